Background: an optimization exercise with open tools, aiming at small area and a short achievable clock period. Do not read the settings as production practice.
At most, simulation tests tie the RTL to the original design; equivalence was not proved.
Runs are listed by start time; runs that overlapped did not see each other's results, and the first one shown may already differ from the original design.
The series may have gaps, and a smaller design here may also do less where the tests do not look.
Only the layout flow was run in runs 2, 3 and 5 to 9; the RTL was not checked for function there.

File: run.sh
#!/bin/bash
# synth_recipe.tcl (not shown) runs the flow's synth.tcl, then flattens the netlist and writes it again
# the make line also repeats each setting of config.mk as NAME=value (left out here)
make -C /OpenROAD-flow-scripts/flow DESIGN_CONFIG=/design/flow/config.mk WORK_HOME=/design/flow/orfs CLKGATE_MAP_FILE= SYNTH_SCRIPT=/design/flow/synth_recipe.tcl finish
File: config.mk
export PLATFORM = sky130hd
export DESIGN_NAME = sin_cos
export DESIGN_NICKNAME = sin_cos
export VERILOG_FILES = /design/flow/design.v
export SDC_FILE = /design/flow/constraint.sdc
export NUM_CORES = 4
export LEC_CHECK = 0
export CAP_MARGIN = 20
export CORE_MARGIN = 2
export CORE_UTILIZATION = 40
export SLEW_MARGIN = 20
File: constraint.sdc
create_clock -name core_clock -period 6.5 [get_ports {clock}]
set_input_delay 1.3000 -clock core_clock [delete_from_list [all_inputs] [get_ports {clock}]]
set_output_delay 1.3000 -clock core_clock [all_outputs]
set_load 0.01 [all_outputs]
File: design.v
`timescale 1ns/1ps
module rotation #(
	parameter DSIZE		= 16
)(
	input				clock,
	input				rst_n,
	input [DSIZE-1:0]	idata,
	input [DSIZE-1:0]	comp,
	output[DSIZE-1:0]	odata,
	output				cmp_rel			 
);
reg [DSIZE-1:0]	data_reg;
always@(posedge clock,negedge rst_n)
	if(~rst_n)	data_reg	<= {DSIZE{1'b0}};
	else begin
		if(comp > idata)
				data_reg	<= idata;
		else	data_reg	<= idata - comp;
	end   
reg 			cmp_reg;
always@(posedge clock)
	cmp_reg		<= !(comp > idata);
assign	odata	= data_reg;
assign	cmp_rel	= cmp_reg;
endmodule
`timescale 1ns/1ps
module shift_add #(
	parameter	DSIZE	= 16,
	parameter	SNUM	= 0
)(
	input				clock	,
	input				en		,
	input [DSIZE-1:0]	X       ,
	input [DSIZE-1:0]	Y       ,
	output[DSIZE-1:0]	Z       
);
reg [DSIZE:0]		data;
always@(posedge clock)
	if(en)	data	<= X + (Y>>SNUM);
	else	data	<= X;
assign	Z = data[DSIZE]? {DSIZE{1'b1}} : data[DSIZE-1:0];
endmodule
`timescale 1ns/1ps
module shift_sub #(
	parameter	DSIZE	= 16,
	parameter	SNUM
)(
	input				clock	,
	input				en		,
	input [DSIZE-1:0]	X		,
	input [DSIZE-1:0]	Y		,
	output[DSIZE-1:0]	Z
);
reg [DSIZE:0]	data;
always@(posedge clock)
	if(en)	data	<= X - (Y>>SNUM);
	else	data	<= X;
assign	Z	= data[DSIZE]? {DSIZE{1'b0}} : data[DSIZE-1:0];
endmodule
`timescale 1ns/1ps
module collect_cos #(
	parameter		DSIZE	= 16,
	parameter		SEL		= 16
)(
	input				clock	,
	input				en		,
	input [DSIZE-1:0]	X		,
	output[DSIZE-1:0]	Y
);
localparam		CSIZE	= DSIZE;
localparam		COS_45_000		=  0.7071 * 2**CSIZE,      
                COS_26_565      =  0.8944 * 2**CSIZE,
                COS_14_036      =  0.9701 * 2**CSIZE,
                COS_7_1250      =  0.9923 * 2**CSIZE,
                COS_3_5763      =  0.9981 * 2**CSIZE,
                COS_1_7899      =  0.9995 * 2**CSIZE,
                COS_0_8952      =  0.9999 * 2**CSIZE,
                COS_0_4476      =  1.0000 * 2**CSIZE,
                COS_0_2238      =  1.0000 * 2**CSIZE,
                COS_0_1119      =  1.0000 * 2**CSIZE,
                COS_0_0560      =  1.0000 * 2**CSIZE,
                COS_0_0280      =  1.0000 * 2**CSIZE,
                COS_0_0140      =  1.0000 * 2**CSIZE,
                COS_0_0070      =  1.0000 * 2**CSIZE,
                COS_0_0035      =  1.0000 * 2**CSIZE,
                COS_0_0017      =  1.0000 * 2**CSIZE,
	            COS_0_0009	    =  1.0000 * 2**CSIZE;
wire [CSIZE:0]	cos_cf [16:0]	;
assign	cos_cf[ 0]	= COS_45_000		;
assign	cos_cf[ 1]	= COS_26_565		;
assign	cos_cf[ 2]	= COS_14_036		;
assign	cos_cf[ 3]	= COS_7_1250		;
assign	cos_cf[ 4]	= COS_3_5763		;
assign	cos_cf[ 5]	= COS_1_7899		;
assign	cos_cf[ 6]	= COS_0_8952		;
assign	cos_cf[ 7]	= COS_0_4476		;
assign	cos_cf[ 8]	= COS_0_2238		;
assign	cos_cf[ 9]	= COS_0_1119		;
assign	cos_cf[10]	= COS_0_0560		;
assign	cos_cf[11]	= COS_0_0280		;
assign	cos_cf[12]	= COS_0_0140		;
assign	cos_cf[13]	= COS_0_0070		;
assign	cos_cf[14]	= COS_0_0035		;
assign	cos_cf[15]	= COS_0_0017		;
assign	cos_cf[16]	= COS_0_0009		;
localparam [4:0]	SM = (SEL > 16)? 16 : SEL; 
reg [DSIZE+CSIZE-1:0]		mul_data;
always@(posedge clock)
	case(SM)
	5'd0	: mul_data	<= en? X * cos_cf[ 0]	: X << CSIZE ;
	5'd1    : mul_data	<= en? X * cos_cf[ 1]   : X << CSIZE ;
    5'd2    : mul_data	<= en? X * cos_cf[ 2]   : X << CSIZE ;
    5'd3    : mul_data	<= en? X * cos_cf[ 3]   : X << CSIZE ;
    5'd4    : mul_data	<= en? X * cos_cf[ 4]   : X << CSIZE ;
    5'd5    : mul_data	<= en? X * cos_cf[ 5]   : X << CSIZE ;
    5'd6    : mul_data	<= en? X * cos_cf[ 6]   : X << CSIZE ;
    5'd7    : mul_data	<= en? X * cos_cf[ 7]   : X << CSIZE ;
    5'd8    : mul_data	<= en? X * cos_cf[ 8]   : X << CSIZE ;
    5'd9    : mul_data	<= en? X * cos_cf[ 9]   : X << CSIZE ;
    5'd10   : mul_data	<= en? X * cos_cf[10]   : X << CSIZE ;
    5'd11   : mul_data	<= en? X * cos_cf[11]   : X << CSIZE ;
    5'd12   : mul_data	<= en? X * cos_cf[12]   : X << CSIZE ;
    5'd13   : mul_data	<= en? X * cos_cf[13]   : X << CSIZE ;
    5'd14   : mul_data	<= en? X * cos_cf[14]   : X << CSIZE ;
	5'd15   : mul_data	<= en? X * cos_cf[15]   : X << CSIZE ;
	5'd16   : mul_data	<= en? X * cos_cf[16]   : X << CSIZE ;  
	default : mul_data	<= X << DSIZE;
	endcase
assign	Y = mul_data[CSIZE+DSIZE-1-:DSIZE];
endmodule
`timescale 1ns/1ps
module sin_cos #(
	parameter	ASIZE	=	16,
	parameter	DSIZE	= 	16,
	parameter	RNUM	= 	16
)(
	input				clock 	,
	input [ASIZE-1:0]	angle   ,
	output[DSIZE-1:0]	cos		,
	output[DSIZE-1:0]	sin		
);
localparam	RSIZE	= (RNUM > 16)? 16 : RNUM;
localparam		Angle_45		= 45*2**     (1*ASIZE)	/90,			 
				Angle_26		= 26.5651*2**(1*ASIZE)	/90,       
				Angle_14		= 14.0362*2**(1*ASIZE)	/90,       
				Angle_7			= 7.1250*2** (1*ASIZE)	/90,        
				Angle_3			= 3.5763*2** (1*ASIZE)	/90,        
				Angle_1_7899	= 1.7899*2** (1*ASIZE)	/90,        
				Angle_0_8952	= 0.8952*2** (1*ASIZE)	/90,        
				Angle_0_4476	= 0.4476*2** (1*ASIZE)	/90,        
				Angle_0_2238	= 0.2238*2** (1*ASIZE)	/90,        
				Angle_0_1119	= 0.1119*2** (1*ASIZE)	/90,
				Angle_0_0560	= 0.0560*2** (1*ASIZE)	/90,
				Angle_0_0280	= 0.0280*2** (1*ASIZE)	/90,    	
                Angle_0_0140    = 0.0140*2** (1*ASIZE)	/90,
                Angle_0_0070    = 0.0070*2** (1*ASIZE)	/90,
                Angle_0_0035    = 0.0035*2** (1*ASIZE)	/90,
                Angle_0_0017    = 0.0017*2** (1*ASIZE)	/90,
                Angle_0_0009    = 0.0009*2** (1*ASIZE)	/90;
wire [ASIZE-1:0]	ANGLE [16:0];
assign	ANGLE [ 0]	= Angle_45				;    
assign	ANGLE [ 1]	= Angle_26	            ;
assign	ANGLE [ 2]	= Angle_14	            ;
assign	ANGLE [ 3]	= Angle_7		        ;
assign	ANGLE [ 4]	= Angle_3		        ;
assign	ANGLE [ 5]	= Angle_1_7899          ;
assign	ANGLE [ 6]	= Angle_0_8952          ;
assign	ANGLE [ 7]	= Angle_0_4476          ;
assign	ANGLE [ 8]	= Angle_0_2238          ;
assign	ANGLE [ 9]	= Angle_0_1119          ;
assign	ANGLE [10]	= Angle_0_0560          ;
assign	ANGLE [11]	= Angle_0_0280          ;
assign	ANGLE [12]	= Angle_0_0140          ;
assign	ANGLE [13]	= Angle_0_0070          ;
assign	ANGLE [14]	= Angle_0_0035          ;
assign	ANGLE [15]	= Angle_0_0017          ;
assign	ANGLE [16]	= Angle_0_0009          ;
wire[ASIZE-1:0]		angle_value	[RSIZE-1:0];
wire[ASIZE-1:0]		angle_rotate_result [RSIZE-1:0];	 
reg [RSIZE-1:0]		rotation_occure;
wire[RSIZE-1:0]		shift_en;			
assign	angle_value[0] = angle;
genvar II;
generate
for(II=0;II<RSIZE;II=II+1)begin:LOOP_BLOCK
rotation #(
	.DSIZE			(ASIZE)
)rotation_inst(
	.clock			(clock						),
	.rst_n          (1'b1						),
	.idata          (angle_value[II]			),
	.comp           (ANGLE[II]					),
	.odata          (angle_rotate_result[II]	),
	.cmp_rel		(shift_en[II]				)
);
if(II != (RSIZE-1))begin
assign	angle_value[II+1]	= angle_rotate_result[II];
end
end
endgenerate
wire[DSIZE:0]	xcoords_value 	[RSIZE-1:0];
wire[DSIZE:0]	ycoords_value	[RSIZE-1:0];
wire[DSIZE:0]	x_shift_result [RSIZE-1:0];
wire[DSIZE:0]	y_shift_result [RSIZE-1:0];
assign	xcoords_value[0]	= 1'b1<<DSIZE;
assign	ycoords_value[0]	= {DSIZE{1'b0}};
generate
for (II = 0;II<RSIZE;II=II+1)begin:SHIFT_BLOCK
shift_sub #(
	.DSIZE		(DSIZE+1		),
	.SNUM 		(II				)
)shift_sub_inst(
	.clock		(clock					),
	.en			(shift_en[II]           ),
	.X			(xcoords_value[II]          ),
	.Y			(ycoords_value[II]          ),
	.Z      	(x_shift_result[II]   )
);
shift_add #(
	.DSIZE		(DSIZE+1		),
	.SNUM 		(II				)
)shift_add_inst(
	.clock		(clock					),
	.en			(shift_en[II]           ),
	.X			(ycoords_value[II]          ),
	.Y			(xcoords_value[II]          ),
	.Z      	(y_shift_result[II]   )
);
if(II != (RSIZE-1))begin
assign	ycoords_value[II+1] = y_shift_result[II];
assign	xcoords_value[II+1]	= x_shift_result[II];
end
end
endgenerate
wire[DSIZE-1:0]		cos_coeff [RSIZE-1:0];
wire[DSIZE-1:0]		cos_coeff_result [RSIZE-1:0];
assign	cos_coeff[0]	= {DSIZE{1'b1}};
generate
for(II=0;II<RSIZE;II=II+1)begin:COS_COEFF_BLOCK
collect_cos #(
	.DSIZE			(DSIZE		),
	.SEL			(II			)
)collect_cos_inst(
	.clock			(clock					),
	.en				(shift_en[II]           ),
	.X				(cos_coeff[II]          ),
	.Y      		(cos_coeff_result[II]   )
);
if(II != (RSIZE-1))begin
assign	 cos_coeff[II+1] = cos_coeff_result[II];
end
end
endgenerate
reg [DSIZE+DSIZE:0]		X_reg,Y_reg;
always@(posedge clock)begin
	X_reg	<=  cos_coeff_result[RSIZE-1][DSIZE-1:0] *  x_shift_result[RSIZE-1][DSIZE-:(DSIZE+1)]; 
	Y_reg	<=  cos_coeff_result[RSIZE-1][DSIZE-1:0] *  y_shift_result[RSIZE-1][DSIZE-:(DSIZE+1)]; 
end
assign	cos	= X_reg[DSIZE+DSIZE-1-:DSIZE];
assign	sin	= Y_reg[DSIZE+DSIZE-1-:DSIZE];
endmodule
==> results_dict.tcl, run 1 <==
set metrics [dict create \
    status "timing/DRC/antenna clean" \
    seqCellArea_um2 19400 \
    grt_pass1_wl_um 288000 \
    slowest_delay_ps 550 \
    worst-path-buf-inv 5 \
    grt_overflow 0 \
    synthesis.area_um2 79100 \
    cts.sinks 970 \
    finalSetupViolCount 0 \
    final-hold-violation-count 0 \
    ctsHtreeMaxLevel 3 \
    cts_buffer_depth 3 \
    hold_class "reg -> reg" \
    synth-seq-cells 970 \
    final_cell_mix "inv_1 (1391), dfxtp_1 (965), fa_1 (918), ha_1 (916), nand2_1 (606)" \
    required_ps 7090 \
    fin_crit_sh 0.957 \
    cp_max_fo 14 \
    core_um2 197000 \
    largest_reg_flops 239 \
    drc 0 \
    ant_nets 0 \
    path_delay_family "adder cells" \
    fin_worst_skew_ps 51.7 \
    crit_arrival_ps 6810 \
    multi_input_area_um2 53800 \
    synth_area_per_cell_um2 9.46 \
    cpMostUsedCell "fa_1" \
    drive_gt1_frac 0.0731 \
    synth-edff-count 0 \
    first_global_vias 57679 \
    gp_congestion 0.899 \
    die-area_um2 201000 \
    final_common_cell "inv_1" \
    drt_first_iter_violations 2636 \
    first_pass_iters 6 \
    tightest_slew_ps 910 \
    ys.flop_type "dfxtp_1" \
    routedWlPerCell_um 15.4 \
    vias_per_cell 4.87 \
    ctsHoldBuffers 0 \
    rsz0062_at_grt "yes" \
    grt_max_degree 59 \
    cts_tree "done" \
    synthArstFlopShare 0 \
    fin_util 0.443 \
    dpl.hpwl_um 142000 \
    netlist-cell-type-count 99 \
    clk_pin_slew_ps 60 \
    cts-root-buf "clkbuf_16" \
    n_fill_cell 18978 \
    finalMaxSlewViolations 0 \
    initial_core_util 0.402 \
    rows 163 \
    ios 49 \
    drv_cap 0 \
    routed_wl_um 172000 \
    clock_latency_ps 750 \
    vias 54535 \
    hold_ws_ps 297 \
    yosys_warnings 354 \
    antenna_found_initial 6 \
    r2r_slack_ps 280 \
    critical_path_class "reg -> reg" \
    critPathCaptureType "register" \
    die_y_um 449 \
    nNetsFinal 10328 \
    track_usage 0.173 \
    fmax_mhz 161 \
    numCtsBuffers 106 \
    portBuffers 48 \
    path_cells "buf_4, or2_2, and2_1, fa_1, fa_1, fa_1, fa_1, fa_1, inv_1, fa_1, inv_1, ha_1, buf_4, a21oi_1, o21a_1, a2bb2oi_1, nand4_1, nand2_2, buf_4, o21ai_0, a211oi_1, nor2_1" \
    fin_crit_ps 6220 \
    worst_path_max_delay_cell "fa_1" \
    area_growth_pct 10.4 \
    synth.yosys.seq_area_share 0.245 \
    syn_inst 8368 \
    die-width_um 449 \
    slew_headroom 0.392 \
    start_kind "register" \
]
## path summary, 6_finish.rpt
| kind | to | depth (start not counted) | start |
|---|---|---|---|
| worst min-delay path | COS_COEFF_BLOCK[14].collect_cos_inst.mul_data[29]$_DFF_P_ | 0 | COS_COEFF_BLOCK[13].collect_cos_inst.mul_data[29]$_DFF_P_ |
| worst max register to register | Y_reg[26]$_DFF_P_ | 22 | SHIFT_BLOCK[15].shift_add_inst.data[17]$_SDFF_PN0_ |
| worst max-delay path | Y_reg[26]$_DFF_P_ | 22 | SHIFT_BLOCK[15].shift_add_inst.data[17]$_SDFF_PN0_ |
| worst min register to register | COS_COEFF_BLOCK[14].collect_cos_inst.mul_data[29]$_DFF_P_ | 0 | COS_COEFF_BLOCK[13].collect_cos_inst.mul_data[29]$_DFF_P_ |
## routing by layer
metal | GRT usage | up-vias | share of wire
li1 | - | 27099 | -
met1 | 0.214 | 26343 | 0.44
met2 | 0.313 | 814 | 0.50
met3 | 0.0207 | 279 | 0.031
met4 | 0.0535 | 0 | 0.031
met5 | 0 | - | 0
## cells in the mapped netlist, types with 30 or more instances
cell type,count,area [µm²]
a21oi_1,317,1590
mux2_2,93,1050
xor2_1,191,1670
a21o_1,128,961
o21a_1,47,353
nand4_1,33,206
nand2_1,607,2280
o21bai_1,38,285
or3_1,31,194
o21ai_0,236,1180
a31oi_1,33,206
fa_1,919,18400
clkbuf_1,196,736
and3_1,40,250
nand3_1,95,475
xnor2_1,305,2670
nor3_1,169,846
dfxtp_1,970,19400
nor2b_1,218,1360
and2_1,249,1560
nor2_1,506,1900
a211oi_1,37,278
or2_2,119,744
ha_1,916,11500
mux2i_1,30,300
nand2b_1,54,338
nor4_1,45,282
inv_1,1393,5230
## per-stage QoR
stage	area [µm²]	cells	TNS [ps]	setup WS, ps
global placement	83400	11006	-104	-58.4
floorplan	79200	8376	-71.7	-71.7
CTS	87200	11204	0	27.2
finish	87300	11209	0	277
global route	87300	11208	-62.6	-48.0
detailed placement	83400	11006	-275	-124
## cell type report
type,count,area share
Sequential cell,970,0.222
Tap cell,2640,0.0378
Multi-Input combinational cell,5793,0.616
Clock buffer,147,0.0352
Timing Repair Buffer,205,0.0206
Antenna cell,3,0.0000859
Clock inverter,51,0.00755
Inverter,1400,0.0602
## cell families (layout without fill, tap and decap cells)
| group | after synthesis | count (layout) | share of synthesized area |
|---|---|---|---|
| and+or+nand+nor | 2244 | 2244 | 0.140 |
| xor gates and xnor gates | 496 | 496 | 0.0549 |
| adders and majority gates | 1835 | 1835 | 0.377 |
| other | 2 | 13 | 0.0000949 |
| DFF | 970 | 970 | 0.245 |
| AOI/OAI and AO/OA | 1085 | 1085 | 0.0884 |
| buffers and inverters | 1613 | 1803 | 0.0768 |
| muxes | 123 | 123 | 0.0170 |
## timing repair
item | in CTS | in global routing
endpoints found under the setup margin | 8 | 17
buffers inserted | 0 | 2
gates resized for setup | 10 | 33
pin swaps | 1 | 4
endpoints found under the hold margin | 0 | 0
Power of run 1 is left out: the tool's default activity adds up to more than one toggle a clock period on the data nets, which glitch-free logic cannot reach.
--- run 2: outline of the changes from run 1 ---
design.v: 261 -> 1217 lines; modules unchanged: 0
  sin_cos: edited, 130 -> 1216 lines, shown in part
  removed: rotation, shift_add, shift_sub, collect_cos
  code outside the modules changed too, not shown
==> module sin_cos as of run 2, first 37 of 1216 lines <==
module sin_cos #(parameter ASIZE = 16, parameter DSIZE = 16, parameter RNUM = 16) (
  input clock, input [15:0] angle, output [15:0] cos, output [15:0] sin);
reg [15:0] a0;
always @(posedge clock) a0 <= angle;
wire [14:0] r1 = a0[14:0];
wire c1 = r1 >= 15'd19344;
wire c2 = c1 ? (r1 >= 15'd29565) : (r1 >= 15'd10221);
wire [14:0] r3n = r1 - (c1 ? (c2 ? 15'd29565 : 15'd19344) : (c2 ? 15'd10221 : 15'd0));
reg [13:0] r3; reg [2:0] e_1;
always @(posedge clock) begin r3 <= r3n[13:0]; e_1 <= {c2, c1, a0[15]}; end
wire c3 = r3 >= 14'd5188;
wire [13:0] r4n = c3 ? r3 - 14'd5188 : r3;
reg [12:0] r4; reg [3:0] e_2;
always @(posedge clock) begin r4 <= r4n[12:0]; e_2 <= {c3, e_1}; end
reg [16:0] x4n, y4n;
always @* case (e_2)
  4'd0: begin x4n = 17'd65536; y4n = 17'd0; end
  4'd1: begin x4n = 17'd65536; y4n = 17'd65536; end
  4'd2: begin x4n = 17'd65536; y4n = 17'd32768; end
  4'd3: begin x4n = 17'd32768; y4n = 17'd98304; end
  4'd4: begin x4n = 17'd65536; y4n = 17'd16384; end
  4'd5: begin x4n = 17'd49152; y4n = 17'd81920; end
  4'd6: begin x4n = 17'd57344; y4n = 17'd49152; end
  4'd7: begin x4n = 17'd8192; y4n = 17'd106496; end
  4'd8: begin x4n = 17'd65536; y4n = 17'd8192; end
  4'd9: begin x4n = 17'd57344; y4n = 17'd73728; end
  4'd10: begin x4n = 17'd61440; y4n = 17'd40960; end
  4'd11: begin x4n = 17'd20480; y4n = 17'd102400; end
  4'd12: begin x4n = 17'd63488; y4n = 17'd24576; end
  4'd13: begin x4n = 17'd38912; y4n = 17'd88064; end
  4'd14: begin x4n = 17'd51200; y4n = 17'd56320; end
  4'd15: begin x4n = 17'd0; y4n = 17'd107520; end
  default: begin x4n = 17'd0; y4n = 17'd0; end
endcase
wire c4 = r4 >= 13'd2604;
wire [12:0] r5n = c4 ? r4 - 13'd2604 : r4;
reg [16:0] x4, y4; reg [11:0] r5; reg e4; reg [3:0] g_3;
==> results_dict.tcl, run 2 <==
set metrics [dict create \
    nNetsFinal 6194 \
    syn_inst 5801 \
    required_ps 7030 \
    synth-seq-cells 791 \
    holdPathStages 0 \
    post-place-ws_ps 1370 \
    clock_latency_ps 700 \
    critPathCaptureType "register" \
    reg2reg_from "g[5]$_DFF_P_" \
    ctsHoldBuffers 0 \
    area_growth_pct 10.1 \
    drt_first_iter_violations 3286 \
    fmax_mhz 189 \
    grt_overflow 0 \
    cp_max_fo 35 \
    portBuffers 48 \
    synth.top_cells.by_count "dfxtp_1 (791), nand2_1 (524), a21oi_1 (491)" \
    fin_util 0.443 \
    die-width_um 353 \
    ant_nets 0 \
    clk_pin_slew_ps 70 \
    initial_core_util 0.402 \
    cts.sinks 791 \
    synth_top_area_share 0.324 \
    start_kind "register" \
    finalWorstSetupSlack_ps 1220 \
    yosysMostFrequentCell "dfxtp_1" \
    vias 39664 \
    r2r_end "ps_b[20]$_DFF_P_" \
    grt_util_met1 0.272 \
    final-hold-violation-count 0 \
    routedWlPerCell_um 18.0 \
    netlist-cell-type-count 77 \
    ios 49 \
    hold_path_end "g_7[2]$_DFF_P_" \
    track_usage 0.209 \
    yosys_warnings 1 \
    grt_pass1_wl_um 210000 \
    reg2regPathDepth 15 \
    finalSetupViolCount 0 \
    finalMaxSlewViolations 0 \
    critical_path_class "reg -> reg" \
    cts-root-buf "clkbuf_16" \
    r2r_slack_ps 1220 \
    core_um2 121000 \
    status "timing/DRC/antenna clean" \
    die_y_um 353 \
    grt_max_degree 92 \
    reg_top3 "pc_a (32), ps_a (32), ps_b (31)" \
    drc 0 \
    cts_tree "done" \
    use_met2 0.345 \
    tightest_slew_ps 1170 \
    yosys.area.top_type "dfxtp_1" \
    slew_headroom 0.221 \
    fin_crit_ps 5280 \
    dpl.hpwl_um 95400 \
    drv_cap 0 \
    grtUsageMet3 0.0304 \
    crit_arrival_ps 5810 \
    vias_per_cell 5.41 \
    die-area_um2 125000 \
    final_area_um2 53800 \
    numCtsBuffers 87 \
    first_global_vias 38089 \
    rsz0062_at_grt "no" \
    fin_worst_skew_ps 55.7 \
    antenna_found_initial 3 \
    ys.flop_type "dfxtp_1" \
    synthesis.area_um2 48800 \
    final_cell_mix "dfxtp_1 (774), nand2_1 (523), a21oi_1 (491), inv_1 (470), nor2_1 (450)" \
    cts_setup_buffers 0 \
    gp_congestion 0.918 \
    synth_area_per_cell_um2 8.42 \
    finalSetupTns_ps 0 \
    rows 128 \
    synthArstFlopShare 0 \
    synth-edff-count 0 \
    drive_gt1_frac 0.0498 \
    synth.area.top_cells "dfxtp_1 (32%), fa_1 (9.5%), ha_1 (7.9%)" \
    cts_resized 0 \
    hold_class "reg -> reg" \
    routed_wl_um 132000 \
    grt-busiest-layer "met2" \
    first_pass_iters 7 \
    placed_cell_area_um2 50600 \
    final_common_cell "dfxtp_1" \
    fin_crit_sh 0.813 \
    synth.yosys.seq_area_share 0.324 \
    min_from "g_6[2]$_DFF_P_" \
    ctsHtreeMaxLevel 3 \
    cts_buffer_depth 3 \
]
## run 2: cell count changes after synthesis, sizes merged, moves of 170 or more
cell	previous run	this run
inv	1396	475
fa	919	231
ha	916	308
dfxtp	970	791
a21oi	318	493
nor2b	218	48
## run 2: through the flow
stage	hold WS, ps	instances
after floorplan	310	5801
after global placement	311	7174
after detailed placement	312	7174
after CTS	286	7333
after global routing	293	7336
final	298	7336
## run 2: critical path: stages (launching register included)
cell      delay (ps)
dfxtp_2          770
buf_4            400
nor2b_1          730
buf_4            330
nand2_1           70
o211ai_1          90
o21ai_0          130
o21ai_0          170
inv_1             80
ha_1             320
fa_1             520
inv_1             60
fa_1             440
fa_1             510
inv_1             50
fa_1             440
## run 2: final cells by class
| cell class | count | area (µm²) |
|---|---|---|
| Clock inverter | 42 | 704 |
| Timing Repair Buffer | 123 | 1060 |
| Tap cell | 1625 | 2030 |
| Clock buffer | 117 | 2490 |
| Multi-Input combinational cell | 4142 | 29700 |
| Inverter | 493 | 1850 |
| Fill cell | 11944 | 67600 |
| Antenna cell | 3 | 7.51 |
| Sequential cell | 791 | 15900 |
## run 2: logic make-up after synthesis
| group | after synthesis | synth area share |
|---|---|---|
| muxes | 33 | 0.00825 |
| adders and majority gates | 604 | 0.187 |
| DFF | 791 | 0.324 |
| AOI/OAI and AO/OA | 1501 | 0.187 |
| xor gates and xnor gates | 449 | 0.0805 |
| and+or+nand+nor | 1555 | 0.146 |
| buffers and inverters | 868 | 0.0668 |
## run 2: how the worst max path moves through the flow
| stage | start | endpoint | depth (start not counted) |
|---|---|---|---|
| finish | g[5]$_DFF_P_ | ps_b[20]$_DFF_P_ | 15 |
| floorplan | g[3]$_DFF_P_ | pc_b[19]$_DFF_P_ | 13 |
| global placement | g[5]$_DFF_P_ | ps_b[20]$_DFF_P_ | 15 |
| CTS | g[5]$_DFF_P_ | ps_b[20]$_DFF_P_ | 15 |
| detailed placement | g[5]$_DFF_P_ | ps_b[20]$_DFF_P_ | 15 |
| global route | g[5]$_DFF_P_ | ps_b[20]$_DFF_P_ | 15 |
## run 2: metal layers
metal  vias to the layer above  part of all wire
met4                         4             0.040
met5                         -           0.00020
li1                      19426                 -
met2                      1417              0.46
met1                     18512              0.43
met3                       305             0.069
Power of run 2 is left out for the same reason.
## Run 3: large edit since run 2, in outline
design.v: 1217 -> 3725 lines; modules unchanged: 0
  sin_cos: edited, 1216 -> 3724 lines, shown in part
==> module sin_cos, changes in run 3, first 37 of 4679 lines <==
@@ -1,112 +1,2599 @@
-module sin_cos #(parameter ASIZE = 16, parameter DSIZE = 16, parameter RNUM = 16) (
+module sin_cos (
   input clock, input [15:0] angle, output [15:0] cos, output [15:0] sin);
-reg [15:0] a0;
-always @(posedge clock) a0 <= angle;
-wire [14:0] r1 = a0[14:0];
-wire c1 = r1 >= 15'd19344;
-wire c2 = c1 ? (r1 >= 15'd29565) : (r1 >= 15'd10221);
-wire [14:0] r3n = r1 - (c1 ? (c2 ? 15'd29565 : 15'd19344) : (c2 ? 15'd10221 : 15'd0));
-reg [13:0] r3; reg [2:0] e_1;
-always @(posedge clock) begin r3 <= r3n[13:0]; e_1 <= {c2, c1, a0[15]}; end
-wire c3 = r3 >= 14'd5188;
-wire [13:0] r4n = c3 ? r3 - 14'd5188 : r3;
-reg [12:0] r4; reg [3:0] e_2;
-always @(posedge clock) begin r4 <= r4n[12:0]; e_2 <= {c3, e_1}; end
-reg [16:0] x4n, y4n;
-always @* case (e_2)
-  4'd0: begin x4n = 17'd65536; y4n = 17'd0; end
-  4'd1: begin x4n = 17'd65536; y4n = 17'd65536; end
-  4'd2: begin x4n = 17'd65536; y4n = 17'd32768; end
-  4'd3: begin x4n = 17'd32768; y4n = 17'd98304; end
-  4'd4: begin x4n = 17'd65536; y4n = 17'd16384; end
-  4'd5: begin x4n = 17'd49152; y4n = 17'd81920; end
-  4'd6: begin x4n = 17'd57344; y4n = 17'd49152; end
-  4'd7: begin x4n = 17'd8192; y4n = 17'd106496; end
-  4'd8: begin x4n = 17'd65536; y4n = 17'd8192; end
-  4'd9: begin x4n = 17'd57344; y4n = 17'd73728; end
-  4'd10: begin x4n = 17'd61440; y4n = 17'd40960; end
-  4'd11: begin x4n = 17'd20480; y4n = 17'd102400; end
-  4'd12: begin x4n = 17'd63488; y4n = 17'd24576; end
-  4'd13: begin x4n = 17'd38912; y4n = 17'd88064; end
-  4'd14: begin x4n = 17'd51200; y4n = 17'd56320; end
-  4'd15: begin x4n = 17'd0; y4n = 17'd107520; end
-  default: begin x4n = 17'd0; y4n = 17'd0; end
+reg e0_0; always @(posedge clock) e0_0 <= angle[15];
+reg e0_1; always @(posedge clock) e0_1 <= e0_0;
--- a/config.mk
+++ b/config.mk
@@ -5,7 +5,9 @@
 export SDC_FILE = /design/flow/constraint.sdc
 export NUM_CORES = 4
 export LEC_CHECK = 0
+export ABC_CLOCK_PERIOD_IN_PS = 2700
 export CAP_MARGIN = 20
 export CORE_MARGIN = 2
 export CORE_UTILIZATION = 40
+export SETUP_SLACK_MARGIN = 3.6
 export SLEW_MARGIN = 20
==> results_dict.tcl, run 3 <==
set metrics [dict create \
    synth_adder_area_share 0.229 \
    grt_overflow 0 \
    start_kind "register" \
    yosys.area.top_type "dfxtp_1" \
    synthArstFlopShare 0 \
    cts.sinks 793 \
    final_cell_mix "dfxtp_1 (730), inv_1 (471), xnor2_1 (352), ha_1 (338), nand2_1 (287)" \
    vias 29689 \
    numCtsBuffers 87 \
    holdPathStages 0 \
    routed_wl_um 94800 \
    reg2regPathDepth 13 \
    vias_per_cell 5.01 \
    cts_buffer_depth 3 \
    synth_top_area_share 0.365 \
    crit_arrival_ps 3820 \
    synth_compound_area_frac 0.126 \
    clock_latency_ps 670 \
    synth.area.top_cells "dfxtp_1 (36%), fa_1 (13%), ha_1 (10%)" \
    grt_max_degree 74 \
    ios 49 \
    status "timing/DRC/antenna clean" \
    fin_util 0.469 \
    cts-root-buf "clkbuf_16" \
    synth_xor_area_frac 0.116 \
    cp_max_fo 3 \
    post-place-ws_ps 2490 \
    finalMaxSlewViolations 0 \
    finalSetupViolCount 0 \
    ant_nets 0 \
    reg2reg_from "pc_h2[1]$_DFF_P_" \
    dpl.hpwl_um 65700 \
    critPathCaptureType "register" \
    grt_pass1_wl_um 155000 \
    synth-edff-count 0 \
    ys.flop_type "dfxtp_1" \
    rsz0062_at_grt "yes" \
    synth-seq-cells 793 \
    rows 120 \
    netlist-cell-type-count 79 \
    required_ps 7050 \
    tightest_slew_ps 1070 \
    first_global_vias 30335 \
    synth.top_cells.by_count "dfxtp_1 (793), inv_1 (481), xnor2_1 (354)" \
    finalWorstSetupSlack_ps 3230 \
    core_um2 108000 \
    synth_area_per_cell_um2 9.86 \
    synth_top_family_by_area "adder cells" \
    fin_worst_skew_ps 36.3 \
    yosys_warnings 1 \
    drv_cap 0 \
    cp-startpoint "pc_h2[1]$_DFF_P_" \
    final-hold-violation-count 0 \
    portBuffers 48 \
    synth.yosys.seq_area_share 0.365 \
    fin_crit_ps 3270 \
    finalSetupTns_ps 0 \
    critical_path_class "reg -> reg" \
    die-area_um2 111000 \
    cpMostUsedCell "fa_1" \
    min_from "e2_8$_DFF_P_" \
    die-width_um 334 \
    n_antenna_cell 0 \
    ctsHtreeMaxLevel 3 \
    gp_congestion 0.867 \
    synth-simple-area-share 0.0950 \
    initial_core_util 0.405 \
    final_common_cell "dfxtp_1" \
    antenna_found_initial 0 \
    syn_inst 4414 \
    synthMuxAreaShare 0.00685 \
    slowest_delay_ps 520 \
    hold_class "reg -> reg" \
    fin_crit_sh 0.503 \
    first_pass_iters 8 \
    routedWlPerCell_um 16.0 \
    fmax_mhz 306 \
    drt_first_iter_violations 1690 \
    clk_pin_slew_ps 60 \
    slew_headroom 0.286 \
    area_growth_pct 15.8 \
    die_y_um 334 \
    track_usage 0.170 \
    drc 0 \
    yosysMostFrequentCell "dfxtp_1" \
    nNetsFinal 5095 \
    worst_path_max_delay_cell "fa_1" \
    path_cells "fa_1, inv_1, fa_1, inv_2, ha_4, a31o_4, a211oi_4, nor3b_2, nor3_2, buf_4, a21oi_4, a311oi_2, xnor2_1" \
    synthesis.area_um2 43500 \
    cts_tree "done" \
    drive_gt1_frac 0.121 \
]
## run 3: cell types whose count changed after synthesis, sizes merged, moves of 75 or more
cell,change
nor2,-276
nand2,-235
o22ai,-93
o21ai,-229
a21oi,-329
a22oi,+196
nand3,-92
xnor2,+75
clkbuf,-82
## run 3: final cells by class
class,count,area (µm²)
tap,1403,1760
clock inverter,43,608
fill,10067,57100
sequential,793,16000
multi-input combinational,2904,25900
clock buffer,120,2530
timing repair buffer,179,1680
inverter,486,1840
## run 3: per-stage QoR
step / instance area, µm² / hold WS [ps] / std cells
after floorplan: 43800 / 310 / 4414
after global placement: 45300 / 310 / 5666
after detailed placement: 45300 / 312 / 5666
after CTS: 49300 / 300 / 5877
after global routing: 50400 / 317 / 5928
final: 50400 / 296 / 5928
## run 3: logic make-up after synthesis
group,Yosys count
buf+inv,717
flops,793
fa+ha+maj,631
compound gates,820
simple gates,849
mux,26
xor+xnor,578
## run 3: worst max-delay path: cells and delay by family, from the launching register on
kind / cells / cell delay, ps
AO/OA/AOI/OAI: 4 / 870
XOR/XNOR: 1 / 170
adder cells (fa/ha/maj): 3 / 1250
buffers and inverters: 3 / 260
flip-flops: 1 / 320
AND/OR/NAND/NOR: 2 / 290
## run 3: layer usage
metal	vias to the layer above	GRT usage	wire (µm)
li1	14720	-	-
met1	14128	0.206	39900
met2	662	0.303	47400
met3	179	0.0265	4360
met4	0	0.0609	3140
met5	-	0	0
## run 3: worst paths after layout
check                                         end  slack, ps
worst min register to register       e2_9$_DFF_P_        300
worst max register to register  cos_r[10]$_DFF_P_       3230
worst max-delay path            cos_r[10]$_DFF_P_       3230
worst min-delay path                 e2_9$_DFF_P_        300
## run 3: what timing repair did
| action | in CTS | in global routing |
|---|---|---|
| gates resized for setup | 187 | 154 |
| hold buffers | 0 | 0 |
| setup endpoints to repair | 197 | 154 |
| setup buffers | 45 | 50 |
| pin swaps | 60 | 93 |
| gates cloned | 3 | 1 |
Power of run 3 is left out for the same reason.
==> run 4: changes to the inputs <==
==> design.v (replaced) <==
`timescale 1ns/1ps
module sin_cos (
  input clock, input [15:0] angle, output [15:0] cos, output [15:0] sin);
reg [15:0] a0;
always @(posedge clock) a0 <= angle;
reg e0_1; always @(posedge clock) e0_1 <= a0[15];
reg e0_2; always @(posedge clock) e0_2 <= e0_1;
reg e0_3; always @(posedge clock) e0_3 <= e0_2;
reg e0_4; always @(posedge clock) e0_4 <= e0_3;
reg e0_5; always @(posedge clock) e0_5 <= e0_4;
reg e0_6; always @(posedge clock) e0_6 <= e0_5;
reg e0_7; always @(posedge clock) e0_7 <= e0_6;
reg e0_8; always @(posedge clock) e0_8 <= e0_7;
reg e0_9; always @(posedge clock) e0_9 <= e0_8;
reg e0_10; always @(posedge clock) e0_10 <= e0_9;
reg e0_11; always @(posedge clock) e0_11 <= e0_10;
reg e0_12; always @(posedge clock) e0_12 <= e0_11;
reg e0_13; always @(posedge clock) e0_13 <= e0_12;
reg e1_2; always @(posedge clock) e1_2 <= e1_1;
reg e1_3; always @(posedge clock) e1_3 <= e1_2;
reg e1_4; always @(posedge clock) e1_4 <= e1_3;
reg e1_5; always @(posedge clock) e1_5 <= e1_4;
reg e1_6; always @(posedge clock) e1_6 <= e1_5;
reg e1_7; always @(posedge clock) e1_7 <= e1_6;
reg e1_8; always @(posedge clock) e1_8 <= e1_7;
reg e1_9; always @(posedge clock) e1_9 <= e1_8;
reg e1_10; always @(posedge clock) e1_10 <= e1_9;
reg e1_11; always @(posedge clock) e1_11 <= e1_10;
reg e1_12; always @(posedge clock) e1_12 <= e1_11;
reg e1_13; always @(posedge clock) e1_13 <= e1_12;
reg e2_2; always @(posedge clock) e2_2 <= e2_1;
reg e2_3; always @(posedge clock) e2_3 <= e2_2;
reg e2_4; always @(posedge clock) e2_4 <= e2_3;
reg e2_5; always @(posedge clock) e2_5 <= e2_4;
reg e2_6; always @(posedge clock) e2_6 <= e2_5;
reg e2_7; always @(posedge clock) e2_7 <= e2_6;
reg e2_8; always @(posedge clock) e2_8 <= e2_7;
reg e2_9; always @(posedge clock) e2_9 <= e2_8;
reg e2_10; always @(posedge clock) e2_10 <= e2_9;
reg e2_11; always @(posedge clock) e2_11 <= e2_10;
reg e2_12; always @(posedge clock) e2_12 <= e2_11;
reg e2_13; always @(posedge clock) e2_13 <= e2_12;
reg e3_3; always @(posedge clock) e3_3 <= e3_2;
reg e3_4; always @(posedge clock) e3_4 <= e3_3;
reg e3_5; always @(posedge clock) e3_5 <= e3_4;
reg e3_6; always @(posedge clock) e3_6 <= e3_5;
reg e3_7; always @(posedge clock) e3_7 <= e3_6;
reg e3_8; always @(posedge clock) e3_8 <= e3_7;
reg e3_9; always @(posedge clock) e3_9 <= e3_8;
reg e3_10; always @(posedge clock) e3_10 <= e3_9;
reg e3_11; always @(posedge clock) e3_11 <= e3_10;
reg e3_12; always @(posedge clock) e3_12 <= e3_11;
reg e3_13; always @(posedge clock) e3_13 <= e3_12;
reg e4_4; always @(posedge clock) e4_4 <= e4_3;
reg e4_5; always @(posedge clock) e4_5 <= e4_4;
reg e4_6; always @(posedge clock) e4_6 <= e4_5;
reg e4_7; always @(posedge clock) e4_7 <= e4_6;
reg e4_8; always @(posedge clock) e4_8 <= e4_7;
reg e4_9; always @(posedge clock) e4_9 <= e4_8;
reg e4_10; always @(posedge clock) e4_10 <= e4_9;
reg e4_11; always @(posedge clock) e4_11 <= e4_10;
reg e4_12; always @(posedge clock) e4_12 <= e4_11;
reg e4_13; always @(posedge clock) e4_13 <= e4_12;
reg e5_5; always @(posedge clock) e5_5 <= e5_4;
reg e5_6; always @(posedge clock) e5_6 <= e5_5;
reg e5_7; always @(posedge clock) e5_7 <= e5_6;
reg e5_8; always @(posedge clock) e5_8 <= e5_7;
reg e5_9; always @(posedge clock) e5_9 <= e5_8;
reg e5_10; always @(posedge clock) e5_10 <= e5_9;
reg e5_11; always @(posedge clock) e5_11 <= e5_10;
reg e5_12; always @(posedge clock) e5_12 <= e5_11;
reg e5_13; always @(posedge clock) e5_13 <= e5_12;
reg e6_6; always @(posedge clock) e6_6 <= e6_5;
reg e6_7; always @(posedge clock) e6_7 <= e6_6;
reg e6_8; always @(posedge clock) e6_8 <= e6_7;
reg e6_9; always @(posedge clock) e6_9 <= e6_8;
reg e6_10; always @(posedge clock) e6_10 <= e6_9;
reg e6_11; always @(posedge clock) e6_11 <= e6_10;
reg e6_12; always @(posedge clock) e6_12 <= e6_11;
reg e6_13; always @(posedge clock) e6_13 <= e6_12;
wire c1 = (a0[14:0] >= 15'd19344);
wire c2 = (c1 ? (a0[14:0] >= 15'd29565) : (a0[14:0] >= 15'd10221));
wire [14:0] r3n = a0[14:0] - ((c1 ? 15'd19344 : 15'd0) + (c2 ? 15'd10221 : 15'd0));
reg [13:0] r3; always @(posedge clock) r3 <= r3n[13:0];
reg e1_1; always @(posedge clock) e1_1 <= c1;
reg e2_1; always @(posedge clock) e2_1 <= c2;
wire c3 = (r3 >= 14'd5188);
wire [13:0] r4n = r3 - ((c3 ? 14'd5188 : 14'd0));
reg [12:0] r4; always @(posedge clock) r4 <= r4n[12:0];
reg e3_2; always @(posedge clock) e3_2 <= c3;
wire c4 = (r4 >= 13'd2604);
wire [12:0] r5n = r4 - ((c4 ? 13'd2604 : 13'd0));
reg [11:0] r5; always @(posedge clock) r5 <= r5n[11:0];
reg e4_3; always @(posedge clock) e4_3 <= c4;
wire c5 = (r5 >= 12'd1303);
wire [11:0] r6n = r5 - ((c5 ? 12'd1303 : 12'd0));
reg [10:0] r6; always @(posedge clock) r6 <= r6n[10:0];
reg e5_4; always @(posedge clock) e5_4 <= c5;
wire c6 = (r6 >= 11'd652);
wire [10:0] r7n = r6 - ((c6 ? 11'd652 : 11'd0));
reg [9:0] r7; always @(posedge clock) r7 <= r7n[9:0];
reg e6_5; always @(posedge clock) e6_5 <= c6;
wire c7 = (r7 >= 10'd326);
wire [9:0] r8n = r7 - ((c7 ? 10'd326 : 10'd0));
reg [8:0] r8; always @(posedge clock) r8 <= r8n[8:0];
reg e7_6; always @(posedge clock) e7_6 <= c7;
wire c8 = (r8 >= 9'd163);
wire [8:0] r9n = r8 - ((c8 ? 9'd163 : 9'd0));
reg [7:0] r9; always @(posedge clock) r9 <= r9n[7:0];
reg e8_7; always @(posedge clock) e8_7 <= c8;
wire c9 = (r9 >= 8'd81);
wire [7:0] r10n = r9 - ((c9 ? 8'd81 : 8'd0));
reg [6:0] r10; always @(posedge clock) r10 <= r10n[6:0];
reg e9_8; always @(posedge clock) e9_8 <= c9;
wire c10 = (r10 >= 7'd41);
wire [6:0] r11n = r10 - ((c10 ? 7'd41 : 7'd0));
reg [5:0] r11; always @(posedge clock) r11 <= r11n[5:0];
reg e10_9; always @(posedge clock) e10_9 <= c10;
wire c11 = (r11 >= 6'd20);
wire [5:0] r12n = r11 - ((c11 ? 6'd20 : 6'd0));
reg [4:0] r12; always @(posedge clock) r12 <= r12n[4:0];
reg e11_10; always @(posedge clock) e11_10 <= c11;
wire c12 = (r12 >= 5'd10);
wire [4:0] r13n = r12 - ((c12 ? 5'd10 : 5'd0));
reg [3:0] r13; always @(posedge clock) r13 <= r13n[3:0];
reg e12_11; always @(posedge clock) e12_11 <= c12;
wire c13 = (r13 >= 4'd5);
wire [3:0] r14n = r13 - ((c13 ? 4'd5 : 4'd0));
reg [2:0] r14; always @(posedge clock) r14 <= r14n[2:0];
reg e13_12; always @(posedge clock) e13_12 <= c13;
wire c14 = (r14 >= 3'd3);
wire [2:0] r15n = r14 - ((c14 ? 3'd3 : 3'd0));
reg [1:0] r15; always @(posedge clock) r15 <= r15n[1:0];
reg e14_13; always @(posedge clock) e14_13 <= c14;
wire c15 = (r15 >= 2'd1);
reg e15_14; always @(posedge clock) e15_14 <= c15;
reg [16:0] x6n, y6n;
always @* case ({e5_4, e4_4, e3_4, e2_4, e1_4, e0_4})
  6'd0: begin x6n = 17'd65536; y6n = 17'd0; end
  6'd1: begin x6n = 17'd65536; y6n = 17'd65536; end
  6'd2: begin x6n = 17'd65536; y6n = 17'd32768; end
  6'd3: begin x6n = 17'd32768; y6n = 17'd98304; end
  6'd4: begin x6n = 17'd65536; y6n = 17'd16384; end
  6'd5: begin x6n = 17'd49152; y6n = 17'd81920; end
  6'd6: begin x6n = 17'd57344; y6n = 17'd49152; end
  6'd7: begin x6n = 17'd8192; y6n = 17'd106496; end
  6'd8: begin x6n = 17'd65536; y6n = 17'd8192; end
  6'd9: begin x6n = 17'd57344; y6n = 17'd73728; end
  6'd10: begin x6n = 17'd61440; y6n = 17'd40960; end
  6'd11: begin x6n = 17'd20480; y6n = 17'd102400; end
  6'd12: begin x6n = 17'd63488; y6n = 17'd24576; end
  6'd13: begin x6n = 17'd38912; y6n = 17'd88064; end
  6'd14: begin x6n = 17'd51200; y6n = 17'd56320; end
  6'd15: begin x6n = 17'd0; y6n = 17'd107520; end
  6'd16: begin x6n = 17'd65536; y6n = 17'd4096; end
  6'd17: begin x6n = 17'd61440; y6n = 17'd69632; end
  6'd18: begin x6n = 17'd63488; y6n = 17'd36864; end
  6'd19: begin x6n = 17'd26624; y6n = 17'd100352; end
  6'd20: begin x6n = 17'd64512; y6n = 17'd20480; end
  6'd21: begin x6n = 17'd44032; y6n = 17'd84992; end
  6'd22: begin x6n = 17'd54272; y6n = 17'd52736; end
  6'd23: begin x6n = 17'd1536; y6n = 17'd107008; end
  6'd24: begin x6n = 17'd65024; y6n = 17'd12288; end
  6'd25: begin x6n = 17'd52736; y6n = 17'd77312; end
  6'd26: begin x6n = 17'd58880; y6n = 17'd44800; end
  6'd27: begin x6n = 17'd14080; y6n = 17'd103680; end
  6'd28: begin x6n = 17'd61952; y6n = 17'd28544; end
  6'd29: begin x6n = 17'd33408; y6n = 17'd90496; end
  6'd30: begin x6n = 17'd47680; y6n = 17'd59520; end
  6'd31: begin x6n = 17'd0; y6n = 17'd107520; end
  6'd32: begin x6n = 17'd65536; y6n = 17'd2048; end
  6'd33: begin x6n = 17'd63488; y6n = 17'd67584; end
  6'd34: begin x6n = 17'd64512; y6n = 17'd34816; end
  6'd35: begin x6n = 17'd29696; y6n = 17'd99328; end
  6'd36: begin x6n = 17'd65024; y6n = 17'd18432; end
  6'd37: begin x6n = 17'd46592; y6n = 17'd83456; end
  6'd38: begin x6n = 17'd55808; y6n = 17'd50944; end
  6'd39: begin x6n = 17'd4864; y6n = 17'd106752; end
  6'd40: begin x6n = 17'd65280; y6n = 17'd10240; end
  6'd41: begin x6n = 17'd55040; y6n = 17'd75520; end
  6'd42: begin x6n = 17'd60160; y6n = 17'd42880; end
  6'd43: begin x6n = 17'd17280; y6n = 17'd103040; end
  6'd44: begin x6n = 17'd62720; y6n = 17'd26560; end
  6'd45: begin x6n = 17'd36160; y6n = 17'd89280; end
  6'd46: begin x6n = 17'd49440; y6n = 17'd57920; end
  6'd47: begin x6n = 17'd0; y6n = 17'd107520; end
  6'd48: begin x6n = 17'd65408; y6n = 17'd6144; end
  6'd49: begin x6n = 17'd59264; y6n = 17'd71552; end
  6'd50: begin x6n = 17'd62336; y6n = 17'd38848; end
  6'd51: begin x6n = 17'd23488; y6n = 17'd101184; end
  6'd52: begin x6n = 17'd63872; y6n = 17'd22496; end
  6'd53: begin x6n = 17'd41376; y6n = 17'd86368; end
  6'd54: begin x6n = 17'd52624; y6n = 17'd54432; end
  6'd55: begin x6n = 17'd0; y6n = 17'd107056; end
  6'd56: begin x6n = 17'd64640; y6n = 17'd14320; end
  6'd57: begin x6n = 17'd50320; y6n = 17'd78960; end
  6'd58: begin x6n = 17'd57480; y6n = 17'd46640; end
  6'd59: begin x6n = 17'd10840; y6n = 17'd104120; end
  6'd60: begin x6n = 17'd61060; y6n = 17'd30480; end
  6'd61: begin x6n = 17'd30580; y6n = 17'd91540; end
  6'd62: begin x6n = 17'd45820; y6n = 17'd61010; end
  6'd63: begin x6n = 17'd0; y6n = 17'd107520; end
  default: begin x6n = 17'd0; y6n = 17'd0; end
endcase
reg [16:0] x6, y6;
always @(posedge clock) begin x6 <= x6n; y6 <= y6n; end
wire [16:0] x7n = x6 - ({17{e6_5}} & (y6 >> 6));
wire [16:0] y7n = y6 + ({17{e6_5}} & (x6 >> 6));
reg [16:0] x7, y7;
always @(posedge clock) begin x7 <= x7n; y7 <= y7n; end
wire [16:0] x8n = x7 - ({17{e7_6}} & (y7 >> 7));
wire [16:0] y8n = y7 + ({17{e7_6}} & (x7 >> 7));
reg [16:0] x8, y8;
always @(posedge clock) begin x8 <= x8n; y8 <= y8n; end
wire [16:0] x9n = x8 - ({17{e8_7}} & (y8 >> 8));
wire [16:0] y9n = y8 + ({17{e8_7}} & (x8 >> 8));
reg [16:0] x9, y9;
always @(posedge clock) begin x9 <= x9n; y9 <= y9n; end
wire [16:0] x10n = x9 - ({17{e9_8}} & (y9 >> 9));
wire [16:0] y10n = y9 + ({17{e9_8}} & (x9 >> 9));
reg [16:0] x10, y10;
always @(posedge clock) begin x10 <= x10n; y10 <= y10n; end
wire [16:0] x11n = x10 - ({17{e10_9}} & (y10 >> 10));
wire [16:0] y11n = y10 + ({17{e10_9}} & (x10 >> 10));
reg [16:0] x11, y11;
always @(posedge clock) begin x11 <= x11n; y11 <= y11n; end
wire [16:0] x12n = x11 - ({17{e11_10}} & (y11 >> 11));
wire [16:0] y12n = y11 + ({17{e11_10}} & (x11 >> 11));
reg [16:0] x12, y12;
always @(posedge clock) begin x12 <= x12n; y12 <= y12n; end
wire [16:0] x13n = x12 - ({17{e12_11}} & (y12 >> 12));
wire [16:0] y13n = y12 + ({17{e12_11}} & (x12 >> 12));
reg [16:0] x13, y13;
always @(posedge clock) begin x13 <= x13n; y13 <= y13n; end
wire [16:0] x14n = x13 - ({17{e13_12}} & (y13 >> 13));
wire [16:0] y14n = y13 + ({17{e13_12}} & (x13 >> 13));
reg [16:0] x14, y14;
always @(posedge clock) begin x14 <= x14n; y14 <= y14n; end
wire [16:0] x15n = x14 - ({17{e14_13}} & (y14 >> 14));
wire [16:0] y15n = y14 + ({17{e14_13}} & (x14 >> 14));
reg [16:0] x15, y15;
always @(posedge clock) begin x15 <= x15n; y15 <= y15n; end
wire [16:0] x16n = x15 - ({17{e15_14}} & (y15 >> 15));
wire [16:0] y16n = y15 + ({17{e15_14}} & (x15 >> 15));
reg [16:0] x16, y16;
always @(posedge clock) begin x16 <= x16n; y16 <= y16n; end
reg [15:0] gn;
always @* case ({e6_13, e5_13, e4_13, e3_13, e2_13, e1_13, e0_13})
  7'd0: gn = 16'd65535;
  7'd1: gn = 16'd46340;
  7'd2: gn = 16'd58614;
  7'd3: gn = 16'd41446;
  7'd4: gn = 16'd63575;
  7'd5: gn = 16'd44954;
  7'd6: gn = 16'd56861;
  7'd7: gn = 16'd40206;
  7'd8: gn = 16'd65030;
  7'd9: gn = 16'd45982;
  7'd10: gn = 16'd58162;
  7'd11: gn = 16'd41126;
  7'd12: gn = 16'd63085;
  7'd13: gn = 16'd44607;
  7'd14: gn = 16'd56422;
  7'd15: gn = 16'd39896;
  7'd16: gn = 16'd65410;
  7'd17: gn = 16'd46251;
  7'd18: gn = 16'd58502;
  7'd19: gn = 16'd41366;
  7'd20: gn = 16'd63453;
  7'd21: gn = 16'd44868;
  7'd22: gn = 16'd56752;
  7'd23: gn = 16'd40129;
  7'd24: gn = 16'd64905;
  7'd25: gn = 16'd45894;
  7'd26: gn = 16'd58051;
  7'd27: gn = 16'd41047;
  7'd28: gn = 16'd62964;
  7'd29: gn = 16'd44521;
  7'd30: gn = 16'd56314;
  7'd31: gn = 16'd39819;
  7'd32: gn = 16'd65502;
  7'd33: gn = 16'd46316;
  7'd34: gn = 16'd58584;
  7'd35: gn = 16'd41425;
  7'd36: gn = 16'd63542;
  7'd37: gn = 16'd44931;
  7'd38: gn = 16'd56832;
  7'd39: gn = 16'd40185;
  7'd40: gn = 16'd64997;
  7'd41: gn = 16'd45958;
  7'd42: gn = 16'd58132;
  7'd43: gn = 16'd41105;
  7'd44: gn = 16'd63053;
  7'd45: gn = 16'd44584;
  7'd46: gn = 16'd56393;
  7'd47: gn = 16'd39875;
  7'd48: gn = 16'd65377;
  7'd49: gn = 16'd46227;
  7'd50: gn = 16'd58472;
  7'd51: gn = 16'd41345;
  7'd52: gn = 16'd63421;
  7'd53: gn = 16'd44845;
  7'd54: gn = 16'd56723;
  7'd55: gn = 16'd40108;
  7'd56: gn = 16'd64872;
  7'd57: gn = 16'd45870;
  7'd58: gn = 16'd58021;
  7'd59: gn = 16'd41026;
  7'd60: gn = 16'd62932;
  7'd61: gn = 16'd44498;
  7'd62: gn = 16'd56285;
  7'd63: gn = 16'd39798;
  7'd64: gn = 16'd65528;
  7'd65: gn = 16'd46335;
  7'd66: gn = 16'd58607;
  7'd67: gn = 16'd41441;
  7'd68: gn = 16'd63568;
  7'd69: gn = 16'd44949;
  7'd70: gn = 16'd56854;
  7'd71: gn = 16'd40201;
  7'd72: gn = 16'd65023;
  7'd73: gn = 16'd45977;
  7'd74: gn = 16'd58155;
  7'd75: gn = 16'd41121;
  7'd76: gn = 16'd63078;
  7'd77: gn = 16'd44602;
  7'd78: gn = 16'd56415;
  7'd79: gn = 16'd39891;
  7'd80: gn = 16'd65403;
  7'd81: gn = 16'd46246;
  7'd82: gn = 16'd58495;
  7'd83: gn = 16'd41361;
  7'd84: gn = 16'd63446;
  7'd85: gn = 16'd44863;
  7'd86: gn = 16'd56745;
  7'd87: gn = 16'd40124;
  7'd88: gn = 16'd64898;
  7'd89: gn = 16'd45889;
  7'd90: gn = 16'd58044;
  7'd91: gn = 16'd41042;
  7'd92: gn = 16'd62957;
  7'd93: gn = 16'd44516;
  7'd94: gn = 16'd56307;
  7'd95: gn = 16'd39814;
  7'd96: gn = 16'd65495;
  7'd97: gn = 16'd46311;
  7'd98: gn = 16'd58577;
  7'd99: gn = 16'd41420;
  7'd100: gn = 16'd63535;
  7'd101: gn = 16'd44926;
  7'd102: gn = 16'd56825;
  7'd103: gn = 16'd40180;
  7'd104: gn = 16'd64990;
  7'd105: gn = 16'd45953;
  7'd106: gn = 16'd58125;
  7'd107: gn = 16'd41100;
  7'd108: gn = 16'd63046;
  7'd109: gn = 16'd44579;
  7'd110: gn = 16'd56386;
  7'd111: gn = 16'd39870;
  7'd112: gn = 16'd65370;
  7'd113: gn = 16'd46222;
  7'd114: gn = 16'd58465;
  7'd115: gn = 16'd41340;
  7'd116: gn = 16'd63414;
  7'd117: gn = 16'd44840;
  7'd118: gn = 16'd56716;
  7'd119: gn = 16'd40103;
  7'd120: gn = 16'd64865;
  7'd121: gn = 16'd45865;
  7'd122: gn = 16'd58014;
  7'd123: gn = 16'd41021;
  7'd124: gn = 16'd62925;
  7'd125: gn = 16'd44493;
  7'd126: gn = 16'd56278;
  7'd127: gn = 16'd39793;
  default: gn = 16'd0;
endcase
reg [15:0] g14; always @(posedge clock) g14 <= gn;
wire [17:0] g3n = {2'b00, g14} + {1'b0, g14, 1'b0};
reg [15:0] gm; reg [17:0] g3m; always @(posedge clock) begin gm <= g14; g3m <= g3n; end
wire [19:0] pc_xe = {2'b00, x16n, 1'b0};
reg [5:0] pc_d1, pc_d2, pc_d3, pc_d4, pc_dn;
always @(posedge clock) begin : pc_enc
  integer j; reg [3:0] q; reg [2:0] v;
  for (j = 0; j < 6; j = j + 1) begin
    q = pc_xe[3*j +: 4];
    v = {1'b0, q[2]} * 2 + q[1] + q[0];
    if (q[3]) v = 3'd4 - v;
    pc_d1[j] <= (v == 3'd1); pc_d2[j] <= (v == 3'd2); pc_d3[j] <= (v == 3'd3); pc_d4[j] <= (v == 3'd4);
    pc_dn[j] <= q[3];
  end
end
wire [19:0] ps_xe = {2'b00, y16n, 1'b0};
reg [5:0] ps_d1, ps_d2, ps_d3, ps_d4, ps_dn;
always @(posedge clock) begin : ps_enc
  integer j; reg [3:0] q; reg [2:0] v;
  for (j = 0; j < 6; j = j + 1) begin
    q = ps_xe[3*j +: 4];
    v = {1'b0, q[2]} * 2 + q[1] + q[0];
    if (q[3]) v = 3'd4 - v;
    ps_d1[j] <= (v == 3'd1); ps_d2[j] <= (v == 3'd2); ps_d3[j] <= (v == 3'd3); ps_d4[j] <= (v == 3'd4);
    ps_dn[j] <= q[3];
  end
end
wire pc_t1 = ((pc_d1[0] & gm[0]) | (pc_d3[0] & g3m[0])) ^ pc_dn[0];
wire pc_t2 = ((pc_d1[0] & gm[1]) | (pc_d2[0] & gm[0]) | (pc_d3[0] & g3m[1])) ^ pc_dn[0];
wire pc_t3 = ((pc_d1[0] & gm[2]) | (pc_d2[0] & gm[1]) | (pc_d3[0] & g3m[2]) | (pc_d4[0] & gm[0])) ^ pc_dn[0];
wire pc_t4 = ((pc_d1[0] & gm[3]) | (pc_d2[0] & gm[2]) | (pc_d3[0] & g3m[3]) | (pc_d4[0] & gm[1])) ^ pc_dn[0];
wire pc_t5 = ((pc_d1[0] & gm[4]) | (pc_d2[0] & gm[3]) | (pc_d3[0] & g3m[4]) | (pc_d4[0] & gm[2])) ^ pc_dn[0];
wire pc_t6 = ((pc_d1[0] & gm[5]) | (pc_d2[0] & gm[4]) | (pc_d3[0] & g3m[5]) | (pc_d4[0] & gm[3])) ^ pc_dn[0];
wire pc_t7 = ((pc_d1[0] & gm[6]) | (pc_d2[0] & gm[5]) | (pc_d3[0] & g3m[6]) | (pc_d4[0] & gm[4])) ^ pc_dn[0];
wire pc_t8 = ((pc_d1[0] & gm[7]) | (pc_d2[0] & gm[6]) | (pc_d3[0] & g3m[7]) | (pc_d4[0] & gm[5])) ^ pc_dn[0];
wire pc_t9 = ((pc_d1[0] & gm[8]) | (pc_d2[0] & gm[7]) | (pc_d3[0] & g3m[8]) | (pc_d4[0] & gm[6])) ^ pc_dn[0];
wire pc_t10 = ((pc_d1[0] & gm[9]) | (pc_d2[0] & gm[8]) | (pc_d3[0] & g3m[9]) | (pc_d4[0] & gm[7])) ^ pc_dn[0];
wire pc_t11 = ((pc_d1[0] & gm[10]) | (pc_d2[0] & gm[9]) | (pc_d3[0] & g3m[10]) | (pc_d4[0] & gm[8])) ^ pc_dn[0];
wire pc_t12 = ((pc_d1[0] & gm[11]) | (pc_d2[0] & gm[10]) | (pc_d3[0] & g3m[11]) | (pc_d4[0] & gm[9])) ^ pc_dn[0];
wire pc_t13 = ((pc_d1[0] & gm[12]) | (pc_d2[0] & gm[11]) | (pc_d3[0] & g3m[12]) | (pc_d4[0] & gm[10])) ^ pc_dn[0];
wire pc_t14 = ((pc_d1[0] & gm[13]) | (pc_d2[0] & gm[12]) | (pc_d3[0] & g3m[13]) | (pc_d4[0] & gm[11])) ^ pc_dn[0];
wire pc_t15 = ((pc_d1[0] & gm[14]) | (pc_d2[0] & gm[13]) | (pc_d3[0] & g3m[14]) | (pc_d4[0] & gm[12])) ^ pc_dn[0];
wire pc_t16 = ((pc_d1[0] & gm[15]) | (pc_d2[0] & gm[14]) | (pc_d3[0] & g3m[15]) | (pc_d4[0] & gm[13])) ^ pc_dn[0];
wire pc_t17 = ((pc_d2[0] & gm[15]) | (pc_d3[0] & g3m[16]) | (pc_d4[0] & gm[14])) ^ pc_dn[0];
wire pc_t18 = ((pc_d3[0] & g3m[17]) | (pc_d4[0] & gm[15])) ^ pc_dn[0];
wire pc_t19 = ~pc_dn[0];
wire pc_t20 = ((pc_d1[1] & gm[0]) | (pc_d3[1] & g3m[0])) ^ pc_dn[1];
wire pc_t21 = ((pc_d1[1] & gm[1]) | (pc_d2[1] & gm[0]) | (pc_d3[1] & g3m[1])) ^ pc_dn[1];
wire pc_t22 = ((pc_d1[1] & gm[2]) | (pc_d2[1] & gm[1]) | (pc_d3[1] & g3m[2]) | (pc_d4[1] & gm[0])) ^ pc_dn[1];
wire pc_t23 = ((pc_d1[1] & gm[3]) | (pc_d2[1] & gm[2]) | (pc_d3[1] & g3m[3]) | (pc_d4[1] & gm[1])) ^ pc_dn[1];
wire pc_t24 = ((pc_d1[1] & gm[4]) | (pc_d2[1] & gm[3]) | (pc_d3[1] & g3m[4]) | (pc_d4[1] & gm[2])) ^ pc_dn[1];
wire pc_t25 = ((pc_d1[1] & gm[5]) | (pc_d2[1] & gm[4]) | (pc_d3[1] & g3m[5]) | (pc_d4[1] & gm[3])) ^ pc_dn[1];
wire pc_t26 = ((pc_d1[1] & gm[6]) | (pc_d2[1] & gm[5]) | (pc_d3[1] & g3m[6]) | (pc_d4[1] & gm[4])) ^ pc_dn[1];
wire pc_t27 = ((pc_d1[1] & gm[7]) | (pc_d2[1] & gm[6]) | (pc_d3[1] & g3m[7]) | (pc_d4[1] & gm[5])) ^ pc_dn[1];
wire pc_t28 = ((pc_d1[1] & gm[8]) | (pc_d2[1] & gm[7]) | (pc_d3[1] & g3m[8]) | (pc_d4[1] & gm[6])) ^ pc_dn[1];
wire pc_t29 = ((pc_d1[1] & gm[9]) | (pc_d2[1] & gm[8]) | (pc_d3[1] & g3m[9]) | (pc_d4[1] & gm[7])) ^ pc_dn[1];
wire pc_t30 = ((pc_d1[1] & gm[10]) | (pc_d2[1] & gm[9]) | (pc_d3[1] & g3m[10]) | (pc_d4[1] & gm[8])) ^ pc_dn[1];
wire pc_t31 = ((pc_d1[1] & gm[11]) | (pc_d2[1] & gm[10]) | (pc_d3[1] & g3m[11]) | (pc_d4[1] & gm[9])) ^ pc_dn[1];
wire pc_t32 = ((pc_d1[1] & gm[12]) | (pc_d2[1] & gm[11]) | (pc_d3[1] & g3m[12]) | (pc_d4[1] & gm[10])) ^ pc_dn[1];
wire pc_t33 = ((pc_d1[1] & gm[13]) | (pc_d2[1] & gm[12]) | (pc_d3[1] & g3m[13]) | (pc_d4[1] & gm[11])) ^ pc_dn[1];
wire pc_t34 = ((pc_d1[1] & gm[14]) | (pc_d2[1] & gm[13]) | (pc_d3[1] & g3m[14]) | (pc_d4[1] & gm[12])) ^ pc_dn[1];
wire pc_t35 = ((pc_d1[1] & gm[15]) | (pc_d2[1] & gm[14]) | (pc_d3[1] & g3m[15]) | (pc_d4[1] & gm[13])) ^ pc_dn[1];
wire pc_t36 = ((pc_d2[1] & gm[15]) | (pc_d3[1] & g3m[16]) | (pc_d4[1] & gm[14])) ^ pc_dn[1];
wire pc_t37 = ((pc_d3[1] & g3m[17]) | (pc_d4[1] & gm[15])) ^ pc_dn[1];
wire pc_t38 = ~pc_dn[1];
wire pc_t39 = ((pc_d1[2] & gm[0]) | (pc_d3[2] & g3m[0])) ^ pc_dn[2];
wire pc_t40 = ((pc_d1[2] & gm[1]) | (pc_d2[2] & gm[0]) | (pc_d3[2] & g3m[1])) ^ pc_dn[2];
wire pc_t41 = ((pc_d1[2] & gm[2]) | (pc_d2[2] & gm[1]) | (pc_d3[2] & g3m[2]) | (pc_d4[2] & gm[0])) ^ pc_dn[2];
wire pc_t42 = ((pc_d1[2] & gm[3]) | (pc_d2[2] & gm[2]) | (pc_d3[2] & g3m[3]) | (pc_d4[2] & gm[1])) ^ pc_dn[2];
wire pc_t43 = ((pc_d1[2] & gm[4]) | (pc_d2[2] & gm[3]) | (pc_d3[2] & g3m[4]) | (pc_d4[2] & gm[2])) ^ pc_dn[2];
wire pc_t44 = ((pc_d1[2] & gm[5]) | (pc_d2[2] & gm[4]) | (pc_d3[2] & g3m[5]) | (pc_d4[2] & gm[3])) ^ pc_dn[2];
wire pc_t45 = ((pc_d1[2] & gm[6]) | (pc_d2[2] & gm[5]) | (pc_d3[2] & g3m[6]) | (pc_d4[2] & gm[4])) ^ pc_dn[2];
wire pc_t46 = ((pc_d1[2] & gm[7]) | (pc_d2[2] & gm[6]) | (pc_d3[2] & g3m[7]) | (pc_d4[2] & gm[5])) ^ pc_dn[2];
wire pc_t47 = ((pc_d1[2] & gm[8]) | (pc_d2[2] & gm[7]) | (pc_d3[2] & g3m[8]) | (pc_d4[2] & gm[6])) ^ pc_dn[2];
wire pc_t48 = ((pc_d1[2] & gm[9]) | (pc_d2[2] & gm[8]) | (pc_d3[2] & g3m[9]) | (pc_d4[2] & gm[7])) ^ pc_dn[2];
wire pc_t49 = ((pc_d1[2] & gm[10]) | (pc_d2[2] & gm[9]) | (pc_d3[2] & g3m[10]) | (pc_d4[2] & gm[8])) ^ pc_dn[2];
wire pc_t50 = ((pc_d1[2] & gm[11]) | (pc_d2[2] & gm[10]) | (pc_d3[2] & g3m[11]) | (pc_d4[2] & gm[9])) ^ pc_dn[2];
wire pc_t51 = ((pc_d1[2] & gm[12]) | (pc_d2[2] & gm[11]) | (pc_d3[2] & g3m[12]) | (pc_d4[2] & gm[10])) ^ pc_dn[2];
wire pc_t52 = ((pc_d1[2] & gm[13]) | (pc_d2[2] & gm[12]) | (pc_d3[2] & g3m[13]) | (pc_d4[2] & gm[11])) ^ pc_dn[2];
wire pc_t53 = ((pc_d1[2] & gm[14]) | (pc_d2[2] & gm[13]) | (pc_d3[2] & g3m[14]) | (pc_d4[2] & gm[12])) ^ pc_dn[2];
wire pc_t54 = ((pc_d1[2] & gm[15]) | (pc_d2[2] & gm[14]) | (pc_d3[2] & g3m[15]) | (pc_d4[2] & gm[13])) ^ pc_dn[2];
wire pc_t55 = ((pc_d2[2] & gm[15]) | (pc_d3[2] & g3m[16]) | (pc_d4[2] & gm[14])) ^ pc_dn[2];
wire pc_t56 = ((pc_d3[2] & g3m[17]) | (pc_d4[2] & gm[15])) ^ pc_dn[2];
wire pc_t57 = ~pc_dn[2];
wire pc_t58 = ((pc_d1[3] & gm[0]) | (pc_d3[3] & g3m[0])) ^ pc_dn[3];
wire pc_t59 = ((pc_d1[3] & gm[1]) | (pc_d2[3] & gm[0]) | (pc_d3[3] & g3m[1])) ^ pc_dn[3];
wire pc_t60 = ((pc_d1[3] & gm[2]) | (pc_d2[3] & gm[1]) | (pc_d3[3] & g3m[2]) | (pc_d4[3] & gm[0])) ^ pc_dn[3];
wire pc_t61 = ((pc_d1[3] & gm[3]) | (pc_d2[3] & gm[2]) | (pc_d3[3] & g3m[3]) | (pc_d4[3] & gm[1])) ^ pc_dn[3];
wire pc_t62 = ((pc_d1[3] & gm[4]) | (pc_d2[3] & gm[3]) | (pc_d3[3] & g3m[4]) | (pc_d4[3] & gm[2])) ^ pc_dn[3];
wire pc_t63 = ((pc_d1[3] & gm[5]) | (pc_d2[3] & gm[4]) | (pc_d3[3] & g3m[5]) | (pc_d4[3] & gm[3])) ^ pc_dn[3];
wire pc_t64 = ((pc_d1[3] & gm[6]) | (pc_d2[3] & gm[5]) | (pc_d3[3] & g3m[6]) | (pc_d4[3] & gm[4])) ^ pc_dn[3];
wire pc_t65 = ((pc_d1[3] & gm[7]) | (pc_d2[3] & gm[6]) | (pc_d3[3] & g3m[7]) | (pc_d4[3] & gm[5])) ^ pc_dn[3];
wire pc_t66 = ((pc_d1[3] & gm[8]) | (pc_d2[3] & gm[7]) | (pc_d3[3] & g3m[8]) | (pc_d4[3] & gm[6])) ^ pc_dn[3];
wire pc_t67 = ((pc_d1[3] & gm[9]) | (pc_d2[3] & gm[8]) | (pc_d3[3] & g3m[9]) | (pc_d4[3] & gm[7])) ^ pc_dn[3];
wire pc_t68 = ((pc_d1[3] & gm[10]) | (pc_d2[3] & gm[9]) | (pc_d3[3] & g3m[10]) | (pc_d4[3] & gm[8])) ^ pc_dn[3];
wire pc_t69 = ((pc_d1[3] & gm[11]) | (pc_d2[3] & gm[10]) | (pc_d3[3] & g3m[11]) | (pc_d4[3] & gm[9])) ^ pc_dn[3];
wire pc_t70 = ((pc_d1[3] & gm[12]) | (pc_d2[3] & gm[11]) | (pc_d3[3] & g3m[12]) | (pc_d4[3] & gm[10])) ^ pc_dn[3];
wire pc_t71 = ((pc_d1[3] & gm[13]) | (pc_d2[3] & gm[12]) | (pc_d3[3] & g3m[13]) | (pc_d4[3] & gm[11])) ^ pc_dn[3];
wire pc_t72 = ((pc_d1[3] & gm[14]) | (pc_d2[3] & gm[13]) | (pc_d3[3] & g3m[14]) | (pc_d4[3] & gm[12])) ^ pc_dn[3];
wire pc_t73 = ((pc_d1[3] & gm[15]) | (pc_d2[3] & gm[14]) | (pc_d3[3] & g3m[15]) | (pc_d4[3] & gm[13])) ^ pc_dn[3];
wire pc_t74 = ((pc_d2[3] & gm[15]) | (pc_d3[3] & g3m[16]) | (pc_d4[3] & gm[14])) ^ pc_dn[3];
wire pc_t75 = ((pc_d3[3] & g3m[17]) | (pc_d4[3] & gm[15])) ^ pc_dn[3];
wire pc_t76 = ~pc_dn[3];
wire pc_t77 = ((pc_d1[4] & gm[0]) | (pc_d3[4] & g3m[0])) ^ pc_dn[4];
wire pc_t78 = ((pc_d1[4] & gm[1]) | (pc_d2[4] & gm[0]) | (pc_d3[4] & g3m[1])) ^ pc_dn[4];
wire pc_t79 = ((pc_d1[4] & gm[2]) | (pc_d2[4] & gm[1]) | (pc_d3[4] & g3m[2]) | (pc_d4[4] & gm[0])) ^ pc_dn[4];
wire pc_t80 = ((pc_d1[4] & gm[3]) | (pc_d2[4] & gm[2]) | (pc_d3[4] & g3m[3]) | (pc_d4[4] & gm[1])) ^ pc_dn[4];
wire pc_t81 = ((pc_d1[4] & gm[4]) | (pc_d2[4] & gm[3]) | (pc_d3[4] & g3m[4]) | (pc_d4[4] & gm[2])) ^ pc_dn[4];
wire pc_t82 = ((pc_d1[4] & gm[5]) | (pc_d2[4] & gm[4]) | (pc_d3[4] & g3m[5]) | (pc_d4[4] & gm[3])) ^ pc_dn[4];
wire pc_t83 = ((pc_d1[4] & gm[6]) | (pc_d2[4] & gm[5]) | (pc_d3[4] & g3m[6]) | (pc_d4[4] & gm[4])) ^ pc_dn[4];
wire pc_t84 = ((pc_d1[4] & gm[7]) | (pc_d2[4] & gm[6]) | (pc_d3[4] & g3m[7]) | (pc_d4[4] & gm[5])) ^ pc_dn[4];
wire pc_t85 = ((pc_d1[4] & gm[8]) | (pc_d2[4] & gm[7]) | (pc_d3[4] & g3m[8]) | (pc_d4[4] & gm[6])) ^ pc_dn[4];
wire pc_t86 = ((pc_d1[4] & gm[9]) | (pc_d2[4] & gm[8]) | (pc_d3[4] & g3m[9]) | (pc_d4[4] & gm[7])) ^ pc_dn[4];
wire pc_t87 = ((pc_d1[4] & gm[10]) | (pc_d2[4] & gm[9]) | (pc_d3[4] & g3m[10]) | (pc_d4[4] & gm[8])) ^ pc_dn[4];
wire pc_t88 = ((pc_d1[4] & gm[11]) | (pc_d2[4] & gm[10]) | (pc_d3[4] & g3m[11]) | (pc_d4[4] & gm[9])) ^ pc_dn[4];
wire pc_t89 = ((pc_d1[4] & gm[12]) | (pc_d2[4] & gm[11]) | (pc_d3[4] & g3m[12]) | (pc_d4[4] & gm[10])) ^ pc_dn[4];
wire pc_t90 = ((pc_d1[4] & gm[13]) | (pc_d2[4] & gm[12]) | (pc_d3[4] & g3m[13]) | (pc_d4[4] & gm[11])) ^ pc_dn[4];
wire pc_t91 = ((pc_d1[4] & gm[14]) | (pc_d2[4] & gm[13]) | (pc_d3[4] & g3m[14]) | (pc_d4[4] & gm[12])) ^ pc_dn[4];
wire pc_t92 = ((pc_d1[4] & gm[15]) | (pc_d2[4] & gm[14]) | (pc_d3[4] & g3m[15]) | (pc_d4[4] & gm[13])) ^ pc_dn[4];
wire pc_t93 = ((pc_d2[4] & gm[15]) | (pc_d3[4] & g3m[16]) | (pc_d4[4] & gm[14])) ^ pc_dn[4];
wire pc_t94 = ((pc_d3[4] & g3m[17]) | (pc_d4[4] & gm[15])) ^ pc_dn[4];
wire pc_t95 = ~pc_dn[4];
wire pc_t96 = (pc_d1[5] & gm[0]) | (pc_d3[5] & g3m[0]);
wire pc_t97 = (pc_d1[5] & gm[1]) | (pc_d2[5] & gm[0]) | (pc_d3[5] & g3m[1]);
wire pc_t98 = (pc_d1[5] & gm[2]) | (pc_d2[5] & gm[1]) | (pc_d3[5] & g3m[2]) | (pc_d4[5] & gm[0]);
wire pc_t99 = (pc_d1[5] & gm[3]) | (pc_d2[5] & gm[2]) | (pc_d3[5] & g3m[3]) | (pc_d4[5] & gm[1]);
wire pc_t100 = (pc_d1[5] & gm[4]) | (pc_d2[5] & gm[3]) | (pc_d3[5] & g3m[4]) | (pc_d4[5] & gm[2]);
wire pc_t101 = (pc_d1[5] & gm[5]) | (pc_d2[5] & gm[4]) | (pc_d3[5] & g3m[5]) | (pc_d4[5] & gm[3]);
wire pc_t102 = (pc_d1[5] & gm[6]) | (pc_d2[5] & gm[5]) | (pc_d3[5] & g3m[6]) | (pc_d4[5] & gm[4]);
wire pc_t103 = (pc_d1[5] & gm[7]) | (pc_d2[5] & gm[6]) | (pc_d3[5] & g3m[7]) | (pc_d4[5] & gm[5]);
wire pc_t104 = (pc_d1[5] & gm[8]) | (pc_d2[5] & gm[7]) | (pc_d3[5] & g3m[8]) | (pc_d4[5] & gm[6]);
wire pc_t105 = (pc_d1[5] & gm[9]) | (pc_d2[5] & gm[8]) | (pc_d3[5] & g3m[9]) | (pc_d4[5] & gm[7]);
wire pc_t106 = (pc_d1[5] & gm[10]) | (pc_d2[5] & gm[9]) | (pc_d3[5] & g3m[10]) | (pc_d4[5] & gm[8]);
wire pc_t107 = (pc_d1[5] & gm[11]) | (pc_d2[5] & gm[10]) | (pc_d3[5] & g3m[11]) | (pc_d4[5] & gm[9]);
wire pc_t108 = (pc_d1[5] & gm[12]) | (pc_d2[5] & gm[11]) | (pc_d3[5] & g3m[12]) | (pc_d4[5] & gm[10]);
wire pc_t109 = (pc_d1[5] & gm[13]) | (pc_d2[5] & gm[12]) | (pc_d3[5] & g3m[13]) | (pc_d4[5] & gm[11]);
wire pc_t110 = (pc_d1[5] & gm[14]) | (pc_d2[5] & gm[13]) | (pc_d3[5] & g3m[14]) | (pc_d4[5] & gm[12]);
wire pc_t111 = (pc_d1[5] & gm[15]) | (pc_d2[5] & gm[14]) | (pc_d3[5] & g3m[15]) | (pc_d4[5] & gm[13]);
wire pc_t112 = (pc_d2[5] & gm[15]) | (pc_d3[5] & g3m[16]) | (pc_d4[5] & gm[14]);
wire pc_t113 = (pc_d3[5] & g3m[17]) | (pc_d4[5] & gm[15]);
wire pc_t114 = pc_t10 ^ pc_t26;
wire pc_t115 = pc_t10 & pc_t26;
wire pc_t116 = pc_t11 ^ pc_t27;
wire pc_t117 = pc_t11 & pc_t27;
wire pc_t118 = pc_t12 ^ pc_t28;
wire pc_t119 = pc_t12 & pc_t28;
wire pc_t120 = pc_t13 ^ pc_t29 ^ pc_t45;
wire pc_t121 = (pc_t13 & pc_t29) | (pc_t13 & pc_t45) | (pc_t29 & pc_t45);
wire pc_t122 = pc_t61 ^ pc_t77;
wire pc_t123 = pc_t61 & pc_t77;
wire pc_t124 = pc_t14 ^ pc_t30 ^ pc_t46;
wire pc_t125 = (pc_t14 & pc_t30) | (pc_t14 & pc_t46) | (pc_t30 & pc_t46);
wire pc_t126 = pc_t62 ^ pc_t78;
wire pc_t127 = pc_t62 & pc_t78;
wire pc_t128 = pc_t15 ^ pc_t31 ^ pc_t47;
wire pc_t129 = (pc_t15 & pc_t31) | (pc_t15 & pc_t47) | (pc_t31 & pc_t47);
wire pc_t130 = pc_t63 ^ pc_t79;
wire pc_t131 = pc_t63 & pc_t79;
wire pc_t132 = pc_t16 ^ pc_t32 ^ pc_t48;
wire pc_t133 = (pc_t16 & pc_t32) | (pc_t16 & pc_t48) | (pc_t32 & pc_t48);
wire pc_t134 = pc_t64 ^ pc_t80 ^ pc_t96;
wire pc_t135 = (pc_t64 & pc_t80) | (pc_t64 & pc_t96) | (pc_t80 & pc_t96);
wire pc_t136 = pc_t17 ^ pc_t33 ^ pc_t49;
wire pc_t137 = (pc_t17 & pc_t33) | (pc_t17 & pc_t49) | (pc_t33 & pc_t49);
wire pc_t138 = pc_t65 ^ pc_t81 ^ pc_t97;
wire pc_t139 = (pc_t65 & pc_t81) | (pc_t65 & pc_t97) | (pc_t81 & pc_t97);
wire pc_t140 = pc_t18 ^ pc_t34 ^ pc_t50;
wire pc_t141 = (pc_t18 & pc_t34) | (pc_t18 & pc_t50) | (pc_t34 & pc_t50);
wire pc_t142 = pc_t66 ^ pc_t82 ^ pc_t98;
wire pc_t143 = (pc_t66 & pc_t82) | (pc_t66 & pc_t98) | (pc_t82 & pc_t98);
wire pc_t144 = pc_t35 ^ pc_t51 ^ pc_t67;
wire pc_t145 = (pc_t35 & pc_t51) | (pc_t35 & pc_t67) | (pc_t51 & pc_t67);
wire pc_t146 = pc_t83 ^ pc_t99 ^ pc_dn[0];
wire pc_t147 = (pc_t83 & pc_t99) | (pc_t83 & pc_dn[0]) | (pc_t99 & pc_dn[0]);
wire pc_t148 = pc_t36 ^ pc_t52 ^ pc_t68;
wire pc_t149 = (pc_t36 & pc_t52) | (pc_t36 & pc_t68) | (pc_t52 & pc_t68);
wire pc_t150 = pc_t84 ^ pc_t100 ^ pc_dn[0];
wire pc_t151 = (pc_t84 & pc_t100) | (pc_t84 & pc_dn[0]) | (pc_t100 & pc_dn[0]);
wire pc_t152 = pc_t37 ^ pc_t53 ^ pc_t69;
wire pc_t153 = (pc_t37 & pc_t53) | (pc_t37 & pc_t69) | (pc_t53 & pc_t69);
wire pc_t154 = pc_t85 ^ pc_t101 ^ pc_dn[0];
wire pc_t155 = (pc_t85 & pc_t101) | (pc_t85 & pc_dn[0]) | (pc_t101 & pc_dn[0]);
wire pc_t156 = pc_t38 ^ pc_t54 ^ pc_t70;
wire pc_t157 = (pc_t38 & pc_t54) | (pc_t38 & pc_t70) | (pc_t54 & pc_t70);
wire pc_t158 = pc_t86 ^ pc_t102 ^ pc_t19;
wire pc_t159 = (pc_t86 & pc_t102) | (pc_t86 & pc_t19) | (pc_t102 & pc_t19);
wire pc_t160 = pc_t55 ^ pc_t71 ^ pc_t87;
wire pc_t161 = (pc_t55 & pc_t71) | (pc_t55 & pc_t87) | (pc_t71 & pc_t87);
wire pc_t162 = pc_t103 ^ 1'b1;
wire pc_t163 = pc_t103 & 1'b1;
wire pc_t164 = pc_t56 ^ pc_t72 ^ pc_t88;
wire pc_t165 = (pc_t56 & pc_t72) | (pc_t56 & pc_t88) | (pc_t72 & pc_t88);
wire pc_t166 = pc_t104 ^ 1'b1;
wire pc_t167 = pc_t104 & 1'b1;
wire pc_t168 = pc_t57 ^ pc_t73 ^ pc_t89;
wire pc_t169 = (pc_t57 & pc_t73) | (pc_t57 & pc_t89) | (pc_t73 & pc_t89);
wire pc_t170 = pc_t74 ^ pc_t90;
wire pc_t171 = pc_t74 & pc_t90;
wire pc_t172 = pc_t75 ^ pc_t91;
wire pc_t173 = pc_t75 & pc_t91;
wire pc_t174 = pc_t7 ^ pc_t23;
wire pc_t175 = pc_t7 & pc_t23;
wire pc_t176 = pc_t8 ^ pc_t24;
wire pc_t177 = pc_t8 & pc_t24;
wire pc_t178 = pc_t9 ^ pc_t25;
wire pc_t179 = pc_t9 & pc_t25;
wire pc_t180 = pc_t114 ^ pc_t42 ^ pc_t58;
wire pc_t181 = (pc_t114 & pc_t42) | (pc_t114 & pc_t58) | (pc_t42 & pc_t58);
wire pc_t182 = pc_t115 ^ pc_t116 ^ pc_t43;
wire pc_t183 = (pc_t115 & pc_t116) | (pc_t115 & pc_t43) | (pc_t116 & pc_t43);
wire pc_t184 = pc_t117 ^ pc_t118 ^ pc_t44;
wire pc_t185 = (pc_t117 & pc_t118) | (pc_t117 & pc_t44) | (pc_t118 & pc_t44);
wire pc_t186 = pc_t119 ^ pc_t120 ^ pc_t122;
wire pc_t187 = (pc_t119 & pc_t120) | (pc_t119 & pc_t122) | (pc_t120 & pc_t122);
wire pc_t188 = pc_t121 ^ pc_t123 ^ pc_t124;
wire pc_t189 = (pc_t121 & pc_t123) | (pc_t121 & pc_t124) | (pc_t123 & pc_t124);
wire pc_t190 = pc_t125 ^ pc_t127 ^ pc_t128;
wire pc_t191 = (pc_t125 & pc_t127) | (pc_t125 & pc_t128) | (pc_t127 & pc_t128);
wire pc_t192 = pc_t129 ^ pc_t131 ^ pc_t132;
wire pc_t193 = (pc_t129 & pc_t131) | (pc_t129 & pc_t132) | (pc_t131 & pc_t132);
wire pc_t194 = pc_t133 ^ pc_t135 ^ pc_t136;
wire pc_t195 = (pc_t133 & pc_t135) | (pc_t133 & pc_t136) | (pc_t135 & pc_t136);
wire pc_t196 = pc_t137 ^ pc_t139 ^ pc_t140;
wire pc_t197 = (pc_t137 & pc_t139) | (pc_t137 & pc_t140) | (pc_t139 & pc_t140);
wire pc_t198 = pc_t141 ^ pc_t143 ^ pc_t144;
wire pc_t199 = (pc_t141 & pc_t143) | (pc_t141 & pc_t144) | (pc_t143 & pc_t144);
wire pc_t200 = pc_t145 ^ pc_t147 ^ pc_t148;
wire pc_t201 = (pc_t145 & pc_t147) | (pc_t145 & pc_t148) | (pc_t147 & pc_t148);
wire pc_t202 = pc_t149 ^ pc_t151 ^ pc_t152;
wire pc_t203 = (pc_t149 & pc_t151) | (pc_t149 & pc_t152) | (pc_t151 & pc_t152);
wire pc_t204 = pc_t153 ^ pc_t155 ^ pc_t156;
wire pc_t205 = (pc_t153 & pc_t155) | (pc_t153 & pc_t156) | (pc_t155 & pc_t156);
wire pc_t206 = pc_t157 ^ pc_t159 ^ pc_t160;
wire pc_t207 = (pc_t157 & pc_t159) | (pc_t157 & pc_t160) | (pc_t159 & pc_t160);
wire pc_t208 = pc_t161 ^ pc_t163 ^ pc_t164;
wire pc_t209 = (pc_t161 & pc_t163) | (pc_t161 & pc_t164) | (pc_t163 & pc_t164);
wire pc_t210 = pc_t165 ^ pc_t167 ^ pc_t168;
wire pc_t211 = (pc_t165 & pc_t167) | (pc_t165 & pc_t168) | (pc_t167 & pc_t168);
wire pc_t212 = pc_t169 ^ pc_t170 ^ pc_t106;
wire pc_t213 = (pc_t169 & pc_t170) | (pc_t169 & pc_t106) | (pc_t170 & pc_t106);
wire pc_t214 = pc_t171 ^ pc_t172 ^ pc_t107;
wire pc_t215 = (pc_t171 & pc_t172) | (pc_t171 & pc_t107) | (pc_t172 & pc_t107);
wire pc_t216 = pc_t173 ^ pc_t76 ^ pc_t92;
wire pc_t217 = (pc_t173 & pc_t76) | (pc_t173 & pc_t92) | (pc_t76 & pc_t92);
wire pc_t218 = pc_t93 ^ pc_t109;
wire pc_t219 = pc_t93 & pc_t109;
wire pc_t220 = pc_t94 ^ pc_t110;
wire pc_t221 = pc_t94 & pc_t110;
wire pc_t222 = pc_t4 ^ pc_t20;
wire pc_t223 = pc_t4 & pc_t20;
wire pc_t224 = pc_t5 ^ pc_t21;
wire pc_t225 = pc_t5 & pc_t21;
wire pc_t226 = pc_t6 ^ pc_t22;
wire pc_t227 = pc_t6 & pc_t22;
wire pc_t228 = pc_t174 ^ pc_t39 ^ pc_dn[2];
wire pc_t229 = (pc_t174 & pc_t39) | (pc_t174 & pc_dn[2]) | (pc_t39 & pc_dn[2]);
wire pc_t230 = pc_t175 ^ pc_t176 ^ pc_t40;
wire pc_t231 = (pc_t175 & pc_t176) | (pc_t175 & pc_t40) | (pc_t176 & pc_t40);
wire pc_t232 = pc_t177 ^ pc_t178 ^ pc_t41;
wire pc_t233 = (pc_t177 & pc_t178) | (pc_t177 & pc_t41) | (pc_t178 & pc_t41);
wire pc_t234 = pc_t179 ^ pc_t180 ^ pc_dn[3];
wire pc_t235 = (pc_t179 & pc_t180) | (pc_t179 & pc_dn[3]) | (pc_t180 & pc_dn[3]);
wire pc_t236 = pc_t181 ^ pc_t182 ^ pc_t59;
wire pc_t237 = (pc_t181 & pc_t182) | (pc_t181 & pc_t59) | (pc_t182 & pc_t59);
wire pc_t238 = pc_t183 ^ pc_t184 ^ pc_t60;
wire pc_t239 = (pc_t183 & pc_t184) | (pc_t183 & pc_t60) | (pc_t184 & pc_t60);
wire pc_t240 = pc_t185 ^ pc_t186 ^ pc_dn[4];
wire pc_t241 = (pc_t185 & pc_t186) | (pc_t185 & pc_dn[4]) | (pc_t186 & pc_dn[4]);
wire pc_t242 = pc_t187 ^ pc_t188 ^ pc_t126;
wire pc_t243 = (pc_t187 & pc_t188) | (pc_t187 & pc_t126) | (pc_t188 & pc_t126);
wire pc_t244 = pc_t189 ^ pc_t190 ^ pc_t130;
wire pc_t245 = (pc_t189 & pc_t190) | (pc_t189 & pc_t130) | (pc_t190 & pc_t130);
wire pc_t246 = pc_t191 ^ pc_t192 ^ pc_t134;
wire pc_t247 = (pc_t191 & pc_t192) | (pc_t191 & pc_t134) | (pc_t192 & pc_t134);
wire pc_t248 = pc_t193 ^ pc_t194 ^ pc_t138;
wire pc_t249 = (pc_t193 & pc_t194) | (pc_t193 & pc_t138) | (pc_t194 & pc_t138);
wire pc_t250 = pc_t195 ^ pc_t196 ^ pc_t142;
wire pc_t251 = (pc_t195 & pc_t196) | (pc_t195 & pc_t142) | (pc_t196 & pc_t142);
wire pc_t252 = pc_t197 ^ pc_t198 ^ pc_t146;
wire pc_t253 = (pc_t197 & pc_t198) | (pc_t197 & pc_t146) | (pc_t198 & pc_t146);
wire pc_t254 = pc_t199 ^ pc_t200 ^ pc_t150;
wire pc_t255 = (pc_t199 & pc_t200) | (pc_t199 & pc_t150) | (pc_t200 & pc_t150);
wire pc_t256 = pc_t201 ^ pc_t202 ^ pc_t154;
wire pc_t257 = (pc_t201 & pc_t202) | (pc_t201 & pc_t154) | (pc_t202 & pc_t154);
wire pc_t258 = pc_t203 ^ pc_t204 ^ pc_t158;
wire pc_t259 = (pc_t203 & pc_t204) | (pc_t203 & pc_t158) | (pc_t204 & pc_t158);
wire pc_t260 = pc_t205 ^ pc_t206 ^ pc_t162;
wire pc_t261 = (pc_t205 & pc_t206) | (pc_t205 & pc_t162) | (pc_t206 & pc_t162);
wire pc_t262 = pc_t207 ^ pc_t208 ^ pc_t166;
wire pc_t263 = (pc_t207 & pc_t208) | (pc_t207 & pc_t166) | (pc_t208 & pc_t166);
wire pc_t264 = pc_t209 ^ pc_t210 ^ pc_t105;
wire pc_t265 = (pc_t209 & pc_t210) | (pc_t209 & pc_t105) | (pc_t210 & pc_t105);
wire pc_t266 = pc_t211 ^ pc_t212 ^ 1'b1;
wire pc_t267 = (pc_t211 & pc_t212) | (pc_t211 & 1'b1) | (pc_t212 & 1'b1);
wire pc_t268 = pc_t213 ^ pc_t214 ^ 1'b1;
wire pc_t269 = (pc_t213 & pc_t214) | (pc_t213 & 1'b1) | (pc_t214 & 1'b1);
wire pc_t270 = pc_t215 ^ pc_t216 ^ pc_t108;
wire pc_t271 = (pc_t215 & pc_t216) | (pc_t215 & pc_t108) | (pc_t216 & pc_t108);
wire pc_t272 = pc_t217 ^ pc_t218 ^ 1'b1;
wire pc_t273 = (pc_t217 & pc_t218) | (pc_t217 & 1'b1) | (pc_t218 & 1'b1);
wire pc_t274 = pc_t219 ^ pc_t220 ^ 1'b1;
wire pc_t275 = (pc_t219 & pc_t220) | (pc_t219 & 1'b1) | (pc_t220 & 1'b1);
wire pc_t276 = pc_t221 ^ pc_t95 ^ pc_t111;
wire pc_t277 = (pc_t221 & pc_t95) | (pc_t221 & pc_t111) | (pc_t95 & pc_t111);
wire pc_t278 = pc_t112 ^ 1'b1;
wire pc_t279 = pc_t112 & 1'b1;
reg [31:0] pc_a, pc_b;
always @(posedge clock) begin pc_a <= {pc_t277, pc_t275, pc_t273, pc_t271, pc_t269, pc_t267, pc_t265, pc_t263, pc_t261, pc_t259, pc_t257, pc_t255, pc_t253, pc_t251, pc_t249, pc_t247, pc_t245, pc_t243, pc_t241, pc_t239, pc_t237, pc_t235, pc_t233, pc_t231, pc_t229, pc_t227, pc_t225, pc_t223, pc_t222, pc_t3, pc_t2, pc_t1}; pc_b <= {pc_t278, pc_t276, pc_t274, pc_t272, pc_t270, pc_t268, pc_t266, pc_t264, pc_t262, pc_t260, pc_t258, pc_t256, pc_t254, pc_t252, pc_t250, pc_t248, pc_t246, pc_t244, pc_t242, pc_t240, pc_t238, pc_t236, pc_t234, pc_t232, pc_t230, pc_t228, pc_t226, pc_t224, pc_dn[1], 1'b0, 1'b0, pc_dn[0]}; end
wire ps_t1 = ((ps_d1[0] & gm[0]) | (ps_d3[0] & g3m[0])) ^ ps_dn[0];
wire ps_t2 = ((ps_d1[0] & gm[1]) | (ps_d2[0] & gm[0]) | (ps_d3[0] & g3m[1])) ^ ps_dn[0];
wire ps_t3 = ((ps_d1[0] & gm[2]) | (ps_d2[0] & gm[1]) | (ps_d3[0] & g3m[2]) | (ps_d4[0] & gm[0])) ^ ps_dn[0];
wire ps_t4 = ((ps_d1[0] & gm[3]) | (ps_d2[0] & gm[2]) | (ps_d3[0] & g3m[3]) | (ps_d4[0] & gm[1])) ^ ps_dn[0];
wire ps_t5 = ((ps_d1[0] & gm[4]) | (ps_d2[0] & gm[3]) | (ps_d3[0] & g3m[4]) | (ps_d4[0] & gm[2])) ^ ps_dn[0];
wire ps_t6 = ((ps_d1[0] & gm[5]) | (ps_d2[0] & gm[4]) | (ps_d3[0] & g3m[5]) | (ps_d4[0] & gm[3])) ^ ps_dn[0];
wire ps_t7 = ((ps_d1[0] & gm[6]) | (ps_d2[0] & gm[5]) | (ps_d3[0] & g3m[6]) | (ps_d4[0] & gm[4])) ^ ps_dn[0];
wire ps_t8 = ((ps_d1[0] & gm[7]) | (ps_d2[0] & gm[6]) | (ps_d3[0] & g3m[7]) | (ps_d4[0] & gm[5])) ^ ps_dn[0];
wire ps_t9 = ((ps_d1[0] & gm[8]) | (ps_d2[0] & gm[7]) | (ps_d3[0] & g3m[8]) | (ps_d4[0] & gm[6])) ^ ps_dn[0];
wire ps_t10 = ((ps_d1[0] & gm[9]) | (ps_d2[0] & gm[8]) | (ps_d3[0] & g3m[9]) | (ps_d4[0] & gm[7])) ^ ps_dn[0];
wire ps_t11 = ((ps_d1[0] & gm[10]) | (ps_d2[0] & gm[9]) | (ps_d3[0] & g3m[10]) | (ps_d4[0] & gm[8])) ^ ps_dn[0];
wire ps_t12 = ((ps_d1[0] & gm[11]) | (ps_d2[0] & gm[10]) | (ps_d3[0] & g3m[11]) | (ps_d4[0] & gm[9])) ^ ps_dn[0];
wire ps_t13 = ((ps_d1[0] & gm[12]) | (ps_d2[0] & gm[11]) | (ps_d3[0] & g3m[12]) | (ps_d4[0] & gm[10])) ^ ps_dn[0];
wire ps_t14 = ((ps_d1[0] & gm[13]) | (ps_d2[0] & gm[12]) | (ps_d3[0] & g3m[13]) | (ps_d4[0] & gm[11])) ^ ps_dn[0];
wire ps_t15 = ((ps_d1[0] & gm[14]) | (ps_d2[0] & gm[13]) | (ps_d3[0] & g3m[14]) | (ps_d4[0] & gm[12])) ^ ps_dn[0];
wire ps_t16 = ((ps_d1[0] & gm[15]) | (ps_d2[0] & gm[14]) | (ps_d3[0] & g3m[15]) | (ps_d4[0] & gm[13])) ^ ps_dn[0];
wire ps_t17 = ((ps_d2[0] & gm[15]) | (ps_d3[0] & g3m[16]) | (ps_d4[0] & gm[14])) ^ ps_dn[0];
wire ps_t18 = ((ps_d3[0] & g3m[17]) | (ps_d4[0] & gm[15])) ^ ps_dn[0];
wire ps_t19 = ~ps_dn[0];
wire ps_t20 = ((ps_d1[1] & gm[0]) | (ps_d3[1] & g3m[0])) ^ ps_dn[1];
wire ps_t21 = ((ps_d1[1] & gm[1]) | (ps_d2[1] & gm[0]) | (ps_d3[1] & g3m[1])) ^ ps_dn[1];
wire ps_t22 = ((ps_d1[1] & gm[2]) | (ps_d2[1] & gm[1]) | (ps_d3[1] & g3m[2]) | (ps_d4[1] & gm[0])) ^ ps_dn[1];
wire ps_t23 = ((ps_d1[1] & gm[3]) | (ps_d2[1] & gm[2]) | (ps_d3[1] & g3m[3]) | (ps_d4[1] & gm[1])) ^ ps_dn[1];
wire ps_t24 = ((ps_d1[1] & gm[4]) | (ps_d2[1] & gm[3]) | (ps_d3[1] & g3m[4]) | (ps_d4[1] & gm[2])) ^ ps_dn[1];
wire ps_t25 = ((ps_d1[1] & gm[5]) | (ps_d2[1] & gm[4]) | (ps_d3[1] & g3m[5]) | (ps_d4[1] & gm[3])) ^ ps_dn[1];
wire ps_t26 = ((ps_d1[1] & gm[6]) | (ps_d2[1] & gm[5]) | (ps_d3[1] & g3m[6]) | (ps_d4[1] & gm[4])) ^ ps_dn[1];
wire ps_t27 = ((ps_d1[1] & gm[7]) | (ps_d2[1] & gm[6]) | (ps_d3[1] & g3m[7]) | (ps_d4[1] & gm[5])) ^ ps_dn[1];
wire ps_t28 = ((ps_d1[1] & gm[8]) | (ps_d2[1] & gm[7]) | (ps_d3[1] & g3m[8]) | (ps_d4[1] & gm[6])) ^ ps_dn[1];
wire ps_t29 = ((ps_d1[1] & gm[9]) | (ps_d2[1] & gm[8]) | (ps_d3[1] & g3m[9]) | (ps_d4[1] & gm[7])) ^ ps_dn[1];
wire ps_t30 = ((ps_d1[1] & gm[10]) | (ps_d2[1] & gm[9]) | (ps_d3[1] & g3m[10]) | (ps_d4[1] & gm[8])) ^ ps_dn[1];
wire ps_t31 = ((ps_d1[1] & gm[11]) | (ps_d2[1] & gm[10]) | (ps_d3[1] & g3m[11]) | (ps_d4[1] & gm[9])) ^ ps_dn[1];
wire ps_t32 = ((ps_d1[1] & gm[12]) | (ps_d2[1] & gm[11]) | (ps_d3[1] & g3m[12]) | (ps_d4[1] & gm[10])) ^ ps_dn[1];
wire ps_t33 = ((ps_d1[1] & gm[13]) | (ps_d2[1] & gm[12]) | (ps_d3[1] & g3m[13]) | (ps_d4[1] & gm[11])) ^ ps_dn[1];
wire ps_t34 = ((ps_d1[1] & gm[14]) | (ps_d2[1] & gm[13]) | (ps_d3[1] & g3m[14]) | (ps_d4[1] & gm[12])) ^ ps_dn[1];
wire ps_t35 = ((ps_d1[1] & gm[15]) | (ps_d2[1] & gm[14]) | (ps_d3[1] & g3m[15]) | (ps_d4[1] & gm[13])) ^ ps_dn[1];
wire ps_t36 = ((ps_d2[1] & gm[15]) | (ps_d3[1] & g3m[16]) | (ps_d4[1] & gm[14])) ^ ps_dn[1];
wire ps_t37 = ((ps_d3[1] & g3m[17]) | (ps_d4[1] & gm[15])) ^ ps_dn[1];
wire ps_t38 = ~ps_dn[1];
wire ps_t39 = ((ps_d1[2] & gm[0]) | (ps_d3[2] & g3m[0])) ^ ps_dn[2];
wire ps_t40 = ((ps_d1[2] & gm[1]) | (ps_d2[2] & gm[0]) | (ps_d3[2] & g3m[1])) ^ ps_dn[2];
wire ps_t41 = ((ps_d1[2] & gm[2]) | (ps_d2[2] & gm[1]) | (ps_d3[2] & g3m[2]) | (ps_d4[2] & gm[0])) ^ ps_dn[2];
wire ps_t42 = ((ps_d1[2] & gm[3]) | (ps_d2[2] & gm[2]) | (ps_d3[2] & g3m[3]) | (ps_d4[2] & gm[1])) ^ ps_dn[2];
wire ps_t43 = ((ps_d1[2] & gm[4]) | (ps_d2[2] & gm[3]) | (ps_d3[2] & g3m[4]) | (ps_d4[2] & gm[2])) ^ ps_dn[2];
wire ps_t44 = ((ps_d1[2] & gm[5]) | (ps_d2[2] & gm[4]) | (ps_d3[2] & g3m[5]) | (ps_d4[2] & gm[3])) ^ ps_dn[2];
wire ps_t45 = ((ps_d1[2] & gm[6]) | (ps_d2[2] & gm[5]) | (ps_d3[2] & g3m[6]) | (ps_d4[2] & gm[4])) ^ ps_dn[2];
wire ps_t46 = ((ps_d1[2] & gm[7]) | (ps_d2[2] & gm[6]) | (ps_d3[2] & g3m[7]) | (ps_d4[2] & gm[5])) ^ ps_dn[2];
wire ps_t47 = ((ps_d1[2] & gm[8]) | (ps_d2[2] & gm[7]) | (ps_d3[2] & g3m[8]) | (ps_d4[2] & gm[6])) ^ ps_dn[2];
wire ps_t48 = ((ps_d1[2] & gm[9]) | (ps_d2[2] & gm[8]) | (ps_d3[2] & g3m[9]) | (ps_d4[2] & gm[7])) ^ ps_dn[2];
wire ps_t49 = ((ps_d1[2] & gm[10]) | (ps_d2[2] & gm[9]) | (ps_d3[2] & g3m[10]) | (ps_d4[2] & gm[8])) ^ ps_dn[2];
wire ps_t50 = ((ps_d1[2] & gm[11]) | (ps_d2[2] & gm[10]) | (ps_d3[2] & g3m[11]) | (ps_d4[2] & gm[9])) ^ ps_dn[2];
wire ps_t51 = ((ps_d1[2] & gm[12]) | (ps_d2[2] & gm[11]) | (ps_d3[2] & g3m[12]) | (ps_d4[2] & gm[10])) ^ ps_dn[2];
wire ps_t52 = ((ps_d1[2] & gm[13]) | (ps_d2[2] & gm[12]) | (ps_d3[2] & g3m[13]) | (ps_d4[2] & gm[11])) ^ ps_dn[2];
wire ps_t53 = ((ps_d1[2] & gm[14]) | (ps_d2[2] & gm[13]) | (ps_d3[2] & g3m[14]) | (ps_d4[2] & gm[12])) ^ ps_dn[2];
wire ps_t54 = ((ps_d1[2] & gm[15]) | (ps_d2[2] & gm[14]) | (ps_d3[2] & g3m[15]) | (ps_d4[2] & gm[13])) ^ ps_dn[2];
wire ps_t55 = ((ps_d2[2] & gm[15]) | (ps_d3[2] & g3m[16]) | (ps_d4[2] & gm[14])) ^ ps_dn[2];
wire ps_t56 = ((ps_d3[2] & g3m[17]) | (ps_d4[2] & gm[15])) ^ ps_dn[2];
wire ps_t57 = ~ps_dn[2];
wire ps_t58 = ((ps_d1[3] & gm[0]) | (ps_d3[3] & g3m[0])) ^ ps_dn[3];
wire ps_t59 = ((ps_d1[3] & gm[1]) | (ps_d2[3] & gm[0]) | (ps_d3[3] & g3m[1])) ^ ps_dn[3];
wire ps_t60 = ((ps_d1[3] & gm[2]) | (ps_d2[3] & gm[1]) | (ps_d3[3] & g3m[2]) | (ps_d4[3] & gm[0])) ^ ps_dn[3];
wire ps_t61 = ((ps_d1[3] & gm[3]) | (ps_d2[3] & gm[2]) | (ps_d3[3] & g3m[3]) | (ps_d4[3] & gm[1])) ^ ps_dn[3];
wire ps_t62 = ((ps_d1[3] & gm[4]) | (ps_d2[3] & gm[3]) | (ps_d3[3] & g3m[4]) | (ps_d4[3] & gm[2])) ^ ps_dn[3];
wire ps_t63 = ((ps_d1[3] & gm[5]) | (ps_d2[3] & gm[4]) | (ps_d3[3] & g3m[5]) | (ps_d4[3] & gm[3])) ^ ps_dn[3];
wire ps_t64 = ((ps_d1[3] & gm[6]) | (ps_d2[3] & gm[5]) | (ps_d3[3] & g3m[6]) | (ps_d4[3] & gm[4])) ^ ps_dn[3];
wire ps_t65 = ((ps_d1[3] & gm[7]) | (ps_d2[3] & gm[6]) | (ps_d3[3] & g3m[7]) | (ps_d4[3] & gm[5])) ^ ps_dn[3];
wire ps_t66 = ((ps_d1[3] & gm[8]) | (ps_d2[3] & gm[7]) | (ps_d3[3] & g3m[8]) | (ps_d4[3] & gm[6])) ^ ps_dn[3];
wire ps_t67 = ((ps_d1[3] & gm[9]) | (ps_d2[3] & gm[8]) | (ps_d3[3] & g3m[9]) | (ps_d4[3] & gm[7])) ^ ps_dn[3];
wire ps_t68 = ((ps_d1[3] & gm[10]) | (ps_d2[3] & gm[9]) | (ps_d3[3] & g3m[10]) | (ps_d4[3] & gm[8])) ^ ps_dn[3];
wire ps_t69 = ((ps_d1[3] & gm[11]) | (ps_d2[3] & gm[10]) | (ps_d3[3] & g3m[11]) | (ps_d4[3] & gm[9])) ^ ps_dn[3];
wire ps_t70 = ((ps_d1[3] & gm[12]) | (ps_d2[3] & gm[11]) | (ps_d3[3] & g3m[12]) | (ps_d4[3] & gm[10])) ^ ps_dn[3];
wire ps_t71 = ((ps_d1[3] & gm[13]) | (ps_d2[3] & gm[12]) | (ps_d3[3] & g3m[13]) | (ps_d4[3] & gm[11])) ^ ps_dn[3];
wire ps_t72 = ((ps_d1[3] & gm[14]) | (ps_d2[3] & gm[13]) | (ps_d3[3] & g3m[14]) | (ps_d4[3] & gm[12])) ^ ps_dn[3];
wire ps_t73 = ((ps_d1[3] & gm[15]) | (ps_d2[3] & gm[14]) | (ps_d3[3] & g3m[15]) | (ps_d4[3] & gm[13])) ^ ps_dn[3];
wire ps_t74 = ((ps_d2[3] & gm[15]) | (ps_d3[3] & g3m[16]) | (ps_d4[3] & gm[14])) ^ ps_dn[3];
wire ps_t75 = ((ps_d3[3] & g3m[17]) | (ps_d4[3] & gm[15])) ^ ps_dn[3];
wire ps_t76 = ~ps_dn[3];
wire ps_t77 = ((ps_d1[4] & gm[0]) | (ps_d3[4] & g3m[0])) ^ ps_dn[4];
wire ps_t78 = ((ps_d1[4] & gm[1]) | (ps_d2[4] & gm[0]) | (ps_d3[4] & g3m[1])) ^ ps_dn[4];
wire ps_t79 = ((ps_d1[4] & gm[2]) | (ps_d2[4] & gm[1]) | (ps_d3[4] & g3m[2]) | (ps_d4[4] & gm[0])) ^ ps_dn[4];
wire ps_t80 = ((ps_d1[4] & gm[3]) | (ps_d2[4] & gm[2]) | (ps_d3[4] & g3m[3]) | (ps_d4[4] & gm[1])) ^ ps_dn[4];
wire ps_t81 = ((ps_d1[4] & gm[4]) | (ps_d2[4] & gm[3]) | (ps_d3[4] & g3m[4]) | (ps_d4[4] & gm[2])) ^ ps_dn[4];
wire ps_t82 = ((ps_d1[4] & gm[5]) | (ps_d2[4] & gm[4]) | (ps_d3[4] & g3m[5]) | (ps_d4[4] & gm[3])) ^ ps_dn[4];
wire ps_t83 = ((ps_d1[4] & gm[6]) | (ps_d2[4] & gm[5]) | (ps_d3[4] & g3m[6]) | (ps_d4[4] & gm[4])) ^ ps_dn[4];
wire ps_t84 = ((ps_d1[4] & gm[7]) | (ps_d2[4] & gm[6]) | (ps_d3[4] & g3m[7]) | (ps_d4[4] & gm[5])) ^ ps_dn[4];
wire ps_t85 = ((ps_d1[4] & gm[8]) | (ps_d2[4] & gm[7]) | (ps_d3[4] & g3m[8]) | (ps_d4[4] & gm[6])) ^ ps_dn[4];
wire ps_t86 = ((ps_d1[4] & gm[9]) | (ps_d2[4] & gm[8]) | (ps_d3[4] & g3m[9]) | (ps_d4[4] & gm[7])) ^ ps_dn[4];
wire ps_t87 = ((ps_d1[4] & gm[10]) | (ps_d2[4] & gm[9]) | (ps_d3[4] & g3m[10]) | (ps_d4[4] & gm[8])) ^ ps_dn[4];
wire ps_t88 = ((ps_d1[4] & gm[11]) | (ps_d2[4] & gm[10]) | (ps_d3[4] & g3m[11]) | (ps_d4[4] & gm[9])) ^ ps_dn[4];
wire ps_t89 = ((ps_d1[4] & gm[12]) | (ps_d2[4] & gm[11]) | (ps_d3[4] & g3m[12]) | (ps_d4[4] & gm[10])) ^ ps_dn[4];
wire ps_t90 = ((ps_d1[4] & gm[13]) | (ps_d2[4] & gm[12]) | (ps_d3[4] & g3m[13]) | (ps_d4[4] & gm[11])) ^ ps_dn[4];
wire ps_t91 = ((ps_d1[4] & gm[14]) | (ps_d2[4] & gm[13]) | (ps_d3[4] & g3m[14]) | (ps_d4[4] & gm[12])) ^ ps_dn[4];
wire ps_t92 = ((ps_d1[4] & gm[15]) | (ps_d2[4] & gm[14]) | (ps_d3[4] & g3m[15]) | (ps_d4[4] & gm[13])) ^ ps_dn[4];
wire ps_t93 = ((ps_d2[4] & gm[15]) | (ps_d3[4] & g3m[16]) | (ps_d4[4] & gm[14])) ^ ps_dn[4];
wire ps_t94 = ((ps_d3[4] & g3m[17]) | (ps_d4[4] & gm[15])) ^ ps_dn[4];
wire ps_t95 = ~ps_dn[4];
wire ps_t96 = (ps_d1[5] & gm[0]) | (ps_d3[5] & g3m[0]);
wire ps_t97 = (ps_d1[5] & gm[1]) | (ps_d2[5] & gm[0]) | (ps_d3[5] & g3m[1]);
wire ps_t98 = (ps_d1[5] & gm[2]) | (ps_d2[5] & gm[1]) | (ps_d3[5] & g3m[2]) | (ps_d4[5] & gm[0]);
wire ps_t99 = (ps_d1[5] & gm[3]) | (ps_d2[5] & gm[2]) | (ps_d3[5] & g3m[3]) | (ps_d4[5] & gm[1]);
wire ps_t100 = (ps_d1[5] & gm[4]) | (ps_d2[5] & gm[3]) | (ps_d3[5] & g3m[4]) | (ps_d4[5] & gm[2]);
wire ps_t101 = (ps_d1[5] & gm[5]) | (ps_d2[5] & gm[4]) | (ps_d3[5] & g3m[5]) | (ps_d4[5] & gm[3]);
wire ps_t102 = (ps_d1[5] & gm[6]) | (ps_d2[5] & gm[5]) | (ps_d3[5] & g3m[6]) | (ps_d4[5] & gm[4]);
wire ps_t103 = (ps_d1[5] & gm[7]) | (ps_d2[5] & gm[6]) | (ps_d3[5] & g3m[7]) | (ps_d4[5] & gm[5]);
wire ps_t104 = (ps_d1[5] & gm[8]) | (ps_d2[5] & gm[7]) | (ps_d3[5] & g3m[8]) | (ps_d4[5] & gm[6]);
wire ps_t105 = (ps_d1[5] & gm[9]) | (ps_d2[5] & gm[8]) | (ps_d3[5] & g3m[9]) | (ps_d4[5] & gm[7]);
wire ps_t106 = (ps_d1[5] & gm[10]) | (ps_d2[5] & gm[9]) | (ps_d3[5] & g3m[10]) | (ps_d4[5] & gm[8]);
wire ps_t107 = (ps_d1[5] & gm[11]) | (ps_d2[5] & gm[10]) | (ps_d3[5] & g3m[11]) | (ps_d4[5] & gm[9]);
wire ps_t108 = (ps_d1[5] & gm[12]) | (ps_d2[5] & gm[11]) | (ps_d3[5] & g3m[12]) | (ps_d4[5] & gm[10]);
wire ps_t109 = (ps_d1[5] & gm[13]) | (ps_d2[5] & gm[12]) | (ps_d3[5] & g3m[13]) | (ps_d4[5] & gm[11]);
wire ps_t110 = (ps_d1[5] & gm[14]) | (ps_d2[5] & gm[13]) | (ps_d3[5] & g3m[14]) | (ps_d4[5] & gm[12]);
wire ps_t111 = (ps_d1[5] & gm[15]) | (ps_d2[5] & gm[14]) | (ps_d3[5] & g3m[15]) | (ps_d4[5] & gm[13]);
wire ps_t112 = (ps_d2[5] & gm[15]) | (ps_d3[5] & g3m[16]) | (ps_d4[5] & gm[14]);
wire ps_t113 = (ps_d3[5] & g3m[17]) | (ps_d4[5] & gm[15]);
wire ps_t114 = ps_t10 ^ ps_t26;
wire ps_t115 = ps_t10 & ps_t26;
wire ps_t116 = ps_t11 ^ ps_t27;
wire ps_t117 = ps_t11 & ps_t27;
wire ps_t118 = ps_t12 ^ ps_t28;
wire ps_t119 = ps_t12 & ps_t28;
wire ps_t120 = ps_t13 ^ ps_t29 ^ ps_t45;
wire ps_t121 = (ps_t13 & ps_t29) | (ps_t13 & ps_t45) | (ps_t29 & ps_t45);
wire ps_t122 = ps_t61 ^ ps_t77;
wire ps_t123 = ps_t61 & ps_t77;
wire ps_t124 = ps_t14 ^ ps_t30 ^ ps_t46;
wire ps_t125 = (ps_t14 & ps_t30) | (ps_t14 & ps_t46) | (ps_t30 & ps_t46);
wire ps_t126 = ps_t62 ^ ps_t78;
wire ps_t127 = ps_t62 & ps_t78;
wire ps_t128 = ps_t15 ^ ps_t31 ^ ps_t47;
wire ps_t129 = (ps_t15 & ps_t31) | (ps_t15 & ps_t47) | (ps_t31 & ps_t47);
wire ps_t130 = ps_t63 ^ ps_t79;
wire ps_t131 = ps_t63 & ps_t79;
wire ps_t132 = ps_t16 ^ ps_t32 ^ ps_t48;
wire ps_t133 = (ps_t16 & ps_t32) | (ps_t16 & ps_t48) | (ps_t32 & ps_t48);
wire ps_t134 = ps_t64 ^ ps_t80 ^ ps_t96;
wire ps_t135 = (ps_t64 & ps_t80) | (ps_t64 & ps_t96) | (ps_t80 & ps_t96);
wire ps_t136 = ps_t17 ^ ps_t33 ^ ps_t49;
wire ps_t137 = (ps_t17 & ps_t33) | (ps_t17 & ps_t49) | (ps_t33 & ps_t49);
wire ps_t138 = ps_t65 ^ ps_t81 ^ ps_t97;
wire ps_t139 = (ps_t65 & ps_t81) | (ps_t65 & ps_t97) | (ps_t81 & ps_t97);
wire ps_t140 = ps_t18 ^ ps_t34 ^ ps_t50;
wire ps_t141 = (ps_t18 & ps_t34) | (ps_t18 & ps_t50) | (ps_t34 & ps_t50);
wire ps_t142 = ps_t66 ^ ps_t82 ^ ps_t98;
wire ps_t143 = (ps_t66 & ps_t82) | (ps_t66 & ps_t98) | (ps_t82 & ps_t98);
wire ps_t144 = ps_t35 ^ ps_t51 ^ ps_t67;
wire ps_t145 = (ps_t35 & ps_t51) | (ps_t35 & ps_t67) | (ps_t51 & ps_t67);
wire ps_t146 = ps_t83 ^ ps_t99 ^ ps_dn[0];
wire ps_t147 = (ps_t83 & ps_t99) | (ps_t83 & ps_dn[0]) | (ps_t99 & ps_dn[0]);
wire ps_t148 = ps_t36 ^ ps_t52 ^ ps_t68;
wire ps_t149 = (ps_t36 & ps_t52) | (ps_t36 & ps_t68) | (ps_t52 & ps_t68);
wire ps_t150 = ps_t84 ^ ps_t100 ^ ps_dn[0];
wire ps_t151 = (ps_t84 & ps_t100) | (ps_t84 & ps_dn[0]) | (ps_t100 & ps_dn[0]);
wire ps_t152 = ps_t37 ^ ps_t53 ^ ps_t69;
wire ps_t153 = (ps_t37 & ps_t53) | (ps_t37 & ps_t69) | (ps_t53 & ps_t69);
wire ps_t154 = ps_t85 ^ ps_t101 ^ ps_dn[0];
wire ps_t155 = (ps_t85 & ps_t101) | (ps_t85 & ps_dn[0]) | (ps_t101 & ps_dn[0]);
wire ps_t156 = ps_t38 ^ ps_t54 ^ ps_t70;
wire ps_t157 = (ps_t38 & ps_t54) | (ps_t38 & ps_t70) | (ps_t54 & ps_t70);
wire ps_t158 = ps_t86 ^ ps_t102 ^ ps_t19;
wire ps_t159 = (ps_t86 & ps_t102) | (ps_t86 & ps_t19) | (ps_t102 & ps_t19);
wire ps_t160 = ps_t55 ^ ps_t71 ^ ps_t87;
wire ps_t161 = (ps_t55 & ps_t71) | (ps_t55 & ps_t87) | (ps_t71 & ps_t87);
wire ps_t162 = ps_t103 ^ 1'b1;
wire ps_t163 = ps_t103 & 1'b1;
wire ps_t164 = ps_t56 ^ ps_t72 ^ ps_t88;
wire ps_t165 = (ps_t56 & ps_t72) | (ps_t56 & ps_t88) | (ps_t72 & ps_t88);
wire ps_t166 = ps_t104 ^ 1'b1;
wire ps_t167 = ps_t104 & 1'b1;
wire ps_t168 = ps_t57 ^ ps_t73 ^ ps_t89;
wire ps_t169 = (ps_t57 & ps_t73) | (ps_t57 & ps_t89) | (ps_t73 & ps_t89);
wire ps_t170 = ps_t74 ^ ps_t90;
wire ps_t171 = ps_t74 & ps_t90;
wire ps_t172 = ps_t75 ^ ps_t91;
wire ps_t173 = ps_t75 & ps_t91;
wire ps_t174 = ps_t7 ^ ps_t23;
wire ps_t175 = ps_t7 & ps_t23;
wire ps_t176 = ps_t8 ^ ps_t24;
wire ps_t177 = ps_t8 & ps_t24;
wire ps_t178 = ps_t9 ^ ps_t25;
wire ps_t179 = ps_t9 & ps_t25;
wire ps_t180 = ps_t114 ^ ps_t42 ^ ps_t58;
wire ps_t181 = (ps_t114 & ps_t42) | (ps_t114 & ps_t58) | (ps_t42 & ps_t58);
wire ps_t182 = ps_t115 ^ ps_t116 ^ ps_t43;
wire ps_t183 = (ps_t115 & ps_t116) | (ps_t115 & ps_t43) | (ps_t116 & ps_t43);
wire ps_t184 = ps_t117 ^ ps_t118 ^ ps_t44;
wire ps_t185 = (ps_t117 & ps_t118) | (ps_t117 & ps_t44) | (ps_t118 & ps_t44);
wire ps_t186 = ps_t119 ^ ps_t120 ^ ps_t122;
wire ps_t187 = (ps_t119 & ps_t120) | (ps_t119 & ps_t122) | (ps_t120 & ps_t122);
wire ps_t188 = ps_t121 ^ ps_t123 ^ ps_t124;
wire ps_t189 = (ps_t121 & ps_t123) | (ps_t121 & ps_t124) | (ps_t123 & ps_t124);
wire ps_t190 = ps_t125 ^ ps_t127 ^ ps_t128;
wire ps_t191 = (ps_t125 & ps_t127) | (ps_t125 & ps_t128) | (ps_t127 & ps_t128);
wire ps_t192 = ps_t129 ^ ps_t131 ^ ps_t132;
wire ps_t193 = (ps_t129 & ps_t131) | (ps_t129 & ps_t132) | (ps_t131 & ps_t132);
wire ps_t194 = ps_t133 ^ ps_t135 ^ ps_t136;
wire ps_t195 = (ps_t133 & ps_t135) | (ps_t133 & ps_t136) | (ps_t135 & ps_t136);
wire ps_t196 = ps_t137 ^ ps_t139 ^ ps_t140;
wire ps_t197 = (ps_t137 & ps_t139) | (ps_t137 & ps_t140) | (ps_t139 & ps_t140);
wire ps_t198 = ps_t141 ^ ps_t143 ^ ps_t144;
wire ps_t199 = (ps_t141 & ps_t143) | (ps_t141 & ps_t144) | (ps_t143 & ps_t144);
wire ps_t200 = ps_t145 ^ ps_t147 ^ ps_t148;
wire ps_t201 = (ps_t145 & ps_t147) | (ps_t145 & ps_t148) | (ps_t147 & ps_t148);
wire ps_t202 = ps_t149 ^ ps_t151 ^ ps_t152;
wire ps_t203 = (ps_t149 & ps_t151) | (ps_t149 & ps_t152) | (ps_t151 & ps_t152);
wire ps_t204 = ps_t153 ^ ps_t155 ^ ps_t156;
wire ps_t205 = (ps_t153 & ps_t155) | (ps_t153 & ps_t156) | (ps_t155 & ps_t156);
wire ps_t206 = ps_t157 ^ ps_t159 ^ ps_t160;
wire ps_t207 = (ps_t157 & ps_t159) | (ps_t157 & ps_t160) | (ps_t159 & ps_t160);
wire ps_t208 = ps_t161 ^ ps_t163 ^ ps_t164;
wire ps_t209 = (ps_t161 & ps_t163) | (ps_t161 & ps_t164) | (ps_t163 & ps_t164);
wire ps_t210 = ps_t165 ^ ps_t167 ^ ps_t168;
wire ps_t211 = (ps_t165 & ps_t167) | (ps_t165 & ps_t168) | (ps_t167 & ps_t168);
wire ps_t212 = ps_t169 ^ ps_t170 ^ ps_t106;
wire ps_t213 = (ps_t169 & ps_t170) | (ps_t169 & ps_t106) | (ps_t170 & ps_t106);
wire ps_t214 = ps_t171 ^ ps_t172 ^ ps_t107;
wire ps_t215 = (ps_t171 & ps_t172) | (ps_t171 & ps_t107) | (ps_t172 & ps_t107);
wire ps_t216 = ps_t173 ^ ps_t76 ^ ps_t92;
wire ps_t217 = (ps_t173 & ps_t76) | (ps_t173 & ps_t92) | (ps_t76 & ps_t92);
wire ps_t218 = ps_t93 ^ ps_t109;
wire ps_t219 = ps_t93 & ps_t109;
wire ps_t220 = ps_t94 ^ ps_t110;
wire ps_t221 = ps_t94 & ps_t110;
wire ps_t222 = ps_t4 ^ ps_t20;
wire ps_t223 = ps_t4 & ps_t20;
wire ps_t224 = ps_t5 ^ ps_t21;
wire ps_t225 = ps_t5 & ps_t21;
wire ps_t226 = ps_t6 ^ ps_t22;
wire ps_t227 = ps_t6 & ps_t22;
wire ps_t228 = ps_t174 ^ ps_t39 ^ ps_dn[2];
wire ps_t229 = (ps_t174 & ps_t39) | (ps_t174 & ps_dn[2]) | (ps_t39 & ps_dn[2]);
wire ps_t230 = ps_t175 ^ ps_t176 ^ ps_t40;
wire ps_t231 = (ps_t175 & ps_t176) | (ps_t175 & ps_t40) | (ps_t176 & ps_t40);
wire ps_t232 = ps_t177 ^ ps_t178 ^ ps_t41;
wire ps_t233 = (ps_t177 & ps_t178) | (ps_t177 & ps_t41) | (ps_t178 & ps_t41);
wire ps_t234 = ps_t179 ^ ps_t180 ^ ps_dn[3];
wire ps_t235 = (ps_t179 & ps_t180) | (ps_t179 & ps_dn[3]) | (ps_t180 & ps_dn[3]);
wire ps_t236 = ps_t181 ^ ps_t182 ^ ps_t59;
wire ps_t237 = (ps_t181 & ps_t182) | (ps_t181 & ps_t59) | (ps_t182 & ps_t59);
wire ps_t238 = ps_t183 ^ ps_t184 ^ ps_t60;
wire ps_t239 = (ps_t183 & ps_t184) | (ps_t183 & ps_t60) | (ps_t184 & ps_t60);
wire ps_t240 = ps_t185 ^ ps_t186 ^ ps_dn[4];
wire ps_t241 = (ps_t185 & ps_t186) | (ps_t185 & ps_dn[4]) | (ps_t186 & ps_dn[4]);
wire ps_t242 = ps_t187 ^ ps_t188 ^ ps_t126;
wire ps_t243 = (ps_t187 & ps_t188) | (ps_t187 & ps_t126) | (ps_t188 & ps_t126);
wire ps_t244 = ps_t189 ^ ps_t190 ^ ps_t130;
wire ps_t245 = (ps_t189 & ps_t190) | (ps_t189 & ps_t130) | (ps_t190 & ps_t130);
wire ps_t246 = ps_t191 ^ ps_t192 ^ ps_t134;
wire ps_t247 = (ps_t191 & ps_t192) | (ps_t191 & ps_t134) | (ps_t192 & ps_t134);
wire ps_t248 = ps_t193 ^ ps_t194 ^ ps_t138;
wire ps_t249 = (ps_t193 & ps_t194) | (ps_t193 & ps_t138) | (ps_t194 & ps_t138);
wire ps_t250 = ps_t195 ^ ps_t196 ^ ps_t142;
wire ps_t251 = (ps_t195 & ps_t196) | (ps_t195 & ps_t142) | (ps_t196 & ps_t142);
wire ps_t252 = ps_t197 ^ ps_t198 ^ ps_t146;
wire ps_t253 = (ps_t197 & ps_t198) | (ps_t197 & ps_t146) | (ps_t198 & ps_t146);
wire ps_t254 = ps_t199 ^ ps_t200 ^ ps_t150;
wire ps_t255 = (ps_t199 & ps_t200) | (ps_t199 & ps_t150) | (ps_t200 & ps_t150);
wire ps_t256 = ps_t201 ^ ps_t202 ^ ps_t154;
wire ps_t257 = (ps_t201 & ps_t202) | (ps_t201 & ps_t154) | (ps_t202 & ps_t154);
wire ps_t258 = ps_t203 ^ ps_t204 ^ ps_t158;
wire ps_t259 = (ps_t203 & ps_t204) | (ps_t203 & ps_t158) | (ps_t204 & ps_t158);
wire ps_t260 = ps_t205 ^ ps_t206 ^ ps_t162;
wire ps_t261 = (ps_t205 & ps_t206) | (ps_t205 & ps_t162) | (ps_t206 & ps_t162);
wire ps_t262 = ps_t207 ^ ps_t208 ^ ps_t166;
wire ps_t263 = (ps_t207 & ps_t208) | (ps_t207 & ps_t166) | (ps_t208 & ps_t166);
wire ps_t264 = ps_t209 ^ ps_t210 ^ ps_t105;
wire ps_t265 = (ps_t209 & ps_t210) | (ps_t209 & ps_t105) | (ps_t210 & ps_t105);
wire ps_t266 = ps_t211 ^ ps_t212 ^ 1'b1;
wire ps_t267 = (ps_t211 & ps_t212) | (ps_t211 & 1'b1) | (ps_t212 & 1'b1);
wire ps_t268 = ps_t213 ^ ps_t214 ^ 1'b1;
wire ps_t269 = (ps_t213 & ps_t214) | (ps_t213 & 1'b1) | (ps_t214 & 1'b1);
wire ps_t270 = ps_t215 ^ ps_t216 ^ ps_t108;
wire ps_t271 = (ps_t215 & ps_t216) | (ps_t215 & ps_t108) | (ps_t216 & ps_t108);
wire ps_t272 = ps_t217 ^ ps_t218 ^ 1'b1;
wire ps_t273 = (ps_t217 & ps_t218) | (ps_t217 & 1'b1) | (ps_t218 & 1'b1);
wire ps_t274 = ps_t219 ^ ps_t220 ^ 1'b1;
wire ps_t275 = (ps_t219 & ps_t220) | (ps_t219 & 1'b1) | (ps_t220 & 1'b1);
wire ps_t276 = ps_t221 ^ ps_t95 ^ ps_t111;
wire ps_t277 = (ps_t221 & ps_t95) | (ps_t221 & ps_t111) | (ps_t95 & ps_t111);
wire ps_t278 = ps_t112 ^ 1'b1;
wire ps_t279 = ps_t112 & 1'b1;
reg [31:0] ps_a, ps_b;
always @(posedge clock) begin ps_a <= {ps_t277, ps_t275, ps_t273, ps_t271, ps_t269, ps_t267, ps_t265, ps_t263, ps_t261, ps_t259, ps_t257, ps_t255, ps_t253, ps_t251, ps_t249, ps_t247, ps_t245, ps_t243, ps_t241, ps_t239, ps_t237, ps_t235, ps_t233, ps_t231, ps_t229, ps_t227, ps_t225, ps_t223, ps_t222, ps_t3, ps_t2, ps_t1}; ps_b <= {ps_t278, ps_t276, ps_t274, ps_t272, ps_t270, ps_t268, ps_t266, ps_t264, ps_t262, ps_t260, ps_t258, ps_t256, ps_t254, ps_t252, ps_t250, ps_t248, ps_t246, ps_t244, ps_t242, ps_t240, ps_t238, ps_t236, ps_t234, ps_t232, ps_t230, ps_t228, ps_t226, ps_t224, ps_dn[1], 1'b0, 1'b0, ps_dn[0]}; end
wire [31:0] pcs = pc_a + pc_b;
wire [31:0] pss = ps_a + ps_b;
reg [15:0] cos_r, sin_r;
always @(posedge clock) begin cos_r <= pcs[31:16]; sin_r <= pss[31:16]; end
assign cos = cos_r;
assign sin = sin_r;
endmodule
--- a/config.mk
+++ b/config.mk
@@ -5,9 +5,9 @@
 export SDC_FILE = /design/flow/constraint.sdc
 export NUM_CORES = 4
 export LEC_CHECK = 0
-export ABC_CLOCK_PERIOD_IN_PS = 2700
+export ABC_CLOCK_PERIOD_IN_PS = 2500
 export CAP_MARGIN = 20
 export CORE_MARGIN = 2
 export CORE_UTILIZATION = 40
-export SETUP_SLACK_MARGIN = 3.6
+export SETUP_SLACK_MARGIN = 3.8
 export SLEW_MARGIN = 20
==> results_dict.tcl, run 4 <==
set metrics [dict create \
    tightest_slew_ps 971 \
    cp_max_fo 3 \
    synthArstFlopShare 0 \
    first_global_vias 32784 \
    r2r_slack_ps 3270 \
    cts_buffer_depth 3 \
    synth.top_cells.by_count "dfxtp_1 (806), inv_1 (425), xnor2_1 (402)" \
    die-width_um 335 \
    finalSetupViolCount 0 \
    synth_xor_area_frac 0.112 \
    drive_gt1_frac 0.189 \
    reg2regPathDepth 16 \
    area_growth_pct 21.3 \
    holdPathStages 0 \
    drc 0 \
    clock_latency_ps 670 \
    portBuffers 48 \
    ctsHoldBuffers 0 \
    ant_nets 0 \
    ctsHtreeMaxLevel 3 \
    ys.flop_type "dfxtp_1" \
    crit_arrival_ps 3820 \
    reg2reg_from "a0[7]$_DFF_P_" \
    finalSetupTns_ps 0 \
    grt_max_degree 73 \
    slew_headroom 0.352 \
    vias 33476 \
    synth-edff-count 0 \
    n_fill_cell 9925 \
    synth_area_per_cell_um2 9.30 \
    netlist-cell-type-count 79 \
    track_usage 0.188 \
    routed_wl_um 110000 \
    initial_core_util 0.403 \
    critical_path_class "reg -> reg" \
    yosys_warnings 1 \
    ios 49 \
    final_cell_mix "dfxtp_1 (715), xnor2_1 (369), inv_1 (368), nand2_1 (328), ha_1 (308)" \
    yosysMostFrequentCell "dfxtp_1" \
    core_um2 109000 \
    first_pass_iters 8 \
    synth_compound_area_frac 0.169 \
    synthesis.area_um2 43800 \
    rows 121 \
    final_common_cell "dfxtp_1" \
    fin_crit_ps 3230 \
    critPathCaptureType "register" \
    reg_top3 "pc_a (32), ps_a (32)" \
    synth-seq-cells 806 \
    synth-simple-area-share 0.117 \
    synth.area.top_cells "dfxtp_1 (37%), ha_1 (10%), xnor2_1 (8.0%)" \
    grt_pass1_wl_um 172000 \
    required_ps 7090 \
    cts.sinks 806 \
    synth.yosys.seq_area_share 0.368 \
    finalMaxSlewViolations 0 \
    cts_tree "done" \
    numCtsBuffers 87 \
    gp_congestion 0.859 \
    start_kind "register" \
    hold_path_end "e3_8$_DFF_P_" \
    drt_first_iter_violations 2216 \
    die_y_um 335 \
    r2r_end "r3[11]$_DFF_P_" \
    rsz0062_at_grt "yes" \
    fin_worst_skew_ps 25.2 \
    n_antenna_cell 0 \
    antenna_found_initial 0 \
    routedWlPerCell_um 17.6 \
    synth_top_area_share 0.368 \
    fmax_mhz 310 \
    nNetsFinal 5310 \
    final-hold-violation-count 0 \
    die-area_um2 112000 \
    cts-root-buf "clkbuf_16" \
    min_from "e3_7$_DFF_P_" \
    syn_inst 4709 \
    grt_overflow 0 \
    fin_crit_sh 0.497 \
    synthMuxAreaShare 0.00849 \
    synth_top_family_by_area "compound AO/OA/AOI/OAI gates" \
    clk_pin_slew_ps 60 \
    synth_adder_area_share 0.165 \
    dpl.hpwl_um 74200 \
    status "timing/DRC/antenna clean" \
    yosys.area.top_type "dfxtp_1" \
    vias_per_cell 5.33 \
    hold_class "reg -> reg" \
    drv_cap 0 \
]
-- run 4: repair_timing --
action                     in CTS  in global routing
pin swaps                     145                186
buffers inserted               72                 97
setup endpoints to repair     282                220
gates resized for setup       338                340
gates cloned                    6                  3
-- run 4: metal layers --
metal,global-route usage,vias up,share of wire
li1,-,16385,-
met1,0.220,15726,0.40
met2,0.335,1029,0.50
met3,0.0270,336,0.055
met4,0.0900,0,0.051
met5,0,-,0
-- run 4: worst max-delay path by stage --
stage	from	to	slack [ps]
2_1_floorplan	a0[5]$_DFF_P_	r3[11]$_DFF_P_	3460
3_5_place_dp	ps_dn[2]$_DFF_P_	ps_b[23]$_DFF_P_	3100
5_1_grt	a0[8]$_DFF_P_	r3[11]$_DFF_P_	3110
6_report	a0[7]$_DFF_P_	r3[11]$_DFF_P_	3270
3_3_place_gp	a0[5]$_DFF_P_	r3[11]$_DFF_P_	3120
4_1_cts	e15_14$_DFF_P_	pc_d2[4]$_DFF_P_	3390
-- run 4: through the flow --
step | cell area (µm²) | instances | worst slack [ps] | hold WS, ps | utilization
floorplan | 44800 | 4709 | 3460 | 310 | -
global placement | 46000 | 5948 | 3120 | 310 | 0.423
detailed placement | 46000 | 5948 | 3100 | 312 | 0.423
CTS | 50900 | 6185 | 3390 | 321 | 0.468
global route | 53100 | 6285 | 3110 | 324 | 0.489
finish | 53100 | 6285 | 3270 | 317 | 0.489
-- run 4: layout make-up --
class / instances / area, µm² / share of cell area
Multi-Input combinational cell: 3214 / 27800 / 0.523
Inverter: 432 / 1660 / 0.0312
Clock inverter: 39 / 548 / 0.0103
Timing Repair Buffer: 260 / 2550 / 0.0481
Sequential cell: 806 / 16300 / 0.307
Clock buffer: 120 / 2500 / 0.0471
Tap cell: 1414 / 1770 / 0.0333
-- run 4: logic make-up (layout without fill, tap and decap cells) --
family          count (synthesis)  count (layout)
mux                            30              30
buf+inv                       689             851
xor+xnor                      561             561
compound gates               1052            1052
fa+ha+maj                     496             496
simple gates                 1075            1075
flops                         806             806
-- run 4: worst max-delay path, cell delays in order, from the launching register on --
cell and delay [ps]:
dfxtp_1 390, a31oi_2 120, nor3_1 280, o31ai_2 120, nor2_2 150, nor2_4 80, buf_6 120, ha_1 330
nand2_1 100, o31a_1 270, o21a_1 200, o21a_1 210, o211ai_1 200, nand2_1 120, a41oi_2 180, nor2b_2 180
xnor2_1 110
Power of run 4 is left out for the same reason.
==> run 5: too many edits to list; what changed since run 4 <==
design.v: 974 -> 3657 lines; modules unchanged: 0
  sin_cos: edited, 973 -> 3656 lines, shown in part
==> module sin_cos, changes in run 5, first 39 of 4012 lines <==
@@ -1,8 +1,7 @@
 module sin_cos (
   input clock, input [15:0] angle, output [15:0] cos, output [15:0] sin);
-reg [15:0] a0;
-always @(posedge clock) a0 <= angle;
-reg e0_1; always @(posedge clock) e0_1 <= a0[15];
+reg e0_0; always @(posedge clock) e0_0 <= angle[15];
+reg e0_1; always @(posedge clock) e0_1 <= e0_0;
 reg e0_2; always @(posedge clock) e0_2 <= e0_1;
 reg e0_3; always @(posedge clock) e0_3 <= e0_2;
 reg e0_4; always @(posedge clock) e0_4 <= e0_3;
@@ -15,6 +14,8 @@
 reg e0_11; always @(posedge clock) e0_11 <= e0_10;
 reg e0_12; always @(posedge clock) e0_12 <= e0_11;
 reg e0_13; always @(posedge clock) e0_13 <= e0_12;
+reg e0_14; always @(posedge clock) e0_14 <= e0_13;
+reg e1_1; always @(posedge clock) e1_1 <= e1_0;
 reg e1_2; always @(posedge clock) e1_2 <= e1_1;
 reg e1_3; always @(posedge clock) e1_3 <= e1_2;
 reg e1_4; always @(posedge clock) e1_4 <= e1_3;
@@ -27,6 +28,7 @@
 reg e1_11; always @(posedge clock) e1_11 <= e1_10;
 reg e1_12; always @(posedge clock) e1_12 <= e1_11;
 reg e1_13; always @(posedge clock) e1_13 <= e1_12;
+reg e1_14; always @(posedge clock) e1_14 <= e1_13;
 reg e2_2; always @(posedge clock) e2_2 <= e2_1;
 reg e2_3; always @(posedge clock) e2_3 <= e2_2;
 reg e2_4; always @(posedge clock) e2_4 <= e2_3;
@@ -39,6 +41,7 @@
 reg e2_11; always @(posedge clock) e2_11 <= e2_10;
 reg e2_12; always @(posedge clock) e2_12 <= e2_11;
 reg e2_13; always @(posedge clock) e2_13 <= e2_12;
+reg e2_14; always @(posedge clock) e2_14 <= e2_13;
 reg e3_3; always @(posedge clock) e3_3 <= e3_2;
 reg e3_4; always @(posedge clock) e3_4 <= e3_3;
 reg e3_5; always @(posedge clock) e3_5 <= e3_4;
@@ -50,6 +53,7 @@
 reg e3_11; always @(posedge clock) e3_11 <= e3_10;
 reg e3_12; always @(posedge clock) e3_12 <= e3_11;
--- a/config.mk
+++ b/config.mk
@@ -5,9 +5,12 @@
 export SDC_FILE = /design/flow/constraint.sdc
 export NUM_CORES = 4
 export LEC_CHECK = 0
-export ABC_CLOCK_PERIOD_IN_PS = 2500
+export ABC_CLOCK_PERIOD_IN_PS = 2700
 export CAP_MARGIN = 20
 export CORE_MARGIN = 2
 export CORE_UTILIZATION = 40
-export SETUP_SLACK_MARGIN = 3.8
+export CTS_BUF_LIST = sky130_fd_sc_hd__clkbuf_4 sky130_fd_sc_hd__clkbuf_8
+export CTS_CLUSTER_DIAMETER = 60
+export CTS_CLUSTER_SIZE = 30
+export SETUP_SLACK_MARGIN = 3.75
 export SLEW_MARGIN = 20
==> results_dict.tcl, run 5 <==
set metrics [dict create \
    r2r_end "sin_r[7]$_DFF_P_" \
    cpMostUsedCell "inv_2" \
    reg2reg_from "ps_h1[6]$_DFF_P_" \
    finalMaxSlewViolations 0 \
    hold_class "reg -> reg" \
    fin_worst_skew_ps 77.1 \
    vias_per_cell 5.08 \
    ios 49 \
    routed_wl_um 102000 \
    cts_buffer_depth 3 \
    first_global_vias 30582 \
    yosys_warnings 1 \
    worst_path_max_delay_cell "fa_1" \
    vias 30101 \
    cp_max_fo 5 \
    ant_nets 0 \
    synth-edff-count 0 \
    min_from "e3_12$_DFF_P_" \
    drive_gt1_frac 0.145 \
    cp-startpoint "ps_h1[6]$_DFF_P_" \
    cts.sinks 825 \
    hold_path_end "e3_13$_DFF_P_" \
    cts_tree "done" \
    cts-root-buf "clkbuf_8" \
    synth.top_cells.by_count "dfxtp_1 (825), inv_1 (459), xnor2_1 (371)" \
    gp_congestion 0.873 \
    drt_first_iter_violations 1726 \
    synthesis.area_um2 43800 \
    drc 0 \
    portBuffers 48 \
    antenna_found_initial 2 \
    routedWlPerCell_um 17.2 \
    reg2regPathDepth 13 \
    first_pass_iters 5 \
    grt_pass1_wl_um 162000 \
    synth.yosys.seq_area_share 0.377 \
    synth.area.top_cells "dfxtp_1 (38%), fa_1 (13%), ha_1 (8.7%)" \
    final_cell_mix "dfxtp_1 (723), inv_1 (444), xnor2_1 (367), nand2_1 (309), ha_1 (284)" \
    synthArstFlopShare 0 \
    fin_crit_ps 2960 \
    synth-seq-cells 825 \
    final-hold-violation-count 0 \
    ys.flop_type "dfxtp_1" \
    syn_inst 4411 \
    fin_crit_sh 0.455 \
    reg_top3 "pc_h0 (32), ps_h0 (32), ps_h1 (31)" \
    dpl.hpwl_um 68500 \
    n_fill_cell 10108 \
    tightest_slew_ps 1040 \
    grt_max_degree 71 \
    start_kind "register" \
    ctsHtreeMaxLevel 3 \
    yosysMostFrequentCell "dfxtp_1" \
    clk_pin_slew_ps 120 \
    path_cells "inv_2, fa_1, inv_2, ha_4, a21oi_2, o21ai_2, o211ai_1, a31oi_4, a311oi_4, buf_4, buf_6, o21bai_4, xor2_1" \
    yosys.area.top_type "dfxtp_1" \
    synth_area_per_cell_um2 9.94 \
    fmax_mhz 338 \
    critPathCaptureType "register" \
    holdPathStages 0 \
    slowest_delay_ps 540 \
    crit_arrival_ps 3590 \
    required_ps 7130 \
    slew_headroom 0.306 \
    status "timing/DRC/antenna clean" \
    die-area_um2 112000 \
    nNetsFinal 5047 \
    critical_path_class "reg -> reg" \
    finalSetupTns_ps 0 \
    numCtsBuffers 75 \
    netlist-cell-type-count 83 \
    die-width_um 335 \
    r2r_slack_ps 3540 \
    synth_top_area_share 0.377 \
    drv_cap 0 \
    rsz0062_at_grt "yes" \
    die_y_um 335 \
    clock_latency_ps 770 \
    area_growth_pct 14.5 \
    final_common_cell "dfxtp_1" \
    core_um2 109000 \
    initial_core_util 0.403 \
    rows 121 \
    grt_overflow 0 \
    finalSetupViolCount 0 \
    track_usage 0.179 \
]
## run 5: cell families (layout without fill, tap and decap cells)
kind of cell,after synthesis,in the layout,share of synthesized area
AND/OR/NAND/NOR,876,876,0.0978
flip-flops,825,825,0.377
AO/OA/AOI/OAI,815,815,0.125
buffers and inverters,699,793,0.0601
adder cells (fa/ha/maj),591,591,0.217
XOR/XNOR,574,574,0.115
multiplexers,31,31,0.00876
other,0,2,0
## run 5: worst max-delay path by stage
stage | endpoint | cells after the start
2_1_floorplan | r2[13]$_DFF_P_ | 14
3_3_place_gp | r2[13]$_DFF_P_ | 15
3_5_place_dp | r2[13]$_DFF_P_ | 15
4_1_cts | sin_r[12]$_DFF_P_ | 13
5_1_grt | cos_r[13]$_DFF_P_ | 12
6_report | sin_r[7]$_DFF_P_ | 13
## run 5: stage by stage
stage               utilization  std cells  setup slack (ps)  hold WS (ps)  area (µm²)
floorplan                     -       4411              3400           310       44100
global placement          0.419       5664              2640           311       45600
detailed placement        0.419       5664              2670           312       45600
CTS                       0.450       5867              3540           316       48900
global route              0.462       5921              3370           320       50200
finish                    0.462       5921              3540           311       50200
## run 5: layout make-up
cell class | count | area, µm² | share of cell area
Multi-Input combinational cell | 2887 | 26100 | 0.520
Clock buffer | 81 | 1090 | 0.0217
Timing Repair Buffer | 191 | 1970 | 0.0393
Inverter | 462 | 1760 | 0.0351
Clock inverter | 58 | 726 | 0.0145
Timing Repair inverter | 1 | 7.51 | 0.000150
Tap cell | 1414 | 1770 | 0.0353
Antenna cell | 2 | 5.00 | 0.0000997
Sequential cell | 825 | 16800 | 0.334
## run 5: what timing repair did
action / in CTS / in global routing
hold buffers: 0 / 0
buffers inserted: 62 / 51
pin swaps: 68 / 93
cloned: 2 / 1
gates resized for setup: 314 / 223
endpoints found under the setup margin: 296 / 188
## run 5: critical path: cells and delay by family, from the launching register on
kind,cells,cell delay (ps)
xor+xnor,1,160
flops,1,340
fa+ha+maj,2,800
buf+inv,4,390
compound gates,6,1170
## run 5: layer usage
layer | GRT usage | wire length [µm] | vias up
met5 | 0 | 0 | -
met4 | 0.0612 | 3450 | 0
met3 | 0.0295 | 5350 | 224
met2 | 0.320 | 50700 | 815
met1 | 0.218 | 42200 | 14385
li1 | - | - | 14677
Power of run 5 is left out for the same reason.
==> run 6: changes to the inputs <==
--- a/design.v
+++ b/design.v
@@ -85,370 +85,341 @@
 reg e6_12; always @(posedge clock) e6_12 <= e6_11;
 reg e6_13; always @(posedge clock) e6_13 <= e6_12;
 reg e6_14; always @(posedge clock) e6_14 <= e6_13;
-wire c1 = (angle[14:0] >= 15'd19344);
-wire [14:0] r2n = angle[14:0] - ((c1 ? 15'd19344 : 15'd0));
+wire [15:0] d1 = {1'b0, angle[14:0]} - 16'd19344;
+wire c1 = ~d1[15];
+wire [14:0] r2n = c1 ? d1[14:0] : angle[14:0];
 reg [14:0] r2; always @(posedge clock) r2 <= r2n[14:0];
 reg e1_0; always @(posedge clock) e1_0 <= c1;
-wire c2 = (r2 >= 15'd10221);
-wire [14:0] r3n = r2 - ((c2 ? 15'd10221 : 15'd0));
+wire [15:0] d2 = {1'b0, r2} - 16'd10221;
+wire c2 = ~d2[15];
+wire [14:0] r3n = c2 ? d2[14:0] : r2;
 reg [13:0] r3; always @(posedge clock) r3 <= r3n[13:0];
 reg e2_1; always @(posedge clock) e2_1 <= c2;
-wire c3 = (r3 >= 14'd5188);
-wire [13:0] r4n = r3 - ((c3 ? 14'd5188 : 14'd0));
+wire [14:0] d3 = {1'b0, r3} - 15'd5188;
+wire c3 = ~d3[14];
+wire [13:0] r4n = c3 ? d3[13:0] : r3;
 reg [12:0] r4; always @(posedge clock) r4 <= r4n[12:0];
 reg e3_2; always @(posedge clock) e3_2 <= c3;
-wire c4 = (r4 >= 13'd2604);
-wire [12:0] r5n = r4 - ((c4 ? 13'd2604 : 13'd0));
+wire [13:0] d4 = {1'b0, r4} - 14'd2604;
+wire c4 = ~d4[13];
+wire [12:0] r5n = c4 ? d4[12:0] : r4;
 reg [11:0] r5; always @(posedge clock) r5 <= r5n[11:0];
 reg e4_3; always @(posedge clock) e4_3 <= c4;
-wire c5 = (r5 >= 12'd1303);
-wire [11:0] r6n = r5 - ((c5 ? 12'd1303 : 12'd0));
+wire [12:0] d5 = {1'b0, r5} - 13'd1303;
+wire c5 = ~d5[12];
+wire [11:0] r6n = c5 ? d5[11:0] : r5;
 reg [10:0] r6; always @(posedge clock) r6 <= r6n[10:0];
 reg e5_4; always @(posedge clock) e5_4 <= c5;
-wire c6 = (r6 >= 11'd652);
-wire [10:0] r7n = r6 - ((c6 ? 11'd652 : 11'd0));
+wire [11:0] d6 = {1'b0, r6} - 12'd652;
+wire c6 = ~d6[11];
+wire [10:0] r7n = c6 ? d6[10:0] : r6;
 reg [9:0] r7; always @(posedge clock) r7 <= r7n[9:0];
 reg e6_5; always @(posedge clock) e6_5 <= c6;
-wire c7 = (r7 >= 10'd326);
-wire [9:0] r8n = r7 - ((c7 ? 10'd326 : 10'd0));
+wire [10:0] d7 = {1'b0, r7} - 11'd326;
+wire c7 = ~d7[10];
+wire [9:0] r8n = c7 ? d7[9:0] : r7;
 reg [8:0] r8; always @(posedge clock) r8 <= r8n[8:0];
 reg e7_6; always @(posedge clock) e7_6 <= c7;
-wire c8 = (r8 >= 9'd163);
-wire [8:0] r9n = r8 - ((c8 ? 9'd163 : 9'd0));
+wire [9:0] d8 = {1'b0, r8} - 10'd163;
+wire c8 = ~d8[9];
+wire [8:0] r9n = c8 ? d8[8:0] : r8;
 reg [7:0] r9; always @(posedge clock) r9 <= r9n[7:0];
 reg e8_7; always @(posedge clock) e8_7 <= c8;
-wire c9 = (r9 >= 8'd81);
-wire [7:0] r10n = r9 - ((c9 ? 8'd81 : 8'd0));
+wire [8:0] d9 = {1'b0, r9} - 9'd81;
+wire c9 = ~d9[8];
+wire [7:0] r10n = c9 ? d9[7:0] : r9;
 reg [6:0] r10; always @(posedge clock) r10 <= r10n[6:0];
 reg e9_8; always @(posedge clock) e9_8 <= c9;
-wire c10 = (r10 >= 7'd41);
-wire [6:0] r11n = r10 - ((c10 ? 7'd41 : 7'd0));
+wire [7:0] d10 = {1'b0, r10} - 8'd41;
+wire c10 = ~d10[7];
+wire [6:0] r11n = c10 ? d10[6:0] : r10;
 reg [5:0] r11; always @(posedge clock) r11 <= r11n[5:0];
 reg e10_9; always @(posedge clock) e10_9 <= c10;
-wire c11 = (r11 >= 6'd20);
-wire [5:0] r12n = r11 - ((c11 ? 6'd20 : 6'd0));
+wire [6:0] d11 = {1'b0, r11} - 7'd20;
+wire c11 = ~d11[6];
+wire [5:0] r12n = c11 ? d11[5:0] : r11;
 reg [4:0] r12; always @(posedge clock) r12 <= r12n[4:0];
 reg e11_10; always @(posedge clock) e11_10 <= c11;
-wire c12 = (r12 >= 5'd10);
-wire [4:0] r13n = r12 - ((c12 ? 5'd10 : 5'd0));
+wire [5:0] d12 = {1'b0, r12} - 6'd10;
+wire c12 = ~d12[5];
+wire [4:0] r13n = c12 ? d12[4:0] : r12;
 reg [3:0] r13; always @(posedge clock) r13 <= r13n[3:0];
 reg e12_11; always @(posedge clock) e12_11 <= c12;
-wire c13 = (r13 >= 4'd5);
-wire [3:0] r14n = r13 - ((c13 ? 4'd5 : 4'd0));
+wire [4:0] d13 = {1'b0, r13} - 5'd5;
+wire c13 = ~d13[4];
+wire [3:0] r14n = c13 ? d13[3:0] : r13;
 reg [2:0] r14; always @(posedge clock) r14 <= r14n[2:0];
 reg e13_12; always @(posedge clock) e13_12 <= c13;
-wire c14 = (r14 >= 3'd3);
-wire [2:0] r15n = r14 - ((c14 ? 3'd3 : 3'd0));
+wire [3:0] d14 = {1'b0, r14} - 4'd3;
+wire c14 = ~d14[3];
+wire [2:0] r15n = c14 ? d14[2:0] : r14;
 reg [1:0] r15; always @(posedge clock) r15 <= r15n[1:0];
 reg e14_13; always @(posedge clock) e14_13 <= c14;
 wire c15 = (r15 >= 2'd1);
 reg e15_14; always @(posedge clock) e15_14 <= c15;
-reg [16:0] x6n, y6n;
-always @* case ({e5_4, e4_4, e3_4, e2_4, e1_4, e0_4})
-  6'd0: begin x6n = 17'd65536; y6n = 17'd0; end
-  6'd1: begin x6n = 17'd65536; y6n = 17'd65536; end
-  6'd2: begin x6n = 17'd65536; y6n = 17'd32768; end
-  6'd3: begin x6n = 17'd32768; y6n = 17'd98304; end
-  6'd4: begin x6n = 17'd65536; y6n = 17'd16384; end
-  6'd5: begin x6n = 17'd49152; y6n = 17'd81920; end
-  6'd6: begin x6n = 17'd57344; y6n = 17'd49152; end
-  6'd7: begin x6n = 17'd8192; y6n = 17'd106496; end
-  6'd8: begin x6n = 17'd65536; y6n = 17'd8192; end
-  6'd9: begin x6n = 17'd57344; y6n = 17'd73728; end
-  6'd10: begin x6n = 17'd61440; y6n = 17'd40960; end
-  6'd11: begin x6n = 17'd20480; y6n = 17'd102400; end
-  6'd12: begin x6n = 17'd63488; y6n = 17'd24576; end
-  6'd13: begin x6n = 17'd38912; y6n = 17'd88064; end
-  6'd14: begin x6n = 17'd51200; y6n = 17'd56320; end
-  6'd15: begin x6n = 17'd0; y6n = 17'd107520; end
-  6'd16: begin x6n = 17'd65536; y6n = 17'd4096; end
-  6'd17: begin x6n = 17'd61440; y6n = 17'd69632; end
-  6'd18: begin x6n = 17'd63488; y6n = 17'd36864; end
-  6'd19: begin x6n = 17'd26624; y6n = 17'd100352; end
-  6'd20: begin x6n = 17'd64512; y6n = 17'd20480; end
-  6'd21: begin x6n = 17'd44032; y6n = 17'd84992; end
-  6'd22: begin x6n = 17'd54272; y6n = 17'd52736; end
-  6'd23: begin x6n = 17'd1536; y6n = 17'd107008; end
-  6'd24: begin x6n = 17'd65024; y6n = 17'd12288; end
-  6'd25: begin x6n = 17'd52736; y6n = 17'd77312; end
-  6'd26: begin x6n = 17'd58880; y6n = 17'd44800; end
-  6'd27: begin x6n = 17'd14080; y6n = 17'd103680; end
-  6'd28: begin x6n = 17'd61952; y6n = 17'd28544; end
-  6'd29: begin x6n = 17'd33408; y6n = 17'd90496; end
-  6'd30: begin x6n = 17'd47680; y6n = 17'd59520; end
-  6'd31: begin x6n = 17'd0; y6n = 17'd107520; end
-  6'd32: begin x6n = 17'd65536; y6n = 17'd2048; end
-  6'd33: begin x6n = 17'd63488; y6n = 17'd67584; end
-  6'd34: begin x6n = 17'd64512; y6n = 17'd34816; end
-  6'd35: begin x6n = 17'd29696; y6n = 17'd99328; end
-  6'd36: begin x6n = 17'd65024; y6n = 17'd18432; end
-  6'd37: begin x6n = 17'd46592; y6n = 17'd83456; end
-  6'd38: begin x6n = 17'd55808; y6n = 17'd50944; end
-  6'd39: begin x6n = 17'd4864; y6n = 17'd106752; end
-  6'd40: begin x6n = 17'd65280; y6n = 17'd10240; end
-  6'd41: begin x6n = 17'd55040; y6n = 17'd75520; end
-  6'd42: begin x6n = 17'd60160; y6n = 17'd42880; end
-  6'd43: begin x6n = 17'd17280; y6n = 17'd103040; end
-  6'd44: begin x6n = 17'd62720; y6n = 17'd26560; end
-  6'd45: begin x6n = 17'd36160; y6n = 17'd89280; end
-  6'd46: begin x6n = 17'd49440; y6n = 17'd57920; end
-  6'd47: begin x6n = 17'd0; y6n = 17'd107520; end
-  6'd48: begin x6n = 17'd65408; y6n = 17'd6144; end
-  6'd49: begin x6n = 17'd59264; y6n = 17'd71552; end
-  6'd50: begin x6n = 17'd62336; y6n = 17'd38848; end
-  6'd51: begin x6n = 17'd23488; y6n = 17'd101184; end
-  6'd52: begin x6n = 17'd63872; y6n = 17'd22496; end
-  6'd53: begin x6n = 17'd41376; y6n = 17'd86368; end
-  6'd54: begin x6n = 17'd52624; y6n = 17'd54432; end
-  6'd55: begin x6n = 17'd0; y6n = 17'd107056; end
-  6'd56: begin x6n = 17'd64640; y6n = 17'd14320; end
-  6'd57: begin x6n = 17'd50320; y6n = 17'd78960; end
-  6'd58: begin x6n = 17'd57480; y6n = 17'd46640; end
-  6'd59: begin x6n = 17'd10840; y6n = 17'd104120; end
-  6'd60: begin x6n = 17'd61060; y6n = 17'd30480; end
-  6'd61: begin x6n = 17'd30580; y6n = 17'd91540; end
-  6'd62: begin x6n = 17'd45820; y6n = 17'd61010; end
-  6'd63: begin x6n = 17'd0; y6n = 17'd107520; end
-  default: begin x6n = 17'd0; y6n = 17'd0; end
+reg [16:0] x7n, y7n;
+always @* case ({e6_5, e5_5, e4_5, e3_5, e2_5, e1_5, e0_5})
+  7'd0: x7n = 17'd65536;
+  7'd1: x7n = 17'd65536;
+  7'd2: x7n = 17'd65536;
+  7'd3: x7n = 17'd32768;
+  7'd4: x7n = 17'd65536;
+  7'd5: x7n = 17'd49152;
+  7'd6: x7n = 17'd57344;
+  7'd7: x7n = 17'd8192;
+  7'd8: x7n = 17'd65536;
+  7'd9: x7n = 17'd57344;
+  7'd10: x7n = 17'd61440;
+  7'd11: x7n = 17'd20480;
+  7'd12: x7n = 17'd63488;
+  7'd13: x7n = 17'd38912;
+  7'd14: x7n = 17'd51200;
+  7'd15: x7n = 17'd0;
+  7'd16: x7n = 17'd65536;
+  7'd17: x7n = 17'd61440;
+  7'd18: x7n = 17'd63488;
+  7'd19: x7n = 17'd26624;
+  7'd20: x7n = 17'd64512;
+  7'd21: x7n = 17'd44032;
+  7'd22: x7n = 17'd54272;
+  7'd23: x7n = 17'd1536;
+  7'd24: x7n = 17'd65024;
+  7'd25: x7n = 17'd52736;
+  7'd26: x7n = 17'd58880;
+  7'd27: x7n = 17'd14080;
+  7'd28: x7n = 17'd61952;
+  7'd29: x7n = 17'd33408;
+  7'd30: x7n = 17'd47680;
+  7'd31: x7n = 17'd0;
+  7'd32: x7n = 17'd65536;
+  7'd33: x7n = 17'd63488;
+  7'd34: x7n = 17'd64512;
+  7'd35: x7n = 17'd29696;
+  7'd36: x7n = 17'd65024;
+  7'd37: x7n = 17'd46592;
+  7'd38: x7n = 17'd55808;
+  7'd39: x7n = 17'd4864;
+  7'd40: x7n = 17'd65280;
+  7'd41: x7n = 17'd55040;
+  7'd42: x7n = 17'd60160;
+  7'd43: x7n = 17'd17280;
+  7'd44: x7n = 17'd62720;
+  7'd45: x7n = 17'd36160;
+  7'd46: x7n = 17'd49440;
+  7'd47: x7n = 17'd0;
+  7'd48: x7n = 17'd65408;
+  7'd49: x7n = 17'd59264;
+  7'd50: x7n = 17'd62336;
+  7'd51: x7n = 17'd23488;
+  7'd52: x7n = 17'd63872;
+  7'd53: x7n = 17'd41376;
+  7'd54: x7n = 17'd52624;
+  7'd55: x7n = 17'd0;
+  7'd56: x7n = 17'd64640;
+  7'd57: x7n = 17'd50320;
+  7'd58: x7n = 17'd57480;
+  7'd59: x7n = 17'd10840;
+  7'd60: x7n = 17'd61060;
+  7'd61: x7n = 17'd30580;
+  7'd62: x7n = 17'd45820;
+  7'd63: x7n = 17'd0;
+  7'd64: x7n = 17'd65536;
+  7'd65: x7n = 17'd64512;
+  7'd66: x7n = 17'd65024;
+  7'd67: x7n = 17'd31232;
+  7'd68: x7n = 17'd65280;
+  7'd69: x7n = 17'd47872;
+  7'd70: x7n = 17'd56576;
+  7'd71: x7n = 17'd6528;
+  7'd72: x7n = 17'd65408;
+  7'd73: x7n = 17'd56192;
+  7'd74: x7n = 17'd60800;
+  7'd75: x7n = 17'd18880;
+  7'd76: x7n = 17'd63104;
+  7'd77: x7n = 17'd37536;
+  7'd78: x7n = 17'd50320;
+  7'd79: x7n = 17'd0;
+  7'd80: x7n = 17'd65472;
+  7'd81: x7n = 17'd60352;
+  7'd82: x7n = 17'd62912;
+  7'd83: x7n = 17'd25056;
+  7'd84: x7n = 17'd64192;
+  7'd85: x7n = 17'd42704;
+  7'd86: x7n = 17'd53448;
+  7'd87: x7n = 17'd0;
+  7'd88: x7n = 17'd64832;
+  7'd89: x7n = 17'd51528;
+  7'd90: x7n = 17'd58180;
+  7'd91: x7n = 17'd12460;
+  7'd92: x7n = 17'd61506;
+  7'd93: x7n = 17'd31994;
+  7'd94: x7n = 17'd46750;
+  7'd95: x7n = 17'd0;
+  7'd96: x7n = 17'd65504;
+  7'd97: x7n = 17'd62432;
+  7'd98: x7n = 17'd63968;
+  7'd99: x7n = 17'd28144;
+  7'd100: x7n = 17'd64736;
+  7'd101: x7n = 17'd45288;
+  7'd102: x7n = 17'd55012;
+  7'd103: x7n = 17'd3196;
+  7'd104: x7n = 17'd65120;
+  7'd105: x7n = 17'd53860;
+  7'd106: x7n = 17'd59490;
+  7'd107: x7n = 17'd15670;
+  7'd108: x7n = 17'd62305;
+  7'd109: x7n = 17'd34765;
+  7'd110: x7n = 17'd48535;
+  7'd111: x7n = 17'd0;
+  7'd112: x7n = 17'd65312;
+  7'd113: x7n = 17'd58146;
+  7'd114: x7n = 17'd61729;
+  7'd115: x7n = 17'd21907;
+  7'd116: x7n = 17'd63521;
+  7'd117: x7n = 17'd40027;
+  7'd118: x7n = 17'd51774;
+  7'd119: x7n = 17'd0;
+  7'd120: x7n = 17'd64417;
+  7'd121: x7n = 17'd49087;
+  7'd122: x7n = 17'd56752;
+  7'd123: x7n = 17'd9214;
+  7'd124: x7n = 17'd60584;
+  7'd125: x7n = 17'd29150;
+  7'd126: x7n = 17'd44867;
+  7'd127: x7n = 17'd0;
+  default: x7n = 17'd0;
+endcase
+always @* case ({e6_5, e5_5, e4_5, e3_5, e2_5, e1_5, e0_5})
+  7'd0: y7n = 17'd0;
+  7'd1: y7n = 17'd65536;
+  7'd2: y7n = 17'd32768;
+  7'd3: y7n = 17'd98304;
+  7'd4: y7n = 17'd16384;
+  7'd5: y7n = 17'd81920;
+  7'd6: y7n = 17'd49152;
+  7'd7: y7n = 17'd106496;
+  7'd8: y7n = 17'd8192;
+  7'd9: y7n = 17'd73728;
+  7'd10: y7n = 17'd40960;
+  7'd11: y7n = 17'd102400;
+  7'd12: y7n = 17'd24576;
+  7'd13: y7n = 17'd88064;
+  7'd14: y7n = 17'd56320;
+  7'd15: y7n = 17'd107520;
+  7'd16: y7n = 17'd4096;
+  7'd17: y7n = 17'd69632;
+  7'd18: y7n = 17'd36864;
+  7'd19: y7n = 17'd100352;
+  7'd20: y7n = 17'd20480;
+  7'd21: y7n = 17'd84992;
+  7'd22: y7n = 17'd52736;
+  7'd23: y7n = 17'd107008;
+  7'd24: y7n = 17'd12288;
+  7'd25: y7n = 17'd77312;
+  7'd26: y7n = 17'd44800;
+  7'd27: y7n = 17'd103680;
+  7'd28: y7n = 17'd28544;
+  7'd29: y7n = 17'd90496;
+  7'd30: y7n = 17'd59520;
+  7'd31: y7n = 17'd107520;
+  7'd32: y7n = 17'd2048;
+  7'd33: y7n = 17'd67584;
+  7'd34: y7n = 17'd34816;
+  7'd35: y7n = 17'd99328;
+  7'd36: y7n = 17'd18432;
+  7'd37: y7n = 17'd83456;
+  7'd38: y7n = 17'd50944;
+  7'd39: y7n = 17'd106752;
+  7'd40: y7n = 17'd10240;
+  7'd41: y7n = 17'd75520;
+  7'd42: y7n = 17'd42880;
+  7'd43: y7n = 17'd103040;
+  7'd44: y7n = 17'd26560;
+  7'd45: y7n = 17'd89280;
+  7'd46: y7n = 17'd57920;
+  7'd47: y7n = 17'd107520;
+  7'd48: y7n = 17'd6144;
+  7'd49: y7n = 17'd71552;
+  7'd50: y7n = 17'd38848;
+  7'd51: y7n = 17'd101184;
+  7'd52: y7n = 17'd22496;
+  7'd53: y7n = 17'd86368;
+  7'd54: y7n = 17'd54432;
+  7'd55: y7n = 17'd107056;
+  7'd56: y7n = 17'd14320;
+  7'd57: y7n = 17'd78960;
+  7'd58: y7n = 17'd46640;
+  7'd59: y7n = 17'd104120;
+  7'd60: y7n = 17'd30480;
+  7'd61: y7n = 17'd91540;
+  7'd62: y7n = 17'd61010;
+  7'd63: y7n = 17'd107520;
+  7'd64: y7n = 17'd1024;
+  7'd65: y7n = 17'd66560;
+  7'd66: y7n = 17'd33792;
+  7'd67: y7n = 17'd98816;
+  7'd68: y7n = 17'd17408;
+  7'd69: y7n = 17'd82688;
+  7'd70: y7n = 17'd50048;
+  7'd71: y7n = 17'd106624;
+  7'd72: y7n = 17'd9216;
+  7'd73: y7n = 17'd74624;
+  7'd74: y7n = 17'd41920;
+  7'd75: y7n = 17'd102720;
+  7'd76: y7n = 17'd25568;
+  7'd77: y7n = 17'd88672;
+  7'd78: y7n = 17'd57120;
+  7'd79: y7n = 17'd107520;
+  7'd80: y7n = 17'd5120;
+  7'd81: y7n = 17'd70592;
+  7'd82: y7n = 17'd37856;
+  7'd83: y7n = 17'd100768;
+  7'd84: y7n = 17'd21488;
+  7'd85: y7n = 17'd85680;
+  7'd86: y7n = 17'd53584;
+  7'd87: y7n = 17'd107032;
+  7'd88: y7n = 17'd13304;
+  7'd89: y7n = 17'd78136;
+  7'd90: y7n = 17'd45720;
+  7'd91: y7n = 17'd103900;
+  7'd92: y7n = 17'd29512;
+  7'd93: y7n = 17'd91018;
+  7'd94: y7n = 17'd60265;
+  7'd95: y7n = 17'd107520;
+  7'd96: y7n = 17'd3072;
+  7'd97: y7n = 17'd68576;
+  7'd98: y7n = 17'd35824;
+  7'd99: y7n = 17'd99792;
+  7'd100: y7n = 17'd19448;
+  7'd101: y7n = 17'd84184;
+  7'd102: y7n = 17'd51816;
+  7'd103: y7n = 17'd106828;
+  7'd104: y7n = 17'd11260;
+  7'd105: y7n = 17'd76380;
+  7'd106: y7n = 17'd43820;
+  7'd107: y7n = 17'd103310;
+  7'd108: y7n = 17'd27540;
+  7'd109: y7n = 17'd89845;
+  7'd110: y7n = 17'd58692;
+  7'd111: y7n = 17'd107520;
+  7'd112: y7n = 17'd7166;
+  7'd113: y7n = 17'd72478;
+  7'd114: y7n = 17'd39822;
+  7'd115: y7n = 17'd101551;
+  7'd116: y7n = 17'd23494;
+  7'd117: y7n = 17'd87014;
+  7'd118: y7n = 17'd55254;
+  7'd119: y7n = 17'd107056;
+  7'd120: y7n = 17'd15330;
+  7'd121: y7n = 17'd79746;
+  7'd122: y7n = 17'd47538;
+  7'd123: y7n = 17'd104289;
+  7'd124: y7n = 17'd31434;
+  7'd125: y7n = 17'd92017;
+  7'd126: y7n = 17'd61725;
+  7'd127: y7n = 17'd107520;
+  default: y7n = 17'd0;
 endcase
-reg [16:0] x6, y6;
-always @(posedge clock) begin x6 <= x6n; y6 <= y6n; end
-wire ax6_1 = x6[0] & ~(e6_5 & y6[6]);
-wire ax6_2 = x6[1] & ~(e6_5 & y6[7]);
-wire ax6_3 = x6[2] & ~(e6_5 & y6[8]);
-wire ax6_4 = x6[3] & ~(e6_5 & y6[9]);
-wire ax6_5 = x6[4] & ~(e6_5 & y6[10]);
-wire ax6_6 = x6[5] & ~(e6_5 & y6[11]);
-wire ax6_7 = x6[6] & ~(e6_5 & y6[12]);
-wire ax6_8 = x6[7] & ~(e6_5 & y6[13]);
-wire ax6_9 = x6[8] & ~(e6_5 & y6[14]);
-wire ax6_10 = x6[9] & ~(e6_5 & y6[15]);
-wire ax6_11 = x6[10] & ~(e6_5 & y6[16]);
-wire ax6_12 = x6[11] & 1'b1;
-wire ax6_13 = x6[12] & 1'b1;
-wire ax6_14 = x6[13] & 1'b1;
-wire ax6_15 = x6[14] & 1'b1;
-wire ax6_16 = x6[15] & 1'b1;
-wire ax6_17 = x6[16] & 1'b1;
-wire ax6_18 = x6[0] ^ ~(e6_5 & y6[6]);
-wire ax6_19 = x6[1] ^ ~(e6_5 & y6[7]);
-wire ax6_20 = x6[2] ^ ~(e6_5 & y6[8]);
-wire ax6_21 = x6[3] ^ ~(e6_5 & y6[9]);
-wire ax6_22 = x6[4] ^ ~(e6_5 & y6[10]);
-wire ax6_23 = x6[5] ^ ~(e6_5 & y6[11]);
-wire ax6_24 = x6[6] ^ ~(e6_5 & y6[12]);
-wire ax6_25 = x6[7] ^ ~(e6_5 & y6[13]);
-wire ax6_26 = x6[8] ^ ~(e6_5 & y6[14]);
-wire ax6_27 = x6[9] ^ ~(e6_5 & y6[15]);
-wire ax6_28 = x6[10] ^ ~(e6_5 & y6[16]);
-wire ax6_29 = x6[11] ^ 1'b1;
-wire ax6_30 = x6[12] ^ 1'b1;
-wire ax6_31 = x6[13] ^ 1'b1;
-wire ax6_32 = x6[14] ^ 1'b1;
-wire ax6_33 = x6[15] ^ 1'b1;
-wire ax6_34 = x6[16] ^ 1'b1;
-wire ax6_35 = ax6_1 | (ax6_18 & 1'b1);
-wire ax6_36 = ax6_2 | (ax6_19 & ax6_35);
-wire ax6_37 = ax6_19 & ax6_18;
-wire ax6_38 = ax6_4 | (ax6_21 & ax6_3);
-wire ax6_39 = ax6_21 & ax6_20;
-wire ax6_40 = ax6_6 | (ax6_23 & ax6_5);
-wire ax6_41 = ax6_23 & ax6_22;
-wire ax6_42 = ax6_8 | (ax6_25 & ax6_7);
-wire ax6_43 = ax6_25 & ax6_24;
-wire ax6_44 = ax6_10 | (ax6_27 & ax6_9);
-wire ax6_45 = ax6_27 & ax6_26;
-wire ax6_46 = ax6_12 | (ax6_29 & ax6_11);
-wire ax6_47 = ax6_29 & ax6_28;
-wire ax6_48 = ax6_14 | (ax6_31 & ax6_13);
-wire ax6_49 = ax6_31 & ax6_30;
-wire ax6_50 = ax6_16 | (ax6_33 & ax6_15);
-wire ax6_51 = ax6_33 & ax6_32;
-wire ax6_52 = ax6_3 | (ax6_20 & ax6_36);
-wire ax6_53 = ax6_20 & ax6_37;
-wire ax6_54 = ax6_38 | (ax6_39 & ax6_36);
-wire ax6_55 = ax6_39 & ax6_37;
-wire ax6_56 = ax6_7 | (ax6_24 & ax6_40);
-wire ax6_57 = ax6_24 & ax6_41;
-wire ax6_58 = ax6_42 | (ax6_43 & ax6_40);
-wire ax6_59 = ax6_43 & ax6_41;
-wire ax6_60 = ax6_11 | (ax6_28 & ax6_44);
-wire ax6_61 = ax6_28 & ax6_45;
-wire ax6_62 = ax6_46 | (ax6_47 & ax6_44);
-wire ax6_63 = ax6_47 & ax6_45;
-wire ax6_64 = ax6_15 | (ax6_32 & ax6_48);
-wire ax6_65 = ax6_32 & ax6_49;
-wire ax6_66 = ax6_50 | (ax6_51 & ax6_48);
-wire ax6_67 = ax6_51 & ax6_49;
-wire ax6_68 = ax6_5 | (ax6_22 & ax6_54);
-wire ax6_69 = ax6_22 & ax6_55;
-wire ax6_70 = ax6_40 | (ax6_41 & ax6_54);
-wire ax6_71 = ax6_41 & ax6_55;
-wire ax6_72 = ax6_56 | (ax6_57 & ax6_54);
-wire ax6_73 = ax6_57 & ax6_55;
-wire ax6_74 = ax6_58 | (ax6_59 & ax6_54);
-wire ax6_75 = ax6_59 & ax6_55;
-wire ax6_76 = ax6_13 | (ax6_30 & ax6_62);
-wire ax6_77 = ax6_30 & ax6_63;
-wire ax6_78 = ax6_48 | (ax6_49 & ax6_62);
-wire ax6_79 = ax6_49 & ax6_63;
-wire ax6_80 = ax6_64 | (ax6_65 & ax6_62);
-wire ax6_81 = ax6_65 & ax6_63;
-wire ax6_82 = ax6_66 | (ax6_67 & ax6_62);
-wire ax6_83 = ax6_67 & ax6_63;
-wire ax6_84 = ax6_9 | (ax6_26 & ax6_74);
-wire ax6_85 = ax6_26 & ax6_75;
-wire ax6_86 = ax6_44 | (ax6_45 & ax6_74);
-wire ax6_87 = ax6_45 & ax6_75;
-wire ax6_88 = ax6_60 | (ax6_61 & ax6_74);
-wire ax6_89 = ax6_61 & ax6_75;
-wire ax6_90 = ax6_62 | (ax6_63 & ax6_74);
-wire ax6_91 = ax6_63 & ax6_75;
-wire ax6_92 = ax6_76 | (ax6_77 & ax6_74);
-wire ax6_93 = ax6_77 & ax6_75;
-wire ax6_94 = ax6_78 | (ax6_79 & ax6_74);
-wire ax6_95 = ax6_79 & ax6_75;
-wire ax6_96 = ax6_80 | (ax6_81 & ax6_74);
-wire ax6_97 = ax6_81 & ax6_75;
-wire ax6_98 = ax6_82 | (ax6_83 & ax6_74);
-wire ax6_99 = ax6_83 & ax6_75;
-wire ax6_100 = ax6_17 | (ax6_34 & ax6_98);
-wire ax6_101 = ax6_34 & ax6_99;
-wire ax6_102 = ax6_18 ^ 1'b1;
-wire ax6_103 = ax6_19 ^ ax6_35;
-wire ax6_104 = ax6_20 ^ ax6_36;
-wire ax6_105 = ax6_21 ^ ax6_52;
-wire ax6_106 = ax6_22 ^ ax6_54;
-wire ax6_107 = ax6_23 ^ ax6_68;
-wire ax6_108 = ax6_24 ^ ax6_70;
-wire ax6_109 = ax6_25 ^ ax6_72;
-wire ax6_110 = ax6_26 ^ ax6_74;
-wire ax6_111 = ax6_27 ^ ax6_84;
-wire ax6_112 = ax6_28 ^ ax6_86;
-wire ax6_113 = ax6_29 ^ ax6_88;
-wire ax6_114 = ax6_30 ^ ax6_90;
-wire ax6_115 = ax6_31 ^ ax6_92;
-wire ax6_116 = ax6_32 ^ ax6_94;
-wire ax6_117 = ax6_33 ^ ax6_96;
-wire ax6_118 = ax6_34 ^ ax6_98;
-wire ay6_1 = y6[0] & (e6_5 & x6[6]);
-wire ay6_2 = y6[1] & (e6_5 & x6[7]);
-wire ay6_3 = y6[2] & (e6_5 & x6[8]);
-wire ay6_4 = y6[3] & (e6_5 & x6[9]);
-wire ay6_5 = y6[4] & (e6_5 & x6[10]);
-wire ay6_6 = y6[5] & (e6_5 & x6[11]);
-wire ay6_7 = y6[6] & (e6_5 & x6[12]);
-wire ay6_8 = y6[7] & (e6_5 & x6[13]);
-wire ay6_9 = y6[8] & (e6_5 & x6[14]);
-wire ay6_10 = y6[9] & (e6_5 & x6[15]);
-wire ay6_11 = y6[10] & (e6_5 & x6[16]);
-wire ay6_12 = y6[11] & 1'b0;
-wire ay6_13 = y6[12] & 1'b0;
-wire ay6_14 = y6[13] & 1'b0;
-wire ay6_15 = y6[14] & 1'b0;
-wire ay6_16 = y6[15] & 1'b0;
-wire ay6_17 = y6[16] & 1'b0;
-wire ay6_18 = y6[0] ^ (e6_5 & x6[6]);
-wire ay6_19 = y6[1] ^ (e6_5 & x6[7]);
-wire ay6_20 = y6[2] ^ (e6_5 & x6[8]);
-wire ay6_21 = y6[3] ^ (e6_5 & x6[9]);
-wire ay6_22 = y6[4] ^ (e6_5 & x6[10]);
-wire ay6_23 = y6[5] ^ (e6_5 & x6[11]);
-wire ay6_24 = y6[6] ^ (e6_5 & x6[12]);
-wire ay6_25 = y6[7] ^ (e6_5 & x6[13]);
-wire ay6_26 = y6[8] ^ (e6_5 & x6[14]);
-wire ay6_27 = y6[9] ^ (e6_5 & x6[15]);
-wire ay6_28 = y6[10] ^ (e6_5 & x6[16]);
-wire ay6_29 = y6[11] ^ 1'b0;
-wire ay6_30 = y6[12] ^ 1'b0;
-wire ay6_31 = y6[13] ^ 1'b0;
-wire ay6_32 = y6[14] ^ 1'b0;
-wire ay6_33 = y6[15] ^ 1'b0;
-wire ay6_34 = y6[16] ^ 1'b0;
-wire ay6_35 = ay6_2 | (ay6_19 & ay6_1);
-wire ay6_36 = ay6_19 & ay6_18;
-wire ay6_37 = ay6_4 | (ay6_21 & ay6_3);
-wire ay6_38 = ay6_21 & ay6_20;
-wire ay6_39 = ay6_6 | (ay6_23 & ay6_5);
-wire ay6_40 = ay6_23 & ay6_22;
-wire ay6_41 = ay6_8 | (ay6_25 & ay6_7);
-wire ay6_42 = ay6_25 & ay6_24;
-wire ay6_43 = ay6_10 | (ay6_27 & ay6_9);
-wire ay6_44 = ay6_27 & ay6_26;
-wire ay6_45 = ay6_12 | (ay6_29 & ay6_11);
-wire ay6_46 = ay6_29 & ay6_28;
-wire ay6_47 = ay6_14 | (ay6_31 & ay6_13);
-wire ay6_48 = ay6_31 & ay6_30;
-wire ay6_49 = ay6_16 | (ay6_33 & ay6_15);
-wire ay6_50 = ay6_33 & ay6_32;
-wire ay6_51 = ay6_3 | (ay6_20 & ay6_35);
-wire ay6_52 = ay6_20 & ay6_36;
-wire ay6_53 = ay6_37 | (ay6_38 & ay6_35);
-wire ay6_54 = ay6_38 & ay6_36;
-wire ay6_55 = ay6_7 | (ay6_24 & ay6_39);
-wire ay6_56 = ay6_24 & ay6_40;
-wire ay6_57 = ay6_41 | (ay6_42 & ay6_39);
-wire ay6_58 = ay6_42 & ay6_40;
-wire ay6_59 = ay6_11 | (ay6_28 & ay6_43);
-wire ay6_60 = ay6_28 & ay6_44;
-wire ay6_61 = ay6_45 | (ay6_46 & ay6_43);
-wire ay6_62 = ay6_46 & ay6_44;
-wire ay6_63 = ay6_15 | (ay6_32 & ay6_47);
-wire ay6_64 = ay6_32 & ay6_48;
-wire ay6_65 = ay6_49 | (ay6_50 & ay6_47);
-wire ay6_66 = ay6_50 & ay6_48;
-wire ay6_67 = ay6_5 | (ay6_22 & ay6_53);
-wire ay6_68 = ay6_22 & ay6_54;
-wire ay6_69 = ay6_39 | (ay6_40 & ay6_53);
-wire ay6_70 = ay6_40 & ay6_54;
-wire ay6_71 = ay6_55 | (ay6_56 & ay6_53);
-wire ay6_72 = ay6_56 & ay6_54;
-wire ay6_73 = ay6_57 | (ay6_58 & ay6_53);
-wire ay6_74 = ay6_58 & ay6_54;
-wire ay6_75 = ay6_13 | (ay6_30 & ay6_61);
-wire ay6_76 = ay6_30 & ay6_62;
-wire ay6_77 = ay6_47 | (ay6_48 & ay6_61);
-wire ay6_78 = ay6_48 & ay6_62;
-wire ay6_79 = ay6_63 | (ay6_64 & ay6_61);
-wire ay6_80 = ay6_64 & ay6_62;
-wire ay6_81 = ay6_65 | (ay6_66 & ay6_61);
-wire ay6_82 = ay6_66 & ay6_62;
-wire ay6_83 = ay6_9 | (ay6_26 & ay6_73);
-wire ay6_84 = ay6_26 & ay6_74;
-wire ay6_85 = ay6_43 | (ay6_44 & ay6_73);
-wire ay6_86 = ay6_44 & ay6_74;
-wire ay6_87 = ay6_59 | (ay6_60 & ay6_73);
-wire ay6_88 = ay6_60 & ay6_74;
-wire ay6_89 = ay6_61 | (ay6_62 & ay6_73);
-wire ay6_90 = ay6_62 & ay6_74;
-wire ay6_91 = ay6_75 | (ay6_76 & ay6_73);
-wire ay6_92 = ay6_76 & ay6_74;
-wire ay6_93 = ay6_77 | (ay6_78 & ay6_73);
-wire ay6_94 = ay6_78 & ay6_74;
-wire ay6_95 = ay6_79 | (ay6_80 & ay6_73);
-wire ay6_96 = ay6_80 & ay6_74;
-wire ay6_97 = ay6_81 | (ay6_82 & ay6_73);
-wire ay6_98 = ay6_82 & ay6_74;
-wire ay6_99 = ay6_17 | (ay6_34 & ay6_97);
-wire ay6_100 = ay6_34 & ay6_98;
-wire ay6_101 = ay6_19 ^ ay6_1;
-wire ay6_102 = ay6_20 ^ ay6_35;
-wire ay6_103 = ay6_21 ^ ay6_51;
-wire ay6_104 = ay6_22 ^ ay6_53;
-wire ay6_105 = ay6_23 ^ ay6_67;
-wire ay6_106 = ay6_24 ^ ay6_69;
-wire ay6_107 = ay6_25 ^ ay6_71;
-wire ay6_108 = ay6_26 ^ ay6_73;
-wire ay6_109 = ay6_27 ^ ay6_83;
-wire ay6_110 = ay6_28 ^ ay6_85;
-wire ay6_111 = ay6_29 ^ ay6_87;
-wire ay6_112 = ay6_30 ^ ay6_89;
-wire ay6_113 = ay6_31 ^ ay6_91;
-wire ay6_114 = ay6_32 ^ ay6_93;
-wire ay6_115 = ay6_33 ^ ay6_95;
-wire ay6_116 = ay6_34 ^ ay6_97;
-wire [16:0] x7n = {ax6_118, ax6_117, ax6_116, ax6_115, ax6_114, ax6_113, ax6_112, ax6_111, ax6_110, ax6_109, ax6_108, ax6_107, ax6_106, ax6_105, ax6_104, ax6_103, ax6_102};
-wire [16:0] y7n = {ay6_116, ay6_115, ay6_114, ay6_113, ay6_112, ay6_111, ay6_110, ay6_109, ay6_108, ay6_107, ay6_106, ay6_105, ay6_104, ay6_103, ay6_102, ay6_101, ay6_18};
 reg [16:0] x7, y7;
 always @(posedge clock) begin x7 <= x7n; y7 <= y7n; end
 wire ax7_1 = x7[0] & ~(e7_6 & y7[7]);
--- a/config.mk
+++ b/config.mk
@@ -9,8 +9,5 @@
 export CAP_MARGIN = 20
 export CORE_MARGIN = 2
 export CORE_UTILIZATION = 40
-export CTS_BUF_LIST = sky130_fd_sc_hd__clkbuf_4 sky130_fd_sc_hd__clkbuf_8
-export CTS_CLUSTER_DIAMETER = 60
-export CTS_CLUSTER_SIZE = 30
 export SETUP_SLACK_MARGIN = 3.75
 export SLEW_MARGIN = 20
==> results_dict.tcl, run 6 <==
set metrics [dict create \
    first_global_vias 31331 \
    fin_crit_sh 0.487 \
    finalSetupTns_ps 0 \
    core_um2 107000 \
    routedWlPerCell_um 17.9 \
    rsz0062_at_grt "yes" \
    slowest_delay_ps 600 \
    synth.yosys.seq_area_share 0.371 \
    tightest_slew_ps 992 \
    antenna_found_initial 1 \
    synth-edff-count 0 \
    fin_crit_ps 3160 \
    die-width_um 331 \
    grt_max_degree 85 \
    ys.flop_type "dfxtp_1" \
    netlist-cell-type-count 92 \
    cts.sinks 794 \
    finalMaxSlewViolations 0 \
    reg2regPathDepth 12 \
    dpl.hpwl_um 69100 \
    grt_overflow 0 \
    synth_top_area_share 0.371 \
    clk_pin_slew_ps 60 \
    crit_arrival_ps 3740 \
    syn_inst 4401 \
    gp_congestion 0.907 \
    drive_gt1_frac 0.167 \
    status "timing/DRC/antenna clean" \
    cts_tree "done" \
    synth_xor_area_frac 0.117 \
    finalWorstSetupSlack_ps 3340 \
    drc 0 \
    first_pass_iters 6 \
    hold_class "reg -> reg" \
    area_growth_pct 19.3 \
    synth_area_per_cell_um2 9.73 \
    track_usage 0.187 \
    n_antenna_cell 0 \
    start_kind "register" \
    path_depth 12 \
    final_cell_mix "dfxtp_1 (708), inv_1 (399), xnor2_1 (385), nand2_1 (330), fa_1 (254)" \
    nNetsFinal 5049 \
    ios 49 \
    multi_input_area_um2 25600 \
    fmax_mhz 316 \
    numCtsBuffers 86 \
    worst_path_max_delay_cell "fa_1" \
    routed_wl_um 107000 \
    ant_nets 0 \
    cpMostUsedCell "o31ai_4" \
    drv_cap 0 \
    reg_top3 "pc_h0 (32), ps_h0 (32), ps_h1 (31)" \
    holdPathStages 0 \
    rows 120 \
    slew_headroom 0.338 \
    portBuffers 48 \
    die_y_um 331 \
    critPathCaptureType "register" \
    cts-root-buf "clkbuf_16" \
    n_fill_cell 9859 \
    ctsHtreeMaxLevel 3 \
    synthMuxAreaShare 0.0114 \
    synth_top_family_by_area "adder cells" \
    critical_path_class "reg -> reg" \
    synthesis.area_um2 42800 \
    path_cells "fa_1, ha_4, a211oi_2, o211ai_1, a211o_1, o31a_1, o31ai_4, o21ai_2, buf_4, buf_6, o31ai_4, xnor2_1" \
    vias_per_cell 5.21 \
    hold_ws_ps 322 \
    fin_worst_skew_ps 39.4 \
    synth-simple-area-share 0.0946 \
    post-place-ws_ps 3080 \
    seqCellArea_um2 16100 \
    synth_compound_area_frac 0.142 \
    worst-path-buf-inv 2 \
    vias 31143 \
    synth-seq-cells 794 \
    synth_adder_area_share 0.202 \
    clock_latency_ps 670 \
    cp_max_fo 3 \
    yosys.area.top_type "dfxtp_1" \
    grt_pass1_wl_um 166000 \
    synthArstFlopShare 0 \
    path_delay_family "compound AO/OA/AOI/OAI gates" \
    finalSetupViolCount 0 \
    yosys_warnings 1 \
    cts_buffer_depth 3 \
    die-area_um2 110000 \
    drt_first_iter_violations 2436 \
    synth.top_cells.by_count "dfxtp_1 (794), inv_1 (424), xnor2_1 (395)" \
    required_ps 7080 \
    initial_core_util 0.402 \
    final_common_cell "dfxtp_1" \
    yosysMostFrequentCell "dfxtp_1" \
    synth.area.top_cells "dfxtp_1 (37%), fa_1 (13%), xnor2_1 (8.1%)" \
    final-hold-violation-count 0 \
]
-- run 6: cell types whose count changed in the layout (fill, tap and decap cells not counted), moves of 25 or more --
cell and delta:
xor2_1 -26, and2_1 -37, inv_1 -45, clkbuf_16 +94, ha_1 -67, clkbuf_8 -61
o21ai_0 +25, buf_6 +28, a21oi_1 +39, buf_4 +65
-- run 6: routing by layer --
layer,part of all wire,global-route usage,wire length [µm]
met1,0.39,0.221,41600
met4,0.045,0.0792,4770
met3,0.064,0.0298,6850
met5,0,0,0
met2,0.50,0.336,53800
-- run 6: stage by stage --
| stage | util | cell area, µm² | cells |
|---|---|---|---|
| 2_1_floorplan | - | 43200 | 4401 |
| 3_3_place_gp | 0.418 | 44600 | 5618 |
| 3_5_place_dp | 0.418 | 44600 | 5618 |
| 4_1_cts | 0.463 | 49400 | 5888 |
| 5_1_grt | 0.479 | 51100 | 5979 |
| 6_report | 0.479 | 51100 | 5979 |
-- run 6: repair_timing --
| action | CTS | global route |
|---|---|---|
| pin swaps | 82 | 116 |
| gates cloned | 0 | 8 |
| buffers inserted | 113 | 83 |
| hold buffers | 0 | 0 |
| endpoints found under the setup margin | 256 | 187 |
| resized for setup | 288 | 221 |
-- run 6: cell type report --
class | instances | area share
Multi-Input combinational cell | 2896 | 0.502
Sequential cell | 794 | 0.315
Clock inverter | 44 | 0.0123
Timing Repair Buffer | 288 | 0.0557
Inverter | 441 | 0.0331
Clock buffer | 113 | 0.0477
Tap cell | 1403 | 0.0344
-- run 6: cells by family after synthesis --
kind of cell,Yosys count
simple gates,858
flops,794
xor+xnor,570
fa+ha+maj,530
compound gates,897
buf+inv,711
mux,41
-- run 6: worst paths after layout --
check / start / to / slack (ps)
hold / removal: e3_11$_DFF_P_ / e3_12$_DFF_P_ / 320
setup / recovery: pc_h1[13]$_DFF_P_ / cos_r[13]$_DFF_P_ / 3340
setup reg to reg: pc_h1[13]$_DFF_P_ / cos_r[13]$_DFF_P_ / 3340
hold reg to reg: e3_11$_DFF_P_ / e3_12$_DFF_P_ / 320
-- run 6: worst register-to-register path, delay by kind of cell, from the launching register on --
kind	cells	cell delay [ps]
fa+ha+maj	2	820
compound gates	7	1570
xor+xnor	1	160
flops	1	310
buf+inv	2	260
Power of run 6 is left out for the same reason.
==> run 7: changes to the inputs <==
--- a/config.mk
+++ b/config.mk
@@ -9,5 +9,8 @@
 export CAP_MARGIN = 20
 export CORE_MARGIN = 2
 export CORE_UTILIZATION = 40
+export CTS_BUF_LIST = sky130_fd_sc_hd__clkbuf_8
+export CTS_CLUSTER_DIAMETER = 45
+export CTS_CLUSTER_SIZE = 20
 export SETUP_SLACK_MARGIN = 3.75
 export SLEW_MARGIN = 20
==> results_dict.tcl, run 7 <==
set metrics [dict create \
    die-area_um2 110000 \
    ant_nets 0 \
    crit_arrival_ps 3810 \
    fin_crit_ps 3130 \
    dr.max_layer_used "met4" \
    synth-simple-area-share 0.0946 \
    synth_area_per_cell_um2 9.73 \
    drv_cap 0 \
    synth_top_family_by_area "adder cells" \
    portBuffers 48 \
    clk_pin_slew_ps 90 \
    n_fill_cell 10004 \
    die-width_um 331 \
    ctsHtreeMaxLevel 3 \
    fin_worst_skew_ps 53.3 \
    cp_max_fo 3 \
    first_global_vias 31335 \
    vias 31265 \
    synth.top_cells.by_count "dfxtp_1 (794), inv_1 (424), xnor2_1 (395)" \
    critical_path_class "reg -> reg" \
    yosys.area.top_type "dfxtp_1" \
    cts-root-buf "clkbuf_8" \
    numCtsBuffers 101 \
    path_cells "fa_1, ha_4, a211oi_2, o211ai_1, a211o_1, o31a_1, buf_6, o31ai_4, o21ai_2, o41ai_2, o21ba_1, xnor2_1" \
    routedWlPerCell_um 17.6 \
    ios 49 \
    clock_latency_ps 790 \
    dpl.hpwl_um 69100 \
    drt-met1-wl_um 41300 \
    grt_max_degree 85 \
    fin_crit_sh 0.482 \
    die_y_um 331 \
    final_cell_mix "dfxtp_1 (709), inv_1 (407), xnor2_1 (382), nand2_1 (328), fa_1 (254)" \
    critPathCaptureType "register" \
    yosys_warnings 1 \
    ys.flop_type "dfxtp_1" \
    synth-edff-count 0 \
    first_pass_iters 6 \
    gp_congestion 0.907 \
    reg_top3 "pc_h0 (32), ps_h0 (32), ps_h1 (31)" \
    hold_class "reg -> reg" \
    tightest_slew_ps 936 \
    cts_tree "done" \
    core_um2 107000 \
    antenna_found_initial 3 \
    track_usage 0.186 \
    status "timing/DRC/antenna clean" \
    drt_first_iter_violations 2371 \
    cts_buffer_depth 3 \
    start_kind "register" \
    finalSetupViolCount 0 \
    worst_path_max_delay_cell "fa_1" \
    nNetsFinal 5064 \
    final_common_cell "dfxtp_1" \
    finalSetupTns_ps 0 \
    synthArstFlopShare 0 \
    fmax_mhz 319 \
    vias_per_cell 5.20 \
    synth-seq-cells 794 \
    area_growth_pct 17.7 \
    synth.yosys.seq_area_share 0.371 \
    yosysMostFrequentCell "dfxtp_1" \
    synth_xor_area_frac 0.117 \
    synthMuxAreaShare 0.0114 \
    route.met3.wl_um 6710 \
    wl_met2_um 53400 \
    slowest_delay_ps 590 \
    grt_pass1_wl_um 165000 \
    syn_inst 4401 \
    drive_gt1_frac 0.177 \
    required_ps 7180 \
    synthesis.area_um2 42800 \
    drc 0 \
    cts.sinks 794 \
    routed_wl_um 106000 \
    initial_core_util 0.402 \
    rsz0062_at_grt "yes" \
    finalMaxSlewViolations 0 \
    final-hold-violation-count 0 \
    synth_top_area_share 0.371 \
    synth_adder_area_share 0.202 \
    slew_headroom 0.375 \
    synth_compound_area_frac 0.142 \
    netlist-cell-type-count 92 \
    rows 120 \
    synth.area.top_cells "dfxtp_1 (37%), fa_1 (13%), xnor2_1 (8.1%)" \
    grt_overflow 0 \
]
## run 7: cell counts after synthesis
No cell type changed its count.
## run 7: layout make-up
cell class | count | area [µm²] | share of cell area
Clock buffer | 112 | 1540 | 0.0306
Multi-Input combinational cell | 2896 | 25700 | 0.509
Clock inverter | 77 | 871 | 0.0173
Antenna cell | 2 | 5.00 | 0.0000993
Sequential cell | 794 | 16100 | 0.320
Tap cell | 1403 | 1760 | 0.0348
Timing Repair Buffer | 288 | 2770 | 0.0550
Inverter | 441 | 1700 | 0.0337
## run 7: final timing paths
check                    start           endpoint  slack (ps)  depth (start not counted)
max reg2reg  pc_h0[13]$_DFF_P_  cos_r[15]$_DFF_P_        3370                         12
max          pc_h0[13]$_DFF_P_  cos_r[15]$_DFF_P_        3370                         12
min reg2reg      r4[0]$_DFF_P_      r5[0]$_DFF_P_         320                          0
min              r4[0]$_DFF_P_      r5[0]$_DFF_P_         320                          0
## run 7: routing by layer
layer  up-vias  GRT usage
met5         -          0
met4         0     0.0809
met3       288     0.0316
met2      1105      0.331
met1     14960      0.219
li1      14912          -
## run 7: critical path, delay by kind of cell, from the launching register on
kind                     cells  cell delay (ps)
AO/OA/AOI/OAI                8             1650
adder cells (fa/ha/maj)      2              810
flip-flops                   1              330
buffers and inverters        1              140
XOR/XNOR                     1              130
## run 7: cells by family (layout without fill, tap and decap cells)
group           count (synthesis)  in the layout
compound gates                897            897
simple gates                  858            858
flops                         794            794
buf+inv                       711            918
xor+xnor                      570            570
fa+ha+maj                     530            530
mux                            41             41
other cells                     0              2
## run 7: what timing repair did
action | in CTS | in global routing
gates resized for setup | 322 | 231
gates cloned | 0 | 5
hold buffers | 0 | 0
buffers inserted | 123 | 76
setup endpoints to repair | 254 | 183
pin swaps | 91 | 121
## run 7: stage by stage
step	instances	util	setup WS (ps)	cell area (µm²)	hold slack, ps
after floorplan	4401	-	3450	43200	310
after global placement	5618	0.418	3150	44600	310
after global routing	6013	0.473	3220	50400	319
final	6013	0.473	3370	50400	318
after detailed placement	5618	0.418	3080	44600	312
after CTS	5930	0.457	3250	48800	313
Power of run 7 is left out for the same reason.
==> run 8: changes to the inputs <==
==> config.mk (replaced) <==
export PLATFORM = sky130hd
export DESIGN_NAME = sin_cos
export DESIGN_NICKNAME = sin_cos
export VERILOG_FILES = /design/flow/design.v
export SDC_FILE = /design/flow/constraint.sdc
export NUM_CORES = 4
export LEC_CHECK = 0
export ABC_AREA = 1
export CAP_MARGIN = 20
export CORE_MARGIN = 2
export CORE_UTILIZATION = 40
export SETUP_SLACK_MARGIN = 3.8
export SLEW_MARGIN = 20
==> results_dict.tcl, run 8 <==
set metrics [dict create \
    status "timing/DRC/antenna clean" \
    crit_arrival_ps 3290 \
    numCtsBuffers 88 \
    cts-root-buf "clkbuf_16" \
    synth.top_cells.by_count "nand2_1 (1555), inv_1 (994), dfxtp_1 (794)" \
    critical_path_class "reg -> reg" \
    yosys.area.top_type "dfxtp_1" \
    cts_tree "done" \
    n_antenna_cell 0 \
    finalSetupViolCount 0 \
    portBuffers 48 \
    slew_headroom 0.441 \
    drive_gt1_frac 0.0844 \
    yosysMostFrequentCell "nand2_1" \
    critPathCaptureType "register" \
    fmax_mhz 365 \
    synth-edff-count 0 \
    rsz0062_at_grt "yes" \
    vias_per_cell 4.99 \
    fin_util 0.460 \
    netlist-cell-type-count 56 \
    vias 38219 \
    finalSetupTns_ps 0 \
    final_cell_mix "nand2_1 (1554), inv_1 (960), dfxtp_1 (752), xor2_1 (346), nor2_1 (331)" \
    grt_pass1_wl_um 198000 \
    synthArstFlopShare 0 \
    finalMaxSlewViolations 0 \
    cp_max_fo 4 \
    antenna_found_initial 0 \
    drv_cap 0 \
    cts_buffer_depth 3 \
    die_y_um 345 \
    area_growth_pct 14.5 \
    dp.cells 7385 \
    fin_worst_skew_ps 61.3 \
    synth.yosys.seq_area_share 0.342 \
    synth_area_per_cell_um2 7.80 \
    ios 49 \
    drt_first_iter_violations 2892 \
    hold_ws_ps 323 \
    holdPathStages 0 \
    ys.flop_type "dfxtp_1" \
    first_pass_iters 6 \
    drc 0 \
    initial_core_util 0.402 \
    final_common_cell "nand2_1" \
    r2r_end "pc_h1[19]$_DFF_P_" \
    start_kind "register" \
    ctsHtreeMaxLevel 3 \
    ant_nets 0 \
    yosys_warnings 1 \
    fin_cells 7665 \
    nNetsFinal 6614 \
    synth.area.top_cells "dfxtp_1 (34%), nand2_1 (13%), fa_1 (12%)" \
    die-width_um 345 \
    routed_wl_um 125000 \
    grt_overflow 0 \
    min_from "r3[0]$_DFF_P_" \
    cts.sinks 794 \
    final-hold-violation-count 0 \
    required_ps 7050 \
    tightest_slew_ps 836 \
    routedWlPerCell_um 16.3 \
    syn_inst 5969 \
    clk_pin_slew_ps 80 \
    fin_crit_ps 2740 \
    reg2regPathDepth 8 \
    fin_crit_sh 0.421 \
    synth-seq-cells 794 \
    hold_path_end "r4[0]$_DFF_P_" \
    reg2reg_from "b_one[1]$_DFF_P_" \
    synth_top_area_share 0.342 \
    rows 125 \
    clock_latency_ps 710 \
    synthesis.area_um2 46500 \
    die-area_um2 119000 \
    r2r_slack_ps 3760 \
    track_usage 0.207 \
    core_um2 116000 \
    ctsHoldBuffers 0 \
    first_global_vias 37533 \
    n_fill_cell 11377 \
    gp_congestion 0.935 \
    dpl.hpwl_um 90000 \
    reg_top3 "pc_h0 (32), ps_h0 (32), ps_h1 (31)" \
    grt_max_degree 58 \
    hold_class "reg -> reg" \
]
## run 8: changes by cell type after synthesis, sizes merged, moves of 38 or more
cell and delta:
xnor2 -338, and2 -48, inv +573, clkbuf -136
xor2 +178, nand3 +223, a211oi -38, nor2 +150
buf +49, a22oi -248, nand2b -39, nand2 +1232
o22ai +253
## run 8: worst max path at each step
stage                           startpoint                 to  slack [ps]  depth (start not counted)
after floorplan           b_one[2]$_DFF_P_  pc_h1[13]$_DFF_P_        3800                          9
after global placement    b_neg[2]$_DFF_P_  pc_h1[12]$_DFF_P_        2410                          6
after detailed placement  b_neg[2]$_DFF_P_  pc_h1[12]$_DFF_P_        2840                          6
after CTS                   x16[8]$_DFF_P_  pc_h1[13]$_DFF_P_        3780                          8
after global routing      b_one[1]$_DFF_P_  pc_h1[14]$_DFF_P_        3700                          9
final                     b_one[1]$_DFF_P_  pc_h1[19]$_DFF_P_        3760                          8
## run 8: cell families (layout without fill, tap and decap cells)
family | count (synthesis) | in the layout | share of synthesized area
AND/OR/NAND/NOR | 2333 | 2333 | 0.205
flip-flops | 794 | 794 | 0.342
buffers and inverters | 1209 | 1381 | 0.102
adder cells (fa/ha/maj) | 527 | 527 | 0.185
AO/OA/AOI/OAI | 691 | 691 | 0.0873
XOR/XNOR | 410 | 410 | 0.0775
multiplexers | 5 | 5 | 0.00121
## run 8: final cells by class
class                           count  area, µm²  share of cell area
Clock buffer                      115       2470              0.0464
Tap cell                         1524       1910              0.0358
Inverter                         1026       4050              0.0760
Timing Repair inverter              8       60.1             0.00113
Multi-Input combinational cell   3966      26200               0.492
Sequential cell                   794      16000               0.300
Clock inverter                     44        726              0.0136
Timing Repair Buffer              188       1860              0.0348
## run 8: routing by layer
| metal | routed length, µm | global-route usage | share of wire |
|---|---|---|---|
| met5 | 0 | 0 | 0 |
| met1 | 49700 | 0.245 | 0.40 |
| met4 | 5310 | 0.0880 | 0.042 |
| met2 | 61300 | 0.368 | 0.49 |
| met3 | 8600 | 0.0343 | 0.069 |
## run 8: metrics by stage
stage	area [µm²]	setup slack, ps
finish	53300	3760
detailed placement	48200	2840
global placement	48200	2410
global route	53300	3700
CTS	52400	3780
floorplan	46600	3800
## run 8: repair_timing
item | CTS | global route
pin swaps | 3 | 28
resized for setup | 145 | 119
hold endpoints to repair | 0 | 0
cloned | 8 | 2
endpoints found under the setup margin | 187 | 111
buffers inserted | 67 | 44
## run 8: worst max-delay path, cell delays in order (launching register included)
cell and delay (ps):
dfxtp_4 390, clkinvlp_4 160, buf_6 170, buf_4 160
o22ai_1 200, xor2_1 200, fa_1 470, fa_1 410
fa_1 450
Power of run 8 is left out for the same reason.
==> run 9: too many edits to list; what changed since run 8 <==
design.v: 3628 -> 1522 lines; modules unchanged: 0
  sin_cos: edited, 3627 -> 1521 lines, shown in part
==> module sin_cos as of run 9, first 36 of 1521 lines <==
module sin_cos (
  input clock, input [15:0] angle, output [15:0] cos, output [15:0] sin);
reg e0_0; always @(posedge clock) e0_0 <= angle[15];
reg e0_1; always @(posedge clock) e0_1 <= e0_0;
reg e0_2; always @(posedge clock) e0_2 <= e0_1;
reg e0_3; always @(posedge clock) e0_3 <= e0_2;
reg e0_4; always @(posedge clock) e0_4 <= e0_3;
reg e0_5; always @(posedge clock) e0_5 <= e0_4;
reg e0_6; always @(posedge clock) e0_6 <= e0_5;
reg e0_7; always @(posedge clock) e0_7 <= e0_6;
reg e0_8; always @(posedge clock) e0_8 <= e0_7;
reg e0_9; always @(posedge clock) e0_9 <= e0_8;
reg e0_10; always @(posedge clock) e0_10 <= e0_9;
reg e0_11; always @(posedge clock) e0_11 <= e0_10;
reg e0_12; always @(posedge clock) e0_12 <= e0_11;
reg e0_13; always @(posedge clock) e0_13 <= e0_12;
reg e0_14; always @(posedge clock) e0_14 <= e0_13;
reg e1_1; always @(posedge clock) e1_1 <= e1_0;
reg e1_2; always @(posedge clock) e1_2 <= e1_1;
reg e1_3; always @(posedge clock) e1_3 <= e1_2;
reg e1_4; always @(posedge clock) e1_4 <= e1_3;
reg e1_5; always @(posedge clock) e1_5 <= e1_4;
reg e1_6; always @(posedge clock) e1_6 <= e1_5;
reg e1_7; always @(posedge clock) e1_7 <= e1_6;
reg e1_8; always @(posedge clock) e1_8 <= e1_7;
reg e1_9; always @(posedge clock) e1_9 <= e1_8;
reg e1_10; always @(posedge clock) e1_10 <= e1_9;
reg e1_11; always @(posedge clock) e1_11 <= e1_10;
reg e1_12; always @(posedge clock) e1_12 <= e1_11;
reg e1_13; always @(posedge clock) e1_13 <= e1_12;
reg e1_14; always @(posedge clock) e1_14 <= e1_13;
reg e2_2; always @(posedge clock) e2_2 <= e2_1;
reg e2_3; always @(posedge clock) e2_3 <= e2_2;
reg e2_4; always @(posedge clock) e2_4 <= e2_3;
reg e2_5; always @(posedge clock) e2_5 <= e2_4;
reg e2_6; always @(posedge clock) e2_6 <= e2_5;
--- a/config.mk
+++ b/config.mk
@@ -5,7 +5,6 @@
 export SDC_FILE = /design/flow/constraint.sdc
 export NUM_CORES = 4
 export LEC_CHECK = 0
-export ABC_AREA = 1
 export CAP_MARGIN = 20
 export CORE_MARGIN = 2
 export CORE_UTILIZATION = 40
==> results_dict.tcl, run 9 <==
set metrics [dict create \
    status "timing/DRC/antenna clean" \
    reg2reg_from "ps_h2[12]$_DFF_P_" \
    antenna_found_initial 3 \
    area_growth_pct 13.9 \
    fin_crit_ps 3030 \
    synth_area_per_cell_um2 9.48 \
    yosys.area.top_type "dfxtp_1" \
    slew_headroom 0.332 \
    dpl.hpwl_um 72300 \
    synth_top_area_share 0.364 \
    routed_wl_um 106000 \
    first_pass_iters 6 \
    clock_latency_ps 670 \
    yosysMostFrequentCell "dfxtp_1" \
    synthArstFlopShare 0 \
    track_usage 0.188 \
    synth_adder_area_share 0.182 \
    die-width_um 334 \
    crit_arrival_ps 3570 \
    cts.sinks 794 \
    rsz0062_at_grt "yes" \
    final-hold-violation-count 0 \
    finalSetupTns_ps 0 \
    grt_pass1_wl_um 171000 \
    fin_worst_skew_ps 37.6 \
    critPathCaptureType "register" \
    multi_input_area_um2 25900 \
    ios 49 \
    ctsHtreeMaxLevel 3 \
    finalSetupViolCount 0 \
    fmax_mhz 330 \
    n_antenna_cell 0 \
    cpMostUsedCell "a221oi_2" \
    synth_xor_area_frac 0.125 \
    synth_compound_area_frac 0.152 \
    syn_inst 4606 \
    start_kind "register" \
    synth.area.top_cells "dfxtp_1 (36%), fa_1 (11%), xnor2_1 (8.9%)" \
    synthesis.area_um2 43700 \
    finalMaxSlewViolations 0 \
    path_depth 10 \
    tightest_slew_ps 1000 \
    reg_top3 "pc_h0 (32), ps_h0 (32), pc_h1 (31)" \
    synth-edff-count 0 \
    final_common_cell "dfxtp_1" \
    netlist-cell-type-count 83 \
    fin_crit_sh 0.467 \
    drv_cap 0 \
    ys.flop_type "dfxtp_1" \
    first_global_vias 32012 \
    required_ps 7040 \
    ant_nets 0 \
    slowest_delay_ps 570 \
    seqCellArea_um2 16000 \
    die_y_um 334 \
    nNetsFinal 5069 \
    crit_end "sin_r[12]$_DFF_P_" \
    routedWlPerCell_um 17.6 \
    synth-simple-area-share 0.111 \
    drive_gt1_frac 0.0997 \
    vias_per_cell 5.30 \
    yosys_warnings 1 \
    n_fill_cell 10225 \
    critical_path_class "reg -> reg" \
    hold_class "reg -> reg" \
    gp_congestion 0.928 \
    path_delay_family "compound AO/OA/AOI/OAI gates" \
    final_cell_mix "dfxtp_1 (723), xnor2_1 (445), nand2_1 (348), inv_1 (338), a22oi_1 (255)" \
    numCtsBuffers 87 \
    synth.top_cells.by_count "dfxtp_1 (794), xnor2_1 (445), inv_1 (353)" \
    die-area_um2 112000 \
    cts_buffer_depth 3 \
    rows 121 \
    drc 0 \
    core_um2 109000 \
    r2r_end "sin_r[12]$_DFF_P_" \
    path_cells "fa_1, ha_4, a211oi_2, o211ai_1, a221oi_2, o221ai_4, a31oi_4, o21ai_4, a221oi_2, xnor2_1" \
    cts-root-buf "clkbuf_16" \
    r2r_slack_ps 3470 \
    worst-path-buf-inv 0 \
    initial_core_util 0.402 \
    clk_pin_slew_ps 70 \
    cts_tree "done" \
    cp_max_fo 5 \
    synthMuxAreaShare 0.0119 \
    drt_first_iter_violations 2391 \
    ctsHoldBuffers 0 \
    cp-startpoint "ps_h2[12]$_DFF_P_" \
    worst_path_max_delay_cell "fa_1" \
    portBuffers 48 \
    vias 32057 \
    synth_top_family_by_area "adder cells" \
    grt_overflow 0 \
    synth.yosys.seq_area_share 0.364 \
    reg2regPathDepth 10 \
    synth-seq-cells 794 \
    grt_max_degree 95 \
]
## run 9: final cells by class
class | instances | share of cell area
Multi-Input combinational cell | 3184 | 0.522
Sequential cell | 794 | 0.323
Clock buffer | 112 | 0.0489
Tap cell | 1414 | 0.0356
Inverter | 364 | 0.0285
Timing Repair Buffer | 132 | 0.0285
Clock inverter | 46 | 0.0142
Timing Repair inverter | 1 | 0.000101
## run 9: how the worst min path moves through the flow
stage | start | endpoint | slack [ps] | cells past startpoint
2_1_floorplan | e0_0$_DFF_P_ | e0_1$_DFF_P_ | 310 | 0
3_3_place_gp | e5_6$_DFF_P_ | e5_7$_DFF_P_ | 310 | 0
3_5_place_dp | e3_12$_DFF_P_ | e3_13$_DFF_P_ | 310 | 0
4_1_cts | e4_6$_DFF_P_ | e4_7$_DFF_P_ | 320 | 0
5_1_grt | e0_7$_DFF_P_ | e0_8$_DFF_P_ | 330 | 0
6_report | e4_6$_DFF_P_ | e4_7$_DFF_P_ | 320 | 0
## run 9: kinds of logic (layout without fill, tap and decap cells)
group	Yosys count	count (layout)
xor gates and xnor gates	622	622
buffers and inverters	628	655
and+or+nand+nor	1025	1025
muxes	42	42
AOI/OAI and AO/OA	1003	1003
adders and majority gates	492	492
DFF	794	794
## run 9: layer usage
metal,GRT usage,part of all wire,up-vias
met2,0.315,0.47,1042
met1,0.242,0.43,15242
met3,0.0297,0.065,228
met4,0.0780,0.034,0
li1,-,-,15545
met5,0,0,-
## run 9: worst register-to-register path: stages, from the launching register on
cell,delay [ps]
dfxtp_2,320
fa_1,570
ha_4,210
a211oi_2,220
o211ai_1,140
a221oi_2,400
o221ai_4,230
a31oi_4,330
o21ai_4,100
a221oi_2,270
xnor2_1,110
## run 9: per-stage QoR
stage,util,cells,hold WS (ps),setup slack [ps],instance area [µm²]
floorplan,-,4606,310,3780,43800
global placement,0.417,5839,310,3190,45300
detailed placement,0.417,5839,312,3140,45300
CTS,0.451,6014,317,3450,48900
global route,0.458,6047,329,3280,49700
finish,0.458,6047,318,3470,49700
## run 9: repair_timing
action | CTS | global route
buffers inserted | 17 | 30
endpoints found under the hold margin | 0 | 0
endpoints found under the setup margin | 238 | 160
resized for setup | 182 | 150
pin swaps | 34 | 56
gates cloned | 0 | 3
Power of run 9 is left out for the same reason.
==> run 10: too many edits to list; what changed since run 9 <==
design.v: 1522 -> 1224 lines; modules unchanged: 0
  sin_cos: edited, 1521 -> 1223 lines, shown in part
==> module sin_cos as of run 10, first 37 of 1223 lines <==
module sin_cos (
  input clock, input [15:0] angle, output [15:0] cos, output [15:0] sin);
reg e0_0; always @(posedge clock) e0_0 <= angle[15];
reg e0_1; always @(posedge clock) e0_1 <= e0_0;
reg e0_2; always @(posedge clock) e0_2 <= e0_1;
reg e0_3; always @(posedge clock) e0_3 <= e0_2;
reg e0_4; always @(posedge clock) e0_4 <= e0_3;
reg e0_5; always @(posedge clock) e0_5 <= e0_4;
reg e0_6; always @(posedge clock) e0_6 <= e0_5;
reg e0_7; always @(posedge clock) e0_7 <= e0_6;
reg e0_8; always @(posedge clock) e0_8 <= e0_7;
reg e0_9; always @(posedge clock) e0_9 <= e0_8;
reg e0_10; always @(posedge clock) e0_10 <= e0_9;
reg e0_11; always @(posedge clock) e0_11 <= e0_10;
reg e0_12; always @(posedge clock) e0_12 <= e0_11;
reg e0_13; always @(posedge clock) e0_13 <= e0_12;
reg e1_1; always @(posedge clock) e1_1 <= e1_0;
reg e1_2; always @(posedge clock) e1_2 <= e1_1;
reg e1_3; always @(posedge clock) e1_3 <= e1_2;
reg e1_4; always @(posedge clock) e1_4 <= e1_3;
reg e1_5; always @(posedge clock) e1_5 <= e1_4;
reg e1_6; always @(posedge clock) e1_6 <= e1_5;
reg e1_7; always @(posedge clock) e1_7 <= e1_6;
reg e1_8; always @(posedge clock) e1_8 <= e1_7;
reg e1_9; always @(posedge clock) e1_9 <= e1_8;
reg e1_10; always @(posedge clock) e1_10 <= e1_9;
reg e1_11; always @(posedge clock) e1_11 <= e1_10;
reg e1_12; always @(posedge clock) e1_12 <= e1_11;
reg e1_13; always @(posedge clock) e1_13 <= e1_12;
reg e2_2; always @(posedge clock) e2_2 <= e2_1;
reg e2_3; always @(posedge clock) e2_3 <= e2_2;
reg e2_4; always @(posedge clock) e2_4 <= e2_3;
reg e2_5; always @(posedge clock) e2_5 <= e2_4;
reg e2_6; always @(posedge clock) e2_6 <= e2_5;
reg e2_7; always @(posedge clock) e2_7 <= e2_6;
reg e2_8; always @(posedge clock) e2_8 <= e2_7;
reg e2_9; always @(posedge clock) e2_9 <= e2_8;
--- a/config.mk
+++ b/config.mk
@@ -5,8 +5,12 @@
 export SDC_FILE = /design/flow/constraint.sdc
 export NUM_CORES = 4
 export LEC_CHECK = 0
+export ABC_AREA = 1
 export CAP_MARGIN = 20
 export CORE_MARGIN = 2
 export CORE_UTILIZATION = 40
-export SETUP_SLACK_MARGIN = 3.8
+export CTS_BUF_LIST = sky130_fd_sc_hd__clkbuf_16
+export CTS_CLUSTER_DIAMETER = 100
+export CTS_CLUSTER_SIZE = 30
+export SETUP_SLACK_MARGIN = 3.9
 export SLEW_MARGIN = 20
==> results_dict.tcl, run 10 <==
set metrics [dict create \
    synth.top_cells.by_count "nand2_1 (1022), dfxtp_1 (818), inv_1 (718)" \
    worst_path_max_delay_cell "a21oi_1" \
    fin_crit_sh 0.412 \
    cts-root-buf "clkbuf_16" \
    cts_tree "done" \
    fin_worst_skew_ps 45.0 \
    rsz0062_at_grt "yes" \
    final_cell_mix "nand2_1 (1014), dfxtp_1 (769), inv_1 (684), xor2_1 (414), nor2_1 (372)" \
    yosys.area.top_type "dfxtp_1" \
    ios 49 \
    synth-edff-count 0 \
    ctsHtreeMaxLevel 2 \
    ant_nets 0 \
    status "timing/DRC/antenna clean" \
    vias 39053 \
    finalMaxSlewViolations 0 \
    synth_top_area_share 0.353 \
    drc 0 \
    grt_max_degree 62 \
    gp_congestion 0.978 \
    synth.yosys.seq_area_share 0.353 \
    routed_wl_um 132000 \
    slowest_delay_ps 570 \
    crit_arrival_ps 3200 \
    path_cells "buf_4, clkinvlp_4, a21oi_1, fa_1, fa_1" \
    initial_core_util 0.404 \
    drv_cap 0 \
    critical_path_class "reg -> reg" \
    finalSetupViolCount 0 \
    numCtsBuffers 39 \
    grt_overflow 0 \
    cts_buffer_depth 3 \
    first_global_vias 37873 \
    synthArstFlopShare 0 \
    cp_max_fo 23 \
    fin_crit_ps 2680 \
    final-hold-violation-count 0 \
    ys.flop_type "dfxtp_1" \
    fmax_mhz 373 \
    synthesis.area_um2 46400 \
    grtUsageMet3 0.0425 \
    grt_pass1_wl_um 207000 \
    die-area_um2 119000 \
    core_um2 115000 \
    portBuffers 48 \
    die_y_um 344 \
    start_kind "register" \
    n_antenna_cell 0 \
    required_ps 7020 \
    track_usage 0.218 \
    synth.area.top_cells "dfxtp_1 (35%), ha_1 (8.6%), nand2_1 (8.3%)" \
    tightest_slew_ps 910 \
    grt-busiest-layer "met2" \
    final_common_cell "nand2_1" \
    ctsHoldBuffers 0 \
    drt_first_iter_violations 3993 \
    vias_per_cell 5.38 \
    critPathCaptureType "register" \
    hold_class "reg -> reg" \
    antenna_found_initial 2 \
    clock_latency_ps 660 \
    synth_area_per_cell_um2 8.04 \
    netlist-cell-type-count 72 \
    nNetsFinal 6205 \
    slew_headroom 0.390 \
    reg_top3 "pc_h0 (32), ps_h0 (32)" \
    use_met2 0.374 \
    first_pass_iters 7 \
    clk_pin_slew_ps 110 \
    yosysMostFrequentCell "nand2_1" \
    syn_inst 5770 \
    finalSetupTns_ps 0 \
    yosys_warnings 1 \
    drive_gt1_frac 0.0647 \
    routedWlPerCell_um 18.2 \
    dpl.hpwl_um 98200 \
    cts.sinks 818 \
    die-width_um 344 \
    r2r_slack_ps 3820 \
    grt_util_met1 0.270 \
    cpMostUsedCell "fa_1" \
    synth-seq-cells 818 \
    rows 124 \
    area_growth_pct 8.88 \
]
run 10: changes by cell type after synthesis, sizes merged, moves of 172 or more:
cell   change
xor2     +238
xnor2    -335
nand3    +172
a22oi    -249
nand2    +677
inv      +397
run 10: cell type report:
type / count / area (µm²)
timing repair inverter: 10 / 67.6
tap: 1512 / 1890
fill: 11592 / 64200
inverter: 765 / 3030
multi-input combinational: 3962 / 26500
sequential: 818 / 16500
clock buffer: 39 / 976
timing repair buffer: 132 / 1110
clock inverter: 23 / 388
run 10: metrics by stage:
stage	hold slack (ps)	area (µm²)	cells	utilization	setup slack [ps]
2_1_floorplan	310	46400	5770	-	4110
3_3_place_gp	310	47900	7120	0.418	3090
3_5_place_dp	312	47900	7120	0.418	3090
4_1_cts	318	49700	7219	0.434	3900
5_1_grt	323	50500	7261	0.440	3830
6_report	310	50500	7261	0.440	3820
run 10: cells by family (layout without fill, tap and decap cells):
kind of cell / after synthesis / in the layout / share of synthesized area
simple gates: 1839 / 1839 / 0.165
compound gates: 1130 / 1130 / 0.152
buf+inv: 990 / 969 / 0.0816
flops: 818 / 818 / 0.353
xor+xnor: 525 / 525 / 0.0993
fa+ha+maj: 462 / 462 / 0.147
mux: 6 / 6 / 0.00140
run 10: what timing repair did:
action                                 in CTS  in global routing
cloned                                      8                  2
pin swaps                                   2                 14
endpoints found under the hold margin       0                  0
setup endpoints to repair                 197                132
buffers inserted                           29                 40
resized for setup                         114                117
run 10: routing by layer:
layer	wire length (µm)	part of all wire	up-vias
met5	7	0.000053	-
met4	5850	0.044	2
met3	10900	0.082	429
met2	61600	0.47	1639
met1	54000	0.41	17962
li1	-	-	19021
run 10: final timing paths:
check | from | depth (start not counted) | end
worst min-delay path | e1_11$_DFF_P_ | 0 | e1_12$_DFF_P_
worst min register to register | e1_11$_DFF_P_ | 0 | e1_12$_DFF_P_
worst max-delay path | g3m[0]$_DFF_P_ | 5 | ps_h1[16]$_DFF_P_
worst max register to register | g3m[0]$_DFF_P_ | 5 | ps_h1[16]$_DFF_P_
run 10: critical path: cells and delay by family, from the launching register on:
kind | cells | cell delay (ps)
buf+inv | 2 | 870
fa+ha+maj | 2 | 770
compound gates | 1 | 570
flops | 1 | 330
Power of run 10 is left out for the same reason.
==> run 11: changes to the inputs <==
--- a/config.mk
+++ b/config.mk
@@ -9,8 +9,5 @@
 export CAP_MARGIN = 20
 export CORE_MARGIN = 2
 export CORE_UTILIZATION = 40
-export CTS_BUF_LIST = sky130_fd_sc_hd__clkbuf_16
-export CTS_CLUSTER_DIAMETER = 100
-export CTS_CLUSTER_SIZE = 30
 export SETUP_SLACK_MARGIN = 3.9
 export SLEW_MARGIN = 20
==> results_dict.tcl, run 11 <==
set metrics [dict create \
    status "timing/DRC/antenna clean" \
    core_um2 115000 \
    cpMostUsedCell "fa_1" \
    crit_arrival_ps 3200 \
    yosysMostFrequentCell "nand2_1" \
    fin_cells 7364 \
    hold_class "reg -> reg" \
    slew_headroom 0.341 \
    antenna_found_initial 2 \
    fin_worst_skew_ps 28.8 \
    area_growth_pct 12.8 \
    cp-startpoint "ps_d3[1]$_DFF_P_" \
    netlist-cell-type-count 72 \
    track_usage 0.221 \
    fin_crit_sh 0.410 \
    grt_pass1_wl_um 209000 \
    die-area_um2 119000 \
    n_antenna_cell 0 \
    rows 124 \
    drv_cap 0 \
    vias_per_cell 5.35 \
    drt_first_iter_violations 3890 \
    finalSetupTns_ps 0 \
    synth.area.top_cells "dfxtp_1 (35%), ha_1 (8.6%), nand2_1 (8.3%)" \
    synthesis.area_um2 46400 \
    cts_buffer_depth 3 \
    cp_max_fo 18 \
    placed_cell_area_um2 47900 \
    worst-path-buf-inv 0 \
    required_ps 7030 \
    yosys.area.top_type "dfxtp_1" \
    clk_pin_slew_ps 60 \
    yosys_warnings 1 \
    cts-root-buf "clkbuf_16" \
    synth.top_cells.by_count "nand2_1 (1022), dfxtp_1 (818), inv_1 (718)" \
    drc 0 \
    hold_ws_ps 323 \
    initial_core_util 0.404 \
    final_area_um2 52300 \
    vias 39417 \
    path_cells "a221oi_1, xor2_1, fa_1, fa_1" \
    first_pass_iters 9 \
    synthArstFlopShare 0 \
    syn_inst 5770 \
    worst_path_max_delay_cell "dfxtp_1" \
    drive_gt1_frac 0.0796 \
    gp_congestion 0.978 \
    nNetsFinal 6256 \
    ctsHoldBuffers 0 \
    grt_overflow 0 \
    ys.flop_type "dfxtp_1" \
    first_global_vias 38415 \
    tightest_slew_ps 983 \
    final_common_cell "nand2_1" \
    synth-seq-cells 818 \
    synth-edff-count 0 \
    die-width_um 344 \
    ctsHtreeMaxLevel 3 \
    finalMaxSlewViolations 0 \
    cts_tree "done" \
    clock_latency_ps 680 \
    die_y_um 344 \
    seqCellArea_um2 16500 \
    final-hold-violation-count 0 \
    critPathCaptureType "register" \
    fmax_mhz 375 \
    dpl.hpwl_um 98200 \
    synth_area_per_cell_um2 8.04 \
    cts.sinks 818 \
    n_fill_cell 11456 \
    grt_max_degree 62 \
    reg2reg_from "ps_d3[1]$_DFF_P_" \
    routedWlPerCell_um 18.1 \
    path_delay_family "adder cells" \
    ios 49 \
    critical_path_class "reg -> reg" \
    fin_crit_ps 2670 \
    finalSetupViolCount 0 \
    dp.cells 7120 \
    min_from "e1_8$_DFF_P_" \
    ant_nets 0 \
    start_kind "register" \
    final_cell_mix "nand2_1 (1012), dfxtp_1 (769), inv_1 (683), xor2_1 (414), nor2_1 (373)" \
    reg_top3 "pc_h0 (32), ps_h0 (32)" \
    synth_top_area_share 0.353 \
    portBuffers 48 \
    multi_input_area_um2 26500 \
    numCtsBuffers 91 \
    slowest_delay_ps 890 \
    rsz0062_at_grt "yes" \
    routed_wl_um 133000 \
    synth.yosys.seq_area_share 0.353 \
]
run 11: layer usage:
layer	GRT usage	share of wire	vias to the layer above
met5	0	0	-
met4	0.0962	0.048	0
met3	0.0484	0.080	452
met2	0.374	0.46	1665
met1	0.271	0.41	18104
li1	-	-	19196
run 11: kinds of logic after synthesis:
family                   share of synthesized area
multiplexers                               0.00140
XOR/XNOR                                    0.0993
AND/OR/NAND/NOR                              0.165
flip-flops                                   0.353
buffers and inverters                       0.0816
AO/OA/AOI/OAI                                0.152
adder cells (fa/ha/maj)                      0.147
run 11: final timing paths:
path                            end  slack (ps)  cells past startpoint
hold reg to reg        e1_9$_DFF_P_         320                      0
setup reg to reg  ps_h1[19]$_DFF_P_        3830                      4
setup / recovery  ps_h1[19]$_DFF_P_        3830                      4
hold / removal         e1_9$_DFF_P_         320                      0
run 11: layout make-up:
class                           instances  area share
Clock buffer                          116      0.0488
Tap cell                             1512      0.0362
Clock inverter                         50      0.0133
Timing Repair inverter                 10     0.00129
Multi-Input combinational cell       3962       0.506
Timing Repair Buffer                  131      0.0212
Sequential cell                       818       0.315
Inverter                              765      0.0581
run 11: repair_timing:
| action | CTS | global route |
|---|---|---|
| endpoints found under the setup margin | 197 | 134 |
| pin swaps | 2 | 11 |
| resized for setup | 112 | 125 |
| buffers inserted | 26 | 42 |
| cloned | 8 | 2 |
run 11: worst reg2reg max path, cell delays in order (launching register included):
cell      delay [ps]
dfxtp_1          890
a221oi_1         240
xor2_1           440
fa_1             510
fa_1             450
run 11: stage by stage:
| stage | setup slack [ps] | utilization |
|---|---|---|
| 2_1_floorplan | 4110 | - |
| 3_3_place_gp | 3090 | 0.418 |
| 3_5_place_dp | 3090 | 0.418 |
| 4_1_cts | 3900 | 0.450 |
| 5_1_grt | 3840 | 0.456 |
| 6_report | 3830 | 0.456 |
Power of run 11 is left out for the same reason.
==> run 12: changes to the inputs <==
--- a/config.mk
+++ b/config.mk
@@ -9,5 +9,8 @@
 export CAP_MARGIN = 20
 export CORE_MARGIN = 2
 export CORE_UTILIZATION = 40
+export CTS_BUF_LIST = sky130_fd_sc_hd__clkbuf_16
+export CTS_CLUSTER_DIAMETER = 80
+export CTS_CLUSTER_SIZE = 24
 export SETUP_SLACK_MARGIN = 3.9
 export SLEW_MARGIN = 20
==> results_dict.tcl, run 12 <==
set metrics [dict create \
    holdPathStages 0 \
    rsz0062_at_grt "yes" \
    drt_first_iter_violations 4143 \
    slowest_delay_ps 920 \
    synthesis.area_um2 46400 \
    clock_latency_ps 680 \
    cpMostUsedCell "fa_1" \
    synth_area_per_cell_um2 8.04 \
    ctsHtreeMaxLevel 2 \
    reg2reg_from "ps_d4[2]$_DFF_P_" \
    fin_crit_ps 2620 \
    portBuffers 48 \
    ios 49 \
    drc 0 \
    finalMaxSlewViolations 0 \
    hold_class "reg -> reg" \
    grt_max_degree 62 \
    required_ps 7050 \
    synth-seq-cells 818 \
    nNetsFinal 6213 \
    status "timing/DRC/antenna clean" \
    initial_core_util 0.404 \
    path_delay_family "flip-flops" \
    ys.flop_type "dfxtp_1" \
    vias_per_cell 5.37 \
    post-place-ws_ps 3090 \
    vias 39039 \
    cts_buffer_depth 3 \
    cp_max_fo 16 \
    first_global_vias 37930 \
    final-hold-violation-count 0 \
    synth_top_area_share 0.353 \
    die-width_um 344 \
    die-area_um2 119000 \
    synth.yosys.seq_area_share 0.353 \
    grt_pass1_wl_um 207000 \
    start_kind "register" \
    fin_worst_skew_ps 21.7 \
    core_um2 115000 \
    final_common_cell "nand2_1" \
    finalSetupTns_ps 0 \
    critical_path_class "reg -> reg" \
    syn_inst 5770 \
    final_cell_mix "nand2_1 (1017), dfxtp_1 (772), inv_1 (685), xor2_1 (414), nor2_1 (374)" \
    rows 124 \
    cts.sinks 818 \
    track_usage 0.219 \
    synth.area.top_cells "dfxtp_1 (35%), ha_1 (8.6%), nand2_1 (8.3%)" \
    netlist-cell-type-count 72 \
    worst_path_max_delay_cell "dfxtp_1" \
    fin_util 0.441 \
    reg2regPathDepth 5 \
    synth.top_cells.by_count "nand2_1 (1022), dfxtp_1 (818), inv_1 (718)" \
    multi_input_area_um2 26500 \
    slew_headroom 0.367 \
    reg_top3 "pc_h0 (32), ps_h0 (32)" \
    cts-root-buf "clkbuf_16" \
    gp_congestion 0.978 \
    cts_tree "done" \
    yosys_warnings 1 \
    r2r_end "ps_h1[22]$_DFF_P_" \
    dpl.hpwl_um 98200 \
    n_fill_cell 11601 \
    first_pass_iters 7 \
    routedWlPerCell_um 18.2 \
    crit_arrival_ps 3170 \
    hold_path_end "e1_13$_DFF_P_" \
    min_from "e1_12$_DFF_P_" \
    fmax_mhz 382 \
    path_cells "a221oi_1, xor2_1, fa_1, inv_1, fa_1" \
    tightest_slew_ps 944 \
    area_growth_pct 9.14 \
    synthArstFlopShare 0 \
    critPathCaptureType "register" \
    synth-edff-count 0 \
    die_y_um 344 \
    ant_nets 0 \
    yosys.area.top_type "dfxtp_1" \
    finalSetupViolCount 0 \
    drv_cap 0 \
    n_antenna_cell 0 \
    seqCellArea_um2 16500 \
    antenna_found_initial 2 \
    grt_overflow 0 \
    drive_gt1_frac 0.0639 \
    yosysMostFrequentCell "nand2_1" \
    worst-path-buf-inv 1 \
    hold_ws_ps 328 \
    fin_crit_sh 0.403 \
    r2r_slack_ps 3880 \
    finalWorstSetupSlack_ps 3880 \
    routed_wl_um 132000 \
    clk_pin_slew_ps 90 \
    numCtsBuffers 49 \
]
[run 12: cell counts after synthesis]
Identical to the previous run, type by type.
[run 12: stage by stage]
stage | instance area [µm²] | std cells
finish | 50600 | 7274
global route | 50600 | 7274
CTS | 49900 | 7231
detailed placement | 47900 | 7120
global placement | 47900 | 7120
floorplan | 46400 | 5770
[run 12: cell type report]
cell class	count	area share
clock inverter	28	0.00697
clock buffer	49	0.0242
multi-input combinational	3962	0.523
timing repair buffer	130	0.0216
sequential	818	0.326
timing repair inverter	10	0.00129
tap	1512	0.0374
inverter	765	0.0599
[run 12: worst max path at each step]
stage | end | slack (ps) | depth (start not counted) | start
final | ps_h1[22]$_DFF_P_ | 3880 | 5 | ps_d4[2]$_DFF_P_
after detailed placement | pc_h1[14]$_DFF_P_ | 3090 | 7 | gm[7]$_DFF_P_
after floorplan | ps_d1[4]$_DFF_P_ | 4110 | 14 | y15[2]$_DFF_P_
after CTS | ps_h1[18]$_DFF_P_ | 3900 | 6 | ps_d1[2]$_DFF_P_
after global routing | x9[11]$_DFF_P_ | 3840 | 10 | e8_7$_DFF_P_
after global placement | pc_h1[14]$_DFF_P_ | 3090 | 7 | gm[7]$_DFF_P_
[run 12: timing repair]
item | CTS | global route
gates resized for setup | 109 | 114
gates cloned | 8 | 2
pin swaps | 2 | 7
hold buffers | 0 | 0
endpoints found under the setup margin | 196 | 142
setup buffers | 26 | 41
[run 12: cell families after synthesis]
logic type                 share of synthesized area
AOI/OAI and AO/OA                              0.152
xor gates and xnor gates                      0.0993
adders and majority gates                      0.147
buffers and inverters                         0.0816
DFF                                            0.353
muxes                                        0.00140
and+or+nand+nor                                0.165
[run 12: metal layers]
metal	global-route usage	routed length [µm]	share of wire
met5	0	0	0
met4	0.0853	5790	0.044
met3	0.0458	11100	0.083
met2	0.373	61700	0.47
met1	0.269	53900	0.41
[run 12: worst reg2reg max path, delay by kind of cell, from the launching register on]
family,cells,cell delay (ps)
AOI/OAI and AO/OA,1,230
buffers and inverters,1,80
adders and majority gates,2,860
DFF,1,920
xor gates and xnor gates,1,420
Power of run 12 is left out for the same reason.
==> run 13: changes to the inputs <==
--- a/config.mk
+++ b/config.mk
@@ -8,7 +8,7 @@
 export ABC_AREA = 1
 export CAP_MARGIN = 20
 export CORE_MARGIN = 2
-export CORE_UTILIZATION = 40
+export CORE_UTILIZATION = 55
 export CTS_BUF_LIST = sky130_fd_sc_hd__clkbuf_16
 export CTS_CLUSTER_DIAMETER = 80
 export CTS_CLUSTER_SIZE = 24
==> results_dict.tcl, run 13 <==
set metrics [dict create \
    ys.flop_type "dfxtp_1" \
    track_usage 0.302 \
    rsz0062_at_grt "yes" \
    crit_arrival_ps 3130 \
    synth-seq-cells 818 \
    first_pass_iters 8 \
    final-hold-violation-count 0 \
    fin_worst_skew_ps 31.5 \
    synth.area.top_cells "dfxtp_1 (35%), ha_1 (8.6%), nand2_1 (8.3%)" \
    reg2reg_from "gm[1]$_DFF_P_" \
    dpl.hpwl_um 97500 \
    final_common_cell "nand2_1" \
    r2r_end "ps_h1[15]$_DFF_P_" \
    cts-root-buf "clkbuf_16" \
    grt_overflow 0 \
    synth_area_per_cell_um2 8.04 \
    grt_pass1_wl_um 207000 \
    vias_per_cell 5.75 \
    hold_ws_ps 327 \
    gp_congestion 0.965 \
    antenna_found_initial 1 \
    required_ps 7030 \
    clock_latency_ps 640 \
    start_kind "register" \
    core_um2 83600 \
    grt_max_degree 61 \
    routed_wl_um 133000 \
    cts_tree "done" \
    tightest_slew_ps 1090 \
    synth_top_area_share 0.353 \
    synthesis.area_um2 46400 \
    portBuffers 48 \
    syn_inst 5770 \
    hold_path_end "e6_13$_DFF_P_" \
    yosys.area.top_type "dfxtp_1" \
    initial_core_util 0.555 \
    nNetsFinal 6208 \
    cts_buffer_depth 3 \
    vias 39297 \
    status "timing/DRC/antenna clean" \
    slew_headroom 0.271 \
    yosysMostFrequentCell "nand2_1" \
    die-width_um 294 \
    cp_max_fo 15 \
    synth-edff-count 0 \
    critical_path_class "reg -> reg" \
    synth.yosys.seq_area_share 0.353 \
    drive_gt1_frac 0.0632 \
    min_from "e6_12$_DFF_P_" \
    synthArstFlopShare 0 \
    cts.sinks 818 \
    die-area_um2 86600 \
    fin_crit_sh 0.400 \
    r2r_slack_ps 3900 \
    die_y_um 294 \
    clk_pin_slew_ps 100 \
    ios 49 \
    routedWlPerCell_um 19.4 \
    yosys_warnings 1 \
    reg_top3 "pc_h0 (32), ps_h0 (32)" \
    first_global_vias 38251 \
    area_growth_pct 7.72 \
    drc 0 \
    ctsHtreeMaxLevel 2 \
    fin_crit_ps 2600 \
    ant_nets 0 \
    final_cell_mix "nand2_1 (1019), dfxtp_1 (773), inv_1 (687), xor2_1 (414), nor2_1 (374)" \
    n_fill_cell 7713 \
    holdPathStages 0 \
    critPathCaptureType "register" \
    rows 106 \
    finalSetupViolCount 0 \
    reg2regPathDepth 8 \
    numCtsBuffers 47 \
    drt_first_iter_violations 3764 \
    synth.top_cells.by_count "nand2_1 (1022), dfxtp_1 (818), inv_1 (718)" \
    finalSetupTns_ps 0 \
    netlist-cell-type-count 72 \
    fmax_mhz 384 \
    finalMaxSlewViolations 0 \
    drv_cap 0 \
    hold_class "reg -> reg" \
]
==> run 13: cell counts after synthesis <==
Identical to the previous run, type by type.
==> run 13: what timing repair did <==
item	CTS	global route
setup buffers	27	36
gates resized for setup	105	103
endpoints found under the setup margin	185	124
gates cloned	8	1
pin swaps	1	9
hold buffers	0	0
==> run 13: cells by family (layout without fill, tap and decap cells) <==
logic type | Yosys count | after routing | share of synthesized area
buffers and inverters | 990 | 975 | 0.0816
adders and majority gates | 462 | 462 | 0.147
xor gates and xnor gates | 525 | 525 | 0.0993
other | 0 | 1 | 0
DFF | 818 | 818 | 0.353
muxes | 6 | 6 | 0.00140
AOI/OAI and AO/OA | 1130 | 1130 | 0.152
and+or+nand+nor | 1839 | 1839 | 0.165
==> run 13: worst max-delay path, cell delays in order, from the launching register on <==
cell	delay, ps
dfxtp_1	320
buf_4	290
clkinvlp_4	400
buf_4	310
o22ai_1	170
a221oi_1	90
xor2_1	200
ha_1	240
fa_1	470
==> run 13: through the flow <==
step / cells / worst slack (ps) / util / cell area, µm²
6_report: 6836 / 3900 / 0.598 / 49900
3_3_place_gp: 6689 / 3120 / 0.567 / 47400
4_1_cts: 6797 / 3860 / 0.590 / 49300
3_5_place_dp: 6689 / 3130 / 0.567 / 47400
2_1_floorplan: 5770 / 4110 / - / 46400
5_1_grt: 6835 / 3900 / 0.598 / 49900
==> run 13: how the worst max path moves through the flow <==
stage                startpoint                 to  cells past startpoint  slack (ps)
6_report          gm[1]$_DFF_P_  ps_h1[15]$_DFF_P_                      8        3900
5_1_grt          y15[5]$_DFF_P_   ps_d4[4]$_DFF_P_                     16        3900
4_1_cts        ps_d1[3]$_DFF_P_  ps_h1[24]$_DFF_P_                      8        3860
3_5_place_dp     gm[10]$_DFF_P_  ps_h1[23]$_DFF_P_                      7        3130
3_3_place_gp     gm[10]$_DFF_P_  ps_h1[23]$_DFF_P_                      7        3120
2_1_floorplan    y15[2]$_DFF_P_   ps_d1[4]$_DFF_P_                     14        4110
==> run 13: metal layers <==
layer  routed length, µm  part of all wire  global-route usage  vias up
li1                    -                 -                   -    19007
met1               52900              0.40               0.365    18028
met5                   0                 0                   0        -
met4                8040             0.061               0.162        0
met2               61300              0.46               0.508     1772
met3               10500             0.079              0.0556      490
==> run 13: final cells by class <==
cell class / count / area (µm²) / area share
repair buffers: 128 / 1080 / 0.0216
clock buffers: 47 / 1180 / 0.0235
multi-input cells: 3962 / 26500 / 0.530
flip-flops and latches: 818 / 16500 / 0.330
diodes: 1 / 2.50 / 0.0000501
repair inverters: 9 / 60.1 / 0.00120
well taps: 1080 / 1350 / 0.0271
clock inverters: 26 / 299 / 0.00599
inverters: 765 / 3040 / 0.0608
Power of run 13 is left out for the same reason.
## Run 14: large edit since run 13, in outline
design.v: 1224 -> 2904 lines; modules unchanged: 0
  sin_cos: edited, 1223 -> 2903 lines, shown in part
==> module sin_cos, changes in run 14, first 49 of 1733 lines <==
@@ -414,36 +414,1716 @@
 endcase
 reg [16:0] x7, y7;
 always @(posedge clock) begin x7 <= x7n; y7 <= y7n; end
-wire [16:0] x8n = x7 - ({17{e7_6}} & (y7 >> 7));
-wire [16:0] y8n = y7 + ({17{e7_6}} & (x7 >> 7));
+wire ax7_1 = x7[0] & ~(e7_6 & y7[7]);
+wire ax7_2 = x7[1] & ~(e7_6 & y7[8]);
+wire ax7_3 = x7[2] & ~(e7_6 & y7[9]);
+wire ax7_4 = x7[3] & ~(e7_6 & y7[10]);
+wire ax7_5 = x7[4] & ~(e7_6 & y7[11]);
+wire ax7_6 = x7[5] & ~(e7_6 & y7[12]);
+wire ax7_7 = x7[6] & ~(e7_6 & y7[13]);
+wire ax7_8 = x7[7] & ~(e7_6 & y7[14]);
+wire ax7_9 = x7[8] & ~(e7_6 & y7[15]);
+wire ax7_10 = x7[9] & ~(e7_6 & y7[16]);
+wire ax7_11 = x7[10] & 1'b1;
+wire ax7_12 = x7[11] & 1'b1;
+wire ax7_13 = x7[12] & 1'b1;
+wire ax7_14 = x7[13] & 1'b1;
+wire ax7_15 = x7[14] & 1'b1;
+wire ax7_16 = x7[15] & 1'b1;
+wire ax7_17 = x7[16] & 1'b1;
+wire ax7_18 = x7[0] ^ ~(e7_6 & y7[7]);
+wire ax7_19 = x7[1] ^ ~(e7_6 & y7[8]);
+wire ax7_20 = x7[2] ^ ~(e7_6 & y7[9]);
+wire ax7_21 = x7[3] ^ ~(e7_6 & y7[10]);
+wire ax7_22 = x7[4] ^ ~(e7_6 & y7[11]);
+wire ax7_23 = x7[5] ^ ~(e7_6 & y7[12]);
+wire ax7_24 = x7[6] ^ ~(e7_6 & y7[13]);
+wire ax7_25 = x7[7] ^ ~(e7_6 & y7[14]);
+wire ax7_26 = x7[8] ^ ~(e7_6 & y7[15]);
+wire ax7_27 = x7[9] ^ ~(e7_6 & y7[16]);
+wire ax7_28 = x7[10] ^ 1'b1;
+wire ax7_29 = x7[11] ^ 1'b1;
+wire ax7_30 = x7[12] ^ 1'b1;
+wire ax7_31 = x7[13] ^ 1'b1;
+wire ax7_32 = x7[14] ^ 1'b1;
+wire ax7_33 = x7[15] ^ 1'b1;
+wire ax7_34 = x7[16] ^ 1'b1;
+wire ax7_35 = ax7_1 | (ax7_18 & 1'b1);
+wire ax7_36 = ax7_2 | (ax7_19 & ax7_35);
+wire ax7_37 = ax7_19 & ax7_18;
+wire ax7_38 = ax7_4 | (ax7_21 & ax7_3);
+wire ax7_39 = ax7_21 & ax7_20;
+wire ax7_40 = ax7_6 | (ax7_23 & ax7_5);
+wire ax7_41 = ax7_23 & ax7_22;
+wire ax7_42 = ax7_8 | (ax7_25 & ax7_7);
+wire ax7_43 = ax7_25 & ax7_24;
==> results_dict.tcl, run 14 <==
set metrics [dict create \
    final_cell_mix "nand2_1 (849), dfxtp_1 (779), inv_1 (737), xor2_1 (363), ha_1 (363)" \
    nNetsFinal 5953 \
    routed_wl_um 127000 \
    synth.yosys.seq_area_share 0.359 \
    antenna_found_initial 1 \
    n_fill_cell 7461 \
    synthArstFlopShare 0 \
    yosys_warnings 1 \
    fin_crit_ps 2680 \
    tightest_slew_ps 1010 \
    ant_nets 0 \
    multi_input_area_um2 25500 \
    cts.sinks 818 \
    gp_congestion 0.961 \
    grt_overflow 0 \
    synthesis.area_um2 45600 \
    final_common_cell "nand2_1" \
    reg_top3 "pc_h0 (32), ps_h0 (32)" \
    fin_worst_skew_ps 30.0 \
    synth_top_area_share 0.359 \
    core_um2 82100 \
    critical_path_class "reg -> reg" \
    numCtsBuffers 48 \
    required_ps 7020 \
    ios 49 \
    die-width_um 292 \
    crit_arrival_ps 3190 \
    die_y_um 292 \
    portBuffers 48 \
    initial_core_util 0.555 \
    track_usage 0.293 \
    synth-edff-count 0 \
    clk_pin_slew_ps 100 \
    drt_first_iter_violations 3468 \
    final-hold-violation-count 0 \
    vias_per_cell 5.75 \
    netlist-cell-type-count 74 \
    slew_headroom 0.329 \
    dp.cells 6312 \
    clock_latency_ps 650 \
    fin_util 0.600 \
    synth.area.top_cells "dfxtp_1 (36%), ha_1 (10%), fa_1 (7.9%)" \
    status "timing/DRC/antenna clean" \
    drc 0 \
    first_pass_iters 6 \
    fmax_mhz 374 \
    die-area_um2 85200 \
    ctsHtreeMaxLevel 2 \
    fin_crit_sh 0.412 \
    cp_max_fo 18 \
    rsz0062_at_grt "yes" \
    area_growth_pct 8.14 \
    synth_area_per_cell_um2 8.43 \
    drive_gt1_frac 0.0766 \
    finalSetupViolCount 0 \
    vias 37217 \
    start_kind "register" \
    finalMaxSlewViolations 0 \
    hold_class "reg -> reg" \
    seqCellArea_um2 16500 \
    fin_cells 6473 \
    finalSetupTns_ps 0 \
    rows 105 \
    cts-root-buf "clkbuf_16" \
    first_global_vias 36031 \
    grt_pass1_wl_um 197000 \
    critPathCaptureType "register" \
    syn_inst 5404 \
    routedWlPerCell_um 19.6 \
    grt_max_degree 53 \
    dpl.hpwl_um 91700 \
    yosysMostFrequentCell "nand2_1" \
    yosys.area.top_type "dfxtp_1" \
    synth.top_cells.by_count "nand2_1 (859), dfxtp_1 (818), inv_1 (770)" \
    cts_buffer_depth 3 \
    drv_cap 0 \
    ctsHoldBuffers 0 \
    cts_tree "done" \
    synth-seq-cells 818 \
    ys.flop_type "dfxtp_1" \
]
==> run 14: cell count changes after synthesis, moves of 43 or more <==
| cell | change |
|---|---|
| ha_1 | +56 |
| xnor2_1 | -43 |
| xor2_1 | -51 |
| inv_1 | +52 |
| nand2_1 | -163 |
| nor2_1 | -100 |
| buf_2 | +43 |
==> run 14: cell type report <==
class / instances / share of cell area
multi-input combinational: 3555 / 0.518
inverter: 804 / 0.0644
sequential: 818 / 0.334
clock buffer: 48 / 0.0244
timing repair buffer: 143 / 0.0245
tap: 1070 / 0.0272
timing repair inverter: 10 / 0.00132
clock inverter: 24 / 0.00622
antenna: 1 / 0.0000508
==> run 14: per-stage QoR <==
stage	setup slack (ps)	area, µm²	hold WS (ps)
5_1_grt	3770	49300	333
6_report	3820	49300	330
2_1_floorplan	4090	45600	310
3_5_place_dp	3040	46500	312
3_3_place_gp	3080	46500	310
4_1_cts	3890	48400	331
==> run 14: final timing paths <==
check / start / endpoint / slack [ps] / cells after the start
setup / recovery: pc_d3[1]$_DFF_P_ / pc_h1[19]$_DFF_P_ / 3820 / 4
hold / removal: e0_12$_DFF_P_ / e0_13$_DFF_P_ / 330 / 0
setup reg to reg: pc_d3[1]$_DFF_P_ / pc_h1[19]$_DFF_P_ / 3820 / 4
hold reg to reg: e0_12$_DFF_P_ / e0_13$_DFF_P_ / 330 / 0
==> run 14: cells by family (layout without fill, tap and decap cells) <==
family                   after synthesis  after routing  synth area share
buffers and inverters               1031           1029            0.0879
AO/OA/AOI/OAI                       1023           1023             0.142
other                                  0              1                 0
multiplexers                           5              5           0.00118
AND/OR/NAND/NOR                     1536           1536             0.143
adder cells (fa/ha/maj)              558            558             0.183
flip-flops                           818            818             0.359
XOR/XNOR                             433            433            0.0840
==> run 14: layer usage <==
| layer | vias to the layer above | GRT usage | wire length [µm] |
|---|---|---|---|
| met3 | 442 | 0.0446 | 9160 |
| met5 | - | 0 | 0 |
| li1 | 17770 | - | - |
| met4 | 0 | 0.146 | 7060 |
| met2 | 1699 | 0.508 | 60900 |
| met1 | 17306 | 0.352 | 49500 |
==> run 14: timing repair <==
item | CTS | global route
endpoints found under the setup margin | 238 | 155
pin swaps | 0 | 15
setup buffers | 23 | 55
gates resized for setup | 110 | 117
gates cloned | 9 | 1
==> run 14: critical path, stage by stage, from the launching register on <==
cell	delay (ps)
dfxtp_1	990
a221oi_1	270
xor2_1	350
fa_1	470
fa_1	450
Power of run 14 is left out for the same reason.
==> run 15: changes to the inputs <==
--- a/config.mk
+++ b/config.mk
@@ -8,7 +8,7 @@
 export ABC_AREA = 1
 export CAP_MARGIN = 20
 export CORE_MARGIN = 2
-export CORE_UTILIZATION = 55
+export CORE_UTILIZATION = 40
 export CTS_BUF_LIST = sky130_fd_sc_hd__clkbuf_16
 export CTS_CLUSTER_DIAMETER = 80
 export CTS_CLUSTER_SIZE = 24
==> results_dict.tcl, run 15 <==
set metrics [dict create \
    crit_arrival_ps 3190 \
    netlist-cell-type-count 74 \
    synth-edff-count 0 \
    path_cells "inv_2, xor2_1, fa_1, inv_1, fa_1, inv_1" \
    reg2regPathDepth 6 \
    synth_xor_area_frac 0.0840 \
    synth_top_area_share 0.359 \
    nNetsFinal 5979 \
    rows 123 \
    yosysMostFrequentCell "nand2_1" \
    final-hold-violation-count 0 \
    synth_adder_area_share 0.183 \
    area_growth_pct 9.76 \
    required_ps 7060 \
    finalSetupViolCount 0 \
    synthMuxAreaShare 0.00118 \
    start_kind "register" \
    vias_per_cell 5.36 \
    die_y_um 341 \
    status "timing/DRC/antenna clean" \
    ctsHoldBuffers 0 \
    final_common_cell "nand2_1" \
    holdPathStages 0 \
    ys.flop_type "dfxtp_1" \
    critPathCaptureType "register" \
    fin_crit_ps 2630 \
    clock_latency_ps 660 \
    synth-simple-area-share 0.143 \
    synthArstFlopShare 0 \
    core_um2 113000 \
    drv_cap 0 \
    synth_area_per_cell_um2 8.43 \
    numCtsBuffers 49 \
    first_global_vias 36446 \
    grt_pass1_wl_um 198000 \
    fin_worst_skew_ps 28.6 \
    drive_gt1_frac 0.0772 \
    cts_tree "done" \
    critical_path_class "reg -> reg" \
    hold_class "reg -> reg" \
    synth_top_family_by_area "adder cells" \
    reg2reg_from "pc_dn[3]$_DFF_P_" \
    grt_max_degree 53 \
    fin_util 0.443 \
    dpl.hpwl_um 91900 \
    drt_first_iter_violations 3703 \
    routed_wl_um 126000 \
    yosys.area.top_type "dfxtp_1" \
    min_from "e2_8$_DFF_P_" \
    vias 37147 \
    rsz0062_at_grt "yes" \
    die-width_um 341 \
    reg_top3 "pc_h0 (32), ps_h0 (32)" \
    first_pass_iters 9 \
    n_antenna_cell 0 \
    fin_crit_sh 0.405 \
    ant_nets 0 \
    synth-seq-cells 818 \
    antenna_found_initial 0 \
    ios 49 \
    drc 0 \
    finalSetupTns_ps 0 \
    cp-startpoint "pc_dn[3]$_DFF_P_" \
    portBuffers 48 \
    r2r_slack_ps 3870 \
    fmax_mhz 380 \
    synth.area.top_cells "dfxtp_1 (36%), ha_1 (10%), fa_1 (7.9%)" \
    cts.sinks 818 \
    tightest_slew_ps 993 \
    synthesis.area_um2 45600 \
    cp_max_fo 16 \
    r2r_end "pc_h1[24]$_DFF_P_" \
    cts-root-buf "clkbuf_16" \
    synth_compound_area_frac 0.142 \
    routedWlPerCell_um 18.2 \
    synth.top_cells.by_count "nand2_1 (859), dfxtp_1 (818), inv_1 (770)" \
    track_usage 0.212 \
    clk_pin_slew_ps 90 \
    cts_buffer_depth 3 \
    initial_core_util 0.404 \
    ctsHtreeMaxLevel 2 \
    finalMaxSlewViolations 0 \
    grt_overflow 0 \
    die-area_um2 117000 \
    synth.yosys.seq_area_share 0.359 \
    final_cell_mix "nand2_1 (856), dfxtp_1 (777), inv_1 (736), ha_1 (369), xor2_1 (364)" \
    slowest_delay_ps 740 \
    slew_headroom 0.337 \
    hold_path_end "e2_9$_DFF_P_" \
    yosys_warnings 1 \
    syn_inst 5404 \
    gp_congestion 0.969 \
    worst_path_max_delay_cell "dfxtp_1" \
]
[run 15: how the worst max path moves through the flow]
stage                                   end  slack [ps]  cells past startpoint
after floorplan            ps_d1[4]$_DFF_P_        4090                     16
after global placement    ps_h1[13]$_DFF_P_        3060                      7
after detailed placement  ps_h1[12]$_DFF_P_        3010                      7
after CTS                           sin[14]        3900                      1
after global routing          y7[6]$_DFF_P_        3890                     10
final                     pc_h1[24]$_DFF_P_        3870                      6
[run 15: kinds of logic after synthesis]
group / after synthesis
buffers and inverters: 1031
DFF: 818
and+or+nand+nor: 1536
adders and majority gates: 558
xor gates and xnor gates: 433
muxes: 5
AOI/OAI and AO/OA: 1023
[run 15: through the flow]
stage / hold slack, ps / instances / area, µm² / worst slack, ps
2_1_floorplan: 310 / 5404 / 45600 / 4090
3_3_place_gp: 310 / 6742 / 47100 / 3060
3_5_place_dp: 312 / 6742 / 47100 / 3010
4_1_cts: 308 / 6859 / 49100 / 3900
5_1_grt: 303 / 6930 / 50000 / 3890
6_report: 309 / 6930 / 50000 / 3870
[run 15: cell type report]
| class | count | area [µm²] |
|---|---|---|
| multi-input combinational | 3555 | 25300 |
| inverter | 804 | 3170 |
| clock inverter | 25 | 360 |
| clock buffer | 50 | 1250 |
| timing repair buffer | 168 | 1450 |
| timing repair inverter | 10 | 67.6 |
| fill | 11181 | 62800 |
| sequential | 818 | 16500 |
| tap | 1500 | 1880 |
[run 15: layer usage]
metal	vias up	part of all wire	track usage	routed length, µm
li1	17812	-	-	-
met1	17273	0.40	0.256	50400
met2	1632	0.47	0.366	59300
met3	430	0.077	0.0379	9750
met4	0	0.054	0.0970	6880
met5	-	0	0	0
[run 15: critical path, delay by kind of cell (launching register included)]
| family | cells | cell delay, ps |
|---|---|---|
| xor+xnor | 1 | 290 |
| fa+ha+maj | 2 | 1000 |
| buf+inv | 3 | 500 |
| flops | 1 | 740 |
[run 15: repair_timing]
action,4_1_cts,5_1_grt
pin swaps,3,8
gates cloned,9,1
setup buffers,33,70
endpoints found under the setup margin,231,148
resized for setup,116,90
Power of run 15 is left out for the same reason.
==> run 16: changes to the inputs <==
--- a/design.v
+++ b/design.v
@@ -166,8 +166,8 @@
   7'd11: x7n = 17'd20480;
   7'd12: x7n = 17'd63488;
   7'd13: x7n = 17'd38912;
-  7'd14: x7n = 17'd51200;
-  7'd15: x7n = 17'd0;
+  7'd14: x7n = 17'd63488;
+  7'd15: x7n = 17'd63488;
   7'd16: x7n = 17'd65536;
   7'd17: x7n = 17'd61440;
   7'd18: x7n = 17'd63488;
@@ -182,8 +182,8 @@
   7'd27: x7n = 17'd14080;
   7'd28: x7n = 17'd61952;
   7'd29: x7n = 17'd33408;
-  7'd30: x7n = 17'd47680;
-  7'd31: x7n = 17'd0;
+  7'd30: x7n = 17'd61952;
+  7'd31: x7n = 17'd61952;
   7'd32: x7n = 17'd65536;
   7'd33: x7n = 17'd63488;
   7'd34: x7n = 17'd64512;
@@ -198,24 +198,24 @@
   7'd43: x7n = 17'd17280;
   7'd44: x7n = 17'd62720;
   7'd45: x7n = 17'd36160;
-  7'd46: x7n = 17'd49440;
-  7'd47: x7n = 17'd0;
+  7'd46: x7n = 17'd62720;
+  7'd47: x7n = 17'd62720;
   7'd48: x7n = 17'd65408;
   7'd49: x7n = 17'd59264;
   7'd50: x7n = 17'd62336;
   7'd51: x7n = 17'd23488;
   7'd52: x7n = 17'd63872;
   7'd53: x7n = 17'd41376;
-  7'd54: x7n = 17'd52624;
-  7'd55: x7n = 17'd0;
+  7'd54: x7n = 17'd63872;
+  7'd55: x7n = 17'd63872;
   7'd56: x7n = 17'd64640;
   7'd57: x7n = 17'd50320;
   7'd58: x7n = 17'd57480;
   7'd59: x7n = 17'd10840;
   7'd60: x7n = 17'd61060;
   7'd61: x7n = 17'd30580;
-  7'd62: x7n = 17'd45820;
-  7'd63: x7n = 17'd0;
+  7'd62: x7n = 17'd61060;
+  7'd63: x7n = 17'd61060;
   7'd64: x7n = 17'd65536;
   7'd65: x7n = 17'd64512;
   7'd66: x7n = 17'd65024;
@@ -230,24 +230,24 @@
   7'd75: x7n = 17'd18880;
   7'd76: x7n = 17'd63104;
   7'd77: x7n = 17'd37536;
-  7'd78: x7n = 17'd50320;
-  7'd79: x7n = 17'd0;
+  7'd78: x7n = 17'd63104;
+  7'd79: x7n = 17'd63104;
   7'd80: x7n = 17'd65472;
   7'd81: x7n = 17'd60352;
   7'd82: x7n = 17'd62912;
   7'd83: x7n = 17'd25056;
   7'd84: x7n = 17'd64192;
   7'd85: x7n = 17'd42704;
-  7'd86: x7n = 17'd53448;
-  7'd87: x7n = 17'd0;
+  7'd86: x7n = 17'd64192;
+  7'd87: x7n = 17'd64192;
   7'd88: x7n = 17'd64832;
   7'd89: x7n = 17'd51528;
   7'd90: x7n = 17'd58180;
   7'd91: x7n = 17'd12460;
   7'd92: x7n = 17'd61506;
   7'd93: x7n = 17'd31994;
-  7'd94: x7n = 17'd46750;
-  7'd95: x7n = 17'd0;
+  7'd94: x7n = 17'd61506;
+  7'd95: x7n = 17'd61506;
   7'd96: x7n = 17'd65504;
   7'd97: x7n = 17'd62432;
   7'd98: x7n = 17'd63968;
@@ -262,24 +262,24 @@
   7'd107: x7n = 17'd15670;
   7'd108: x7n = 17'd62305;
   7'd109: x7n = 17'd34765;
-  7'd110: x7n = 17'd48535;
-  7'd111: x7n = 17'd0;
+  7'd110: x7n = 17'd62305;
+  7'd111: x7n = 17'd62305;
   7'd112: x7n = 17'd65312;
   7'd113: x7n = 17'd58146;
   7'd114: x7n = 17'd61729;
   7'd115: x7n = 17'd21907;
   7'd116: x7n = 17'd63521;
   7'd117: x7n = 17'd40027;
-  7'd118: x7n = 17'd51774;
-  7'd119: x7n = 17'd0;
+  7'd118: x7n = 17'd63521;
+  7'd119: x7n = 17'd63521;
   7'd120: x7n = 17'd64417;
   7'd121: x7n = 17'd49087;
   7'd122: x7n = 17'd56752;
   7'd123: x7n = 17'd9214;
-  7'd124: x7n = 17'd60584;
-  7'd125: x7n = 17'd29150;
-  7'd126: x7n = 17'd44867;
-  7'd127: x7n = 17'd0;
+  7'd124: x7n = 17'd64417;
+  7'd125: x7n = 17'd64417;
+  7'd126: x7n = 17'd64417;
+  7'd127: x7n = 17'd64417;
   default: x7n = 17'd0;
 endcase
 always @* case ({e6_5, e5_5, e4_5, e3_5, e2_5, e1_5, e0_5})
@@ -297,8 +297,8 @@
   7'd11: y7n = 17'd102400;
   7'd12: y7n = 17'd24576;
   7'd13: y7n = 17'd88064;
-  7'd14: y7n = 17'd56320;
-  7'd15: y7n = 17'd107520;
+  7'd14: y7n = 17'd24576;
+  7'd15: y7n = 17'd24576;
   7'd16: y7n = 17'd4096;
   7'd17: y7n = 17'd69632;
   7'd18: y7n = 17'd36864;
@@ -313,8 +313,8 @@
   7'd27: y7n = 17'd103680;
   7'd28: y7n = 17'd28544;
   7'd29: y7n = 17'd90496;
-  7'd30: y7n = 17'd59520;
-  7'd31: y7n = 17'd107520;
+  7'd30: y7n = 17'd28544;
+  7'd31: y7n = 17'd28544;
   7'd32: y7n = 17'd2048;
   7'd33: y7n = 17'd67584;
   7'd34: y7n = 17'd34816;
@@ -329,24 +329,24 @@
   7'd43: y7n = 17'd103040;
   7'd44: y7n = 17'd26560;
   7'd45: y7n = 17'd89280;
-  7'd46: y7n = 17'd57920;
-  7'd47: y7n = 17'd107520;
+  7'd46: y7n = 17'd26560;
+  7'd47: y7n = 17'd26560;
   7'd48: y7n = 17'd6144;
   7'd49: y7n = 17'd71552;
   7'd50: y7n = 17'd38848;
   7'd51: y7n = 17'd101184;
   7'd52: y7n = 17'd22496;
   7'd53: y7n = 17'd86368;
-  7'd54: y7n = 17'd54432;
-  7'd55: y7n = 17'd107056;
+  7'd54: y7n = 17'd22496;
+  7'd55: y7n = 17'd22496;
   7'd56: y7n = 17'd14320;
   7'd57: y7n = 17'd78960;
   7'd58: y7n = 17'd46640;
   7'd59: y7n = 17'd104120;
   7'd60: y7n = 17'd30480;
   7'd61: y7n = 17'd91540;
-  7'd62: y7n = 17'd61010;
-  7'd63: y7n = 17'd107520;
+  7'd62: y7n = 17'd30480;
+  7'd63: y7n = 17'd30480;
   7'd64: y7n = 17'd1024;
   7'd65: y7n = 17'd66560;
   7'd66: y7n = 17'd33792;
@@ -361,24 +361,24 @@
   7'd75: y7n = 17'd102720;
   7'd76: y7n = 17'd25568;
   7'd77: y7n = 17'd88672;
-  7'd78: y7n = 17'd57120;
-  7'd79: y7n = 17'd107520;
+  7'd78: y7n = 17'd25568;
+  7'd79: y7n = 17'd25568;
   7'd80: y7n = 17'd5120;
   7'd81: y7n = 17'd70592;
   7'd82: y7n = 17'd37856;
   7'd83: y7n = 17'd100768;
   7'd84: y7n = 17'd21488;
   7'd85: y7n = 17'd85680;
-  7'd86: y7n = 17'd53584;
-  7'd87: y7n = 17'd107032;
+  7'd86: y7n = 17'd21488;
+  7'd87: y7n = 17'd21488;
   7'd88: y7n = 17'd13304;
   7'd89: y7n = 17'd78136;
   7'd90: y7n = 17'd45720;
   7'd91: y7n = 17'd103900;
   7'd92: y7n = 17'd29512;
   7'd93: y7n = 17'd91018;
-  7'd94: y7n = 17'd60265;
-  7'd95: y7n = 17'd107520;
+  7'd94: y7n = 17'd29512;
+  7'd95: y7n = 17'd29512;
   7'd96: y7n = 17'd3072;
   7'd97: y7n = 17'd68576;
   7'd98: y7n = 17'd35824;
@@ -393,24 +393,24 @@
   7'd107: y7n = 17'd103310;
   7'd108: y7n = 17'd27540;
   7'd109: y7n = 17'd89845;
-  7'd110: y7n = 17'd58692;
-  7'd111: y7n = 17'd107520;
+  7'd110: y7n = 17'd27540;
+  7'd111: y7n = 17'd27540;
   7'd112: y7n = 17'd7166;
   7'd113: y7n = 17'd72478;
   7'd114: y7n = 17'd39822;
   7'd115: y7n = 17'd101551;
   7'd116: y7n = 17'd23494;
   7'd117: y7n = 17'd87014;
-  7'd118: y7n = 17'd55254;
-  7'd119: y7n = 17'd107056;
+  7'd118: y7n = 17'd23494;
+  7'd119: y7n = 17'd23494;
   7'd120: y7n = 17'd15330;
   7'd121: y7n = 17'd79746;
   7'd122: y7n = 17'd47538;
   7'd123: y7n = 17'd104289;
-  7'd124: y7n = 17'd31434;
-  7'd125: y7n = 17'd92017;
-  7'd126: y7n = 17'd61725;
-  7'd127: y7n = 17'd107520;
+  7'd124: y7n = 17'd15330;
+  7'd125: y7n = 17'd15330;
+  7'd126: y7n = 17'd15330;
+  7'd127: y7n = 17'd15330;
   default: y7n = 17'd0;
 endcase
 reg [16:0] x7, y7;
@@ -2178,8 +2178,8 @@
   7'd11: gn = 16'd41126;
   7'd12: gn = 16'd63085;
   7'd13: gn = 16'd44607;
-  7'd14: gn = 16'd56422;
-  7'd15: gn = 16'd39896;
+  7'd14: gn = 16'd63085;
+  7'd15: gn = 16'd63085;
   7'd16: gn = 16'd65410;
   7'd17: gn = 16'd46251;
   7'd18: gn = 16'd58502;
@@ -2194,8 +2194,8 @@
   7'd27: gn = 16'd41047;
   7'd28: gn = 16'd62964;
   7'd29: gn = 16'd44521;
-  7'd30: gn = 16'd56314;
-  7'd31: gn = 16'd39819;
+  7'd30: gn = 16'd62964;
+  7'd31: gn = 16'd62964;
   7'd32: gn = 16'd65502;
   7'd33: gn = 16'd46316;
   7'd34: gn = 16'd58584;
@@ -2210,24 +2210,24 @@
   7'd43: gn = 16'd41105;
   7'd44: gn = 16'd63053;
   7'd45: gn = 16'd44584;
-  7'd46: gn = 16'd56393;
-  7'd47: gn = 16'd39875;
+  7'd46: gn = 16'd63053;
+  7'd47: gn = 16'd63053;
   7'd48: gn = 16'd65377;
   7'd49: gn = 16'd46227;
   7'd50: gn = 16'd58472;
   7'd51: gn = 16'd41345;
   7'd52: gn = 16'd63421;
   7'd53: gn = 16'd44845;
-  7'd54: gn = 16'd56723;
-  7'd55: gn = 16'd40108;
+  7'd54: gn = 16'd63421;
+  7'd55: gn = 16'd63421;
   7'd56: gn = 16'd64872;
   7'd57: gn = 16'd45870;
   7'd58: gn = 16'd58021;
   7'd59: gn = 16'd41026;
   7'd60: gn = 16'd62932;
   7'd61: gn = 16'd44498;
-  7'd62: gn = 16'd56285;
-  7'd63: gn = 16'd39798;
+  7'd62: gn = 16'd62932;
+  7'd63: gn = 16'd62932;
   7'd64: gn = 16'd65528;
   7'd65: gn = 16'd46335;
   7'd66: gn = 16'd58607;
@@ -2242,24 +2242,24 @@
   7'd75: gn = 16'd41121;
   7'd76: gn = 16'd63078;
   7'd77: gn = 16'd44602;
-  7'd78: gn = 16'd56415;
-  7'd79: gn = 16'd39891;
+  7'd78: gn = 16'd63078;
+  7'd79: gn = 16'd63078;
   7'd80: gn = 16'd65403;
   7'd81: gn = 16'd46246;
   7'd82: gn = 16'd58495;
   7'd83: gn = 16'd41361;
   7'd84: gn = 16'd63446;
   7'd85: gn = 16'd44863;
-  7'd86: gn = 16'd56745;
-  7'd87: gn = 16'd40124;
+  7'd86: gn = 16'd63446;
+  7'd87: gn = 16'd63446;
   7'd88: gn = 16'd64898;
   7'd89: gn = 16'd45889;
   7'd90: gn = 16'd58044;
   7'd91: gn = 16'd41042;
   7'd92: gn = 16'd62957;
   7'd93: gn = 16'd44516;
-  7'd94: gn = 16'd56307;
-  7'd95: gn = 16'd39814;
+  7'd94: gn = 16'd62957;
+  7'd95: gn = 16'd62957;
   7'd96: gn = 16'd65495;
   7'd97: gn = 16'd46311;
   7'd98: gn = 16'd58577;
@@ -2274,24 +2274,24 @@
   7'd107: gn = 16'd41100;
   7'd108: gn = 16'd63046;
   7'd109: gn = 16'd44579;
-  7'd110: gn = 16'd56386;
-  7'd111: gn = 16'd39870;
+  7'd110: gn = 16'd63046;
+  7'd111: gn = 16'd63046;
   7'd112: gn = 16'd65370;
   7'd113: gn = 16'd46222;
   7'd114: gn = 16'd58465;
   7'd115: gn = 16'd41340;
   7'd116: gn = 16'd63414;
   7'd117: gn = 16'd44840;
-  7'd118: gn = 16'd56716;
-  7'd119: gn = 16'd40103;
+  7'd118: gn = 16'd63414;
+  7'd119: gn = 16'd63414;
   7'd120: gn = 16'd64865;
   7'd121: gn = 16'd45865;
   7'd122: gn = 16'd58014;
   7'd123: gn = 16'd41021;
-  7'd124: gn = 16'd62925;
-  7'd125: gn = 16'd44493;
-  7'd126: gn = 16'd56278;
-  7'd127: gn = 16'd39793;
+  7'd124: gn = 16'd64865;
+  7'd125: gn = 16'd64865;
+  7'd126: gn = 16'd64865;
+  7'd127: gn = 16'd64865;
   default: gn = 16'd0;
 endcase
 reg [15:0] g14; always @(posedge clock) g14 <= gn;
==> results_dict.tcl, run 16 <==
set metrics [dict create \
    fin_worst_skew_ps 20.2 \
    crit_arrival_ps 3160 \
    synth_adder_area_share 0.184 \
    path_depth 8 \
    initial_core_util 0.403 \
    cts-root-buf "clkbuf_16" \
    yosysMostFrequentCell "dfxtp_1" \
    ctsHtreeMaxLevel 2 \
    cp_max_fo 6 \
    final_cell_mix "nand2_1 (794), dfxtp_1 (780), inv_1 (742), ha_1 (371), xor2_1 (365)" \
    hold_class "reg -> reg" \
    ctsHoldBuffers 0 \
    fin_cells 6818 \
    hold_ws_ps 323 \
    synthesis.area_um2 45200 \
    cpMostUsedCell "buf_4" \
    routedWlPerCell_um 17.7 \
    placed_cell_area_um2 46700 \
    fin_crit_sh 0.404 \
    synth.yosys.seq_area_share 0.363 \
    first_global_vias 34683 \
    fin_crit_ps 2620 \
    required_ps 7040 \
    reg2regPathDepth 8 \
    ant_nets 0 \
    ys.flop_type "dfxtp_1" \
    die_y_um 340 \
    synthMuxAreaShare 0.00119 \
    n_fill_cell 11128 \
    antenna_found_initial 0 \
    worst-path-buf-inv 3 \
    first_pass_iters 6 \
    status "timing/DRC/antenna clean" \
    synth.area.top_cells "dfxtp_1 (36%), ha_1 (10%), fa_1 (7.9%)" \
    drc 0 \
    netlist-cell-type-count 65 \
    track_usage 0.202 \
    grt_overflow 0 \
    core_um2 112000 \
    final-hold-violation-count 0 \
    fmax_mhz 381 \
    final_common_cell "nand2_1" \
    grt_max_degree 47 \
    synth_top_family_by_area "adder cells" \
    yosys_warnings 1 \
    dp.cells 6656 \
    grt_pass1_wl_um 189000 \
    synth-seq-cells 820 \
    drt_first_iter_violations 3158 \
    die-width_um 340 \
    path_delay_family "buffers and inverters" \
    holdPathStages 0 \
    clock_latency_ps 660 \
    vias_per_cell 5.31 \
    slowest_delay_ps 470 \
    synthArstFlopShare 0 \
    drv_cap 0 \
    yosys.area.top_type "dfxtp_1" \
    syn_inst 5311 \
    cts_buffer_depth 3 \
    dpl.hpwl_um 88400 \
    synth.top_cells.by_count "dfxtp_1 (820), nand2_1 (798), inv_1 (778)" \
    cts.sinks 820 \
    synth_area_per_cell_um2 8.51 \
    slew_headroom 0.343 \
    die-area_um2 116000 \
    synth-edff-count 0 \
    start_kind "register" \
    path_cells "clkinvlp_2, buf_4, buf_4, o22ai_1, a221oi_1, xor2_1, ha_1, fa_1" \
    synth-simple-area-share 0.140 \
    drive_gt1_frac 0.0707 \
    rsz0062_at_grt "no" \
    gp_congestion 0.951 \
    critical_path_class "reg -> reg" \
    finalMaxSlewViolations 0 \
    worst_path_max_delay_cell "dfxtp_2" \
    clk_pin_slew_ps 90 \
    finalSetupTns_ps 0 \
    vias 36173 \
    rows 123 \
    nNetsFinal 5869 \
    reg_top3 "pc_h0 (32), ps_h0 (32)" \
    synth_xor_area_frac 0.0872 \
    synth_compound_area_frac 0.137 \
    ios 49 \
    cts_tree "done" \
    critPathCaptureType "register" \
    routed_wl_um 121000 \
    area_growth_pct 9.21 \
    numCtsBuffers 47 \
    synth_top_area_share 0.363 \
    finalSetupViolCount 0 \
    final_area_um2 49300 \
    portBuffers 48 \
    tightest_slew_ps 985 \
]
## run 16: cell types whose count changed after synthesis, moves of 9 or more
cell      delta
o21ai_1     -32
o211ai_1    +13
a21oi_1     -12
xnor2_1     +11
nand2_1     -61
inv_2        -9
## run 16: layout make-up
cell class	instances	area [µm²]	area share
clock buffers	47	1180	0.0238
clock inverters	23	343	0.00695
flip-flops and latches	820	16500	0.335
diodes	1	2.50	0.0000507
inverters	803	3190	0.0647
repair inverters	9	57.6	0.00117
repair buffers	145	1190	0.0240
well taps	1500	1880	0.0380
multi-input cells	3470	25000	0.506
## run 16: cell families (layout without fill, tap and decap cells)
| logic type | after synthesis | count (layout) |
|---|---|---|
| other | 0 | 1 |
| and+or+nand+nor | 1483 | 1483 |
| adders and majority gates | 558 | 558 |
| DFF | 820 | 820 |
| muxes | 5 | 5 |
| buffers and inverters | 1021 | 1027 |
| AOI/OAI and AO/OA | 978 | 978 |
| xor gates and xnor gates | 446 | 446 |
## run 16: through the flow
stage           util  setup WS, ps
2_1_floorplan      -          3980
3_3_place_gp   0.416          2890
3_5_place_dp   0.416          2930
4_1_cts        0.433          3900
5_1_grt        0.440          3880
6_report       0.440          3880
## run 16: worst paths after layout
path	start	slack [ps]	end
max	ps_d1[3]$_DFF_P_	3880	ps_h1[14]$_DFF_P_
min	e0_6$_DFF_P_	320	e0_7$_DFF_P_
max reg2reg	ps_d1[3]$_DFF_P_	3880	ps_h1[14]$_DFF_P_
min reg2reg	e0_6$_DFF_P_	320	e0_7$_DFF_P_
## run 16: what timing repair did
action | in CTS | in global routing
buffers inserted | 26 | 56
setup endpoints to repair | 255 | 185
cloned | 6 | 3
pin swaps | 0 | 6
resized for setup | 111 | 97
## run 16: routing by layer
metal,part of all wire,global-route usage,vias to the layer above
met5,0,0,-
met4,0.051,0.0858,0
met3,0.073,0.0314,404
met2,0.47,0.349,1513
met1,0.40,0.250,16840
li1,-,-,17416
Power of run 16 is left out for the same reason.
==> run 17: changes to the inputs <==
==> design.v: back to that of run 14 <==
--- a/config.mk
+++ b/config.mk
@@ -12,5 +12,5 @@
 export CTS_BUF_LIST = sky130_fd_sc_hd__clkbuf_16
 export CTS_CLUSTER_DIAMETER = 80
 export CTS_CLUSTER_SIZE = 24
-export SETUP_SLACK_MARGIN = 3.9
+export SETUP_SLACK_MARGIN = 4.0
 export SLEW_MARGIN = 20
==> results_dict.tcl, run 17 <==
set metrics [dict create \
    synth-edff-count 0 \
    hold_class "reg -> reg" \
    fin_worst_skew_ps 31.7 \
    tightest_slew_ps 869 \
    die_y_um 341 \
    ys.flop_type "dfxtp_1" \
    track_usage 0.213 \
    routed_wl_um 127000 \
    synthArstFlopShare 0 \
    fin_crit_sh 0.390 \
    rsz0062_at_grt "yes" \
    finalSetupViolCount 0 \
    clock_latency_ps 660 \
    grt_max_degree 53 \
    ios 49 \
    area_growth_pct 11.6 \
    finalMaxSlewViolations 0 \
    ant_nets 0 \
    numCtsBuffers 49 \
    die-width_um 341 \
    synth.area.top_cells "dfxtp_1 (36%), ha_1 (10%), fa_1 (7.9%)" \
    synth.yosys.seq_area_share 0.359 \
    dpl.hpwl_um 91900 \
    drive_gt1_frac 0.113 \
    nNetsFinal 6035 \
    drt_first_iter_violations 3506 \
    fmax_mhz 394 \
    cts-root-buf "clkbuf_16" \
    critical_path_class "reg -> reg" \
    ctsHtreeMaxLevel 2 \
    final_common_cell "nand2_1" \
    gp_congestion 0.969 \
    drc 0 \
    synthesis.area_um2 45600 \
    grt_overflow 0 \
    yosys_warnings 1 \
    antenna_found_initial 0 \
    first_global_vias 36616 \
    routedWlPerCell_um 18.2 \
    yosysMostFrequentCell "nand2_1" \
    rows 123 \
    clk_pin_slew_ps 90 \
    cp_max_fo 16 \
    finalSetupTns_ps 0 \
    syn_inst 5404 \
    cts_buffer_depth 3 \
    drv_cap 0 \
    synth.top_cells.by_count "nand2_1 (859), dfxtp_1 (818), inv_1 (770)" \
    slew_headroom 0.420 \
    n_fill_cell 11083 \
    synth_area_per_cell_um2 8.43 \
    critPathCaptureType "register" \
    portBuffers 48 \
    initial_core_util 0.404 \
    cts.sinks 818 \
    vias 37398 \
    required_ps 7030 \
    cts_tree "done" \
    netlist-cell-type-count 74 \
    start_kind "register" \
    final_cell_mix "nand2_1 (842), dfxtp_1 (746), inv_1 (732), xor2_1 (363), ha_1 (355)" \
    synth-seq-cells 818 \
    die-area_um2 117000 \
    core_um2 113000 \
    yosys.area.top_type "dfxtp_1" \
    fin_crit_ps 2540 \
    hold_ws_ps 309 \
    status "timing/DRC/antenna clean" \
    reg_top3 "pc_h0 (32), ps_h0 (32)" \
    first_pass_iters 9 \
    synth_top_area_share 0.359 \
    final-hold-violation-count 0 \
    grt_pass1_wl_um 199000 \
    crit_arrival_ps 3070 \
    vias_per_cell 5.35 \
]
## run 17: changes by cell type after synthesis, moves of 7 or more
cell | previous run | this run
nor4_1 | 8 | 15
xnor2_1 | 77 | 66
a21oi_1 | 257 | 269
o211ai_1 | 46 | 33
inv_2 | 19 | 28
nand4_1 | 38 | 30
buf_2 | 76 | 83
nand3_1 | 213 | 206
o21ai_1 | 5 | 37
or2_2 | 16 | 9
o21ai_0 | 219 | 212
inv_1 | 778 | 770
nand2_1 | 798 | 859
## run 17: routing by layer
metal,up-vias,part of all wire,GRT usage
li1,17912,-,-
met1,17405,0.40,0.254
met2,1641,0.47,0.368
met3,440,0.079,0.0409
met4,0,0.052,0.0977
met5,-,0,0
## run 17: metrics by stage
step	instances	setup slack [ps]	utilization	cell area [µm²]
2_1_floorplan	5404	4090	-	45600
3_3_place_gp	6742	3060	0.417	47100
3_5_place_dp	6742	3010	0.417	47100
4_1_cts	6884	3940	0.438	49400
5_1_grt	6986	3920	0.451	50800
6_report	6987	3960	0.451	50800
## run 17: timing repair
item	4_1_cts	5_1_grt
setup buffers	57	100
hold buffers	0	0
pin swaps	8	32
cloned	10	2
setup endpoints to repair	293	183
resized for setup	257	182
## run 17: final cells by class
| cell class | instances | area, µm² | area share |
|---|---|---|---|
| Inverter | 804 | 3190 | 0.0628 |
| Clock buffer | 50 | 1250 | 0.0246 |
| Timing Repair Buffer | 222 | 1790 | 0.0352 |
| Multi-Input combinational cell | 3555 | 25700 | 0.506 |
| Timing Repair inverter | 12 | 80.1 | 0.00157 |
| Clock inverter | 25 | 360 | 0.00709 |
| Antenna cell | 1 | 2.50 | 0.0000492 |
| Tap cell | 1500 | 1880 | 0.0369 |
| Sequential cell | 818 | 16500 | 0.325 |
## run 17: path summary, 6_finish.rpt
| check | cells after the start | slack [ps] | startpoint | end |
|---|---|---|---|---|
| max | 4 | 3960 | pc_d4[1]$_DFF_P_ | pc_h1[19]$_DFF_P_ |
| min | 0 | 310 | e2_8$_DFF_P_ | e2_9$_DFF_P_ |
| max reg2reg | 4 | 3960 | pc_d4[1]$_DFF_P_ | pc_h1[19]$_DFF_P_ |
| min reg2reg | 0 | 310 | e2_8$_DFF_P_ | e2_9$_DFF_P_ |
## run 17: critical path, cell delays in order (launching register included)
cell and delay (ps):
dfxtp_1 840, a221oi_1 230, xor2_1 410, fa_1 510, fa_1 430
## run 17: kinds of logic after synthesis
kind of cell	synth area share
and+or+nand+nor	0.143
adders and majority gates	0.183
xor gates and xnor gates	0.0840
AOI/OAI and AO/OA	0.142
muxes	0.00118
buffers and inverters	0.0879
DFF	0.359
Power of run 17 is left out for the same reason.
==> run 18: changes to the inputs <==
==> design.v: back to that of run 16 <==
==> results_dict.tcl, run 18 <==
set metrics [dict create \
    synthMuxAreaShare 0.00119 \
    worst_path_max_delay_cell "dfxtp_1" \
    fin_worst_skew_ps 42.1 \
    crit_arrival_ps 3050 \
    synthesis.area_um2 45200 \
    route.met3.wl_um 9620 \
    critPathCaptureType "register" \
    min_from "e0_9$_DFF_P_" \
    vias 36459 \
    holdPathStages 0 \
    post-place-ws_ps 2960 \
    ctsHtreeMaxLevel 2 \
    drive_gt1_frac 0.106 \
    fin_crit_sh 0.384 \
    dr.max_layer_used "met4" \
    final-hold-violation-count 0 \
    clk_pin_slew_ps 90 \
    synth.area.top_cells "dfxtp_1 (36%), ha_1 (10%), fa_1 (7.9%)" \
    cpMostUsedCell "fa_1" \
    reg_top3 "pc_h0 (32), ps_h0 (32)" \
    rsz0062_at_grt "yes" \
    netlist-cell-type-count 65 \
    cp_max_fo 16 \
    antenna_found_initial 0 \
    finalSetupViolCount 0 \
    tightest_slew_ps 940 \
    wl_met2_um 59600 \
    reg2reg_from "pc_d4[2]$_DFF_P_" \
    synth_area_per_cell_um2 8.51 \
    gp_congestion 0.953 \
    drc 0 \
    syn_inst 5311 \
    yosys_warnings 1 \
    drt-met1-wl_um 49100 \
    synth_top_family_by_area "adder cells" \
    synth.top_cells.by_count "dfxtp_1 (820), nand2_1 (798), inv_1 (778)" \
    path_depth 5 \
    status "timing/DRC/antenna clean" \
    clock_latency_ps 690 \
    ys.flop_type "dfxtp_1" \
    synth_compound_area_frac 0.137 \
    slowest_delay_ps 850 \
    grt_max_degree 47 \
    routed_wl_um 124000 \
    final_cell_mix "nand2_1 (785), dfxtp_1 (752), inv_1 (740), xor2_1 (361), ha_1 (358)" \
    die-width_um 340 \
    first_pass_iters 10 \
    critical_path_class "reg -> reg" \
    synth-simple-area-share 0.140 \
    initial_core_util 0.403 \
    r2r_end "pc_h1[22]$_DFF_P_" \
    first_global_vias 35237 \
    finalWorstSetupSlack_ps 4000 \
    slew_headroom 0.367 \
    die-area_um2 116000 \
    path_cells "a221oi_1, xor2_1, fa_1, inv_1, fa_1" \
    hold_class "reg -> reg" \
    fmax_mhz 400 \
    n_antenna_cell 0 \
    drv_cap 0 \
    fin_crit_ps 2500 \
    synth.yosys.seq_area_share 0.363 \
    synth-edff-count 0 \
    start_kind "register" \
    ios 49 \
    ant_nets 0 \
    core_um2 112000 \
    drt_first_iter_violations 3603 \
    numCtsBuffers 50 \
    routedWlPerCell_um 18.1 \
    cts.sinks 820 \
    reg2regPathDepth 5 \
    finalSetupTns_ps 0 \
    grt_pass1_wl_um 193000 \
    yosysMostFrequentCell "dfxtp_1" \
    track_usage 0.208 \
    synth_xor_area_frac 0.0872 \
    path_delay_family "adder cells" \
    required_ps 7050 \
    vias_per_cell 5.30 \
    rows 123 \
    grt_overflow 0 \
    synth_adder_area_share 0.184 \
    cts-root-buf "clkbuf_16" \
    synth-seq-cells 820 \
    finalMaxSlewViolations 0 \
    r2r_slack_ps 4000 \
    cts_buffer_depth 3 \
    yosys.area.top_type "dfxtp_1" \
    cts_tree "done" \
    final_common_cell "nand2_1" \
    die_y_um 340 \
    portBuffers 48 \
    nNetsFinal 5931 \
    hold_path_end "e0_10$_DFF_P_" \
    dpl.hpwl_um 89700 \
    area_growth_pct 11.4 \
    synth_top_area_share 0.363 \
    synthArstFlopShare 0 \
    worst-path-buf-inv 1 \
]
-- run 18: cell types whose count changed after synthesis, sizes merged, moves of 8 or more --
cell,change
a21oi,-14
o211ai,+13
xnor2,+11
nand2,-67
nand3,+8
o21ai,-28
-- run 18: cells by family after synthesis --
family          count (synthesis)
simple gates                 1483
buf+inv                      1021
compound gates                978
flops                         820
fa+ha+maj                     558
xor+xnor                      446
mux                             5
-- run 18: metal layers --
metal | up-vias | global-route usage
met5 | - | 0
met4 | 0 | 0.0926
met3 | 373 | 0.0365
met2 | 1581 | 0.358
met1 | 16943 | 0.254
li1 | 17562 | -
-- run 18: how the worst max path moves through the flow --
stage,start,endpoint,slack [ps]
6_report,pc_d4[2]$_DFF_P_,pc_h1[22]$_DFF_P_,4000
5_1_grt,e11_10$_DFF_P_,y12[15]$_DFF_P_,3940
4_1_cts,pc_d2[3]$_DFF_P_,pc_h1[24]$_DFF_P_,4000
3_5_place_dp,gm[10]$_DFF_P_,pc_h1[13]$_DFF_P_,2960
3_3_place_gp,gm[10]$_DFF_P_,ps_h1[13]$_DFF_P_,2960
2_1_floorplan,y15[2]$_DFF_P_,ps_d1[4]$_DFF_P_,4000
-- run 18: final cells by class --
type                            instances  area [µm²]
Multi-Input combinational cell       3470       25400
Tap cell                             1500        1880
Clock inverter                         29         443
Timing Repair inverter                 12        82.6
Inverter                              803        3200
Clock buffer                           50        1250
Timing Repair Buffer                  201        1540
Sequential cell                       820       16600
Fill cell                           10938       61900
-- run 18: through the flow --
| stage | instance area (µm²) | std cells | hold slack [ps] | util |
|---|---|---|---|---|
| finish | 50300 | 6885 | 318 | 0.449 |
| global route | 50300 | 6885 | 333 | 0.449 |
| floorplan | 45200 | 5311 | 310 | - |
| global placement | 46700 | 6657 | 310 | 0.416 |
| CTS | 49000 | 6795 | 320 | 0.437 |
| detailed placement | 46700 | 6657 | 312 | 0.416 |
-- run 18: timing repair --
item / 4_1_cts / 5_1_grt
setup buffers: 51 / 86
endpoints found under the setup margin: 301 / 172
pin swaps: 5 / 30
hold buffers: 0 / 0
resized for setup: 264 / 171
cloned: 8 / 4
Power of run 18 is left out for the same reason.
==> run 19: changes to the inputs <==
--- a/config.mk
+++ b/config.mk
@@ -8,7 +8,7 @@
 export ABC_AREA = 1
 export CAP_MARGIN = 20
 export CORE_MARGIN = 2
-export CORE_UTILIZATION = 40
+export CORE_UTILIZATION = 50
 export CTS_BUF_LIST = sky130_fd_sc_hd__clkbuf_16
 export CTS_CLUSTER_DIAMETER = 80
 export CTS_CLUSTER_SIZE = 24
==> results_dict.tcl, run 19 <==
set metrics [dict create \
    status "timing/DRC/antenna clean" \
    start_kind "register" \
    synthesis.area_um2 45200 \
    drt_first_iter_violations 3460 \
    drc 0 \
    vias_per_cell 5.61 \
    fin_crit_ps 2490 \
    hold_class "reg -> reg" \
    synth_xor_area_frac 0.0872 \
    dp.cells 6339 \
    grt_pass1_wl_um 195000 \
    portBuffers 48 \
    critical_path_class "reg -> reg" \
    die_y_um 305 \
    synth.top_cells.by_count "dfxtp_1 (820), nand2_1 (798), inv_1 (778)" \
    critPathCaptureType "register" \
    reg2regPathDepth 5 \
    routed_wl_um 126000 \
    rows 110 \
    die-area_um2 92800 \
    hold_ws_ps 315 \
    finalSetupViolCount 0 \
    fin_util 0.557 \
    synth-edff-count 0 \
    reg_top3 "pc_h0 (32), ps_h0 (32)" \
    synthMuxAreaShare 0.00119 \
    drv_cap 0 \
    finalMaxSlewViolations 0 \
    synth.area.top_cells "dfxtp_1 (36%), ha_1 (10%), fa_1 (7.9%)" \
    n_antenna_cell 0 \
    path_cells "a221oi_1, xor2_1, fa_1, inv_1, fa_1" \
    crit_arrival_ps 3030 \
    holdPathStages 0 \
    cts-root-buf "clkbuf_16" \
    gp_congestion 0.959 \
    synth.yosys.seq_area_share 0.363 \
    cts.sinks 820 \
    synth_compound_area_frac 0.137 \
    die-width_um 305 \
    netlist-cell-type-count 65 \
    antenna_found_initial 1 \
    final_cell_mix "nand2_1 (782), dfxtp_1 (752), inv_1 (739), xor2_1 (360), ha_1 (351)" \
    cpMostUsedCell "fa_1" \
    yosys.area.top_type "dfxtp_1" \
    synth_top_family_by_area "adder cells" \
    synth_adder_area_share 0.184 \
    final_common_cell "nand2_1" \
    core_um2 89700 \
    ios 49 \
    dpl.hpwl_um 89100 \
    fin_worst_skew_ps 42.2 \
    final-hold-violation-count 0 \
    ys.flop_type "dfxtp_1" \
    numCtsBuffers 49 \
    ant_nets 0 \
    cts_tree "done" \
    tightest_slew_ps 1060 \
    initial_core_util 0.503 \
    track_usage 0.264 \
    syn_inst 5311 \
    synthArstFlopShare 0 \
    cp_max_fo 12 \
    fmax_mhz 402 \
    grt_max_degree 47 \
    synth_area_per_cell_um2 8.51 \
    n_fill_cell 8292 \
    fin_cells 6549 \
    clk_pin_slew_ps 90 \
    vias 36714 \
    slew_headroom 0.292 \
    ctsHtreeMaxLevel 2 \
    nNetsFinal 5925 \
    fin_crit_sh 0.383 \
    grt_overflow 0 \
    slowest_delay_ps 870 \
    drive_gt1_frac 0.109 \
    yosysMostFrequentCell "dfxtp_1" \
    yosys_warnings 1 \
    finalSetupTns_ps 0 \
    first_global_vias 35594 \
    clock_latency_ps 680 \
    rsz0062_at_grt "yes" \
    area_growth_pct 10.7 \
    worst_path_max_delay_cell "dfxtp_1" \
    cts_buffer_depth 3 \
    ctsHoldBuffers 0 \
    synth_top_area_share 0.363 \
    first_pass_iters 7 \
    synth-seq-cells 820 \
    required_ps 7040 \
    routedWlPerCell_um 19.2 \
    synth-simple-area-share 0.140 \
]
==> run 19: cell counts after synthesis <==
No cell type changed its count.
==> run 19: area by class of cell <==
type	count	area, µm²	area share
clock inverter	23	345	0.00691
timing repair inverter	10	65.1	0.00130
timing repair buffer	198	1580	0.0315
sequential	820	16600	0.331
tap	1176	1470	0.0294
multi-input combinational	3470	25600	0.511
inverter	803	3210	0.0642
clock buffer	49	1230	0.0245
==> run 19: critical path: cells and delay by family, from the launching register on <==
family          cells  cell delay [ps]
compound gates      1              260
xor+xnor            1              220
fa+ha+maj           2              960
buf+inv             1               50
flops               1              870
==> run 19: worst paths after layout <==
path,startpoint,endpoint,slack (ps)
min,e3_10$_DFF_P_,e3_11$_DFF_P_,310
max,g3m[6]$_DFF_P_,pc_h1[12]$_DFF_P_,4010
min reg2reg,e3_10$_DFF_P_,e3_11$_DFF_P_,310
max reg2reg,g3m[6]$_DFF_P_,pc_h1[12]$_DFF_P_,4010
==> run 19: cells by family after synthesis <==
kind of cell               count (synthesis)
and+or+nand+nor                         1483
buffers and inverters                   1021
AOI/OAI and AO/OA                        978
DFF                                      820
adders and majority gates                558
xor gates and xnor gates                 446
muxes                                      5
==> run 19: routing by layer <==
layer / GRT usage / routed length, µm / vias to the layer above
met2: 0.452 / 59100 / 1573
met5: 0 / 0 / -
li1: - / - / 17552
met4: 0.124 / 7070 / 0
met3: 0.0561 / 10300 / 468
met1: 0.317 / 49400 / 17121
==> run 19: per-stage QoR <==
step / setup slack (ps) / area [µm²]
final: 4010 / 50000
after global routing: 3850 / 50000
after CTS: 3980 / 48600
after detailed placement: 2930 / 46400
after global placement: 3020 / 46400
after floorplan: 4000 / 45200
==> run 19: repair_timing <==
item / 4_1_cts / 5_1_grt
pin swaps: 3 / 35
setup endpoints to repair: 294 / 199
resized for setup: 263 / 202
gates cloned: 7 / 3
buffers inserted: 57 / 71
Power of run 19 is left out for the same reason.
==> run 20: changes to the inputs <==
--- a/config.mk
+++ b/config.mk
@@ -8,7 +8,7 @@
 export ABC_AREA = 1
 export CAP_MARGIN = 20
 export CORE_MARGIN = 2
-export CORE_UTILIZATION = 50
+export CORE_UTILIZATION = 60
 export CTS_BUF_LIST = sky130_fd_sc_hd__clkbuf_16
 export CTS_CLUSTER_DIAMETER = 80
 export CTS_CLUSTER_SIZE = 24
==> results_dict.tcl, run 20 <==
set metrics [dict create \
    holdPathStages 0 \
    final_cell_mix "nand2_1 (779), dfxtp_1 (759), inv_1 (738), xor2_1 (362), ha_1 (349)" \
    routed_wl_um 123000 \
    nNetsFinal 5925 \
    synth.yosys.seq_area_share 0.363 \
    ios 49 \
    ctsHoldBuffers 0 \
    first_pass_iters 7 \
    synthesis.area_um2 45200 \
    drv_cap 0 \
    grt_max_degree 47 \
    vias_per_cell 5.85 \
    finalSetupViolCount 0 \
    hold_class "reg -> reg" \
    start_kind "register" \
    tightest_slew_ps 994 \
    synth_top_area_share 0.363 \
    grt_overflow 0 \
    placed_cell_area_um2 46100 \
    synth-edff-count 0 \
    yosys.area.top_type "dfxtp_1" \
    hold_ws_ps 303 \
    rsz0062_at_grt "yes" \
    n_antenna_cell 0 \
    cts_tree "done" \
    routedWlPerCell_um 19.3 \
    slew_headroom 0.337 \
    grt_pass1_wl_um 192000 \
    ant_nets 0 \
    clk_pin_slew_ps 90 \
    antenna_found_initial 0 \
    synth.top_cells.by_count "dfxtp_1 (820), nand2_1 (798), inv_1 (778)" \
    ctsHtreeMaxLevel 2 \
    vias 37107 \
    final-hold-violation-count 0 \
    cts.sinks 820 \
    synthArstFlopShare 0 \
    crit_arrival_ps 3050 \
    reg_top3 "pc_h0 (32), ps_h0 (32)" \
    fmax_mhz 397 \
    final_area_um2 49800 \
    dpl.hpwl_um 86600 \
    reg2regPathDepth 4 \
    rows 100 \
    die_y_um 278 \
    netlist-cell-type-count 65 \
    first_global_vias 35991 \
    cts_buffer_depth 3 \
    synth_area_per_cell_um2 8.51 \
    ys.flop_type "dfxtp_1" \
    area_growth_pct 10.2 \
    fin_crit_ps 2520 \
    finalMaxSlewViolations 0 \
    core_um2 74400 \
    drc 0 \
    die-width_um 278 \
    die-area_um2 77500 \
    track_usage 0.310 \
    syn_inst 5311 \
    n_fill_cell 6230 \
    cp_max_fo 15 \
    required_ps 7030 \
    fin_crit_sh 0.388 \
    yosys_warnings 1 \
    critical_path_class "reg -> reg" \
    yosysMostFrequentCell "dfxtp_1" \
    status "timing/DRC/antenna clean" \
    gp_congestion 0.992 \
    final_common_cell "nand2_1" \
    drt_first_iter_violations 3729 \
    portBuffers 48 \
    finalSetupTns_ps 0 \
    synth-seq-cells 820 \
    synth.area.top_cells "dfxtp_1 (36%), ha_1 (10%), fa_1 (7.9%)" \
    drive_gt1_frac 0.108 \
    critPathCaptureType "register" \
    numCtsBuffers 47 \
    clock_latency_ps 640 \
    cts-root-buf "clkbuf_16" \
    initial_core_util 0.607 \
    fin_worst_skew_ps 40.5 \
    fin_util 0.669 \
]
==> run 20: through the flow <==
stage | cells | worst slack, ps
after floorplan | 5311 | 4000
after global placement | 6130 | 3020
after detailed placement | 6130 | 2920
after CTS | 6260 | 4000
after global routing | 6343 | 3960
final | 6343 | 3980
==> run 20: kinds of logic after synthesis <==
| family | Yosys count | synth area share |
|---|---|---|
| buf+inv | 1021 | 0.0876 |
| flops | 820 | 0.363 |
| fa+ha+maj | 558 | 0.184 |
| simple gates | 1483 | 0.140 |
| xor+xnor | 446 | 0.0872 |
| compound gates | 978 | 0.137 |
| mux | 5 | 0.00119 |
==> run 20: worst max-delay path, stage by stage, from the launching register on <==
cell and delay, ps:
dfxtp_1 690, inv_2 410, xor2_2 300, fa_1 600, fa_1 410
==> run 20: layout make-up <==
type | count | area (µm²) | share of cell area
Timing Repair Buffer | 201 | 1700 | 0.0342
Sequential cell | 820 | 16500 | 0.332
Timing Repair inverter | 9 | 57.6 | 0.00116
Clock inverter | 24 | 290 | 0.00583
Inverter | 803 | 3220 | 0.0647
Multi-Input combinational cell | 3470 | 25600 | 0.514
Clock buffer | 47 | 1180 | 0.0236
Tap cell | 969 | 1210 | 0.0244
==> run 20: metal layers <==
metal / routed length [µm] / share of wire / up-vias / track usage
met5: 0 / 0 / - / 0
met4: 7230 / 0.059 / 0 / 0.153
met3: 10100 / 0.082 / 514 / 0.0606
met2: 58100 / 0.47 / 1815 / 0.536
met1: 47100 / 0.38 / 17211 / 0.369
li1: - / - / 17567 / -
==> run 20: final timing paths <==
path              slack [ps]                end        startpoint
hold / removal           300      e6_12$_DFF_P_     e6_11$_DFF_P_
setup reg to reg        3980  pc_h1[19]$_DFF_P_  pc_dn[1]$_DFF_P_
setup / recovery        3980  pc_h1[19]$_DFF_P_  pc_dn[1]$_DFF_P_
hold reg to reg          300      e6_12$_DFF_P_     e6_11$_DFF_P_
==> run 20: timing repair <==
| action | CTS | global route |
|---|---|---|
| endpoints found under the setup margin | 307 | 222 |
| gates resized for setup | 207 | 233 |
| pin swaps | 4 | 34 |
| buffers inserted | 52 | 81 |
| gates cloned | 7 | 2 |
Power of run 20 is left out for the same reason.
==> run 21: changes to the inputs <==
--- a/config.mk
+++ b/config.mk
@@ -8,7 +8,7 @@
 export ABC_AREA = 1
 export CAP_MARGIN = 20
 export CORE_MARGIN = 2
-export CORE_UTILIZATION = 60
+export CORE_UTILIZATION = 70
 export CTS_BUF_LIST = sky130_fd_sc_hd__clkbuf_16
 export CTS_CLUSTER_DIAMETER = 80
 export CTS_CLUSTER_SIZE = 24
==> results_dict.tcl, run 21 <==
set metrics [dict create \
    status "timing/DRC/antenna clean" \
    ctsHoldBuffers 0 \
    routed_wl_um 127000 \
    cts.sinks 820 \
    drive_gt1_frac 0.105 \
    use_met2 0.617 \
    synth.top_cells.by_count "dfxtp_1 (820), nand2_1 (798), inv_1 (778)" \
    die_y_um 258 \
    cts_tree "done" \
    critPathCaptureType "register" \
    routedWlPerCell_um 20.4 \
    dpl.hpwl_um 86900 \
    finalMaxSlewViolations 0 \
    start_kind "register" \
    cp_max_fo 16 \
    track_usage 0.362 \
    crit_arrival_ps 3080 \
    grt-busiest-layer "met2" \
    synth.area.top_cells "dfxtp_1 (36%), ha_1 (10%), fa_1 (7.9%)" \
    synthArstFlopShare 0 \
    slew_headroom 0.278 \
    grt_pass1_wl_um 192000 \
    rows 93 \
    initial_core_util 0.705 \
    hold_ws_ps 323 \
    antenna_found_initial 2 \
    ctsHtreeMaxLevel 2 \
    rsz0062_at_grt "yes" \
    grt_overflow 0 \
    first_global_vias 37075 \
    drv_cap 0 \
    netlist-cell-type-count 65 \
    area_growth_pct 9.31 \
    fin_crit_sh 0.391 \
    final-hold-violation-count 0 \
    syn_inst 5311 \
    vias 38262 \
    synth_area_per_cell_um2 8.51 \
    ios 49 \
    clk_pin_slew_ps 90 \
    gp_congestion 1.01 \
    portBuffers 48 \
    synthesis.area_um2 45200 \
    critical_path_class "reg -> reg" \
    grt_util_met1 0.414 \
    synth-seq-cells 820 \
    yosysMostFrequentCell "dfxtp_1" \
    required_ps 7030 \
    fin_worst_skew_ps 37.4 \
    first_pass_iters 11 \
    vias_per_cell 6.15 \
    die-area_um2 66600 \
    nNetsFinal 5919 \
    fmax_mhz 393 \
    tightest_slew_ps 1070 \
    yosys.area.top_type "dfxtp_1" \
    core_um2 64100 \
    ys.flop_type "dfxtp_1" \
    reg_top3 "pc_h0 (32), ps_h0 (32)" \
    yosys_warnings 1 \
    finalSetupTns_ps 0 \
    synth_top_area_share 0.363 \
    cts_buffer_depth 3 \
    synth.yosys.seq_area_share 0.363 \
    clock_latency_ps 660 \
    final_cell_mix "nand2_1 (780), dfxtp_1 (751), inv_1 (738), xor2_1 (363), ha_1 (355)" \
    hold_class "reg -> reg" \
    fin_crit_ps 2540 \
    final_common_cell "nand2_1" \
    die-width_um 258 \
    drt_first_iter_violations 5033 \
    ant_nets 0 \
    numCtsBuffers 45 \
    grt_max_degree 47 \
    grtUsageMet3 0.0795 \
    fin_util 0.770 \
    cts-root-buf "clkbuf_16" \
    finalSetupViolCount 0 \
    synth-edff-count 0 \
    drc 0 \
]
## run 21: area by class of cell
type / count / area (µm²)
multi-input combinational: 3470 / 25500
antenna: 1 / 2.50
sequential: 820 / 16600
clock inverter: 17 / 231
tap: 855 / 1070
clock buffer: 45 / 1130
fill: 4426 / 14700
timing repair buffer: 195 / 1650
inverter: 803 / 3200
timing repair inverter: 11 / 70.1
## run 21: what timing repair did
item                       4_1_cts  5_1_grt
setup endpoints to repair      294      244
resized for setup              210      220
gates cloned                     7        4
setup buffers                   45       85
pin swaps                        2       27
## run 21: cells by family after synthesis
| family | count (synthesis) | synth area share |
|---|---|---|
| buffers and inverters | 1021 | 0.0876 |
| AND/OR/NAND/NOR | 1483 | 0.140 |
| XOR/XNOR | 446 | 0.0872 |
| flip-flops | 820 | 0.363 |
| AO/OA/AOI/OAI | 978 | 0.137 |
| multiplexers | 5 | 0.00119 |
| adder cells (fa/ha/maj) | 558 | 0.184 |
## run 21: layer usage
metal	share of wire	vias up
met1	0.36	17655
li1	-	17546
met2	0.47	2278
met3	0.099	777
met5	0.00036	-
met4	0.076	6
## run 21: worst paths after layout
check                                 startpoint           endpoint  slack, ps  cells past startpoint
worst max register to register  pc_d4[0]$_DFF_P_  pc_h1[12]$_DFF_P_       3960                      5
worst min register to register      e2_8$_DFF_P_       e2_9$_DFF_P_        320                      0
worst max-delay path            pc_d4[0]$_DFF_P_  pc_h1[12]$_DFF_P_       3960                      5
worst min-delay path                e2_8$_DFF_P_       e2_9$_DFF_P_        320                      0
## run 21: worst max-delay path, stage by stage, from the launching register on
cell and delay, ps:
dfxtp_1 880, a221oi_1 250, xor2_1 230, fa_1 560, inv_1 60, fa_1 440
## run 21: metrics by stage
stage | cells | setup WS, ps | instance area (µm²)
final | 6217 | 3960 | 49400
after global routing | 6216 | 3870 | 49400
after CTS | 6126 | 4000 | 47900
after detailed placement | 6012 | 3040 | 45900
after global placement | 6012 | 3150 | 45900
after floorplan | 5311 | 4000 | 45200
Power of run 21 is left out for the same reason.

==> afterwards: timing with drivers on the ports <==
No port has a modelled driver above. Below, the same layouts with a new extraction and two added sets of constraints. Step 1: set_driving_cell puts a clkbuf_16 on clock and a buf_2 on each other input, an assumption about the parent block. Step 2 adds t to the input delays and takes it off the output delays; t is the mean of the earliest and latest rising clock arrival at the registers after step 1. Input paths then give back, and output paths get back, about the clock's delay inside the block. a / b / c = no drivers / after step 1 / after step 2; a / b = the first two.
run | shift t [ns] | slack for setup (ns) | worst slew at a driven data input, ns | cell pins on the clock port's net
run 1 | 0.801 | 0.277 / 0.277 / 0.277 | 0.04 | 1
run 2 | 0.746 | 1.216 / 1.216 / 1.216 | 0.04 | 1
run 3 | 0.712 | 3.234 / 3.234 / 3.018 | 0.03 | 1
run 4 | 0.720 | 3.270 / 3.270 / 3.270 | 0.04 | 1
run 5 | 0.795 | 3.542 / 3.542 / 3.043 | 0.07 | 1
run 6 | 0.720 | 3.336 / 3.336 / 3.336 | 0.03 | 1
run 7 | 0.831 | 3.366 / 3.366 / 3.186 | 0.03 | 1
run 8 | 0.739 | 3.761 / 3.761 / 3.608 | 0.03 | 1
run 9 | 0.726 | 3.466 / 3.466 / 3.361 | 0.04 | 1
run 10 | 0.700 | 3.819 / 3.819 / 3.470 | 0.03 | 1
run 11 | 0.740 | 3.834 / 3.834 / 3.487 | 0.03 | 1
run 12 | 0.728 | 3.881 / 3.881 / 3.484 | 0.03 | 1
run 13 | 0.688 | 3.898 / 3.888 / 3.466 | 0.03 | 1
run 14 | 0.706 | 3.824 / 3.824 / 3.504 | 0.04 | 1
run 15 | 0.708 | 3.867 / 3.867 / 3.430 | 0.03 | 1
run 16 | 0.721 | 3.877 / 3.877 / 3.436 | 0.03 | 1
run 17 | 0.709 | 3.963 / 3.963 / 3.453 | 0.03 | 1
run 18 | 0.732 | 4.002 / 4.001 / 3.457 | 0.03 | 1
run 19 | 0.725 | 4.010 / 3.992 / 3.509 | 0.03 | 1
run 20 | 0.689 | 3.978 / 3.963 / 3.500 | 0.04 | 1
run 21 | 0.705 | 3.957 / 3.945 / 3.512 | 0.05 | 1
After both steps every run listed still meets setup and hold. For run 18, which loses most, drivers alone change the setup slack by -0.001 ns; drivers and shift together by -0.545 ns.
